From an optimization exercise on the open Yosys and OpenROAD flow, aimed at small area, a short achievable clock period and few clock cycles; shortcuts taken in it are not production practice. At most, simulation tests tie the RTL to the original design; equivalence was not proved. Runs are listed by start time; runs that overlapped did not see each other's results, and the first one shown may already differ from the original design. Some runs may be left out. An edit can pass the tests and still lose a function that they never use. For runs 5 to 12, 15, 16, 47 and 49, only the layout was checked, not whether the RTL still works.

**run.sh**
```bash
#!/bin/bash
# synth_recipe.tcl (not shown) runs the flow's synth.tcl, then flattens the netlist and writes it again
# the make line also repeats each setting of config.mk as NAME=value (left out here)
make -C /OpenROAD-flow-scripts/flow DESIGN_CONFIG=/design/flow/config.mk WORK_HOME=/design/flow/orfs CLKGATE_MAP_FILE= SYNTH_SCRIPT=/design/flow/synth_recipe.tcl finish
```
**config.mk**
```make
export PLATFORM = sky130hd
export DESIGN_NAME = huffman
export DESIGN_NICKNAME = huffman
export VERILOG_FILES = /design/flow/design.v
export SDC_FILE = /design/flow/constraint.sdc
export NUM_CORES = 4
export LEC_CHECK = 0
export CAP_MARGIN = 20
export CORE_MARGIN = 2
export CORE_UTILIZATION = 40
export SLEW_MARGIN = 20
```
**constraint.sdc**
```tcl
create_clock -name core_clock -period 6.2 [get_ports {clk}]
set_input_delay 1.2400 -clock core_clock [delete_from_list [all_inputs] [get_ports {clk}]]
set_output_delay 1.2400 -clock core_clock [all_outputs]
set_load 0.01 [all_outputs]
```
**design.v**
```verilog
module huffman(clk, reset, gray_valid, gray_data, CNT_valid, CNT1, CNT2, CNT3, CNT4, CNT5, CNT6,
    code_valid, HC1, HC2, HC3, HC4, HC5, HC6, M1, M2, M3, M4, M5, M6);
input clk;
input reset;
input gray_valid;
input [7:0] gray_data;
output CNT_valid;
output [7:0] CNT1, CNT2, CNT3, CNT4, CNT5, CNT6;
output code_valid;
output [7:0] HC1, HC2, HC3, HC4, HC5, HC6;
output [7:0] M1, M2, M3, M4, M5, M6;
parameter Wait = 0;
parameter GetData = 1;
parameter Bubble = 2;
parameter Calculate = 3;
parameter Reorder = 4;
parameter Done = 5;
reg [2:0] state;
reg [7:0] gray_data_ [1:6];    
reg [5:0] group_ [1:6];        
reg [7:0] huffman_code [1:6];
reg [7:0] Mi_ [1:6];
reg [6:0] data_count;
reg [2:0] x, y;                
reg [2:0] last;                
reg [2:0] z;                   
reg finishGetData, finish;
assign CNT1 = gray_data_[1];
assign CNT2 = gray_data_[2];
assign CNT3 = gray_data_[3];
assign CNT4 = gray_data_[4];
assign CNT5 = gray_data_[5];
assign CNT6 = gray_data_[6];
assign CNT_valid = finishGetData;
assign HC1 = huffman_code[1];
assign HC2 = huffman_code[2];
assign HC3 = huffman_code[3];
assign HC4 = huffman_code[4];
assign HC5 = huffman_code[5];
assign HC6 = huffman_code[6];
assign M1 = Mi_[1];
assign M2 = Mi_[2];
assign M3 = Mi_[3];
assign M4 = Mi_[4];
assign M5 = Mi_[5];
assign M6 = Mi_[6];
assign code_valid = finish;
wire [7:0] upper_w = gray_data_[last - 3'd1];
wire [7:0] lower_w = gray_data_[last];
wire [5:0] upper_g = group_[last - 3'd1];
wire [5:0] lower_g = group_[last];
integer i;
always@(posedge clk)begin
  finishGetData <= 1'b0;
  finish <= 1'b0;
  if(reset)begin
	state <= Wait;
	data_count <= 7'd0;
	x <= 3'd1;
	y <= 3'd1;
	z <= 3'd1;
	last <= 3'd6;
	for(i = 1;i < 7;i = i + 1)begin
		gray_data_[i] <= 8'd0;
		group_[i] <= 6'd1 << (i - 1);
		Mi_[i] <= 8'd0;
		huffman_code[i] <= 8'd0;
	end
  end
  else begin
	case(state)
		Wait, GetData:begin
			if(gray_valid)begin
				state <= GetData;
				for(i = 1;i < 7;i = i + 1)
					if(gray_data == i)
						gray_data_[i] <= gray_data_[i] + 8'd1;
				data_count <= data_count + 7'd1;
				if(data_count == 7'd99)begin
					finishGetData <= 1'b1;
					state <= Bubble;
				end
			end
		end
		Bubble:begin
			if(gray_data_[x] < gray_data_[x + 3'd1])begin
				gray_data_[x] <= gray_data_[x + 3'd1];
				gray_data_[x + 3'd1] <= gray_data_[x];
				group_[x] <= group_[x + 3'd1];
				group_[x + 3'd1] <= group_[x];
			end
			if((x + y) < 6)
				x <= x + 3'd1;
			else begin
				x <= 3'd1;
				if(y == 3'd5)
					state <= Calculate;
				else
					y <= y + 3'd1;
			end
		end
		Calculate:begin
			for(i = 1;i < 7;i = i + 1)begin
				if(lower_g[i - 1])begin
					huffman_code[i] <= huffman_code[i] | (Mi_[i] + 8'd1);
					Mi_[i] <= {Mi_[i][6:0], 1'b1};
				end
				if(upper_g[i - 1])
					Mi_[i] <= {Mi_[i][6:0], 1'b1};
			end
			gray_data_[last - 3'd1] <= upper_w + lower_w;
			group_[last - 3'd1] <= upper_g | lower_g;
			last <= last - 3'd1;
			z <= last - 3'd1;
			if(last == 3'd2)begin
				finish <= 1'b1;
				state <= Done;
			end
			else
				state <= Reorder;
		end
		Reorder:begin
			if(z >= 3'd2 && gray_data_[z - 3'd1] < gray_data_[z])begin
				gray_data_[z] <= gray_data_[z - 3'd1];
				gray_data_[z - 3'd1] <= gray_data_[z];
				group_[z] <= group_[z - 3'd1];
				group_[z - 3'd1] <= group_[z];
				z <= z - 3'd1;
			end
			else
				state <= Calculate;
		end
		default:
			state <= Done;
	endcase
  end
end
endmodule
```
==> results of run 1 <==
==> cell usage in the layout, fill, tap and decap left out, types with 7 or more instances in the layout <==
cell type        Yosys  layout
clkbuf_16            0      29
ha_1                43      43
nand4_1              8       8
nor2_1             145     145
xnor2_1             41      41
inv_1               31      31
o21ai_1             12      12
nor3_1              14      14
mux2_2              25      25
a221o_1              8       8
mux2i_1            106     106
o211ai_1             7       7
dfxtp_1            129     124
nand3_1             65      65
o22ai_1             36      36
o221ai_1            37      37
edfxtp_1           112     112
and3_1              21      21
a21oi_1             81      81
buf_4                8      43
xor2_1              45      45
o31ai_1              7       7
a211oi_1            10      10
o21ai_0             25      25
nand2b_1            10      10
clkdlybuf4s50_1      0     155
mux4_2             168     168
nand2_1            157     157
a22oi_1             11      11
==> cells in the mapped netlist, drive strengths merged (3+ instances only) <==
cell type / count
a41oi: 7
xnor2: 41
a21o: 3
mux4: 168
nand4: 8
a31oi: 3
or2: 3
nor3: 14
nand2: 158
o211ai: 7
o32ai: 4
or3: 6
o21a: 5
o21ai: 43
o22ai: 36
a211o: 4
xor2: 46
nor2b: 5
mux2i: 108
clkbuf: 64
a21oi: 85
a22oi: 13
and3: 21
a221o: 8
a211oi: 10
mux2: 26
inv: 31
o221ai: 37
dfxtp: 129
o21bai: 3
nand2b: 12
nor3b: 6
or4: 3
o31ai: 7
buf: 50
o31a: 4
nor4: 4
edfxtp: 112
nand3: 66
and2: 7
nand3b: 3
nor2: 145
ha: 43
==> per-stage QoR <==
step / setup WS, ns / utilization [%] / area [um^2] / std cells
after CTS: 0.646 / 47.4 / 20300 / 2304
after global routing: 0.302 / 47.4 / 20300 / 2304
after global placement: 0.853 / 45.3 / 19400 / 2250
after floorplan: 0.349 / - / 17300 / 1581
final: 0.559 / 47.4 / 20300 / 2304
after detailed placement: 0.689 / 45.3 / 19400 / 2250
==> kinds of logic after synthesis <==
group                    synth area share (%)
flip-flops                               34.4
XOR/XNOR                                 4.45
AND/OR/NAND/NOR                          12.4
buffers and inverters                    3.69
AO/OA/AOI/OAI                            11.9
adder cells (fa/ha/maj)                  3.34
multiplexers                             29.9
==> routing by layer <==
| layer | vias to the layer above | wire, um |
|---|---|---|
| met5 | - | 0 |
| li1 | 6359 | - |
| met3 | 142 | 7540 |
| met1 | 7374 | 23800 |
| met4 | 0 | 1800 |
| met2 | 1023 | 26000 |
==> worst register-to-register path: stages, from the launching register on <==
cell and delay [ns]:
dfxtp_2 0.33, clkinv_1 0.26, ha_1 0.72, buf_4 0.29, mux4_2 0.52, nand2_1 0.08, nand2_1 0.08, ha_1 0.31
o21ai_0 0.09, a21oi_1 0.28, nor4_2 0.10, a21oi_4 0.42, buf_4 0.41, o31a_1 0.57, nand3_1 0.42, or2_2 0.51
==> flip-flops by register name (all words and copies together), names as in the netlist, named ones only <==
| name | cells |
|---|---|
| data_count | 7 |
| last | 3 |
| gray_data_ | 64 |
| huffman_code | 48 |
| y | 3 |
| Mi_ | 48 |
| group_ | 48 |
| state | 3 |
| finish | 1 |
| finishGetData | 1 |
| z | 3 |
| x | 3 |
==> layout make-up <==
class | instances | area share [%]
clock buffers | 39 | 3.95
inverters | 33 | 0.609
flip-flops and latches | 241 | 29.3
clock inverters | 15 | 0.584
repair buffers | 198 | 9.21
well taps | 585 | 3.60
multi-input cells | 1193 | 52.8
==> worst min-delay path by stage <==
stage                                  start                  to  slack (ns)  cells past startpoint
final                     huffman_code[3][3]  huffman_code[3][3]        0.46                      2
after global routing           data_count[1]       data_count[1]        0.49                      2
after CTS                 huffman_code[3][3]  huffman_code[3][3]        0.47                      2
after detailed placement  huffman_code[3][3]  huffman_code[3][3]        0.45                      2
after global placement    huffman_code[3][3]  huffman_code[3][3]        0.45                      2
after floorplan                data_count[1]       data_count[1]        0.45                      2
==> key figures, run 1 <==
Critical path
  – Critical Path RT: 6.49 ns
  – Worst path depth: 15
  – Worst r2r dst: gray_data_[4][6]
  – FF-to-FF Start: z[0]
  – Startpoint types: register
  – Worst r2r path cells: 15
  – CP top delay family: compound AO/OA/AOI/OAI gates
  – Worst reg2reg setup slack: 0.56 ns
  – CP Launch Point: z[0]
  – Worst setup path class: reg -> reg
  – Max FO, Critical Path: 31
  – CP endpoint kind: register
  – WP buf/inv: 3
  – Worst Setup EP: gray_data_[4][6]
  – Crit-path cells: clkinv_1 -> ha_1 -> buf_4 -> mux4_2 -> nand2_1 -> nand2_1 -> ha_1 -> o21ai_0 -> a21oi_1 -> nor4_2 -> a21oi_4 -> buf_4 -> o31a_1 -> nand3_1 -> or2_2
  – CP peak stage delay: around 0.72 ns
  – WP data arrival: 5.93 ns
  – Slowest-stage cell, CP: ha_1

Clock network
  – Postcts setup bufs: 0
  – Clk sinks: approximately 240
  – Max Buffers Root-to-Sink: 3
  – Clk slew on worst S/H paths: 0.06 ns
  – Hold_buf cts: 0
  – # H-tree levels: 1
  – Clk root buf: clkbuf_16
  – TritonCTS clock tree: done
  – Worst-Skew Late Latency: roughly 0.57 ns
  – # resized after CTS: 0
  – Total CTS buffers: 29

Logic synthesis
  – Avg Inst Size Synth: 10.9 um^2
  – Most used DFF post-synth: dfxtp_1
  – Post-Syn Instances: 1581
  – Seq/Total Area, Yosys: between 30% and 40%
  – Yosys top cell by area: mux4_2
  – EDFF count, synth: around 110
  – Largest cells by area after synthesis: mux4_2 22%, edfxtp_1 19%, dfxtp_1 15%
  – Async set-or-reset flop fraction in the synthesized netlist: 0%
  – Synthesis Warnings: 3
  – Synthesized flop and latch total: around 240
  – Syn Std Cell Area: 0.0173 mm^2
  – Post-synth top area share: 21.9%
  – Netlist cell types: 82

Placed design
  – HPWL Detailed: between 40000 and 50000 um
  – GPL Wtd Cong: 0.946
  – I/O Buffers: 156

Finish
  – Register Area: approximately 0.006 mm^2
  – Multi-input gate area: 0.0107 mm^2
  – Fill cells: 3962
  – Layout Nets: approximately 1800
  – Area growth syn-to-layout: 17.6%
  – Layout cell share with drive strength beyond 1: about a fifth
  – # diodes: 0

Route
  – Remaining DRCs: 0
  – Total number of vias: 14900
  – Total Wirelength: 59200 um
  – Antenna Nets Post-Route: 0
  – Via/cell ratio: 6.47
  – First-pass DRT Iterations: 8
  – WL per Instance: 25.7 um
  – Initial DRC Count: 1770

Timing
  – Worst slew margin: roughly 26%
  – Worst-Margin Slew: roughly 1.1 ns
  – Fmax: 177 MHz
  – Crit path time final: 5.64 ns
  – Tcrit/Tclk final: 91.0%
  – Setup TNS: 0 ns
  – Final Hold Viols: 0
  – RSZ-0062 raised after global routing: false
  – Setup violators final: 0
  – Hold_ws: ~0.46 ns
  – Worst Clk Skew: approximately 0.015 ns
  – Max-slew violation count: 0

Die
  – Die Ht: 212 um
  – Chip Width: roughly 210 um
  – I/O pin cnt: 157
  – Core footprint: 0.0429 mm^2
  – Initial Util: slightly above 40%
  – Number of placement rows: 76
  – DIE AREA: approximately 0.045 mm^2

Global routing
  – Met2 Resource Use GR: 39.8%
  – Total track usage: 26.2%
  – Met3 Use GR: 6.37%
  – Total gr overflow: 0
  – Largest net degree at the start of global routing: 92
  – Initial antenna violation count: 0
  – M1 GR Usage: 36.7%
  – First-pass GRT wire length: 89900 um
  – GR peak layer: met2
  – Number of global-route vias before repair: 14300

Outcome
  – Status: timing/DRC/antenna clean

Worst hold path
  – Hold WC Path Type: reg -> reg

Run
  – Max-Cap Viols: 0
Testbench counts, summed over its fixed seeds: cycles 8,199.
Power of run 1 is not shown: the default activity estimate is doubtful for this run.
==> run 2: changes to the inputs <==
==> design.v (replaced) <==
module huffman(clk, reset, gray_valid, gray_data, CNT_valid, CNT1, CNT2, CNT3, CNT4, CNT5, CNT6,
    code_valid, HC1, HC2, HC3, HC4, HC5, HC6, M1, M2, M3, M4, M5, M6);
input clk;
input reset;
input gray_valid;
input [7:0] gray_data;
output CNT_valid;
output [7:0] CNT1, CNT2, CNT3, CNT4, CNT5, CNT6;
output code_valid;
output [7:0] HC1, HC2, HC3, HC4, HC5, HC6;
output [7:0] M1, M2, M3, M4, M5, M6;
reg [41:0] W;    
reg [17:0] D;    
reg [29:0] R;    
reg [6:0] S;     
reg [3:0] t;     
reg pv;          
wire start = (t == 4'd0) & pv & ~gray_valid;
wire rnk = (t <= 4'd4);
wire rank_en = start | (t >= 4'd1 && t <= 4'd4);
wire comb = (t >= 4'd5 && t <= 4'd9);
integer i;
reg [6:0] w [0:5];
reg [2:0] d [0:5];
reg [4:0] r [0:5];
always @* begin
  for (i = 0; i < 6; i = i + 1) begin
    w[i] = W[7*i +: 7];
    d[i] = D[3*i +: 3];
    r[i] = R[5*i +: 5];
  end
end
reg [6:0] P, Q;
always @* begin
  P = 7'd0;
  Q = 7'd0;
  for (i = 0; i < 6; i = i + 1) begin
    if (rnk ? (t == i) : (d[i] == 3'd2)) P = P | w[i];
    if (d[i] == 3'd3) Q = Q | w[i];
  end
end
wire [6:0] X = rnk ? P : S;
reg [5:0] lt;
reg [7:0] diff;
always @* begin
  for (i = 0; i < 6; i = i + 1) begin
    diff = {1'b0, w[i]} + {1'b0, ~X} + {7'd0, (t > ((i < 4) ? i : 4))};
    lt[i] = ~diff[7];
  end
end
reg [5:2] h;
always @* begin
  h = 4'd0;
  for (i = 0; i < 6; i = i + 1)
    if (d[i] >= 3'd2 && lt[i]) h[d[i]] = 1'b1;
end
wire [2:0] m = {h[5], h[3] & ~h[5], (h[2] & ~h[3]) | (h[4] & ~h[5])};
wire [6:0] S_next = P + (h[3] ? Q : S);
reg [4:0] rn;
reg [5:0] T;
reg inc;
always @(posedge clk) begin
  if (reset) begin
    W <= 42'd0;
    D <= {6{3'd2}};
    R <= {6{5'd1}};
    S <= 7'h7f;
    t <= 4'd0;
    pv <= 1'b0;
  end else begin
    pv <= gray_valid;
    if (t == 4'd0)
      t <= start ? 4'd1 : 4'd0;
    else if (t != 4'd11)
      t <= t + 4'd1;
    if (comb)
      S <= S_next;
    for (i = 0; i < 6; i = i + 1) begin
      if (t == 4'd0 && gray_valid && gray_data == i + 1)
        W[7*i +: 7] <= w[i] + 7'd1;
      if (rank_en) begin
        inc = (i < 5 && t == i) ? lt[5] : ~lt[i];
        D[3*i +: 3] <= d[i] + {2'b00, inc};
      end
      if (comb) begin
        if (d[i] <= 3'd1) begin
          W[7*i +: 7] <= S;
          D[3*i +: 3] <= m;
          T[5] = 1'b0;
          for (integer k = 4; k >= 0; k = k - 1)
            T[k] = T[k+1] | r[i][k];
          for (integer k = 0; k < 5; k = k + 1)
            rn[k] = T[k+1] ? r[i][k] : (r[i][k] ? (d[i] == 3'd0) : ((k > 0) ? r[i][k-1] : 1'b0));
          R[5*i +: 5] <= rn;
        end else
          D[3*i +: 3] <= d[i] + {2'b11, ~lt[i]};
      end
    end
  end
end
reg [7:0] hc [0:5];
reg [7:0] mk [0:5];
reg [5:0] TT;
always @* begin
  for (i = 0; i < 6; i = i + 1) begin
    TT[5] = 1'b0;
    for (integer k = 4; k >= 0; k = k - 1)
      TT[k] = TT[k+1] | r[i][k];
    mk[i] = {3'b000, TT[4:0]};
    for (integer k = 0; k < 5; k = k + 1)
      hc[i][k] = r[i][k] & (TT[k+1] | (d[i] == 3'd0));
    hc[i][7:5] = 3'b000;
  end
end
assign CNT_valid = (t == 4'd1);
assign code_valid = (t == 4'd10);
assign CNT1 = {1'b0, W[6:0]};
assign CNT2 = {1'b0, W[13:7]};
assign CNT3 = {1'b0, W[20:14]};
assign CNT4 = {1'b0, W[27:21]};
assign CNT5 = {1'b0, W[34:28]};
assign CNT6 = {1'b0, W[41:35]};
assign HC1 = hc[0];
assign HC2 = hc[1];
assign HC3 = hc[2];
assign HC4 = hc[3];
assign HC5 = hc[4];
assign HC6 = hc[5];
assign M1 = mk[0];
assign M2 = mk[1];
assign M3 = mk[2];
assign M4 = mk[3];
assign M5 = mk[4];
assign M6 = mk[5];
endmodule
==> run 2 against run 1 <==
  * Still clean on timing, DRC and antenna
  * Clock-buffer cell count shrank 30
  * Synthesized cell count shrank 25%
  * Maximum frequency shrank 5.7%
  * Die area shrank 45%
  * Core utilization grew 1.5 points
  * Global-route usage shrank 1.1 points
  * Register-to-register slack lost 0.34 ns
  * Clock skew shrank 0.0030 ns
  * Via count shrank 37%
  * Setup slack lost 0.34 ns
  * Non-clock buffer count shrank 16
  * First-iteration DRC count shrank 48%
==> key figures, run 2 <==
Critical path
  – Worst path depth: 25 (+10)
  – Slowest-stage cell, CP: or4_1
  – CP top delay family: compound AO/OA/AOI/OAI gates
  – Worst r2r dst: S[6]
  – Startpoint types: register
  – WP buf/inv: 1 (-2)
  – Worst r2r path cells: 25 (+10)
  – Worst setup path class: reg -> reg
  – Max FO, Critical Path: 7 (-77%)
  – Critical Path RT: 6.43 ns (-0.06 ns)
  – WP data arrival: 6.21 ns (+0.28 ns)
  – CP peak stage delay: 0.50 ns (-0.22 ns)
  – FF-to-FF Start: t[3]
  – CP endpoint kind: register
  – Worst reg2reg setup slack: 0.22 ns (-0.34 ns)

Route
  – Via/cell ratio: 5.68 (-12%)
  – First-pass DRT Iterations: 7 (-1)
  – Total Wirelength: 31200 um (-47%)
  – Remaining DRCs: 0 (unchanged)
  – WL per Instance: 18.9 um (-26%)
  – Initial DRC Count: 912 (-48%)
  – Total number of vias: 9353 (-37%)
  – Antenna Nets Post-Route: 0 (unchanged)

Die
  – I/O pin cnt: 157 (unchanged)
  – Initial Util: 40.4% (+0.050 points)
  – DIE AREA: 0.0248 mm^2 (-45%)
  – Chip Width: 157 um (-26%)
  – Core footprint: 0.0233 mm^2 (-46%)
  – Number of placement rows: 56 (-26%)
  – Die Ht: 157 um (-26%)

Finish
  – # diodes: 0 (unchanged)
  – Top flop regs: W: 42 flops, R: 30 flops, D: 18 flops
  – Commonest non-fill, non-tap cell in the layout: ha_1
  – Max reg flops: 42 (-34%)
  – Fin util: 49.0% (+1.5 points)
  – Post-route cell area: 0.0114 mm^2 (-44%)
  – Area growth syn-to-layout: 21.3%
  – Multi-input gate area: 0.00678 mm^2 (-37%)
  – Top reg by flops: W
  – Layout Cells excl Fill: 1646 (-29%)
  – Commonest cells after routing, fill and taps aside: 136 x ha_1, 118 x nor2_1, 113 x clkdlybuf4s50_1
  – Register Area: 0.00204 mm^2 (-66%)
  – Layout Nets: 1478 (-16%)
  – Fill cells: 2295 (-42%)
  – Layout cell share with drive strength beyond 1: 9.95% (-8.8 points)

Timing
  – Min setup slack post-route: 0.220 ns (-0.339 ns)
  – Crit path time final: 5.98 ns (+0.339 ns)
  – Final Hold Viols: 0 (unchanged)
  – Worst Clk Skew: 0.0119 ns (-0.00295 ns)
  – Fmax: 167 MHz (-5.7%)
  – Worst-Margin Slew: 0.960 ns (-0.146 ns)
  – Max-slew violation count: 0 (unchanged)
  – Worst slew margin: 35.9% (+10 points)
  – Setup violators final: 0 (unchanged)
  – Tcrit/Tclk final: 96.5% (+5.5 points)

Global routing
  – Largest net degree at the start of global routing: 57 (-38%)
  – Initial antenna violation count: 0 (unchanged)
  – First-pass GRT wire length: 47800 um (-47%)
  – Number of global-route vias before repair: 8389 (-41%)
  – Total track usage: 25.1% (-1.1 points)
  – Total gr overflow: 0 (unchanged)

Logic synthesis
  – Avg Inst Size Synth: 7.93 um^2 (-28%)
  – Synthesis Warnings: 6 (+3)
  – Post-synth top area share: 21.7% (-0.20 points)
  – Largest cells by area after synthesis: dfxtp_1 22%, ha_1 18%, nor2_1 4.7%
  – Async set-or-reset flop fraction in the synthesized netlist: 0% (unchanged)
  – Seq/Total Area, Yosys: 21.7% (-13 points)
  – Most used DFF post-synth: dfxtp_1
  – Netlist cell types: 73 (-11%)
  – Post-Syn Instances: 1189 (-25%)
  – Yosys top cell by area: dfxtp_1
  – EDFF count, synth: 0 (-100%)
  – Commonest cells post-synth: 138 x ha_1, 118 x nor2_1, 102 x dfxtp_1
  – Most numerous cell in the Yosys netlist: ha_1
  – Synthesized flop and latch total: 102 (-58%)
  – Syn Std Cell Area: 0.00942 mm^2 (-46%)

Clock network
  – Clk slew on worst S/H paths: 0.08 ns (+0.02 ns)
  – Clk root buf: clkbuf_16
  – Max Buffers Root-to-Sink: 2 (-1)
  – Clk sinks: 102 (-58%)
  – Hold_buf cts: 0 (unchanged)
  – # H-tree levels: 3 (+2)
  – Worst-Skew Late Latency: 0.37 ns (-0.20 ns)
  – TritonCTS clock tree: done
  – Total CTS buffers: 9 (-69%)

Placed design
  – GPL Wtd Cong: 0.988 (+4.4%)
  – DP Area: 0.0110 mm^2 (-43%)
  – Placed cells: 1626 (-28%)
  – I/O Buffers: 114 (-27%)
  – DP Worst Slack: -0.177 ns (-0.866 ns)
  – HPWL Detailed: 23400 um (-46%)

Worst hold path
  – Hold path depth: 2 (unchanged)
  – Hold endpoint: R[23]
  – Hold path start: R[23]
  – Hold WC Path Type: reg -> reg

Outcome
  – Status: timing/DRC/antenna clean

Run
  – Max-Cap Viols: 0 (unchanged)
run 2: cell families after synthesis:
kind of cell,after synthesis,share of synthesized area [%]
buf+inv,173,9.05
flops,102,21.7
xor+xnor,37,3.44
simple gates,382,20.0
other cells,1,0.0398
fa+ha+maj,145,19.8
mux,16,1.71
compound gates,333,24.3
run 2: final cells by class:
cell class	instances	share of cell area, %
repair buffers	182	14.5
flip-flops and latches	102	17.9
inverters	72	2.36
well taps	319	3.49
clock inverters	7	0.482
clock buffers	9	1.97
multi-input cells	955	59.3
run 2: how the worst max path moves through the flow:
stage / startpoint / slack (ns) / endpoint
floorplan: t[1] / 0.16 / S[6]
global placement: t[1] / 0.02 / S[6]
detailed placement: t[1] / -0.18 / S[6]
CTS: t[1] / 0.02 / S[6]
global route: t[0] / -0.04 / S[6]
finish: t[3] / 0.22 / S[6]
run 2: timing repair:
action	in CTS	in global routing
pin swaps	0	5
setup buffers	0	3
endpoints found under the setup margin	1	2
cloned	0	0
gates resized for setup	5	24
run 2: tightest hold or removal path, stage by stage (launching register included):
cell     delay (ns)
dfxtp_1        0.33
o21ai_0        0.08
a21oi_1        0.06
run 2: metal layers:
| layer | vias up | track usage [%] | wire (um) |
|---|---|---|---|
| met5 | - | 0 | 0 |
| met4 | 0 | 8.18 | 994 |
| met3 | 73 | 4.05 | 2390 |
| met2 | 378 | 38.3 | 13400 |
| met1 | 4399 | 35.9 | 14400 |
| li1 | 4503 | - | - |
run 2: metrics by stage:
| step | TNS (ns) | hold WS, ns |
|---|---|---|
| after floorplan | 0 | 0.465 |
| after global placement | 0 | 0.498 |
| after detailed placement | -0.177 | 0.504 |
| after CTS | 0 | 0.514 |
| after global routing | -0.0422 | 0.545 |
| final | 0 | 0.517 |
Testbench counts for the RTL of run 2, summed over its fixed seeds: cycles 7,104.
Power of run 2 is not shown: the default activity estimate is doubtful for this run.
==> run 3: changes to the inputs <==
--- a/config.mk
+++ b/config.mk
@@ -6,6 +6,8 @@
 export NUM_CORES = 4
 export LEC_CHECK = 0
+export ABC_CLOCK_PERIOD_IN_PS = 3200
 export CAP_MARGIN = 20
 export CORE_MARGIN = 2
 export CORE_UTILIZATION = 40
+export SETUP_SLACK_MARGIN = 3.0
 export SLEW_MARGIN = 20
==> run 3 against run 2 <==
  * Still clean on timing, DRC and antenna
  * Maximum frequency increased by 2.8%
  * Register-to-register slack improved by 0.16 ns
  * Cell count grew 6.1%
  * Worst hold slack worse by 0.021 ns
  * Via count increased by 5.9%
  * Critical path depth up 2
  * Design area is 13% higher
  * Sequential cell count unchanged
  * Critical endpoint unchanged
  * Largest cell class unchanged
  * Highest routed layer unchanged
==> key figures, run 3 <==
Finish
  – Layout Cells excl Fill: 1746 (+6.1%)
  – Layout cell share with drive strength beyond 1: 24.4% (+14 points)
  – Area growth syn-to-layout: 37.5%
  – # diodes: 0 (unchanged)
  – Fin util: 55.6% (+6.6 points)
  – Commonest cells after routing, fill and taps aside: 140 x buf_4, 120 x ha_1, 105 x nor2_1
  – Commonest non-fill, non-tap cell in the layout: buf_4
  – Max reg flops: 42 (unchanged)
  – Fill cells: 2187 (-4.7%)
  – Layout Nets: 1578 (+6.8%)
  – Top flop regs: W: 42 flops, R: 30 flops, D: 18 flops
  – Top reg by flops: W

Die
  – Die Ht: 157 um (unchanged)
  – Core footprint: 0.0233 mm^2 (unchanged)
  – Chip Width: 157 um (unchanged)
  – Number of placement rows: 56 (unchanged)
  – I/O pin cnt: 157 (unchanged)
  – DIE AREA: 0.0248 mm^2 (unchanged)
  – Initial Util: 40.4% (unchanged)

Logic synthesis
  – Largest cells by area after synthesis: dfxtp_1 22%, ha_1 18%, nor2_1 4.7%
  – Netlist cell types: 73 (unchanged)
  – EDFF count, synth: 0 (unchanged)
  – Simple-gate share of the synthesized area: 20.0% (unchanged)
  – Synthesis Warnings: 6 (unchanged)
  – Async set-or-reset flop fraction in the synthesized netlist: 0% (unchanged)
  – Syn Std Cell Area: 0.00942 mm^2 (unchanged)
  – Synthesized flop and latch total: 102 (unchanged)
  – Avg Inst Size Synth: 7.93 um^2 (unchanged)
  – Synth Area in Adders: 19.8% (unchanged)
  – Xor and xnor area share after synthesis: 3.44% (unchanged)
  – Yosys top cell by area: dfxtp_1
  – Compound-Gate Fraction of Synth Area: 24.3% (unchanged)
  – Post-Syn Instances: 1189 (unchanged)
  – Most used DFF post-synth: dfxtp_1
  – Seq/Total Area, Yosys: 21.7% (unchanged)
  – Commonest cells post-synth: 138 x ha_1, 118 x nor2_1, 102 x dfxtp_1
  – Post-synthesis mux area share: 1.71% (unchanged)
  – Main combinational cell family by area after synthesis: compound AO/OA/AOI/OAI gates
  – Post-synth top area share: 21.7% (unchanged)
  – Most numerous cell in the Yosys netlist: ha_1

Route
  – Total Wirelength: 33900 um (+8.8%)
  – Initial DRC Count: 909 (-0.33%)
  – Total number of vias: 9906 (+5.9%)
  – Remaining DRCs: 0 (unchanged)
  – First-pass DRT Iterations: 9 (+2)
  – Via/cell ratio: 5.67 (-0.15%)
  – WL per Instance: 19.4 um (+2.5%)
  – Antenna Nets Post-Route: 0 (unchanged)

Critical path
  – FF-to-FF Start: t[0]
  – Worst reg2reg setup slack: 0.38 ns (+0.16 ns)
  – Startpoint types: register
  – CP Launch Point: t[0]
  – CP endpoint kind: register
  – Worst r2r path cells: 27 (+8.0%)
  – Critical Path RT: 6.42 ns (about the same)
  – Worst r2r dst: S[6]
  – WP data arrival: 6.04 ns (-0.17 ns)
  – Worst setup path class: reg -> reg
  – Max FO, Critical Path: 8 (+1)
  – Worst Setup EP: S[6]

Global routing
  – Total track usage: 26.3% (+1.2 points)
  – Largest net degree at the start of global routing: 82 (+44%)
  – First-pass GRT wire length: 50800 um (+6.2%)
  – Number of global-route vias before repair: 9152 (+9.1%)
  – Initial antenna violation count: 0 (unchanged)
  – Total gr overflow: 0 (unchanged)

Timing
  – Tcrit/Tclk final: 93.8% (-2.6 points)
  – Min setup slack post-route: 0.382 ns (+0.162 ns)
  – Final Hold Viols: 0 (unchanged)
  – Fmax: 172 MHz (+2.8%)
  – Worst slew margin: 26.6% (-9.3 points)
  – Worst-Margin Slew: 1.10 ns (+0.141 ns)
  – Crit path time final: 5.82 ns (-0.162 ns)
  – Worst Clk Skew: 0.0118 ns (-0.000133 ns)
  – Setup violators final: 0 (unchanged)
  – RSZ-0062 raised after global routing: true
  – Setup TNS: 0 ns (unchanged)
  – Max-slew violation count: 0 (unchanged)

Placed design
  – I/O Buffers: 114 (unchanged)
  – HPWL Detailed: 23300 um (-0.51%)
  – Placed cells: 1603 (-1.4%)
  – DP Worst Slack: 0.00130 ns (+0.178 ns)
  – GPL Wtd Cong: 0.937 (-5.2%)

Worst hold path
  – Hold WC Path Type: reg -> reg
  – Hold path start: R[8]

Clock network
  – # H-tree levels: 3 (unchanged)
  – Max Buffers Root-to-Sink: 2 (unchanged)
  – Clk root buf: clkbuf_16
  – Clk slew on worst S/H paths: 0.09 ns (about the same)
  – Hold_buf cts: 0 (unchanged)
  – Worst-Skew Late Latency: 0.38 ns (about the same)
  – Clk sinks: 102 (unchanged)
  – Total CTS buffers: 9 (unchanged)
  – TritonCTS clock tree: done

Outcome
  – Status: timing/DRC/antenna clean

Run
  – Max-Cap Viols: 0 (unchanged)
-- run 3: cell counts after synthesis --
Identical to the previous run, type by type.
-- run 3: layout make-up --
| class | count | area [um^2] | share of cell area, % |
|---|---|---|---|
| Inverter | 72 | 287 | 2.21 |
| Sequential cell | 102 | 2080 | 16.0 |
| Multi-Input combinational cell | 955 | 7350 | 56.7 |
| Clock inverter | 7 | 93.8 | 0.724 |
| Timing Repair Buffer | 282 | 2520 | 19.5 |
| Tap cell | 319 | 399 | 3.08 |
| Clock buffer | 9 | 225 | 1.74 |
-- run 3: how the worst min path moves through the flow --
stage | cells after the start | endpoint
2_1_floorplan | 2 | t[0]
3_3_place_gp | 2 | R[23]
3_5_place_dp | 2 | R[9]
4_1_cts | 1 | R[3]
5_1_grt | 2 | R[9]
6_report | 2 | R[9]
-- run 3: per-stage QoR --
stage	hold slack [ns]	cell area, um^2
floorplan	0.465	9700
global placement	0.498	10900
detailed placement	0.500	10900
CTS	0.519	12200
global route	0.534	13000
finish	0.496	13000
-- run 3: routing by layer --
metal	part of all wire, %	vias up	track usage [%]
met4	3.7	0	8.79
met1	44	4663	35.8
met2	44	434	41.9
met5	0	-	0
li1	-	4718	-
met3	7.8	91	4.85
-- run 3: timing repair --
item	CTS	global route
setup buffers	87	39
cloned	0	1
resized for setup	107	131
setup endpoints to repair	97	86
pin swaps	36	46
-- run 3: worst max-delay path, cell delays in order, from the launching register on --
cell      delay (ns)
dfxtp_4         0.39
or3_4           0.40
a32o_2          0.34
a222oi_1        0.48
a21oi_1         0.16
a21oi_2         0.15
buf_4           0.17
ha_4            0.20
a21oi_1         0.14
o21bai_1        0.09
nor3_2          0.29
inv_1           0.10
o32a_1          0.38
o311ai_2        0.09
a211o_1         0.24
nor2_1          0.06
a31oi_1         0.22
ha_2            0.22
inv_2           0.04
fa_2            0.34
nor2b_2         0.13
o21ai_1         0.07
nand2b_1        0.11
a31oi_2         0.13
xnor2_2         0.18
or3_1           0.34
a21oi_2         0.15
o31ai_1         0.07
-- run 3: cells by family (layout without fill, tap and decap cells) --
kind of cell,after synthesis,after routing
AND/OR/NAND/NOR,382,382
AO/OA/AOI/OAI,333,333
buffers and inverters,173,370
adder cells (fa/ha/maj),145,145
flip-flops,102,102
XOR/XNOR,37,37
multiplexers,16,16
other,1,42
Power of run 3 is not shown: the default activity estimate is doubtful for this run.
==> run 4: changes to the inputs <==
--- a/config.mk
+++ b/config.mk
@@ -6,8 +6,9 @@
 export NUM_CORES = 4
 export LEC_CHECK = 0
+export ABC_AREA = 1
 export ABC_CLOCK_PERIOD_IN_PS = 3200
 export CAP_MARGIN = 20
 export CORE_MARGIN = 2
 export CORE_UTILIZATION = 40
-export SETUP_SLACK_MARGIN = 3.0
+export SETUP_SLACK_MARGIN = 2.5
 export SLEW_MARGIN = 20
==> run 4 against run 3 <==
  * Synthesized cell count grew 21%
  * Via count increased by 3.9%
  * Largest cell class unchanged
  * Synthesized area increased by 5.0%
  * Routed wire length grew 3.3%
  * Highest routed layer unchanged
  * Sequential cell count did not move
  * Critical path depth is 13 higher
  * Non-clock buffer count decreased by 70
==> key figures, run 4 <==
Outcome
  – Status: timing/DRC/antenna clean

Timing
  – Fmax: 185 MHz (+7.5%)
  – Worst slew margin: 41.0% (+14 points)
  – Final Hold Viols: 0 (unchanged)
  – Crit path time final: 5.41 ns (-0.407 ns)
  – Max-slew violation count: 0 (unchanged)
  – Worst-Margin Slew: 0.884 ns (-0.216 ns)
  – Setup TNS: 0 ns (unchanged)
  – Worst Clk Skew: 0.0131 ns (+0.00134 ns)
  – Tcrit/Tclk final: 87.3% (-6.6 points)
  – RSZ-0062 raised after global routing: true
  – Setup violators final: 0 (unchanged)

Finish
  – Layout Nets: 1777 (+13%)
  – Commonest cells after routing, fill and taps aside: 231 x inv_1, 219 x nand2_1, 128 x ha_1
  – Top flop regs: W: 42 flops, R: 30 flops, D: 18 flops
  – Fin util: 52.7% (-2.8 points)
  – Area growth syn-to-layout: 29.5%
  – Top reg by flops: W
  – Layout cell share with drive strength beyond 1: 15.4% (-9.0 points)
  – Commonest non-fill, non-tap cell in the layout: inv_1
  – # diodes: 0 (unchanged)
  – Max reg flops: 42 (unchanged)

Critical path
  – Critical Path RT: 6.50 ns (+0.08 ns)
  – WP data arrival: 5.72 ns (-0.32 ns)
  – CP peak stage delay: 0.39 ns (-0.09 ns)
  – Worst setup path class: reg -> reg
  – WP buf/inv: 9 (+6)
  – Startpoint types: register
  – Max FO, Critical Path: 5 (-3)
  – Slowest-stage cell, CP: dfxtp_4
  – CP top delay family: simple AND/OR/NAND/NOR gates
  – CP endpoint kind: register

Global routing
  – Total gr overflow: 0 (unchanged)
  – Total track usage: 26.6% (+0.28 points)
  – Initial antenna violation count: 0 (unchanged)
  – Number of global-route vias before repair: 9940 (+8.6%)
  – Largest net degree at the start of global routing: 43 (-48%)
  – First-pass GRT wire length: 54300 um (+7.0%)

Die
  – Number of placement rows: 57 (+1.8%)
  – Chip Width: 161 um (+2.4%)
  – DIE AREA: 0.0260 mm^2 (+4.9%)
  – Core footprint: 0.0243 mm^2 (+4.2%)
  – Die Ht: 161 um (+2.4%)
  – I/O pin cnt: 157 (unchanged)
  – Initial Util: 40.7% (+0.29 points)

Clock network
  – Worst-Skew Late Latency: 0.36 ns (-0.02 ns)
  – Clk root buf: clkbuf_16
  – Total CTS buffers: 9 (unchanged)
  – # H-tree levels: 3 (unchanged)
  – Clk slew on worst S/H paths: 0.08 ns (about the same)
  – Clk sinks: 102 (unchanged)
  – Hold_buf cts: 0 (unchanged)
  – TritonCTS clock tree: done
  – Max Buffers Root-to-Sink: 2 (unchanged)

Logic synthesis
  – Avg Inst Size Synth: 6.89 um^2 (-13%)
  – Seq/Total Area, Yosys: 20.6% (-1.0 points)
  – Synthesized flop and latch total: 102 (unchanged)
  – Async set-or-reset flop fraction in the synthesized netlist: 0% (unchanged)
  – Netlist cell types: 52 (-29%)
  – Yosys top cell by area: dfxtp_1
  – Commonest cells post-synth: 241 x inv_1, 231 x nand2_1, 138 x ha_1
  – Post-synth top area share: 20.6% (-1.0 points)
  – Most used DFF post-synth: dfxtp_1
  – EDFF count, synth: 0 (unchanged)
  – Most numerous cell in the Yosys netlist: inv_1
  – Synthesis Warnings: 6 (unchanged)
  – Post-Syn Instances: 1437 (+21%)
  – Largest cells by area after synthesis: dfxtp_1 21%, ha_1 17%, inv_1 9.1%
  – Syn Std Cell Area: 0.00989 mm^2 (+5.0%)

Run
  – Max-Cap Viols: 0 (unchanged)

Worst hold path
  – Hold WC Path Type: reg -> reg

Placed design
  – I/O Buffers: 114 (unchanged)
  – GPL Wtd Cong: 0.945 (+0.83%)
  – HPWL Detailed: 25900 um (+11%)

Route
  – First-pass DRT Iterations: 5 (-4)
  – Initial DRC Count: 776 (-15%)
  – WL per Instance: 18.0 um (-7.5%)
  – Antenna Nets Post-Route: 0 (unchanged)
  – Remaining DRCs: 0 (unchanged)
  – Total number of vias: 10300 (+3.9%)
  – Via/cell ratio: 5.28 (-7.0%)
  – Total Wirelength: 35000 um (+3.3%)
## run 4: cell types whose count changed in the layout (fill, tap and decap cells not counted), moves of 21 or more
cell | before | now
a211oi_1 | 43 | 9
buf_4 | 140 | 54
clkdlybuf4s50_1 | 72 | 114
dlymetal6s2s_1 | 26 | 0
inv_1 | 62 | 231
nand2_1 | 94 | 219
nand3_1 | 27 | 72
o211ai_1 | 7 | 51
o21a_1 | 22 | 1
o21ai_0 | 24 | 63
## run 4: cell type report
class | count | area [um^2]
Timing Repair Buffer | 212 | 2070
Multi-Input combinational cell | 1041 | 7010
Tap cell | 324 | 405
Clock inverter | 6 | 42.5
Fill cell | 2403 | 11500
Inverter | 255 | 991
Sequential cell | 102 | 2080
Clock buffer | 10 | 229
## run 4: cells by family after synthesis
group / after synthesis / share of synthesized area (%)
muxes: 4 / 0.455
buffers and inverters: 335 / 14.7
other: 1 / 0.0379
AOI/OAI and AO/OA: 297 / 18.4
adders and majority gates: 145 / 18.9
DFF: 102 / 20.6
and+or+nand+nor: 506 / 22.8
xor gates and xnor gates: 47 / 4.16
## run 4: final timing paths
path                            from   end  slack (ns)  cells after the start
worst max-delay path            t[2]  S[6]        0.79                     40
worst min register to register  S[3]  S[3]        0.48                      2
worst max register to register  t[2]  S[6]        0.79                     40
worst min-delay path            S[3]  S[3]        0.48                      2
## run 4: metal layers
metal / share of wire (%) / GRT usage [%] / vias to the layer above
met3: 5.9 / 3.98 / 94
met5: 0 / 0 / -
met2: 47 / 45.4 / 379
li1: - / - / 5025
met1: 43 / 33.2 / 4792
met4: 4.2 / 12.1 / 0
## run 4: tightest hold or removal path, cell delays in order (launching register included)
cell and delay, ns:
dfxtp_1 0.33, nand2_1 0.07, o311ai_2 0.06
## run 4: what timing repair did
action | CTS | global route
endpoints found under the setup margin | 25 | 37
endpoints found under the hold margin | 0 | 0
pin swaps | 37 | 32
setup buffers | 78 | 11
gates resized for setup | 97 | 45
## run 4: per-stage QoR
stage	setup WS, ns	hold slack [ns]	cells	instance area [um^2]
global placement	0.648	0.455	1845	11300
floorplan	1.63	0.436	1478	10100
finish	0.788	0.483	1950	12800
global route	0.529	0.513	1950	12800
CTS	1.11	0.483	1939	12500
detailed placement	0.632	0.457	1845	11300
Power of run 4 is not shown: the default activity estimate is doubtful for this run.
==> run 5: changes to the inputs <==
==> design.v (replaced) <==
module huffman(clk, reset, gray_valid, gray_data, CNT_valid, CNT1, CNT2, CNT3, CNT4, CNT5, CNT6,
    code_valid, HC1, HC2, HC3, HC4, HC5, HC6, M1, M2, M3, M4, M5, M6);
input clk;
input reset;
input gray_valid;
input [7:0] gray_data;
output CNT_valid;
output [7:0] CNT1, CNT2, CNT3, CNT4, CNT5, CNT6;
output code_valid;
output [7:0] HC1, HC2, HC3, HC4, HC5, HC6;
output [7:0] M1, M2, M3, M4, M5, M6;
function lt7(input [6:0] a, input [6:0] b, input le);
  reg [6:0] l, e;
  reg l10, e10, l32, e32, l54, e54, l30, e30, l60, e60;
  begin
    l = ~a & b;
    e = ~(a ^ b);
    l10 = l[1] | (e[1] & l[0]);   e10 = e[1] & e[0];
    l32 = l[3] | (e[3] & l[2]);   e32 = e[3] & e[2];
    l54 = l[5] | (e[5] & l[4]);   e54 = e[5] & e[4];
    l30 = l32 | (e32 & l10);      e30 = e32 & e10;
    l60 = l[6] | (e[6] & l54);    e60 = e[6] & e54;
    lt7 = l60 | (e60 & (l30 | (e30 & le)));
  end
endfunction
function [6:0] add7(input [6:0] a, input [6:0] b);
  reg [6:0] g, p, c;
  reg [6:0] g1, p1, g2, p2;
  integer j;
  begin
    g = a & b;
    p = a ^ b;
    g1 = g; p1 = p;
    for (j = 1; j < 7; j = j + 1) begin g1[j] = g[j] | (p[j] & g[j-1]); p1[j] = p[j] & p[j-1]; end
    g2 = g1; p2 = p1;
    for (j = 2; j < 7; j = j + 1) begin g2[j] = g1[j] | (p1[j] & g1[j-2]); p2[j] = p1[j] & p1[j-2]; end
    c = g2;
    for (j = 4; j < 7; j = j + 1) c[j] = g2[j] | (p2[j] & g2[j-4]);
    add7 = p ^ {c[5:0], 1'b0};
  end
endfunction
reg [3:0] t;     
reg pv;          
reg [6:0] S;     
wire t0 = (t == 4'd0);
wire t1 = (t == 4'd1);
wire t2 = (t == 4'd2);
wire t3 = (t == 4'd3);
wire t4 = (t == 4'd4);
wire rnk = t0 | t1 | t2 | t3 | t4;
wire start = t0 & pv & ~gray_valid;
wire rank_en = start | t1 | t2 | t3 | t4;
wire comb = (t == 4'd5) | (t == 4'd6) | (t == 4'd7) | (t == 4'd8) | (t == 4'd9);
wire [5:0] self = {1'b0, t4, t3, t2, t1, t0};
wire [5:0] le = {rnk, rnk, t0 | t1 | t2 | t3, t0 | t1 | t2, t0 | t1, t0};
reg [6:0] w [0:5];
reg [2:0] d [0:5];
reg [4:0] r [0:5];    
wire [5:0] lt;
wire [5:0] kp, kq;
wire [6:0] X = t0 ? w[0] : S;
genvar gi;
generate for (gi = 0; gi < 6; gi = gi + 1) begin : sym
  assign lt[gi] = lt7(w[gi], X, le[gi]);
  assign kp[gi] = (gi >= 1 && gi <= 4) ? (rnk ? (t == gi - 1) : (d[gi] == 3'd2)) : (d[gi] == 3'd2) & ~rnk;
  assign kq[gi] = (d[gi] == 3'd3);
end endgenerate
reg [6:0] P, Q;
reg [5:2] h;     
integer i;
always @* begin
  P = 7'd0;
  Q = 7'd0;
  h = 4'd0;
  for (i = 0; i < 6; i = i + 1) begin
    P = P | (w[i] & {7{kp[i]}});
    Q = Q | (w[i] & {7{kq[i]}});
    if (d[i] == 3'd2 && lt[i]) h[2] = 1'b1;
    if (d[i] == 3'd3 && lt[i]) h[3] = 1'b1;
    if (d[i] == 3'd4 && lt[i]) h[4] = 1'b1;
    if (d[i] == 3'd5 && lt[i]) h[5] = 1'b1;
  end
end
wire [2:0] m = {h[5], h[3] & ~h[5], (h[2] & ~h[3]) | (h[4] & ~h[5])};
wire [6:0] PQ = add7(P, Q);
wire [6:0] PS = add7(P, S);
always @(posedge clk) begin
  if (rnk)
    S <= t4 ? 7'h7f : P;
  else if (comb)
    S <= (PQ & {7{h[3]}}) | (PS & {7{~h[3]}});
  if (reset) begin
    t <= 4'd0;
    pv <= 1'b0;
  end else begin
    pv <= gray_valid;
    if (t0)
      t <= {3'b000, start};
    else if (t != 4'd11)
      t <= t + 4'd1;
  end
end
generate for (gi = 0; gi < 6; gi = gi + 1) begin : upd
  wire member = (d[gi][2:1] == 2'b00);
  wire inc = (gi < 5 && self[gi]) ? lt[5] : ~lt[gi];
  wire [5:0] above = {1'b0, r[gi][4], |r[gi][4:3], |r[gi][4:2], |r[gi][4:1], |r[gi][4:0]};
  wire [4:0] rn = (r[gi] & (above[5:1] | {5{~d[gi][0]}})) | ({r[gi][3:0], 1'b0} & ~above[4:0]);
  always @(posedge clk) begin
    if (reset) begin
      w[gi] <= 7'd0;
      r[gi] <= 5'd1;
    end else begin
      if (t0 && gray_valid && gray_data == gi + 1)
        w[gi] <= w[gi] + 7'd1;
      if (comb && member) begin
        w[gi] <= S;
        r[gi] <= rn;
      end
    end
    if (rank_en)
      d[gi] <= (t0 ? 3'd2 : d[gi]) + {2'b00, inc};
    else if (comb)
      d[gi] <= member ? m : d[gi] + {2'b11, ~lt[gi]};
  end
end endgenerate
wire [7:0] hc [0:5];
wire [7:0] mo [0:5];
generate for (gi = 0; gi < 6; gi = gi + 1) begin : outs
  wire [5:0] above = {1'b0, r[gi][4], |r[gi][4:3], |r[gi][4:2], |r[gi][4:1], |r[gi][4:0]};
  assign mo[gi] = {3'b000, above[4:0]};
  assign hc[gi] = {3'b000, r[gi] & (above[5:1] | {5{d[gi] == 3'd0}})};
end endgenerate
assign CNT_valid = t1;
assign code_valid = (t == 4'd10);
assign CNT1 = {1'b0, w[0]};
assign CNT2 = {1'b0, w[1]};
assign CNT3 = {1'b0, w[2]};
assign CNT4 = {1'b0, w[3]};
assign CNT5 = {1'b0, w[4]};
assign CNT6 = {1'b0, w[5]};
assign HC1 = hc[0];
assign HC2 = hc[1];
assign HC3 = hc[2];
assign HC4 = hc[3];
assign HC5 = hc[4];
assign HC6 = hc[5];
assign M1 = mo[0];
assign M2 = mo[1];
assign M3 = mo[2];
assign M4 = mo[3];
assign M5 = mo[4];
assign M6 = mo[5];
endmodule
--- a/config.mk
+++ b/config.mk
@@ -6,6 +6,4 @@
 export NUM_CORES = 4
 export LEC_CHECK = 0
-export ABC_AREA = 1
-export ABC_CLOCK_PERIOD_IN_PS = 3200
 export CAP_MARGIN = 20
 export CORE_MARGIN = 2
==> run 5 against run 4 <==
  * Sequential share of layout area grew 4.1 points
  * Design area is 11% lower
  * Register-to-register slack improved by 1.5 ns
  * Global-route usage shrank 0.79 points
  * Still clean
  * Clock-buffer cell count did not move
  * Clock skew decreased by 0.0050 ns
  * Routed wire length fell by 8.4%
  * Largest cell class unchanged
  * Cell count shrank 21%
  * Worst hold slack gained 0.0082 ns
  * Critical path depth is 24 lower
  * Critical path type unchanged
  * Critical endpoint is now S[6]
==> key figures, run 5 <==
Timing
  – Min setup slack post-route: 2.27 ns (+1.48 ns)
  – Setup violators final: 0 (unchanged)
  – Worst slew margin: 37.8% (-3.2 points)
  – Fmax: 254 MHz (+38%)
  – Hold_ws: 0.491 ns (+0.00822 ns)
  – Final Hold Viols: 0 (unchanged)
  – Max-slew violation count: 0 (unchanged)
  – Worst Clk Skew: 0.00811 ns (-0.00499 ns)
  – Worst-Margin Slew: 0.931 ns (+0.0471 ns)
  – Tcrit/Tclk final: 63.4% (-24 points)
  – Crit path time final: 3.93 ns (-1.48 ns)
  – RSZ-0062 raised after global routing: true
  – Setup TNS: 0 ns (unchanged)

Critical path
  – Worst reg2reg setup slack: 2.27 ns (+1.48 ns)
  – CP endpoint kind: register
  – Crit-path cells: inv_1 -> nor3b_1 -> inv_1 -> o21ai_0 -> a221oi_1 -> o221ai_1 -> ha_2 -> fa_2 -> a21o_1 -> a21oi_2 -> o21bai_1 -> a21oi_1 -> xor2_1 -> mux2i_1 -> xnor2_1 -> o21ai_1
  – Worst setup path class: reg -> reg
  – Max FO, Critical Path: 9 (+4)
  – CP peak stage delay: 0.77 ns (+0.38 ns)
  – Most used cell, CP: inv_1
  – Slowest-stage cell, CP: nor3b_1
  – WP buf/inv: 2 (-7)
  – Critical Path RT: 6.32 ns (-0.18 ns)
  – Startpoint types: register
  – WP data arrival: 4.05 ns (-1.67 ns)
  – CP top delay family: compound AO/OA/AOI/OAI gates

Run
  – Max-Cap Viols: 0 (unchanged)

Clock network
  – Total CTS buffers: 9 (unchanged)
  – Clk slew on worst S/H paths: 0.08 ns (about the same)
  – Hold_buf cts: 0 (unchanged)
  – TritonCTS clock tree: done
  – Max Buffers Root-to-Sink: 2 (unchanged)
  – Clk root buf: clkbuf_16
  – # H-tree levels: 3 (unchanged)
  – Clk sinks: 102 (unchanged)
  – Worst-Skew Late Latency: 0.36 ns (about the same)

Placed design
  – DP Worst Slack: 1.40 ns (+0.766 ns)
  – Placed cells: 1469 (-20%)
  – HPWL Detailed: 23000 um (-11%)
  – I/O Buffers: 114 (unchanged)
  – GPL Wtd Cong: 0.971 (+2.8%)

Global routing
  – Number of global-route vias before repair: 8435 (-15%)
  – Total gr overflow: 0 (unchanged)
  – Initial antenna violation count: 0 (unchanged)
  – Largest net degree at the start of global routing: 41 (-4.7%)
  – Total track usage: 25.8% (-0.79 points)
  – First-pass GRT wire length: 47700 um (-12%)

Route
  – First-pass DRT Iterations: 6 (+1)
  – Antenna Nets Post-Route: 0 (unchanged)
  – Total number of vias: 9197 (-11%)
  – WL per Instance: 20.7 um (+15%)
  – Total Wirelength: 32100 um (-8.4%)
  – Via/cell ratio: 5.95 (+13%)
  – Initial DRC Count: 979 (+26%)
  – Remaining DRCs: 0 (unchanged)

Die
  – DIE AREA: 0.0233 mm^2 (-10%)
  – I/O pin cnt: 157 (unchanged)
  – Initial Util: 40.7% (about the same)
  – Die Ht: 153 um (-5.3%)
  – Core footprint: 0.0218 mm^2 (-11%)
  – Chip Width: 153 um (-5.3%)
  – Number of placement rows: 54 (-5.3%)

Finish
  – Layout cell share with drive strength beyond 1: 14.5% (-0.85 points)
  – Top reg by flops: w
  – Layout Nets: 1364 (-23%)
  – Commonest cells after routing, fill and taps aside: 113 x clkdlybuf4s50_1, 89 x inv_1, 88 x nor2_1
  – # diodes: 0 (unchanged)
  – Commonest non-fill, non-tap cell in the layout: clkdlybuf4s50_1
  – Top flop regs: w: 42 flops, r: 30 flops, d: 18 flops
  – Layout Cells excl Fill: 1547 (-21%)
  – Area growth syn-to-layout: 28.3%
  – Max reg flops: 42 (unchanged)

Logic synthesis
  – Post-synth top area share: 17.4% (-3.2 points)
  – Yosys top cell by area: dfxtp_1
  – Avg Inst Size Synth: 7.89 um^2 (+15%)
  – Post-Syn Instances: 1121 (-22%)
  – Synthesized flop and latch total: 102 (unchanged)
  – Commonest cells post-synth: 93 x inv_1, 93 x nor2_1, 89 x ha_1
  – Most used DFF post-synth: dfxtp_1
  – Largest cells by area after synthesis: dfxtp_1 17%, ha_1 13%, edfxtp_1 8.5%
  – Async set-or-reset flop fraction in the synthesized netlist: 0% (unchanged)
  – Syn Std Cell Area: 0.00885 mm^2 (-11%)
  – Seq/Total Area, Yosys: 25.9% (+5.3 points)
  – Netlist cell types: 66 (+27%)
  – Synthesis Warnings: 4 (-2)
  – EDFF count, synth: 25 (+25)

Outcome
  – Status: timing/DRC/antenna clean

Worst hold path
  – Hold WC Path Type: reg -> reg
[run 5: cell types whose count changed after synthesis, moves of 26 or more]
cell      change
and3_1       +36
nor2_1       -26
inv_1       -148
xor2_1       -26
ha_1         -49
nand2_1     -150
o211ai_1     -49
nand3_1      -41
[run 5: cells by family after synthesis]
kind of cell               Yosys count  synth area share [%]
adders and majority gates           91                  13.0
other                                1                0.0424
muxes                                6                 0.679
and+or+nand+nor                    371                  21.6
AOI/OAI and AO/OA                  334                  25.4
DFF                                102                  25.9
xor gates and xnor gates            27                  2.67
buffers and inverters              189                  10.7
[run 5: layout make-up]
type                    count  area [um^2]
clock buffers              10          239
multi-input cells         873         6300
well taps                 280          350
clock inverters             6         70.1
flip-flops and latches    102         2300
inverters                  93          354
fillers                  2091        10400
repair buffers            183         1740
[run 5: through the flow]
step                cell area, um^2  util (%)
floorplan                      9160         -
global placement              10100      46.3
detailed placement            10100      46.3
CTS                           10800      49.6
global route                  11400      52.2
finish                        11400      52.2
[run 5: tightest hold or removal path: cells and delay by family (launching register included)]
| kind | cells | cell delay, ns |
|---|---|---|
| flops | 1 | 0.33 |
| simple gates | 1 | 0.07 |
| compound gates | 1 | 0.05 |
[run 5: path summary, 6_finish.rpt]
check,start,to,depth (start not counted)
hold reg to reg,r[3][2],r[3][3],2
setup / recovery,d[3][1],S[6],16
setup reg to reg,d[3][1],S[6],16
hold / removal,r[3][2],r[3][3],2
[run 5: repair_timing]
action                                  4_1_cts  5_1_grt
endpoints found under the setup margin       27       46
pin swaps                                    19       41
buffers inserted                             28       31
resized for setup                            41       72
cloned                                        1        1
[run 5: metal layers]
layer | share of wire, % | wire length, um | track usage (%)
met1 | 42 | 13600 | 34.7
met3 | 8.1 | 2600 | 4.10
met5 | 0 | 0 | 0
met2 | 45 | 14500 | 41.1
met4 | 4.4 | 1400 | 11.2
Power of run 5 is not shown: the default activity estimate is doubtful for this run.
==> run 6: changes to the inputs <==
--- a/config.mk
+++ b/config.mk
@@ -9,4 +9,3 @@
 export CORE_MARGIN = 2
 export CORE_UTILIZATION = 40
-export SETUP_SLACK_MARGIN = 2.5
 export SLEW_MARGIN = 20
==> run 6 against run 5 <==
  * Still clean
  * Core utilization shrank 4.7 points
  * Design area shrank 9.1%
  * Sequential share of layout area grew 1.9 points
  * Die area is the same
  * Cell count shrank 3.4%
  * Worst hold slack lost 0.0073 ns
  * Register-to-register slack lost 1.0 ns
  * Critical endpoint is now d[3][0]
  * Largest cell class unchanged
==> key figures, run 6 <==
Outcome
  – Status: timing/DRC/antenna clean

Global routing
  – Total track usage: 25.1% (-0.74 points)
  – First-pass GRT wire length: 46400 um (-2.7%)
  – Initial antenna violation count: 0 (unchanged)
  – Largest net degree at the start of global routing: 78 (+90%)
  – Met2 Resource Use GR: 39.3% (-1.8 points)
  – Number of global-route vias before repair: 8070 (-4.3%)
  – M1 GR Usage: 34.2% (-0.45 points)
  – GR peak layer: met2
  – Met3 Use GR: 4.86% (+0.77 points)
  – Total gr overflow: 0 (unchanged)

Finish
  – # diodes: 0 (unchanged)
  – Area growth syn-to-layout: 16.7%
  – Layout Nets: 1311 (-3.9%)
  – Top flop regs: w: 42 flops, r: 30 flops, d: 18 flops
  – Fill cells: 2160 (+3.3%)
  – Register Area: 0.00229 mm^2 (-0.54%)
  – Multi-input gate area: 0.00578 mm^2 (-8.3%)
  – Layout cell share with drive strength beyond 1: 4.61% (-9.9 points)
  – Top reg by flops: w
  – Commonest non-fill, non-tap cell in the layout: clkdlybuf4s50_1
  – Commonest cells after routing, fill and taps aside: 113 x clkdlybuf4s50_1, 93 x inv_1, 93 x nor2_1
  – Max reg flops: 42 (unchanged)

Placed design
  – GPL Wtd Cong: 0.960 (-1.1%)
  – HPWL Detailed: 22800 um (-0.93%)
  – I/O Buffers: 114 (unchanged)

Critical path
  – CP endpoint kind: register
  – CP peak stage delay: 0.72 ns (-0.05 ns)
  – Most used cell, CP: ha_1
  – Worst setup path class: reg -> reg
  – Slowest-stage cell, CP: or4_1
  – WP data arrival: 5.18 ns (+1.13 ns)
  – Crit-path cells: inv_1 -> ha_1 -> nand2_1 -> buf_4 -> o21ai_0 -> ha_1 -> a21oi_1 -> o41ai_1 -> a211oi_2 -> o2111ai_1 -> or4_1 -> a21o_1 -> a21oi_2 -> a221o_1
  – Startpoint types: register
  – Worst r2r path cells: 14 (-2)
  – Max FO, Critical Path: 20 (+11)
  – Critical Path RT: 6.45 ns (+0.13 ns)

Route
  – Via/cell ratio: 5.86 (-1.4%)
  – Initial DRC Count: 904 (-7.7%)
  – Total Wirelength: 30300 um (-5.6%)
  – Antenna Nets Post-Route: 0 (unchanged)
  – Total number of vias: 8754 (-4.8%)
  – WL per Instance: 20.3 um (-2.2%)
  – Remaining DRCs: 0 (unchanged)
  – First-pass DRT Iterations: 7 (+1)

Logic synthesis
  – Most used DFF post-synth: dfxtp_1
  – Largest cells by area after synthesis: dfxtp_1 17%, ha_1 13%, edfxtp_1 8.5%
  – Post-synth top area share: 17.4% (unchanged)
  – Synthesized flop and latch total: 102 (unchanged)
  – Async set-or-reset flop fraction in the synthesized netlist: 0% (unchanged)
  – Post-Syn Instances: 1121 (unchanged)
  – Syn Std Cell Area: 0.00885 mm^2 (unchanged)
  – Synthesis Warnings: 4 (unchanged)
  – Seq/Total Area, Yosys: 25.9% (unchanged)
  – Commonest cells post-synth: 93 x inv_1, 93 x nor2_1, 89 x ha_1
  – EDFF count, synth: 25 (unchanged)
  – Yosys top cell by area: dfxtp_1
  – Netlist cell types: 66 (unchanged)
  – Avg Inst Size Synth: 7.89 um^2 (unchanged)

Worst hold path
  – Hold path depth: 2 (unchanged)
  – Hold WC Path Type: reg -> reg

Clock network
  – Postcts setup bufs: 0 (-100%)
  – Max Buffers Root-to-Sink: 2 (unchanged)
  – Clk root buf: clkbuf_16
  – Clk sinks: 102 (unchanged)
  – # H-tree levels: 3 (unchanged)
  – Hold_buf cts: 0 (unchanged)
  – Clk slew on worst S/H paths: 0.08 ns (about the same)
  – Worst-Skew Late Latency: 0.37 ns (about the same)
  – TritonCTS clock tree: done
  – Total CTS buffers: 9 (unchanged)
  – # resized after CTS: 0 (-100%)

Die
  – Chip Width: 153 um (unchanged)
  – Die Ht: 153 um (unchanged)
  – I/O pin cnt: 157 (unchanged)
  – Number of placement rows: 54 (unchanged)
  – Core footprint: 0.0218 mm^2 (unchanged)
  – DIE AREA: 0.0233 mm^2 (unchanged)
  – Initial Util: 40.7% (unchanged)

Timing
  – Setup violators final: 0 (unchanged)
  – Worst-Margin Slew: 1.19 ns (+0.260 ns)
  – Tcrit/Tclk final: 79.7% (+16 points)
  – Worst Clk Skew: 0.0120 ns (+0.00393 ns)
  – Final Hold Viols: 0 (unchanged)
  – Max-slew violation count: 0 (unchanged)
  – Crit path time final: 4.94 ns (+1.01 ns)
  – Fmax: 202 MHz (-20%)
  – Setup TNS: 0 ns (unchanged)
  – Worst slew margin: 20.5% (-17 points)
  – RSZ-0062 raised after global routing: false

Run
  – Max-Cap Viols: 0 (unchanged)
==> run 6: final timing paths <==
| check | from | to | slack, ns |
|---|---|---|---|
| min reg2reg | r[3][2] | r[3][3] | 0.48 |
| min | r[3][2] | r[3][3] | 0.48 |
| max | t[0] | d[3][0] | 1.26 |
| max reg2reg | t[0] | d[3][0] | 1.26 |
==> run 6: metrics by stage <==
step / hold slack (ns) / area (um^2) / std cells / setup WS (ns) / utilization (%)
detailed placement: 0.490 / 10000 / 1478 / 1.30 / 46.1
global placement: 0.487 / 10000 / 1478 / 1.46 / 46.1
floorplan: 0.463 / 9000 / 1162 / 1.85 / -
finish: 0.484 / 10300 / 1494 / 1.26 / 47.5
CTS: 0.481 / 10300 / 1494 / 1.30 / 47.4
global route: 0.503 / 10300 / 1494 / 0.974 / 47.5
==> run 6: critical path: cells and delay by family (launching register included) <==
| family | cells | cell delay, ns |
|---|---|---|
| AOI/OAI and AO/OA | 8 | 2.39 |
| adders and majority gates | 2 | 0.77 |
| buffers and inverters | 2 | 0.37 |
| DFF | 1 | 0.36 |
| and+or+nand+nor | 2 | 0.93 |
==> run 6: cells by family (layout without fill, tap and decap cells) <==
kind of cell | count (synthesis) | count (layout) | share of synthesized area [%]
DFF | 102 | 102 | 25.9
other | 1 | 42 | 0.0424
AOI/OAI and AO/OA | 334 | 334 | 25.4
and+or+nand+nor | 371 | 371 | 21.6
adders and majority gates | 91 | 91 | 13.0
buffers and inverters | 189 | 241 | 10.7
xor gates and xnor gates | 27 | 27 | 2.67
muxes | 6 | 6 | 0.679
==> run 6: cell type report <==
cell class                      count  share of cell area [%]
Clock buffer                        9                    2.18
Clock inverter                      7                   0.570
Inverter                           93                    3.38
Multi-Input combinational cell    871                    56.0
Sequential cell                   102                    22.2
Tap cell                          280                    3.39
Timing Repair Buffer              132                    12.3
==> run 6: metal layers <==
| metal | share of wire (%) | vias up |
|---|---|---|
| li1 | - | 4186 |
| met1 | 45 | 4115 |
| met2 | 45 | 379 |
| met3 | 7.3 | 74 |
| met4 | 3.5 | 0 |
| met5 | 0 | - |
Power of run 6 is not shown: the default activity estimate is doubtful for this run.
==> run 7: changes to the inputs <==
--- a/config.mk
+++ b/config.mk
@@ -9,3 +9,4 @@
 export CORE_MARGIN = 2
 export CORE_UTILIZATION = 40
+export SETUP_SLACK_MARGIN = 3.0
 export SLEW_MARGIN = 20
==> run 7 against run 6 <==
  * Cell count is 6.7% higher
  * Routed wire length is 5.3% higher
  * Design area is 15% higher
  * Sequential cell count stayed put
  * Core utilization is 6.9 points higher
  * First-iteration DRC count is 7.2% higher
  * Synthesized area stayed put
  * Non-clock buffer count is 98 higher
  * Setup slack better by 1.2 ns
  * Die area stayed put
  * Via count is 7.1% higher
==> key figures, run 7 <==
Clock network
  – Clk root buf: clkbuf_16
  – Clk sinks: 102 (unchanged)
  – Hold_buf cts: 0 (unchanged)
  – # H-tree levels: 3 (unchanged)
  – Worst-Skew Late Latency: 0.37 ns (about the same)
  – Clk slew on worst S/H paths: 0.08 ns (about the same)
  – Max Buffers Root-to-Sink: 2 (unchanged)
  – Total CTS buffers: 9 (unchanged)
  – TritonCTS clock tree: done

Timing
  – Final Hold Viols: 0 (unchanged)
  – Tcrit/Tclk final: 60.8% (-19 points)
  – Max-slew violation count: 0 (unchanged)
  – Worst-Margin Slew: 0.879 ns (-0.311 ns)
  – Worst slew margin: 41.4% (+21 points)
  – Worst Clk Skew: 0.0140 ns (+0.00199 ns)
  – Setup violators final: 0 (unchanged)
  – Setup TNS: 0 ns (unchanged)
  – Crit path time final: 3.77 ns (-1.17 ns)
  – RSZ-0062 raised after global routing: true
  – Hold_ws: 0.493 ns (+0.00895 ns)
  – Fmax: 265 MHz (+31%)

Worst hold path
  – Hold path depth: 2 (unchanged)
  – Hold WC Path Type: reg -> reg

Placed design
  – HPWL Detailed: 22400 um (-1.6%)
  – DP Area: 0.0101 mm^2 (+0.99%)
  – GPL Wtd Cong: 0.976 (+1.6%)
  – I/O Buffers: 114 (unchanged)

Outcome
  – Status: timing/DRC/antenna clean

Finish
  – Layout cell share with drive strength beyond 1: 19.6% (+15 points)
  – Post-route cell area: 0.0118 mm^2 (+15%)
  – Register Area: 0.00231 mm^2 (+0.93%)
  – Top reg by flops: w
  – Multi-input gate area: 0.00642 mm^2 (+11%)
  – Commonest non-fill, non-tap cell in the layout: buf_4
  – Max reg flops: 42 (unchanged)
  – Commonest cells after routing, fill and taps aside: 106 x buf_4, 89 x inv_1, 81 x nor2_1
  – # diodes: 0 (unchanged)
  – Fill cells: 2048 (-5.2%)
  – Fin util: 54.4% (+6.9 points)
  – Layout Nets: 1411 (+7.6%)
  – Top flop regs: w: 42 flops, r: 30 flops, d: 18 flops
  – Area growth syn-to-layout: 33.7%

Critical path
  – CP endpoint kind: register
  – WP data arrival: 3.90 ns (-1.28 ns)
  – CP top delay family: compound AO/OA/AOI/OAI gates
  – WP buf/inv: 5 (+3)
  – Max FO, Critical Path: 7 (-65%)
  – CP peak stage delay: 0.42 ns (-0.30 ns)
  – Crit-path cells: inv_4 -> ha_4 -> buf_4 -> buf_8 -> nand2_8 -> nand2_1 -> o21ai_4 -> ha_4 -> a2111o_1 -> o32ai_4 -> buf_4 -> buf_6 -> nor4b_1 -> a211oi_1 -> a21o_1 -> a21oi_4 -> a221o_1
  – Worst path depth: 17 (+3)
  – Slowest-stage cell, CP: a2111o_1
  – Startpoint types: register
  – Worst r2r path cells: 17 (+3)
  – Worst setup path class: reg -> reg
  – Critical Path RT: 6.32 ns (-0.13 ns)

Die
  – Initial Util: 40.7% (unchanged)
  – Chip Width: 153 um (unchanged)
  – Core footprint: 0.0218 mm^2 (unchanged)
  – Number of placement rows: 54 (unchanged)
  – DIE AREA: 0.0233 mm^2 (unchanged)
  – I/O pin cnt: 157 (unchanged)
  – Die Ht: 153 um (unchanged)

Logic synthesis
  – Synthesized flop and latch total: 102 (unchanged)
  – Post-Syn Instances: 1121 (unchanged)
  – Syn Std Cell Area: 0.00885 mm^2 (unchanged)
  – Yosys top cell by area: dfxtp_1
  – Synthesis Warnings: 4 (unchanged)
  – Commonest cells post-synth: 93 x inv_1, 93 x nor2_1, 89 x ha_1
  – Netlist cell types: 66 (unchanged)
  – Post-synth top area share: 17.4% (unchanged)
  – Largest cells by area after synthesis: dfxtp_1 17%, ha_1 13%, edfxtp_1 8.5%
  – Async set-or-reset flop fraction in the synthesized netlist: 0% (unchanged)
  – EDFF count, synth: 25 (unchanged)
  – Seq/Total Area, Yosys: 25.9% (unchanged)
  – Avg Inst Size Synth: 7.89 um^2 (unchanged)
  – Most used DFF post-synth: dfxtp_1

Global routing
  – First-pass GRT wire length: 48200 um (+3.7%)
  – Total track usage: 25.8% (+0.78 points)
  – Initial antenna violation count: 0 (unchanged)
  – Total gr overflow: 0 (unchanged)
  – Number of global-route vias before repair: 8513 (+5.5%)
  – Largest net degree at the start of global routing: 78 (unchanged)

Route
  – Initial DRC Count: 969 (+7.2%)
  – First-pass DRT Iterations: 9 (+2)
  – Antenna Nets Post-Route: 0 (unchanged)
  – Total Wirelength: 31900 um (+5.3%)
  – WL per Instance: 20.0 um (-1.3%)
  – Total number of vias: 9376 (+7.1%)
  – Via/cell ratio: 5.88 (+0.39%)
  – Remaining DRCs: 0 (unchanged)

Run
  – Max-Cap Viols: 0 (unchanged)
## run 7: cell counts after synthesis
No cell type changed its count.
## run 7: path summary, 6_finish.rpt
kind	slack, ns	endpoint	from
max	2.43	d[3][0]	t[1]
min	0.49	r[4][1]	r[4][0]
max reg2reg	2.43	d[3][0]	t[1]
min reg2reg	0.49	r[4][1]	r[4][0]
## run 7: metrics by stage
| stage | cells | worst slack, ns |
|---|---|---|
| floorplan | 1162 | 2.52 |
| global placement | 1473 | 1.88 |
| detailed placement | 1473 | 1.76 |
| CTS | 1549 | 2.44 |
| global route | 1594 | 2.25 |
| finish | 1594 | 2.43 |
## run 7: logic make-up after synthesis
family,Yosys count,synth area share [%]
AO/OA/AOI/OAI,334,25.4
XOR/XNOR,27,2.67
adder cells (fa/ha/maj),91,13.0
buffers and inverters,189,10.7
flip-flops,102,25.9
multiplexers,6,0.679
other,1,0.0424
AND/OR/NAND/NOR,371,21.6
## run 7: per-layer routing
metal	routed length, um	up-vias	global-route usage (%)
met5	0	-	0
met4	1220	0	10.9
met3	2440	89	3.67
met2	14500	454	41.2
met1	13700	4443	35.1
li1	-	4390	-
## run 7: area by class of cell
class                      count  area share, %
clock buffer                  10           2.02
inverter                      93           2.99
sequential                   102           19.6
multi-input combinational    873           54.3
tap                          280           2.96
timing repair buffer         230           17.7
clock inverter                 6          0.434
## run 7: worst min-delay path: stages, from the launching register on
cell and delay [ns]:
dfxtp_1 0.33, nand3_1 0.07, a21oi_1 0.05
## run 7: repair_timing
item,4_1_cts,5_1_grt
resized for setup,114,66
gates cloned,2,0
endpoints found under the setup margin,116,88
pin swaps,33,34
buffers inserted,58,45
Power of run 7 is not shown: the default activity estimate is doubtful for this run.
==> run 8: changes to the inputs <==
--- a/config.mk
+++ b/config.mk
@@ -9,4 +9,4 @@
 export CORE_MARGIN = 2
 export CORE_UTILIZATION = 40
-export SETUP_SLACK_MARGIN = 3.0
+export SETUP_SLACK_MARGIN = 3.5
 export SLEW_MARGIN = 20
==> run 8 against run 7 <==
  * Non-clock buffer count up 96
  * Sequential cell count stayed put
  * First-iteration DRC count increased by 14%
  * Global-route usage increased by 1.7 points
  * Routed wire length up 10%
  * Clock skew is 0.0047 ns lower
  * Register-to-register slack worse by 0.18 ns
  * Clock-buffer cell count did not move
  * Via count increased by 6.9%
  * Die area did not move
  * Critical path type unchanged
  * Largest cell class unchanged
==> key figures, run 8 <==
Route
  – Antenna Nets Post-Route: 0 (unchanged)
  – Total number of vias: 10000 (+6.9%)
  – WL per Instance: 20.8 um (+4.1%)
  – Initial DRC Count: 1104 (+14%)
  – Remaining DRCs: 0 (unchanged)
  – First-pass DRT Iterations: 10 (+1)
  – Total Wirelength: 35200 um (+10%)
  – Via/cell ratio: 5.93 (+0.79%)

Logic synthesis
  – Avg Inst Size Synth: 7.89 um^2 (unchanged)
  – Seq/Total Area, Yosys: 25.9% (unchanged)
  – Post-Syn Instances: 1121 (unchanged)
  – Commonest cells post-synth: 93 x inv_1, 93 x nor2_1, 89 x ha_1
  – Syn Std Cell Area: 0.00885 mm^2 (unchanged)
  – Async set-or-reset flop fraction in the synthesized netlist: 0% (unchanged)
  – Synthesis Warnings: 4 (unchanged)
  – Netlist cell types: 66 (unchanged)
  – Most used DFF post-synth: dfxtp_1
  – Synthesized flop and latch total: 102 (unchanged)
  – Post-synth top area share: 17.4% (unchanged)
  – Yosys top cell by area: dfxtp_1
  – EDFF count, synth: 25 (unchanged)
  – Largest cells by area after synthesis: dfxtp_1 17%, ha_1 13%, edfxtp_1 8.5%

Finish
  – Layout cell share with drive strength beyond 1: 38.4% (+19 points)
  – Commonest non-fill, non-tap cell in the layout: buf_4
  – Max reg flops: 42 (unchanged)
  – Top reg by flops: w
  – Commonest cells after routing, fill and taps aside: 141 x buf_4, 82 x inv_1, 79 x nor2_1
  – Area growth syn-to-layout: 51.8%
  – Layout Nets: 1507 (+6.8%)
  – Top flop regs: w: 42 flops, r: 30 flops, d: 18 flops
  – # diodes: 0 (unchanged)
  – Layout Cells excl Fill: 1690 (+6.0%)

Placed design
  – Placed cells: 1475 (+0.14%)
  – I/O Buffers: 114 (unchanged)
  – HPWL Detailed: 22300 um (-0.35%)
  – GPL Wtd Cong: 0.978 (+0.24%)

Critical path
  – Startpoint types: register
  – Worst reg2reg setup slack: 2.25 ns (-0.18 ns)
  – WP data arrival: 4.19 ns (+0.29 ns)
  – CP endpoint kind: register
  – Worst setup path class: reg -> reg
  – Max FO, Critical Path: 7 (unchanged)
  – Critical Path RT: 6.44 ns (+0.12 ns)

Timing
  – RSZ-0062 raised after global routing: true
  – Worst Clk Skew: 0.00935 ns (-0.00468 ns)
  – Fmax: 253 MHz (-4.5%)
  – Worst slew margin: 19.0% (-22 points)
  – Setup violators final: 0 (unchanged)
  – Final Hold Viols: 0 (unchanged)
  – Crit path time final: 3.95 ns (+0.180 ns)
  – Tcrit/Tclk final: 63.7% (+2.9 points)
  – Max-slew violation count: 0 (unchanged)
  – Setup TNS: 0 ns (unchanged)
  – Worst-Margin Slew: 1.21 ns (+0.327 ns)

Global routing
  – Total track usage: 27.5% (+1.7 points)
  – Number of global-route vias before repair: 9269 (+8.9%)
  – Largest net degree at the start of global routing: 78 (unchanged)
  – Total gr overflow: 0 (unchanged)
  – Initial antenna violation count: 0 (unchanged)
  – First-pass GRT wire length: 51300 um (+6.4%)

Die
  – I/O pin cnt: 157 (unchanged)
  – Number of placement rows: 54 (unchanged)
  – Die Ht: 153 um (unchanged)
  – Core footprint: 0.0218 mm^2 (unchanged)
  – Initial Util: 40.7% (unchanged)
  – DIE AREA: 0.0233 mm^2 (unchanged)
  – Chip Width: 153 um (unchanged)

Clock network
  – Clk slew on worst S/H paths: 0.08 ns (about the same)
  – Worst-Skew Late Latency: 0.37 ns (about the same)
  – Clk root buf: clkbuf_16
  – # H-tree levels: 3 (unchanged)
  – Max Buffers Root-to-Sink: 2 (unchanged)
  – Total CTS buffers: 9 (unchanged)
  – TritonCTS clock tree: done
  – Hold_buf cts: 0 (unchanged)
  – Clk sinks: 102 (unchanged)

Run
  – Max-Cap Viols: 0 (unchanged)

Worst hold path
  – Hold WC Path Type: reg -> reg

Outcome
  – Status: timing/DRC/antenna clean
[run 8: cell counts after synthesis]
No cell type changed its count.
[run 8: final cells by class]
cell class                      instances  area [um^2]
Multi-Input combinational cell        873         7130
Sequential cell                       102         2380
Tap cell                              280          350
Inverter                               93          357
Clock inverter                          6         75.1
Clock buffer                           10          250
Timing Repair Buffer                  326         2890
Fill cell                            1847         8320
[run 8: final timing paths]
path,depth (start not counted),to,start
hold / removal,2,r[3][3],r[3][2]
setup / recovery,18,d[3][1],t[0]
hold reg to reg,2,r[3][3],r[3][2]
setup reg to reg,18,d[3][1],t[0]
[run 8: what timing repair did]
item                       4_1_cts  5_1_grt
cloned                           2        0
pin swaps                       71       90
resized for setup              391      215
buffers inserted               127       70
setup endpoints to repair      166      139
[run 8: worst max-delay path, stage by stage, from the launching register on]
cell	delay [ns]
dfxtp_4	0.40
inv_4	0.06
ha_4	0.17
buf_4	0.14
buf_6	0.10
buf_6	0.11
buf_12	0.13
nand2_8	0.13
nand2_4	0.07
o21ai_4	0.19
ha_4	0.27
a2111o_1	0.42
o32ai_4	0.30
buf_12	0.16
nor3_2	0.05
or4_4	0.47
or2_4	0.32
nor3_2	0.12
o22a_1	0.17
[run 8: logic make-up after synthesis]
kind of cell | Yosys count | synth area share, %
multiplexers | 6 | 0.679
buffers and inverters | 189 | 10.7
adder cells (fa/ha/maj) | 91 | 13.0
flip-flops | 102 | 25.9
AO/OA/AOI/OAI | 334 | 25.4
AND/OR/NAND/NOR | 371 | 21.6
other | 1 | 0.0424
XOR/XNOR | 27 | 2.67
[run 8: layer usage]
layer  GRT usage [%]  share of wire (%)  up-vias
met5               0                  0        -
met3            4.89                8.7      139
met2            44.9                 46      554
met4            13.0                5.5        0
li1                -                  -     4593
met1            35.3                 40     4733
[run 8: metrics by stage]
stage                     hold slack [ns]  utilization [%]  setup WS [ns]  area [um^2]
after floorplan                     0.463                -           2.52         9300
after global placement              0.483             47.0           1.91        10200
after detailed placement            0.489             47.0           1.77        10200
after CTS                           0.502             55.6           2.45        12100
after global routing                0.515             61.7           2.13        13400
final                               0.492             61.7           2.25        13400
Power of run 8 is not shown: the default activity estimate is doubtful for this run.
==> run 9: changes to the inputs <==
--- a/design.v
+++ b/design.v
@@ -50,5 +50,4 @@
 wire rnk = t0 | t1 | t2 | t3 | t4;
 wire start = t0 & pv & ~gray_valid;
-wire rank_en = start | t1 | t2 | t3 | t4;
 wire comb = (t == 4'd5) | (t == 4'd6) | (t == 4'd7) | (t == 4'd8) | (t == 4'd9);
 wire [5:0] self = {1'b0, t4, t3, t2, t1, t0};
@@ -59,9 +58,10 @@
 wire [5:0] lt;
 wire [5:0] kp, kq;
-wire [6:0] X = t0 ? w[0] : S;
+wire [6:0] X = S;
+reg [6:0] w0n;    
 genvar gi;
 generate for (gi = 0; gi < 6; gi = gi + 1) begin : sym
   assign lt[gi] = lt7(w[gi], X, le[gi]);
-  assign kp[gi] = (gi >= 1 && gi <= 4) ? (rnk ? (t == gi - 1) : (d[gi] == 3'd2)) : (d[gi] == 3'd2) & ~rnk;
+  assign kp[gi] = (gi >= 1 && gi <= 4) ? (rnk ? self[gi - 1] : (d[gi] == 3'd2)) : (d[gi] == 3'd2) & ~rnk;
   assign kq[gi] = (d[gi] == 3'd3);
 end endgenerate
@@ -86,7 +86,9 @@
 wire [6:0] PS = add7(P, S);
 always @(posedge clk) begin
-  if (rnk)
+  if (t0 & ~start)
+    S <= w0n;
+  else if (rnk)
     S <= t4 ? 7'h7f : P;
-  else if (comb)
+  else
     S <= (PQ & {7{h[3]}}) | (PS & {7{~h[3]}});
   if (reset) begin
@@ -100,4 +102,9 @@
       t <= t + 4'd1;
   end
+end
+always @* begin
+  w0n = w[0];
+  if (gray_valid && gray_data == 8'd1)
+    w0n = w[0] + 7'd1;
 end
 generate for (gi = 0; gi < 6; gi = gi + 1) begin : upd
@@ -118,7 +125,7 @@
       end
     end
-    if (rank_en)
+    if (rnk)
       d[gi] <= (t0 ? 3'd2 : d[gi]) + {2'b00, inc};
-    else if (comb)
+    else
       d[gi] <= member ? m : d[gi] + {2'b11, ~lt[gi]};
   end
--- a/config.mk
+++ b/config.mk
@@ -8,5 +8,6 @@
 export CAP_MARGIN = 20
 export CORE_MARGIN = 2
-export CORE_UTILIZATION = 40
-export SETUP_SLACK_MARGIN = 3.5
+export CORE_UTILIZATION = 60
+export PLACE_DENSITY = 0.75
+export SETUP_SLACK_MARGIN = 3.0
 export SLEW_MARGIN = 20
==> run 9 against run 8 <==
  * Largest cell class unchanged
  * Critical endpoint is now S[6]
  * First-iteration DRC count shrank 5.3%
  * Maximum frequency grew 7.0%
  * Still clean on timing, DRC and antenna
  * Critical path depth is the same
  * Critical path type unchanged
==> key figures, run 9 <==
Timing
  – Setup TNS: 0 ns (unchanged)
  – RSZ-0062 raised after global routing: true
  – Tcrit/Tclk final: 59.6% (-4.2 points)
  – Min setup slack post-route: 2.51 ns (+0.259 ns)
  – Worst Clk Skew: 0.0100 ns (+0.000649 ns)
  – Fmax: 271 MHz (+7.0%)
  – Crit path time final: 3.69 ns (-0.259 ns)
  – Max-slew violation count: 0 (unchanged)
  – Worst-Margin Slew: 0.914 ns (-0.292 ns)
  – Final Hold Viols: 0 (unchanged)
  – Setup violators final: 0 (unchanged)
  – Worst slew margin: 39.1% (+20 points)

Critical path
  – CP peak stage delay: 0.53 ns (+0.06 ns)
  – WP buf/inv: 2 (-4)
  – Crit-path cells: inv_4 -> ha_4 -> nor2b_2 -> nor3_4 -> buf_6 -> o21bai_4 -> a222oi_1 -> nand3_4 -> ha_4 -> fa_2 -> a21oi_2 -> nor2_1 -> o21ai_0 -> a21oi_1 -> xor2_1 -> mux2i_1 -> xnor2_1 -> a222oi_1
  – Worst r2r path cells: 18 (unchanged)
  – Worst r2r dst: S[6]
  – Worst reg2reg setup slack: 2.51 ns (+0.26 ns)
  – Slowest-stage cell, CP: a222oi_1
  – Critical Path RT: 6.46 ns (+0.02 ns)
  – CP endpoint kind: register
  – FF-to-FF Start: t[1]
  – Startpoint types: register
  – CP top delay family: compound AO/OA/AOI/OAI gates
  – Max FO, Critical Path: 6 (-1)
  – WP data arrival: 3.95 ns (-0.24 ns)
  – Worst setup path class: reg -> reg

Finish
  – Fill cells: 1111 (-40%)
  – Top reg by flops: w
  – Commonest cells after routing, fill and taps aside: 99 x nor2_1, 98 x a21oi_1, 97 x clkdlybuf4s50_1
  – Layout cell share with drive strength beyond 1: 16.3% (-22 points)
  – Layout Nets: 1411 (-6.4%)
  – Multi-input gate area: 0.00658 mm^2 (-7.7%)
  – Register Area: 0.00207 mm^2 (-13%)
  – Post-route cell area: 0.0112 mm^2 (-17%)
  – Max reg flops: 42 (unchanged)
  – Top flop regs: w: 42 flops, r: 30 flops, d: 18 flops
  – Commonest non-fill, non-tap cell in the layout: nor2_1
  – # diodes: 0 (unchanged)
  – Area growth syn-to-layout: 27.5%

Global routing
  – Total track usage: 36.4% (+8.9 points)
  – Number of global-route vias before repair: 8660 (-6.6%)
  – Initial antenna violation count: 0 (unchanged)
  – Total gr overflow: 0 (unchanged)
  – First-pass GRT wire length: 45900 um (-10%)
  – Largest net degree at the start of global routing: 78 (unchanged)

Clock network
  – Clk root buf: clkbuf_16
  – Max Buffers Root-to-Sink: 2 (unchanged)
  – TritonCTS clock tree: done
  – Hold_buf cts: 0 (unchanged)
  – Clk slew on worst S/H paths: 0.08 ns (about the same)
  – Total CTS buffers: 9 (unchanged)
  – Worst-Skew Late Latency: 0.36 ns (about the same)
  – Clk sinks: 102 (unchanged)
  – # H-tree levels: 3 (unchanged)

Worst hold path
  – Hold WC Path Type: reg -> reg
  – Hold endpoint: r[1][1]
  – Hold path depth: 2 (unchanged)
  – Hold path start: r[1][0]

Logic synthesis
  – Avg Inst Size Synth: 7.45 um^2 (-5.6%)
  – Commonest cells post-synth: 106 x nor2_1, 102 x a21oi_1, 102 x dfxtp_1
  – EDFF count, synth: 0 (-100%)
  – Synthesis Warnings: 4 (unchanged)
  – Netlist cell types: 74 (+12%)
  – Post-Syn Instances: 1180 (+5.3%)
  – Async set-or-reset flop fraction in the synthesized netlist: 0% (unchanged)
  – Yosys top cell by area: dfxtp_1
  – Syn Std Cell Area: 0.00879 mm^2 (-0.64%)
  – Seq/Total Area, Yosys: 23.2% (-2.7 points)
  – Largest cells by area after synthesis: dfxtp_1 23%, ha_1 13%, a21oi_1 5.8%
  – Post-synth top area share: 23.2% (+5.8 points)
  – Most numerous cell in the Yosys netlist: nor2_1
  – Most used DFF post-synth: dfxtp_1
  – Synthesized flop and latch total: 102 (unchanged)

Route
  – Total Wirelength: 29500 um (-16%)
  – Initial DRC Count: 1045 (-5.3%)
  – Total number of vias: 9515 (-5.0%)
  – First-pass DRT Iterations: 9 (-1)
  – WL per Instance: 19.7 um (-5.4%)
  – Via/cell ratio: 6.35 (+7.1%)
  – Remaining DRCs: 0 (unchanged)
  – Antenna Nets Post-Route: 0 (unchanged)

Run
  – Max-Cap Viols: 0 (unchanged)

Die
  – Initial Util: 60.9% (+20 points)
  – Number of placement rows: 44 (-19%)
  – Chip Width: 125 um (-18%)
  – I/O pin cnt: 157 (unchanged)
  – Die Ht: 125 um (-18%)
  – Core footprint: 0.0144 mm^2 (-34%)
  – DIE AREA: 0.0156 mm^2 (-33%)

Placed design
  – DP Worst Slack: 2.04 ns (+0.266 ns)
  – I/O Buffers: 114 (unchanged)
  – DP Area: 0.00997 mm^2 (-2.4%)
  – HPWL Detailed: 20500 um (-8.1%)
  – GPL Wtd Cong: 0.988 (+1.0%)

Outcome
  – Status: timing/DRC/antenna clean
## run 9: cell count changes after synthesis, sizes merged, moves of 10 or more
| cell | delta |
|---|---|
| a21oi | +24 |
| and2 | +10 |
| and3 | -12 |
| dfxtp | +25 |
| edfxtp | -25 |
| nand2 | +18 |
| nor2 | +13 |
## run 9: what timing repair did
| action | CTS | global route |
|---|---|---|
| pin swaps | 32 | 48 |
| endpoints found under the setup margin | 99 | 73 |
| gates cloned | 1 | 0 |
| buffers inserted | 34 | 11 |
| gates resized for setup | 89 | 82 |
## run 9: layer usage
metal | GRT usage (%) | vias up | wire length [um]
met5 | 0 | - | 0
met4 | 16.9 | 0 | 1160
met3 | 6.33 | 98 | 2840
met2 | 56.9 | 539 | 13000
met1 | 49.1 | 4461 | 12500
li1 | - | 4417 | -
## run 9: how the worst max path moves through the flow
stage                     start   end  slack [ns]  cells after the start
after CTS                  t[1]  S[6]        2.59                     19
after detailed placement   t[0]  S[6]        2.04                     18
after floorplan            t[0]  S[6]        2.71                     17
after global routing       t[1]  S[6]        2.31                     18
final                      t[1]  S[6]        2.51                     18
after global placement     t[0]  S[6]        2.07                     18
## run 9: area by class of cell
class | count | share of cell area, %
multi-input combinational | 931 | 58.7
sequential | 102 | 18.5
timing repair buffer | 174 | 14.9
inverter | 91 | 3.16
tap | 184 | 2.05
clock buffer | 9 | 2.01
clock inverter | 7 | 0.692
## run 9: per-stage QoR
step	utilization [%]	hold slack [ns]	std cells
2_1_floorplan	-	0.463	1221
3_3_place_gp	69.1	0.483	1436
3_5_place_dp	69.1	0.492	1436
4_1_cts	75.0	0.503	1487
5_1_grt	77.7	0.520	1498
6_report	77.7	0.500	1498
## run 9: tightest hold or removal path: cells and delay by family, from the launching register on
kind	cells	cell delay, ns
DFF	1	0.33
and+or+nand+nor	1	0.07
AOI/OAI and AO/OA	1	0.05
## run 9: cells by family (layout without fill, tap and decap cells)
kind of cell,after synthesis,after routing,share of synthesized area [%]
adders and majority gates,91,91,13.1
and+or+nand+nor,419,419,24.3
buffers and inverters,188,281,10.4
muxes,5,5,0.569
xor gates and xnor gates,28,28,2.79
DFF,102,102,23.2
AOI/OAI and AO/OA,346,346,25.6
other,1,42,0.0427
Power of run 9 is not shown: the default activity estimate is doubtful for this run.
==> run 10: changes to the inputs <==
--- a/config.mk
+++ b/config.mk
@@ -8,6 +8,5 @@
 export CAP_MARGIN = 20
 export CORE_MARGIN = 2
-export CORE_UTILIZATION = 60
-export PLACE_DENSITY = 0.75
+export CORE_UTILIZATION = 40
 export SETUP_SLACK_MARGIN = 3.0
 export SLEW_MARGIN = 20
==> run 10 against run 9 <==
  * Clock skew increased by 0.00094 ns
  * Critical path type unchanged
  * Worst hold slack got worse by 0.0027 ns
  * Routed wire length rose by 8.1%
==> key figures, run 10 <==
Global routing
  – Largest net degree at the start of global routing: 44 (-44%)
  – Initial antenna violation count: 0 (unchanged)
  – Number of global-route vias before repair: 8747 (+1.0%)
  – Total gr overflow: 0 (unchanged)
  – Total track usage: 26.5% (-9.9 points)
  – First-pass GRT wire length: 49400 um (+7.6%)

Logic synthesis
  – Largest cells by area after synthesis: dfxtp_1 23%, ha_1 13%, a21oi_1 5.8%
  – Commonest cells post-synth: 106 x nor2_1, 102 x a21oi_1, 102 x dfxtp_1
  – Most numerous cell in the Yosys netlist: nor2_1
  – Async set-or-reset flop fraction in the synthesized netlist: 0% (unchanged)
  – Syn Std Cell Area: 0.00879 mm^2 (unchanged)
  – Yosys top cell by area: dfxtp_1
  – Netlist cell types: 74 (unchanged)
  – EDFF count, synth: 0 (unchanged)
  – Seq/Total Area, Yosys: 23.2% (unchanged)
  – Synthesis Warnings: 4 (unchanged)
  – Synthesized flop and latch total: 102 (unchanged)
  – Avg Inst Size Synth: 7.45 um^2 (unchanged)
  – Post-synth top area share: 23.2% (unchanged)
  – Most used DFF post-synth: dfxtp_1
  – Post-Syn Instances: 1180 (unchanged)

Critical path
  – WP data arrival: 4.03 ns (+0.08 ns)
  – Worst r2r dst: S[0]
  – Max FO, Critical Path: 4 (-2)
  – Most used cell, CP: buf_6
  – FF-to-FF Start: t[0]
  – Startpoint types: register
  – Worst setup path class: reg -> reg
  – CP endpoint kind: register
  – Worst r2r path cells: 22 (+4)
  – Slowest-stage cell, CP: a222oi_1
  – CP peak stage delay: 0.49 ns (-0.04 ns)
  – Worst reg2reg setup slack: 2.42 ns (-0.08 ns)
  – Critical Path RT: 6.45 ns (about the same)
  – Crit-path cells: inv_4 -> ha_4 -> nor2b_4 -> nor3_4 -> buf_6 -> o21bai_4 -> a222oi_1 -> nand3_2 -> buf_4 -> buf_6 -> buf_4 -> buf_6 -> buf_6 -> buf_6 -> buf_6 -> buf_6 -> buf_6 -> buf_6 -> buf_6 -> buf_6 -> a211oi_2 -> o22ai_1

Finish
  – Commonest non-fill, non-tap cell in the layout: nor2_1
  – Layout Cells excl Fill: 1612 (+7.6%)
  – Layout Nets: 1429 (+1.3%)
  – Top flop regs: w: 42 flops, r: 30 flops, d: 18 flops
  – Fill cells: 2058 (+85%)
  – # diodes: 0 (unchanged)
  – Area growth syn-to-layout: 30.8%
  – Max reg flops: 42 (unchanged)
  – Layout cell share with drive strength beyond 1: 17.1% (+0.83 points)
  – Top reg by flops: w
  – Commonest cells after routing, fill and taps aside: 99 x nor2_1, 97 x a21oi_1, 97 x clkdlybuf4s50_1

Die
  – DIE AREA: 0.0232 mm^2 (+48%)
  – Chip Width: 152 um (+22%)
  – Core footprint: 0.0217 mm^2 (+50%)
  – Die Ht: 152 um (+22%)
  – Initial Util: 40.5% (-20 points)
  – Number of placement rows: 54 (+23%)
  – I/O pin cnt: 157 (unchanged)

Clock network
  – Total CTS buffers: 9 (unchanged)
  – Hold_buf cts: 0 (unchanged)
  – Max Buffers Root-to-Sink: 2 (unchanged)
  – Clk root buf: clkbuf_16
  – TritonCTS clock tree: done
  – Worst-Skew Late Latency: 0.37 ns (about the same)
  – # H-tree levels: 3 (unchanged)
  – Clk slew on worst S/H paths: 0.08 ns (about the same)
  – Clk sinks: 102 (unchanged)

Route
  – Via/cell ratio: 5.85 (-7.8%)
  – Remaining DRCs: 0 (unchanged)
  – Total Wirelength: 31900 um (+8.1%)
  – Antenna Nets Post-Route: 0 (unchanged)
  – Total number of vias: 9437 (-0.82%)
  – First-pass DRT Iterations: 8 (-1)
  – WL per Instance: 19.8 um (+0.47%)
  – Initial DRC Count: 968 (-7.4%)

Timing
  – Final Hold Viols: 0 (unchanged)
  – Worst Clk Skew: 0.0109 ns (+0.000943 ns)
  – Worst slew margin: 33.9% (-5.2 points)
  – RSZ-0062 raised after global routing: true
  – Crit path time final: 3.78 ns (+0.0834 ns)
  – Hold_ws: 0.497 ns (-0.00267 ns)
  – Worst-Margin Slew: 0.992 ns (+0.0778 ns)
  – Setup TNS: 0 ns (unchanged)
  – Tcrit/Tclk final: 60.9% (+1.3 points)
  – Max-slew violation count: 0 (unchanged)
  – Fmax: 265 MHz (-2.2%)
  – Setup violators final: 0 (unchanged)

Placed design
  – I/O Buffers: 114 (unchanged)
  – HPWL Detailed: 22900 um (+12%)
  – GPL Wtd Cong: 1.00 (+1.3%)
  – Placed cells: 1533 (+6.8%)

Worst hold path
  – Hold path start: r[3][0]
  – Hold WC Path Type: reg -> reg
  – Hold path depth: 2 (unchanged)
  – Hold endpoint: r[3][1]

Outcome
  – Status: timing/DRC/antenna clean

Run
  – Max-Cap Viols: 0 (unchanged)
[run 10: cell count changes in the layout (fill, tap and decap cells not counted), sizes merged]
cell	before	now
dlygate4sd2	4	5
clkinv	0	2
clkbuf	9	10
dlymetal6s2s	8	7
inv	95	93
buf	63	81
clkinvlp	2	1
[run 10: area by class of cell]
| cell class | instances | area (um^2) | share of cell area (%) |
|---|---|---|---|
| multi-input combinational | 931 | 6580 | 57.2 |
| timing repair buffer | 192 | 1830 | 15.9 |
| clock buffer | 10 | 250 | 2.18 |
| sequential | 102 | 2070 | 18.0 |
| tap | 280 | 350 | 3.05 |
| inverter | 91 | 354 | 3.08 |
| clock inverter | 6 | 65.1 | 0.566 |
[run 10: through the flow]
stage	area, um^2	worst slack (ns)	util, %
final	11500	2.42	53.0
after global routing	11500	2.32	53.0
after CTS	11200	2.56	51.4
after detailed placement	10100	1.69	46.6
after global placement	10100	1.82	46.6
after floorplan	9070	2.71	-
[run 10: cells by family after synthesis]
family                     Yosys count  synth area share, %
adders and majority gates           91                 13.1
AOI/OAI and AO/OA                  346                 25.6
xor gates and xnor gates            28                 2.79
DFF                                102                 23.2
buffers and inverters              188                 10.4
and+or+nand+nor                    419                 24.3
other                                1               0.0427
muxes                                5                0.569
[run 10: repair_timing]
action | CTS | global route
gates cloned | 1 | 0
pin swaps | 41 | 30
endpoints found under the setup margin | 101 | 65
resized for setup | 107 | 62
setup buffers | 49 | 13
[run 10: worst max path at each step]
stage / slack, ns / depth (start not counted) / from / end
3_5_place_dp: 1.69 / 17 / t[1] / S[6]
3_3_place_gp: 1.82 / 17 / t[0] / S[6]
5_1_grt: 2.32 / 18 / t[0] / S[6]
6_report: 2.42 / 22 / t[0] / S[0]
2_1_floorplan: 2.71 / 17 / t[0] / S[6]
4_1_cts: 2.56 / 19 / t[1] / S[6]
[run 10: worst max-delay path: cells and delay by family, from the launching register on]
kind / cells / cell delay (ns)
buf+inv: 14 / 1.64
compound gates: 4 / 0.87
simple gates: 3 / 0.61
flops: 1 / 0.38
fa+ha+maj: 1 / 0.17
[run 10: per-layer routing]
layer  wire length, um  GRT usage (%)  vias up
met1             14000           36.0     4419
met4              1250           12.1        0
met5                 0              0        -
li1                  -              -     4457
met2             14200           41.2      476
met3              2520           4.27       85
Power of run 10 is not shown: the default activity estimate is doubtful for this run.
==> run 11: changes to the inputs <==
==> flow/run.sh (new file) <==
#!/bin/bash
# The standard layout, except that synthesis leaves adders and comparators
# to abc instead of extracting them into full/half-adder cells: an empty
# ADDER_MAP_FILE skips ORFS's extract_fa step. Registers are mapped as in the
# standard synthesis.
export ADDER_MAP_FILE=
bash standard.sh > standard.log 2>&1
==> standard.sh (new file) <==
#!/bin/bash
# synth_recipe.tcl (not shown) runs the flow's synth.tcl, then flattens the netlist and writes it again
# the make line also repeats each setting of config.mk as NAME=value (left out here)
make -C /OpenROAD-flow-scripts/flow DESIGN_CONFIG=/design/flow/config.mk WORK_HOME=/design/flow/orfs CLKGATE_MAP_FILE= SYNTH_SCRIPT=/design/flow/synth_recipe.tcl "${@:-finish}"
--- a/config.mk
+++ b/config.mk
@@ -8,5 +8,6 @@
 export CAP_MARGIN = 20
 export CORE_MARGIN = 2
-export CORE_UTILIZATION = 40
+export CORE_UTILIZATION = 60
+export PLACE_DENSITY = 0.75
 export SETUP_SLACK_MARGIN = 3.0
 export SLEW_MARGIN = 20
removed: run.sh
==> run 11 against run 10 <==
  * Still clean
  * Setup slack gained 0.39 ns
  * Clock-buffer cell count is the same
  * Sequential share of layout area grew 1.5 points
  * Core utilization grew 21 points
  * Routed wire length grew 1.4%
  * Global-route usage grew 12 points
  * Critical path depth shrank 10
  * Worst hold slack gained 0.0087 ns
  * Synthesized cell count grew 5.6%
  * Design area shrank 7.1%
  * Die area shrank 32%
  * Critical path type unchanged
  * Largest cell class unchanged
==> key figures, run 11 <==
Critical path
  – Worst setup path class: reg -> reg
  – Max FO, Critical Path: 11 (+7)
  – Startpoint types: register
  – CP endpoint kind: register
  – Critical Path RT: 6.46 ns (about the same)
  – WP data arrival: 3.64 ns (-0.39 ns)

Die
  – Chip Width: 125 um (-18%)
  – DIE AREA: 0.0157 mm^2 (-32%)
  – I/O pin cnt: 157 (unchanged)
  – Initial Util: 61.1% (+21 points)
  – Number of placement rows: 44 (-19%)
  – Die Ht: 125 um (-18%)
  – Core footprint: 0.0144 mm^2 (-33%)

Global routing
  – Total gr overflow: 0 (unchanged)
  – Number of global-route vias before repair: 9012 (+3.0%)
  – Largest net degree at the start of global routing: 78 (+77%)
  – Total track usage: 38.8% (+12 points)
  – First-pass GRT wire length: 49000 um (-0.91%)
  – Initial antenna violation count: 0 (unchanged)

Finish
  – Fin util: 74.1% (+21 points)
  – Top flop regs: w: 42 flops, r: 30 flops, d: 18 flops
  – Commonest cells after routing, fill and taps aside: 99 x nor2_1, 97 x a21oi_1, 97 x clkdlybuf4s50_1
  – Max reg flops: 42 (unchanged)
  – Area growth syn-to-layout: 21.3%
  – Layout Nets: 1326 (-7.2%)
  – # diodes: 0 (unchanged)
  – Top reg by flops: w
  – Layout cell share with drive strength beyond 1: 13.9% (-3.3 points)
  – Commonest non-fill, non-tap cell in the layout: nor2_1

Run
  – Max-Cap Viols: 0 (unchanged)

Logic synthesis
  – EDFF count, synth: 0 (unchanged)
  – Most used DFF post-synth: dfxtp_1
  – Netlist cell types: 77 (+4.1%)
  – Avg Inst Size Synth: 7.07 um^2 (-5.1%)
  – Most numerous cell in the Yosys netlist: nor2_1
  – Syn Std Cell Area: 0.00881 mm^2 (+0.20%)
  – Synthesized flop and latch total: 102 (unchanged)
  – Synthesis Warnings: 4 (unchanged)
  – Async set-or-reset flop fraction in the synthesized netlist: 0% (unchanged)
  – Yosys top cell by area: dfxtp_1
  – Largest cells by area after synthesis: dfxtp_1 23%, a21oi_1 5.6%, nor2_1 4.9%
  – Post-synth top area share: 23.2% (-0.046 points)
  – Commonest cells post-synth: 114 x nor2_1, 102 x dfxtp_1, 99 x a21oi_1
  – Post-Syn Instances: 1246 (+5.6%)
  – Seq/Total Area, Yosys: 23.2% (-0.046 points)

Clock network
  – Clk slew on worst S/H paths: 0.07 ns (about the same)
  – Max Buffers Root-to-Sink: 2 (unchanged)
  – Clk sinks: 102 (unchanged)
  – Clk root buf: clkbuf_16
  – Hold_buf cts: 0 (unchanged)
  – Worst-Skew Late Latency: 0.37 ns (about the same)
  – Total CTS buffers: 9 (unchanged)
  – # H-tree levels: 3 (unchanged)
  – TritonCTS clock tree: done

Timing
  – Tcrit/Tclk final: 54.6% (-6.3 points)
  – Final Hold Viols: 0 (unchanged)
  – Worst Clk Skew: 0.00913 ns (-0.00181 ns)
  – Setup TNS: 0 ns (unchanged)
  – Worst slew margin: 23.3% (-11 points)
  – Fmax: 296 MHz (+12%)
  – Setup violators final: 0 (unchanged)
  – RSZ-0062 raised after global routing: true
  – Worst-Margin Slew: 1.14 ns (+0.151 ns)
  – Max-slew violation count: 0 (unchanged)
  – Crit path time final: 3.38 ns (-0.392 ns)

Placed design
  – HPWL Detailed: 22300 um (-2.9%)
  – GPL Wtd Cong: 1.05 (+4.9%)
  – I/O Buffers: 114 (unchanged)

Route
  – WL per Instance: 21.5 um (+8.7%)
  – Total Wirelength: 32400 um (+1.4%)
  – Initial DRC Count: 1570 (+62%)
  – Remaining DRCs: 0 (unchanged)
  – Via/cell ratio: 6.83 (+17%)
  – First-pass DRT Iterations: 8 (unchanged)
  – Total number of vias: 10300 (+8.8%)
  – Antenna Nets Post-Route: 0 (unchanged)

Worst hold path
  – Hold WC Path Type: reg -> reg

Outcome
  – Status: timing/DRC/antenna clean
-- run 11: cell count changes after synthesis, moves of 16 or more --
cell      delta
inv_1       -35
o21ai_1     -19
xnor2_1     +16
a211oi_1    +21
clkbuf_1    +44
ha_1        -89
nand2b_1    +21
-- run 11: per-layer routing --
metal / track usage (%) / share of wire [%]
met5: 0 / 0
met4: 18.2 / 4.2
met3: 10.1 / 14
met2: 56.8 / 42
met1: 53.5 / 40
-- run 11: layout make-up --
type	instances	area (um^2)
repair buffers	163	1530
inverters	56	211
clock buffers	10	229
well taps	184	230
flip-flops and latches	102	2090
fillers	1183	3740
multi-input cells	983	6340
clock inverters	6	70.1
-- run 11: through the flow --
stage | area [um^2] | hold WS (ns) | std cells | worst slack [ns]
2_1_floorplan | 8960 | 0.463 | 1287 | 3.03
3_3_place_gp | 9720 | 0.485 | 1456 | 2.17
3_5_place_dp | 9720 | 0.494 | 1456 | 2.10
4_1_cts | 10300 | 0.508 | 1483 | 2.83
5_1_grt | 10700 | 0.538 | 1504 | 2.76
6_report | 10700 | 0.506 | 1504 | 2.82
-- run 11: cells by family (layout without fill, tap and decap cells) --
kind of cell    Yosys count  count (layout)  synth area share (%)
fa+ha+maj                 7               7                 0.810
flops                   102             102                  23.2
xor+xnor                 41              41                  4.08
mux                      13              13                  1.56
compound gates          410             410                  31.7
simple gates            470             470                  27.8
other cells               1              42                0.0426
buf+inv                 202             235                  10.9
-- run 11: final timing paths --
kind	to	depth (start not counted)	from	slack [ns]
min	r[0][1]	2	r[0][0]	0.51
min reg2reg	r[0][1]	2	r[0][0]	0.51
max	S[4]	12	t[2]	2.82
max reg2reg	S[4]	12	t[2]	2.82
-- run 11: what timing repair did --
action                     CTS  global route
setup endpoints to repair   79            75
gates cloned                 0             1
gates resized for setup     72            62
setup buffers               11            20
pin swaps                    8            16
-- run 11: critical path, stage by stage (launching register included) --
cell	delay, ns
dfxtp_4	0.38
buf_4	0.15
or2_4	0.30
nor2_1	0.50
or2_2	0.25
a221oi_2	0.07
buf_4	0.17
buf_4	0.16
and3_1	0.16
a2111o_1	0.35
o41ai_2	0.34
xnor2_1	0.13
o311a_1	0.29
Power of run 11 is not shown: the default activity estimate is doubtful for this run.
==> run 12: changes to the inputs <==
--- a/config.mk
+++ b/config.mk
@@ -6,4 +6,5 @@
 export NUM_CORES = 4
 export LEC_CHECK = 0
+export ABC_AREA = 1
 export CAP_MARGIN = 20
 export CORE_MARGIN = 2
==> run 12 against run 11 <==
  * Routed wire length decreased by 1.5%
  * Clock-buffer cell count increased by 1
  * Highest routed layer unchanged
  * Via count increased by 3.0%
  * Global-route usage increased by 0.36 points
  * First-iteration DRC count decreased by 9.7%
  * Die area decreased by 0.88%
  * Cell count increased by 18%
  * Critical path type unchanged
  * Core utilization decreased by 1.9 points
  * Sequential cell count unchanged
  * Worst hold slack got worse by 0.027 ns
==> key figures, run 12 <==
Outcome
  – Status: timing/DRC/antenna clean

Timing
  – Final Hold Viols: 0 (unchanged)
  – Fmax: 310 MHz (+4.9%)
  – Crit path time final: 3.22 ns (-0.160 ns)
  – Setup violators final: 0 (unchanged)
  – Worst Clk Skew: 0.0118 ns (+0.00262 ns)
  – Tcrit/Tclk final: 52.0% (-2.6 points)
  – RSZ-0062 raised after global routing: true
  – Worst slew margin: 37.6% (+14 points)
  – Setup TNS: 0 ns (unchanged)
  – Max-slew violation count: 0 (unchanged)
  – Worst-Margin Slew: 0.935 ns (-0.207 ns)

Die
  – Number of placement rows: 44 (unchanged)
  – Core footprint: 0.0144 mm^2 (-0.38%)
  – DIE AREA: 0.0155 mm^2 (-0.88%)
  – Initial Util: 60.7% (-0.32 points)
  – I/O pin cnt: 157 (unchanged)
  – Die Ht: 125 um (-0.44%)
  – Chip Width: 125 um (-0.44%)

Global routing
  – Total track usage: 39.2% (+0.36 points)
  – Largest net degree at the start of global routing: 42 (-46%)
  – Number of global-route vias before repair: 9479 (+5.2%)
  – First-pass GRT wire length: 49000 um (about the same)
  – Initial antenna violation count: 0 (unchanged)
  – Total gr overflow: 0 (unchanged)

Finish
  – Top reg by flops: w
  – Multi-input gate area: 0.00560 mm^2 (-12%)
  – Layout Nets: 1592 (+20%)
  – # diodes: 0 (unchanged)
  – Commonest non-fill, non-tap cell in the layout: nand2_1
  – Top flop regs: w: 42 flops, r: 30 flops, d: 18 flops
  – Fill cells: 1311 (+11%)
  – Max reg flops: 42 (unchanged)
  – Register Area: 0.00205 mm^2 (-1.5%)
  – Layout cell share with drive strength beyond 1: 8.64% (-5.2 points)
  – Area growth syn-to-layout: 18.9%
  – Commonest cells after routing, fill and taps aside: 327 x nand2_1, 216 x inv_1, 151 x nor2_1

Critical path
  – CP top delay family: simple AND/OR/NAND/NOR gates
  – Critical Path RT: 6.45 ns (about the same)
  – Max FO, Critical Path: 13 (+2)
  – Worst setup path class: reg -> reg
  – CP Launch Point: S[6]
  – Worst reg2reg setup slack: 2.98 ns (+0.16 ns)
  – CP peak stage delay: 0.69 ns (+0.19 ns)
  – Worst r2r dst: S[6]
  – Slowest-stage cell, CP: dfxtp_1
  – Worst Setup EP: S[6]
  – FF-to-FF Start: S[6]
  – Crit-path cells: clkinvlp_4 -> nor2_1 -> nor3_1 -> nand2_1 -> nand2_1 -> nand2_1 -> nand2_1 -> inv_2 -> nand4_2 -> nand3_1 -> nand2_1 -> nand2_1 -> nand2_1 -> nand2_1 -> nand2_1
  – CP endpoint kind: register
  – WP buf/inv: 2 (-1)
  – WP data arrival: 3.47 ns (-0.17 ns)
  – Startpoint types: register
  – Worst r2r path cells: 15 (+3)
  – Worst path depth: 15 (+3)
  – Most used cell, CP: nand2_1

Logic synthesis
  – Most numerous cell in the Yosys netlist: nand2_1
  – Yosys top cell by area: dfxtp_1
  – Most used DFF post-synth: dfxtp_1
  – Async set-or-reset flop fraction in the synthesized netlist: 0% (unchanged)
  – Synthesis Warnings: 4 (unchanged)
  – Syn Std Cell Area: 0.00873 mm^2 (-0.91%)
  – Netlist cell types: 47 (-39%)
  – EDFF count, synth: 0 (unchanged)
  – Seq/Total Area, Yosys: 23.4% (+0.21 points)
  – Post-synth top area share: 23.4% (+0.21 points)
  – Commonest cells post-synth: 329 x nand2_1, 224 x inv_1, 178 x nor2_1
  – Post-Syn Instances: 1481 (+19%)
  – Avg Inst Size Synth: 5.89 um^2 (-17%)
  – Synthesized flop and latch total: 102 (unchanged)
  – Largest cells by area after synthesis: dfxtp_1 23%, nand2_1 14%, inv_1 9.6%

Placed design
  – HPWL Detailed: 23600 um (+6.2%)
  – GPL Wtd Cong: 1.07 (+1.4%)
  – I/O Buffers: 114 (unchanged)

Worst hold path
  – Hold WC Path Type: reg -> reg
  – Hold path depth: 2 (unchanged)

Clock network
  – Clk root buf: clkbuf_16
  – Total CTS buffers: 9 (unchanged)
  – # H-tree levels: 3 (unchanged)
  – Clk slew on worst S/H paths: 0.07 ns (about the same)
  – Max Buffers Root-to-Sink: 2 (unchanged)
  – TritonCTS clock tree: done
  – Clk sinks: 102 (unchanged)
  – Worst-Skew Late Latency: 0.36 ns (about the same)

Route
  – Total number of vias: 10600 (+3.0%)
  – Remaining DRCs: 0 (unchanged)
  – Initial DRC Count: 1417 (-9.7%)
  – First-pass DRT Iterations: 8 (unchanged)
  – Total Wirelength: 31900 um (-1.5%)
  – Antenna Nets Post-Route: 0 (unchanged)
  – Via/cell ratio: 5.97 (-13%)
  – WL per Instance: 18.0 um (-16%)

Run
  – Max-Cap Viols: 0 (unchanged)
==> run 12: changes by cell type in the layout (fill, tap and decap cells not counted), moves of 16 or more <==
cell,before,now
nand3_1,44,141
o21a_1,28,2
nor2_1,99,151
inv_1,54,216
a21oi_1,97,72
xor2_1,7,23
buf_4,42,17
a211oi_1,31,4
a22oi_1,21,2
nor2_2,9,27
nand2b_1,30,0
nand2_1,90,327
==> run 12: worst min path at each step <==
stage | startpoint | end | slack (ns)
2_1_floorplan | r[0][0] | r[0][0] | 0.45
3_3_place_gp | r[4][0] | r[4][0] | 0.46
3_5_place_dp | r[2][0] | r[2][0] | 0.47
4_1_cts | r[2][0] | r[2][0] | 0.48
5_1_grt | r[2][0] | r[2][0] | 0.52
6_report | r[2][0] | r[2][0] | 0.48
==> run 12: cells by family (layout without fill, tap and decap cells) <==
logic type,Yosys count,after routing,synth area share (%)
AND/OR/NAND/NOR,750,750,37.6
buffers and inverters,319,383,16.1
AO/OA/AOI/OAI,263,263,18.1
flip-flops,102,102,23.4
XOR/XNOR,45,45,4.52
adder cells (fa/ha/maj),1,1,0.115
other,1,42,0.0430
==> run 12: tightest hold or removal path, delay by kind of cell (launching register included) <==
family / cells / cell delay (ns)
DFF: 1 / 0.32
AOI/OAI and AO/OA: 1 / 0.07
and+or+nand+nor: 1 / 0.05
==> run 12: cell type report <==
type                    instances  area share (%)
multi-input cells            1101            54.0
well taps                     184            2.22
flip-flops and latches        102            19.8
repair buffers                131            12.4
clock buffers                  11            2.24
clock inverters                 5           0.639
inverters                     236            8.70
==> run 12: per-stage QoR <==
| stage | setup WS (ns) | hold WS, ns | utilization, % | area (um^2) | instances |
|---|---|---|---|---|---|
| CTS | 2.95 | 0.479 | 70.5 | 10100 | 1758 |
| finish | 2.98 | 0.478 | 72.2 | 10400 | 1770 |
| floorplan | 3.20 | 0.450 | - | 8880 | 1522 |
| global route | 2.96 | 0.515 | 72.2 | 10400 | 1770 |
| detailed placement | 2.35 | 0.468 | 67.9 | 9760 | 1741 |
| global placement | 2.46 | 0.463 | 67.9 | 9760 | 1741 |
==> run 12: what timing repair did <==
action                     4_1_cts  5_1_grt
hold buffers                     0        0
gates resized for setup         23       58
buffers inserted                 1       12
pin swaps                        1        7
setup endpoints to repair       79       69
==> run 12: metal layers <==
| layer | wire length, um | GRT usage [%] | up-vias |
|---|---|---|---|
| li1 | - | - | 4935 |
| met1 | 12500 | 50.4 | 4806 |
| met2 | 13600 | 58.5 | 711 |
| met3 | 4190 | 13.0 | 117 |
| met4 | 1630 | 20.1 | 0 |
| met5 | 0 | 0 | - |
Power of run 12 is not shown: the default activity estimate is doubtful for this run.
==> run 13: changes to the inputs <==
--- a/design.v
+++ b/design.v
@@ -59,9 +59,17 @@
 wire [5:0] kp, kq;
 wire [6:0] X = S;
+reg [6:0] bc;
+always @*
+  case (t[1:0])
+    2'd0: bc = w[1];
+    2'd1: bc = w[2];
+    2'd2: bc = w[3];
+    default: bc = w[4];
+  endcase
 reg [6:0] w0n;    
 genvar gi;
 generate for (gi = 0; gi < 6; gi = gi + 1) begin : sym
   assign lt[gi] = lt7(w[gi], X, le[gi]);
-  assign kp[gi] = (gi >= 1 && gi <= 4) ? (rnk ? self[gi - 1] : (d[gi] == 3'd2)) : (d[gi] == 3'd2) & ~rnk;
+  assign kp[gi] = (d[gi] == 3'd2);
   assign kq[gi] = (d[gi] == 3'd3);
 end endgenerate
@@ -86,8 +94,6 @@
 wire [6:0] PS = add7(P, S);
 always @(posedge clk) begin
-  if (t0 & ~start)
-    S <= w0n;
-  else if (rnk)
-    S <= t4 ? 7'h7f : P;
+  if (rnk)
+    S <= (t0 & gray_valid) ? w0n : t4 ? 7'h7f : bc;
   else
     S <= (PQ & {7{h[3]}}) | (PS & {7{~h[3]}});
@@ -105,5 +111,5 @@
 always @* begin
   w0n = w[0];
-  if (gray_valid && gray_data == 8'd1)
+  if (gray_data == 8'd1)
     w0n = w[0] + 7'd1;
 end
@@ -136,5 +142,5 @@
   wire [5:0] above = {1'b0, r[gi][4], |r[gi][4:3], |r[gi][4:2], |r[gi][4:1], |r[gi][4:0]};
   assign mo[gi] = {3'b000, above[4:0]};
-  assign hc[gi] = {3'b000, r[gi] & (above[5:1] | {5{d[gi] == 3'd0}})};
+  assign hc[gi] = {3'b000, r[gi] & (above[5:1] | {5{~d[gi][0]}})};
 end endgenerate
 assign CNT_valid = t1;
--- a/config.mk
+++ b/config.mk
@@ -11,4 +11,4 @@
 export CORE_UTILIZATION = 60
 export PLACE_DENSITY = 0.75
-export SETUP_SLACK_MARGIN = 3.0
+export SETUP_SLACK_MARGIN = 3.4
 export SLEW_MARGIN = 20
==> run 13 against run 12 <==
  * Still clean on timing, DRC and antenna
  * Register-to-register slack gained 0.48 ns
  * Maximum frequency grew 12%
  * Cell count grew 7.6%
  * Clock-buffer cell count shrank 1
  * Critical path type is now reg -> out
  * Largest cell class unchanged
==> key figures, run 13 <==
Route
  – Total Wirelength: 35200 um (+11%)
  – Antenna Nets Post-Route: 0 (unchanged)
  – Remaining DRCs: 0 (unchanged)
  – Total number of vias: 11600 (+9.6%)
  – WL per Instance: 18.5 um (+2.7%)
  – Initial DRC Count: 1730 (+22%)
  – First-pass DRT Iterations: 9 (+1)
  – Via/cell ratio: 6.08 (+1.9%)

Logic synthesis
  – Largest cells by area after synthesis: dfxtp_1 22%, nand2_1 18%, inv_1 9.5%
  – Most numerous cell in the Yosys netlist: nand2_1
  – Post-synth top area share: 22.3% (-1.1 points)
  – Seq/Total Area, Yosys: 22.3% (-1.1 points)
  – EDFF count, synth: 0 (unchanged)
  – Post-Syn Instances: 1596 (+7.8%)
  – Most used DFF post-synth: dfxtp_1
  – Netlist cell types: 49 (+4.3%)
  – Avg Inst Size Synth: 5.73 um^2 (-2.7%)
  – Yosys top cell by area: dfxtp_1
  – Commonest cells post-synth: 432 x nand2_1, 232 x inv_1, 195 x nor2_1
  – Synthesis Warnings: 4 (unchanged)
  – Async set-or-reset flop fraction in the synthesized netlist: 0% (unchanged)
  – Synthesized flop and latch total: 102 (unchanged)
  – Syn Std Cell Area: 0.00915 mm^2 (+4.8%)

Timing
  – Final Hold Viols: 0 (unchanged)
  – Tcrit/Tclk final: 46.4% (-5.6 points)
  – Crit path time final: 2.88 ns (-0.349 ns)
  – Worst slew margin: 43.0% (+5.4 points)
  – Fmax: 348 MHz (+12%)
  – Worst-Margin Slew: 0.852 ns (-0.0828 ns)
  – Max-slew violation count: 0 (unchanged)
  – Setup violators final: 0 (unchanged)
  – Worst Clk Skew: 0.0161 ns (+0.00436 ns)
  – RSZ-0062 raised after global routing: true
  – Setup TNS: 0 ns (unchanged)
  – Min setup slack post-route: 3.32 ns (+0.349 ns)

Critical path
  – Critical Path RT: 4.96 ns (-1.49 ns)
  – FF-to-FF Start: S[4]
  – WP data arrival: 1.64 ns (-1.83 ns)
  – Worst setup path class: reg -> out
  – Max FO, Critical Path: 3 (-10)
  – Startpoint types: register
  – CP Launch Point: d[2][0]
  – CP endpoint kind: primary output

Clock network
  – Total CTS buffers: 9 (unchanged)
  – Hold_buf cts: 0 (unchanged)
  – Clk root buf: clkbuf_16
  – TritonCTS clock tree: done
  – Clk slew on worst S/H paths: 0.08 ns (about the same)
  – Worst-Skew Late Latency: 0.38 ns (+0.02 ns)
  – # H-tree levels: 3 (unchanged)
  – Max Buffers Root-to-Sink: 2 (unchanged)
  – Clk sinks: 102 (unchanged)

Finish
  – Top flop regs: w: 42 flops, r: 30 flops, d: 18 flops
  – Top reg by flops: w
  – Fill cells: 1358 (+3.6%)
  – Commonest non-fill, non-tap cell in the layout: nand2_1
  – Layout cell share with drive strength beyond 1: 13.4% (+4.8 points)
  – Multi-input gate area: 0.00576 mm^2 (+2.9%)
  – Register Area: 0.00210 mm^2 (+2.1%)
  – Layout Nets: 1723 (+8.2%)
  – Max reg flops: 42 (unchanged)
  – Area growth syn-to-layout: 19.1%
  – Commonest cells after routing, fill and taps aside: 421 x nand2_1, 213 x inv_1, 173 x nor2_1
  – # diodes: 0 (unchanged)

Outcome
  – Status: timing/DRC/antenna clean

Run
  – Max-Cap Viols: 0 (unchanged)

Die
  – Number of placement rows: 45 (+2.3%)
  – DIE AREA: 0.0163 mm^2 (+4.7%)
  – Die Ht: 128 um (+2.3%)
  – Initial Util: 60.9% (+0.13 points)
  – I/O pin cnt: 157 (unchanged)
  – Chip Width: 128 um (+2.3%)
  – Core footprint: 0.0150 mm^2 (+4.6%)

Global routing
  – Total track usage: 41.7% (+2.5 points)
  – First-pass GRT wire length: 53300 um (+8.7%)
  – Total gr overflow: 0 (unchanged)
  – Initial antenna violation count: 0 (unchanged)
  – Largest net degree at the start of global routing: 44 (+4.8%)
  – Number of global-route vias before repair: 10200 (+7.3%)

Worst hold path
  – Hold WC Path Type: reg -> reg
  – Hold path start: pv

Placed design
  – GPL Wtd Cong: 1.08 (+1.4%)
  – I/O Buffers: 114 (unchanged)
  – HPWL Detailed: 24500 um (+3.8%)
  – DP Worst Slack: 2.81 ns (+0.459 ns)
[run 13: changes by cell type after synthesis, moves of 17 or more]
cell / change
a21oi_1: -35
nor2_1: +17
nand4_1: +33
a21boi_0: -17
o21ai_1: +19
nand2_1: +103
buf_4: +19
xnor2_1: -19
nand3_1: -43
[run 13: worst paths after layout]
check             endpoint  slack, ns  depth (start not counted)
setup / recovery    HC3[3]       3.32                          6
setup reg to reg   d[3][1]       3.46                         15
hold reg to reg       t[0]       0.51                          2
hold / removal        t[0]       0.51                          2
[run 13: cell families after synthesis]
kind of cell	Yosys count	synth area share, %
AO/OA/AOI/OAI	262	17.7
AND/OR/NAND/NOR	848	39.8
buffers and inverters	364	18.3
other	1	0.0410
flip-flops	102	22.3
XOR/XNOR	19	1.82
[run 13: stage by stage]
step / utilization [%] / hold slack [ns] / area, um^2 / instances
after global routing: 72.5 / 0.535 / 10900 / 1905
after CTS: 71.3 / 0.495 / 10700 / 1892
after floorplan: - / 0.459 / 9310 / 1637
after global placement: 66.6 / 0.481 / 10000 / 1838
after detailed placement: 66.6 / 0.485 / 10000 / 1838
final: 72.5 / 0.507 / 10900 / 1905
[run 13: timing repair]
item / in CTS / in global routing
buffers inserted: 38 / 13
pin swaps: 19 / 20
setup endpoints to repair: 75 / 84
gates resized for setup: 129 / 78
[run 13: critical path, cell delays in order, from the launching register on]
cell and delay [ns]:
dfxtp_4 0.37, clkinvlp_4 0.17, buf_4 0.18, buf_4 0.12, nor2_1 0.08, nor2_1 0.06, dlygate4sd2_1 0.28
[run 13: routing by layer]
layer	global-route usage [%]	share of wire [%]	vias to the layer above
li1	-	-	5337
met1	51.7	36	5181
met2	65.6	44	877
met3	10.6	13	192
met4	24.3	6.5	0
met5	0	0	-
[run 13: area by class of cell]
| type | count | share of cell area, % |
|---|---|---|
| clock inverters | 6 | 0.471 |
| multi-input cells | 1171 | 52.9 |
| inverters | 259 | 9.24 |
| clock buffers | 10 | 2.10 |
| well taps | 188 | 2.16 |
| repair buffers | 169 | 13.9 |
| flip-flops and latches | 102 | 19.2 |
Testbench counts for the RTL of run 13, summed over its fixed seeds: cycles 7,104.
Power of run 13 is not shown: the default activity estimate is doubtful for this run.
==> run 14: changes to the inputs <==
--- a/config.mk
+++ b/config.mk
@@ -11,4 +11,4 @@
 export CORE_UTILIZATION = 60
 export PLACE_DENSITY = 0.75
-export SETUP_SLACK_MARGIN = 3.4
+export SETUP_SLACK_MARGIN = 3.0
 export SLEW_MARGIN = 20
==> run 14 against run 13 <==
  * Routed wire length decreased by 4.3%
  * Clock-buffer cell count unchanged
  * Critical path type unchanged
  * Clock skew decreased by 0.0025 ns
  * Register-to-register slack worse by 0.34 ns
  * Critical endpoint is now CNT_valid
  * Core utilization is 2.8 points lower
==> key figures, run 14 <==
Finish
  – Area growth syn-to-layout: 14.4%
  – Max reg flops: 42 (unchanged)
  – Top flop regs: w: 42 flops, r: 30 flops, d: 18 flops
  – Post-route cell area: 0.0105 mm^2 (-3.9%)
  – Top reg by flops: w
  – Commonest non-fill, non-tap cell in the layout: nand2_1
  – # diodes: 0 (unchanged)
  – Layout Nets: 1679 (-2.6%)
  – Commonest cells after routing, fill and taps aside: 432 x nand2_1, 228 x inv_1, 180 x nor2_1
  – Layout cell share with drive strength beyond 1: 7.41% (-6.0 points)

Global routing
  – Largest net degree at the start of global routing: 44 (unchanged)
  – Number of global-route vias before repair: 9866 (-3.0%)
  – Initial antenna violation count: 0 (unchanged)
  – Total gr overflow: 0 (unchanged)
  – Total track usage: 40.4% (-1.2 points)
  – First-pass GRT wire length: 51600 um (-3.2%)

Logic synthesis
  – Yosys top cell by area: dfxtp_1
  – Post-synthesis mux area share: 0% (unchanged)
  – Most used DFF post-synth: dfxtp_1
  – Largest cells by area after synthesis: dfxtp_1 22%, nand2_1 18%, inv_1 9.5%
  – Avg Inst Size Synth: 5.73 um^2 (unchanged)
  – Syn Std Cell Area: 0.00915 mm^2 (unchanged)
  – Main combinational cell family by area after synthesis: simple AND/OR/NAND/NOR gates
  – Async set-or-reset flop fraction in the synthesized netlist: 0% (unchanged)
  – Compound-Gate Fraction of Synth Area: 17.7% (unchanged)
  – Synthesized flop and latch total: 102 (unchanged)
  – Netlist cell types: 49 (unchanged)
  – Post-synth top area share: 22.3% (unchanged)
  – Post-Syn Instances: 1596 (unchanged)
  – Most numerous cell in the Yosys netlist: nand2_1
  – Simple-gate share of the synthesized area: 39.8% (unchanged)
  – Commonest cells post-synth: 432 x nand2_1, 232 x inv_1, 195 x nor2_1
  – Xor and xnor area share after synthesis: 1.82% (unchanged)
  – Seq/Total Area, Yosys: 22.3% (unchanged)
  – EDFF count, synth: 0 (unchanged)
  – Synth Area in Adders: 0% (unchanged)
  – Synthesis Warnings: 4 (unchanged)

Placed design
  – I/O Buffers: 114 (unchanged)
  – HPWL Detailed: 24500 um (unchanged)
  – GPL Wtd Cong: 1.08 (unchanged)
  – DP Area: 0.0100 mm^2 (unchanged)

Clock network
  – Hold_buf cts: 0 (unchanged)
  – # H-tree levels: 3 (unchanged)
  – Clk slew on worst S/H paths: 0.08 ns (about the same)
  – Clk sinks: 102 (unchanged)
  – Clk root buf: clkbuf_16
  – Total CTS buffers: 9 (unchanged)
  – Worst-Skew Late Latency: 0.37 ns (about the same)
  – Max Buffers Root-to-Sink: 2 (unchanged)
  – TritonCTS clock tree: done

Critical path
  – Startpoint types: register
  – Worst path depth: 4 (-2)
  – CP peak stage delay: 0.56 ns (+0.19 ns)
  – Worst setup path class: reg -> out
  – Worst reg2reg setup slack: 3.12 ns (-0.34 ns)
  – CP endpoint kind: primary output
  – Worst r2r dst: d[3][1]
  – Most used cell, CP: nor2_4
  – CP top delay family: buffers and inverters
  – WP buf/inv: 2 (-2)
  – Crit-path cells: nor2_4 -> inv_2 -> nor2_4 -> clkdlybuf4s50_1
  – Critical Path RT: 4.96 ns (about the same)
  – CP Launch Point: t[3]
  – Worst Setup EP: CNT_valid
  – Max FO, Critical Path: 9 (+6)
  – FF-to-FF Start: S[4]
  – Worst r2r path cells: 15 (unchanged)
  – Slowest-stage cell, CP: clkdlybuf4s50_1
  – WP data arrival: 1.93 ns (+0.29 ns)

Route
  – WL per Instance: 18.1 um (-2.0%)
  – Via/cell ratio: 6.07 (-0.29%)
  – Antenna Nets Post-Route: 0 (unchanged)
  – First-pass DRT Iterations: 9 (unchanged)
  – Total number of vias: 11300 (-2.6%)
  – Total Wirelength: 33700 um (-4.3%)
  – Initial DRC Count: 1598 (-7.6%)
  – Remaining DRCs: 0 (unchanged)

Die
  – Die Ht: 128 um (unchanged)
  – Number of placement rows: 45 (unchanged)
  – I/O pin cnt: 157 (unchanged)
  – Core footprint: 0.0150 mm^2 (unchanged)
  – Initial Util: 60.9% (unchanged)
  – Chip Width: 128 um (unchanged)
  – DIE AREA: 0.0163 mm^2 (unchanged)

Timing
  – Max-slew violation count: 0 (unchanged)
  – Fmax: 315 MHz (-9.3%)
  – Worst-Margin Slew: 0.857 ns (+0.00440 ns)
  – Worst slew margin: 42.7% (-0.29 points)
  – RSZ-0062 raised after global routing: true
  – Setup violators final: 0 (unchanged)
  – Final Hold Viols: 0 (unchanged)
  – Setup TNS: 0 ns (unchanged)
  – Crit path time final: 3.17 ns (+0.296 ns)
  – Worst Clk Skew: 0.0136 ns (-0.00251 ns)
  – Tcrit/Tclk final: 51.1% (+4.8 points)

Worst hold path
  – Hold WC Path Type: reg -> reg
  – Hold path depth: 2 (unchanged)
  – Hold path start: r[2][0]

Run
  – Max-Cap Viols: 0 (unchanged)

Outcome
  – Status: timing/DRC/antenna clean
run 14: cell counts after synthesis:
No cell type changed its count.
run 14: repair_timing:
| action | CTS | global route |
|---|---|---|
| gates resized for setup | 21 | 30 |
| setup buffers | 5 | 2 |
| endpoints found under the hold margin | 0 | 0 |
| endpoints found under the setup margin | 19 | 27 |
| pin swaps | 0 | 1 |
run 14: metal layers:
layer	vias to the layer above	track usage, %	routed length, um
met5	-	0	0
met4	0	23.4	2250
met3	169	10.5	4640
met2	832	62.8	14300
met1	5038	50.8	12500
li1	5248	-	-
run 14: kinds of logic (layout without fill, tap and decap cells):
| group | Yosys count | count (layout) |
|---|---|---|
| simple gates | 848 | 848 |
| buf+inv | 364 | 400 |
| compound gates | 262 | 262 |
| xor+xnor | 19 | 19 |
| flops | 102 | 102 |
| other cells | 1 | 42 |
run 14: worst min path at each step:
stage               to  slack (ns)
2_1_floorplan     t[0]        0.46
3_3_place_gp   r[2][1]        0.48
3_5_place_dp   r[2][1]        0.48
4_1_cts        r[2][1]        0.50
5_1_grt           t[0]        0.53
6_report       r[2][1]        0.50
run 14: worst reg2reg max path, cell delays in order, from the launching register on:
cell,delay (ns)
dfxtp_1,0.76
inv_2,0.37
o21ai_1,0.28
inv_1,0.06
nand2_1,0.07
nor2_1,0.04
nand2_1,0.07
nand2_2,0.14
nand2_1,0.17
nand2_1,0.07
nor2_1,0.13
nand3_2,0.28
nand2_2,0.26
nor2_1,0.06
o21ai_1,0.13
nand2_1,0.06
run 14: final cells by class:
cell class	instances	area [um^2]
repair buffers	125	1230
clock buffers	10	229
inverters	259	990
multi-input cells	1171	5670
clock inverters	6	51.3
well taps	188	235
flip-flops and latches	102	2060
fillers	1434	4570
run 14: per-stage QoR:
stage                     utilization [%]  setup slack [ns]  hold WS, ns  std cells
after floorplan                         -              3.58        0.459       1637
after global placement               66.6              2.86        0.481       1838
after detailed placement             66.6              2.81        0.485       1838
after CTS                            69.0              2.93        0.498       1859
after global routing                 69.6              2.97        0.535       1861
final                                69.6              3.03        0.496       1861
Power of run 14 is not shown: the default activity estimate is doubtful for this run.
==> run 15: changes to the inputs <==
--- a/design.v
+++ b/design.v
@@ -42,4 +42,5 @@
 reg [3:0] t;     
 reg pv;          
+reg cv, hv;      
 reg [6:0] S;     
 wire t0 = (t == 4'd0);
@@ -101,6 +102,10 @@
     t <= 4'd0;
     pv <= 1'b0;
+    cv <= 1'b0;
+    hv <= 1'b0;
   end else begin
     pv <= gray_valid;
+    cv <= start;
+    hv <= (t == 4'd9);
     if (t0)
       t <= {3'b000, start};
@@ -144,6 +149,6 @@
   assign hc[gi] = {3'b000, r[gi] & (above[5:1] | {5{~d[gi][0]}})};
 end endgenerate
-assign CNT_valid = t1;
-assign code_valid = (t == 4'd10);
+assign CNT_valid = cv;
+assign code_valid = hv;
 assign CNT1 = {1'b0, w[0]};
 assign CNT2 = {1'b0, w[1]};
==> flow/run.sh (replaced) <==
#!/bin/bash
# The standard layout (standard.sh) with these changes:
#  - synthesis: ADDER_MAP_FILE is empty, so ORFS does not extract full/half
#    adder cells and abc maps the arithmetic like the rest of the logic; abc
#    runs flow/abc.script (area-oriented mapping; the layout's repair steps
#    size the gates) instead of ORFS's script. Registers are mapped by the
#    same dfflibmap step as in the standard synthesis.
#  - every port still gets a buffer, but a buf_4 instead of the delay cell
#    buffer_ports picks by default, and repair may resize cells across
#    footprints (MATCH_CELL_FOOTPRINT=0).
set -euo pipefail
here=$(pwd)
export ADDER_MAP_FILE=
export MY_ABC_SCRIPT=$here/flow/abc.script
sed -e "s#SYNTH_SCRIPT=[^ ]*#SYNTH_SCRIPT=$here/flow/synth.tcl#" \
    -e 's#"${@:-finish}"#MATCH_CELL_FOOTPRINT=0 "BUFFER_PORTS_ARGS=-buffer_cell sky130_fd_sc_hd__buf_4" "${@:-finish}"#' \
    standard.sh > my_standard.sh
bash my_standard.sh > standard.log 2>&1
==> flow/abc.script (new file) <==
strash
&get -n
&fraig -x
&put
scorr
dc2
dretime
strash
&get -n
&dch -f
&nf -R 1000
&put
==> flow/synth.tcl (new file) <==
# The standard flow's synthesis script (synth_recipe.tcl), with abc given our own script
# (abc.script beside this file) in place of ORFS's abc_speed/abc_area script.
proc synth {args} { yosys synth -nofsm -noshare {*}$args }
proc abc {args} {
  set i [lsearch -exact $args -script]
  if { $i >= 0 } { lset args [expr {$i + 1}] $::env(MY_ABC_SCRIPT) }
  yosys abc {*}$args
}
source $::env(SCRIPTS_DIR)/synth.tcl
# left out here: clear keep_hierarchy, flatten, clean up, hide names made inside functions, write 1_2_yosys.v
--- a/config.mk
+++ b/config.mk
@@ -6,9 +6,7 @@
 export NUM_CORES = 4
 export LEC_CHECK = 0
-export ABC_AREA = 1
 export CAP_MARGIN = 20
 export CORE_MARGIN = 2
-export CORE_UTILIZATION = 60
-export PLACE_DENSITY = 0.75
-export SETUP_SLACK_MARGIN = 3.0
+export CORE_UTILIZATION = 45
+export SETUP_SLACK_MARGIN = 3.4
 export SLEW_MARGIN = 20
==> run 15 against run 14 <==
  * Still clean
  * Clock skew fell by 0.0031 ns
  * Cell count fell by 24%
  * Register-to-register slack got worse by 0.20 ns
  * Via count fell by 23%
==> key figures, run 15 <==
Logic synthesis
  – Post-Syn Instances: 1005 (-37%)
  – Most used DFF post-synth: dfxtp_1
  – Seq/Total Area, Yosys: 28.5% (+6.2 points)
  – Synthesis Warnings: 4 (unchanged)
  – Synth Area in Adders: 0.822% (+0.82 points)
  – Largest cells by area after synthesis: dfxtp_1 28%, a21oi_1 8.8%, nor2_1 6.2%
  – Post-synthesis mux area share: 0.582% (+0.58 points)
  – Compound-Gate Fraction of Synth Area: 34.3% (+17 points)
  – EDFF count, synth: 0 (unchanged)
  – Xor and xnor area share after synthesis: 4.55% (+2.7 points)
  – Avg Inst Size Synth: 7.27 um^2 (+27%)
  – Synthesized flop and latch total: 104 (+2.0%)
  – Syn Std Cell Area: 0.00731 mm^2 (-20%)
  – Main combinational cell family by area after synthesis: compound AO/OA/AOI/OAI gates
  – Most numerous cell in the Yosys netlist: a21oi_1
  – Yosys top cell by area: dfxtp_1
  – Simple-gate share of the synthesized area: 22.7% (-17 points)
  – Commonest cells post-synth: 129 x a21oi_1, 121 x nor2_1, 104 x dfxtp_1
  – Netlist cell types: 54 (+10%)
  – Async set-or-reset flop fraction in the synthesized netlist: 0% (unchanged)
  – Post-synth top area share: 28.5% (+6.2 points)

Timing
  – Min setup slack post-route: 2.92 ns (-0.111 ns)
  – RSZ-0062 raised after global routing: true
  – Fmax: 305 MHz (-3.4%)
  – Setup TNS: 0 ns (unchanged)
  – Tcrit/Tclk final: 52.9% (+1.8 points)
  – Worst slew margin: 36.1% (-6.6 points)
  – Setup violators final: 0 (unchanged)
  – Worst-Margin Slew: 0.952 ns (+0.0951 ns)
  – Final Hold Viols: 0 (unchanged)
  – Crit path time final: 3.28 ns (+0.111 ns)
  – Worst Clk Skew: 0.0105 ns (-0.00312 ns)
  – Max-slew violation count: 0 (unchanged)

Clock network
  – Clk sinks: 104 (+2.0%)
  – Clk root buf: clkbuf_16
  – Worst-Skew Late Latency: 0.36 ns (about the same)
  – Hold_buf cts: 0 (unchanged)
  – Total CTS buffers: 9 (unchanged)
  – Max Buffers Root-to-Sink: 2 (unchanged)
  – # H-tree levels: 3 (unchanged)
  – Clk slew on worst S/H paths: 0.08 ns (about the same)
  – TritonCTS clock tree: done

Critical path
  – Worst reg2reg setup slack: 2.92 ns (-0.20 ns)
  – Max FO, Critical Path: 13 (+4)
  – Critical Path RT: 6.46 ns (+1.50 ns)
  – WP data arrival: 3.54 ns (+1.61 ns)
  – CP endpoint kind: register
  – Startpoint types: register
  – Worst setup path class: reg -> reg

Placed design
  – I/O Buffers: 114 (unchanged)
  – GPL Wtd Cong: 0.947 (-12%)
  – DP Worst Slack: 2.32 ns (-0.489 ns)
  – HPWL Detailed: 18800 um (-23%)
  – DP Area: 0.00852 mm^2 (-15%)
  – Placed cells: 1330 (-28%)

Global routing
  – Met3 Use GR: 5.90% (-4.6 points)
  – Initial antenna violation count: 0 (unchanged)
  – First-pass GRT wire length: 42700 um (-17%)
  – Total gr overflow: 0 (unchanged)
  – Total track usage: 30.5% (-10 points)
  – M1 GR Usage: 39.2% (-12 points)
  – GR peak layer: met2
  – Number of global-route vias before repair: 7897 (-20%)
  – Met2 Resource Use GR: 49.9% (-13 points)
  – Largest net degree at the start of global routing: 62 (+41%)

Outcome
  – Status: timing/DRC/antenna clean

Route
  – Via/cell ratio: 6.14 (+1.3%)
  – Total Wirelength: 27400 um (-19%)
  – WL per Instance: 19.4 um (+7.2%)
  – Total number of vias: 8681 (-23%)
  – Antenna Nets Post-Route: 0 (unchanged)
  – Initial DRC Count: 1245 (-22%)
  – First-pass DRT Iterations: 12 (+3)
  – Remaining DRCs: 0 (unchanged)

Die
  – I/O pin cnt: 157 (unchanged)
  – Core footprint: 0.0159 mm^2 (+5.7%)
  – Chip Width: 131 um (+3.1%)
  – DIE AREA: 0.0173 mm^2 (+6.3%)
  – Number of placement rows: 46 (+2.2%)
  – Die Ht: 131 um (+3.1%)
  – Initial Util: 46.0% (-15 points)

Finish
  – Register Area: 0.00217 mm^2 (+5.0%)
  – Top flop regs: w: 42 flops, r: 30 flops, d: 18 flops
  – Layout Cells excl Fill: 1413 (-24%)
  – Top reg by flops: w
  – Commonest cells after routing, fill and taps aside: 183 x buf_4, 123 x a21oi_1, 89 x nor2_1
  – Layout cell share with drive strength beyond 1: 30.1% (+23 points)
  – Post-route cell area: 0.00987 mm^2 (-5.7%)
  – Fill cells: 1528 (+6.6%)
  – Multi-input gate area: 0.00546 mm^2 (-3.8%)
  – Layout Nets: 1203 (-28%)
  – Max reg flops: 42 (unchanged)
  – # diodes: 0 (unchanged)
  – Commonest non-fill, non-tap cell in the layout: buf_4
  – Area growth syn-to-layout: 35.0%

Run
  – Max-Cap Viols: 0 (unchanged)

Worst hold path
  – Hold WC Path Type: reg -> reg
## run 15: cell count changes after synthesis, moves of 25 or more
cell,delta
clkinv_1,+53
nand2_1,-341
a22oi_1,+28
a21oi_1,+92
inv_1,-232
xnor2_1,+25
nand4_1,-52
nor2_1,-74
o21ai_1,-26
a222oi_1,+36
nand3_1,-81
## run 15: worst paths after layout
path / cells past startpoint / from / endpoint
worst max-delay path: 14 / d[1][0] / S[6]
worst min-delay path: 1 / pv / cv
worst max register to register: 14 / d[1][0] / S[6]
worst min register to register: 1 / pv / cv
## run 15: through the flow
step	utilization, %	hold slack (ns)
finish	62.1	0.486
global route	62.1	0.502
CTS	60.1	0.487
detailed placement	53.6	0.479
global placement	53.6	0.478
floorplan	-	0.460
## run 15: what timing repair did
| action | 4_1_cts | 5_1_grt |
|---|---|---|
| endpoints found under the setup margin | 67 | 68 |
| pin swaps | 46 | 35 |
| gates resized for setup | 118 | 60 |
| buffers inserted | 49 | 17 |
| gates cloned | 1 | 0 |
## run 15: cells by family after synthesis
family                     Yosys count
AOI/OAI and AO/OA                  381
and+or+nand+nor                    360
buffers and inverters              111
DFF                                104
xor gates and xnor gates            38
adders and majority gates            6
muxes                                4
other                                1
## run 15: area by class of cell
| cell class | count | area share (%) |
|---|---|---|
| inverter | 57 | 2.32 |
| multi-input combinational | 832 | 55.3 |
| sequential | 104 | 22.0 |
| timing repair buffer | 188 | 14.6 |
| clock buffer | 10 | 2.42 |
| clock inverter | 6 | 0.684 |
| tap | 216 | 2.74 |
## run 15: worst max-delay path, cell delays in order (launching register included)
cell and delay (ns):
dfxtp_4 0.46, clkinv_1 0.17, nor2_2 0.33, a222oi_1 0.12, and2_0 0.23, xnor2_2 0.21
nand3_1 0.20, a21oi_2 0.26, o21a_1 0.18, o21a_1 0.13, o21ba_1 0.17, maj3_1 0.36
xnor2_1 0.13, a21oi_1 0.16, nor2_1 0.07
## run 15: routing by layer
layer  up-vias  routed length (um)
met4         0                 920
met2       438               12900
li1       4084                   -
met5         -                   0
met3        88                2270
met1      4071               11300
Power of run 15 is not shown: the default activity estimate is doubtful for this run.
==> run 16: changes to the inputs <==
==> flow/abc.script (replaced) <==
strash
dch
map -a
topo
stime -c
buffer -c
upsize -c
dnsize -c
==> run 16 against run 15 <==
  * Clock-buffer cell count shrank 1
  * First-iteration DRC count shrank 8.3%
  * Clock skew grew 0.0032 ns
  * Worst hold slack lost 0.019 ns
  * Routed wire length grew 18%
  * Design area grew 4.4%
  * Critical path depth shrank 1
==> key figures, run 16 <==
Route
  – Via/cell ratio: 5.88 (-4.4%)
  – WL met3: 3490 um (+53%)
  – Top layer in use: met4
  – Remaining DRCs: 0 (unchanged)
  – Met2 wire len: 13400 um (+3.7%)
  – Total number of vias: 9690 (+12%)
  – Total Wirelength: 32200 um (+18%)
  – Antenna Nets Post-Route: 0 (unchanged)
  – First-pass DRT Iterations: 6 (-6)
  – Initial DRC Count: 1142 (-8.3%)
  – WL per Instance: 19.5 um (+0.72%)
  – M1 WL: 13900 um (+23%)

Logic synthesis
  – Async set-or-reset flop fraction in the synthesized netlist: 0% (unchanged)
  – Synthesis Warnings: 4 (unchanged)
  – Commonest cells post-synth: 215 x nor2_1, 157 x inv_1, 155 x a21oi_1
  – Yosys top cell by area: dfxtp_1
  – Syn Std Cell Area: 0.00804 mm^2 (+10%)
  – Largest cells by area after synthesis: dfxtp_1 26%, nor2_1 10%, a21oi_1 9.6%
  – Post-Syn Instances: 1268 (+26%)
  – Synthesized flop and latch total: 104 (unchanged)
  – Most used DFF post-synth: dfxtp_1
  – Most numerous cell in the Yosys netlist: nor2_1
  – EDFF count, synth: 0 (unchanged)
  – Post-synth top area share: 25.9% (-2.6 points)
  – Avg Inst Size Synth: 6.34 um^2 (-13%)
  – Netlist cell types: 57 (+5.6%)
  – Seq/Total Area, Yosys: 25.9% (-2.6 points)

Finish
  – Post-route cell area: 0.0103 mm^2 (+4.4%)
  – Top reg by flops: w
  – # diodes: 0 (unchanged)
  – Layout cell share with drive strength beyond 1: 26.1% (-4.0 points)
  – Max reg flops: 42 (unchanged)
  – Commonest non-fill, non-tap cell in the layout: nor2_1
  – Top flop regs: w: 42 flops, r: 30 flops, d: 18 flops
  – Layout Nets: 1430 (+19%)
  – Area growth syn-to-layout: 28.2%
  – Commonest cells after routing, fill and taps aside: 193 x nor2_1, 186 x buf_4, 153 x a21oi_1

Die
  – Initial Util: 46.3% (+0.31 points)
  – DIE AREA: 0.0190 mm^2 (+9.7%)
  – Number of placement rows: 48 (+4.3%)
  – Core footprint: 0.0174 mm^2 (+9.3%)
  – I/O pin cnt: 157 (unchanged)
  – Chip Width: 138 um (+4.7%)
  – Die Ht: 138 um (+4.7%)

Timing
  – Fmax: 348 MHz (+14%)
  – Min setup slack post-route: 3.33 ns (+0.409 ns)
  – Final Hold Viols: 0 (unchanged)
  – Crit path time final: 2.87 ns (-0.409 ns)
  – Setup violators final: 0 (unchanged)
  – RSZ-0062 raised after global routing: true
  – Tcrit/Tclk final: 46.3% (-6.6 points)
  – Setup TNS: 0 ns (unchanged)
  – Worst Clk Skew: 0.0136 ns (+0.00317 ns)
  – Worst-Margin Slew: 0.703 ns (-0.248 ns)
  – Worst slew margin: 53.1% (+17 points)
  – Max-slew violation count: 0 (unchanged)

Critical path
  – CP peak stage delay: 0.43 ns (-0.03 ns)
  – Startpoint types: register
  – Critical Path RT: 6.45 ns (about the same)
  – Worst r2r dst: d[3][0]
  – Most used cell, CP: nor2_1
  – Slowest-stage cell, CP: dfxtp_4
  – Worst Setup EP: d[3][0]
  – Worst setup path class: reg -> reg
  – FF-to-FF Start: w[3][0]
  – WP data arrival: 3.13 ns (-0.41 ns)
  – CP Launch Point: w[3][0]
  – Worst reg2reg setup slack: 3.33 ns (+0.41 ns)
  – WP buf/inv: 1 (unchanged)
  – CP endpoint kind: register
  – Worst path depth: 13 (-1)
  – CP top delay family: compound AO/OA/AOI/OAI gates
  – Max FO, Critical Path: 7 (-6)
  – Crit-path cells: inv_1 -> o21ai_1 -> o221ai_2 -> a41oi_1 -> nor2_1 -> nor2_4 -> nor2_1 -> a32oi_1 -> o311ai_2 -> nor3_2 -> o22ai_4 -> a211oi_1 -> a21oi_1
  – Worst r2r path cells: 13 (-1)

Placed design
  – DP Worst Slack: 2.37 ns (+0.0509 ns)
  – I/O Buffers: 114 (unchanged)
  – DP Area: 0.00881 mm^2 (+3.4%)
  – HPWL Detailed: 23300 um (+24%)
  – GPL Wtd Cong: 1.09 (+15%)

Global routing
  – Total track usage: 33.1% (+2.6 points)
  – Number of global-route vias before repair: 8455 (+7.1%)
  – Total gr overflow: 0 (unchanged)
  – Largest net degree at the start of global routing: 55 (-11%)
  – Initial antenna violation count: 0 (unchanged)
  – First-pass GRT wire length: 47800 um (+12%)

Clock network
  – Clk sinks: 104 (unchanged)
  – # H-tree levels: 3 (unchanged)
  – Max Buffers Root-to-Sink: 2 (unchanged)
  – Worst-Skew Late Latency: 0.37 ns (about the same)
  – TritonCTS clock tree: done
  – Hold_buf cts: 0 (unchanged)
  – Clk slew on worst S/H paths: 0.08 ns (about the same)
  – Clk root buf: clkbuf_16
  – Total CTS buffers: 9 (unchanged)

Run
  – Max-Cap Viols: 0 (unchanged)

Outcome
  – Status: timing/DRC/antenna clean

Worst hold path
  – Hold WC Path Type: reg -> reg
-- run 16: kinds of logic after synthesis --
family                     after synthesis  synth area share (%)
xor gates and xnor gates                24                  2.61
and+or+nand+nor                        447                  24.0
other                                    1                0.0466
DFF                                    104                  25.9
AOI/OAI and AO/OA                      414                  31.6
buffers and inverters                  277                  15.7
adders and majority gates                1                 0.140
-- run 16: layer usage --
layer  vias up  GRT usage [%]
met2       600           48.1
met5         -              0
met1      4422           47.3
met3       109           6.11
met4         0           14.8
li1       4559              -
-- run 16: final cells by class --
class / instances / area, um^2
multi-input cells: 928 / 5280
clock inverters: 7 / 92.6
fillers: 1733 / 7050
repair buffers: 193 / 1510
clock buffers: 9 / 225
inverters: 183 / 748
flip-flops and latches: 104 / 2170
well taps: 225 / 282
-- run 16: what timing repair did --
item,in CTS,in global routing
pin swaps,16,39
endpoints found under the setup margin,73,72
gates resized for setup,77,99
setup buffers,23,51
-- run 16: worst min path at each step --
stage	from	to	cells past startpoint
floorplan	r[3][0]	r[3][0]	2
CTS	r[3][0]	r[3][0]	2
global route	r[3][1]	r[3][1]	2
global placement	r[3][0]	r[3][0]	2
finish	r[3][0]	r[3][0]	2
detailed placement	r[3][0]	r[3][0]	2
-- run 16: worst min-delay path, stage by stage (launching register included) --
cell and delay, ns:
dfxtp_1 0.33, a21oi_1 0.06, nand2_1 0.05
-- run 16: through the flow --
stage          hold slack (ns)  utilization (%)  std cells
2_1_floorplan            0.433                -       1309
3_3_place_gp             0.441             50.7       1559
3_5_place_dp             0.449             50.7       1559
4_1_cts                  0.469             55.1       1598
5_1_grt                  0.512             59.4       1649
6_report                 0.468             59.4       1649
Power of run 16 is not shown: the default activity estimate is doubtful for this run.
==> run 17: changes to the inputs <==
--- a/design.v
+++ b/design.v
@@ -146,5 +146,5 @@
 generate for (gi = 0; gi < 6; gi = gi + 1) begin : outs
   wire [5:0] above = {1'b0, r[gi][4], |r[gi][4:3], |r[gi][4:2], |r[gi][4:1], |r[gi][4:0]};
-  assign mo[gi] = {3'b000, above[4:0]};
+  assign mo[gi] = {3'b000, above[4:1], 1'b1};
   assign hc[gi] = {3'b000, r[gi] & (above[5:1] | {5{~d[gi][0]}})};
 end endgenerate
==> flow/abc.script (replaced) <==
strash
&get -n
&st
&dch
&nf -a
&put
topo
stime -c
buffer -c
upsize -c
dnsize -c
==> run 17 against run 16 <==
  * Largest cell class unchanged
  * Still clean
  * Sequential cell count stayed put
  * Sequential share of layout area is 0.12 points higher
  * Register-to-register slack worse by 0.05 ns
==> key figures, run 17 <==
Outcome
  – Status: timing/DRC/antenna clean

Clock network
  – Max Buffers Root-to-Sink: 2 (unchanged)
  – TritonCTS clock tree: done
  – Clk slew on worst S/H paths: 0.08 ns (about the same)
  – # H-tree levels: 3 (unchanged)
  – Clk root buf: clkbuf_16
  – Clk sinks: 104 (unchanged)
  – Worst-Skew Late Latency: 0.37 ns (about the same)
  – Total CTS buffers: 9 (unchanged)
  – Hold_buf cts: 0 (unchanged)

Timing
  – Max-slew violation count: 0 (unchanged)
  – Crit path time final: 2.92 ns (+0.0468 ns)
  – Setup violators final: 0 (unchanged)
  – Worst Clk Skew: 0.0104 ns (-0.00322 ns)
  – Worst slew margin: 42.1% (-11 points)
  – RSZ-0062 raised after global routing: true
  – Final Hold Viols: 0 (unchanged)
  – Fmax: 342 MHz (-1.6%)
  – Setup TNS: 0 ns (unchanged)
  – Tcrit/Tclk final: 47.1% (+0.76 points)
  – Worst-Margin Slew: 0.869 ns (+0.166 ns)

Die
  – Chip Width: 140 um (+2.0%)
  – Number of placement rows: 49 (+2.1%)
  – DIE AREA: 0.0197 mm^2 (+4.0%)
  – Core footprint: 0.0181 mm^2 (+4.2%)
  – I/O pin cnt: 157 (unchanged)
  – Die Ht: 140 um (+2.0%)
  – Initial Util: 46.3% (about the same)

Placed design
  – HPWL Detailed: 20100 um (-14%)
  – GPL Wtd Cong: 0.986 (-9.2%)
  – I/O Buffers: 108 (-5.3%)

Finish
  – Layout cell share with drive strength beyond 1: 25.9% (-0.22 points)
  – Top reg by flops: w
  – Commonest non-fill, non-tap cell in the layout: buf_4
  – Layout Nets: 1276 (-11%)
  – Top flop regs: w: 42 flops, r: 30 flops, d: 18 flops
  – Area growth syn-to-layout: 21.6%
  – # diodes: 0 (unchanged)
  – Fill cells: 1791 (+3.3%)
  – Max reg flops: 42 (unchanged)
  – Commonest cells after routing, fill and taps aside: 170 x buf_4, 120 x a21oi_1, 113 x nand2_1

Logic synthesis
  – EDFF count, synth: 0 (unchanged)
  – Synthesis Warnings: 4 (unchanged)
  – Largest cells by area after synthesis: dfxtp_1 25%, a21oi_1 7.7%, buf_4 5.4%
  – Most numerous cell in the Yosys netlist: a21oi_1
  – Avg Inst Size Synth: 7.00 um^2 (+10%)
  – Synthesized flop and latch total: 104 (unchanged)
  – Syn Std Cell Area: 0.00838 mm^2 (+4.2%)
  – Seq/Total Area, Yosys: 24.9% (-1.0 points)
  – Commonest cells post-synth: 129 x a21oi_1, 116 x nor2_1, 115 x nand2_1
  – Post-synth top area share: 24.9% (-1.0 points)
  – Most used DFF post-synth: dfxtp_1
  – Yosys top cell by area: dfxtp_1
  – Netlist cell types: 69 (+21%)
  – Async set-or-reset flop fraction in the synthesized netlist: 0% (unchanged)
  – Post-Syn Instances: 1196 (-5.7%)

Global routing
  – Largest net degree at the start of global routing: 79 (+44%)
  – Number of global-route vias before repair: 7913 (-6.4%)
  – Initial antenna violation count: 0 (unchanged)
  – First-pass GRT wire length: 43600 um (-8.8%)
  – Total track usage: 27.9% (-5.2 points)
  – Total gr overflow: 0 (unchanged)

Critical path
  – Worst setup path class: reg -> reg
  – Critical Path RT: 6.49 ns (+0.04 ns)
  – Crit-path cells: buf_4 -> nor3_1 -> a221oi_1 -> o221ai_1 -> a21oi_4 -> buf_4 -> nor4b_1 -> a311oi_1 -> and3_4 -> o2bb2ai_4 -> nor3_2 -> o22ai_1
  – CP peak stage delay: 0.41 ns (-0.02 ns)
  – Startpoint types: register
  – Slowest-stage cell, CP: nor3_1
  – Max FO, Critical Path: 7 (unchanged)
  – Worst reg2reg setup slack: 3.28 ns (-0.05 ns)
  – WP data arrival: 3.21 ns (+0.08 ns)
  – CP endpoint kind: register
  – Most used cell, CP: buf_4

Route
  – Total Wirelength: 29000 um (-10%)
  – WL per Instance: 19.3 um (-1.2%)
  – Remaining DRCs: 0 (unchanged)
  – Via/cell ratio: 5.97 (+1.5%)
  – First-pass DRT Iterations: 9 (+3)
  – Initial DRC Count: 1003 (-12%)
  – Antenna Nets Post-Route: 0 (unchanged)
  – Total number of vias: 8944 (-7.7%)

Worst hold path
  – Hold WC Path Type: reg -> reg

Run
  – Max-Cap Viols: 0 (unchanged)
==> run 17: area by class of cell <==
| type | instances | area [um^2] | area share [%] |
|---|---|---|---|
| Multi-Input combinational cell | 908 | 5820 | 57.2 |
| Sequential cell | 104 | 2160 | 21.2 |
| Timing Repair Buffer | 175 | 1340 | 13.2 |
| Tap cell | 229 | 287 | 2.81 |
| Inverter | 66 | 259 | 2.54 |
| Clock buffer | 9 | 225 | 2.21 |
| Clock inverter | 7 | 88.8 | 0.872 |
| Timing Repair inverter | 1 | 5.00 | 0.0491 |
==> run 17: stage by stage <==
| step | hold slack (ns) | area, um^2 | worst slack, ns | utilization (%) | instances |
|---|---|---|---|---|---|
| 6_report | 0.497 | 10200 | 3.28 | 56.3 | 1499 |
| 5_1_grt | 0.526 | 10200 | 3.17 | 56.3 | 1499 |
| 4_1_cts | 0.501 | 9790 | 3.32 | 54.1 | 1480 |
| 3_5_place_dp | 0.484 | 8950 | 2.77 | 49.5 | 1431 |
| 3_3_place_gp | 0.481 | 8950 | 2.85 | 49.5 | 1431 |
| 2_1_floorplan | 0.444 | 8550 | 3.43 | - | 1242 |
==> run 17: per-layer routing <==
| metal | GRT usage (%) | up-vias | share of wire [%] |
|---|---|---|---|
| met2 | 44.4 | 476 | 45 |
| li1 | - | 4267 | - |
| met5 | 0 | - | 0 |
| met3 | 4.44 | 53 | 8.7 |
| met4 | 10.9 | 0 | 2.8 |
| met1 | 37.9 | 4148 | 44 |
==> run 17: what timing repair did <==
| action | CTS | global route |
|---|---|---|
| gates cloned | 1 | 0 |
| endpoints found under the setup margin | 43 | 49 |
| resized for setup | 77 | 82 |
| pin swaps | 11 | 23 |
| buffers inserted | 32 | 19 |
| hold endpoints to repair | 0 | 0 |
==> run 17: critical path: cells and delay by family (launching register included) <==
family,cells,cell delay (ns)
AND/OR/NAND/NOR,4,1.02
AO/OA/AOI/OAI,6,1.12
buffers and inverters,2,0.31
flip-flops,1,0.37
==> run 17: cell families (layout without fill, tap and decap cells) <==
logic type | after synthesis | count (layout) | synth area share (%)
other cells | 2 | 48 | 0.0897
fa+ha+maj | 5 | 5 | 0.598
xor+xnor | 73 | 73 | 7.63
simple gates | 394 | 394 | 22.9
mux | 5 | 5 | 0.598
buf+inv | 230 | 258 | 13.2
flops | 104 | 104 | 24.9
compound gates | 383 | 383 | 30.2
==> run 17: path summary, 6_finish.rpt <==
path	from	end	cells after the start
worst max-delay path	t[3]	d[1][0]	12
worst min-delay path	r[0][0]	r[0][0]	2
worst max register to register	t[3]	d[1][0]	12
worst min register to register	r[0][0]	r[0][0]	2
Testbench counts for the RTL of run 17, summed over its fixed seeds: cycles 7,104.
Power of run 17 is not shown: the default activity estimate is doubtful for this run.
==> run 18: changes to the inputs <==
==> flow/abc.script (replaced) <==
strash
dch
map -a
topo
stime -c
buffer -c
upsize -c
dnsize -c
--- a/config.mk
+++ b/config.mk
@@ -9,4 +9,4 @@
 export CORE_MARGIN = 2
 export CORE_UTILIZATION = 45
-export SETUP_SLACK_MARGIN = 3.4
+export SETUP_SLACK_MARGIN = 3.6
 export SLEW_MARGIN = 20
==> run 18 against run 17 <==
  * Clock skew shrank 0.0012 ns
  * Clock-buffer cell count is the same
  * Via count up 10%
  * Largest cell class unchanged
  * Setup slack gained 0.23 ns
  * Routed wire length grew 12%
==> key figures, run 18 <==
Route
  – Via/cell ratio: 5.81 (-2.6%)
  – Total number of vias: 9842 (+10%)
  – Remaining DRCs: 0 (unchanged)
  – Initial DRC Count: 1111 (+11%)
  – Total Wirelength: 32400 um (+12%)
  – First-pass DRT Iterations: 6 (-3)
  – WL per Instance: 19.1 um (-0.90%)
  – Antenna Nets Post-Route: 0 (unchanged)

Global routing
  – Largest net degree at the start of global routing: 48 (-39%)
  – Total gr overflow: 0 (unchanged)
  – First-pass GRT wire length: 48300 um (+11%)
  – Number of global-route vias before repair: 8579 (+8.4%)
  – Total track usage: 31.5% (+3.6 points)
  – Initial antenna violation count: 0 (unchanged)

Critical path
  – Crit-path cells: inv_2 -> o21ai_2 -> inv_2 -> buf_6
  – WP buf/inv: 3 (+1)
  – CP endpoint kind: primary output
  – Most used cell, CP: inv_2
  – WP data arrival: 1.45 ns (-1.76 ns)
  – CP peak stage delay: 0.53 ns (+0.12 ns)
  – Worst r2r path cells: 11 (-1)
  – Slowest-stage cell, CP: dfxtp_2
  – Max FO, Critical Path: 8 (+1)
  – Critical Path RT: 4.96 ns (-1.53 ns)
  – Startpoint types: register
  – Worst setup path class: reg -> out
  – CP top delay family: flip-flops
  – Worst path depth: 4 (-8)

Timing
  – Max-slew violation count: 0 (unchanged)
  – Fmax: 372 MHz (+8.7%)
  – Worst-Margin Slew: 0.648 ns (-0.221 ns)
  – Final Hold Viols: 0 (unchanged)
  – Worst slew margin: 56.8% (+15 points)
  – Crit path time final: 2.69 ns (-0.234 ns)
  – Worst Clk Skew: 0.00924 ns (-0.00119 ns)
  – RSZ-0062 raised after global routing: true
  – Setup violators final: 0 (unchanged)
  – Setup TNS: 0 ns (unchanged)
  – Tcrit/Tclk final: 43.3% (-3.8 points)

Logic synthesis
  – Most numerous cell in the Yosys netlist: nor2_1
  – EDFF count, synth: 0 (unchanged)
  – Post-synth top area share: 25.4% (+0.51 points)
  – Netlist cell types: 66 (-4.3%)
  – Post-synthesis mux area share: 0% (-0.60 points)
  – Syn Std Cell Area: 0.00821 mm^2 (-2.0%)
  – Async set-or-reset flop fraction in the synthesized netlist: 0% (unchanged)
  – Simple-gate share of the synthesized area: 24.8% (+1.9 points)
  – Synthesis Warnings: 4 (unchanged)
  – Seq/Total Area, Yosys: 25.4% (+0.51 points)
  – Synthesized flop and latch total: 104 (unchanged)
  – Largest cells by area after synthesis: dfxtp_1 25%, a21oi_1 8.5%, nor2_1 8.4%
  – Xor and xnor area share after synthesis: 1.71% (-5.9 points)
  – Yosys top cell by area: dfxtp_1
  – Compound-Gate Fraction of Synth Area: 31.6% (+1.5 points)
  – Synth Area in Adders: 0% (-0.60 points)
  – Most used DFF post-synth: dfxtp_1
  – Commonest cells post-synth: 183 x nor2_1, 155 x inv_1, 146 x nand2_1
  – Post-Syn Instances: 1277 (+6.8%)
  – Avg Inst Size Synth: 6.43 um^2 (-8.2%)
  – Main combinational cell family by area after synthesis: compound AO/OA/AOI/OAI gates

Clock network
  – Clk slew on worst S/H paths: 0.07 ns (about the same)
  – # H-tree levels: 3 (unchanged)
  – Clk sinks: 104 (unchanged)
  – Total CTS buffers: 9 (unchanged)
  – Worst-Skew Late Latency: 0.37 ns (about the same)
  – TritonCTS clock tree: done
  – Max Buffers Root-to-Sink: 2 (unchanged)
  – Clk root buf: clkbuf_16

Finish
  – # diodes: 0 (unchanged)
  – Top reg by flops: w
  – Fill cells: 1779 (-0.67%)
  – Layout Nets: 1471 (+15%)
  – Top flop regs: w: 42 flops, r: 30 flops, d: 18 flops
  – Register Area: 0.00219 mm^2 (+1.6%)
  – Max reg flops: 42 (unchanged)
  – Layout cell share with drive strength beyond 1: 32.6% (+6.7 points)
  – Multi-input gate area: 0.00546 mm^2 (-6.2%)
  – Area growth syn-to-layout: 31.9%
  – Commonest cells after routing, fill and taps aside: 185 x buf_4, 159 x nor2_1, 138 x inv_1
  – Commonest non-fill, non-tap cell in the layout: buf_4

Outcome
  – Status: timing/DRC/antenna clean

Run
  – Max-Cap Viols: 0 (unchanged)

Placed design
  – GPL Wtd Cong: 0.969 (-1.8%)
  – HPWL Detailed: 22500 um (+12%)
  – I/O Buffers: 108 (unchanged)

Worst hold path
  – Hold WC Path Type: reg -> reg
  – Hold path depth: 2 (unchanged)

Die
  – Core footprint: 0.0179 mm^2 (-1.0%)
  – Number of placement rows: 49 (unchanged)
  – Chip Width: 139 um (-0.98%)
  – I/O pin cnt: 157 (unchanged)
  – Initial Util: 45.8% (-0.47 points)
  – DIE AREA: 0.0193 mm^2 (-2.0%)
  – Die Ht: 139 um (-0.98%)
## run 18: cell count changes in the layout (fill, tap and decap cells not counted), sizes merged, moves of 14 or more
cell    previous run  this run
xor2              26        12
inv               65       190
a21boi            21         1
a22oi             43        62
nor2             117       208
buf              175       219
nor2b             21         0
nand2b            20         0
a211oi            30         4
nand2            115       149
xnor2             47         4
o21ai             50       111
## run 18: repair_timing
item                                    in CTS  in global routing
endpoints found under the setup margin      85                 97
hold buffers                                 0                  0
buffers inserted                            48                 54
endpoints found under the hold margin        0                  0
pin swaps                                   28                 51
resized for setup                          104                152
gates cloned                                 2                  1
## run 18: cell families (layout without fill, tap and decap cells)
| logic type | after synthesis | count (layout) |
|---|---|---|
| buffers and inverters | 291 | 432 |
| AOI/OAI and AO/OA | 420 | 420 |
| DFF | 104 | 104 |
| xor gates and xnor gates | 16 | 16 |
| other | 2 | 48 |
| and+or+nand+nor | 444 | 445 |
## run 18: through the flow
step                cells  hold slack, ns  setup WS, ns  area (um^2)  util, %
floorplan            1323           0.443          3.53         8400        -
global placement     1573           0.470          2.73         8950     50.0
detailed placement   1573           0.479          2.82         8950     50.0
CTS                  1639           0.509          3.52         9890     55.2
global route         1694           0.548          3.36        10800     60.5
finish               1694           0.507          3.51        10800     60.5
## run 18: layout make-up
cell class	instances	area share [%]
inverters	195	7.25
flip-flops and latches	104	20.2
clock buffers	9	2.08
multi-input cells	929	50.5
clock inverters	7	0.520
well taps	229	2.65
repair inverters	2	0.150
repair buffers	219	16.6
## run 18: path summary, 6_finish.rpt
kind	slack (ns)	from	endpoint
setup / recovery	3.51	d[4][0]	HC5[0]
hold / removal	0.51	r[0][1]	r[0][1]
setup reg to reg	3.52	w[3][1]	d[5][0]
hold reg to reg	0.51	r[0][1]	r[0][1]
## run 18: worst register-to-register path, stage by stage, from the launching register on
cell and delay [ns]:
dfxtp_1 0.55, inv_1 0.13, o2111ai_1 0.21, a31oi_1 0.12, nor2_2 0.30, buf_4 0.17
nor3_1 0.05, a311oi_1 0.30, nand2_2 0.21, o21ai_4 0.33, a21oi_2 0.10, o21ai_1 0.14
## run 18: routing by layer
metal / GRT usage, % / part of all wire, %
met4: 9.89 / 2.1
met3: 7.01 / 9.6
met2: 48.5 / 45
met5: 0 / 0
met1: 44.0 / 43
Power of run 18 is not shown: the default activity estimate is doubtful for this run.
==> run 19: changes to the inputs <==
--- a/config.mk
+++ b/config.mk
@@ -9,4 +9,4 @@
 export CORE_MARGIN = 2
 export CORE_UTILIZATION = 45
-export SETUP_SLACK_MARGIN = 3.6
+export SETUP_SLACK_MARGIN = 3.9
 export SLEW_MARGIN = 20
==> run 19 against run 18 <==
  * Synthesized cell count is the same
  * Maximum frequency shrank 2.3%
  * Critical path depth increased by 3
  * Synthesized area unchanged
  * Still clean
  * Critical endpoint is now HC3[0]
  * Highest routed layer unchanged
==> key figures, run 19 <==
Global routing
  – Initial antenna violation count: 1 (+1)
  – Number of global-route vias before repair: 9376 (+9.3%)
  – Total gr overflow: 0 (unchanged)
  – Largest net degree at the start of global routing: 48 (unchanged)
  – First-pass GRT wire length: 51300 um (+6.1%)
  – Total track usage: 33.0% (+1.5 points)

Placed design
  – Placed cells: 1572 (-0.064%)
  – DP Area: 0.00914 mm^2 (+2.1%)
  – GPL Wtd Cong: 0.983 (+1.5%)
  – HPWL Detailed: 22400 um (-0.72%)
  – I/O Buffers: 108 (unchanged)

Logic synthesis
  – EDFF count, synth: 0 (unchanged)
  – Yosys top cell by area: dfxtp_1
  – Synthesized flop and latch total: 104 (unchanged)
  – Netlist cell types: 66 (unchanged)
  – Syn Std Cell Area: 0.00821 mm^2 (unchanged)
  – Commonest cells post-synth: 183 x nor2_1, 155 x inv_1, 146 x nand2_1
  – Most numerous cell in the Yosys netlist: nor2_1
  – Post-Syn Instances: 1277 (unchanged)
  – Post-synth top area share: 25.4% (unchanged)
  – Avg Inst Size Synth: 6.43 um^2 (unchanged)
  – Seq/Total Area, Yosys: 25.4% (unchanged)
  – Most used DFF post-synth: dfxtp_1
  – Largest cells by area after synthesis: dfxtp_1 25%, a21oi_1 8.5%, nor2_1 8.4%
  – Synthesis Warnings: 4 (unchanged)
  – Async set-or-reset flop fraction in the synthesized netlist: 0% (unchanged)

Clock network
  – Total CTS buffers: 9 (unchanged)
  – # H-tree levels: 3 (unchanged)
  – Hold_buf cts: 0 (unchanged)
  – Max Buffers Root-to-Sink: 2 (unchanged)
  – Clk slew on worst S/H paths: 0.08 ns (about the same)
  – Worst-Skew Late Latency: 0.37 ns (about the same)
  – Clk root buf: clkbuf_16
  – TritonCTS clock tree: done
  – Clk sinks: 104 (unchanged)

Finish
  – Top reg by flops: w
  – Top flop regs: w: 42 flops, r: 30 flops, d: 18 flops
  – Post-route cell area: 0.0127 mm^2 (+17%)
  – Layout cell share with drive strength beyond 1: 45.2% (+13 points)
  – Area growth syn-to-layout: 54.9%
  – Fill cells: 1441 (-19%)
  – Layout Nets: 1573 (+6.9%)
  – # diodes: 0 (unchanged)
  – Layout Cells excl Fill: 1796 (+6.0%)
  – Commonest non-fill, non-tap cell in the layout: buf_4
  – Commonest cells after routing, fill and taps aside: 197 x buf_4, 137 x nor2_1, 130 x nand2_1
  – Max reg flops: 42 (unchanged)

Route
  – WL per Instance: 20.0 um (+4.3%)
  – Total Wirelength: 35900 um (+11%)
  – Initial DRC Count: 1158 (+4.2%)
  – Via/cell ratio: 5.90 (+1.6%)
  – Antenna Nets Post-Route: 0 (unchanged)
  – Remaining DRCs: 0 (unchanged)
  – First-pass DRT Iterations: 7 (+1)
  – Total number of vias: 10600 (+7.7%)

Timing
  – Setup TNS: 0 ns (unchanged)
  – Fmax: 364 MHz (-2.3%)
  – Worst Clk Skew: 0.0126 ns (+0.00335 ns)
  – Hold_ws: 0.510 ns (+0.00290 ns)
  – Worst slew margin: 54.6% (-2.1 points)
  – Crit path time final: 2.75 ns (+0.0640 ns)
  – Setup violators final: 0 (unchanged)
  – Max-slew violation count: 0 (unchanged)
  – RSZ-0062 raised after global routing: true
  – Tcrit/Tclk final: 44.4% (+1.0 points)
  – Worst-Margin Slew: 0.680 ns (+0.0322 ns)
  – Final Hold Viols: 0 (unchanged)

Die
  – Chip Width: 139 um (unchanged)
  – Core footprint: 0.0179 mm^2 (unchanged)
  – Number of placement rows: 49 (unchanged)
  – Die Ht: 139 um (unchanged)
  – DIE AREA: 0.0193 mm^2 (unchanged)
  – I/O pin cnt: 157 (unchanged)
  – Initial Util: 45.8% (unchanged)

Critical path
  – Critical Path RT: 4.96 ns (about the same)
  – Max FO, Critical Path: 2 (-6)
  – CP endpoint kind: primary output
  – Worst setup path class: reg -> out
  – Startpoint types: register
  – WP data arrival: 1.51 ns (+0.06 ns)

Outcome
  – Status: timing/DRC/antenna clean

Worst hold path
  – Hold WC Path Type: reg -> reg

Run
  – Max-Cap Viols: 0 (unchanged)
[run 19: cell count changes in the layout (fill, tap and decap cells not counted), sizes merged, moves of 2 or more]
cell	delta
buf	+100
bufinv	+2
clkinv	-4
inv	-2
clkinvlp	+4
[run 19: path summary, 6_finish.rpt]
path	slack (ns)	from	endpoint	depth (start not counted)
worst max register to register	3.64	d[1][1]	S[6]	15
worst max-delay path	3.45	r[2][4]	HC3[0]	7
worst min register to register	0.51	r[0][1]	r[0][1]	2
worst min-delay path	0.51	r[0][1]	r[0][1]	2
[run 19: cells by family (layout without fill, tap and decap cells)]
group,Yosys count,in the layout,share of synthesized area [%]
buffers and inverters,291,533,16.4
other,2,48,0.0915
AND/OR/NAND/NOR,444,446,24.8
AO/OA/AOI/OAI,420,420,31.6
flip-flops,104,104,25.4
XOR/XNOR,16,16,1.71
[run 19: worst max-delay path, stage by stage (launching register included)]
cell and delay (ns):
dfxtp_4 0.36, nor2_4 0.11, inv_2 0.07, nor2_4 0.12
nand2_2 0.10, o21ai_2 0.18, inv_1 0.08, buf_6 0.12
[run 19: through the flow]
stage          setup WS, ns  util, %
6_report               3.45     71.0
5_1_grt                3.43     71.0
4_1_cts                3.59     62.8
3_5_place_dp           2.89     51.0
3_3_place_gp           2.86     51.0
2_1_floorplan          3.63        -
[run 19: repair_timing]
action	in CTS	in global routing
cloned	4	1
pin swaps	65	78
resized for setup	222	238
endpoints found under the setup margin	142	127
endpoints found under the hold margin	0	0
buffers inserted	135	68
[run 19: cell type report]
class	instances	area, um^2	share of cell area [%]
Clock buffer	9	225	1.77
Clock inverter	7	109	0.856
Inverter	195	837	6.58
Multi-Input combinational cell	930	6050	47.6
Sequential cell	104	2230	17.6
Tap cell	229	287	2.25
Timing Repair Buffer	320	2960	23.2
Timing Repair inverter	2	13.8	0.108
[run 19: routing by layer]
metal  part of all wire, %  track usage (%)  routed length [um]
met5                     0                0                   0
met4                   5.2             14.8                1860
met3                    11             5.90                3890
met2                    45             51.2               16100
met1                    39             45.0               14000
Power of run 19 is not shown: the default activity estimate is doubtful for this run.
==> run 20: changes to the inputs <==
--- a/flow/run.sh
+++ b/flow/run.sh
@@ -6,5 +6,5 @@
 #    size the gates) instead of ORFS's script. Registers are mapped by the
 #    same dfflibmap step as in the standard synthesis.
-#  - every port still gets a buffer, but a buf_4 instead of the delay cell
+#  - every port still gets a buffer, but a buf_1 instead of the delay cell
 #    buffer_ports picks by default, and repair may resize cells across
 #    footprints (MATCH_CELL_FOOTPRINT=0).
@@ -14,5 +14,5 @@
 export MY_ABC_SCRIPT=$here/flow/abc.script
 sed -e "s#SYNTH_SCRIPT=[^ ]*#SYNTH_SCRIPT=$here/flow/synth.tcl#" \
-    -e 's#"${@:-finish}"#MATCH_CELL_FOOTPRINT=0 "BUFFER_PORTS_ARGS=-buffer_cell sky130_fd_sc_hd__buf_4" "${@:-finish}"#' \
+    -e 's#"${@:-finish}"#MATCH_CELL_FOOTPRINT=0 "BUFFER_PORTS_ARGS=-buffer_cell sky130_fd_sc_hd__buf_1" "${@:-finish}"#' \
     standard.sh > my_standard.sh
 bash my_standard.sh > standard.log 2>&1
==> flow/abc.script (replaced) <==
strash
dch -f
map -D 1500
topo
stime -c
buffer -c
upsize -c -D 1500
dnsize -c -D 1500
--- a/config.mk
+++ b/config.mk
@@ -9,4 +9,4 @@
 export CORE_MARGIN = 2
 export CORE_UTILIZATION = 45
-export SETUP_SLACK_MARGIN = 3.9
+export SETUP_SLACK_MARGIN = 3.6
 export SLEW_MARGIN = 20
==> run 20 against run 19 <==
  * Core utilization is 12 points lower
  * Sequential share of layout area is 3.6 points higher
  * Clock skew is 0.0034 ns lower
  * Cell count is 6.6% lower
  * Non-clock buffer count is 104 lower
  * Design area is 19% lower
  * Clock-buffer cell count is 2 higher
  * Synthesized cell count hardly changed
  * First-iteration DRC count is 7.5% lower
  * Global-route usage hardly changed
  * Setup slack better by 0.079 ns
  * Maximum frequency is 3.0% higher
==> key figures, run 20 <==
Outcome
  – Status: timing/DRC/antenna clean

Route
  – Total Wirelength: 32600 um (-9.2%)
  – Via/cell ratio: 5.88 (-0.31%)
  – Remaining DRCs: 0 (unchanged)
  – First-pass DRT Iterations: 6 (-1)
  – Total number of vias: 9866 (-6.9%)
  – Antenna Nets Post-Route: 0 (unchanged)
  – Initial DRC Count: 1071 (-7.5%)
  – WL per Instance: 19.4 um (-2.8%)

Clock network
  – Worst-Skew Late Latency: 0.37 ns (about the same)
  – # H-tree levels: 3 (unchanged)
  – Total CTS buffers: 9 (unchanged)
  – Clk root buf: clkbuf_16
  – Clk slew on worst S/H paths: 0.08 ns (about the same)
  – Clk sinks: 104 (unchanged)
  – Hold_buf cts: 0 (unchanged)
  – TritonCTS clock tree: done
  – Max Buffers Root-to-Sink: 2 (unchanged)

Placed design
  – I/O Buffers: 108 (unchanged)
  – HPWL Detailed: 22700 um (+1.7%)
  – DP Area: 0.00842 mm^2 (-7.9%)
  – GPL Wtd Cong: 1.02 (+3.8%)

Global routing
  – Largest net degree at the start of global routing: 46 (-4.2%)
  – Total gr overflow: 0 (unchanged)
  – Initial antenna violation count: 0 (-1)
  – First-pass GRT wire length: 47700 um (-6.9%)
  – Number of global-route vias before repair: 8497 (-9.4%)
  – Total track usage: 33.1% (+0.036 points)

Timing
  – Worst slew margin: 46.8% (-7.8 points)
  – Setup TNS: 0 ns (unchanged)
  – Max-slew violation count: 0 (unchanged)
  – Worst-Margin Slew: 0.797 ns (+0.117 ns)
  – Fmax: 374 MHz (+3.0%)
  – Crit path time final: 2.67 ns (-0.0795 ns)
  – Final Hold Viols: 0 (unchanged)
  – Tcrit/Tclk final: 43.1% (-1.3 points)
  – Setup violators final: 0 (unchanged)
  – RSZ-0062 raised after global routing: true
  – Worst Clk Skew: 0.00918 ns (-0.00341 ns)

Finish
  – Max reg flops: 42 (unchanged)
  – Post-route cell area: 0.0103 mm^2 (-19%)
  – # diodes: 0 (unchanged)
  – Commonest non-fill, non-tap cell in the layout: nand2_1
  – Top flop regs: w: 42 flops, r: 30 flops, d: 18 flops
  – Area growth syn-to-layout: 28.2%
  – Layout Nets: 1458 (-7.3%)
  – Fin util: 59.4% (-12 points)
  – Layout cell share with drive strength beyond 1: 25.1% (-20 points)
  – Top reg by flops: w
  – Commonest cells after routing, fill and taps aside: 170 x nand2_1, 139 x nor2_1, 124 x inv_1

Logic synthesis
  – Synthesized flop and latch total: 104 (unchanged)
  – Syn Std Cell Area: 0.00807 mm^2 (-1.7%)
  – Commonest cells post-synth: 184 x nand2_1, 174 x nor2_1, 151 x inv_1
  – Seq/Total Area, Yosys: 25.8% (+0.44 points)
  – Async set-or-reset flop fraction in the synthesized netlist: 0% (unchanged)
  – Netlist cell types: 59 (-11%)
  – Largest cells by area after synthesis: dfxtp_1 26%, nand2_1 8.6%, nor2_1 8.1%
  – EDFF count, synth: 0 (unchanged)
  – Avg Inst Size Synth: 6.32 um^2 (-1.6%)
  – Most used DFF post-synth: dfxtp_1
  – Yosys top cell by area: dfxtp_1
  – Post-Syn Instances: 1276 (-0.078%)
  – Synthesis Warnings: 4 (unchanged)
  – Post-synth top area share: 25.8% (+0.44 points)
  – Most numerous cell in the Yosys netlist: nand2_1

Critical path
  – Critical Path RT: 4.96 ns (about the same)
  – CP peak stage delay: 0.36 ns (about the same)
  – Max FO, Critical Path: 4 (+2)
  – Worst setup path class: reg -> out
  – CP top delay family: buffers and inverters
  – Worst r2r path cells: 12 (-3)
  – Worst Setup EP: M2[2]
  – WP buf/inv: 5 (+2)
  – Crit-path cells: nor2_4 -> inv_2 -> nor2_4 -> buf_4 -> buf_4 -> inv_1 -> clkbuf_2
  – CP Launch Point: r[1][4]
  – Slowest-stage cell, CP: dfxtp_4
  – WP data arrival: 1.43 ns (-0.08 ns)
  – Worst reg2reg setup slack: 3.56 ns (-0.08 ns)
  – Worst path depth: 7 (unchanged)
  – Worst r2r dst: d[5][1]
  – FF-to-FF Start: S[6]
  – CP endpoint kind: primary output
  – Startpoint types: register

Die
  – Initial Util: 46.3% (+0.48 points)
  – Die Ht: 138 um (-0.83%)
  – I/O pin cnt: 157 (unchanged)
  – Number of placement rows: 48 (-2.0%)
  – Chip Width: 138 um (-0.83%)
  – DIE AREA: 0.0190 mm^2 (-1.6%)
  – Core footprint: 0.0174 mm^2 (-2.7%)

Worst hold path
  – Hold WC Path Type: reg -> reg

Run
  – Max-Cap Viols: 0 (unchanged)
[run 20: how the worst min path moves through the flow]
stage / from / end / slack (ns) / cells after the start
after global routing: pv / cv / 0.52 / 2
final: pv / cv / 0.48 / 2
after CTS: pv / cv / 0.48 / 2
after global placement: r[3][0] / r[3][0] / 0.47 / 2
after detailed placement: r[5][0] / r[5][0] / 0.47 / 2
after floorplan: r[3][0] / r[3][0] / 0.44 / 2
[run 20: area by class of cell]
cell class,instances,area (um^2)
tap,225,282
sequential,104,2190
multi-input combinational,956,5620
clock buffer,11,243
timing repair buffer,216,1330
inverter,159,631
fill,1759,7070
clock inverter,5,45.0
timing repair inverter,1,7.51
[run 20: what timing repair did]
| action | CTS | global route |
|---|---|---|
| gates resized for setup | 146 | 147 |
| setup endpoints to repair | 121 | 87 |
| pin swaps | 28 | 51 |
| gates cloned | 1 | 0 |
| setup buffers | 47 | 53 |
[run 20: kinds of logic after synthesis]
group                     count (synthesis)  synth area share, %
and+or+nand+nor                         472                 25.2
buffers and inverters                   262                 15.3
other                                     2               0.0931
DFF                                     104                 25.8
xor gates and xnor gates                 16                 1.74
AOI/OAI and AO/OA                       420                 31.8
[run 20: per-layer routing]
| layer | part of all wire [%] | track usage [%] | routed length (um) | vias up |
|---|---|---|---|---|
| li1 | - | - | - | 4655 |
| met1 | 43 | 46.2 | 13900 | 4535 |
| met2 | 43 | 48.2 | 13800 | 589 |
| met3 | 11 | 7.75 | 3580 | 87 |
| met4 | 3.8 | 14.6 | 1250 | 0 |
| met5 | 0 | 0 | 0 | - |
[run 20: tightest hold or removal path: cells and delay by family, from the launching register on]
kind / cells / cell delay [ns]
flip-flops: 1 / 0.30
AND/OR/NAND/NOR: 2 / 0.13
[run 20: through the flow]
stage               setup slack [ns]  std cells  hold slack, ns
finish                          3.53       1677           0.476
global route                    3.47       1677           0.519
floorplan                       3.50       1322           0.444
CTS                             3.53       1624           0.481
global placement                2.67       1560           0.473
detailed placement              2.72       1560           0.472
Power of run 20 is not shown: the default activity estimate is doubtful for this run.
==> run 21: changes to the inputs <==
--- a/design.v
+++ b/design.v
@@ -56,5 +56,6 @@
 reg [6:0] w [0:5];
 reg [2:0] d [0:5];
-reg [4:0] r [0:5];    
+reg [3:0] mk [0:5];   
+reg [3:0] c [0:5];    
 wire [5:0] lt;
 wire [5:0] kp, kq;
@@ -122,10 +123,10 @@
   wire member = (d[gi][2:1] == 2'b00);
   wire inc = (gi < 5 && self[gi]) ? lt[5] : ~lt[gi];
-  wire [5:0] above = {1'b0, r[gi][4], |r[gi][4:3], |r[gi][4:2], |r[gi][4:1], |r[gi][4:0]};
-  wire [4:0] rn = (r[gi] & (above[5:1] | {5{~d[gi][0]}})) | ({r[gi][3:0], 1'b0} & ~above[4:0]);
+  wire [3:0] at = {mk[gi][2:0], 1'b1} & ~mk[gi];
   always @(posedge clk) begin
     if (reset) begin
       w[gi] <= 7'd0;
-      r[gi] <= 5'd1;
+      mk[gi] <= 4'd0;
+      c[gi] <= 4'd0;
     end else begin
       if (t0 && gray_valid && gray_data == gi + 1)
@@ -133,5 +134,6 @@
       if (comb && member) begin
         w[gi] <= S;
-        r[gi] <= rn;
+        mk[gi] <= {mk[gi][2:0], 1'b1};
+        c[gi] <= c[gi] | (at & {4{~d[gi][0]}});
       end
     end
@@ -145,7 +147,6 @@
 wire [7:0] mo [0:5];
 generate for (gi = 0; gi < 6; gi = gi + 1) begin : outs
-  wire [5:0] above = {1'b0, r[gi][4], |r[gi][4:3], |r[gi][4:2], |r[gi][4:1], |r[gi][4:0]};
-  assign mo[gi] = {3'b000, above[4:1], 1'b1};
-  assign hc[gi] = {3'b000, r[gi] & (above[5:1] | {5{~d[gi][0]}})};
+  assign mo[gi] = {3'b000, mk[gi], 1'b1};
+  assign hc[gi] = {3'b000, {1'b0, c[gi]} | ({mk[gi], 1'b1} & ~{1'b0, mk[gi]} & {5{~d[gi][0]}})};
 end endgenerate
 assign CNT_valid = cv;
--- a/config.mk
+++ b/config.mk
@@ -9,4 +9,4 @@
 export CORE_MARGIN = 2
 export CORE_UTILIZATION = 45
-export SETUP_SLACK_MARGIN = 3.6
+export SETUP_SLACK_MARGIN = 3.8
 export SLEW_MARGIN = 20
==> run 21 against run 20 <==
  * Via count increased by 7.2%
  * Maximum frequency increased by 3.0%
  * Sequential cell count increased by 18
  * Setup slack improved by 0.077 ns
  * Critical endpoint is now d[0][2]
==> key figures, run 21 <==
Timing
  – Final Hold Viols: 0 (unchanged)
  – Setup violators final: 0 (unchanged)
  – Crit path time final: 2.59 ns (-0.0768 ns)
  – Worst slew margin: 57.3% (+11 points)
  – Worst Clk Skew: 0.0115 ns (+0.00229 ns)
  – Tcrit/Tclk final: 41.8% (-1.2 points)
  – Max-slew violation count: 0 (unchanged)
  – Setup TNS: 0 ns (unchanged)
  – Fmax: 386 MHz (+3.0%)
  – RSZ-0062 raised after global routing: true
  – Worst-Margin Slew: 0.636 ns (-0.161 ns)

Die
  – Chip Width: 140 um (+1.5%)
  – Die Ht: 140 um (+1.5%)
  – Number of placement rows: 49 (+2.1%)
  – DIE AREA: 0.0196 mm^2 (+3.1%)
  – Core footprint: 0.0181 mm^2 (+3.8%)
  – Initial Util: 46.0% (-0.29 points)
  – I/O pin cnt: 157 (unchanged)

Global routing
  – Largest net degree at the start of global routing: 75 (+63%)
  – First-pass GRT wire length: 50700 um (+6.3%)
  – Total track usage: 32.8% (-0.31 points)
  – Number of global-route vias before repair: 9120 (+7.3%)
  – Total gr overflow: 0 (unchanged)
  – Initial antenna violation count: 0 (unchanged)

Route
  – Antenna Nets Post-Route: 0 (unchanged)
  – WL per Instance: 19.7 um (+1.5%)
  – Initial DRC Count: 1327 (+24%)
  – Remaining DRCs: 0 (unchanged)
  – Total Wirelength: 34700 um (+6.6%)
  – First-pass DRT Iterations: 25 (+19)
  – Total number of vias: 10600 (+7.2%)
  – Via/cell ratio: 6.00 (+2.0%)

Logic synthesis
  – Seq/Total Area, Yosys: 29.3% (+3.5 points)
  – EDFF count, synth: 0 (unchanged)
  – Commonest cells post-synth: 186 x nand2_1, 173 x nor2_1, 168 x inv_1
  – Async set-or-reset flop fraction in the synthesized netlist: 0% (unchanged)
  – Synthesis Warnings: 5 (+1)
  – Post-synth top area share: 29.3% (+3.5 points)
  – Yosys top cell by area: dfxtp_1
  – Synthesized flop and latch total: 122 (+17%)
  – Most numerous cell in the Yosys netlist: nand2_1
  – Netlist cell types: 57 (-3.4%)
  – Avg Inst Size Synth: 6.49 um^2 (+2.7%)
  – Post-Syn Instances: 1282 (+0.47%)
  – Largest cells by area after synthesis: dfxtp_1 29%, nand2_1 8.4%, nor2_1 7.8%
  – Most used DFF post-synth: dfxtp_1
  – Syn Std Cell Area: 0.00833 mm^2 (+3.2%)

Worst hold path
  – Hold WC Path Type: reg -> reg
  – Hold path depth: 2 (unchanged)

Clock network
  – Worst-Skew Late Latency: 0.44 ns (+0.07 ns)
  – TritonCTS clock tree: done
  – Clk root buf: clkbuf_16
  – Total CTS buffers: 17 (+8)
  – Max Buffers Root-to-Sink: 2 (unchanged)
  – # H-tree levels: 4 (+1)
  – Clk slew on worst S/H paths: 0.07 ns (about the same)
  – Hold_buf cts: 0 (unchanged)
  – Clk sinks: 122 (+17%)

Finish
  – Top flop regs: w: 42 flops, c: 24 flops, mk: 24 flops
  – Fill cells: 1567 (-11%)
  – Register Area: 0.00261 mm^2 (+19%)
  – Area growth syn-to-layout: 42.9%
  – Top reg by flops: w
  – Max reg flops: 42 (unchanged)
  – # diodes: 0 (unchanged)
  – Layout cell share with drive strength beyond 1: 32.6% (+7.6 points)
  – Multi-input gate area: 0.00585 mm^2 (+4.2%)
  – Commonest cells after routing, fill and taps aside: 170 x nand2_1, 142 x nor2_1, 124 x buf_4
  – Commonest non-fill, non-tap cell in the layout: nand2_1
  – Layout Nets: 1530 (+4.9%)

Run
  – Max-Cap Viols: 0 (unchanged)

Critical path
  – Startpoint types: register
  – Max FO, Critical Path: 9 (+5)
  – CP endpoint kind: register
  – Worst r2r path cells: 14 (+2)
  – WP data arrival: 2.89 ns (+1.46 ns)
  – Critical Path RT: 6.50 ns (+1.54 ns)
  – Worst setup path class: reg -> reg

Outcome
  – Status: timing/DRC/antenna clean

Placed design
  – HPWL Detailed: 22100 um (-2.8%)
  – GPL Wtd Cong: 1.01 (-1.2%)
  – I/O Buffers: 108 (unchanged)
[run 21: changes by cell type after synthesis, moves of 11 or more]
cell | before | now
dfxtp_1 | 104 | 122
a21oi_1 | 130 | 107
a31oi_1 | 20 | 32
a21boi_0 | 12 | 0
inv_1 | 151 | 168
buf_4 | 61 | 50
[run 21: kinds of logic (layout without fill, tap and decap cells)]
family,after synthesis,in the layout,share of synthesized area [%]
compound gates,398,398,29.4
simple gates,474,476,24.6
xor+xnor,20,20,2.10
other cells,2,48,0.0902
flops,122,122,29.3
buf+inv,266,468,14.4
[run 21: final cells by class]
cell class                 instances  share of cell area, %
multi-input combinational        942                   49.2
sequential                       122                   21.9
timing repair buffer             255                   15.0
inverter                         179                   6.36
clock buffer                      17                   3.57
tap                              229                   2.41
clock inverter                    15                   1.47
timing repair inverter             2                  0.105
[run 21: through the flow]
stage               std cells  instance area [um^2]  setup slack, ns  util, %  hold WS, ns
floorplan                1328                  8540             3.63        -        0.445
global route             1761                 11900             3.54     65.8        0.498
finish                   1761                 11900             3.61     65.8        0.470
detailed placement       1586                  8760             2.93     48.4        0.470
CTS                      1695                 10700             3.69     59.3        0.480
global placement         1586                  8760             2.95     48.4        0.476
[run 21: repair_timing]
action / CTS / global route
setup endpoints to repair: 119 / 99
cloned: 5 / 1
setup buffers: 72 / 65
pin swaps: 44 / 57
endpoints found under the hold margin: 0 / 0
resized for setup: 255 / 192
[run 21: critical path, stage by stage, from the launching register on]
cell and delay (ns):
dfxtp_2 0.33, buf_12 0.14, clkinvlp_4 0.18, buf_4 0.17, nand2_1 0.07, a32oi_2 0.26, o21ai_2 0.15, buf_6 0.15
a31oi_1 0.13, o2111a_2 0.29, nand2_4 0.10, buf_4 0.16, buf_4 0.13, a21oi_1 0.11, o22ai_1 0.08
[run 21: path summary, 6_finish.rpt]
check	startpoint	endpoint	slack, ns
worst min-delay path	pv	cv	0.47
worst max register to register	S[2]	d[0][2]	3.61
worst min register to register	pv	cv	0.47
worst max-delay path	S[2]	d[0][2]	3.61
[run 21: metal layers]
layer  up-vias  track usage [%]  wire length, um
met1      4869             45.8            14200
met5         -                0                0
met2       774             48.7            14900
met4         0             13.2             1450
met3       121             7.76             4120
li1       4808                -                -
Testbench counts for the RTL of run 21, summed over its fixed seeds: cycles 7,104.
Power of run 21 is not shown: the default activity estimate is doubtful for this run.
==> run 22: changes to the inputs <==
--- a/config.mk
+++ b/config.mk
@@ -9,4 +9,4 @@
 export CORE_MARGIN = 2
 export CORE_UTILIZATION = 45
-export SETUP_SLACK_MARGIN = 3.8
+export SETUP_SLACK_MARGIN = 3.6
 export SLEW_MARGIN = 20
==> run 22 against run 21 <==
  * Die area stayed put
  * Synthesized cell count stayed put
  * Sequential share of layout area is 2.8 points higher
  * Still clean on timing, DRC and antenna
  * Register-to-register slack better by 0.05 ns
  * Via count is 7.9% lower
  * Clock skew is 0.0015 ns lower
  * Core utilization is 9.4 points lower
==> key figures, run 22 <==
Finish
  – Area growth syn-to-layout: 22.6%
  – Commonest cells after routing, fill and taps aside: 179 x nand2_1, 156 x nor2_1, 153 x inv_1
  – Layout Cells excl Fill: 1655 (-6.0%)
  – Commonest non-fill, non-tap cell in the layout: nand2_1
  – Post-route cell area: 0.0102 mm^2 (-14%)
  – Layout Nets: 1424 (-6.9%)
  – Top reg by flops: w
  – Top flop regs: w: 42 flops, c: 24 flops, mk: 24 flops
  – Max reg flops: 42 (unchanged)
  – Layout cell share with drive strength beyond 1: 15.8% (-17 points)
  – # diodes: 0 (unchanged)

Route
  – WL per Instance: 18.7 um (-5.0%)
  – Total Wirelength: 31000 um (-11%)
  – Remaining DRCs: 0 (unchanged)
  – Total number of vias: 9741 (-7.9%)
  – Initial DRC Count: 1078 (-19%)
  – Antenna Nets Post-Route: 0 (unchanged)
  – Via/cell ratio: 5.89 (-2.0%)
  – First-pass DRT Iterations: 21 (-16%)

Global routing
  – M1 GR Usage: 43.3% (-2.5 points)
  – Met3 Use GR: 5.85% (-1.9 points)
  – First-pass GRT wire length: 46600 um (-8.1%)
  – Initial antenna violation count: 0 (unchanged)
  – GR peak layer: met2
  – Total gr overflow: 0 (unchanged)
  – Number of global-route vias before repair: 8385 (-8.1%)
  – Total track usage: 30.1% (-2.7 points)
  – Largest net degree at the start of global routing: 75 (unchanged)
  – Met2 Resource Use GR: 45.5% (-3.1 points)

Logic synthesis
  – Most numerous cell in the Yosys netlist: nand2_1
  – Commonest cells post-synth: 186 x nand2_1, 173 x nor2_1, 168 x inv_1
  – Synthesis Warnings: 5 (unchanged)
  – Netlist cell types: 57 (unchanged)
  – Post-synth top area share: 29.3% (unchanged)
  – Largest cells by area after synthesis: dfxtp_1 29%, nand2_1 8.4%, nor2_1 7.8%
  – Synthesized flop and latch total: 122 (unchanged)
  – Seq/Total Area, Yosys: 29.3% (unchanged)
  – Most used DFF post-synth: dfxtp_1
  – EDFF count, synth: 0 (unchanged)
  – Yosys top cell by area: dfxtp_1
  – Async set-or-reset flop fraction in the synthesized netlist: 0% (unchanged)
  – Post-Syn Instances: 1282 (unchanged)
  – Syn Std Cell Area: 0.00833 mm^2 (unchanged)
  – Avg Inst Size Synth: 6.49 um^2 (unchanged)

Clock network
  – Worst-Skew Late Latency: 0.44 ns (about the same)
  – Clk sinks: 122 (unchanged)
  – Clk slew on worst S/H paths: 0.07 ns (about the same)
  – Max Buffers Root-to-Sink: 2 (unchanged)
  – Clk root buf: clkbuf_16
  – Total CTS buffers: 17 (unchanged)
  – Hold_buf cts: 0 (unchanged)
  – # H-tree levels: 4 (unchanged)
  – TritonCTS clock tree: done

Placed design
  – GPL Wtd Cong: 1.03 (+1.8%)
  – HPWL Detailed: 21900 um (-0.72%)
  – DP Worst Slack: 2.79 ns (-0.139 ns)
  – I/O Buffers: 108 (unchanged)
  – Placed cells: 1583 (-0.19%)
  – DP Area: 0.00873 mm^2 (-0.31%)

Critical path
  – CP peak stage delay: 0.41 ns (+0.08 ns)
  – Worst setup path class: reg -> out
  – Startpoint types: register
  – CP top delay family: flip-flops
  – Max FO, Critical Path: 8 (-1)
  – Critical Path RT: 4.96 ns (-1.54 ns)
  – Slowest-stage cell, CP: dfxtp_4
  – WP buf/inv: 3 (-3)
  – Crit-path cells: inv_4 -> a21oi_1 -> inv_1 -> buf_1
  – WP data arrival: 1.38 ns (-1.51 ns)
  – CP endpoint kind: primary output
  – Worst reg2reg setup slack: 3.66 ns (+0.05 ns)

Outcome
  – Status: timing/DRC/antenna clean

Die
  – Number of placement rows: 49 (unchanged)
  – Initial Util: 46.0% (unchanged)
  – DIE AREA: 0.0196 mm^2 (unchanged)
  – I/O pin cnt: 157 (unchanged)
  – Core footprint: 0.0181 mm^2 (unchanged)
  – Chip Width: 140 um (unchanged)
  – Die Ht: 140 um (unchanged)

Timing
  – Worst-Margin Slew: 0.631 ns (-0.00513 ns)
  – Setup TNS: 0 ns (unchanged)
  – Worst Clk Skew: 0.00997 ns (-0.00150 ns)
  – Worst slew margin: 57.7% (+0.34 points)
  – Crit path time final: 2.62 ns (+0.0278 ns)
  – Final Hold Viols: 0 (unchanged)
  – Max-slew violation count: 0 (unchanged)
  – Setup violators final: 0 (unchanged)
  – RSZ-0062 raised after global routing: true
  – Fmax: 381 MHz (-1.1%)
  – Min setup slack post-route: 3.58 ns (-0.0278 ns)
  – Tcrit/Tclk final: 42.3% (+0.45 points)

Run
  – Max-Cap Viols: 0 (unchanged)

Worst hold path
  – Hold WC Path Type: reg -> reg
-- run 22: cell count changes in the layout (fill, tap and decap cells not counted), moves of 21 or more --
cell,change
dfxtp_2,-21
dfxtp_1,+38
buf_1,+30
buf_4,-87
inv_2,-23
inv_1,+30
-- run 22: kinds of logic (layout without fill, tap and decap cells) --
| logic type | Yosys count | after routing | synth area share (%) |
|---|---|---|---|
| and+or+nand+nor | 474 | 476 | 24.6 |
| AOI/OAI and AO/OA | 398 | 398 | 29.4 |
| buffers and inverters | 266 | 362 | 14.4 |
| DFF | 122 | 122 | 29.3 |
| xor gates and xnor gates | 20 | 20 | 2.10 |
| other | 2 | 48 | 0.0902 |
-- run 22: tightest hold or removal path, delay by kind of cell, from the launching register on --
family,cells,cell delay (ns)
DFF,1,0.30
and+or+nand+nor,2,0.14
-- run 22: final cells by class --
type / instances / area [um^2]
clock buffer: 17 / 425
clock inverter: 15 / 175
fill: 1804 / 7880
inverter: 179 / 707
multi-input combinational: 942 / 5310
sequential: 122 / 2520
tap: 229 / 287
timing repair buffer: 150 / 776
timing repair inverter: 1 / 7.51
-- run 22: worst paths after layout --
path	startpoint	endpoint	cells past startpoint
setup / recovery	d[5][0]	HC6[0]	4
hold / removal	pv	cv	2
setup reg to reg	S[1]	d[5][0]	13
hold reg to reg	pv	cv	2
-- run 22: through the flow --
stage                     util, %  hold WS (ns)
after global routing         56.4         0.503
after CTS                    53.4         0.487
final                        56.4         0.485
after detailed placement     48.3         0.477
after floorplan                 -         0.445
after global placement       48.3         0.476
-- run 22: metal layers --
| metal | vias up | part of all wire, % |
|---|---|---|
| li1 | 4604 | - |
| met1 | 4503 | 44 |
| met2 | 563 | 43 |
| met3 | 71 | 9.4 |
| met4 | 0 | 3.2 |
| met5 | - | 0 |
-- run 22: timing repair --
action | in CTS | in global routing
cloned | 2 | 1
gates resized for setup | 68 | 98
pin swaps | 8 | 20
setup endpoints to repair | 99 | 79
endpoints found under the hold margin | 0 | 0
setup buffers | 12 | 25
Power of run 22 is not shown: the default activity estimate is doubtful for this run.
==> run 23: changes to the inputs <==
==> flow/abc.script (replaced) <==
strash
dch -f
map -D 2500
topo
stime -c
buffer -c
upsize -c -D 2500
dnsize -c -D 2500
==> run 23 against run 22 <==
  * Routed wire length is 3.1% higher
  * Synthesized area is 3.1% lower
  * Clock-buffer cell count stayed put
  * Design area up 5.0%
  * Via count up 1.4%
  * Sequential share of layout area down 1.1 points
  * Die area fell by 3.0%
  * Core utilization increased by 5.1 points
  * First-iteration DRC count is 2.2% higher
  * Non-clock buffer count grew 55
  * Setup slack lost 0.11 ns
  * Critical path depth rose by 14
==> key figures, run 23 <==
Timing
  – Final Hold Viols: 0 (unchanged)
  – Tcrit/Tclk final: 44.1% (+1.8 points)
  – Max-slew violation count: 0 (unchanged)
  – Worst slew margin: 57.6% (-0.11 points)
  – Setup TNS: 0 ns (unchanged)
  – Setup violators final: 0 (unchanged)
  – RSZ-0062 raised after global routing: true
  – Fmax: 366 MHz (-4.1%)
  – Worst-Margin Slew: 0.637 ns (+0.00561 ns)
  – Crit path time final: 2.73 ns (+0.111 ns)
  – Worst Clk Skew: 0.00980 ns (-0.000175 ns)

Die
  – Core footprint: 0.0174 mm^2 (-3.7%)
  – Number of placement rows: 48 (-2.0%)
  – Chip Width: 138 um (-1.5%)
  – I/O pin cnt: 157 (unchanged)
  – Die Ht: 138 um (-1.5%)
  – Initial Util: 46.3% (+0.30 points)
  – DIE AREA: 0.0190 mm^2 (-3.0%)

Global routing
  – Number of global-route vias before repair: 8506 (+1.4%)
  – First-pass GRT wire length: 46300 um (-0.71%)
  – Total track usage: 31.9% (+1.8 points)
  – Initial antenna violation count: 0 (unchanged)
  – Total gr overflow: 0 (unchanged)
  – Largest net degree at the start of global routing: 75 (unchanged)

Finish
  – Top reg by flops: w
  – Top flop regs: w: 42 flops, c: 24 flops, mk: 24 flops
  – Commonest non-fill, non-tap cell in the layout: inv_1
  – Layout Nets: 1458 (+2.4%)
  – Fill cells: 1671 (-7.4%)
  – Layout Cells excl Fill: 1685 (+1.8%)
  – Max reg flops: 42 (unchanged)
  – Area growth syn-to-layout: 32.8%
  – Layout cell share with drive strength beyond 1: 22.7% (+6.8 points)
  – Commonest cells after routing, fill and taps aside: 161 x inv_1, 158 x nor2_1, 126 x nand2_1
  – # diodes: 0 (unchanged)

Clock network
  – Clk root buf: clkbuf_16
  – Worst-Skew Late Latency: 0.44 ns (about the same)
  – TritonCTS clock tree: done
  – Max Buffers Root-to-Sink: 2 (unchanged)
  – Total CTS buffers: 17 (unchanged)
  – Clk sinks: 122 (unchanged)
  – # H-tree levels: 4 (unchanged)
  – Clk slew on worst S/H paths: 0.07 ns (about the same)
  – Hold_buf cts: 0 (unchanged)

Logic synthesis
  – Syn Std Cell Area: 0.00807 mm^2 (-3.1%)
  – Post-synth top area share: 30.3% (+0.93 points)
  – Largest cells by area after synthesis: dfxtp_1 30%, nor2_1 9.1%, inv_1 9.0%
  – Async set-or-reset flop fraction in the synthesized netlist: 0% (unchanged)
  – Synthesized flop and latch total: 122 (unchanged)
  – Most numerous cell in the Yosys netlist: nor2_1
  – Post-Syn Instances: 1258 (-1.9%)
  – Netlist cell types: 40 (-30%)
  – Synthesis Warnings: 5 (unchanged)
  – EDFF count, synth: 0 (unchanged)
  – Commonest cells post-synth: 196 x nor2_1, 194 x inv_1, 140 x nand2_1
  – Yosys top cell by area: dfxtp_1
  – Avg Inst Size Synth: 6.42 um^2 (-1.2%)
  – Seq/Total Area, Yosys: 30.3% (+0.93 points)
  – Most used DFF post-synth: dfxtp_1

Route
  – First-pass DRT Iterations: 7 (-67%)
  – Initial DRC Count: 1102 (+2.2%)
  – Antenna Nets Post-Route: 0 (unchanged)
  – WL per Instance: 18.9 um (+1.2%)
  – Remaining DRCs: 0 (unchanged)
  – Total Wirelength: 31900 um (+3.1%)
  – Total number of vias: 9875 (+1.4%)
  – Via/cell ratio: 5.86 (-0.43%)

Critical path
  – WP data arrival: 3.05 ns (+1.67 ns)
  – Max FO, Critical Path: 5 (-3)
  – Worst setup path class: reg -> reg
  – Startpoint types: register
  – CP endpoint kind: register
  – Critical Path RT: 6.51 ns (+1.55 ns)

Placed design
  – GPL Wtd Cong: 0.961 (-6.4%)
  – I/O Buffers: 108 (unchanged)
  – Placed cells: 1564 (-1.2%)
  – HPWL Detailed: 21600 um (-1.6%)

Run
  – Max-Cap Viols: 0 (unchanged)

Outcome
  – Status: timing/DRC/antenna clean

Worst hold path
  – Hold WC Path Type: reg -> reg
-- run 23: what timing repair did --
item | CTS | global route
gates resized for setup | 135 | 139
setup endpoints to repair | 111 | 76
pin swaps | 19 | 55
endpoints found under the hold margin | 0 | 0
buffers inserted | 35 | 53
gates cloned | 1 | 0
-- run 23: final timing paths --
kind,start,end,slack (ns),cells after the start
max reg2reg,t[2],S[2],3.47,18
min,pv,cv,0.48,2
max,t[2],S[2],3.47,18
min reg2reg,pv,cv,0.48,2
-- run 23: final cells by class --
cell class	count	area, um^2	share of cell area (%)
repair buffers	205	1190	11.1
clock inverters	15	145	1.35
well taps	225	282	2.63
flip-flops and latches	122	2530	23.6
clock buffers	17	425	3.97
inverters	198	806	7.52
multi-input cells	902	5340	49.8
repair inverters	1	7.51	0.0700
-- run 23: logic make-up (layout without fill, tap and decap cells) --
family	count (synthesis)	count (layout)	share of synthesized area, %
AOI/OAI and AO/OA	398	398	29.8
xor gates and xnor gates	20	20	2.17
buffers and inverters	280	436	15.3
DFF	122	122	30.3
other	2	48	0.0931
and+or+nand+nor	436	436	22.3
-- run 23: through the flow --
step	setup WS, ns	util (%)	cell area, um^2	hold WS (ns)
2_1_floorplan	3.54	-	8300	0.445
3_3_place_gp	2.74	49.2	8570	0.475
3_5_place_dp	2.54	49.2	8570	0.479
5_1_grt	3.36	61.5	10700	0.504
4_1_cts	3.58	56.4	9820	0.492
6_report	3.47	61.5	10700	0.484
-- run 23: worst max-delay path, stage by stage, from the launching register on --
cell	delay, ns
dfxtp_4	0.36
inv_2	0.06
nor2_2	0.04
inv_2	0.09
nor2_4	0.06
nor2_4	0.17
buf_4	0.17
o21ai_0	0.08
o221ai_1	0.22
nand2_2	0.15
inv_1	0.12
nor2_2	0.05
a221oi_4	0.23
nand3_4	0.11
buf_4	0.15
buf_4	0.13
nand2_1	0.05
o21ai_0	0.07
o21ai_0	0.29
-- run 23: layer usage --
layer	GRT usage [%]	up-vias	routed length, um
li1	-	4613	-
met1	44.9	4599	13700
met2	46.9	578	14000
met3	6.83	85	3070
met4	13.3	0	1120
met5	0	-	0
Power of run 23 is not shown: the default activity estimate is doubtful for this run.
==> run 24: changes to the inputs <==
==> flow/abc.script (replaced) <==
strash
dch -f
map -D 1500
topo
stime -c
buffer -c
upsize -c -D 1500
dnsize -c -D 1500
--- a/config.mk
+++ b/config.mk
@@ -8,5 +8,6 @@
 export CAP_MARGIN = 20
 export CORE_MARGIN = 2
-export CORE_UTILIZATION = 45
+export CORE_UTILIZATION = 55
+export PLACE_DENSITY = 0.7
 export SETUP_SLACK_MARGIN = 3.6
 export SLEW_MARGIN = 20
==> run 24 against run 23 <==
  * Via count is 1.0% higher
  * Design area is 4.9% lower
  * Synthesized cell count is 1.9% higher
==> key figures, run 24 <==
Outcome
  – Status: timing/DRC/antenna clean

Finish
  – # diodes: 0 (unchanged)
  – Commonest non-fill, non-tap cell in the layout: nand2_1
  – Layout Cells excl Fill: 1612 (-4.3%)
  – Top reg by flops: w
  – Layout Nets: 1426 (-2.2%)
  – Max reg flops: 42 (unchanged)
  – Area growth syn-to-layout: 22.4%
  – Top flop regs: w: 42 flops, c: 24 flops, mk: 24 flops
  – Commonest cells after routing, fill and taps aside: 179 x nand2_1, 160 x nor2_1, 150 x inv_1
  – Layout cell share with drive strength beyond 1: 15.9% (-6.8 points)

Timing
  – Worst Clk Skew: 0.00787 ns (-0.00192 ns)
  – Final Hold Viols: 0 (unchanged)
  – Fmax: 389 MHz (+6.2%)
  – Worst-Margin Slew: 0.688 ns (+0.0513 ns)
  – Max-slew violation count: 0 (unchanged)
  – Setup TNS: 0 ns (unchanged)
  – Setup violators final: 0 (unchanged)
  – Tcrit/Tclk final: 41.5% (-2.6 points)
  – Worst slew margin: 53.9% (-3.7 points)
  – Crit path time final: 2.57 ns (-0.160 ns)
  – RSZ-0062 raised after global routing: true

Clock network
  – Hold_buf cts: 0 (unchanged)
  – Clk slew on worst S/H paths: 0.06 ns (about the same)
  – Max Buffers Root-to-Sink: 2 (unchanged)
  – Total CTS buffers: 17 (unchanged)
  – Clk sinks: 122 (unchanged)
  – TritonCTS clock tree: done
  – Clk root buf: clkbuf_16
  – Worst-Skew Late Latency: 0.43 ns (about the same)
  – # H-tree levels: 4 (unchanged)

Placed design
  – Placed cells: 1540 (-1.5%)
  – I/O Buffers: 108 (unchanged)
  – GPL Wtd Cong: 1.02 (+5.9%)
  – HPWL Detailed: 21100 um (-2.2%)

Global routing
  – Largest net degree at the start of global routing: 75 (unchanged)
  – Initial antenna violation count: 0 (unchanged)
  – First-pass GRT wire length: 46500 um (+0.39%)
  – Number of global-route vias before repair: 8656 (+1.8%)
  – Total gr overflow: 0 (unchanged)
  – Total track usage: 36.3% (+4.5 points)

Logic synthesis
  – EDFF count, synth: 0 (unchanged)
  – Seq/Total Area, Yosys: 29.3% (-0.93 points)
  – Commonest cells post-synth: 186 x nand2_1, 173 x nor2_1, 168 x inv_1
  – Netlist cell types: 57 (+43%)
  – Most numerous cell in the Yosys netlist: nand2_1
  – Synthesized flop and latch total: 122 (unchanged)
  – Yosys top cell by area: dfxtp_1
  – Post-synth top area share: 29.3% (-0.93 points)
  – Largest cells by area after synthesis: dfxtp_1 29%, nand2_1 8.4%, nor2_1 7.8%
  – Avg Inst Size Synth: 6.49 um^2 (+1.2%)
  – Post-Syn Instances: 1282 (+1.9%)
  – Async set-or-reset flop fraction in the synthesized netlist: 0% (unchanged)
  – Syn Std Cell Area: 0.00833 mm^2 (+3.2%)
  – Synthesis Warnings: 5 (unchanged)
  – Most used DFF post-synth: dfxtp_1

Die
  – I/O pin cnt: 157 (unchanged)
  – Number of placement rows: 44 (-8.3%)
  – Initial Util: 56.9% (+11 points)
  – Die Ht: 127 um (-7.9%)
  – Chip Width: 127 um (-7.9%)
  – DIE AREA: 0.0161 mm^2 (-15%)
  – Core footprint: 0.0146 mm^2 (-16%)

Route
  – Via/cell ratio: 6.19 (+5.6%)
  – First-pass DRT Iterations: 8 (+1)
  – Total number of vias: 9976 (+1.0%)
  – Remaining DRCs: 0 (unchanged)
  – WL per Instance: 19.1 um (+0.61%)
  – Antenna Nets Post-Route: 0 (unchanged)
  – Initial DRC Count: 1266 (+15%)
  – Total Wirelength: 30700 um (-3.7%)

Critical path
  – Worst reg2reg setup slack: 3.64 ns (+0.17 ns)
  – Worst r2r path cells: 13 (-5)
  – Critical Path RT: 4.96 ns (-1.55 ns)
  – WP data arrival: 1.33 ns (-1.72 ns)
  – CP endpoint kind: primary output
  – Worst setup path class: reg -> out
  – Startpoint types: register
  – Max FO, Critical Path: 8 (+3)

Worst hold path
  – Hold path depth: 2 (unchanged)
  – Hold WC Path Type: reg -> reg

Run
  – Max-Cap Viols: 0 (unchanged)
-- run 24: changes by cell type in the layout (fill, tap and decap cells not counted), moves of 7 or more --
cell	delta
nand2_1	+53
buf_4	-51
nor2_2	-12
inv_1	-11
o211ai_1	+10
dfxtp_1	+7
-- run 24: worst max-delay path, stage by stage, from the launching register on --
cell	delay [ns]
dfxtp_2	0.41
inv_4	0.10
a31oi_1	0.22
inv_1	0.05
buf_1	0.12
-- run 24: layout make-up --
class	instances	area [um^2]
multi-input combinational	941	5320
fill	1310	4460
sequential	122	2500
timing repair buffer	153	806
inverter	179	716
clock buffer	18	439
tap	184	230
clock inverter	14	160
timing repair inverter	1	7.51
-- run 24: timing repair --
| action | 4_1_cts | 5_1_grt |
|---|---|---|
| cloned | 2 | 0 |
| setup buffers | 6 | 32 |
| endpoints found under the setup margin | 85 | 89 |
| resized for setup | 62 | 98 |
| pin swaps | 4 | 25 |
-- run 24: path summary, 6_finish.rpt --
path / to / from
max: HC5[1] / d[4][0]
min: cv / pv
max reg2reg: d[4][2] / w[1][3]
min reg2reg: cv / pv
-- run 24: metal layers --
metal  global-route usage (%)  wire length, um  up-vias
li1                         -                -     4605
met5                        0                0        -
met1                     52.4            12800     4536
met2                     53.4            12600      722
met3                     9.09             4130      113
met4                     11.6             1110        0
-- run 24: cells by family (layout without fill, tap and decap cells) --
group	count (synthesis)	in the layout	share of synthesized area [%]
and+or+nand+nor	474	475	24.6
buffers and inverters	266	365	14.4
other	2	48	0.0902
DFF	122	122	29.3
xor gates and xnor gates	20	20	2.10
AOI/OAI and AO/OA	398	398	29.4
-- run 24: through the flow --
stage               hold slack (ns)  util [%]  worst slack (ns)  instance area (um^2)
floorplan                     0.445         -              3.59                  8530
global placement              0.457      59.4              2.96                  8690
detailed placement            0.463      59.4              2.99                  8690
CTS                           0.468      65.5              3.55                  9590
global route                  0.501      69.6              3.55                 10200
finish                        0.465      69.6              3.63                 10200
Power of run 24 is not shown: the default activity estimate is doubtful for this run.
==> run 25: changes to the inputs <==
==> flow/abc.script (replaced) <==
strash
dch -f
map -D 1000
topo
stime -c
buffer -c
upsize -c -D 1000
dnsize -c -D 1000
--- a/config.mk
+++ b/config.mk
@@ -8,6 +8,5 @@
 export CAP_MARGIN = 20
 export CORE_MARGIN = 2
-export CORE_UTILIZATION = 55
-export PLACE_DENSITY = 0.7
+export CORE_UTILIZATION = 45
 export SETUP_SLACK_MARGIN = 3.6
 export SLEW_MARGIN = 20
==> run 25 against run 24 <==
  * Via count is 14% higher
  * First-iteration DRC count is 7.6% higher
  * Design area is 9.4% higher
  * Core utilization is 14 points lower
  * Global-route usage is 0.39 points higher
  * Critical path depth stayed put
  * Routed wire length is 34% higher
  * Critical path type unchanged
  * Sequential share of layout area is 2.2 points lower
  * Die area is 34% higher
  * Largest cell class unchanged
  * Still clean on timing, DRC and antenna
==> key figures, run 25 <==
Logic synthesis
  – Synthesized flop and latch total: 122 (unchanged)
  – Most used DFF post-synth: dfxtp_1
  – Largest cells by area after synthesis: dfxtp_1 27%, nand2_1 8.6%, a21oi_1 6.6%
  – Commonest cells post-synth: 211 x nand2_1, 131 x inv_1, 131 x nor2_1
  – Most numerous cell in the Yosys netlist: nand2_1
  – Syn Std Cell Area: 0.00919 mm^2 (+10%)
  – Avg Inst Size Synth: 6.52 um^2 (+0.45%)
  – EDFF count, synth: 0 (unchanged)
  – Yosys top cell by area: dfxtp_1
  – Synthesis Warnings: 5 (unchanged)
  – Netlist cell types: 67 (+18%)
  – Seq/Total Area, Yosys: 26.6% (-2.7 points)
  – Async set-or-reset flop fraction in the synthesized netlist: 0% (unchanged)
  – Post-Syn Instances: 1408 (+9.8%)
  – Post-synth top area share: 26.6% (-2.7 points)

Outcome
  – Status: timing/DRC/antenna clean

Die
  – Chip Width: 147 um (+16%)
  – Number of placement rows: 52 (+18%)
  – Core footprint: 0.0201 mm^2 (+37%)
  – DIE AREA: 0.0216 mm^2 (+34%)
  – I/O pin cnt: 157 (unchanged)
  – Die Ht: 147 um (+16%)
  – Initial Util: 45.7% (-11 points)

Timing
  – Worst-Margin Slew: 0.873 ns (+0.185 ns)
  – Worst Clk Skew: 0.0137 ns (+0.00581 ns)
  – Setup violators final: 0 (unchanged)
  – Tcrit/Tclk final: 43.9% (+2.4 points)
  – Final Hold Viols: 0 (unchanged)
  – Max-slew violation count: 0 (unchanged)
  – Setup TNS: 0 ns (unchanged)
  – RSZ-0062 raised after global routing: true
  – Fmax: 367 MHz (-5.6%)
  – Worst slew margin: 41.7% (-12 points)
  – Crit path time final: 2.72 ns (+0.151 ns)

Placed design
  – I/O Buffers: 108 (unchanged)
  – HPWL Detailed: 29400 um (+39%)
  – GPL Wtd Cong: 1.13 (+11%)

Worst hold path
  – Hold WC Path Type: reg -> reg
  – Hold path start: c[4][0]

Critical path
  – Critical Path RT: 4.96 ns (about the same)
  – CP endpoint kind: primary output
  – WP data arrival: 1.48 ns (+0.15 ns)
  – CP Launch Point: d[0][0]
  – Startpoint types: register
  – Worst setup path class: reg -> out
  – Max FO, Critical Path: 5 (-3)
  – FF-to-FF Start: w[5][3]

Clock network
  – TritonCTS clock tree: done
  – Clk root buf: clkbuf_16
  – Total CTS buffers: 17 (unchanged)
  – # H-tree levels: 4 (unchanged)
  – Clk sinks: 122 (unchanged)
  – Hold_buf cts: 0 (unchanged)
  – Worst-Skew Late Latency: 0.44 ns (about the same)
  – Clk slew on worst S/H paths: 0.06 ns (about the same)
  – Max Buffers Root-to-Sink: 2 (unchanged)

Global routing
  – GR peak layer: met2
  – Number of global-route vias before repair: 10100 (+17%)
  – First-pass GRT wire length: 60700 um (+31%)
  – Initial antenna violation count: 0 (unchanged)
  – Total gr overflow: 0 (unchanged)
  – M1 GR Usage: 49.4% (-2.9 points)
  – Largest net degree at the start of global routing: 73 (-2.7%)
  – Total track usage: 36.7% (+0.39 points)
  – Met3 Use GR: 9.29% (+0.20 points)
  – Met2 Resource Use GR: 54.3% (+0.99 points)

Route
  – Via/cell ratio: 6.28 (+1.4%)
  – Total number of vias: 11300 (+14%)
  – Antenna Nets Post-Route: 0 (unchanged)
  – First-pass DRT Iterations: 6 (-2)
  – Total Wirelength: 41200 um (+34%)
  – WL per Instance: 22.8 um (+20%)
  – Remaining DRCs: 0 (unchanged)
  – Initial DRC Count: 1362 (+7.6%)

Finish
  – Commonest non-fill, non-tap cell in the layout: nand2_1
  – Top flop regs: w: 42 flops, c: 24 flops, mk: 24 flops
  – Commonest cells after routing, fill and taps aside: 208 x nand2_1, 128 x inv_1, 121 x nor2_1
  – Layout Nets: 1534 (+7.6%)
  – Layout cell share with drive strength beyond 1: 16.7% (+0.84 points)
  – Multi-input gate area: 0.00617 mm^2 (+16%)
  – Top reg by flops: w
  – Fill cells: 2024 (+55%)
  – # diodes: 0 (unchanged)
  – Area growth syn-to-layout: 21.3%
  – Register Area: 0.00249 mm^2 (-0.55%)
  – Max reg flops: 42 (unchanged)

Run
  – Max-Cap Viols: 0 (unchanged)
-- run 25: cell count changes after synthesis, sizes merged, moves of 9 or more --
cell,delta
nor2,-51
nand4,+46
nand2,+23
nand3,+21
buf,+18
o221ai,+17
a21oi,+16
a221oi,-9
a31oi,+9
o21ai,+9
o21bai,+9
-- run 25: worst paths after layout --
check / depth (start not counted) / end / slack, ns
setup / recovery: 4 / HC1[3] / 3.48
hold / removal: 2 / c[4][0] / 0.49
setup reg to reg: 8 / d[2][1] / 3.57
hold reg to reg: 2 / c[4][0] / 0.49
-- run 25: repair_timing --
item / 4_1_cts / 5_1_grt
buffers inserted: 19 / 21
endpoints found under the setup margin: 94 / 67
pin swaps: 10 / 17
resized for setup: 54 / 102
gates cloned: 0 / 3
hold endpoints to repair: 0 / 0
-- run 25: cells by family (layout without fill, tap and decap cells) --
logic type             Yosys count  in the layout  synth area share (%)
AO/OA/AOI/OAI                  456            456                  31.0
XOR/XNOR                        18             18                  1.72
buffers and inverters          282            362                  14.2
other                            2             48                0.0818
AND/OR/NAND/NOR                526            528                  26.2
multiplexers                     2              2                 0.218
flip-flops                     122            122                  26.6
-- run 25: stage by stage --
stage | instances | setup WS, ns | instance area (um^2) | util [%] | hold WS (ns)
after global routing | 1806 | 3.45 | 11100 | 55.4 | 0.507
final | 1806 | 3.48 | 11100 | 55.4 | 0.492
after floorplan | 1454 | 3.50 | 9390 | - | 0.445
after detailed placement | 1731 | 2.92 | 9550 | 47.5 | 0.479
after CTS | 1782 | 3.51 | 10500 | 52.3 | 0.493
after global placement | 1731 | 2.93 | 9550 | 47.5 | 0.477
-- run 25: critical path: stages, from the launching register on --
cell and delay (ns):
dfxtp_4 0.40, clkinvlp_4 0.22, a31oi_4 0.23, inv_1 0.06
buf_1 0.12
-- run 25: metal layers --
metal / vias up / part of all wire, %
met5: - / 0
met4: 0 / 5.3
met3: 134 / 12
met2: 779 / 43
met1: 5291 / 40
li1: 5131 / -
-- run 25: cell type report --
cell class / count / share of cell area [%]
clock inverters: 14 / 1.67
multi-input cells: 1052 / 55.3
well taps: 270 / 3.03
flip-flops and latches: 122 / 22.4
repair buffers: 160 / 7.86
clock buffers: 18 / 3.85
inverters: 170 / 5.91
Power of run 25 is not shown: the default activity estimate is doubtful for this run.
==> run 26: changes to the inputs <==
--- a/design.v
+++ b/design.v
@@ -55,5 +55,6 @@
 wire [5:0] le = {rnk, rnk, t0 | t1 | t2 | t3, t0 | t1 | t2, t0 | t1, t0};
 reg [6:0] w [0:5];
-reg [2:0] d [0:5];
+reg [2:0] dq [0:5];   
+wire [2:0] d [0:5];
 reg [3:0] mk [0:5];   
 reg [3:0] c [0:5];    
@@ -72,4 +73,5 @@
 genvar gi;
 generate for (gi = 0; gi < 6; gi = gi + 1) begin : sym
+  assign d[gi] = dq[gi] ^ 3'b001;
   assign lt[gi] = lt7(w[gi], X, le[gi]);
   assign kp[gi] = (d[gi] == 3'd2);
@@ -139,7 +141,7 @@
     end
     if (rnk)
-      d[gi] <= (t0 ? 3'd2 : d[gi]) + {2'b00, inc};
+      dq[gi] <= ((t0 ? 3'd2 : d[gi]) + {2'b00, inc}) ^ 3'b001;
     else
-      d[gi] <= member ? m : d[gi] + {2'b11, ~lt[gi]};
+      dq[gi] <= (member ? m : d[gi] + {2'b11, ~lt[gi]}) ^ 3'b001;
   end
 end endgenerate
@@ -148,5 +150,5 @@
 generate for (gi = 0; gi < 6; gi = gi + 1) begin : outs
   assign mo[gi] = {3'b000, mk[gi], 1'b1};
-  assign hc[gi] = {3'b000, {1'b0, c[gi]} | ({mk[gi], 1'b1} & ~{1'b0, mk[gi]} & {5{~d[gi][0]}})};
+  assign hc[gi] = {3'b000, {1'b0, c[gi]} | ({mk[gi], 1'b1} & ~{1'b0, mk[gi]} & {5{dq[gi][0]}})};
 end endgenerate
 assign CNT_valid = cv;
==> flow/abc.script (replaced) <==
strash
dch -f
map -D 1500
topo
stime -c
buffer -c
upsize -c -D 1500
dnsize -c -D 1500
==> run 26 against run 25 <==
  * First-iteration DRC count is 5.4% lower
  * Still clean on timing, DRC and antenna
  * Synthesized area fell by 8.1%
  * Clock skew shrank 0.0062 ns
  * Die area fell by 7.9%
  * Setup slack better by 0.15 ns
  * Register-to-register slack better by 0.06 ns
  * Non-clock buffer count rose by 8
  * Worst hold slack got worse by 0.0023 ns
  * Core utilization down 0.30 points
  * Maximum frequency up 5.8%
  * Via count is 15% lower
==> key figures, run 26 <==
Clock network
  – # H-tree levels: 4 (unchanged)
  – Clk root buf: clkbuf_16
  – Clk sinks: 122 (unchanged)
  – Hold_buf cts: 0 (unchanged)
  – Max Buffers Root-to-Sink: 2 (unchanged)
  – Clk slew on worst S/H paths: 0.07 ns (about the same)
  – Worst-Skew Late Latency: 0.43 ns (about the same)
  – Total CTS buffers: 17 (unchanged)
  – TritonCTS clock tree: done

Global routing
  – First-pass GRT wire length: 46800 um (-23%)
  – Met2 Resource Use GR: 46.8% (-7.5 points)
  – GR peak layer: met2
  – Number of global-route vias before repair: 8654 (-14%)
  – Total track usage: 29.9% (-6.8 points)
  – M1 GR Usage: 40.3% (-9.1 points)
  – Largest net degree at the start of global routing: 75 (+2.7%)
  – Total gr overflow: 0 (unchanged)
  – Met3 Use GR: 7.37% (-1.9 points)
  – Initial antenna violation count: 0 (unchanged)

Finish
  – Commonest cells after routing, fill and taps aside: 166 x nand2_1, 150 x nor2_1, 140 x inv_1
  – Top flop regs: w: 42 flops, c: 24 flops, mk: 24 flops
  – Area growth syn-to-layout: 21.4% (about the same)
  – Layout Cells excl Fill: 1666 (-7.8%)
  – Layout Nets: 1430 (-6.8%)
  – Layout cell share with drive strength beyond 1: 17.4% (+0.66 points)
  – Top reg by flops: w
  – Max reg flops: 42 (unchanged)
  – Fill cells: 1887 (-6.8%)
  – Commonest non-fill, non-tap cell in the layout: nand2_1
  – # diodes: 0 (unchanged)

Placed design
  – Placed cells: 1578 (-8.8%)
  – I/O Buffers: 108 (unchanged)
  – GPL Wtd Cong: 1.03 (-9.0%)
  – HPWL Detailed: 21900 um (-26%)

Logic synthesis
  – Largest cells by area after synthesis: dfxtp_1 29%, nand2_1 7.8%, nor2_1 7.0%
  – EDFF count, synth: 0 (unchanged)
  – Post-Syn Instances: 1273 (-9.6%)
  – Synthesized flop and latch total: 122 (unchanged)
  – Commonest cells post-synth: 176 x nand2_1, 158 x nor2_1, 153 x inv_1
  – Most numerous cell in the Yosys netlist: nand2_1
  – Syn Std Cell Area: 0.00844 mm^2 (-8.1%)
  – Synthesis Warnings: 5 (unchanged)
  – Async set-or-reset flop fraction in the synthesized netlist: 0% (unchanged)
  – Most used DFF post-synth: dfxtp_1
  – Netlist cell types: 62 (-7.5%)
  – Post-synth top area share: 28.9% (+2.3 points)
  – Avg Inst Size Synth: 6.63 um^2 (+1.6%)
  – Yosys top cell by area: dfxtp_1
  – Seq/Total Area, Yosys: 28.9% (+2.3 points)

Critical path
  – Startpoint types: register
  – Critical Path RT: 6.49 ns (+1.53 ns)
  – Worst setup path class: reg -> reg
  – CP endpoint kind: register
  – Max FO, Critical Path: 8 (+3)
  – WP data arrival: 2.86 ns (+1.38 ns)

Route
  – Initial DRC Count: 1289 (-5.4%)
  – First-pass DRT Iterations: 10 (+4)
  – Total number of vias: 9675 (-15%)
  – WL per Instance: 18.5 um (-19%)
  – Antenna Nets Post-Route: 0 (unchanged)
  – Via/cell ratio: 5.81 (-7.5%)
  – Total Wirelength: 30800 um (-25%)
  – Remaining DRCs: 0 (unchanged)

Outcome
  – Status: timing/DRC/antenna clean

Die
  – Core footprint: 0.0186 mm^2 (-7.6%)
  – I/O pin cnt: 157 (unchanged)
  – Chip Width: 141 um (-4.0%)
  – DIE AREA: 0.0199 mm^2 (-7.9%)
  – Initial Util: 45.4% (-0.26 points)
  – Die Ht: 141 um (-4.0%)
  – Number of placement rows: 50 (-3.8%)

Timing
  – Setup TNS: 0 ns (unchanged)
  – RSZ-0062 raised after global routing: true
  – Crit path time final: 2.57 ns (-0.149 ns)
  – Max-slew violation count: 0 (unchanged)
  – Worst slew margin: 45.4% (+3.7 points)
  – Worst Clk Skew: 0.00752 ns (-0.00616 ns)
  – Setup violators final: 0 (unchanged)
  – Worst-Margin Slew: 0.818 ns (-0.0549 ns)
  – Hold_ws: 0.489 ns (-0.00228 ns)
  – Final Hold Viols: 0 (unchanged)
  – Tcrit/Tclk final: 41.5% (-2.4 points)
  – Fmax: 388 MHz (+5.8%)

Run
  – Max-Cap Viols: 0 (unchanged)

Worst hold path
  – Hold WC Path Type: reg -> reg
## run 26: cell count changes after synthesis, sizes merged, moves of 19 or more
cell and change:
nand4 -46, nor2 +38, nand2 -34, nand3 -25
o22ai +23, o21ai -20, buf -19
## run 26: cells by family (layout without fill, tap and decap cells)
| family | Yosys count | in the layout | share of synthesized area (%) |
|---|---|---|---|
| compound gates | 402 | 403 | 29.7 |
| xor+xnor | 16 | 16 | 1.66 |
| simple gates | 466 | 466 | 25.0 |
| buf+inv | 265 | 377 | 14.6 |
| flops | 122 | 122 | 28.9 |
| other cells | 2 | 48 | 0.0890 |
## run 26: metal layers
| metal | wire length (um) | vias up |
|---|---|---|
| li1 | - | 4616 |
| met1 | 13200 | 4464 |
| met3 | 3150 | 72 |
| met4 | 888 | 0 |
| met5 | 0 | - |
| met2 | 13500 | 523 |
## run 26: layout make-up
| type | instances | area, um^2 | area share, % |
|---|---|---|---|
| well taps | 234 | 293 | 2.86 |
| clock buffers | 18 | 439 | 4.29 |
| clock inverters | 14 | 174 | 1.70 |
| multi-input cells | 933 | 5200 | 50.8 |
| repair buffers | 168 | 913 | 8.92 |
| inverters | 176 | 691 | 6.74 |
| flip-flops and latches | 122 | 2520 | 24.6 |
| repair inverters | 1 | 7.51 | 0.0733 |
## run 26: what timing repair did
item	in CTS	in global routing
pin swaps	6	23
gates cloned	2	0
resized for setup	47	86
buffers inserted	12	42
endpoints found under the setup margin	81	76
## run 26: per-stage QoR
stage / setup slack, ns / utilization, % / cell area (um^2)
6_report: 3.63 / 55.1 / 10200
5_1_grt: 3.55 / 55.1 / 10200
4_1_cts: 3.61 / 52.1 / 9670
3_5_place_dp: 2.95 / 47.4 / 8800
3_3_place_gp: 3.00 / 47.4 / 8800
2_1_floorplan: 3.60 / - / 8630
## run 26: final timing paths
kind	startpoint	end	slack, ns	depth (start not counted)
setup / recovery	dq[5][0]	S[6]	3.63	13
hold / removal	c[3][0]	c[3][0]	0.49	2
setup reg to reg	dq[5][0]	S[6]	3.63	13
hold reg to reg	c[3][0]	c[3][0]	0.49	2
## run 26: worst max-delay path: stages (launching register included)
cell and delay, ns:
dfxtp_4 0.37, inv_2 0.08, nor3_4 0.41, nand2_1 0.11, o211ai_1 0.18, or2_1 0.19
nand2_2 0.07, nand4_1 0.15, nand2_2 0.10, nand3_1 0.10, o21ai_2 0.10, a311o_1 0.29
a31oi_2 0.17, a32oi_1 0.10
Testbench counts for the RTL of run 26, summed over its fixed seeds: cycles 7,104.
Power of run 26 is not shown: the default activity estimate is doubtful for this run.
==> run 27: changes to the inputs <==
==> flow/abc.script (replaced) <==
strash
dch -f
map -D 1800
topo
stime -c
buffer -c
upsize -c -D 1800
dnsize -c -D 1800
==> run 27 against run 26 <==
  * Clock-buffer cell count shrank 1
  * Sequential share of layout area is 0.38 points lower
  * Routed wire length is 1.2% higher
  * First-iteration DRC count decreased by 23%
  * Clock skew grew 0.0075 ns
  * Via count up 0.20%
  * Worst hold slack is essentially flat
  * Global-route usage up 0.49 points
==> key figures, run 27 <==
Critical path
  – Worst reg2reg setup slack: 3.63 ns (about the same)
  – CP endpoint kind: register
  – Worst setup path class: reg -> reg
  – FF-to-FF Start: w[2][5]
  – Worst r2r path cells: 11 (-2)
  – WP data arrival: 2.87 ns (about the same)
  – Max FO, Critical Path: 7 (-1)
  – Worst r2r dst: dq[4][0]
  – CP Launch Point: w[2][5]
  – Critical Path RT: 6.50 ns (about the same)
  – Startpoint types: register
  – Worst Setup EP: dq[4][0]

Logic synthesis
  – Seq/Total Area, Yosys: 28.9% (-0.051 points)
  – Syn Std Cell Area: 0.00846 mm^2 (+0.18%)
  – Post-synth top area share: 28.9% (-0.051 points)
  – Largest cells by area after synthesis: dfxtp_1 29%, nor2_1 7.8%, a21oi_1 7.0%
  – Netlist cell types: 61 (-1.6%)
  – Commonest cells post-synth: 175 x nor2_1, 155 x inv_1, 147 x nand2_1
  – Yosys top cell by area: dfxtp_1
  – Avg Inst Size Synth: 6.65 um^2 (+0.34%)
  – Most numerous cell in the Yosys netlist: nor2_1
  – Synthesis Warnings: 5 (unchanged)
  – Async set-or-reset flop fraction in the synthesized netlist: 0% (unchanged)
  – Most used DFF post-synth: dfxtp_1
  – EDFF count, synth: 0 (unchanged)
  – Post-Syn Instances: 1271 (-0.16%)
  – Synthesized flop and latch total: 122 (unchanged)

Route
  – First-pass DRT Iterations: 5 (-5)
  – Via/cell ratio: 5.82 (+0.26%)
  – Total Wirelength: 31100 um (+1.2%)
  – Initial DRC Count: 997 (-23%)
  – WL per Instance: 18.7 um (+1.3%)
  – Remaining DRCs: 0 (unchanged)
  – Antenna Nets Post-Route: 0 (unchanged)
  – Total number of vias: 9694 (+0.20%)

Die
  – Chip Width: 141 um (about the same)
  – Core footprint: 0.0186 mm^2 (unchanged)
  – DIE AREA: 0.0199 mm^2 (+0.17%)
  – I/O pin cnt: 157 (unchanged)
  – Die Ht: 141 um (about the same)
  – Number of placement rows: 50 (unchanged)
  – Initial Util: 45.5% (+0.081 points)

Clock network
  – # H-tree levels: 4 (unchanged)
  – Clk sinks: 122 (unchanged)
  – Total CTS buffers: 17 (unchanged)
  – Worst-Skew Late Latency: 0.45 ns (+0.02 ns)
  – Max Buffers Root-to-Sink: 2 (unchanged)
  – TritonCTS clock tree: done
  – Clk slew on worst S/H paths: 0.07 ns (about the same)
  – Clk root buf: clkbuf_16

Finish
  – Layout Nets: 1429 (-0.070%)
  – Top flop regs: w: 42 flops, c: 24 flops, mk: 24 flops
  – Commonest non-fill, non-tap cell in the layout: nor2_1
  – Top reg by flops: w
  – Commonest cells after routing, fill and taps aside: 160 x nor2_1, 145 x inv_1, 140 x nand2_1
  – Max reg flops: 42 (unchanged)
  – # diodes: 0 (unchanged)
  – Post-route cell area: 0.0104 mm^2 (+1.3%)
  – Fill cells: 1864 (-1.2%)
  – Area growth syn-to-layout: 22.7%
  – Layout cell share with drive strength beyond 1: 19.7% (+2.3 points)
  – Register Area: 0.00252 mm^2 (-0.25%)
  – Multi-input gate area: 0.00526 mm^2 (+1.0%)

Global routing
  – Number of global-route vias before repair: 8614 (-0.46%)
  – Largest net degree at the start of global routing: 75 (unchanged)
  – Total gr overflow: 0 (unchanged)
  – Total track usage: 30.4% (+0.49 points)
  – First-pass GRT wire length: 47100 um (+0.68%)
  – Initial antenna violation count: 0 (unchanged)

Run
  – Max-Cap Viols: 0 (unchanged)

Timing
  – Worst Clk Skew: 0.0150 ns (+0.00753 ns)
  – Setup TNS: 0 ns (unchanged)
  – Worst slew margin: 38.6% (-6.9 points)
  – Setup violators final: 0 (unchanged)
  – Worst-Margin Slew: 0.921 ns (+0.102 ns)
  – Fmax: 390 MHz (+0.39%)
  – Max-slew violation count: 0 (unchanged)
  – Final Hold Viols: 0 (unchanged)
  – Crit path time final: 2.57 ns (-0.00989 ns)
  – RSZ-0062 raised after global routing: true
  – Tcrit/Tclk final: 41.4% (-0.16 points)

Placed design
  – DP Area: 0.00883 mm^2 (+0.33%)
  – I/O Buffers: 108 (unchanged)
  – GPL Wtd Cong: 1.02 (-0.77%)
  – HPWL Detailed: 22000 um (+0.35%)

Worst hold path
  – Hold path start: c[5][0]
  – Hold WC Path Type: reg -> reg

Outcome
  – Status: timing/DRC/antenna clean
==> run 27: worst max-delay path: stages, from the launching register on <==
cell	delay [ns]
dfxtp_1	0.51
inv_1	0.20
o22ai_1	0.27
o22ai_1	0.16
nor2_2	0.18
inv_1	0.11
a41oi_2	0.24
nand4_4	0.19
o21ai_2	0.20
inv_2	0.11
a21oi_2	0.17
a21oi_2	0.06
==> run 27: area by class of cell <==
| class | instances | share of cell area [%] |
|---|---|---|
| multi-input combinational | 918 | 50.6 |
| timing repair buffer | 171 | 9.30 |
| timing repair inverter | 1 | 0.0723 |
| inverter | 187 | 7.10 |
| clock inverter | 15 | 1.70 |
| sequential | 122 | 24.3 |
| tap | 234 | 2.82 |
| clock buffer | 17 | 4.10 |
==> run 27: stage by stage <==
| step | hold WS (ns) | setup WS [ns] | util [%] | instances |
|---|---|---|---|---|
| 2_1_floorplan | 0.445 | 3.61 | - | 1317 |
| 3_3_place_gp | 0.476 | 3.01 | 47.5 | 1574 |
| 3_5_place_dp | 0.480 | 2.98 | 47.5 | 1574 |
| 4_1_cts | 0.493 | 3.59 | 52.2 | 1621 |
| 5_1_grt | 0.511 | 3.55 | 55.9 | 1665 |
| 6_report | 0.490 | 3.63 | 55.9 | 1665 |
==> run 27: worst min-delay path by stage <==
stage                          to  depth (start not counted)
after floorplan                cv                          2
after global placement    c[5][3]                          2
after detailed placement  c[5][0]                          2
after CTS                 c[5][0]                          2
after global routing      c[4][0]                          2
final                     c[5][0]                          2
==> run 27: cell families (layout without fill, tap and decap cells) <==
| family | count (synthesis) | after routing | synth area share [%] |
|---|---|---|---|
| other cells | 2 | 48 | 0.0888 |
| buf+inv | 278 | 391 | 14.9 |
| xor+xnor | 16 | 16 | 1.66 |
| simple gates | 451 | 451 | 24.8 |
| compound gates | 402 | 403 | 29.7 |
| flops | 122 | 122 | 28.9 |
==> run 27: metal layers <==
| metal | share of wire (%) | track usage [%] |
|---|---|---|
| met1 | 43 | 41.3 |
| met2 | 44 | 46.8 |
| met3 | 10 | 7.37 |
| met4 | 2.5 | 10.8 |
| met5 | 0 | 2.51 |
==> run 27: repair_timing <==
item                                    4_1_cts  5_1_grt
hold buffers                                  0        0
resized for setup                            46       98
endpoints found under the setup margin       94       82
gates cloned                                  2        0
buffers inserted                             13       44
pin swaps                                     6       25
Power of run 27 is not shown: the default activity estimate is doubtful for this run.
==> run 28: changes to the inputs <==
==> flow/abc.script (replaced) <==
strash
dch -f
map -D 1500
topo
stime -c
buffer -c
upsize -c -D 1500
dnsize -c -D 1500
--- a/config.mk
+++ b/config.mk
@@ -9,4 +9,7 @@
 export CORE_MARGIN = 2
 export CORE_UTILIZATION = 45
+export CTS_BUF_LIST = sky130_fd_sc_hd__clkbuf_8
+export CTS_CLUSTER_DIAMETER = 100
+export CTS_CLUSTER_SIZE = 30
 export SETUP_SLACK_MARGIN = 3.6
 export SLEW_MARGIN = 20
==> run 28 against run 27 <==
  * Still clean on timing, DRC and antenna
  * Synthesized area fell by 0.18%
  * Cell count fell by 0.30%
  * Sequential cell count unchanged
  * Non-clock buffer count down 9
  * Highest routed layer unchanged
  * Clock skew decreased by 0.0040 ns
  * Critical path type unchanged
  * Clock-buffer cell count grew 1
  * Worst hold slack gained 0.0067 ns
  * Setup slack gained 0.017 ns
  * Maximum frequency is 0.67% higher
  * First-iteration DRC count increased by 37%
  * Synthesized cell count increased by 0.16%
  * Critical path depth increased by 2
==> key figures, run 28 <==
Placed design
  – GPL Wtd Cong: 1.03 (+0.77%)
  – HPWL Detailed: 21900 um (-0.35%)
  – I/O Buffers: 108 (unchanged)

Die
  – Chip Width: 141 um (about the same)
  – DIE AREA: 0.0199 mm^2 (-0.17%)
  – Core footprint: 0.0186 mm^2 (unchanged)
  – I/O pin cnt: 157 (unchanged)
  – Initial Util: 45.4% (-0.081 points)
  – Die Ht: 141 um (about the same)
  – Number of placement rows: 50 (unchanged)

Route
  – Total Wirelength: 30800 um (-1.1%)
  – Initial DRC Count: 1369 (+37%)
  – Antenna Nets Post-Route: 0 (unchanged)
  – Via/cell ratio: 5.82 (about the same)
  – First-pass DRT Iterations: 9 (+4)
  – Total number of vias: 9657 (-0.38%)
  – WL per Instance: 18.6 um (-0.78%)
  – Remaining DRCs: 0 (unchanged)

Outcome
  – Status: timing/DRC/antenna clean

Logic synthesis
  – Avg Inst Size Synth: 6.63 um^2 (-0.33%)
  – Post-Syn Instances: 1273 (+0.16%)
  – Synthesis Warnings: 5 (unchanged)
  – Netlist cell types: 62 (+1.6%)
  – Commonest cells post-synth: 176 x nand2_1, 158 x nor2_1, 153 x inv_1
  – Syn Std Cell Area: 0.00844 mm^2 (-0.18%)
  – Most numerous cell in the Yosys netlist: nand2_1
  – Most used DFF post-synth: dfxtp_1
  – Seq/Total Area, Yosys: 28.9% (+0.051 points)
  – Post-synth top area share: 28.9% (+0.051 points)
  – Async set-or-reset flop fraction in the synthesized netlist: 0% (unchanged)
  – EDFF count, synth: 0 (unchanged)
  – Yosys top cell by area: dfxtp_1
  – Largest cells by area after synthesis: dfxtp_1 29%, nand2_1 7.8%, nor2_1 7.0%
  – Synthesized flop and latch total: 122 (unchanged)

Clock network
  – Worst-Skew Late Latency: 0.49 ns (+0.04 ns)
  – Total CTS buffers: 17 (unchanged)
  – Clk slew on worst S/H paths: 0.09 ns (+0.02 ns)
  – Clk root buf: clkbuf_8
  – TritonCTS clock tree: done
  – Max Buffers Root-to-Sink: 2 (unchanged)
  – # H-tree levels: 4 (unchanged)
  – Hold_buf cts: 0 (unchanged)
  – Clk sinks: 122 (unchanged)

Critical path
  – Worst setup path class: reg -> reg
  – Startpoint types: register
  – Most used cell, CP: nand2_2
  – WP buf/inv: 1 (-2)
  – Critical Path RT: 6.54 ns (+0.04 ns)
  – Crit-path cells: inv_4 -> nor3_4 -> nand2_1 -> o211ai_1 -> or2_1 -> nand2_2 -> nand4_1 -> nand2_2 -> nand3_1 -> o21ai_2 -> a311o_1 -> a31oi_2 -> a32oi_1
  – CP peak stage delay: 0.43 ns (-0.08 ns)
  – CP endpoint kind: register
  – Max FO, Critical Path: 7 (unchanged)
  – WP data arrival: 2.89 ns (+0.02 ns)
  – CP top delay family: simple AND/OR/NAND/NOR gates
  – Slowest-stage cell, CP: dfxtp_4

Timing
  – Final Hold Viols: 0 (unchanged)
  – Worst slew margin: 45.7% (+7.2 points)
  – Tcrit/Tclk final: 41.1% (-0.28 points)
  – Worst Clk Skew: 0.0111 ns (-0.00397 ns)
  – Max-slew violation count: 0 (unchanged)
  – Fmax: 392 MHz (+0.67%)
  – RSZ-0062 raised after global routing: true
  – Setup TNS: 0 ns (unchanged)
  – Crit path time final: 2.55 ns (-0.0171 ns)
  – Setup violators final: 0 (unchanged)
  – Worst-Margin Slew: 0.814 ns (-0.106 ns)

Global routing
  – First-pass GRT wire length: 46400 um (-1.5%)
  – Initial antenna violation count: 0 (unchanged)
  – Met3 Use GR: 7.27% (-0.10 points)
  – Number of global-route vias before repair: 8613 (-0.012%)
  – Total gr overflow: 0 (unchanged)
  – M1 GR Usage: 40.2% (-1.1 points)
  – Total track usage: 29.7% (-0.75 points)
  – Met2 Resource Use GR: 46.5% (-0.34 points)
  – Largest net degree at the start of global routing: 74 (-1.3%)
  – GR peak layer: met2

Finish
  – Layout Nets: 1424 (-0.35%)
  – Fin util: 54.0% (-1.8 points)
  – Layout cell share with drive strength beyond 1: 18.2% (-1.5 points)
  – Max reg flops: 42 (unchanged)
  – Commonest non-fill, non-tap cell in the layout: nand2_1
  – Fill cells: 1917 (+2.8%)
  – Top reg by flops: w
  – Area growth syn-to-layout: 19.0%
  – Top flop regs: w: 42 flops, c: 24 flops, mk: 24 flops
  – # diodes: 0 (unchanged)
  – Commonest cells after routing, fill and taps aside: 167 x nand2_1, 144 x nor2_1, 143 x inv_1

Worst hold path
  – Hold WC Path Type: reg -> reg

Run
  – Max-Cap Viols: 0 (unchanged)
run 28: cell count changes after synthesis, sizes merged, moves of 6 or more:
cell	before	now
a21oi	122	115
inv	184	175
nand2	150	178
nand3	32	38
nor2	192	172
nor3	58	51
o211ai	8	14
o22ai	33	39
run 28: worst register-to-register path, stage by stage (launching register included):
cell and delay [ns]:
dfxtp_4 0.43, inv_4 0.08, nor3_4 0.31, nand2_1 0.09, o211ai_1 0.15, or2_1 0.18, nand2_2 0.08, nand4_1 0.15
nand2_2 0.11, nand3_1 0.11, o21ai_2 0.10, a311o_1 0.34, a31oi_2 0.18, a32oi_1 0.10
run 28: final cells by class:
class / count / area, um^2 / share of cell area, %
Clock inverter: 14 / 174 / 1.73
Timing Repair inverter: 1 / 7.51 / 0.0748
Clock buffer: 18 / 248 / 2.47
Timing Repair Buffer: 162 / 831 / 8.27
Tap cell: 234 / 293 / 2.92
Inverter: 176 / 693 / 6.90
Sequential cell: 122 / 2530 / 25.2
Multi-Input combinational cell: 933 / 5260 / 52.4
run 28: cell families after synthesis:
| kind of cell | synth area share [%] |
|---|---|
| DFF | 28.9 |
| buffers and inverters | 14.6 |
| other | 0.0890 |
| and+or+nand+nor | 25.0 |
| xor gates and xnor gates | 1.66 |
| AOI/OAI and AO/OA | 29.7 |
run 28: routing by layer:
layer  wire (um)  vias up
met5           0        -
met1       13500     4489
met4         726        0
met3        2870       60
met2       13700      508
li1            -     4600
run 28: stage by stage:
stage	hold WS [ns]	setup WS (ns)	cell area, um^2	std cells
global placement	0.476	3.00	8800	1578
finish	0.496	3.65	10000	1660
global route	0.515	3.51	10000	1660
detailed placement	0.480	2.95	8800	1578
floorplan	0.446	3.60	8630	1319
CTS	0.496	3.54	9420	1622
run 28: path summary, 6_finish.rpt:
path	to	cells after the start	start	slack [ns]
max	S[6]	13	dq[1][0]	3.65
min	mk[3][3]	2	mk[3][3]	0.50
max reg2reg	S[6]	13	dq[1][0]	3.65
min reg2reg	mk[3][3]	2	mk[3][3]	0.50
run 28: timing repair:
| item | CTS | global route |
|---|---|---|
| gates resized for setup | 39 | 106 |
| setup buffers | 11 | 37 |
| pin swaps | 4 | 18 |
| setup endpoints to repair | 84 | 103 |
| gates cloned | 1 | 1 |
Power of run 28 is not shown: the default activity estimate is doubtful for this run.
==> run 29: changes to the inputs <==
--- a/flow/run.sh
+++ b/flow/run.sh
@@ -6,4 +6,5 @@
 #    size the gates) instead of ORFS's script. Registers are mapped by the
 #    same dfflibmap step as in the standard synthesis.
+#  - clock tree synthesis without dummy load cells (CTS_ARGS).
 #  - every port still gets a buffer, but a buf_1 instead of the delay cell
 #    buffer_ports picks by default, and repair may resize cells across
@@ -14,5 +15,5 @@
 export MY_ABC_SCRIPT=$here/flow/abc.script
 sed -e "s#SYNTH_SCRIPT=[^ ]*#SYNTH_SCRIPT=$here/flow/synth.tcl#" \
-    -e 's#"${@:-finish}"#MATCH_CELL_FOOTPRINT=0 "BUFFER_PORTS_ARGS=-buffer_cell sky130_fd_sc_hd__buf_1" "${@:-finish}"#' \
+    -e 's#"${@:-finish}"#MATCH_CELL_FOOTPRINT=0 "CTS_ARGS=-sink_clustering_enable -repair_clock_nets -dont_use_dummy_load -sink_clustering_size 30 -sink_clustering_max_diameter 100 -buf_list sky130_fd_sc_hd__clkbuf_8" "BUFFER_PORTS_ARGS=-buffer_cell sky130_fd_sc_hd__buf_1" "${@:-finish}"#' \
     standard.sh > my_standard.sh
 bash my_standard.sh > standard.log 2>&1
--- a/config.mk
+++ b/config.mk
@@ -9,7 +9,4 @@
 export CORE_MARGIN = 2
 export CORE_UTILIZATION = 45
-export CTS_BUF_LIST = sky130_fd_sc_hd__clkbuf_8
-export CTS_CLUSTER_DIAMETER = 100
-export CTS_CLUSTER_SIZE = 30
 export SETUP_SLACK_MARGIN = 3.6
 export SLEW_MARGIN = 20
==> run 29 against run 28 <==
  * Critical path depth shrank 4
  * Via count shrank 0.98%
  * Still clean
  * Die area is the same
  * Synthesized area is the same
  * Highest routed layer unchanged
  * Sequential share of layout area grew 0.65 points
==> key figures, run 29 <==
Timing
  – Crit path time final: 2.58 ns (+0.0318 ns)
  – Worst-Margin Slew: 0.798 ns (-0.0167 ns)
  – Worst slew margin: 46.8% (+1.1 points)
  – Worst Clk Skew: 0.0289 ns (+0.0178 ns)
  – Final Hold Viols: 0 (unchanged)
  – Max-slew violation count: 0 (unchanged)
  – Setup TNS: 0 ns (unchanged)
  – Setup violators final: 0 (unchanged)
  – Fmax: 388 MHz (-1.2%)
  – Tcrit/Tclk final: 41.6% (+0.51 points)
  – RSZ-0062 raised after global routing: true

Run
  – Max-Cap Viols: 0 (unchanged)

Finish
  – Layout Cells excl Fill: 1638 (-1.3%)
  – Commonest cells after routing, fill and taps aside: 170 x nand2_1, 149 x nor2_1, 144 x inv_1
  – Max reg flops: 42 (unchanged)
  – Top reg by flops: w
  – Layout Nets: 1417 (-0.49%)
  – Fin util: 52.3% (-1.7 points)
  – Layout cell share with drive strength beyond 1: 15.3% (-2.9 points)
  – Post-route cell area: 0.00972 mm^2 (-3.2%)
  – Commonest non-fill, non-tap cell in the layout: nand2_1
  – Fill cells: 1926 (+0.47%)
  – Top flop regs: w: 42 flops, c: 24 flops, mk: 24 flops
  – Area growth syn-to-layout: 15.2%
  – # diodes: 0 (unchanged)

Clock network
  – Clk slew on worst S/H paths: 0.08 ns (about the same)
  – Worst-Skew Late Latency: 0.47 ns (-0.02 ns)
  – TritonCTS clock tree: done
  – Max Buffers Root-to-Sink: 2 (unchanged)
  – Total CTS buffers: 17 (unchanged)
  – # H-tree levels: 4 (unchanged)
  – Clk root buf: clkbuf_8
  – Clk sinks: 122 (unchanged)

Die
  – Die Ht: 141 um (unchanged)
  – Initial Util: 45.4% (unchanged)
  – DIE AREA: 0.0199 mm^2 (unchanged)
  – Core footprint: 0.0186 mm^2 (unchanged)
  – Chip Width: 141 um (unchanged)
  – I/O pin cnt: 157 (unchanged)
  – Number of placement rows: 50 (unchanged)

Critical path
  – Max FO, Critical Path: 14 (+7)
  – WP data arrival: 2.90 ns (about the same)
  – Startpoint types: primary input
  – Crit-path cells: buf_1 -> nor4_4 -> nand2_1 -> inv_1 -> nand2_2 -> o21ai_0 -> nand2_1 -> nor2_1 -> a31oi_1
  – Critical Path RT: 6.52 ns (-0.02 ns)
  – Slowest-stage cell, CP: o21ai_0
  – CP peak stage delay: 0.39 ns (-0.04 ns)
  – Worst setup path class: in -> reg
  – Most used cell, CP: nand2_1
  – CP endpoint kind: register

Logic synthesis
  – Netlist cell types: 62 (unchanged)
  – EDFF count, synth: 0 (unchanged)
  – Post-synth top area share: 28.9% (unchanged)
  – Most numerous cell in the Yosys netlist: nand2_1
  – Most used DFF post-synth: dfxtp_1
  – Largest cells by area after synthesis: dfxtp_1 29%, nand2_1 7.8%, nor2_1 7.0%
  – Synthesized flop and latch total: 122 (unchanged)
  – Commonest cells post-synth: 176 x nand2_1, 158 x nor2_1, 153 x inv_1
  – Seq/Total Area, Yosys: 28.9% (unchanged)
  – Async set-or-reset flop fraction in the synthesized netlist: 0% (unchanged)
  – Synthesis Warnings: 5 (unchanged)
  – Yosys top cell by area: dfxtp_1
  – Syn Std Cell Area: 0.00844 mm^2 (unchanged)
  – Post-Syn Instances: 1273 (unchanged)
  – Avg Inst Size Synth: 6.63 um^2 (unchanged)

Global routing
  – Initial antenna violation count: 0 (unchanged)
  – Largest net degree at the start of global routing: 75 (+1.4%)
  – Total track usage: 29.6% (-0.12 points)
  – First-pass GRT wire length: 46100 um (-0.54%)
  – Number of global-route vias before repair: 8536 (-0.89%)
  – Total gr overflow: 0 (unchanged)

Route
  – Remaining DRCs: 0 (unchanged)
  – WL per Instance: 18.5 um (-0.37%)
  – Total number of vias: 9562 (-0.98%)
  – Total Wirelength: 30300 um (-1.7%)
  – Via/cell ratio: 5.84 (+0.35%)
  – First-pass DRT Iterations: 6 (-3)
  – Initial DRC Count: 1307 (-4.5%)
  – Antenna Nets Post-Route: 0 (unchanged)

Placed design
  – GPL Wtd Cong: 1.03 (unchanged)
  – Placed cells: 1578 (unchanged)
  – HPWL Detailed: 21900 um (unchanged)
  – DP Area: 0.00880 mm^2 (unchanged)
  – I/O Buffers: 108 (unchanged)

Worst hold path
  – Hold WC Path Type: reg -> reg

Outcome
  – Status: timing/DRC/antenna clean
[run 29: kinds of logic after synthesis]
family	share of synthesized area, %
AOI/OAI and AO/OA	29.7
xor gates and xnor gates	1.66
buffers and inverters	14.6
DFF	28.9
other	0.0890
and+or+nand+nor	25.0
[run 29: timing repair]
item,CTS,global route
cloned,2,0
gates resized for setup,40,77
setup endpoints to repair,83,76
buffers inserted,10,31
pin swaps,4,20
hold buffers,0,0
[run 29: final cells by class]
class | count | area, um^2 | area share, %
inverter | 176 | 687 | 7.07
multi-input combinational | 933 | 5190 | 53.4
tap | 234 | 293 | 3.01
clock buffer | 17 | 234 | 2.41
timing repair buffer | 155 | 792 | 8.15
timing repair inverter | 1 | 7.51 | 0.0772
sequential | 122 | 2520 | 25.9
[run 29: stage by stage]
step / setup WS, ns / hold slack, ns
2_1_floorplan: 3.60 / 0.446
3_3_place_gp: 3.00 / 0.476
3_5_place_dp: 2.95 / 0.480
4_1_cts: 3.60 / 0.494
5_1_grt: 3.50 / 0.513
6_report: 3.62 / 0.492
[run 29: worst max-delay path, delay by kind of cell]
kind | cells | cell delay, ns
buf+inv | 2 | 0.25
simple gates | 5 | 0.96
compound gates | 2 | 0.45
[run 29: final timing paths]
| kind | from | end | slack [ns] | cells after the start |
|---|---|---|---|---|
| setup / recovery | gray_data[5] | S[5] | 3.62 | 9 |
| hold / removal | c[2][0] | c[2][0] | 0.49 | 2 |
| setup reg to reg | dq[5][0] | S[6] | 3.63 | 13 |
| hold reg to reg | c[2][0] | c[2][0] | 0.49 | 2 |
[run 29: layer usage]
metal / GRT usage, % / vias up / share of wire, %
met4: 9.68 / 0 / 2.3
li1: - / 4552 / -
met1: 40.4 / 4405 / 43
met5: 0 / - / 0
met3: 7.10 / 62 / 10
met2: 46.0 / 543 / 44
Power of run 29 is not shown: the default activity estimate is doubtful for this run.
==> run 30: changes to the inputs <==
--- a/flow/run.sh
+++ b/flow/run.sh
@@ -15,5 +15,5 @@
 export MY_ABC_SCRIPT=$here/flow/abc.script
 sed -e "s#SYNTH_SCRIPT=[^ ]*#SYNTH_SCRIPT=$here/flow/synth.tcl#" \
-    -e 's#"${@:-finish}"#MATCH_CELL_FOOTPRINT=0 "CTS_ARGS=-sink_clustering_enable -repair_clock_nets -dont_use_dummy_load -sink_clustering_size 30 -sink_clustering_max_diameter 100 -buf_list sky130_fd_sc_hd__clkbuf_8" "BUFFER_PORTS_ARGS=-buffer_cell sky130_fd_sc_hd__buf_1" "${@:-finish}"#' \
+    -e 's#"${@:-finish}"#MATCH_CELL_FOOTPRINT=0 "CTS_ARGS=-sink_clustering_enable -repair_clock_nets -dont_use_dummy_load -sink_clustering_size 40 -sink_clustering_max_diameter 150 -sink_buffer_max_cap_derate 1.0 -buf_list sky130_fd_sc_hd__clkbuf_8" "BUFFER_PORTS_ARGS=-buffer_cell sky130_fd_sc_hd__buf_1" "${@:-finish}"#' \
     standard.sh > my_standard.sh
 bash my_standard.sh > standard.log 2>&1
==> run 30 against run 29 <==
  * Non-clock buffer count is the same
  * Register-to-register slack is essentially flat
  * Via count did not move
  * Critical path type unchanged
  * Critical endpoint unchanged
==> key figures, run 30 <==
Clock network
  – TritonCTS clock tree: done
  – Hold_buf cts: 0 (unchanged)
  – Clk sinks: 122 (unchanged)
  – Clk root buf: clkbuf_8
  – Max Buffers Root-to-Sink: 2 (unchanged)
  – # H-tree levels: 4 (unchanged)
  – Total CTS buffers: 17 (unchanged)
  – Worst-Skew Late Latency: 0.47 ns (about the same)
  – Clk slew on worst S/H paths: 0.08 ns (about the same)

Timing
  – RSZ-0062 raised after global routing: true
  – Worst-Margin Slew: 0.798 ns (unchanged)
  – Setup violators final: 0 (unchanged)
  – Final Hold Viols: 0 (unchanged)
  – Tcrit/Tclk final: 41.6% (unchanged)
  – Crit path time final: 2.58 ns (unchanged)
  – Worst Clk Skew: 0.0289 ns (unchanged)
  – Worst slew margin: 46.8% (unchanged)
  – Max-slew violation count: 0 (unchanged)
  – Fmax: 388 MHz (unchanged)
  – Setup TNS: 0 ns (unchanged)

Die
  – DIE AREA: 0.0199 mm^2 (unchanged)
  – I/O pin cnt: 157 (unchanged)
  – Die Ht: 141 um (unchanged)
  – Number of placement rows: 50 (unchanged)
  – Initial Util: 45.4% (unchanged)
  – Chip Width: 141 um (unchanged)
  – Core footprint: 0.0186 mm^2 (unchanged)

Worst hold path
  – Hold path start: c[2][0]
  – Hold path depth: 2 (unchanged)
  – Hold endpoint: c[2][0]
  – Hold WC Path Type: reg -> reg

Global routing
  – Total gr overflow: 0 (unchanged)
  – Number of global-route vias before repair: 8536 (unchanged)
  – Initial antenna violation count: 0 (unchanged)
  – Largest net degree at the start of global routing: 75 (unchanged)
  – First-pass GRT wire length: 46100 um (unchanged)
  – Total track usage: 29.6% (unchanged)

Critical path
  – Startpoint types: primary input
  – CP top delay family: simple AND/OR/NAND/NOR gates
  – CP endpoint kind: register
  – Most used cell, CP: nand2_1
  – WP buf/inv: 2 (unchanged)
  – Critical Path RT: 6.52 ns (about the same)
  – Worst reg2reg setup slack: 3.63 ns (about the same)
  – Worst r2r dst: S[6]
  – FF-to-FF Start: dq[5][0]
  – Crit-path cells: buf_1 -> nor4_4 -> nand2_1 -> inv_1 -> nand2_2 -> o21ai_0 -> nand2_1 -> nor2_1 -> a31oi_1
  – WP data arrival: 2.90 ns (about the same)
  – Slowest-stage cell, CP: o21ai_0
  – Worst setup path class: in -> reg
  – Worst r2r path cells: 13 (unchanged)
  – CP peak stage delay: 0.39 ns (about the same)
  – Max FO, Critical Path: 14 (unchanged)

Placed design
  – I/O Buffers: 108 (unchanged)
  – GPL Wtd Cong: 1.03 (unchanged)
  – HPWL Detailed: 21900 um (unchanged)

Logic synthesis
  – Post-Syn Instances: 1273 (unchanged)
  – Most numerous cell in the Yosys netlist: nand2_1
  – Synthesized flop and latch total: 122 (unchanged)
  – Netlist cell types: 62 (unchanged)
  – Commonest cells post-synth: 176 x nand2_1, 158 x nor2_1, 153 x inv_1
  – Seq/Total Area, Yosys: 28.9% (unchanged)
  – Syn Std Cell Area: 0.00844 mm^2 (unchanged)
  – Yosys top cell by area: dfxtp_1
  – Largest cells by area after synthesis: dfxtp_1 29%, nand2_1 7.8%, nor2_1 7.0%
  – EDFF count, synth: 0 (unchanged)
  – Most used DFF post-synth: dfxtp_1
  – Synthesis Warnings: 5 (unchanged)
  – Avg Inst Size Synth: 6.63 um^2 (unchanged)
  – Async set-or-reset flop fraction in the synthesized netlist: 0% (unchanged)
  – Post-synth top area share: 28.9% (unchanged)

Finish
  – # diodes: 0 (unchanged)
  – Multi-input gate area: 0.00519 mm^2 (unchanged)
  – Top flop regs: w: 42 flops, c: 24 flops, mk: 24 flops
  – Register Area: 0.00252 mm^2 (unchanged)
  – Top reg by flops: w
  – Max reg flops: 42 (unchanged)
  – Layout Nets: 1417 (unchanged)
  – Commonest cells after routing, fill and taps aside: 170 x nand2_1, 149 x nor2_1, 144 x inv_1
  – Layout cell share with drive strength beyond 1: 15.3% (unchanged)
  – Commonest non-fill, non-tap cell in the layout: nand2_1
  – Fill cells: 1926 (unchanged)
  – Area growth syn-to-layout: 15.2% (unchanged)

Run
  – Max-Cap Viols: 0 (unchanged)

Route
  – Via/cell ratio: 5.84 (unchanged)
  – Total number of vias: 9562 (unchanged)
  – Antenna Nets Post-Route: 0 (unchanged)
  – First-pass DRT Iterations: 6 (unchanged)
  – Remaining DRCs: 0 (unchanged)
  – Total Wirelength: 30300 um (unchanged)
  – Initial DRC Count: 1307 (unchanged)
  – WL per Instance: 18.5 um (unchanged)

Outcome
  – Status: timing/DRC/antenna clean
## run 30: cell counts in the layout (fill, tap and decap cells not counted)
Identical to the previous run, type by type.
## run 30: final cells by class
cell class | count | area share [%]
Multi-Input combinational cell | 933 | 53.4
Inverter | 176 | 7.07
Sequential cell | 122 | 25.9
Tap cell | 234 | 3.01
Timing Repair inverter | 1 | 0.0772
Clock buffer | 17 | 2.41
Timing Repair Buffer | 155 | 8.15
## run 30: logic make-up (layout without fill, tap and decap cells)
group | after synthesis | after routing | share of synthesized area, %
and+or+nand+nor | 466 | 466 | 25.0
other | 2 | 48 | 0.0890
AOI/OAI and AO/OA | 402 | 403 | 29.7
xor gates and xnor gates | 16 | 16 | 1.66
buffers and inverters | 265 | 349 | 14.6
DFF | 122 | 122 | 28.9
## run 30: through the flow
| step | setup WS (ns) | util, % | instances | hold WS (ns) | cell area (um^2) |
|---|---|---|---|---|---|
| 6_report | 3.62 | 52.3 | 1638 | 0.492 | 9720 |
| 5_1_grt | 3.50 | 52.3 | 1638 | 0.513 | 9720 |
| 4_1_cts | 3.60 | 49.8 | 1607 | 0.494 | 9250 |
| 3_5_place_dp | 2.95 | 47.4 | 1578 | 0.480 | 8800 |
| 3_3_place_gp | 3.00 | 47.4 | 1578 | 0.476 | 8800 |
| 2_1_floorplan | 3.60 | - | 1319 | 0.446 | 8630 |
## run 30: worst max-delay path by stage
stage / from / to / slack, ns / cells after the start
2_1_floorplan: gray_data[5] / w[0][2] / 3.60 / 8
3_3_place_gp: gray_data[5] / w[0][5] / 3.00 / 9
3_5_place_dp: gray_data[5] / w[0][5] / 2.95 / 9
4_1_cts: dq[2][0] / HC3[4] / 3.60 / 3
5_1_grt: gray_data[5] / S[4] / 3.50 / 9
6_report: gray_data[5] / S[5] / 3.62 / 9
## run 30: routing by layer
layer | routed length (um) | track usage [%]
met3 | 3120 | 7.10
met5 | 0 | 0
met2 | 13400 | 46.0
met1 | 13100 | 40.4
met4 | 703 | 9.68
## run 30: worst register-to-register path: cells and delay by family, from the launching register on
kind / cells / cell delay [ns]
simple gates: 7 / 1.13
buf+inv: 1 / 0.09
flops: 1 / 0.39
compound gates: 5 / 0.84
## run 30: what timing repair did
action | CTS | global route
setup endpoints to repair | 83 | 76
pin swaps | 4 | 20
buffers inserted | 10 | 31
gates resized for setup | 40 | 77
cloned | 2 | 0
Power of run 30 is not shown: the default activity estimate is doubtful for this run.
==> run 31: changes to the inputs <==
--- a/flow/run.sh
+++ b/flow/run.sh
@@ -15,5 +15,5 @@
 export MY_ABC_SCRIPT=$here/flow/abc.script
 sed -e "s#SYNTH_SCRIPT=[^ ]*#SYNTH_SCRIPT=$here/flow/synth.tcl#" \
-    -e 's#"${@:-finish}"#MATCH_CELL_FOOTPRINT=0 "CTS_ARGS=-sink_clustering_enable -repair_clock_nets -dont_use_dummy_load -sink_clustering_size 40 -sink_clustering_max_diameter 150 -sink_buffer_max_cap_derate 1.0 -buf_list sky130_fd_sc_hd__clkbuf_8" "BUFFER_PORTS_ARGS=-buffer_cell sky130_fd_sc_hd__buf_1" "${@:-finish}"#' \
+    -e 's#"${@:-finish}"#MATCH_CELL_FOOTPRINT=0 "CTS_ARGS=-sink_clustering_enable -repair_clock_nets -dont_use_dummy_load -sink_clustering_size 30 -sink_clustering_max_diameter 100 -sink_clustering_levels 1 -buf_list sky130_fd_sc_hd__clkbuf_8" "BUFFER_PORTS_ARGS=-buffer_cell sky130_fd_sc_hd__buf_1" "${@:-finish}"#' \
     standard.sh > my_standard.sh
 bash my_standard.sh > standard.log 2>&1
==> run 31 against run 30 <==
  * Still clean
  * Cell count unchanged
  * Synthesized area is the same
  * Via count unchanged
  * Sequential cell count unchanged
  * Synthesized cell count stayed put
  * Sequential share of layout area is the same
  * Register-to-register slack hardly changed
  * First-iteration DRC count unchanged
  * Critical endpoint unchanged
==> key figures, run 31 <==
Finish
  – # diodes: 0 (unchanged)
  – Fill cells: 1926 (unchanged)
  – Max reg flops: 42 (unchanged)
  – Top flop regs: w: 42 flops, c: 24 flops, mk: 24 flops
  – Commonest non-fill, non-tap cell in the layout: nand2_1
  – Layout cell share with drive strength beyond 1: 15.3% (unchanged)
  – Top reg by flops: w
  – Layout Nets: 1417 (unchanged)
  – Layout Cells excl Fill: 1638 (unchanged)
  – Area growth syn-to-layout: 15.2% (unchanged)
  – Commonest cells after routing, fill and taps aside: 170 x nand2_1, 149 x nor2_1, 144 x inv_1

Global routing
  – Number of global-route vias before repair: 8536 (unchanged)
  – First-pass GRT wire length: 46100 um (unchanged)
  – Initial antenna violation count: 0 (unchanged)
  – Largest net degree at the start of global routing: 75 (unchanged)
  – Total gr overflow: 0 (unchanged)
  – Total track usage: 29.6% (unchanged)

Die
  – Core footprint: 0.0186 mm^2 (unchanged)
  – Die Ht: 141 um (unchanged)
  – Initial Util: 45.4% (unchanged)
  – Chip Width: 141 um (unchanged)
  – Number of placement rows: 50 (unchanged)
  – DIE AREA: 0.0199 mm^2 (unchanged)
  – I/O pin cnt: 157 (unchanged)

Route
  – Top layer in use: met4
  – Via/cell ratio: 5.84 (unchanged)
  – Total number of vias: 9562 (unchanged)
  – M1 WL: 13100 um (unchanged)
  – First-pass DRT Iterations: 6 (unchanged)
  – WL met3: 3120 um (unchanged)
  – Antenna Nets Post-Route: 0 (unchanged)
  – WL per Instance: 18.5 um (unchanged)
  – Met2 wire len: 13400 um (unchanged)
  – Remaining DRCs: 0 (unchanged)
  – Total Wirelength: 30300 um (unchanged)
  – Initial DRC Count: 1307 (unchanged)

Logic synthesis
  – Netlist cell types: 62 (unchanged)
  – Post-synth top area share: 28.9% (unchanged)
  – Yosys top cell by area: dfxtp_1
  – Synthesis Warnings: 5 (unchanged)
  – Commonest cells post-synth: 176 x nand2_1, 158 x nor2_1, 153 x inv_1
  – Most used DFF post-synth: dfxtp_1
  – Seq/Total Area, Yosys: 28.9% (unchanged)
  – Post-Syn Instances: 1273 (unchanged)
  – Synthesized flop and latch total: 122 (unchanged)
  – Async set-or-reset flop fraction in the synthesized netlist: 0% (unchanged)
  – EDFF count, synth: 0 (unchanged)
  – Avg Inst Size Synth: 6.63 um^2 (unchanged)
  – Syn Std Cell Area: 0.00844 mm^2 (unchanged)
  – Most numerous cell in the Yosys netlist: nand2_1
  – Largest cells by area after synthesis: dfxtp_1 29%, nand2_1 7.8%, nor2_1 7.0%

Timing
  – Fmax: 388 MHz (unchanged)
  – Crit path time final: 2.58 ns (unchanged)
  – Max-slew violation count: 0 (unchanged)
  – Setup violators final: 0 (unchanged)
  – RSZ-0062 raised after global routing: true
  – Final Hold Viols: 0 (unchanged)
  – Worst Clk Skew: 0.0289 ns (unchanged)
  – Tcrit/Tclk final: 41.6% (unchanged)
  – Worst slew margin: 46.8% (unchanged)
  – Setup TNS: 0 ns (unchanged)
  – Worst-Margin Slew: 0.798 ns (unchanged)

Clock network
  – Clk sinks: 122 (unchanged)
  – # H-tree levels: 4 (unchanged)
  – Max Buffers Root-to-Sink: 2 (unchanged)
  – Worst-Skew Late Latency: 0.47 ns (about the same)
  – Clk root buf: clkbuf_8
  – Total CTS buffers: 17 (unchanged)
  – Hold_buf cts: 0 (unchanged)
  – Clk slew on worst S/H paths: 0.08 ns (about the same)
  – TritonCTS clock tree: done

Critical path
  – Max FO, Critical Path: 14 (unchanged)
  – WP data arrival: 2.90 ns (about the same)
  – Startpoint types: primary input
  – CP endpoint kind: register
  – Critical Path RT: 6.52 ns (about the same)
  – Worst setup path class: in -> reg

Placed design
  – I/O Buffers: 108 (unchanged)
  – HPWL Detailed: 21900 um (unchanged)
  – GPL Wtd Cong: 1.03 (unchanged)
  – Placed cells: 1578 (unchanged)

Worst hold path
  – Hold WC Path Type: reg -> reg

Outcome
  – Status: timing/DRC/antenna clean

Run
  – Max-Cap Viols: 0 (unchanged)
run 31: cell families (layout without fill, tap and decap cells):
| family | Yosys count | count (layout) | share of synthesized area [%] |
|---|---|---|---|
| AO/OA/AOI/OAI | 402 | 403 | 29.7 |
| other | 2 | 48 | 0.0890 |
| XOR/XNOR | 16 | 16 | 1.66 |
| buffers and inverters | 265 | 349 | 14.6 |
| flip-flops | 122 | 122 | 28.9 |
| AND/OR/NAND/NOR | 466 | 466 | 25.0 |
run 31: metrics by stage:
step	setup WS, ns	hold WS [ns]	utilization [%]	cell area [um^2]
after floorplan	3.60	0.446	-	8630
after global placement	3.00	0.476	47.4	8800
after detailed placement	2.95	0.480	47.4	8800
after CTS	3.60	0.494	49.8	9250
after global routing	3.50	0.513	52.3	9720
final	3.62	0.492	52.3	9720
run 31: area by class of cell:
cell class,instances,area [um^2],area share [%]
multi-input combinational,933,5190,53.4
sequential,122,2520,25.9
timing repair buffer,155,792,8.15
inverter,176,687,7.07
tap,234,293,3.01
clock buffer,17,234,2.41
timing repair inverter,1,7.51,0.0772
run 31: metal layers:
layer / vias to the layer above / track usage, %
met5: - / 0
met4: 0 / 9.68
met3: 62 / 7.10
met2: 543 / 46.0
met1: 4405 / 40.4
li1: 4552 / -
run 31: path summary, 6_finish.rpt:
check,from,to,slack [ns],depth (start not counted)
hold / removal,c[2][0],c[2][0],0.49,2
setup reg to reg,dq[5][0],S[6],3.63,13
hold reg to reg,c[2][0],c[2][0],0.49,2
setup / recovery,gray_data[5],S[5],3.62,9
run 31: worst max-delay path, cell delays in order:
cell     delay [ns]
buf_1          0.10
nor4_4         0.32
nand2_1        0.19
inv_1          0.15
nand2_2        0.20
o21ai_0        0.39
nand2_1        0.12
nor2_1         0.13
a31oi_1        0.06
run 31: repair_timing:
item	4_1_cts	5_1_grt
pin swaps	4	20
gates resized for setup	40	77
cloned	2	0
endpoints found under the setup margin	83	76
buffers inserted	10	31
Power of run 31 is not shown: the default activity estimate is doubtful for this run.
==> run 32: changes to the inputs <==
--- a/flow/run.sh
+++ b/flow/run.sh
@@ -15,5 +15,5 @@
 export MY_ABC_SCRIPT=$here/flow/abc.script
 sed -e "s#SYNTH_SCRIPT=[^ ]*#SYNTH_SCRIPT=$here/flow/synth.tcl#" \
-    -e 's#"${@:-finish}"#MATCH_CELL_FOOTPRINT=0 "CTS_ARGS=-sink_clustering_enable -repair_clock_nets -dont_use_dummy_load -sink_clustering_size 30 -sink_clustering_max_diameter 100 -sink_clustering_levels 1 -buf_list sky130_fd_sc_hd__clkbuf_8" "BUFFER_PORTS_ARGS=-buffer_cell sky130_fd_sc_hd__buf_1" "${@:-finish}"#' \
+    -e 's#"${@:-finish}"#MATCH_CELL_FOOTPRINT=0 "CTS_ARGS=-sink_clustering_enable -repair_clock_nets -dont_use_dummy_load -sink_clustering_size 30 -sink_clustering_max_diameter 100 -buf_list sky130_fd_sc_hd__clkbuf_8" "BUFFER_PORTS_ARGS=-buffer_cell sky130_fd_sc_hd__buf_1" "${@:-finish}"#' \
     standard.sh > my_standard.sh
 bash my_standard.sh > standard.log 2>&1
--- a/config.mk
+++ b/config.mk
@@ -9,4 +9,4 @@
 export CORE_MARGIN = 2
 export CORE_UTILIZATION = 45
-export SETUP_SLACK_MARGIN = 3.6
+export SETUP_SLACK_MARGIN = 3.7
 export SLEW_MARGIN = 20
==> run 32 against run 31 <==
  * Synthesized cell count unchanged
  * Register-to-register slack better by 0.04 ns
  * Critical path depth up 6
  * Sequential cell count unchanged
  * Via count up 4.7%
  * Cell count up 2.4%
  * Sequential share of layout area down 1.4 points
  * Maximum frequency up 1.9%
  * Non-clock buffer count up 39
  * Die area unchanged
  * Clock-buffer cell count unchanged
  * Largest cell class unchanged
==> key figures, run 32 <==
Global routing
  – Initial antenna violation count: 0 (unchanged)
  – Total gr overflow: 0 (unchanged)
  – First-pass GRT wire length: 47400 um (+2.9%)
  – Total track usage: 30.5% (+0.94 points)
  – Number of global-route vias before repair: 8624 (+1.0%)
  – Largest net degree at the start of global routing: 75 (unchanged)

Finish
  – Fill cells: 1825 (-5.2%)
  – Area growth syn-to-layout: 25.3%
  – Commonest cells after routing, fill and taps aside: 163 x nand2_1, 135 x nor2_1, 123 x inv_1
  – Top flop regs: w: 42 flops, c: 24 flops, mk: 24 flops
  – Top reg by flops: w
  – Max reg flops: 42 (unchanged)
  – Layout cell share with drive strength beyond 1: 26.6% (+11 points)
  – Layout Nets: 1456 (+2.8%)
  – Commonest non-fill, non-tap cell in the layout: nand2_1
  – # diodes: 0 (unchanged)

Route
  – Antenna Nets Post-Route: 0 (unchanged)
  – WL per Instance: 19.0 um (+2.6%)
  – Remaining DRCs: 0 (unchanged)
  – First-pass DRT Iterations: 6 (unchanged)
  – Initial DRC Count: 1151 (-12%)
  – Total Wirelength: 31800 um (+5.1%)
  – Total number of vias: 10000 (+4.7%)
  – Via/cell ratio: 5.97 (+2.3%)

Worst hold path
  – Hold endpoint: mk[4][2]
  – Hold path start: mk[4][2]
  – Hold path depth: 2 (unchanged)
  – Hold WC Path Type: reg -> reg

Timing
  – Tcrit/Tclk final: 40.8% (-0.78 points)
  – Final Hold Viols: 0 (unchanged)
  – RSZ-0062 raised after global routing: true
  – Crit path time final: 2.53 ns (-0.0485 ns)
  – Fmax: 395 MHz (+1.9%)
  – Setup violators final: 0 (unchanged)
  – Worst Clk Skew: 0.0341 ns (+0.00526 ns)
  – Worst slew margin: 45.8% (-1.0 points)
  – Worst-Margin Slew: 0.813 ns (+0.0157 ns)
  – Setup TNS: 0 ns (unchanged)
  – Max-slew violation count: 0 (unchanged)

Critical path
  – Critical Path RT: 6.50 ns (-0.02 ns)
  – Worst r2r path cells: 15 (+2)
  – Max FO, Critical Path: 8 (-6)
  – CP peak stage delay: 0.41 ns (+0.02 ns)
  – Worst r2r dst: S[6]
  – Crit-path cells: buf_4 -> inv_4 -> nor3_4 -> buf_12 -> nand2_1 -> o211ai_1 -> or2_1 -> nand2_2 -> nand4_1 -> nand2_2 -> nand3_2 -> o21ai_2 -> a311o_1 -> a31oi_1 -> a32oi_1
  – Most used cell, CP: nand2_2
  – Worst setup path class: reg -> reg
  – Slowest-stage cell, CP: dfxtp_4
  – FF-to-FF Start: dq[1][0]
  – CP endpoint kind: register
  – Startpoint types: register
  – WP data arrival: 2.83 ns (-0.07 ns)
  – Worst reg2reg setup slack: 3.67 ns (+0.04 ns)

Placed design
  – GPL Wtd Cong: 1.03 (about the same)
  – HPWL Detailed: 22100 um (+1.1%)
  – I/O Buffers: 108 (unchanged)

Logic synthesis
  – Netlist cell types: 62 (unchanged)
  – Avg Inst Size Synth: 6.63 um^2 (unchanged)
  – Seq/Total Area, Yosys: 28.9% (unchanged)
  – Most used DFF post-synth: dfxtp_1
  – Most numerous cell in the Yosys netlist: nand2_1
  – EDFF count, synth: 0 (unchanged)
  – Synthesis Warnings: 5 (unchanged)
  – Largest cells by area after synthesis: dfxtp_1 29%, nand2_1 7.8%, nor2_1 7.0%
  – Post-Syn Instances: 1273 (unchanged)
  – Commonest cells post-synth: 176 x nand2_1, 158 x nor2_1, 153 x inv_1
  – Async set-or-reset flop fraction in the synthesized netlist: 0% (unchanged)
  – Yosys top cell by area: dfxtp_1
  – Synthesized flop and latch total: 122 (unchanged)
  – Syn Std Cell Area: 0.00844 mm^2 (unchanged)
  – Post-synth top area share: 28.9% (unchanged)

Clock network
  – # H-tree levels: 4 (unchanged)
  – Total CTS buffers: 17 (unchanged)
  – Hold_buf cts: 0 (unchanged)
  – Clk sinks: 122 (unchanged)
  – Clk root buf: clkbuf_8
  – Max Buffers Root-to-Sink: 2 (unchanged)
  – Clk slew on worst S/H paths: 0.07 ns (about the same)
  – TritonCTS clock tree: done
  – Worst-Skew Late Latency: 0.47 ns (about the same)

Die
  – I/O pin cnt: 157 (unchanged)
  – Number of placement rows: 50 (unchanged)
  – DIE AREA: 0.0199 mm^2 (unchanged)
  – Core footprint: 0.0186 mm^2 (unchanged)
  – Chip Width: 141 um (unchanged)
  – Die Ht: 141 um (unchanged)
  – Initial Util: 45.4% (unchanged)

Run
  – Max-Cap Viols: 0 (unchanged)

Outcome
  – Status: timing/DRC/antenna clean
[run 32: cell counts after synthesis]
No cell type changed its count.
[run 32: timing repair]
| action | in CTS | in global routing |
|---|---|---|
| endpoints found under the setup margin | 118 | 96 |
| cloned | 2 | 0 |
| buffers inserted | 21 | 60 |
| pin swaps | 10 | 62 |
| endpoints found under the hold margin | 0 | 0 |
| gates resized for setup | 83 | 220 |
[run 32: worst max-delay path: cells and delay by family (launching register included)]
family / cells / cell delay [ns]
simple gates: 7 / 0.80
flops: 1 / 0.41
buf+inv: 3 / 0.35
compound gates: 5 / 0.82
[run 32: cell families after synthesis]
| family | count (synthesis) | share of synthesized area [%] |
|---|---|---|
| and+or+nand+nor | 466 | 25.0 |
| other | 2 | 0.0890 |
| buffers and inverters | 265 | 14.6 |
| DFF | 122 | 28.9 |
| AOI/OAI and AO/OA | 402 | 29.7 |
| xor gates and xnor gates | 16 | 1.66 |
[run 32: cell type report]
cell class / instances / area (um^2) / area share [%]
Multi-Input combinational cell: 933 / 5570 / 52.7
Sequential cell: 122 / 2590 / 24.5
Timing Repair inverter: 1 / 7.51 / 0.0710
Clock buffer: 17 / 234 / 2.21
Timing Repair Buffer: 194 / 1170 / 11.0
Tap cell: 234 / 293 / 2.77
Inverter: 176 / 714 / 6.75
[run 32: worst max-delay path by stage]
stage            startpoint  endpoint  slack [ns]  depth (start not counted)
2_1_floorplan  gray_data[6]   w[4][5]        3.69                          9
3_3_place_gp          reset      t[0]        3.03                          5
3_5_place_dp          reset      t[0]        3.03                          5
4_1_cts            mk[1][1]    HC2[1]        3.66                          4
5_1_grt        gray_data[5]   w[4][5]        3.59                         10
6_report           dq[1][0]      S[6]        3.67                         15
[run 32: metrics by stage]
step / hold WS (ns) / setup WS, ns / cells / cell area [um^2] / util, %
6_report: 0.488 / 3.67 / 1677 / 10600 / 56.9
5_1_grt: 0.497 / 3.59 / 1677 / 10600 / 56.9
4_1_cts: 0.489 / 3.66 / 1617 / 9430 / 50.8
3_5_place_dp: 0.479 / 3.03 / 1577 / 8810 / 47.4
3_3_place_gp: 0.476 / 3.03 / 1577 / 8810 / 47.4
2_1_floorplan: 0.446 / 3.69 / 1319 / 8650 / -
[run 32: routing by layer]
layer  GRT usage (%)  up-vias  part of all wire [%]
met4            10.5        0                   3.8
met2            45.7      613                    43
met5               0        -                     0
met3            7.20      114                    10
met1            43.0     4626                    42
li1                -     4659                     -
Power of run 32 is not shown: the default activity estimate is doubtful for this run.
==> run 33: changes to the inputs <==
--- a/config.mk
+++ b/config.mk
@@ -9,4 +9,4 @@
 export CORE_MARGIN = 2
 export CORE_UTILIZATION = 45
-export SETUP_SLACK_MARGIN = 3.7
+export SETUP_SLACK_MARGIN = 3.5
 export SLEW_MARGIN = 20
==> run 33 against run 32 <==
  * Register-to-register slack got worse by 0.05 ns
  * Clock-buffer cell count is the same
  * Cell count decreased by 3.3%
  * Sequential share of layout area increased by 1.6 points
  * Synthesized area did not move
  * Non-clock buffer count down 54
  * Routed wire length down 2.7%
  * Critical endpoint is now HC4[4]
==> key figures, run 33 <==
Critical path
  – Startpoint types: register
  – Max FO, Critical Path: 8 (unchanged)
  – Critical Path RT: 4.96 ns (-1.54 ns)
  – Worst setup path class: reg -> out
  – Slowest-stage cell, CP: dfxtp_2
  – WP buf/inv: 2 (-1)
  – CP peak stage delay: 0.46 ns (+0.05 ns)
  – Crit-path cells: inv_1 -> nor2_1 -> buf_1
  – CP endpoint kind: primary output
  – WP data arrival: 1.41 ns (-1.42 ns)
  – CP top delay family: flip-flops

Logic synthesis
  – Most used DFF post-synth: dfxtp_1
  – Post-synth top area share: 28.9% (unchanged)
  – Yosys top cell by area: dfxtp_1
  – Commonest cells post-synth: 176 x nand2_1, 158 x nor2_1, 153 x inv_1
  – Post-Syn Instances: 1273 (unchanged)
  – Seq/Total Area, Yosys: 28.9% (unchanged)
  – Syn Std Cell Area: 0.00844 mm^2 (unchanged)
  – Avg Inst Size Synth: 6.63 um^2 (unchanged)
  – Largest cells by area after synthesis: dfxtp_1 29%, nand2_1 7.8%, nor2_1 7.0%
  – Netlist cell types: 62 (unchanged)
  – Most numerous cell in the Yosys netlist: nand2_1
  – Synthesis Warnings: 5 (unchanged)
  – EDFF count, synth: 0 (unchanged)
  – Synthesized flop and latch total: 122 (unchanged)
  – Async set-or-reset flop fraction in the synthesized netlist: 0% (unchanged)

Route
  – Total Wirelength: 31000 um (-2.7%)
  – Remaining DRCs: 0 (unchanged)
  – Initial DRC Count: 982 (-15%)
  – WL per Instance: 19.1 um (+0.59%)
  – Total number of vias: 9541 (-4.7%)
  – First-pass DRT Iterations: 6 (unchanged)
  – Antenna Nets Post-Route: 0 (unchanged)
  – Via/cell ratio: 5.88 (-1.5%)

Timing
  – Worst slew margin: 47.9% (+2.1 points)
  – Setup TNS: 0 ns (unchanged)
  – Worst-Margin Slew: 0.777 ns (-0.0365 ns)
  – Worst Clk Skew: 0.0267 ns (-0.00747 ns)
  – Setup violators final: 0 (unchanged)
  – Crit path time final: 2.65 ns (+0.117 ns)
  – Final Hold Viols: 0 (unchanged)
  – Max-slew violation count: 0 (unchanged)
  – Tcrit/Tclk final: 42.7% (+1.9 points)
  – RSZ-0062 raised after global routing: true
  – Fmax: 378 MHz (-4.4%)

Die
  – Initial Util: 45.4% (unchanged)
  – Chip Width: 141 um (unchanged)
  – Core footprint: 0.0186 mm^2 (unchanged)
  – Die Ht: 141 um (unchanged)
  – I/O pin cnt: 157 (unchanged)
  – DIE AREA: 0.0199 mm^2 (unchanged)
  – Number of placement rows: 50 (unchanged)

Placed design
  – I/O Buffers: 108 (unchanged)
  – GPL Wtd Cong: 0.982 (-4.6%)
  – HPWL Detailed: 22800 um (+2.9%)

Finish
  – Register Area: 0.00248 mm^2 (-4.0%)
  – Multi-input gate area: 0.00515 mm^2 (-7.7%)
  – Commonest non-fill, non-tap cell in the layout: nand2_1
  – Commonest cells after routing, fill and taps aside: 170 x nand2_1, 148 x nor2_1, 145 x inv_1
  – Layout cell share with drive strength beyond 1: 12.8% (-14 points)
  – Top reg by flops: w
  – Top flop regs: w: 42 flops, c: 24 flops, mk: 24 flops
  – Layout Nets: 1401 (-3.8%)
  – Fill cells: 1948 (+6.7%)
  – Area growth syn-to-layout: 13.1%
  – Max reg flops: 42 (unchanged)
  – # diodes: 0 (unchanged)

Clock network
  – Max Buffers Root-to-Sink: 2 (unchanged)
  – Clk sinks: 122 (unchanged)
  – Clk slew on worst S/H paths: 0.07 ns (about the same)
  – # H-tree levels: 4 (unchanged)
  – Total CTS buffers: 17 (unchanged)
  – Clk root buf: clkbuf_8
  – Worst-Skew Late Latency: 0.47 ns (about the same)
  – TritonCTS clock tree: done
  – Hold_buf cts: 0 (unchanged)

Run
  – Max-Cap Viols: 0 (unchanged)

Global routing
  – Initial antenna violation count: 0 (unchanged)
  – Number of global-route vias before repair: 8385 (-2.8%)
  – Largest net degree at the start of global routing: 74 (-1.3%)
  – Total track usage: 30.3% (-0.16 points)
  – Total gr overflow: 0 (unchanged)
  – First-pass GRT wire length: 46900 um (-1.1%)

Worst hold path
  – Hold WC Path Type: reg -> reg

Outcome
  – Status: timing/DRC/antenna clean
[run 33: cell counts after synthesis]
Identical to the previous run, type by type.
[run 33: worst register-to-register path, delay by kind of cell, from the launching register on]
kind / cells / cell delay (ns)
AND/OR/NAND/NOR: 6 / 1.06
flip-flops: 1 / 0.39
buffers and inverters: 1 / 0.08
AO/OA/AOI/OAI: 5 / 0.90
[run 33: path summary, 6_finish.rpt]
| kind | startpoint | endpoint | slack (ns) | depth (start not counted) |
|---|---|---|---|---|
| worst max register to register | dq[5][0] | S[6] | 3.62 | 12 |
| worst min register to register | c[5][1] | c[5][1] | 0.49 | 2 |
| worst min-delay path | c[5][1] | c[5][1] | 0.49 | 2 |
| worst max-delay path | dq[3][0] | HC4[4] | 3.55 | 3 |
[run 33: through the flow]
stage | instance area (um^2) | setup WS [ns] | instances | hold slack, ns | util, %
global route | 9550 | 3.44 | 1622 | 0.502 | 51.4
finish | 9550 | 3.55 | 1622 | 0.491 | 51.4
CTS | 9170 | 3.46 | 1603 | 0.491 | 49.4
detailed placement | 8830 | 2.96 | 1582 | 0.479 | 47.5
floorplan | 8620 | 3.54 | 1319 | 0.446 | -
global placement | 8830 | 3.01 | 1582 | 0.475 | 47.5
[run 33: layout make-up]
cell class	instances	share of cell area [%]
Sequential cell	122	26.0
Timing Repair inverter	1	0.0786
Clock buffer	17	2.45
Timing Repair Buffer	140	7.33
Inverter	176	7.14
Tap cell	234	3.07
Multi-Input combinational cell	932	53.9
[run 33: what timing repair did]
item | 4_1_cts | 5_1_grt
hold endpoints to repair | 0 | 0
pin swaps | 3 | 15
setup endpoints to repair | 65 | 72
buffers inserted | 4 | 18
resized for setup | 21 | 66
gates cloned | 0 | 1
[run 33: kinds of logic (layout without fill, tap and decap cells)]
group	Yosys count	after routing	synth area share (%)
xor gates and xnor gates	16	16	1.66
DFF	122	122	28.9
buffers and inverters	265	334	14.6
and+or+nand+nor	466	466	25.0
AOI/OAI and AO/OA	402	402	29.7
other	2	48	0.0890
[run 33: metal layers]
| metal | part of all wire (%) | GRT usage, % |
|---|---|---|
| met5 | 0 | 0 |
| met4 | 2.6 | 10.7 |
| met3 | 9.5 | 7.40 |
| met2 | 42 | 44.7 |
| met1 | 46 | 43.1 |
Power of run 33 is not shown: the default activity estimate is doubtful for this run.
==> run 34: changes to the inputs <==
==> flow/abc.script (replaced) <==
strash
dc2
dch -f
map -D 1500
topo
stime -c
buffer -c
upsize -c -D 1500
dnsize -c -D 1500
==> run 34 against run 33 <==
  * Synthesized area decreased by 2.4%
  * Global-route usage increased by 0.49 points
  * Non-clock buffer count increased by 19
  * Sequential share of layout area increased by 0.057 points
  * Critical endpoint is now HC3[4]
  * Design area decreased by 0.42%
  * Clock-buffer cell count unchanged
  * Core utilization increased by 1.5 points
  * Still clean on timing, DRC and antenna
==> key figures, run 34 <==
Outcome
  – Status: timing/DRC/antenna clean

Route
  – Total Wirelength: 31100 um (+0.47%)
  – Initial DRC Count: 1114 (+13%)
  – Antenna Nets Post-Route: 0 (unchanged)
  – First-pass DRT Iterations: 6 (unchanged)
  – Total number of vias: 9504 (-0.39%)
  – Via/cell ratio: 5.93 (+0.86%)
  – WL per Instance: 19.4 um (+1.7%)
  – Remaining DRCs: 0 (unchanged)

Worst hold path
  – Hold WC Path Type: reg -> reg
  – Hold path start: pv

Die
  – Number of placement rows: 49 (-2.0%)
  – I/O pin cnt: 157 (unchanged)
  – Chip Width: 139 um (-1.2%)
  – DIE AREA: 0.0194 mm^2 (-2.4%)
  – Initial Util: 45.8% (+0.42 points)
  – Core footprint: 0.0180 mm^2 (-3.3%)
  – Die Ht: 139 um (-1.2%)

Logic synthesis
  – Commonest cells post-synth: 170 x inv_1, 159 x nand2_1, 142 x nor2_1
  – Synthesis Warnings: 5 (unchanged)
  – Post-synthesis mux area share: 0% (unchanged)
  – Async set-or-reset flop fraction in the synthesized netlist: 0% (unchanged)
  – Avg Inst Size Synth: 6.64 um^2 (+0.17%)
  – Post-Syn Instances: 1240 (-2.6%)
  – Yosys top cell by area: dfxtp_1
  – Most numerous cell in the Yosys netlist: inv_1
  – Synth Area in Adders: 0% (unchanged)
  – Seq/Total Area, Yosys: 29.7% (+0.72 points)
  – Synthesized flop and latch total: 122 (unchanged)
  – EDFF count, synth: 0 (unchanged)
  – Most used DFF post-synth: dfxtp_1
  – Largest cells by area after synthesis: dfxtp_1 30%, inv_1 7.7%, a21oi_1 7.7%
  – Syn Std Cell Area: 0.00824 mm^2 (-2.4%)
  – Main combinational cell family by area after synthesis: compound AO/OA/AOI/OAI gates
  – Compound-Gate Fraction of Synth Area: 31.3% (+1.6 points)
  – Post-synth top area share: 29.7% (+0.72 points)
  – Simple-gate share of the synthesized area: 22.3% (-2.7 points)
  – Xor and xnor area share after synthesis: 1.81% (+0.15 points)
  – Netlist cell types: 57 (-8.1%)

Timing
  – Worst-Margin Slew: 0.614 ns (-0.163 ns)
  – Worst Clk Skew: 0.0372 ns (+0.0105 ns)
  – Max-slew violation count: 0 (unchanged)
  – Setup violators final: 0 (unchanged)
  – Hold_ws: 0.486 ns (-0.00498 ns)
  – Setup TNS: 0 ns (unchanged)
  – Fmax: 378 MHz (+0.15%)
  – RSZ-0062 raised after global routing: true
  – Crit path time final: 2.64 ns (-0.00407 ns)
  – Tcrit/Tclk final: 42.6% (-0.066 points)
  – Worst slew margin: 58.9% (+11 points)
  – Final Hold Viols: 0 (unchanged)

Placed design
  – I/O Buffers: 108 (unchanged)
  – GPL Wtd Cong: 1.09 (+11%)
  – HPWL Detailed: 22500 um (-1.1%)
  – DP Area: 0.00863 mm^2 (-2.2%)

Clock network
  – # H-tree levels: 4 (unchanged)
  – Clk slew on worst S/H paths: 0.07 ns (about the same)
  – TritonCTS clock tree: done
  – Clk sinks: 122 (unchanged)
  – Hold_buf cts: 0 (unchanged)
  – Worst-Skew Late Latency: 0.47 ns (about the same)
  – Max Buffers Root-to-Sink: 2 (unchanged)
  – Clk root buf: clkbuf_8
  – Total CTS buffers: 17 (unchanged)

Global routing
  – Initial antenna violation count: 0 (unchanged)
  – Total track usage: 30.8% (+0.49 points)
  – Number of global-route vias before repair: 8356 (-0.35%)
  – First-pass GRT wire length: 47400 um (+1.0%)
  – Largest net degree at the start of global routing: 46 (-38%)
  – Total gr overflow: 0 (unchanged)

Finish
  – Top flop regs: w: 42 flops, c: 24 flops, mk: 24 flops
  – # diodes: 0 (unchanged)
  – Top reg by flops: w
  – Commonest non-fill, non-tap cell in the layout: inv_1
  – Max reg flops: 42 (unchanged)
  – Commonest cells after routing, fill and taps aside: 162 x inv_1, 155 x nand2_1, 134 x nor2_1
  – Post-route cell area: 0.00951 mm^2 (-0.42%)
  – Layout cell share with drive strength beyond 1: 12.4% (-0.44 points)
  – Area growth syn-to-layout: 15.4%
  – Layout Nets: 1386 (-1.1%)

Critical path
  – Startpoint types: register
  – CP endpoint kind: primary output
  – Max FO, Critical Path: 11 (+3)
  – CP Launch Point: dq[2][0]
  – Critical Path RT: 4.96 ns (about the same)
  – FF-to-FF Start: w[2][2]
  – Worst setup path class: reg -> out
  – WP data arrival: 1.40 ns (about the same)

Run
  – Max-Cap Viols: 0 (unchanged)
run 34: cell type report:
class	instances	area [um^2]
Clock buffer	17	234
Fill cell	1903	8460
Inverter	179	694
Multi-Input combinational cell	894	4980
Sequential cell	122	2480
Tap cell	229	287
Timing Repair Buffer	159	816
Timing Repair inverter	2	15.0
run 34: worst max-delay path: stages (launching register included):
cell and delay (ns):
dfxtp_4 0.45, inv_1 0.21, nor2_1 0.13, buf_1 0.16
run 34: kinds of logic (layout without fill, tap and decap cells):
family | after synthesis | after routing
other cells | 2 | 48
buf+inv | 271 | 357
flops | 122 | 122
simple gates | 419 | 420
xor+xnor | 17 | 17
compound gates | 409 | 409
run 34: through the flow:
| step | setup WS, ns | util [%] | cells |
|---|---|---|---|
| global placement | 2.81 | 48.0 | 1539 |
| global route | 3.46 | 52.9 | 1602 |
| detailed placement | 2.81 | 48.0 | 1539 |
| CTS | 3.50 | 50.3 | 1561 |
| floorplan | 3.50 | - | 1286 |
| finish | 3.56 | 52.9 | 1602 |
run 34: worst paths after layout:
path	end	slack, ns	cells past startpoint
max	HC3[4]	3.56	3
min	cv	0.49	2
max reg2reg	dq[2][0]	3.58	11
min reg2reg	cv	0.49	2
run 34: routing by layer:
metal	share of wire, %	wire, um	vias up	GRT usage [%]
met5	0	0	-	0
met4	4.8	1490	0	14.9
met3	9.9	3070	110	5.51
met2	43	13300	557	45.6
met1	43	13300	4395	43.4
li1	-	-	4442	-
run 34: what timing repair did:
item,CTS,global route
endpoints found under the setup margin,75,66
buffers inserted,5,38
gates resized for setup,31,46
cloned,0,3
pin swaps,3,22
endpoints found under the hold margin,0,0
Power of run 34 is not shown: the default activity estimate is doubtful for this run.
==> run 35: changes to the inputs <==
--- a/config.mk
+++ b/config.mk
@@ -9,4 +9,4 @@
 export CORE_MARGIN = 2
 export CORE_UTILIZATION = 45
-export SETUP_SLACK_MARGIN = 3.5
+export SETUP_SLACK_MARGIN = 3.7
 export SLEW_MARGIN = 20
==> run 35 against run 34 <==
  * Synthesized area unchanged
  * Setup slack better by 0.0080 ns
  * Largest cell class unchanged
  * Routed wire length up 9.0%
  * Synthesized cell count unchanged
  * Highest routed layer is now met5
  * Global-route usage up 1.7 points
==> key figures, run 35 <==
Critical path
  – CP endpoint kind: primary output
  – Crit-path cells: buf_4 -> a31oi_2 -> inv_1 -> buf_1
  – CP peak stage delay: 0.36 ns (-0.09 ns)
  – Worst reg2reg setup slack: 3.63 ns (+0.05 ns)
  – Critical Path RT: 4.96 ns (about the same)
  – Max FO, Critical Path: 4 (-7)
  – Worst r2r path cells: 13 (+2)
  – CP Launch Point: dq[2][0]
  – Startpoint types: register
  – Worst r2r dst: S[5]
  – WP data arrival: 1.40 ns (about the same)
  – Worst Setup EP: HC3[2]
  – Slowest-stage cell, CP: dfxtp_4
  – FF-to-FF Start: dq[0][1]
  – Worst setup path class: reg -> out

Logic synthesis
  – Commonest cells post-synth: 170 x inv_1, 159 x nand2_1, 142 x nor2_1
  – Synthesis Warnings: 5 (unchanged)
  – Netlist cell types: 57 (unchanged)
  – Most used DFF post-synth: dfxtp_1
  – Post-synth top area share: 29.7% (unchanged)
  – Post-Syn Instances: 1240 (unchanged)
  – Async set-or-reset flop fraction in the synthesized netlist: 0% (unchanged)
  – EDFF count, synth: 0 (unchanged)
  – Most numerous cell in the Yosys netlist: inv_1
  – Syn Std Cell Area: 0.00824 mm^2 (unchanged)
  – Largest cells by area after synthesis: dfxtp_1 30%, inv_1 7.7%, a21oi_1 7.7%
  – Yosys top cell by area: dfxtp_1
  – Seq/Total Area, Yosys: 29.7% (unchanged)
  – Avg Inst Size Synth: 6.64 um^2 (unchanged)
  – Synthesized flop and latch total: 122 (unchanged)

Outcome
  – Status: timing/DRC/antenna clean

Timing
  – Worst Clk Skew: 0.0253 ns (-0.0119 ns)
  – Final Hold Viols: 0 (unchanged)
  – Crit path time final: 2.64 ns (-0.00805 ns)
  – Fmax: 379 MHz (+0.31%)
  – Max-slew violation count: 0 (unchanged)
  – Setup TNS: 0 ns (unchanged)
  – Tcrit/Tclk final: 42.5% (-0.13 points)
  – RSZ-0062 raised after global routing: true
  – Worst slew margin: 62.2% (+3.3 points)
  – Setup violators final: 0 (unchanged)
  – Hold_ws: 0.483 ns (-0.00243 ns)
  – Worst-Margin Slew: 0.567 ns (-0.0466 ns)

Global routing
  – First-pass GRT wire length: 49900 um (+5.3%)
  – Total track usage: 32.5% (+1.7 points)
  – Total gr overflow: 0 (unchanged)
  – Largest net degree at the start of global routing: 47 (+2.2%)
  – Initial antenna violation count: 0 (unchanged)
  – Number of global-route vias before repair: 8985 (+7.5%)

Route
  – Remaining DRCs: 0 (unchanged)
  – WL per Instance: 20.3 um (+4.4%)
  – Total number of vias: 10100 (+6.7%)
  – Total Wirelength: 33900 um (+9.0%)
  – Via/cell ratio: 6.07 (+2.3%)
  – Antenna Nets Post-Route: 0 (unchanged)
  – Initial DRC Count: 1010 (-9.3%)
  – First-pass DRT Iterations: 8 (+2)

Clock network
  – Max Buffers Root-to-Sink: 2 (unchanged)
  – Total CTS buffers: 17 (unchanged)
  – Clk slew on worst S/H paths: 0.07 ns (about the same)
  – Worst-Skew Late Latency: 0.47 ns (about the same)
  – # H-tree levels: 4 (unchanged)
  – Clk root buf: clkbuf_8
  – TritonCTS clock tree: done
  – Clk sinks: 122 (unchanged)

Finish
  – Layout cell share with drive strength beyond 1: 27.2% (+15 points)
  – Fin util: 59.9% (+7.0 points)
  – Top reg by flops: w
  – # diodes: 0 (unchanged)
  – Commonest non-fill, non-tap cell in the layout: nand2_1
  – Layout Nets: 1456 (+5.1%)
  – Area growth syn-to-layout: 30.7%
  – Fill cells: 1756 (-7.7%)
  – Top flop regs: w: 42 flops, c: 24 flops, mk: 24 flops
  – Max reg flops: 42 (unchanged)
  – Commonest cells after routing, fill and taps aside: 150 x nand2_1, 128 x inv_1, 126 x nor2_1
  – Post-route cell area: 0.0108 mm^2 (+13%)

Placed design
  – I/O Buffers: 108 (unchanged)
  – HPWL Detailed: 23700 um (+5.3%)
  – DP Area: 0.00868 mm^2 (+0.59%)
  – GPL Wtd Cong: 1.03 (-5.3%)

Die
  – Die Ht: 139 um (unchanged)
  – Chip Width: 139 um (unchanged)
  – Core footprint: 0.0180 mm^2 (unchanged)
  – Number of placement rows: 49 (unchanged)
  – DIE AREA: 0.0194 mm^2 (unchanged)
  – I/O pin cnt: 157 (unchanged)
  – Initial Util: 45.8% (unchanged)

Run
  – Max-Cap Viols: 0 (unchanged)

Worst hold path
  – Hold WC Path Type: reg -> reg
  – Hold path start: pv
run 35: worst min-delay path by stage:
stage                     endpoint  slack [ns]  cells after the start
final                           cv        0.48                      2
after global routing            cv        0.52                      2
after CTS                 mk[0][2]        0.48                      2
after detailed placement        cv        0.47                      2
after global placement     c[4][0]        0.47                      2
after floorplan                 cv        0.45                      2
run 35: metal layers:
metal / vias up / part of all wire [%] / global-route usage, %
li1: 4600 / - / -
met1: 4771 / 42 / 44.5
met2: 649 / 43 / 48.3
met3: 122 / 11 / 8.88
met4: 2 / 4.3 / 13.2
met5: - / 0.086 / 0
run 35: cells by family after synthesis:
kind of cell           Yosys count  share of synthesized area (%)
AND/OR/NAND/NOR                419                           22.3
AO/OA/AOI/OAI                  409                           31.3
buffers and inverters          271                           14.8
flip-flops                     122                           29.7
XOR/XNOR                        17                           1.81
other                            2                         0.0912
run 35: cell type report:
class                      instances  area [um^2]  share of cell area, %
multi-input combinational        894         5490                   51.0
sequential                       122         2580                   23.9
timing repair buffer             230         1470                   13.6
inverter                         179          706                   6.56
tap                              229          287                   2.66
clock buffer                      17          234                   2.17
timing repair inverter             1         5.00                 0.0465
run 35: what timing repair did:
item                                    CTS  global route
buffers inserted                         52            65
cloned                                    1             1
resized for setup                       118           180
hold buffers                              0             0
endpoints found under the setup margin   88           103
pin swaps                                14            42
run 35: critical path, delay by kind of cell, from the launching register on:
kind | cells | cell delay [ns]
DFF | 1 | 0.36
buffers and inverters | 3 | 0.35
AOI/OAI and AO/OA | 1 | 0.22
run 35: through the flow:
stage               cells  worst slack, ns
global route         1672             3.40
finish               1672             3.56
detailed placement   1536             3.02
floorplan            1286             3.62
CTS                  1606             3.65
global placement     1536             3.00
Power of run 35 is not shown: the default activity estimate is doubtful for this run.
==> run 36: changes to the inputs <==
--- a/config.mk
+++ b/config.mk
@@ -9,4 +9,4 @@
 export CORE_MARGIN = 2
 export CORE_UTILIZATION = 45
-export SETUP_SLACK_MARGIN = 3.7
+export SETUP_SLACK_MARGIN = 3.6
 export SLEW_MARGIN = 20
==> run 36 against run 35 <==
  * Cell count shrank 3.1%
  * Worst hold slack improved by 0.0041 ns
  * Via count decreased by 4.5%
  * Maximum frequency rose by 3.8%
  * Synthesized area unchanged
  * Register-to-register slack gained 0.07 ns
  * Clock-buffer cell count stayed put
  * Highest routed layer is now met4
  * Non-clock buffer count shrank 51
==> key figures, run 36 <==
Clock network
  – TritonCTS clock tree: done
  – Worst-Skew Late Latency: 0.46 ns (about the same)
  – Max Buffers Root-to-Sink: 2 (unchanged)
  – Total CTS buffers: 17 (unchanged)
  – Clk sinks: 122 (unchanged)
  – # H-tree levels: 4 (unchanged)
  – Clk slew on worst S/H paths: 0.06 ns (about the same)
  – Clk root buf: clkbuf_8
  – Hold_buf cts: 0 (unchanged)

Die
  – Number of placement rows: 49 (unchanged)
  – I/O pin cnt: 157 (unchanged)
  – Initial Util: 45.8% (unchanged)
  – Die Ht: 139 um (unchanged)
  – Core footprint: 0.0180 mm^2 (unchanged)
  – Chip Width: 139 um (unchanged)
  – DIE AREA: 0.0194 mm^2 (unchanged)

Logic synthesis
  – Avg Inst Size Synth: 6.64 um^2 (unchanged)
  – Post-synth top area share: 29.7% (unchanged)
  – Compound-Gate Fraction of Synth Area: 31.3% (unchanged)
  – EDFF count, synth: 0 (unchanged)
  – Largest cells by area after synthesis: dfxtp_1 30%, inv_1 7.7%, a21oi_1 7.7%
  – Async set-or-reset flop fraction in the synthesized netlist: 0% (unchanged)
  – Xor and xnor area share after synthesis: 1.81% (unchanged)
  – Netlist cell types: 57 (unchanged)
  – Syn Std Cell Area: 0.00824 mm^2 (unchanged)
  – Most used DFF post-synth: dfxtp_1
  – Most numerous cell in the Yosys netlist: inv_1
  – Synthesized flop and latch total: 122 (unchanged)
  – Post-Syn Instances: 1240 (unchanged)
  – Synth Area in Adders: 0% (unchanged)
  – Main combinational cell family by area after synthesis: compound AO/OA/AOI/OAI gates
  – Seq/Total Area, Yosys: 29.7% (unchanged)
  – Commonest cells post-synth: 170 x inv_1, 159 x nand2_1, 142 x nor2_1
  – Simple-gate share of the synthesized area: 22.3% (unchanged)
  – Yosys top cell by area: dfxtp_1
  – Post-synthesis mux area share: 0% (unchanged)
  – Synthesis Warnings: 5 (unchanged)

Finish
  – Layout Nets: 1405 (-3.5%)
  – Commonest non-fill, non-tap cell in the layout: inv_1
  – # diodes: 0 (unchanged)
  – Top flop regs: w: 42 flops, c: 24 flops, mk: 24 flops
  – Layout cell share with drive strength beyond 1: 16.2% (-11 points)
  – Top reg by flops: w
  – Commonest cells after routing, fill and taps aside: 156 x inv_1, 152 x nand2_1, 133 x nor2_1
  – Post-route cell area: 0.00987 mm^2 (-8.3%)
  – Max reg flops: 42 (unchanged)
  – Area growth syn-to-layout: 19.8%

Timing
  – Hold_ws: 0.487 ns (+0.00406 ns)
  – Final Hold Viols: 0 (unchanged)
  – Max-slew violation count: 0 (unchanged)
  – Worst-Margin Slew: 0.556 ns (-0.0110 ns)
  – Worst Clk Skew: 0.0332 ns (+0.00797 ns)
  – Setup TNS: 0 ns (unchanged)
  – Setup violators final: 0 (unchanged)
  – Worst slew margin: 62.9% (+0.74 points)
  – Fmax: 394 MHz (+3.8%)
  – Tcrit/Tclk final: 41.0% (-1.6 points)
  – RSZ-0062 raised after global routing: true
  – Crit path time final: 2.54 ns (-0.0965 ns)

Placed design
  – GPL Wtd Cong: 1.09 (+5.7%)
  – DP Area: 0.00867 mm^2 (-0.14%)
  – HPWL Detailed: 23400 um (-1.2%)
  – I/O Buffers: 108 (unchanged)

Critical path
  – Worst setup path class: reg -> out
  – Worst r2r path cells: 14 (+1)
  – CP endpoint kind: primary output
  – Startpoint types: register
  – Critical Path RT: 4.96 ns (about the same)
  – Max FO, Critical Path: 8 (+4)
  – WP data arrival: 1.30 ns (-0.10 ns)

Worst hold path
  – Hold path depth: 2 (unchanged)
  – Hold WC Path Type: reg -> reg

Run
  – Max-Cap Viols: 0 (unchanged)

Route
  – First-pass DRT Iterations: 8 (unchanged)
  – Total number of vias: 9683 (-4.5%)
  – Initial DRC Count: 984 (-2.6%)
  – Antenna Nets Post-Route: 0 (unchanged)
  – Remaining DRCs: 0 (unchanged)
  – Via/cell ratio: 5.97 (-1.5%)
  – Total Wirelength: 32400 um (-4.4%)
  – WL per Instance: 20.0 um (-1.4%)

Global routing
  – Number of global-route vias before repair: 8771 (-2.4%)
  – First-pass GRT wire length: 49700 um (-0.46%)
  – Total track usage: 32.4% (-0.11 points)
  – Initial antenna violation count: 0 (unchanged)
  – Largest net degree at the start of global routing: 46 (-2.1%)
  – Total gr overflow: 0 (unchanged)

Outcome
  – Status: timing/DRC/antenna clean
run 36: cell counts after synthesis:
Identical to the previous run, type by type.
run 36: cells by family (layout without fill, tap and decap cells):
group / count (synthesis) / after routing
buffers and inverters: 271 / 376
XOR/XNOR: 17 / 17
other: 2 / 48
flip-flops: 122 / 122
AO/OA/AOI/OAI: 409 / 409
AND/OR/NAND/NOR: 419 / 420
run 36: critical path, stage by stage, from the launching register on:
cell	delay, ns
dfxtp_1	0.30
buf_6	0.15
a31oi_1	0.22
inv_1	0.06
buf_1	0.13
run 36: through the flow:
step                      setup WS, ns  std cells  utilization (%)
after global routing              3.52       1621             54.9
after global placement            2.80       1542             48.3
final                             3.66       1621             54.9
after floorplan                   3.57       1286                -
after CTS                         3.60       1577             51.4
after detailed placement          2.85       1542             48.3
run 36: worst paths after layout:
| check | endpoint | slack (ns) | from |
|---|---|---|---|
| worst max-delay path | HC3[2] | 3.66 | dq[2][0] |
| worst min-delay path | cv | 0.49 | pv |
| worst max register to register | S[5] | 3.70 | S[2] |
| worst min register to register | cv | 0.49 | pv |
run 36: area by class of cell:
type	count	area (um^2)
Clock buffer	17	234
Fill cell	1879	8100
Inverter	179	711
Multi-Input combinational cell	894	5120
Sequential cell	122	2500
Tap cell	229	287
Timing Repair Buffer	179	1010
Timing Repair inverter	1	7.51
run 36: timing repair:
| action | 4_1_cts | 5_1_grt |
|---|---|---|
| buffers inserted | 17 | 43 |
| gates resized for setup | 47 | 85 |
| pin swaps | 8 | 24 |
| cloned | 1 | 1 |
| endpoints found under the setup margin | 91 | 67 |
run 36: metal layers:
layer / vias up / track usage, % / part of all wire, %
met2: 571 / 49.2 / 44
met4: 0 / 14.8 / 4.5
li1: 4497 / - / -
met1: 4504 / 44.5 / 43
met3: 111 / 6.19 / 9.1
met5: - / 0 / 0
Power of run 36 is not shown: the default activity estimate is doubtful for this run.
==> run 37: changes to the inputs <==
--- a/config.mk
+++ b/config.mk
@@ -9,4 +9,5 @@
 export CORE_MARGIN = 2
 export CORE_UTILIZATION = 45
+export GPL_ROUTABILITY_DRIVEN = 0
 export SETUP_SLACK_MARGIN = 3.6
 export SLEW_MARGIN = 20
==> run 37 against run 36 <==
  * Still clean on timing, DRC and antenna
  * Sequential share of layout area decreased by 0.18 points
  * Core utilization is 0.41 points higher
  * Clock-buffer cell count stayed put
  * Via count is essentially flat
  * First-iteration DRC count grew 14%
  * Register-to-register slack got worse by 0.05 ns
  * Design area rose by 0.75%
  * Maximum frequency fell by 3.4%
  * Clock skew decreased by 0.00081 ns
  * Routed wire length decreased by 2.5%
  * Critical path depth grew 7
  * Critical endpoint is now S[5]
  * Largest cell class unchanged
==> key figures, run 37 <==
Logic synthesis
  – Largest cells by area after synthesis: dfxtp_1 30%, inv_1 7.7%, a21oi_1 7.7%
  – Post-Syn Instances: 1240 (unchanged)
  – Syn Std Cell Area: 0.00824 mm^2 (unchanged)
  – Yosys top cell by area: dfxtp_1
  – Commonest cells post-synth: 170 x inv_1, 159 x nand2_1, 142 x nor2_1
  – Netlist cell types: 57 (unchanged)
  – Avg Inst Size Synth: 6.64 um^2 (unchanged)
  – Post-synth top area share: 29.7% (unchanged)
  – Synthesis Warnings: 5 (unchanged)
  – Most numerous cell in the Yosys netlist: inv_1
  – Seq/Total Area, Yosys: 29.7% (unchanged)
  – Most used DFF post-synth: dfxtp_1
  – EDFF count, synth: 0 (unchanged)
  – Synthesized flop and latch total: 122 (unchanged)
  – Async set-or-reset flop fraction in the synthesized netlist: 0% (unchanged)

Global routing
  – Total track usage: 31.4% (-1.0 points)
  – Number of global-route vias before repair: 8682 (-1.0%)
  – Initial antenna violation count: 0 (unchanged)
  – Largest net degree at the start of global routing: 52 (+13%)
  – First-pass GRT wire length: 48200 um (-2.9%)
  – Total gr overflow: 0 (unchanged)

Clock network
  – Clk sinks: 122 (unchanged)
  – Clk slew on worst S/H paths: 0.07 ns (about the same)
  – Worst-Skew Late Latency: 0.47 ns (about the same)
  – TritonCTS clock tree: done
  – Total CTS buffers: 17 (unchanged)
  – # H-tree levels: 4 (unchanged)
  – Clk root buf: clkbuf_8
  – Max Buffers Root-to-Sink: 2 (unchanged)

Finish
  – Layout cell share with drive strength beyond 1: 16.8% (+0.59 points)
  – Post-route cell area: 0.00994 mm^2 (+0.75%)
  – # diodes: 0 (unchanged)
  – Commonest non-fill, non-tap cell in the layout: inv_1
  – Commonest cells after routing, fill and taps aside: 159 x inv_1, 150 x nand2_1, 131 x nor2_1
  – Max reg flops: 42 (unchanged)
  – Top flop regs: w: 42 flops, c: 24 flops, mk: 24 flops
  – Top reg by flops: w
  – Layout Nets: 1398 (-0.50%)
  – Area growth syn-to-layout: 20.7%

Route
  – First-pass DRT Iterations: 7 (-1)
  – WL per Instance: 19.6 um (-2.0%)
  – Antenna Nets Post-Route: 0 (unchanged)
  – Initial DRC Count: 1118 (+14%)
  – Total Wirelength: 31600 um (-2.5%)
  – Total number of vias: 9688 (+0.052%)
  – Remaining DRCs: 0 (unchanged)
  – Via/cell ratio: 6.00 (+0.49%)

Critical path
  – Worst setup path class: in -> reg
  – Max FO, Critical Path: 7 (-1)
  – Critical Path RT: 6.59 ns (+1.63 ns)
  – WP data arrival: 3.02 ns (+1.72 ns)
  – CP endpoint kind: register
  – Worst reg2reg setup slack: 3.65 ns (-0.05 ns)
  – Startpoint types: primary input

Die
  – DIE AREA: 0.0194 mm^2 (unchanged)
  – I/O pin cnt: 157 (unchanged)
  – Chip Width: 139 um (unchanged)
  – Number of placement rows: 49 (unchanged)
  – Die Ht: 139 um (unchanged)
  – Core footprint: 0.0180 mm^2 (unchanged)
  – Initial Util: 45.8% (unchanged)

Run
  – Max-Cap Viols: 0 (unchanged)

Worst hold path
  – Hold WC Path Type: reg -> reg

Timing
  – Max-slew violation count: 0 (unchanged)
  – Worst-Margin Slew: 0.720 ns (+0.164 ns)
  – Final Hold Viols: 0 (unchanged)
  – Worst Clk Skew: 0.0324 ns (-0.000812 ns)
  – Fmax: 380 MHz (-3.4%)
  – RSZ-0062 raised after global routing: true
  – Setup TNS: 0 ns (unchanged)
  – Tcrit/Tclk final: 42.4% (+1.4 points)
  – Setup violators final: 0 (unchanged)
  – Crit path time final: 2.63 ns (+0.0895 ns)
  – Worst slew margin: 51.5% (-11 points)

Placed design
  – I/O Buffers: 108 (unchanged)
  – DP Area: 0.00865 mm^2 (-0.17%)
  – HPWL Detailed: 22200 um (-5.2%)

Outcome
  – Status: timing/DRC/antenna clean
run 37: cell types whose count changed in the layout (fill, tap and decap cells not counted), moves of 4 or more:
| cell | delta |
|---|---|
| dfxtp_2 | -8 |
| buf_4 | -6 |
| dfxtp_1 | +5 |
| a31oi_1 | -4 |
| o221ai_1 | -4 |
run 37: final timing paths:
path	startpoint	end	cells after the start
worst min register to register	pv	cv	2
worst max register to register	S[4]	dq[1][2]	12
worst max-delay path	gray_data[5]	S[5]	11
worst min-delay path	pv	cv	2
run 37: what timing repair did:
| action | 4_1_cts | 5_1_grt |
|---|---|---|
| hold buffers | 0 | 0 |
| buffers inserted | 23 | 33 |
| endpoints found under the setup margin | 89 | 67 |
| gates cloned | 1 | 0 |
| pin swaps | 9 | 32 |
| resized for setup | 46 | 108 |
run 37: worst max-delay path, cell delays in order:
cell,delay [ns]
buf_1,0.08
nor4_2,0.28
inv_1,0.13
nor2_2,0.17
nand2_4,0.11
nor2_4,0.17
clkinvlp_4,0.19
buf_4,0.19
a211oi_1,0.24
nor3_1,0.07
a21oi_1,0.14
run 37: layout make-up:
type | count | area [um^2]
multi-input cells | 894 | 5260
repair buffers | 173 | 956
fillers | 1856 | 8020
inverters | 179 | 706
clock buffers | 17 | 234
well taps | 229 | 287
flip-flops and latches | 122 | 2500
run 37: routing by layer:
metal  track usage (%)  wire [um]  up-vias  share of wire [%]
li1                  -          -     4478                  -
met1              41.8      13100     4474                 41
met2              47.0      13700      602                 43
met3              7.81       3320      134                 11
met4              16.3       1540        0                4.9
met5                 0          0        -                  0
run 37: kinds of logic after synthesis:
family | synth area share, %
AOI/OAI and AO/OA | 31.3
and+or+nand+nor | 22.3
DFF | 29.7
other | 0.0912
buffers and inverters | 14.8
xor gates and xnor gates | 1.81
run 37: through the flow:
| stage | worst slack, ns | cells | util [%] | hold slack [ns] |
|---|---|---|---|---|
| 6_report | 3.57 | 1614 | 55.3 | 0.458 |
| 4_1_cts | 3.61 | 1581 | 51.6 | 0.458 |
| 3_5_place_dp | 2.83 | 1540 | 48.2 | 0.472 |
| 2_1_floorplan | 3.57 | 1286 | - | 0.451 |
| 5_1_grt | 3.52 | 1614 | 55.3 | 0.474 |
| 3_3_place_gp | 2.85 | 1540 | 48.2 | 0.472 |
Power of run 37 is not shown: the default activity estimate is doubtful for this run.
==> run 38: changes to the inputs <==
--- a/config.mk
+++ b/config.mk
@@ -6,8 +6,7 @@
 export NUM_CORES = 4
 export LEC_CHECK = 0
-export CAP_MARGIN = 20
+export CAP_MARGIN = 0
 export CORE_MARGIN = 2
 export CORE_UTILIZATION = 45
-export GPL_ROUTABILITY_DRIVEN = 0
 export SETUP_SLACK_MARGIN = 3.6
-export SLEW_MARGIN = 20
+export SLEW_MARGIN = 0
==> run 38 against run 37 <==
  * Synthesized area unchanged
  * Core utilization decreased by 0.41 points
  * Highest routed layer unchanged
  * Cell count increased by 0.43%
  * Largest cell class unchanged
  * Clock skew increased by 0.00081 ns
==> key figures, run 38 <==
Outcome
  – Status: timing/DRC/antenna clean

Clock network
  – Total CTS buffers: 17 (unchanged)
  – Clk root buf: clkbuf_8
  – TritonCTS clock tree: done
  – # H-tree levels: 4 (unchanged)
  – Worst-Skew Late Latency: 0.46 ns (about the same)
  – Clk slew on worst S/H paths: 0.06 ns (about the same)
  – Clk sinks: 122 (unchanged)
  – Max Buffers Root-to-Sink: 2 (unchanged)

Critical path
  – WP buf/inv: 3 (-1)
  – Worst reg2reg setup slack: 3.70 ns (+0.05 ns)
  – Worst setup path class: reg -> out
  – Worst r2r dst: S[5]
  – Startpoint types: register
  – CP top delay family: buffers and inverters
  – WP data arrival: 1.30 ns (-1.72 ns)
  – Slowest-stage cell, CP: dfxtp_1
  – Crit-path cells: buf_6 -> a31oi_1 -> inv_1 -> buf_1
  – Critical Path RT: 4.96 ns (-1.63 ns)
  – CP endpoint kind: primary output
  – Worst r2r path cells: 14 (+2)
  – FF-to-FF Start: S[2]
  – CP peak stage delay: 0.30 ns (+0.02 ns)
  – Max FO, Critical Path: 8 (+1)

Route
  – Antenna Nets Post-Route: 0 (unchanged)
  – WL met3: 2950 um (-11%)
  – Initial DRC Count: 984 (-12%)
  – Total number of vias: 9683 (-0.052%)
  – M1 WL: 13900 um (+6.6%)
  – Total Wirelength: 32400 um (+2.5%)
  – WL per Instance: 20.0 um (+2.1%)
  – Via/cell ratio: 5.97 (-0.48%)
  – Top layer in use: met4
  – Met2 wire len: 14100 um (+2.9%)
  – First-pass DRT Iterations: 8 (+1)
  – Remaining DRCs: 0 (unchanged)

Finish
  – Post-route cell area: 0.00987 mm^2 (-0.74%)
  – Commonest non-fill, non-tap cell in the layout: inv_1
  – Area growth syn-to-layout: 19.8%
  – Layout cell share with drive strength beyond 1: 16.2% (-0.59 points)
  – Layout Nets: 1405 (+0.50%)
  – Top flop regs: w: 42 flops, c: 24 flops, mk: 24 flops
  – Top reg by flops: w
  – Max reg flops: 42 (unchanged)
  – Commonest cells after routing, fill and taps aside: 156 x inv_1, 152 x nand2_1, 133 x nor2_1
  – # diodes: 0 (unchanged)
  – Fill cells: 1879 (+1.2%)

Die
  – I/O pin cnt: 157 (unchanged)
  – Number of placement rows: 49 (unchanged)
  – Initial Util: 45.8% (unchanged)
  – Chip Width: 139 um (unchanged)
  – Core footprint: 0.0180 mm^2 (unchanged)
  – DIE AREA: 0.0194 mm^2 (unchanged)
  – Die Ht: 139 um (unchanged)

Logic synthesis
  – Post-synth top area share: 29.7% (unchanged)
  – Yosys top cell by area: dfxtp_1
  – Commonest cells post-synth: 170 x inv_1, 159 x nand2_1, 142 x nor2_1
  – Largest cells by area after synthesis: dfxtp_1 30%, inv_1 7.7%, a21oi_1 7.7%
  – Most used DFF post-synth: dfxtp_1
  – EDFF count, synth: 0 (unchanged)
  – Avg Inst Size Synth: 6.64 um^2 (unchanged)
  – Most numerous cell in the Yosys netlist: inv_1
  – Syn Std Cell Area: 0.00824 mm^2 (unchanged)
  – Netlist cell types: 57 (unchanged)
  – Synthesized flop and latch total: 122 (unchanged)
  – Seq/Total Area, Yosys: 29.7% (unchanged)
  – Post-Syn Instances: 1240 (unchanged)
  – Synthesis Warnings: 5 (unchanged)
  – Async set-or-reset flop fraction in the synthesized netlist: 0% (unchanged)

Global routing
  – Number of global-route vias before repair: 8771 (+1.0%)
  – Total track usage: 32.4% (+1.0 points)
  – Initial antenna violation count: 0 (unchanged)
  – Total gr overflow: 0 (unchanged)
  – Largest net degree at the start of global routing: 46 (-12%)
  – First-pass GRT wire length: 49700 um (+3.0%)

Placed design
  – I/O Buffers: 108 (unchanged)
  – DP Area: 0.00867 mm^2 (+0.17%)
  – HPWL Detailed: 23400 um (+5.5%)
  – DP Worst Slack: 2.85 ns (+0.0115 ns)
  – GPL Wtd Cong: 1.09

Timing
  – Tcrit/Tclk final: 41.0% (-1.4 points)
  – Max-slew violation count: 0 (unchanged)
  – Worst slew margin: 62.9% (+11 points)
  – Worst Clk Skew: 0.0332 ns (+0.000812 ns)
  – Min setup slack post-route: 3.66 ns (+0.0895 ns)
  – RSZ-0062 raised after global routing: true
  – Setup violators final: 0 (unchanged)
  – Final Hold Viols: 0 (unchanged)
  – Crit path time final: 2.54 ns (-0.0895 ns)
  – Setup TNS: 0 ns (unchanged)
  – Fmax: 394 MHz (+3.5%)
  – Worst-Margin Slew: 0.556 ns (-0.164 ns)

Run
  – Max-Cap Viols: 0 (unchanged)

Worst hold path
  – Hold path start: pv
  – Hold path depth: 2 (unchanged)
  – Hold WC Path Type: reg -> reg
  – Hold endpoint: cv
run 38: cell counts after synthesis:
Identical to the previous run, type by type.
run 38: worst max path at each step:
stage | from | to | cells after the start
floorplan | gray_valid | w[0][6] | 8
global placement | gray_valid | w[4][3] | 10
detailed placement | gray_valid | w[4][3] | 10
CTS | dq[1][1] | S[5] | 13
global route | dq[2][0] | S[5] | 15
finish | dq[2][0] | HC3[2] | 4
run 38: kinds of logic (layout without fill, tap and decap cells):
logic type / count (synthesis) / after routing / share of synthesized area, %
AOI/OAI and AO/OA: 409 / 409 / 31.3
DFF: 122 / 122 / 29.7
other: 2 / 48 / 0.0912
xor gates and xnor gates: 17 / 17 / 1.81
and+or+nand+nor: 419 / 420 / 22.3
buffers and inverters: 271 / 376 / 14.8
run 38: layout make-up:
cell class	instances	area (um^2)	share of cell area (%)
Sequential cell	122	2500	25.3
Timing Repair Buffer	179	1010	10.2
Multi-Input combinational cell	894	5120	51.9
Inverter	179	711	7.20
Clock buffer	17	234	2.37
Timing Repair inverter	1	7.51	0.0761
Tap cell	229	287	2.90
run 38: metal layers:
metal  vias to the layer above  global-route usage, %
met1                      4504                   44.5
met2                       571                   49.2
met3                       111                   6.19
li1                       4497                      -
met5                         -                      0
met4                         0                   14.8
run 38: through the flow:
| stage | cells | util (%) | hold slack [ns] |
|---|---|---|---|
| floorplan | 1286 | - | 0.451 |
| global placement | 1542 | 48.3 | 0.475 |
| detailed placement | 1542 | 48.3 | 0.474 |
| CTS | 1577 | 51.4 | 0.484 |
| global route | 1621 | 54.9 | 0.521 |
| finish | 1621 | 54.9 | 0.487 |
run 38: worst register-to-register path: stages (launching register included):
cell and delay (ns):
dfxtp_1 0.34, buf_8 0.20, clkinvlp_4 0.18, o22ai_1 0.18, nor2_1 0.06, o22ai_1 0.16
o21ai_0 0.15, a22oi_2 0.16, buf_4 0.19, inv_1 0.09, o2111a_2 0.27, buf_4 0.16
nor2_1 0.10, o21ai_0 0.10, a21oi_1 0.13
run 38: repair_timing:
item	4_1_cts	5_1_grt
setup endpoints to repair	91	67
hold buffers	0	0
cloned	1	1
endpoints found under the hold margin	0	0
buffers inserted	17	43
pin swaps	8	24
resized for setup	47	85
Power of run 38 is not shown: the default activity estimate is doubtful for this run.
==> run 39: changes to the inputs <==
--- a/config.mk
+++ b/config.mk
@@ -6,7 +6,8 @@
 export NUM_CORES = 4
 export LEC_CHECK = 0
-export CAP_MARGIN = 0
+export CAP_MARGIN = 20
 export CORE_MARGIN = 2
 export CORE_UTILIZATION = 45
 export SETUP_SLACK_MARGIN = 3.6
-export SLEW_MARGIN = 0
+export SLEW_MARGIN = 20
+export TNS_END_PERCENT = 50
==> run 39 against run 38 <==
  * Register-to-register slack lost 0.05 ns
  * Routed wire length decreased by 1.6%
  * Critical path type unchanged
  * Clock-buffer cell count stayed put
  * Largest cell class unchanged
  * Still clean
  * Worst hold slack got worse by 0.0083 ns
  * Clock skew is 0.0073 ns higher
  * Die area unchanged
  * Maximum frequency fell by 4.4%
  * Synthesized cell count unchanged
  * Non-clock buffer count down 6
==> key figures, run 39 <==
Outcome
  – Status: timing/DRC/antenna clean

Timing
  – Setup TNS: 0 ns (unchanged)
  – Fmax: 377 MHz (-4.4%)
  – Worst-Margin Slew: 0.546 ns (-0.00972 ns)
  – RSZ-0062 raised after global routing: true
  – Worst Clk Skew: 0.0405 ns (+0.00726 ns)
  – Worst slew margin: 63.2% (+0.31 points)
  – Final Hold Viols: 0 (unchanged)
  – Tcrit/Tclk final: 42.8% (+1.9 points)
  – Setup violators final: 0 (unchanged)
  – Max-slew violation count: 0 (unchanged)
  – Crit path time final: 2.66 ns (+0.117 ns)

Die
  – Die Ht: 139 um (unchanged)
  – Initial Util: 45.8% (unchanged)
  – Chip Width: 139 um (unchanged)
  – Number of placement rows: 49 (unchanged)
  – DIE AREA: 0.0194 mm^2 (unchanged)
  – I/O pin cnt: 157 (unchanged)
  – Core footprint: 0.0180 mm^2 (unchanged)

Critical path
  – Startpoint types: register
  – FF-to-FF Start: t[0]
  – Worst r2r path cells: 12 (-2)
  – WP data arrival: 1.42 ns (+0.12 ns)
  – CP endpoint kind: primary output
  – Critical Path RT: 4.96 ns (about the same)
  – Worst setup path class: reg -> out
  – Worst reg2reg setup slack: 3.65 ns (-0.05 ns)
  – Max FO, Critical Path: 5 (-3)
  – Worst r2r dst: w[4][3]

Route
  – First-pass DRT Iterations: 8 (unchanged)
  – Via/cell ratio: 5.97 (about the same)
  – Total Wirelength: 31900 um (-1.6%)
  – Initial DRC Count: 1082 (+10%)
  – Total number of vias: 9634 (-0.51%)
  – Remaining DRCs: 0 (unchanged)
  – WL per Instance: 19.8 um (-1.2%)
  – Antenna Nets Post-Route: 0 (unchanged)

Finish
  – Top flop regs: w: 42 flops, c: 24 flops, mk: 24 flops
  – Commonest cells after routing, fill and taps aside: 156 x inv_1, 151 x nand2_1, 131 x nor2_1
  – Register Area: 0.00249 mm^2 (-0.25%)
  – Multi-input gate area: 0.00516 mm^2 (+0.68%)
  – Max reg flops: 42 (unchanged)
  – # diodes: 0 (unchanged)
  – Area growth syn-to-layout: 19.4%
  – Fill cells: 1860 (-1.0%)
  – Layout cell share with drive strength beyond 1: 15.9% (-0.28 points)
  – Top reg by flops: w
  – Commonest non-fill, non-tap cell in the layout: inv_1
  – Layout Nets: 1398 (-0.50%)

Worst hold path
  – Hold endpoint: cv
  – Hold WC Path Type: reg -> reg
  – Hold path depth: 2 (unchanged)
  – Hold path start: pv

Logic synthesis
  – Commonest cells post-synth: 170 x inv_1, 159 x nand2_1, 142 x nor2_1
  – Seq/Total Area, Yosys: 29.7% (unchanged)
  – Most used DFF post-synth: dfxtp_1
  – Most numerous cell in the Yosys netlist: inv_1
  – EDFF count, synth: 0 (unchanged)
  – Post-synth top area share: 29.7% (unchanged)
  – Avg Inst Size Synth: 6.64 um^2 (unchanged)
  – Largest cells by area after synthesis: dfxtp_1 30%, inv_1 7.7%, a21oi_1 7.7%
  – Synthesis Warnings: 5 (unchanged)
  – Synthesized flop and latch total: 122 (unchanged)
  – Yosys top cell by area: dfxtp_1
  – Netlist cell types: 57 (unchanged)
  – Post-Syn Instances: 1240 (unchanged)
  – Async set-or-reset flop fraction in the synthesized netlist: 0% (unchanged)
  – Syn Std Cell Area: 0.00824 mm^2 (unchanged)

Clock network
  – Total CTS buffers: 17 (unchanged)
  – # H-tree levels: 4 (unchanged)
  – TritonCTS clock tree: done
  – Worst-Skew Late Latency: 0.47 ns (about the same)
  – Hold_buf cts: 0 (unchanged)
  – Clk root buf: clkbuf_8
  – Clk sinks: 122 (unchanged)
  – Max Buffers Root-to-Sink: 2 (unchanged)
  – Clk slew on worst S/H paths: 0.06 ns (about the same)

Global routing
  – Number of global-route vias before repair: 8501 (-3.1%)
  – Total track usage: 31.2% (-1.2 points)
  – Total gr overflow: 0 (unchanged)
  – Initial antenna violation count: 0 (unchanged)
  – First-pass GRT wire length: 47900 um (-3.6%)
  – Largest net degree at the start of global routing: 52 (+13%)

Placed design
  – I/O Buffers: 108 (unchanged)
  – HPWL Detailed: 22900 um (-2.0%)
  – GPL Wtd Cong: 1.05 (-3.8%)

Run
  – Max-Cap Viols: 0 (unchanged)
run 39: final cells by class:
type	instances	share of cell area [%]
Inverter	179	7.20
Sequential cell	122	25.4
Multi-Input combinational cell	894	52.4
Clock buffer	17	2.38
Timing Repair Buffer	173	9.70
Tap cell	229	2.91
run 39: through the flow:
stage	hold WS, ns	instance area [um^2]	util, %	cells	setup WS (ns)
after global routing	0.504	9830	54.7	1614	3.51
after CTS	0.481	9220	51.3	1575	3.47
after floorplan	0.451	8420	-	1286	3.45
after detailed placement	0.469	8660	48.2	1542	2.84
final	0.479	9830	54.7	1614	3.54
after global placement	0.472	8660	48.2	1542	2.82
run 39: worst max path at each step:
| stage | end | startpoint | slack (ns) |
|---|---|---|---|
| after floorplan | S[3] | gray_data[5] | 3.45 |
| after global placement | w[4][3] | gray_valid | 2.82 |
| after detailed placement | w[4][3] | gray_valid | 2.84 |
| after CTS | HC5[4] | dq[4][0] | 3.47 |
| after global routing | HC3[4] | dq[2][0] | 3.51 |
| final | HC3[4] | dq[2][0] | 3.54 |
run 39: routing by layer:
metal	up-vias	track usage, %	wire length (um)
met5	-	0	0
met4	0	13.4	1270
met3	88	6.47	2940
met2	553	47.8	13900
met1	4513	42.6	13700
li1	4480	-	-
run 39: cells by family after synthesis:
kind of cell | synth area share [%]
AO/OA/AOI/OAI | 31.3
XOR/XNOR | 1.81
buffers and inverters | 14.8
flip-flops | 29.7
other | 0.0912
AND/OR/NAND/NOR | 22.3
run 39: repair_timing:
action,in CTS,in global routing
gates resized for setup,46,92
pin swaps,9,29
cloned,0,2
endpoints found under the setup margin,92,79
buffers inserted,16,37
run 39: worst max-delay path, cell delays in order (launching register included):
cell and delay, ns:
dfxtp_2 0.34, buf_8 0.14, clkinvlp_4 0.18, nor2_2 0.16, buf_2 0.14
Power of run 39 is not shown: the default activity estimate is doubtful for this run.
==> run 40: changes to the inputs <==
==> flow/abc.script (replaced) <==
strash
dc2
dch -f
map -D 1300
topo
stime -c
buffer -c
upsize -c -D 1300
dnsize -c -D 1300
--- a/config.mk
+++ b/config.mk
@@ -11,3 +11,2 @@
 export SETUP_SLACK_MARGIN = 3.6
 export SLEW_MARGIN = 20
-export TNS_END_PERCENT = 50
==> run 40 against run 39 <==
  * Core utilization down 1.2 points
  * Sequential cell count is the same
  * Synthesized cell count is 4.0% higher
  * Clock skew down 0.0099 ns
  * Synthesized area grew 2.9%
  * Die area is 2.9% higher
  * Maximum frequency rose by 1.4%
  * Clock-buffer cell count did not move
  * Routed wire length rose by 7.5%
  * Design area grew 1.1%
  * Critical path depth is the same
  * Still clean
  * Setup slack improved by 0.036 ns
==> key figures, run 40 <==
Outcome
  – Status: timing/DRC/antenna clean

Die
  – I/O pin cnt: 157 (unchanged)
  – Die Ht: 141 um (+1.4%)
  – DIE AREA: 0.0200 mm^2 (+2.9%)
  – Number of placement rows: 50 (+2.0%)
  – Initial Util: 45.6% (-0.22 points)
  – Chip Width: 141 um (+1.4%)
  – Core footprint: 0.0186 mm^2 (+3.4%)

Clock network
  – # H-tree levels: 4 (unchanged)
  – Clk slew on worst S/H paths: 0.07 ns (about the same)
  – Max Buffers Root-to-Sink: 2 (unchanged)
  – Clk root buf: clkbuf_8
  – Worst-Skew Late Latency: 0.47 ns (about the same)
  – Hold_buf cts: 0 (unchanged)
  – Total CTS buffers: 17 (unchanged)
  – Clk sinks: 122 (unchanged)
  – TritonCTS clock tree: done

Finish
  – Layout Nets: 1423 (+1.8%)
  – Layout Cells excl Fill: 1644 (+1.9%)
  – Top reg by flops: w
  – Area growth syn-to-layout: 17.3%
  – Fill cells: 1929 (+3.7%)
  – Max reg flops: 42 (unchanged)
  – # diodes: 0 (unchanged)
  – Commonest cells after routing, fill and taps aside: 163 x inv_1, 143 x nand2_1, 139 x nor2_1
  – Commonest non-fill, non-tap cell in the layout: inv_1
  – Layout cell share with drive strength beyond 1: 14.9% (-0.99 points)
  – Top flop regs: w: 42 flops, c: 24 flops, mk: 24 flops

Critical path
  – CP peak stage delay: 0.43 ns (+0.09 ns)
  – FF-to-FF Start: S[0]
  – Critical Path RT: 4.96 ns (about the same)
  – CP Launch Point: mk[1][1]
  – Crit-path cells: inv_1 -> a31oi_4 -> inv_1 -> clkbuf_2
  – WP data arrival: 1.38 ns (-0.04 ns)
  – CP endpoint kind: primary output
  – Most used cell, CP: inv_1
  – Max FO, Critical Path: 4 (-1)
  – Startpoint types: register
  – Slowest-stage cell, CP: dfxtp_1
  – Worst setup path class: reg -> out

Logic synthesis
  – Commonest cells post-synth: 177 x inv_1, 151 x nand2_1, 149 x nor2_1
  – Synthesized flop and latch total: 122 (unchanged)
  – Async set-or-reset flop fraction in the synthesized netlist: 0% (unchanged)
  – Seq/Total Area, Yosys: 28.8% (-0.85 points)
  – Netlist cell types: 59 (+3.5%)
  – Yosys top cell by area: dfxtp_1
  – Post-synth top area share: 28.8% (-0.85 points)
  – Syn Std Cell Area: 0.00848 mm^2 (+2.9%)
  – Largest cells by area after synthesis: dfxtp_1 29%, inv_1 7.8%, a21oi_1 7.6%
  – Most numerous cell in the Yosys netlist: inv_1
  – Main combinational cell family by area after synthesis: compound AO/OA/AOI/OAI gates
  – Most used DFF post-synth: dfxtp_1
  – Xor and xnor area share after synthesis: 1.45% (-0.36 points)
  – Simple-gate share of the synthesized area: 24.1% (+1.8 points)
  – Post-Syn Instances: 1289 (+4.0%)
  – EDFF count, synth: 0 (unchanged)
  – Synthesis Warnings: 5 (unchanged)
  – Compound-Gate Fraction of Synth Area: 30.5% (-0.85 points)
  – Avg Inst Size Synth: 6.58 um^2 (-0.97%)
  – Synth Area in Adders: 0% (unchanged)
  – Post-synthesis mux area share: 0% (unchanged)

Placed design
  – I/O Buffers: 108 (unchanged)
  – Placed cells: 1590 (+3.1%)
  – GPL Wtd Cong: 0.979 (-6.9%)
  – HPWL Detailed: 25300 um (+10%)

Global routing
  – Initial antenna violation count: 0 (unchanged)
  – Number of global-route vias before repair: 8757 (+3.0%)
  – Largest net degree at the start of global routing: 47 (-9.6%)
  – First-pass GRT wire length: 50600 um (+5.7%)
  – Total gr overflow: 0 (unchanged)
  – Total track usage: 33.0% (+1.8 points)

Route
  – First-pass DRT Iterations: 6 (-2)
  – Total number of vias: 9917 (+2.9%)
  – Total Wirelength: 34300 um (+7.5%)
  – WL per Instance: 20.9 um (+5.5%)
  – Via/cell ratio: 6.03 (+1.1%)
  – Antenna Nets Post-Route: 0 (unchanged)
  – Remaining DRCs: 0 (unchanged)
  – Initial DRC Count: 1111 (+2.7%)

Timing
  – Worst Clk Skew: 0.0306 ns (-0.00986 ns)
  – Max-slew violation count: 0 (unchanged)
  – Tcrit/Tclk final: 42.2% (-0.59 points)
  – RSZ-0062 raised after global routing: true
  – Crit path time final: 2.62 ns (-0.0365 ns)
  – Final Hold Viols: 0 (unchanged)
  – Hold_ws: 0.497 ns (+0.0177 ns)
  – Worst slew margin: 49.5% (-14 points)
  – Setup violators final: 0 (unchanged)
  – Fmax: 382 MHz (+1.4%)
  – Worst-Margin Slew: 0.756 ns (+0.210 ns)
  – Setup TNS: 0 ns (unchanged)

Run
  – Max-Cap Viols: 0 (unchanged)

Worst hold path
  – Hold path start: c[5][0]
  – Hold WC Path Type: reg -> reg
==> run 40: path summary, 6_finish.rpt <==
| path | to | slack (ns) | cells past startpoint |
|---|---|---|---|
| setup / recovery | HC2[1] | 3.58 | 4 |
| hold / removal | c[5][0] | 0.50 | 2 |
| setup reg to reg | dq[2][0] | 3.63 | 13 |
| hold reg to reg | c[5][0] | 0.50 | 2 |
==> run 40: layout make-up <==
| cell class | instances | area (um^2) | share of cell area, % |
|---|---|---|---|
| multi-input cells | 931 | 5310 | 53.4 |
| flip-flops and latches | 122 | 2490 | 25.1 |
| repair buffers | 157 | 868 | 8.73 |
| inverters | 182 | 738 | 7.42 |
| well taps | 234 | 293 | 2.94 |
| clock buffers | 17 | 234 | 2.35 |
| repair inverters | 1 | 5.00 | 0.0503 |
==> run 40: kinds of logic (layout without fill, tap and decap cells) <==
group / after synthesis / in the layout
AO/OA/AOI/OAI: 411 / 411
other: 2 / 48
XOR/XNOR: 14 / 14
buffers and inverters: 283 / 357
flip-flops: 122 / 122
AND/OR/NAND/NOR: 457 / 458
==> run 40: per-layer routing <==
layer | routed length, um | up-vias | part of all wire (%) | track usage, %
met5 | 0 | - | 0 | 0
met4 | 1630 | 0 | 4.7 | 14.7
met3 | 3500 | 109 | 10 | 8.30
met2 | 15000 | 583 | 44 | 51.1
met1 | 14100 | 4594 | 41 | 43.6
li1 | - | 4631 | - | -
==> run 40: per-stage QoR <==
step	util (%)	setup slack [ns]	cell area, um^2
floorplan	-	3.62	8660
global placement	47.8	3.09	8870
detailed placement	47.8	3.12	8870
CTS	50.5	3.59	9390
global route	53.5	3.52	9940
finish	53.5	3.58	9940
==> run 40: worst max-delay path, delay by kind of cell, from the launching register on <==
family,cells,cell delay [ns]
AO/OA/AOI/OAI,1,0.19
flip-flops,1,0.43
buffers and inverters,3,0.30
==> run 40: repair_timing <==
action	CTS	global route
buffers inserted	19	14
pin swaps	4	11
gates cloned	0	4
endpoints found under the setup margin	86	87
resized for setup	33	111
Power of run 40 is not shown: the default activity estimate is doubtful for this run.
==> run 41: changes to the inputs <==
==> flow/abc.script (replaced) <==
strash
dc2
dch -f
map -D 1700
topo
stime -c
buffer -c
upsize -c -D 1700
dnsize -c -D 1700
==> run 41 against run 40 <==
  * Still clean on timing, DRC and antenna
  * Maximum frequency fell by 3.4%
  * Sequential share of layout area is 1.6 points lower
  * Via count shrank 1.4%
  * Die area decreased by 3.0%
  * Non-clock buffer count rose by 55
  * First-iteration DRC count shrank 3.7%
  * Cell count is 0.85% lower
  * Design area increased by 7.6%
==> key figures, run 41 <==
Logic synthesis
  – Netlist cell types: 60 (+1.7%)
  – Yosys top cell by area: dfxtp_1
  – Post-synth top area share: 29.7% (+0.93 points)
  – Largest cells by area after synthesis: dfxtp_1 30%, inv_1 8.1%, a21oi_1 7.4%
  – Most numerous cell in the Yosys netlist: inv_1
  – Commonest cells post-synth: 177 x inv_1, 145 x nor2_1, 144 x nand2_1
  – Avg Inst Size Synth: 6.75 um^2 (+2.6%)
  – EDFF count, synth: 0 (unchanged)
  – Seq/Total Area, Yosys: 29.7% (+0.93 points)
  – Async set-or-reset flop fraction in the synthesized netlist: 0% (unchanged)
  – Most used DFF post-synth: dfxtp_1
  – Synthesis Warnings: 5 (unchanged)
  – Synthesized flop and latch total: 122 (unchanged)
  – Syn Std Cell Area: 0.00821 mm^2 (-3.1%)
  – Post-Syn Instances: 1217 (-5.6%)

Critical path
  – CP endpoint kind: register
  – WP data arrival: 2.97 ns (+1.59 ns)
  – Worst r2r dst: S[5]
  – Worst r2r path cells: 16 (+3)
  – Critical Path RT: 6.46 ns (+1.50 ns)
  – FF-to-FF Start: dq[0][0]
  – Startpoint types: register
  – CP Launch Point: dq[0][0]
  – Max FO, Critical Path: 4 (unchanged)
  – Worst setup path class: reg -> reg
  – Worst reg2reg setup slack: 3.49 ns (-0.14 ns)
  – Worst Setup EP: S[5]

Finish
  – Layout Nets: 1414 (-0.63%)
  – Commonest non-fill, non-tap cell in the layout: inv_1
  – Post-route cell area: 0.0107 mm^2 (+7.6%)
  – Area growth syn-to-layout: 30.2%
  – Fill cells: 1751 (-9.2%)
  – Layout cell share with drive strength beyond 1: 25.6% (+11 points)
  – Max reg flops: 42 (unchanged)
  – # diodes: 0 (unchanged)
  – Top flop regs: w: 42 flops, c: 24 flops, mk: 24 flops
  – Fin util: 59.5% (+6.0 points)
  – Top reg by flops: w
  – Commonest cells after routing, fill and taps aside: 156 x inv_1, 133 x nand2_1, 122 x nor2_1

Route
  – Initial DRC Count: 1070 (-3.7%)
  – Via/cell ratio: 6.00 (-0.55%)
  – Remaining DRCs: 0 (unchanged)
  – M1 WL: 13600 um (-3.7%)
  – Antenna Nets Post-Route: 0 (unchanged)
  – Total number of vias: 9778 (-1.4%)
  – Total Wirelength: 34400 um (+0.17%)
  – First-pass DRT Iterations: 5 (-1)
  – WL met3: 3510 um (+0.20%)
  – Met2 wire len: 15400 um (+2.3%)
  – WL per Instance: 21.1 um (+1.0%)
  – Top layer in use: met4

Clock network
  – Max Buffers Root-to-Sink: 2 (unchanged)
  – Clk sinks: 122 (unchanged)
  – Clk root buf: clkbuf_8
  – # H-tree levels: 4 (unchanged)
  – Clk slew on worst S/H paths: 0.06 ns (about the same)
  – Total CTS buffers: 17 (unchanged)
  – Hold_buf cts: 0 (unchanged)
  – Worst-Skew Late Latency: 0.45 ns (-0.02 ns)
  – TritonCTS clock tree: done

Timing
  – Worst Clk Skew: 0.0326 ns (+0.00192 ns)
  – Setup violators final: 0 (unchanged)
  – Worst slew margin: 48.9% (-0.64 points)
  – Setup TNS: 0 ns (unchanged)
  – Fmax: 369 MHz (-3.4%)
  – Crit path time final: 2.71 ns (+0.0934 ns)
  – Tcrit/Tclk final: 43.8% (+1.5 points)
  – Max-slew violation count: 0 (unchanged)
  – Min setup slack post-route: 3.49 ns (-0.0934 ns)
  – Worst-Margin Slew: 0.766 ns (+0.00966 ns)
  – Final Hold Viols: 0 (unchanged)
  – RSZ-0062 raised after global routing: true

Global routing
  – Number of global-route vias before repair: 8474 (-3.2%)
  – Initial antenna violation count: 0 (unchanged)
  – First-pass GRT wire length: 49300 um (-2.6%)
  – Largest net degree at the start of global routing: 48 (+2.1%)
  – Total gr overflow: 0 (unchanged)
  – Total track usage: 32.7% (-0.30 points)

Die
  – Chip Width: 139 um (-1.5%)
  – Die Ht: 139 um (-1.5%)
  – Initial Util: 45.7% (+0.090 points)
  – Core footprint: 0.0180 mm^2 (-3.3%)
  – Number of placement rows: 49 (-2.0%)
  – DIE AREA: 0.0193 mm^2 (-3.0%)
  – I/O pin cnt: 157 (unchanged)

Placed design
  – GPL Wtd Cong: 1.02 (+3.7%)
  – DP Area: 0.00864 mm^2 (-2.7%)
  – HPWL Detailed: 23500 um (-7.2%)
  – DP Worst Slack: 2.79 ns (-0.325 ns)
  – I/O Buffers: 108 (unchanged)

Worst hold path
  – Hold WC Path Type: reg -> reg

Outcome
  – Status: timing/DRC/antenna clean

Run
  – Max-Cap Viols: 0 (unchanged)
## run 41: cell count changes after synthesis, sizes merged, moves of 5 or more
cell | previous run | this run
a221oi | 3 | 10
inv | 178 | 183
nor2 | 152 | 157
nand3 | 81 | 37
xor2 | 8 | 14
nand4 | 34 | 0
nor3 | 20 | 27
a22oi | 40 | 56
a21oi | 134 | 124
## run 41: stage by stage
| step | instances | hold slack (ns) |
|---|---|---|
| 6_report | 1630 | 0.478 |
| 5_1_grt | 1630 | 0.518 |
| 4_1_cts | 1586 | 0.478 |
| 3_5_place_dp | 1521 | 0.471 |
| 3_3_place_gp | 1521 | 0.475 |
| 2_1_floorplan | 1263 | 0.451 |
## run 41: final cells by class
cell class              count  area (um^2)  area share [%]
repair buffers            212         1370            12.8
clock buffers              17          234            2.19
multi-input cells         863         5540            51.8
inverters                 186          749            7.01
well taps                 229          287            2.68
flip-flops and latches    122         2510            23.5
repair inverters            1         5.00          0.0468
## run 41: layer usage
layer / GRT usage (%) / up-vias
li1: - / 4454
met1: 42.6 / 4579
met2: 51.1 / 608
met3: 7.87 / 137
met4: 15.7 / 0
met5: 0 / -
## run 41: worst min-delay path by stage
stage / startpoint / to / slack [ns] / cells after the start
3_3_place_gp: c[4][2] / c[4][2] / 0.48 / 2
6_report: pv / cv / 0.48 / 2
4_1_cts: pv / cv / 0.48 / 2
5_1_grt: pv / cv / 0.52 / 2
2_1_floorplan: pv / cv / 0.45 / 2
3_5_place_dp: pv / cv / 0.47 / 2
## run 41: critical path: stages (launching register included)
cell,delay (ns)
dfxtp_4,0.37
clkinvlp_4,0.13
nor3_4,0.38
nand2_1,0.14
o211ai_1,0.16
nor2_1,0.09
inv_1,0.10
o21ai_1,0.09
a21boi_2,0.19
nor2_2,0.12
nor2_2,0.06
nor2_4,0.15
o21bai_4,0.09
a21oi_2,0.18
nor2_1,0.05
o21ai_1,0.10
a32oi_1,0.13
## run 41: cell families (layout without fill, tap and decap cells)
kind of cell / count (synthesis) / in the layout / synth area share (%)
AND/OR/NAND/NOR: 386 / 387 / 20.6
other: 2 / 48 / 0.0914
flip-flops: 122 / 122 / 29.7
XOR/XNOR: 18 / 18 / 1.92
AO/OA/AOI/OAI: 410 / 410 / 32.1
buffers and inverters: 279 / 416 / 15.5
## run 41: repair_timing
item / CTS / global route
setup buffers: 46 / 44
setup endpoints to repair: 88 / 87
pin swaps: 20 / 73
gates resized for setup: 103 / 179
cloned: 2 / 0
Power of run 41 is not shown: the default activity estimate is doubtful for this run.
==> run 42: changes to the inputs <==
==> flow/abc.script (replaced) <==
strash
dc2
dch -f
map -D 1500
topo
stime -c
buffer -c
upsize -c -D 1500
dnsize -c -D 1500
--- a/config.mk
+++ b/config.mk
@@ -9,4 +9,4 @@
 export CORE_MARGIN = 2
 export CORE_UTILIZATION = 45
-export SETUP_SLACK_MARGIN = 3.6
+export SETUP_SLACK_MARGIN = 3.65
 export SLEW_MARGIN = 20
==> run 42 against run 41 <==
  * Still clean
  * Maximum frequency is 4.9% higher
  * Routed wire length is 2.5% lower
  * Non-clock buffer count is 27 lower
  * Cell count is 0.18% lower
  * Die area is 0.27% higher
  * Synthesized cell count is 1.9% higher
  * Clock skew is 0.0030 ns higher
  * Sequential cell count stayed put
  * Highest routed layer unchanged
==> key figures, run 42 <==
Clock network
  – Max Buffers Root-to-Sink: 2 (unchanged)
  – Clk sinks: 122 (unchanged)
  – Total CTS buffers: 17 (unchanged)
  – Clk slew on worst S/H paths: 0.07 ns (about the same)
  – Hold_buf cts: 0 (unchanged)
  – # H-tree levels: 4 (unchanged)
  – TritonCTS clock tree: done
  – Worst-Skew Late Latency: 0.47 ns (+0.02 ns)
  – Clk root buf: clkbuf_8

Logic synthesis
  – EDFF count, synth: 0 (unchanged)
  – Largest cells by area after synthesis: dfxtp_1 30%, inv_1 7.7%, a21oi_1 7.7%
  – Post-Syn Instances: 1240 (+1.9%)
  – Yosys top cell by area: dfxtp_1
  – Commonest cells post-synth: 170 x inv_1, 159 x nand2_1, 142 x nor2_1
  – Post-synth top area share: 29.7% (-0.081 points)
  – Seq/Total Area, Yosys: 29.7% (-0.081 points)
  – Synthesis Warnings: 5 (unchanged)
  – Avg Inst Size Synth: 6.64 um^2 (-1.6%)
  – Syn Std Cell Area: 0.00824 mm^2 (+0.27%)
  – Async set-or-reset flop fraction in the synthesized netlist: 0% (unchanged)
  – Synthesized flop and latch total: 122 (unchanged)
  – Most numerous cell in the Yosys netlist: inv_1
  – Most used DFF post-synth: dfxtp_1
  – Netlist cell types: 57 (-5.0%)

Worst hold path
  – Hold WC Path Type: reg -> reg

Route
  – WL met3: 3680 um (+4.9%)
  – WL per Instance: 20.6 um (-2.3%)
  – Remaining DRCs: 0 (unchanged)
  – Via/cell ratio: 6.01 (+0.27%)
  – Antenna Nets Post-Route: 0 (unchanged)
  – Top layer in use: met4
  – First-pass DRT Iterations: 6 (+1)
  – Total number of vias: 9786 (+0.082%)
  – Initial DRC Count: 1166 (+9.0%)
  – Total Wirelength: 33500 um (-2.5%)
  – Met2 wire len: 14200 um (-7.5%)
  – M1 WL: 13800 um (+1.8%)

Timing
  – Setup violators final: 0 (unchanged)
  – Hold_ws: 0.479 ns (+0.00103 ns)
  – Tcrit/Tclk final: 41.7% (-2.0 points)
  – Worst Clk Skew: 0.0356 ns (+0.00305 ns)
  – Setup TNS: 0 ns (unchanged)
  – Max-slew violation count: 0 (unchanged)
  – Crit path time final: 2.59 ns (-0.126 ns)
  – RSZ-0062 raised after global routing: true
  – Worst slew margin: 61.1% (+12 points)
  – Worst-Margin Slew: 0.582 ns (-0.184 ns)
  – Fmax: 387 MHz (+4.9%)
  – Final Hold Viols: 0 (unchanged)

Finish
  – # diodes: 0 (unchanged)
  – Top flop regs: w: 42 flops, c: 24 flops, mk: 24 flops
  – Top reg by flops: w
  – Fill cells: 1782 (+1.8%)
  – Commonest non-fill, non-tap cell in the layout: nand2_1
  – Layout Nets: 1411 (-0.21%)
  – Fin util: 56.6% (-2.9 points)
  – Layout cell share with drive strength beyond 1: 21.1% (-4.5 points)
  – Max reg flops: 42 (unchanged)
  – Commonest cells after routing, fill and taps aside: 150 x nand2_1, 148 x inv_1, 125 x nor2_1
  – Area growth syn-to-layout: 23.5%

Critical path
  – Crit-path cells: buf_1 -> nor4_2 -> inv_2 -> nor2_4 -> nand2_4 -> nor2_4 -> clkinvlp_4 -> buf_4 -> nor2_1 -> a211oi_1 -> nor3_2 -> a21oi_1
  – Critical Path RT: 6.53 ns (+0.07 ns)
  – Most used cell, CP: nor2_4
  – WP data arrival: 2.92 ns (-0.05 ns)
  – Startpoint types: primary input
  – Max FO, Critical Path: 7 (+3)
  – CP endpoint kind: register
  – Worst setup path class: in -> reg
  – Slowest-stage cell, CP: nor4_2
  – CP peak stage delay: 0.29 ns (-0.09 ns)

Global routing
  – Total track usage: 32.7% (about the same)
  – Largest net degree at the start of global routing: 47 (-2.1%)
  – Number of global-route vias before repair: 8491 (+0.20%)
  – First-pass GRT wire length: 49200 um (about the same)
  – Initial antenna violation count: 0 (unchanged)
  – Total gr overflow: 0 (unchanged)

Die
  – I/O pin cnt: 157 (unchanged)
  – Initial Util: 45.8% (+0.13 points)
  – Core footprint: 0.0180 mm^2 (unchanged)
  – Chip Width: 139 um (+0.13%)
  – Number of placement rows: 49 (unchanged)
  – DIE AREA: 0.0194 mm^2 (+0.27%)
  – Die Ht: 139 um (+0.13%)

Placed design
  – I/O Buffers: 108 (unchanged)
  – HPWL Detailed: 23700 um (+1.2%)
  – GPL Wtd Cong: 1.03 (+1.6%)

Outcome
  – Status: timing/DRC/antenna clean

Run
  – Max-Cap Viols: 0 (unchanged)
-- run 42: cell types whose count changed after synthesis, sizes merged, moves of 6 or more --
cell / change
nand3: +24
nand2: +12
nand4: +6
o211ai: +6
a22oi: -9
nor2: -7
-- run 42: path summary, 6_finish.rpt --
check	from	to	slack (ns)	cells after the start
setup reg to reg	dq[1][0]	S[6]	3.70	12
hold reg to reg	pv	cv	0.48	2
setup / recovery	gray_data[6]	S[5]	3.61	12
hold / removal	pv	cv	0.48	2
-- run 42: metal layers --
metal | vias to the layer above | global-route usage, %
met1 | 4514 | 44.7
met4 | 0 | 14.3
met2 | 622 | 49.1
met3 | 138 | 8.02
li1 | 4512 | -
met5 | - | 0
-- run 42: area by class of cell --
cell class                 instances  area, um^2  share of cell area [%]
clock buffer                      17         234                    2.30
inverter                         179         714                    7.02
multi-input combinational        894        5360                    52.6
sequential                       122        2540                    25.0
tap                              229         287                    2.82
timing repair buffer             185        1040                    10.2
timing repair inverter             1        5.00                  0.0492
-- run 42: stage by stage --
step / cells / instance area [um^2] / setup WS [ns]
2_1_floorplan: 1286 / 8460 / 3.57
3_3_place_gp: 1538 / 8660 / 2.97
3_5_place_dp: 1538 / 8660 / 2.99
4_1_cts: 1573 / 9260 / 3.64
5_1_grt: 1627 / 10200 / 3.53
6_report: 1627 / 10200 / 3.61
-- run 42: cell families (layout without fill, tap and decap cells) --
kind of cell	Yosys count	in the layout	share of synthesized area (%)
flip-flops	122	122	29.7
buffers and inverters	271	382	14.8
other	2	48	0.0912
AND/OR/NAND/NOR	419	420	22.3
XOR/XNOR	17	17	1.81
AO/OA/AOI/OAI	409	409	31.3
-- run 42: critical path: cells and delay by family --
family                 cells  cell delay, ns
and+or+nand+nor            6            0.98
AOI/OAI and AO/OA          2            0.12
buffers and inverters      4            0.56
-- run 42: timing repair --
action	in CTS	in global routing
pin swaps	11	45
endpoints found under the setup margin	101	91
gates resized for setup	68	154
endpoints found under the hold margin	0	0
gates cloned	2	0
buffers inserted	16	54
Power of run 42 is not shown: the default activity estimate is doubtful for this run.
==> run 43: changes to the inputs <==
--- a/config.mk
+++ b/config.mk
@@ -8,5 +8,5 @@
 export CAP_MARGIN = 20
 export CORE_MARGIN = 2
-export CORE_UTILIZATION = 45
-export SETUP_SLACK_MARGIN = 3.65
+export CORE_UTILIZATION = 50
+export SETUP_SLACK_MARGIN = 3.6
 export SLEW_MARGIN = 20
==> run 43 against run 42 <==
  * Still clean on timing, DRC and antenna
  * Cell count decreased by 1.7%
  * Routed wire length fell by 5.9%
  * Die area shrank 9.7%
  * Critical path type is now reg -> reg
  * Critical endpoint is now dq[2][0]
  * First-iteration DRC count down 3.1%
  * Register-to-register slack worse by 0.09 ns
  * Critical path depth grew 1
==> key figures, run 43 <==
Clock network
  – Max Buffers Root-to-Sink: 2 (unchanged)
  – TritonCTS clock tree: done
  – # H-tree levels: 4 (unchanged)
  – Worst-Skew Late Latency: 0.47 ns (about the same)
  – Clk slew on worst S/H paths: 0.07 ns (about the same)
  – Clk sinks: 122 (unchanged)
  – Clk root buf: clkbuf_8
  – Hold_buf cts: 0 (unchanged)
  – Total CTS buffers: 17 (unchanged)

Finish
  – Commonest cells after routing, fill and taps aside: 156 x inv_1, 153 x nand2_1, 131 x nor2_1
  – Fin util: 60.7% (+4.0 points)
  – Commonest non-fill, non-tap cell in the layout: inv_1
  – # diodes: 0 (unchanged)
  – Post-route cell area: 0.00971 mm^2 (-4.6%)
  – Layout cell share with drive strength beyond 1: 15.8% (-5.3 points)
  – Top flop regs: w: 42 flops, c: 24 flops, mk: 24 flops
  – Max reg flops: 42 (unchanged)
  – Top reg by flops: w
  – Layout Nets: 1396 (-1.1%)
  – Fill cells: 1601 (-10%)
  – Area growth syn-to-layout: 17.9%

Die
  – Initial Util: 51.5% (+5.6 points)
  – Die Ht: 132 um (-5.0%)
  – DIE AREA: 0.0175 mm^2 (-9.7%)
  – I/O pin cnt: 157 (unchanged)
  – Chip Width: 132 um (-5.0%)
  – Core footprint: 0.0160 mm^2 (-11%)
  – Number of placement rows: 46 (-6.1%)

Placed design
  – HPWL Detailed: 22500 um (-5.3%)
  – DP Area: 0.00864 mm^2 (-0.14%)
  – GPL Wtd Cong: 1.12 (+9.0%)
  – I/O Buffers: 108 (unchanged)

Global routing
  – Number of global-route vias before repair: 8594 (+1.2%)
  – Total gr overflow: 0 (unchanged)
  – Largest net degree at the start of global routing: 46 (-2.1%)
  – Initial antenna violation count: 1 (+1)
  – Total track usage: 34.7% (+2.0 points)
  – First-pass GRT wire length: 47700 um (-3.2%)

Critical path
  – CP peak stage delay: 0.39 ns (+0.10 ns)
  – CP Launch Point: t[0]
  – WP data arrival: 2.91 ns (about the same)
  – Worst setup path class: reg -> reg
  – FF-to-FF Start: t[0]
  – Max FO, Critical Path: 8 (+1)
  – Crit-path cells: clkinvlp_4 -> nor2_4 -> o22ai_1 -> o21ai_0 -> a21oi_1 -> o221ai_1 -> a22oi_2 -> buf_4 -> a22oi_2 -> o2111a_2 -> o21ai_2 -> a21oi_1 -> o22ai_1
  – CP endpoint kind: register
  – Startpoint types: register
  – Critical Path RT: 6.52 ns (about the same)
  – Slowest-stage cell, CP: dfxtp_4

Route
  – Total number of vias: 9602 (-1.9%)
  – First-pass DRT Iterations: 6 (unchanged)
  – Initial DRC Count: 1130 (-3.1%)
  – Via/cell ratio: 6.01 (-0.16%)
  – WL per Instance: 19.7 um (-4.2%)
  – Total Wirelength: 31500 um (-5.9%)
  – Remaining DRCs: 0 (unchanged)
  – Antenna Nets Post-Route: 0 (unchanged)

Worst hold path
  – Hold WC Path Type: reg -> reg
  – Hold path start: c[2][0]

Timing
  – Worst Clk Skew: 0.0277 ns (-0.00795 ns)
  – Worst slew margin: 63.5% (+2.4 points)
  – Setup violators final: 0 (unchanged)
  – Max-slew violation count: 0 (unchanged)
  – Worst-Margin Slew: 0.547 ns (-0.0355 ns)
  – RSZ-0062 raised after global routing: true
  – Crit path time final: 2.59 ns (+0.00327 ns)
  – Final Hold Viols: 0 (unchanged)
  – Fmax: 386 MHz (-0.13%)
  – Setup TNS: 0 ns (unchanged)
  – Tcrit/Tclk final: 41.8% (+0.053 points)

Logic synthesis
  – Avg Inst Size Synth: 6.64 um^2 (unchanged)
  – Yosys top cell by area: dfxtp_1
  – Synth Area in Adders: 0% (unchanged)
  – Post-Syn Instances: 1240 (unchanged)
  – Synthesis Warnings: 5 (unchanged)
  – Most used DFF post-synth: dfxtp_1
  – Simple-gate share of the synthesized area: 22.3% (unchanged)
  – Async set-or-reset flop fraction in the synthesized netlist: 0% (unchanged)
  – Post-synth top area share: 29.7% (unchanged)
  – Syn Std Cell Area: 0.00824 mm^2 (unchanged)
  – Compound-Gate Fraction of Synth Area: 31.3% (unchanged)
  – Xor and xnor area share after synthesis: 1.81% (unchanged)
  – EDFF count, synth: 0 (unchanged)
  – Netlist cell types: 57 (unchanged)
  – Synthesized flop and latch total: 122 (unchanged)
  – Largest cells by area after synthesis: dfxtp_1 30%, inv_1 7.7%, a21oi_1 7.7%
  – Post-synthesis mux area share: 0% (unchanged)
  – Commonest cells post-synth: 170 x inv_1, 159 x nand2_1, 142 x nor2_1
  – Seq/Total Area, Yosys: 29.7% (unchanged)
  – Main combinational cell family by area after synthesis: compound AO/OA/AOI/OAI gates
  – Most numerous cell in the Yosys netlist: inv_1

Run
  – Max-Cap Viols: 0 (unchanged)

Outcome
  – Status: timing/DRC/antenna clean
-- run 43: worst max-delay path: cells and delay by family (launching register included) --
kind | cells | cell delay [ns]
buffers and inverters | 2 | 0.31
AND/OR/NAND/NOR | 1 | 0.23
flip-flops | 1 | 0.39
AO/OA/AOI/OAI | 10 | 1.53
-- run 43: what timing repair did --
item,in CTS,in global routing
cloned,0,1
endpoints found under the setup margin,88,106
buffers inserted,15,38
pin swaps,8,23
hold endpoints to repair,0,0
gates resized for setup,40,84
-- run 43: kinds of logic (layout without fill, tap and decap cells) --
kind of cell              after synthesis  after routing
buffers and inverters                 271            367
xor gates and xnor gates               17             17
other                                   2             48
and+or+nand+nor                       419            420
AOI/OAI and AO/OA                     409            409
DFF                                   122            122
-- run 43: worst paths after layout --
kind / to / slack (ns) / depth (start not counted)
hold reg to reg: c[2][0] / 0.49 / 2
setup / recovery: dq[2][0] / 3.61 / 13
hold / removal: c[2][0] / 0.49 / 2
setup reg to reg: dq[2][0] / 3.61 / 13
-- run 43: layout make-up --
cell class,count,area (um^2),share of cell area (%)
multi-input combinational,894,5070,52.2
sequential,122,2500,25.8
timing repair buffer,171,926,9.54
inverter,179,701,7.22
tap,216,270,2.78
clock buffer,17,234,2.41
-- run 43: per-layer routing --
layer  track usage (%)  wire (um)  vias up
met5                 0          0        -
met4              17.1       1520        0
met3              9.38       3760      121
met2              50.1      13300      639
met1              47.5      13000     4368
li1                  -          -     4474
-- run 43: metrics by stage --
step | cells | setup slack, ns | hold slack, ns
global route | 1599 | 3.51 | 0.514
floorplan | 1286 | 3.57 | 0.451
detailed placement | 1528 | 2.90 | 0.481
finish | 1599 | 3.61 | 0.490
global placement | 1528 | 2.95 | 0.465
CTS | 1560 | 3.53 | 0.495
Power of run 43 is not shown: the default activity estimate is doubtful for this run.
==> run 44: changes to the inputs <==
--- a/config.mk
+++ b/config.mk
@@ -8,5 +8,6 @@
 export CAP_MARGIN = 20
 export CORE_MARGIN = 2
-export CORE_UTILIZATION = 50
+export CORE_UTILIZATION = 45
+export GPL_TIMING_DRIVEN = 0
 export SETUP_SLACK_MARGIN = 3.6
 export SLEW_MARGIN = 20
==> run 44 against run 43 <==
  * Still clean
  * Worst hold slack better by 0.013 ns
  * Clock-buffer cell count stayed put
  * Global-route usage is 0.29 points lower
  * Cell count is 6.8% higher
  * Setup slack better by 0.011 ns
  * Largest cell class unchanged
  * Highest routed layer unchanged
==> key figures, run 44 <==
Clock network
  – Max Buffers Root-to-Sink: 2 (unchanged)
  – Clk root buf: clkbuf_8
  – Total CTS buffers: 17 (unchanged)
  – Worst-Skew Late Latency: 0.48 ns (about the same)
  – Hold_buf cts: 0 (unchanged)
  – TritonCTS clock tree: done
  – Clk slew on worst S/H paths: 0.10 ns (+0.03 ns)
  – Clk sinks: 122 (unchanged)
  – # H-tree levels: 4 (unchanged)

Route
  – WL per Instance: 20.5 um (+4.1%)
  – Total Wirelength: 35000 um (+11%)
  – First-pass DRT Iterations: 9 (+3)
  – Remaining DRCs: 0 (unchanged)
  – Antenna Nets Post-Route: 0 (unchanged)
  – Initial DRC Count: 1144 (+1.2%)
  – Total number of vias: 9996 (+4.1%)
  – Via/cell ratio: 5.86 (-2.5%)

Logic synthesis
  – EDFF count, synth: 0 (unchanged)
  – Yosys top cell by area: dfxtp_1
  – Commonest cells post-synth: 170 x inv_1, 159 x nand2_1, 142 x nor2_1
  – Synthesized flop and latch total: 122 (unchanged)
  – Post-Syn Instances: 1240 (unchanged)
  – Netlist cell types: 57 (unchanged)
  – Most numerous cell in the Yosys netlist: inv_1
  – Async set-or-reset flop fraction in the synthesized netlist: 0% (unchanged)
  – Syn Std Cell Area: 0.00824 mm^2 (unchanged)
  – Largest cells by area after synthesis: dfxtp_1 30%, inv_1 7.7%, a21oi_1 7.7%
  – Post-synth top area share: 29.7% (unchanged)
  – Most used DFF post-synth: dfxtp_1
  – Seq/Total Area, Yosys: 29.7% (unchanged)
  – Synthesis Warnings: 5 (unchanged)
  – Avg Inst Size Synth: 6.64 um^2 (unchanged)

Global routing
  – First-pass GRT wire length: 51400 um (+7.8%)
  – Initial antenna violation count: 0 (-1)
  – Total gr overflow: 0 (unchanged)
  – Largest net degree at the start of global routing: 17 (-63%)
  – Total track usage: 34.4% (-0.29 points)
  – Number of global-route vias before repair: 8828 (+2.7%)

Timing
  – Setup TNS: 0 ns (unchanged)
  – RSZ-0062 raised after global routing: true
  – Worst Clk Skew: 0.0430 ns (+0.0154 ns)
  – Setup violators final: 0 (unchanged)
  – Final Hold Viols: 0 (unchanged)
  – Max-slew violation count: 0 (unchanged)
  – Worst-Margin Slew: 0.829 ns (+0.282 ns)
  – Crit path time final: 2.58 ns (-0.0114 ns)
  – Worst slew margin: 44.8% (-19 points)
  – Tcrit/Tclk final: 41.6% (-0.18 points)
  – Min setup slack post-route: 3.62 ns (+0.0114 ns)
  – Fmax: 388 MHz (+0.44%)

Outcome
  – Status: timing/DRC/antenna clean

Finish
  – Commonest cells after routing, fill and taps aside: 153 x inv_1, 150 x nand2_1, 123 x nor2_1
  – Commonest non-fill, non-tap cell in the layout: inv_1
  – Fill cells: 1800 (+12%)
  – Register Area: 0.00250 mm^2 (about the same)
  – Multi-input gate area: 0.00535 mm^2 (+5.4%)
  – Fin util: 59.3% (-1.4 points)
  – Layout Cells excl Fill: 1707 (+6.8%)
  – Area growth syn-to-layout: 29.3%
  – Max reg flops: 42 (unchanged)
  – Top reg by flops: w
  – Layout Nets: 1490 (+6.7%)
  – Top flop regs: w: 42 flops, c: 24 flops, mk: 24 flops
  – Layout cell share with drive strength beyond 1: 22.7% (+6.9 points)

Critical path
  – WP data arrival: 1.34 ns (-1.57 ns)
  – Slowest-stage cell, CP: dfxtp_1
  – CP peak stage delay: 0.34 ns (-0.05 ns)
  – Max FO, Critical Path: 10 (+2)
  – CP endpoint kind: primary output
  – Critical Path RT: 4.96 ns (-1.56 ns)
  – Startpoint types: register
  – Worst setup path class: reg -> out
  – Crit-path cells: buf_8 -> a31oi_4 -> inv_1 -> buf_1

Placed design
  – HPWL Detailed: 26000 um (+16%)
  – Placed cells: 1622 (+6.2%)
  – DP Worst Slack: 2.88 ns (-0.0227 ns)
  – GPL Wtd Cong: 1.05 (-6.3%)
  – I/O Buffers: 107 (-0.93%)

Die
  – DIE AREA: 0.0194 mm^2 (+11%)
  – I/O pin cnt: 157 (unchanged)
  – Number of placement rows: 49 (+6.5%)
  – Die Ht: 139 um (+5.2%)
  – Chip Width: 139 um (+5.2%)
  – Initial Util: 45.8% (-5.6 points)
  – Core footprint: 0.0180 mm^2 (+12%)

Worst hold path
  – Hold WC Path Type: reg -> reg

Run
  – Max-Cap Viols: 0 (unchanged)
run 44: cell counts after synthesis:
Identical to the previous run, type by type.
run 44: cell families (layout without fill, tap and decap cells):
group                  Yosys count  in the layout  synth area share (%)
AO/OA/AOI/OAI                  409            409                  31.3
XOR/XNOR                        17             17                  1.81
buffers and inverters          271            462                  14.8
flip-flops                     122            122                  29.7
other                            2             49                0.0912
AND/OR/NAND/NOR                419            419                  22.3
run 44: critical path, delay by kind of cell, from the launching register on:
kind                   cells  cell delay (ns)
flip-flops                 1             0.34
AO/OA/AOI/OAI              1             0.20
buffers and inverters      3             0.33
run 44: path summary, 6_finish.rpt:
kind	from	end	slack [ns]	depth (start not counted)
setup / recovery	dq[2][0]	HC3[1]	3.62	4
hold / removal	mk[1][2]	mk[1][2]	0.50	2
setup reg to reg	t[1]	w[3][0]	3.65	10
hold reg to reg	mk[1][2]	mk[1][2]	0.50	2
run 44: area by class of cell:
type / instances / area share, %
timing repair buffer: 174 / 8.84
multi-input combinational: 893 / 50.2
inverter: 179 / 6.54
clock buffer: 17 / 2.20
sequential: 122 / 23.5
tap: 229 / 2.69
buffer: 92 / 5.97
antenna: 1 / 0.0235
run 44: what timing repair did:
action	CTS	global route
setup endpoints to repair	76	114
gates resized for setup	72	174
setup buffers	16	50
pin swaps	11	44
gates cloned	0	1
run 44: through the flow:
step	hold slack, ns	instance area (um^2)
floorplan	0.451	8440
global placement	0.469	9130
detailed placement	0.473	9130
CTS	0.501	9680
global route	0.529	10600
finish	0.503	10600
run 44: layer usage:
layer  track usage [%]  wire (um)  part of all wire (%)  up-vias
li1                  -          -                     -     4664
met1              45.3      14300                    41     4637
met2              54.2      15800                    45      594
met3              7.81       3440                   9.8      101
met4              15.1       1470                   4.2        0
met5                 0          0                     0        -
Power of run 44 is not shown: the default activity estimate is doubtful for this run.
==> run 45: changes to the inputs <==
--- a/config.mk
+++ b/config.mk
@@ -8,6 +8,5 @@
 export CAP_MARGIN = 20
 export CORE_MARGIN = 2
-export CORE_UTILIZATION = 45
-export GPL_TIMING_DRIVEN = 0
+export CORE_UTILIZATION = 40
 export SETUP_SLACK_MARGIN = 3.6
 export SLEW_MARGIN = 20
==> run 45 against run 44 <==
  * Still clean
  * Via count fell by 3.3%
  * First-iteration DRC count down 6.3%
  * Global-route usage fell by 5.3 points
  * Core utilization is 10 points lower
  * Largest cell class unchanged
  * Synthesized cell count did not move
  * Sequential cell count unchanged
  * Maximum frequency down 1.7%
  * Design area fell by 7.3%
  * Worst hold slack got worse by 0.029 ns
  * Highest routed layer unchanged
  * Sequential share of layout area increased by 2.0 points
  * Clock-buffer cell count did not move
==> key figures, run 45 <==
Global routing
  – M1 GR Usage: 38.1% (-7.2 points)
  – Met3 Use GR: 6.54% (-1.3 points)
  – Total track usage: 29.1% (-5.3 points)
  – Number of global-route vias before repair: 8841 (+0.15%)
  – Largest net degree at the start of global routing: 48 (+31)
  – GR peak layer: met2
  – Met2 Resource Use GR: 44.4% (-9.8 points)
  – First-pass GRT wire length: 49400 um (-3.9%)
  – Initial antenna violation count: 0 (unchanged)
  – Total gr overflow: 0 (unchanged)

Worst hold path
  – Hold WC Path Type: reg -> reg
  – Hold path start: pv

Route
  – WL per Instance: 20.0 um (-2.6%)
  – Via/cell ratio: 5.84 (-0.28%)
  – Total number of vias: 9670 (-3.3%)
  – Initial DRC Count: 1072 (-6.3%)
  – Total Wirelength: 33100 um (-5.5%)
  – First-pass DRT Iterations: 6 (-3)
  – Remaining DRCs: 0 (unchanged)
  – Antenna Nets Post-Route: 0 (unchanged)

Die
  – Die Ht: 147 um (+5.9%)
  – Chip Width: 147 um (+5.9%)
  – I/O pin cnt: 157 (unchanged)
  – Number of placement rows: 52 (+6.1%)
  – Initial Util: 40.7% (-5.1 points)
  – DIE AREA: 0.0218 mm^2 (+12%)
  – Core footprint: 0.0202 mm^2 (+13%)

Logic synthesis
  – Seq/Total Area, Yosys: 29.7% (unchanged)
  – Async set-or-reset flop fraction in the synthesized netlist: 0% (unchanged)
  – Most numerous cell in the Yosys netlist: inv_1
  – Avg Inst Size Synth: 6.64 um^2 (unchanged)
  – Post-Syn Instances: 1240 (unchanged)
  – Yosys top cell by area: dfxtp_1
  – Synthesized flop and latch total: 122 (unchanged)
  – Largest cells by area after synthesis: dfxtp_1 30%, inv_1 7.7%, a21oi_1 7.7%
  – Netlist cell types: 57 (unchanged)
  – EDFF count, synth: 0 (unchanged)
  – Post-synth top area share: 29.7% (unchanged)
  – Syn Std Cell Area: 0.00824 mm^2 (unchanged)
  – Most used DFF post-synth: dfxtp_1
  – Commonest cells post-synth: 170 x inv_1, 159 x nand2_1, 142 x nor2_1
  – Synthesis Warnings: 5 (unchanged)

Timing
  – Setup TNS: 0 ns (unchanged)
  – RSZ-0062 raised after global routing: true
  – Final Hold Viols: 0 (unchanged)
  – Tcrit/Tclk final: 42.3% (+0.72 points)
  – Crit path time final: 2.62 ns (+0.0449 ns)
  – Worst Clk Skew: 0.0328 ns (-0.0102 ns)
  – Worst slew margin: 54.7% (+10 points)
  – Max-slew violation count: 0 (unchanged)
  – Worst-Margin Slew: 0.673 ns (-0.156 ns)
  – Fmax: 381 MHz (-1.7%)
  – Min setup slack post-route: 3.58 ns (-0.0449 ns)
  – Setup violators final: 0 (unchanged)

Finish
  – Max reg flops: 42 (unchanged)
  – Top flop regs: w: 42 flops, c: 24 flops, mk: 24 flops
  – Commonest non-fill, non-tap cell in the layout: inv_1
  – # diodes: 0 (-1)
  – Area growth syn-to-layout: 19.8%
  – Commonest cells after routing, fill and taps aside: 158 x inv_1, 152 x nand2_1, 134 x nor2_1
  – Layout cell share with drive strength beyond 1: 15.7% (-7.1 points)
  – Layout Nets: 1399 (-6.1%)
  – Top reg by flops: w

Critical path
  – WP data arrival: 1.38 ns (+0.04 ns)
  – Startpoint types: register
  – CP endpoint kind: primary output
  – Critical Path RT: 4.96 ns (about the same)
  – CP Launch Point: dq[2][0]
  – Worst setup path class: reg -> out
  – FF-to-FF Start: dq[0][1]
  – Max FO, Critical Path: 7 (-3)

Clock network
  – Total CTS buffers: 17 (unchanged)
  – # H-tree levels: 4 (unchanged)
  – Max Buffers Root-to-Sink: 2 (unchanged)
  – Clk slew on worst S/H paths: 0.07 ns (-0.03 ns)
  – Clk sinks: 122 (unchanged)
  – Worst-Skew Late Latency: 0.46 ns (-0.02 ns)
  – TritonCTS clock tree: done
  – Hold_buf cts: 0 (unchanged)
  – Clk root buf: clkbuf_8

Run
  – Max-Cap Viols: 0 (unchanged)

Placed design
  – I/O Buffers: 108 (+0.93%)
  – HPWL Detailed: 23400 um (-10%)
  – DP Worst Slack: 2.83 ns (-0.0504 ns)
  – GPL Wtd Cong: 1.07 (+1.1%)

Outcome
  – Status: timing/DRC/antenna clean
[run 45: cell types whose count changed in the layout (fill, tap and decap cells not counted), moves of 7 or more]
cell | before | now
nor2_1 | 123 | 134
nor2_2 | 14 | 2
clkbuf_1 | 18 | 0
dfxtp_2 | 24 | 15
buf_4 | 111 | 56
clkbuf_2 | 12 | 3
buf_2 | 7 | 0
a31oi_4 | 10 | 0
[run 45: worst paths after layout]
check	slack, ns	endpoint	depth (start not counted)
worst min-delay path	0.47	cv	2
worst max register to register	3.59	S[5]	13
worst min register to register	0.47	cv	2
worst max-delay path	3.58	HC3[2]	4
[run 45: cell type report]
cell class | instances | area (um^2)
Multi-Input combinational cell | 895 | 5130
Sequential cell | 122 | 2510
Fill cell | 2126 | 10400
Tap cell | 270 | 338
Timing Repair Buffer | 173 | 950
Inverter | 179 | 697
Clock buffer | 17 | 234
[run 45: metrics by stage]
| step | hold WS [ns] | instance area [um^2] | util [%] | std cells |
|---|---|---|---|---|
| 6_report | 0.474 | 9870 | 48.8 | 1656 |
| 3_3_place_gp | 0.475 | 8690 | 42.9 | 1579 |
| 3_5_place_dp | 0.479 | 8690 | 42.9 | 1579 |
| 4_1_cts | 0.475 | 9250 | 45.7 | 1616 |
| 2_1_floorplan | 0.451 | 8440 | - | 1286 |
| 5_1_grt | 0.491 | 9870 | 48.8 | 1656 |
[run 45: repair_timing]
| item | 4_1_cts | 5_1_grt |
|---|---|---|
| endpoints found under the setup margin | 91 | 61 |
| gates cloned | 0 | 2 |
| buffers inserted | 20 | 38 |
| hold endpoints to repair | 0 | 0 |
| pin swaps | 12 | 32 |
| gates resized for setup | 46 | 92 |
[run 45: layer usage]
| metal | vias up | part of all wire, % |
|---|---|---|
| li1 | 4493 | - |
| met1 | 4498 | 41 |
| met2 | 545 | 44 |
| met3 | 134 | 9.7 |
| met4 | 0 | 5.1 |
| met5 | - | 0 |
[run 45: logic make-up after synthesis]
group | after synthesis | share of synthesized area [%]
other | 2 | 0.0912
AND/OR/NAND/NOR | 419 | 22.3
XOR/XNOR | 17 | 1.81
buffers and inverters | 271 | 14.8
AO/OA/AOI/OAI | 409 | 31.3
flip-flops | 122 | 29.7
[run 45: worst max-delay path: stages, from the launching register on]
cell,delay (ns)
dfxtp_4,0.39
buf_4,0.16
a31oi_2,0.19
inv_1,0.06
buf_1,0.13
Power of run 45 is not shown: the default activity estimate is doubtful for this run.
==> run 46: changes to the inputs <==
--- a/flow/run.sh
+++ b/flow/run.sh
@@ -15,5 +15,5 @@
 export MY_ABC_SCRIPT=$here/flow/abc.script
 sed -e "s#SYNTH_SCRIPT=[^ ]*#SYNTH_SCRIPT=$here/flow/synth.tcl#" \
-    -e 's#"${@:-finish}"#MATCH_CELL_FOOTPRINT=0 "CTS_ARGS=-sink_clustering_enable -repair_clock_nets -dont_use_dummy_load -sink_clustering_size 30 -sink_clustering_max_diameter 100 -buf_list sky130_fd_sc_hd__clkbuf_8" "BUFFER_PORTS_ARGS=-buffer_cell sky130_fd_sc_hd__buf_1" "${@:-finish}"#' \
+    -e 's#"${@:-finish}"#MATCH_CELL_FOOTPRINT=0 "CTS_ARGS=-sink_clustering_enable -repair_clock_nets -dont_use_dummy_load -sink_clustering_size 50 -sink_clustering_max_diameter 200 -balance_levels -buf_list sky130_fd_sc_hd__clkbuf_8 -clustering_unbalance_ratio 0.6" "BUFFER_PORTS_ARGS=-buffer_cell sky130_fd_sc_hd__buf_1" "${@:-finish}"#' \
     standard.sh > my_standard.sh
 bash my_standard.sh > standard.log 2>&1
--- a/config.mk
+++ b/config.mk
@@ -8,5 +8,5 @@
 export CAP_MARGIN = 20
 export CORE_MARGIN = 2
-export CORE_UTILIZATION = 40
+export CORE_UTILIZATION = 45
 export SETUP_SLACK_MARGIN = 3.6
 export SLEW_MARGIN = 20
==> run 46 against run 45 <==
  * Still clean on timing, DRC and antenna
  * Critical path depth stayed put
  * Die area is 11% lower
  * Cell count is 2.1% lower
  * Synthesized area stayed put
  * Largest cell class unchanged
==> key figures, run 46 <==
Die
  – Initial Util: 45.8% (+5.1 points)
  – Die Ht: 139 um (-5.6%)
  – I/O pin cnt: 157 (unchanged)
  – Core footprint: 0.0180 mm^2 (-11%)
  – Number of placement rows: 49 (-5.8%)
  – DIE AREA: 0.0194 mm^2 (-11%)
  – Chip Width: 139 um (-5.6%)

Timing
  – Setup TNS: 0 ns (unchanged)
  – Tcrit/Tclk final: 41.0% (-1.4 points)
  – Setup violators final: 0 (unchanged)
  – Final Hold Viols: 0 (unchanged)
  – Fmax: 394 MHz (+3.3%)
  – Crit path time final: 2.54 ns (-0.0844 ns)
  – Worst-Margin Slew: 0.556 ns (-0.117 ns)
  – Worst slew margin: 62.9% (+8.2 points)
  – Worst Clk Skew: 0.0332 ns (+0.000404 ns)
  – Max-slew violation count: 0 (unchanged)
  – Hold_ws: 0.487 ns (+0.0130 ns)
  – RSZ-0062 raised after global routing: true

Global routing
  – Total track usage: 32.4% (+3.3 points)
  – Total gr overflow: 0 (unchanged)
  – Number of global-route vias before repair: 8771 (-0.79%)
  – Largest net degree at the start of global routing: 46 (-4.2%)
  – First-pass GRT wire length: 49700 um (+0.52%)
  – Initial antenna violation count: 0 (unchanged)

Logic synthesis
  – Synthesis Warnings: 5 (unchanged)
  – Post-synth top area share: 29.7% (unchanged)
  – Avg Inst Size Synth: 6.64 um^2 (unchanged)
  – Most used DFF post-synth: dfxtp_1
  – Syn Std Cell Area: 0.00824 mm^2 (unchanged)
  – Async set-or-reset flop fraction in the synthesized netlist: 0% (unchanged)
  – Post-Syn Instances: 1240 (unchanged)
  – Yosys top cell by area: dfxtp_1
  – EDFF count, synth: 0 (unchanged)
  – Largest cells by area after synthesis: dfxtp_1 30%, inv_1 7.7%, a21oi_1 7.7%
  – Most numerous cell in the Yosys netlist: inv_1
  – Synthesized flop and latch total: 122 (unchanged)
  – Netlist cell types: 57 (unchanged)
  – Seq/Total Area, Yosys: 29.7% (unchanged)
  – Commonest cells post-synth: 170 x inv_1, 159 x nand2_1, 142 x nor2_1

Clock network
  – Worst-Skew Late Latency: 0.46 ns (about the same)
  – Max Buffers Root-to-Sink: 2 (unchanged)
  – Hold_buf cts: 0 (unchanged)
  – Total CTS buffers: 17 (unchanged)
  – Clk root buf: clkbuf_8
  – # H-tree levels: 4 (unchanged)
  – Clk slew on worst S/H paths: 0.06 ns (about the same)
  – TritonCTS clock tree: done
  – Clk sinks: 122 (unchanged)

Critical path
  – Worst r2r path cells: 14 (+1)
  – WP data arrival: 1.30 ns (-0.08 ns)
  – Critical Path RT: 4.96 ns (about the same)
  – CP endpoint kind: primary output
  – Worst setup path class: reg -> out
  – Startpoint types: register
  – Max FO, Critical Path: 8 (+1)

Route
  – Total number of vias: 9683 (+0.13%)
  – Antenna Nets Post-Route: 0 (unchanged)
  – First-pass DRT Iterations: 8 (+2)
  – Total Wirelength: 32400 um (-2.0%)
  – Initial DRC Count: 984 (-8.2%)
  – Via/cell ratio: 5.97 (+2.3%)
  – Remaining DRCs: 0 (unchanged)
  – WL per Instance: 20.0 um (about the same)

Placed design
  – DP Area: 0.00867 mm^2 (-0.24%)
  – GPL Wtd Cong: 1.09 (+2.6%)
  – Placed cells: 1542 (-2.3%)
  – HPWL Detailed: 23400 um (+0.17%)
  – I/O Buffers: 108 (unchanged)

Finish
  – Fill cells: 1879 (-12%)
  – Top flop regs: w: 42 flops, c: 24 flops, mk: 24 flops
  – Layout cell share with drive strength beyond 1: 16.2% (+0.51 points)
  – Layout Nets: 1405 (+0.43%)
  – Layout Cells excl Fill: 1621 (-2.1%)
  – Area growth syn-to-layout: 19.8% (about the same)
  – Max reg flops: 42 (unchanged)
  – Commonest cells after routing, fill and taps aside: 156 x inv_1, 152 x nand2_1, 133 x nor2_1
  – Post-route cell area: 0.00987 mm^2 (about the same)
  – Top reg by flops: w
  – # diodes: 0 (unchanged)
  – Commonest non-fill, non-tap cell in the layout: inv_1

Outcome
  – Status: timing/DRC/antenna clean

Worst hold path
  – Hold path depth: 2 (unchanged)
  – Hold WC Path Type: reg -> reg

Run
  – Max-Cap Viols: 0 (unchanged)
==> run 46: worst paths after layout <==
kind,start,to,slack (ns)
worst max-delay path,dq[2][0],HC3[2],3.66
worst min register to register,pv,cv,0.49
worst min-delay path,pv,cv,0.49
worst max register to register,S[2],S[5],3.70
==> run 46: worst max-delay path, stage by stage (launching register included) <==
cell	delay (ns)
dfxtp_1	0.30
buf_6	0.15
a31oi_1	0.22
inv_1	0.06
buf_1	0.13
==> run 46: timing repair <==
action | 4_1_cts | 5_1_grt
endpoints found under the setup margin | 91 | 67
buffers inserted | 17 | 43
resized for setup | 47 | 85
cloned | 1 | 1
pin swaps | 8 | 24
==> run 46: through the flow <==
step	util, %	setup slack (ns)
3_5_place_dp	48.3	2.85
4_1_cts	51.4	3.60
2_1_floorplan	-	3.57
6_report	54.9	3.66
3_3_place_gp	48.3	2.80
5_1_grt	54.9	3.52
==> run 46: layout make-up <==
class / instances / area (um^2) / area share, %
repair inverters: 1 / 7.51 / 0.0761
flip-flops and latches: 122 / 2500 / 25.3
inverters: 179 / 711 / 7.20
repair buffers: 179 / 1010 / 10.2
well taps: 229 / 287 / 2.90
multi-input cells: 894 / 5120 / 51.9
clock buffers: 17 / 234 / 2.37
==> run 46: layer usage <==
layer / global-route usage (%) / share of wire (%) / vias to the layer above
li1: - / - / 4497
met1: 44.5 / 43 / 4504
met2: 49.2 / 44 / 571
met3: 6.19 / 9.1 / 111
met4: 14.8 / 4.5 / 0
met5: 0 / 0 / -
==> run 46: logic make-up (layout without fill, tap and decap cells) <==
kind of cell              after synthesis  after routing  share of synthesized area (%)
buffers and inverters                 271            376                           14.8
and+or+nand+nor                       419            420                           22.3
xor gates and xnor gates               17             17                           1.81
DFF                                   122            122                           29.7
other                                   2             48                         0.0912
AOI/OAI and AO/OA                     409            409                           31.3
Power of run 46 is not shown: the default activity estimate is doubtful for this run.
==> run 47: changes to the inputs <==
--- a/design.v
+++ b/design.v
@@ -57,6 +57,5 @@
 reg [2:0] dq [0:5];   
 wire [2:0] d [0:5];
-reg [3:0] mk [0:5];   
-reg [3:0] c [0:5];    
+reg [4:0] r [0:5];    
 wire [5:0] lt;
 wire [5:0] kp, kq;
@@ -125,10 +124,10 @@
   wire member = (d[gi][2:1] == 2'b00);
   wire inc = (gi < 5 && self[gi]) ? lt[5] : ~lt[gi];
-  wire [3:0] at = {mk[gi][2:0], 1'b1} & ~mk[gi];
+  wire [5:0] above = {1'b0, r[gi][4], |r[gi][4:3], |r[gi][4:2], |r[gi][4:1], |r[gi][4:0]};
+  wire [4:0] rn = (r[gi] & (above[5:1] | {5{~d[gi][0]}})) | ({r[gi][3:0], 1'b0} & ~above[4:0]);
   always @(posedge clk) begin
     if (reset) begin
       w[gi] <= 7'd0;
-      mk[gi] <= 4'd0;
-      c[gi] <= 4'd0;
+      r[gi] <= 5'd1;
     end else begin
       if (t0 && gray_valid && gray_data == gi + 1)
@@ -136,6 +135,5 @@
       if (comb && member) begin
         w[gi] <= S;
-        mk[gi] <= {mk[gi][2:0], 1'b1};
-        c[gi] <= c[gi] | (at & {4{~d[gi][0]}});
+        r[gi] <= rn;
       end
     end
@@ -149,6 +147,7 @@
 wire [7:0] mo [0:5];
 generate for (gi = 0; gi < 6; gi = gi + 1) begin : outs
-  assign mo[gi] = {3'b000, mk[gi], 1'b1};
-  assign hc[gi] = {3'b000, {1'b0, c[gi]} | ({mk[gi], 1'b1} & ~{1'b0, mk[gi]} & {5{dq[gi][0]}})};
+  wire [5:0] above = {1'b0, r[gi][4], |r[gi][4:3], |r[gi][4:2], |r[gi][4:1], |r[gi][4:0]};
+  assign mo[gi] = {3'b000, above[4:1], 1'b1};
+  assign hc[gi] = {3'b000, r[gi] & (above[5:1] | {5{dq[gi][0]}})};
 end endgenerate
 assign CNT_valid = cv;
--- a/flow/run.sh
+++ b/flow/run.sh
@@ -15,5 +15,5 @@
 export MY_ABC_SCRIPT=$here/flow/abc.script
 sed -e "s#SYNTH_SCRIPT=[^ ]*#SYNTH_SCRIPT=$here/flow/synth.tcl#" \
-    -e 's#"${@:-finish}"#MATCH_CELL_FOOTPRINT=0 "CTS_ARGS=-sink_clustering_enable -repair_clock_nets -dont_use_dummy_load -sink_clustering_size 50 -sink_clustering_max_diameter 200 -balance_levels -buf_list sky130_fd_sc_hd__clkbuf_8 -clustering_unbalance_ratio 0.6" "BUFFER_PORTS_ARGS=-buffer_cell sky130_fd_sc_hd__buf_1" "${@:-finish}"#' \
+    -e 's#"${@:-finish}"#MATCH_CELL_FOOTPRINT=0 "CTS_ARGS=-sink_clustering_enable -repair_clock_nets -dont_use_dummy_load -sink_clustering_size 30 -sink_clustering_max_diameter 100 -buf_list sky130_fd_sc_hd__clkbuf_8" "BUFFER_PORTS_ARGS=-buffer_cell sky130_fd_sc_hd__buf_1" "${@:-finish}"#' \
     standard.sh > my_standard.sh
 bash my_standard.sh > standard.log 2>&1
==> run 47 against run 46 <==
  * Maximum frequency decreased by 6.8%
  * First-iteration DRC count increased by 19%
  * Via count increased by 0.23%
  * Sequential cell count decreased by 18
  * Largest cell class unchanged
  * Cell count increased by 1.6%
  * Worst hold slack improved by 0.0086 ns
  * Register-to-register slack got worse by 0.07 ns
==> key figures, run 47 <==
Critical path
  – Most used cell, CP: inv_1
  – CP endpoint kind: primary output
  – Startpoint types: register
  – WP data arrival: 1.48 ns (+0.18 ns)
  – Worst setup path class: reg -> out
  – Max FO, Critical Path: 8 (unchanged)
  – CP peak stage delay: 0.40 ns (+0.10 ns)
  – Critical Path RT: 4.96 ns (about the same)
  – WP buf/inv: 4 (+1)
  – Slowest-stage cell, CP: dfxtp_4
  – CP top delay family: flip-flops
  – Crit-path cells: inv_4 -> nand2_1 -> nor2_2 -> inv_1 -> o21ai_2 -> inv_1 -> buf_1
  – FF-to-FF Start: t[2]
  – CP Launch Point: dq[4][0]

Logic synthesis
  – Post-synthesis mux area share: 0% (unchanged)
  – Synthesized flop and latch total: 104 (-15%)
  – Commonest cells post-synth: 170 x nor2_1, 167 x nand2_1, 146 x inv_1
  – Async set-or-reset flop fraction in the synthesized netlist: 0% (unchanged)
  – Syn Std Cell Area: 0.00821 mm^2 (-0.29%)
  – Xor and xnor area share after synthesis: 1.49% (-0.31 points)
  – Compound-Gate Fraction of Synth Area: 32.4% (+1.1 points)
  – EDFF count, synth: 0 (unchanged)
  – Synth Area in Adders: 0% (unchanged)
  – Most numerous cell in the Yosys netlist: nor2_1
  – Main combinational cell family by area after synthesis: compound AO/OA/AOI/OAI gates
  – Simple-gate share of the synthesized area: 25.2% (+2.9 points)
  – Yosys top cell by area: dfxtp_1
  – Seq/Total Area, Yosys: 25.4% (-4.3 points)
  – Most used DFF post-synth: dfxtp_1
  – Post-Syn Instances: 1251 (+0.89%)
  – Netlist cell types: 70 (+23%)
  – Avg Inst Size Synth: 6.56 um^2 (-1.2%)
  – Largest cells by area after synthesis: dfxtp_1 25%, nor2_1 7.8%, nand2_1 7.6%
  – Synthesis Warnings: 4 (-1)
  – Post-synth top area share: 25.4% (-4.3 points)

Route
  – Total number of vias: 9705 (+0.23%)
  – First-pass DRT Iterations: 8 (unchanged)
  – WL per Instance: 19.4 um (-3.0%)
  – Antenna Nets Post-Route: 0 (unchanged)
  – Initial DRC Count: 1167 (+19%)
  – Total Wirelength: 31900 um (-1.5%)
  – Via/cell ratio: 5.89 (-1.4%)
  – Remaining DRCs: 0 (unchanged)

Finish
  – Layout cell share with drive strength beyond 1: 22.1% (+6.0 points)
  – Fill cells: 1813 (-3.5%)
  – Layout Nets: 1431 (+1.9%)
  – Top flop regs: w: 42 flops, r: 30 flops, dq: 18 flops
  – Area growth syn-to-layout: 21.9%
  – Max reg flops: 42 (unchanged)
  – Commonest non-fill, non-tap cell in the layout: nand2_1
  – Commonest cells after routing, fill and taps aside: 158 x nand2_1, 140 x nor2_1, 132 x inv_1
  – Top reg by flops: w
  – Multi-input gate area: 0.00549 mm^2 (+7.3%)
  – # diodes: 0 (unchanged)
  – Register Area: 0.00218 mm^2 (-13%)

Die
  – DIE AREA: 0.0193 mm^2 (-0.28%)
  – I/O pin cnt: 157 (unchanged)
  – Core footprint: 0.0180 mm^2 (unchanged)
  – Die Ht: 139 um (-0.14%)
  – Initial Util: 45.7% (-0.13 points)
  – Chip Width: 139 um (-0.14%)
  – Number of placement rows: 49 (unchanged)

Timing
  – Tcrit/Tclk final: 43.9% (+3.0 points)
  – Worst slew margin: 53.7% (-9.2 points)
  – Final Hold Viols: 0 (unchanged)
  – Worst-Margin Slew: 0.694 ns (+0.138 ns)
  – Fmax: 367 MHz (-6.8%)
  – Crit path time final: 2.72 ns (+0.184 ns)
  – RSZ-0062 raised after global routing: true
  – Setup violators final: 0 (unchanged)
  – Worst Clk Skew: 0.0296 ns (-0.00363 ns)
  – Max-slew violation count: 0 (unchanged)
  – Setup TNS: 0 ns (unchanged)

Clock network
  – Max Buffers Root-to-Sink: 2 (unchanged)
  – Clk sinks: 104 (-15%)
  – Worst-Skew Late Latency: 0.40 ns (-0.06 ns)
  – Clk root buf: clkbuf_8
  – TritonCTS clock tree: done
  – Hold_buf cts: 0 (unchanged)
  – Total CTS buffers: 9 (-8)
  – Clk slew on worst S/H paths: 0.09 ns (+0.03 ns)
  – # H-tree levels: 3 (-1)

Placed design
  – HPWL Detailed: 22300 um (-4.6%)
  – GPL Wtd Cong: 0.972 (-11%)
  – I/O Buffers: 108 (unchanged)

Global routing
  – Largest net degree at the start of global routing: 54 (+17%)
  – Total gr overflow: 0 (unchanged)
  – Number of global-route vias before repair: 8354 (-4.8%)
  – Initial antenna violation count: 0 (unchanged)
  – First-pass GRT wire length: 47900 um (-3.6%)
  – Total track usage: 31.3% (-1.0 points)

Worst hold path
  – Hold WC Path Type: reg -> reg
  – Hold path start: w[3][5]

Run
  – Max-Cap Viols: 0 (unchanged)

Outcome
  – Status: timing/DRC/antenna clean
-- run 47: final timing paths --
kind / cells after the start / end / slack, ns
hold / removal: 2 / w[3][5] / 0.50
hold reg to reg: 2 / w[3][5] / 0.50
setup / recovery: 7 / HC5[0] / 3.48
setup reg to reg: 16 / dq[0][0] / 3.63
-- run 47: kinds of logic (layout without fill, tap and decap cells) --
family	Yosys count	after routing
compound gates	409	409
buf+inv	262	381
other cells	2	48
xor+xnor	14	14
simple gates	460	462
flops	104	104
-- run 47: per-layer routing --
| metal | vias to the layer above | GRT usage [%] | part of all wire [%] |
|---|---|---|---|
| li1 | 4598 | - | - |
| met1 | 4455 | 45.2 | 42 |
| met2 | 572 | 47.5 | 43 |
| met3 | 80 | 6.15 | 12 |
| met4 | 0 | 8.83 | 3.2 |
| met5 | - | 0 | 0 |
-- run 47: what timing repair did --
item                                    in CTS  in global routing
gates cloned                                 3                  0
buffers inserted                            33                 53
pin swaps                                   22                 32
gates resized for setup                    113                116
endpoints found under the setup margin     103                109
-- run 47: worst reg2reg max path, cell delays in order, from the launching register on --
cell and delay (ns):
dfxtp_4 0.38, buf_4 0.14, nand3_4 0.10, nand2_8 0.10
buf_4 0.17, o21ai_2 0.07, a21oi_2 0.08, o21ai_2 0.15
nand2_4 0.14, inv_4 0.12, nor2_2 0.05, a31oi_4 0.22
o2111a_4 0.29, o21ai_2 0.06, buf_4 0.17, a21oi_2 0.13
o22ai_1 0.06
-- run 47: area by class of cell --
cell class	instances	area share, %
inverters	166	6.74
clock buffers	9	1.24
well taps	229	2.86
multi-input cells	933	54.9
flip-flops and latches	104	21.8
repair buffers	205	12.4
repair inverters	1	0.0750
-- run 47: per-stage QoR --
stage	instance area [um^2]	std cells	hold WS, ns	util, %	worst slack (ns)
after global placement	8540	1549	0.465	47.5	3.00
after detailed placement	8540	1549	0.473	47.5	2.99
after floorplan	8400	1297	0.445	-	3.57
after global routing	10000	1647	0.498	55.7	3.40
after CTS	9240	1594	0.484	51.5	3.48
final	10000	1647	0.496	55.7	3.48
Power of run 47 is not shown: the default activity estimate is doubtful for this run.
==> run 48: changes to the inputs <==
--- a/design.v
+++ b/design.v
@@ -57,5 +57,6 @@
 reg [2:0] dq [0:5];   
 wire [2:0] d [0:5];
-reg [4:0] r [0:5];    
+reg [3:0] mk [0:5];   
+reg [3:0] c [0:5];    
 wire [5:0] lt;
 wire [5:0] kp, kq;
@@ -124,10 +125,10 @@
   wire member = (d[gi][2:1] == 2'b00);
   wire inc = (gi < 5 && self[gi]) ? lt[5] : ~lt[gi];
-  wire [5:0] above = {1'b0, r[gi][4], |r[gi][4:3], |r[gi][4:2], |r[gi][4:1], |r[gi][4:0]};
-  wire [4:0] rn = (r[gi] & (above[5:1] | {5{~d[gi][0]}})) | ({r[gi][3:0], 1'b0} & ~above[4:0]);
+  wire [3:0] at = {mk[gi][2:0], 1'b1} & ~mk[gi];
   always @(posedge clk) begin
     if (reset) begin
       w[gi] <= 7'd0;
-      r[gi] <= 5'd1;
+      mk[gi] <= 4'd0;
+      c[gi] <= 4'd0;
     end else begin
       if (t0 && gray_valid && gray_data == gi + 1)
@@ -135,5 +136,6 @@
       if (comb && member) begin
         w[gi] <= S;
-        r[gi] <= rn;
+        mk[gi] <= {mk[gi][2:0], 1'b1};
+        c[gi] <= c[gi] | (at & {4{~d[gi][0]}});
       end
     end
@@ -147,7 +149,6 @@
 wire [7:0] mo [0:5];
 generate for (gi = 0; gi < 6; gi = gi + 1) begin : outs
-  wire [5:0] above = {1'b0, r[gi][4], |r[gi][4:3], |r[gi][4:2], |r[gi][4:1], |r[gi][4:0]};
-  assign mo[gi] = {3'b000, above[4:1], 1'b1};
-  assign hc[gi] = {3'b000, r[gi] & (above[5:1] | {5{dq[gi][0]}})};
+  assign mo[gi] = {3'b000, mk[gi], 1'b1};
+  assign hc[gi] = {3'b000, {1'b0, c[gi]} | ({mk[gi], 1'b1} & ~{1'b0, mk[gi]} & {5{dq[gi][0]}})};
 end endgenerate
 assign CNT_valid = cv;
==> flow/abc.script (replaced) <==
strash
&get -n
&st
&syn2
&put
dch -f
map -D 1500
topo
stime -c
buffer -c
upsize -c -D 1500
dnsize -c -D 1500
==> run 48 against run 47 <==
  * Design area shrank 0.43%
  * Sequential cell count up 18
  * Register-to-register slack worse by 0.05 ns
  * Non-clock buffer count fell by 36
  * Via count rose by 2.9%
  * Critical path depth grew 2
  * Synthesized cell count is 0.56% higher
==> key figures, run 48 <==
Finish
  – Post-route cell area: 0.00997 mm^2 (-0.43%)
  – Commonest cells after routing, fill and taps aside: 160 x inv_1, 144 x nor2_1, 134 x nand2_1
  – Register Area: 0.00252 mm^2 (+16%)
  – Multi-input gate area: 0.00525 mm^2 (-4.4%)
  – Fill cells: 1857 (+2.4%)
  – Commonest non-fill, non-tap cell in the layout: inv_1
  – Layout Nets: 1414 (-1.2%)
  – Top flop regs: w: 42 flops, c: 24 flops, mk: 24 flops
  – Max reg flops: 42 (unchanged)
  – Top reg by flops: w
  – # diodes: 0 (unchanged)
  – Fin util: 54.9% (-0.80 points)
  – Area growth syn-to-layout: 18.8%
  – Layout cell share with drive strength beyond 1: 18.1% (-4.1 points)

Critical path
  – WP buf/inv: 1 (-3)
  – Worst setup path class: reg -> reg
  – FF-to-FF Start: w[5][5]
  – Max FO, Critical Path: 7 (-1)
  – WP data arrival: 2.97 ns (+1.49 ns)
  – CP Launch Point: w[5][5]
  – Crit-path cells: o22ai_1 -> a22oi_1 -> nand2_4 -> a221oi_4 -> buf_4 -> o211ai_2 -> o21ai_2 -> nand2_1 -> a32o_1
  – CP top delay family: compound AO/OA/AOI/OAI gates
  – Startpoint types: register
  – CP endpoint kind: register
  – Critical Path RT: 6.55 ns (+1.59 ns)
  – CP peak stage delay: 0.63 ns (+0.23 ns)
  – Slowest-stage cell, CP: dfxtp_1

Global routing
  – Number of global-route vias before repair: 8675 (+3.8%)
  – Total track usage: 32.9% (+1.6 points)
  – First-pass GRT wire length: 50500 um (+5.6%)
  – Largest net degree at the start of global routing: 73 (+35%)
  – Initial antenna violation count: 0 (unchanged)
  – Total gr overflow: 0 (unchanged)

Timing
  – Tcrit/Tclk final: 42.3% (-1.7 points)
  – RSZ-0062 raised after global routing: true
  – Worst-Margin Slew: 0.925 ns (+0.231 ns)
  – Setup violators final: 0 (unchanged)
  – Final Hold Viols: 0 (unchanged)
  – Worst Clk Skew: 0.0332 ns (+0.00362 ns)
  – Worst slew margin: 38.2% (-15 points)
  – Crit path time final: 2.62 ns (-0.103 ns)
  – Setup TNS: 0 ns (unchanged)
  – Hold_ws: 0.493 ns (-0.00235 ns)
  – Max-slew violation count: 0 (unchanged)
  – Fmax: 382 MHz (+3.9%)

Clock network
  – Max Buffers Root-to-Sink: 2 (unchanged)
  – # H-tree levels: 4 (+1)
  – Total CTS buffers: 17 (+8)
  – Worst-Skew Late Latency: 0.46 ns (+0.06 ns)
  – Clk root buf: clkbuf_8
  – Hold_buf cts: 0 (unchanged)
  – Clk sinks: 122 (+17%)
  – TritonCTS clock tree: done
  – Clk slew on worst S/H paths: 0.07 ns (-0.02 ns)

Die
  – Core footprint: 0.0181 mm^2 (+1.0%)
  – Number of placement rows: 49 (unchanged)
  – Chip Width: 141 um (+1.1%)
  – Initial Util: 46.2% (+0.54 points)
  – Die Ht: 141 um (+1.1%)
  – DIE AREA: 0.0198 mm^2 (+2.1%)
  – I/O pin cnt: 157 (unchanged)

Route
  – Antenna Nets Post-Route: 0 (unchanged)
  – Remaining DRCs: 0 (unchanged)
  – First-pass DRT Iterations: 10 (+2)
  – Total Wirelength: 34100 um (+6.9%)
  – Via/cell ratio: 6.13 (+4.0%)
  – Total number of vias: 9985 (+2.9%)
  – WL per Instance: 20.9 um (+8.0%)
  – Initial DRC Count: 1208 (+3.5%)

Placed design
  – HPWL Detailed: 24100 um (+7.9%)
  – I/O Buffers: 108 (unchanged)
  – GPL Wtd Cong: 1.09 (+12%)
  – DP Area: 0.00877 mm^2 (+2.7%)

Logic synthesis
  – Yosys top cell by area: dfxtp_1
  – EDFF count, synth: 0 (unchanged)
  – Post-Syn Instances: 1258 (+0.56%)
  – Syn Std Cell Area: 0.00839 mm^2 (+2.2%)
  – Synthesis Warnings: 5 (+1)
  – Largest cells by area after synthesis: dfxtp_1 29%, inv_1 8.0%, a21oi_1 7.4%
  – Synthesized flop and latch total: 122 (+17%)
  – Netlist cell types: 65 (-7.1%)
  – Avg Inst Size Synth: 6.67 um^2 (+1.6%)
  – Post-synth top area share: 29.1% (+3.7 points)
  – Async set-or-reset flop fraction in the synthesized netlist: 0% (unchanged)
  – Seq/Total Area, Yosys: 29.1% (+3.7 points)
  – Most numerous cell in the Yosys netlist: inv_1
  – Commonest cells post-synth: 179 x inv_1, 165 x nor2_1, 144 x nand2_1
  – Most used DFF post-synth: dfxtp_1

Worst hold path
  – Hold WC Path Type: reg -> reg
  – Hold path start: c[2][3]

Run
  – Max-Cap Viols: 0 (unchanged)

Outcome
  – Status: timing/DRC/antenna clean
[run 48: changes by cell type in the layout (fill, tap and decap cells not counted), sizes merged, moves of 18 or more]
cell	delta
nand2	-25
dfxtp	+18
buf	-36
a31oi	+25
o21ai	-20
nor3	+26
nand3	-39
[run 48: layout make-up]
| cell class | instances | area share [%] |
|---|---|---|
| timing repair buffer | 169 | 9.10 |
| sequential | 122 | 25.3 |
| tap | 229 | 2.87 |
| multi-input combinational | 902 | 52.7 |
| timing repair inverter | 2 | 0.126 |
| inverter | 189 | 7.61 |
| clock buffer | 17 | 2.35 |
[run 48: tightest hold or removal path: cells and delay by family, from the launching register on]
family | cells | cell delay (ns)
flip-flops | 1 | 0.31
AND/OR/NAND/NOR | 2 | 0.15
[run 48: kinds of logic (layout without fill, tap and decap cells)]
group | Yosys count | count (layout) | share of synthesized area (%)
buffers and inverters | 281 | 377 | 15.0
DFF | 122 | 122 | 29.1
adders and majority gates | 1 | 1 | 0.119
other | 2 | 48 | 0.0895
xor gates and xnor gates | 19 | 19 | 1.98
AOI/OAI and AO/OA | 406 | 407 | 30.7
and+or+nand+nor | 427 | 427 | 22.9
[run 48: timing repair]
action                                  4_1_cts  5_1_grt
pin swaps                                     3       24
buffers inserted                             15       39
endpoints found under the setup margin       86       89
gates resized for setup                      54      116
cloned                                        0        3
[run 48: per-layer routing]
metal / routed length (um) / track usage (%)
met3: 3860 / 9.31
met1: 14200 / 45.6
met4: 1870 / 14.2
met5: 12 / 0
met2: 14200 / 47.9
[run 48: worst paths after layout]
| kind | to | slack (ns) | cells past startpoint |
|---|---|---|---|
| max | S[0] | 3.58 | 9 |
| min | c[2][3] | 0.49 | 2 |
| max reg2reg | S[0] | 3.58 | 9 |
| min reg2reg | c[2][3] | 0.49 | 2 |
[run 48: stage by stage]
stage	cells	setup WS [ns]
finish	1630	3.58
global route	1630	3.48
CTS	1588	3.55
floorplan	1304	3.63
global placement	1556	3.05
detailed placement	1556	3.03
Testbench counts for the RTL of run 48, summed over its fixed seeds: cycles 7,104.
Power of run 48 is not shown: the default activity estimate is doubtful for this run.
==> run 49: changes to the inputs <==
--- a/design.v
+++ b/design.v
@@ -43,4 +43,5 @@
 reg pv;          
 reg cv, hv;      
+reg [2:0] M;     
 reg [6:0] S;     
 wire t0 = (t == 4'd0);
@@ -55,10 +56,12 @@
 wire [5:0] le = {rnk, rnk, t0 | t1 | t2 | t3, t0 | t1 | t2, t0 | t1, t0};
 reg [6:0] w [0:5];
-reg [2:0] dq [0:5];   
-wire [2:0] d [0:5];
+reg [2:0] d [0:5];    
 reg [3:0] mk [0:5];   
 reg [3:0] c [0:5];    
 wire [5:0] lt;
 wire [5:0] kp, kq;
+wire [5:0] nw;        
+wire [5:0] dec2, dec3, dec4, dec5, member, lower;
+wire [5:0] Md = {M == 3'd5, M == 3'd4, M == 3'd3, M == 3'd2, M == 3'd1, M == 3'd0};
 wire [6:0] X = S;
 reg [6:0] bc;
@@ -73,8 +76,14 @@
 genvar gi;
 generate for (gi = 0; gi < 6; gi = gi + 1) begin : sym
-  assign d[gi] = dq[gi] ^ 3'b001;
   assign lt[gi] = lt7(w[gi], X, le[gi]);
-  assign kp[gi] = (d[gi] == 3'd2);
-  assign kq[gi] = (d[gi] == 3'd3);
+  assign nw[gi] = (d[gi] == 3'd7);
+  assign dec2[gi] = (d[gi] == 3'd2) | (nw[gi] & Md[2]);
+  assign dec3[gi] = (d[gi] == 3'd3) | (nw[gi] & Md[3]);
+  assign dec4[gi] = (d[gi] == 3'd4) | (nw[gi] & Md[4]);
+  assign dec5[gi] = (d[gi] == 3'd5) | (nw[gi] & Md[5]);
+  assign member[gi] = (d[gi][2:1] == 2'b00) | (nw[gi] & (Md[0] | Md[1]));
+  assign lower[gi] = d[gi][2] ? ~M[0] : ~d[gi][0];
+  assign kp[gi] = dec2[gi];
+  assign kq[gi] = dec3[gi];
 end endgenerate
 reg [6:0] P, Q;
@@ -88,8 +97,8 @@
     P = P | (w[i] & {7{kp[i]}});
     Q = Q | (w[i] & {7{kq[i]}});
-    if (d[i] == 3'd2 && lt[i]) h[2] = 1'b1;
-    if (d[i] == 3'd3 && lt[i]) h[3] = 1'b1;
-    if (d[i] == 3'd4 && lt[i]) h[4] = 1'b1;
-    if (d[i] == 3'd5 && lt[i]) h[5] = 1'b1;
+    if (dec2[i] && lt[i]) h[2] = 1'b1;
+    if (dec3[i] && lt[i]) h[3] = 1'b1;
+    if (dec4[i] && lt[i]) h[4] = 1'b1;
+    if (dec5[i] && lt[i]) h[5] = 1'b1;
   end
 end
@@ -98,8 +107,11 @@
 wire [6:0] PS = add7(P, S);
 always @(posedge clk) begin
-  if (rnk)
+  if (rnk) begin
     S <= (t0 & gray_valid) ? w0n : t4 ? 7'h7f : bc;
-  else
+    M <= 3'd7;
+  end else begin
     S <= (PQ & {7{h[3]}}) | (PS & {7{~h[3]}});
+    M <= m;
+  end
   if (reset) begin
     t <= 4'd0;
@@ -123,5 +135,5 @@
 end
 generate for (gi = 0; gi < 6; gi = gi + 1) begin : upd
-  wire member = (d[gi][2:1] == 2'b00);
+  wire [2:0] e = nw[gi] ? M : d[gi];    
   wire inc = (gi < 5 && self[gi]) ? lt[5] : ~lt[gi];
   wire [3:0] at = {mk[gi][2:0], 1'b1} & ~mk[gi];
@@ -134,14 +146,14 @@
       if (t0 && gray_valid && gray_data == gi + 1)
         w[gi] <= w[gi] + 7'd1;
-      if (comb && member) begin
+      if (comb && member[gi]) begin
         w[gi] <= S;
         mk[gi] <= {mk[gi][2:0], 1'b1};
-        c[gi] <= c[gi] | (at & {4{~d[gi][0]}});
+        c[gi] <= c[gi] | (at & {4{lower[gi]}});
       end
     end
     if (rnk)
-      dq[gi] <= ((t0 ? 3'd2 : d[gi]) + {2'b00, inc}) ^ 3'b001;
+      d[gi] <= (t0 ? 3'd2 : d[gi]) + {2'b00, inc};
     else
-      dq[gi] <= (member ? m : d[gi] + {2'b11, ~lt[gi]}) ^ 3'b001;
+      d[gi] <= member[gi] ? 3'd7 : e + {2'b11, ~lt[gi]};
   end
 end endgenerate
@@ -150,5 +162,5 @@
 generate for (gi = 0; gi < 6; gi = gi + 1) begin : outs
   assign mo[gi] = {3'b000, mk[gi], 1'b1};
-  assign hc[gi] = {3'b000, {1'b0, c[gi]} | ({mk[gi], 1'b1} & ~{1'b0, mk[gi]} & {5{dq[gi][0]}})};
+  assign hc[gi] = {3'b000, {1'b0, c[gi]} | ({mk[gi], 1'b1} & ~{1'b0, mk[gi]} & {5{lower[gi]}})};
 end endgenerate
 assign CNT_valid = cv;
==> flow/abc.script (replaced) <==
strash
dc2
dch -f
map -D 1500
topo
stime -c
buffer -c
upsize -c -D 1500
dnsize -c -D 1500
==> run 49 against run 48 <==
  * Worst hold slack got worse by 0.011 ns
  * Die area rose by 5.9%
  * Cell count rose by 11%
  * Critical path type is now reg -> out
  * Clock-buffer cell count did not move
  * Synthesized area rose by 6.1%
  * Register-to-register slack got worse by 0.04 ns
  * Still clean on timing, DRC and antenna
  * Design area rose by 16%
  * Core utilization rose by 4.6 points
==> key figures, run 49 <==
Outcome
  – Status: timing/DRC/antenna clean

Die
  – Core footprint: 0.0195 mm^2 (+7.2%)
  – Die Ht: 145 um (+2.9%)
  – Chip Width: 145 um (+2.9%)
  – Initial Util: 45.7% (-0.50 points)
  – DIE AREA: 0.0209 mm^2 (+5.9%)
  – I/O pin cnt: 157 (unchanged)
  – Number of placement rows: 51 (+4.1%)

Route
  – WL met3: 4300 um (+11%)
  – Top layer in use: met4
  – Initial DRC Count: 1340 (+11%)
  – Antenna Nets Post-Route: 0 (unchanged)
  – First-pass DRT Iterations: 9 (-1)
  – Remaining DRCs: 0 (unchanged)
  – Met2 wire len: 16100 um (+13%)
  – Total Wirelength: 37700 um (+10%)
  – Total number of vias: 10900 (+8.9%)
  – WL per Instance: 20.8 um (-0.80%)
  – M1 WL: 15800 um (+12%)
  – Via/cell ratio: 6.00 (-2.1%)

Logic synthesis
  – Yosys top cell by area: dfxtp_1
  – Xor and xnor area share after synthesis: 1.67% (-0.31 points)
  – Avg Inst Size Synth: 6.50 um^2 (-2.5%)
  – EDFF count, synth: 0 (unchanged)
  – Most used DFF post-synth: dfxtp_1
  – Main combinational cell family by area after synthesis: compound AO/OA/AOI/OAI gates
  – Synthesized flop and latch total: 125 (+2.5%)
  – Most numerous cell in the Yosys netlist: nand2_1
  – Synth Area in Adders: 0% (-0.12 points)
  – Largest cells by area after synthesis: dfxtp_1 28%, a21oi_1 8.4%, nand2_1 7.6%
  – Simple-gate share of the synthesized area: 23.1% (+0.15 points)
  – Post-Syn Instances: 1369 (+8.8%)
  – Post-synthesis mux area share: 0% (unchanged)
  – Post-synth top area share: 28.1% (-0.99 points)
  – Seq/Total Area, Yosys: 28.1% (-0.99 points)
  – Commonest cells post-synth: 180 x nand2_1, 178 x inv_1, 150 x nor2_1
  – Syn Std Cell Area: 0.00890 mm^2 (+6.1%)
  – Netlist cell types: 57 (-12%)
  – Synthesis Warnings: 5 (unchanged)
  – Compound-Gate Fraction of Synth Area: 32.2% (+1.4 points)
  – Async set-or-reset flop fraction in the synthesized netlist: 0% (unchanged)

Finish
  – Commonest non-fill, non-tap cell in the layout: inv_1
  – Fill cells: 1904 (+2.5%)
  – Post-route cell area: 0.0116 mm^2 (+16%)
  – Fin util: 59.5% (+4.6 points)
  – # diodes: 0 (unchanged)
  – Top reg by flops: w
  – Layout cell share with drive strength beyond 1: 23.8% (+5.7 points)
  – Commonest cells after routing, fill and taps aside: 160 x inv_1, 155 x nand2_1, 140 x nor2_1
  – Layout Nets: 1562 (+10%)
  – Area growth syn-to-layout: 30.1%
  – Top flop regs: w: 42 flops, c: 24 flops, mk: 24 flops
  – Max reg flops: 42 (unchanged)

Timing
  – Setup TNS: 0 ns (unchanged)
  – Max-slew violation count: 0 (unchanged)
  – Min setup slack post-route: 3.32 ns (-0.259 ns)
  – Tcrit/Tclk final: 46.4% (+4.2 points)
  – Worst slew margin: 56.8% (+19 points)
  – Crit path time final: 2.88 ns (+0.259 ns)
  – Worst Clk Skew: 0.0349 ns (+0.00164 ns)
  – Fmax: 347 MHz (-9.0%)
  – Setup violators final: 0 (unchanged)
  – RSZ-0062 raised after global routing: true
  – Worst-Margin Slew: 0.641 ns (-0.284 ns)
  – Final Hold Viols: 0 (unchanged)

Placed design
  – DP Worst Slack: 2.48 ns (-0.560 ns)
  – I/O Buffers: 108 (unchanged)
  – DP Area: 0.00928 mm^2 (+5.9%)
  – HPWL Detailed: 25700 um (+6.8%)
  – GPL Wtd Cong: 1.03 (-5.5%)

Clock network
  – Clk sinks: 125 (+2.5%)
  – Max Buffers Root-to-Sink: 2 (unchanged)
  – Clk slew on worst S/H paths: 0.08 ns (about the same)
  – Total CTS buffers: 17 (unchanged)
  – Worst-Skew Late Latency: 0.47 ns (about the same)
  – TritonCTS clock tree: done
  – # H-tree levels: 4 (unchanged)
  – Hold_buf cts: 0 (unchanged)
  – Clk root buf: clkbuf_8

Critical path
  – CP Launch Point: M[0]
  – Critical Path RT: 4.96 ns (-1.59 ns)
  – Worst reg2reg setup slack: 3.54 ns (-0.04 ns)
  – Startpoint types: register
  – WP data arrival: 1.64 ns (-1.33 ns)
  – Worst setup path class: reg -> out
  – CP endpoint kind: primary output
  – FF-to-FF Start: M[0]
  – Max FO, Critical Path: 5 (-2)

Global routing
  – Largest net degree at the start of global routing: 50 (-32%)
  – Total track usage: 34.2% (+1.2 points)
  – Number of global-route vias before repair: 9221 (+6.3%)
  – Total gr overflow: 0 (unchanged)
  – Initial antenna violation count: 0 (unchanged)
  – First-pass GRT wire length: 53800 um (+6.4%)

Worst hold path
  – Hold path start: pv
  – Hold WC Path Type: reg -> reg

Run
  – Max-Cap Viols: 0 (unchanged)
## run 49: changes by cell type after synthesis, moves of 17 or more
| cell | change |
|---|---|
| o21ai_0 | +26 |
| nor3_1 | -17 |
| a21oi_1 | +25 |
| nor4_1 | -17 |
| nand2_1 | +36 |
| nand3_1 | +51 |
## run 49: metrics by stage
stage	hold slack [ns]	instances
after detailed placement	0.480	1690
after CTS	0.476	1754
after floorplan	0.450	1415
after global placement	0.471	1690
final	0.482	1814
after global routing	0.497	1814
## run 49: cells by family after synthesis
| group | count (synthesis) |
|---|---|
| flops | 125 |
| other cells | 2 |
| buf+inv | 297 |
| compound gates | 460 |
| simple gates | 468 |
| xor+xnor | 17 |
## run 49: path summary, 6_finish.rpt
path | cells past startpoint | end
setup / recovery | 7 | HC2[3]
hold / removal | 2 | cv
setup reg to reg | 15 | S[6]
hold reg to reg | 2 | cv
## run 49: final cells by class
class | instances | area (um^2) | share of cell area [%]
multi-input combinational | 997 | 6290 | 54.4
sequential | 125 | 2600 | 22.4
timing repair buffer | 214 | 1330 | 11.5
inverter | 196 | 795 | 6.86
tap | 265 | 332 | 2.86
clock buffer | 17 | 234 | 2.02
## run 49: metal layers
layer / GRT usage [%] / vias to the layer above
li1: - / 4995
met1: 47.5 / 5050
met2: 50.3 / 701
met3: 9.90 / 131
met4: 12.3 / 0
met5: 0 / -
## run 49: worst max-delay path, stage by stage, from the launching register on
cell and delay, ns:
dfxtp_4 0.37, clkinvlp_4 0.11, buf_12 0.17, nand2_8 0.09, nand2_8 0.08, a31oi_4 0.18
inv_2 0.07, buf_6 0.12
## run 49: repair_timing
| item | 4_1_cts | 5_1_grt |
|---|---|---|
| pin swaps | 20 | 29 |
| buffers inserted | 46 | 57 |
| gates cloned | 1 | 3 |
| endpoints found under the setup margin | 105 | 80 |
| resized for setup | 196 | 115 |
Power of run 49 is not shown: the default activity estimate is doubtful for this run.

-- static timing again, ports no longer ideal --
The flow's constraints put no driver on any port. The routed layouts listed below were extracted and timed again, unchanged, in two steps. Step 1: set_driving_cell puts a clkbuf_16 on clk and a buf_2 on each other input, an assumption about the parent block. Step 2, shift: input delay + t, output delay - t, t = (earliest + latest rising clock arrival at the registers) / 2. This alone moves slack from input paths to output paths. Three values: ideal, step 1, step 2; two values: the first two.
| run | shift t [ns] | setup WS [ns] | hold slack, ns | latest minus earliest clock arrival (ns) |
|---|---|---|---|---|
| run 1 | 0.613 | 0.559 / 0.559 / 0.559 | 0.461 / 0.461 / 0.461 | 0.019 / 0.019 |
| run 2 | 0.417 | 0.220 / 0.220 / 0.220 | 0.517 / 0.517 / 0.517 | 0.012 / 0.012 |
| run 3 | 0.423 | 0.382 / 0.382 / 0.382 | 0.496 / 0.496 / 0.496 | 0.012 / 0.012 |
| run 4 | 0.402 | 0.788 / 0.788 / 0.788 | 0.483 / 0.483 / 0.483 | 0.013 / 0.013 |
| run 5 | 0.403 | 2.267 / 2.267 / 2.267 | 0.491 / 0.491 / 0.491 | 0.009 / 0.009 |
| run 6 | 0.411 | 1.261 / 1.261 / 1.261 | 0.484 / 0.484 / 0.484 | 0.012 / 0.012 |
| run 7 | 0.415 | 2.428 / 2.428 / 2.428 | 0.493 / 0.493 / 0.493 | 0.014 / 0.014 |
| run 8 | 0.415 | 2.248 / 2.248 / 2.248 | 0.492 / 0.492 / 0.492 | 0.010 / 0.009 |
| run 9 | 0.408 | 2.507 / 2.507 / 2.507 | 0.500 / 0.500 / 0.500 | 0.010 / 0.010 |
| run 10 | 0.407 | 2.424 / 2.424 / 2.424 | 0.497 / 0.497 / 0.497 | 0.012 / 0.011 |
| run 11 | 0.407 | 2.816 / 2.816 / 2.722 | 0.506 / 0.506 / 0.506 | 0.009 / 0.010 |
| run 12 | 0.401 | 2.976 / 2.976 / 2.739 | 0.478 / 0.478 / 0.478 | 0.012 / 0.011 |
| run 13 | 0.415 | 3.325 / 3.279 / 3.066 | 0.507 / 0.507 / 0.507 | 0.016 / 0.016 |
| run 14 | 0.409 | 3.029 / 2.984 / 2.803 | 0.496 / 0.496 / 0.496 | 0.014 / 0.013 |
| run 15 | 0.403 | 2.917 / 2.917 / 2.917 | 0.486 / 0.486 / 0.486 | 0.011 / 0.010 |
| run 16 | 0.411 | 3.326 / 3.326 / 3.115 | 0.467 / 0.467 / 0.467 | 0.013 / 0.014 |
| run 17 | 0.404 | 3.280 / 3.280 / 3.171 | 0.497 / 0.497 / 0.497 | 0.011 / 0.011 |
| run 18 | 0.411 | 3.514 / 3.468 / 3.188 | 0.507 / 0.507 / 0.507 | 0.010 / 0.010 |
| run 19 | 0.408 | 3.450 / 3.405 / 3.130 | 0.510 / 0.510 / 0.510 | 0.014 / 0.013 |
| run 20 | 0.412 | 3.529 / 3.481 / 3.294 | 0.476 / 0.476 / 0.476 | 0.010 / 0.010 |
| run 21 | 0.477 | 3.606 / 3.606 / 3.384 | 0.470 / 0.470 / 0.470 | 0.012 / 0.011 |
| run 22 | 0.475 | 3.578 / 3.535 / 3.232 | 0.485 / 0.485 / 0.485 | 0.010 / 0.010 |
| run 23 | 0.477 | 3.467 / 3.467 / 3.222 | 0.484 / 0.484 / 0.484 | 0.012 / 0.011 |
| run 24 | 0.465 | 3.627 / 3.585 / 3.201 | 0.465 / 0.465 / 0.465 | 0.008 / 0.009 |
| run 25 | 0.485 | 3.476 / 3.425 / 3.258 | 0.492 / 0.492 / 0.492 | 0.014 / 0.014 |
| run 26 | 0.476 | 3.625 / 3.607 / 3.235 | 0.489 / 0.489 / 0.489 | 0.007 / 0.008 |
| run 27 | 0.488 | 3.635 / 3.592 / 3.235 | 0.490 / 0.490 / 0.490 | 0.017 / 0.017 |
| run 28 | 0.524 | 3.652 / 3.615 / 3.172 | 0.496 / 0.496 / 0.496 | 0.011 / 0.012 |
| run 29 | 0.496 | 3.620 / 3.603 / 3.148 | 0.492 / 0.492 / 0.492 | 0.036 / 0.037 |
| run 30 | 0.496 | 3.620 / 3.603 / 3.148 | 0.492 / 0.492 / 0.492 | 0.036 / 0.037 |
| run 31 | 0.496 | 3.620 / 3.603 / 3.148 | 0.492 / 0.492 / 0.492 | 0.036 / 0.037 |
| run 32 | 0.491 | 3.669 / 3.631 / 3.234 | 0.488 / 0.488 / 0.488 | 0.035 / 0.035 |
| run 33 | 0.491 | 3.552 / 3.511 / 3.148 | 0.491 / 0.491 / 0.491 | 0.033 / 0.032 |
| run 34 | 0.495 | 3.556 / 3.511 / 3.098 | 0.486 / 0.486 / 0.486 | 0.038 / 0.038 |
| run 35 | 0.497 | 3.564 / 3.521 / 3.253 | 0.483 / 0.483 / 0.483 | 0.033 / 0.034 |
| run 36 | 0.484 | 3.661 / 3.619 / 3.234 | 0.487 / 0.487 / 0.487 | 0.033 / 0.033 |
| run 37 | 0.497 | 3.571 / 3.548 / 3.093 | 0.458 / 0.458 / 0.458 | 0.033 / 0.032 |
| run 38 | 0.484 | 3.661 / 3.619 / 3.234 | 0.487 / 0.487 / 0.487 | 0.033 / 0.033 |
| run 39 | 0.491 | 3.544 / 3.503 / 3.103 | 0.479 / 0.479 / 0.479 | 0.041 / 0.041 |
| run 40 | 0.496 | 3.581 / 3.537 / 3.221 | 0.497 / 0.497 / 0.497 | 0.031 / 0.031 |
| run 41 | 0.474 | 3.487 / 3.487 / 3.092 | 0.478 / 0.478 / 0.478 | 0.039 / 0.039 |
| run 42 | 0.491 | 3.613 / 3.598 / 3.143 | 0.479 / 0.479 / 0.479 | 0.037 / 0.037 |
| run 43 | 0.497 | 3.610 / 3.579 / 3.192 | 0.490 / 0.490 / 0.490 | 0.027 / 0.028 |
| run 44 | 0.500 | 3.621 / 3.580 / 3.220 | 0.503 / 0.503 / 0.503 | 0.044 / 0.044 |
| run 45 | 0.489 | 3.576 / 3.534 / 3.129 | 0.474 / 0.474 / 0.474 | 0.038 / 0.038 |
| run 46 | 0.484 | 3.661 / 3.619 / 3.234 | 0.487 / 0.487 / 0.487 | 0.033 / 0.033 |
| run 47 | 0.431 | 3.476 / 3.433 / 3.275 | 0.496 / 0.496 / 0.496 | 0.031 / 0.031 |
| run 48 | 0.487 | 3.579 / 3.579 / 3.142 | 0.493 / 0.493 / 0.493 | 0.034 / 0.035 |
| run 49 | 0.497 | 3.320 / 3.274 / 3.246 | 0.482 / 0.482 / 0.482 | 0.037 / 0.036 |
After both steps every run listed still meets setup and hold. The setup slack of run 28, which loses most, moves by -0.037 ns with the drivers and by -0.480 ns with both steps.
